Background: an optimization exercise with open tools, aiming at small area and a short achievable clock period. Do not read the settings as production practice.
Where RTL was checked, it was by simulation tests only, not by an equivalence proof against the original.
The runs stand in the order in which they began. Some may have run side by side, so a run need not build on the results above it, and the first need not be the original design.
Not every run is shown, and edits may drop behaviour that the tests do not exercise.
The RTL of runs 1, 3, 5 to 7, 10, 11, 14 to 16, 18, 19, 22 and 24 was laid out without a check of its function.
Power and IR drop assume default switching activity.

$ cat flow/design.v
`timescale 1 ns / 1 ns 
module add4rpl (a,
   b,
   cin,
   cout,
   sum);
input   [3:0] a;  
input   [3:0] b;  
input   cin;  
output  cout;  
output  [3:0] sum;  
wire    cout; 
wire    [3:0] sum; 
wire    [3:0] cry;  
assign sum[0] = a[0] ^ b[0] ^ cry[0]; 
assign sum[1] = a[1] ^ b[1] ^ cry[1]; 
assign sum[2] = a[2] ^ b[2] ^ cry[2]; 
assign sum[3] = a[3] ^ b[3] ^ cry[3]; 
assign cry[0] = cin; 
assign cry[1] = a[0] & b[0] | cry[0] & a[0] | cry[0] & b[0]; 
assign cry[2] = a[1] & b[1] | cry[1] & a[1] | cry[1] & b[1]; 
assign cry[3] = a[2] & b[2] | cry[2] & a[2] | cry[2] & b[2]; 
assign cout = a[3] & b[3] | cry[3] & a[3] | cry[3] & b[3]; 
endmodule  
`timescale 1 ns / 1 ns  
module addsub8 (a,
   b,
   cin,
   cout4,
   cout8,
   sub,
   sum);
input   [7:0] a;  
input   [7:0] b;  
input   cin;  
output  cout4;  
output  cout8;  
input   sub;  
output  [7:0] sum;  
wire    cout4; 
wire    cout8; 
wire    [7:0] sum; 
wire    [7:0] b_sub;  
wire    [7:0] sub_v;  
wire    cout4l;  
assign sub_v = {{{{{{{sub , sub} , sub} , sub} , sub} , sub} , sub} , sub}; 
assign b_sub = b ^ sub_v; 
assign cout4 = cout4l; 
add4rpl addh (.a(a[7:4]),
          .b(b_sub[7:4]),
          .cin(cout4l),
          .cout(cout8),
.sum(sum[7:4]));
add4rpl addl (.a(a[3:0]),
          .b(b_sub[3:0]),
          .cin(cin),
          .cout(cout4l),
          .sum(sum[3:0]));
endmodule  
`timescale 1 ns / 1 ns  
module alu_log (a,
   b,
   cin,
   cout,
   ctl,
   y);
input   [7:0] a;  
input   [7:0] b;  
input   cin;  
output  cout;  
input   [2:0] ctl;  
output  [7:0] y;  
wire    cout; 
wire    [7:0] y; 
assign y = ctl == 3'b 010 ? {a[6:0] , cin} : 
	ctl == 3'b 011 ? {cin , a[7:1]} : 
	ctl == 3'b 100 ? a & b : 
	ctl == 3'b 101 ? a | b : 
	ctl == 3'b 110 ? a ^ b : 
	~a & b; 
assign cout = ctl == 3'b 010 ? a[7] : 
	a[0]; 
endmodule  
`timescale 1 ns / 1 ns  
module bcd_adj (datai,
   datao,
   bcd_en,
   cin4,
   cin8,
   cout,
   sub);
input   [7:0] datai;  
output  [7:0] datao;  
input   bcd_en;  
input   cin4;  
input   cin8;  
output  cout;  
input   sub;  
wire    [7:0] datao; 
wire    cout; 
wire    [7:0] b;  
wire    cout4;  
wire    cin4l;  
wire    cout8;  
wire    gnd;  
wire    lo_adj;  
wire    hi_adj;  
wire    lo_adj_sub;  
wire    hi_adj_sub;  
assign lo_adj = bcd_en & ~sub & (cin4 | 
		datai[3] & ~(~datai[2] & ~datai[1])); 
assign lo_adj_sub = bcd_en & sub & ~cin4; 
assign hi_adj = bcd_en & ~sub & (cin8 | 
		datai[7] & ~(~cout4 & 
		~datai[6] & ~datai[5] | cout4 & ~datai[6] & ~datai[5] & ~datai[4])); 
assign hi_adj_sub = bcd_en & sub & ~cin8; 
assign b[7:4] = hi_adj_sub == 1'b 1 ? 4'b 1010 : 
	hi_adj == 1'b 1 ? 4'b 0110 : 
	4'b 0000; 
assign b[3:0] = lo_adj_sub == 1'b 1 ? 4'b 1010 : 
	lo_adj == 1'b 1 ? 4'b 0110 : 
	4'b 0000; 
assign cout = cin8 | cout8 & ~hi_adj_sub; 
assign cin4l = cout4 & ~lo_adj_sub; 
assign gnd = 1'b 0; 
add4rpl addh (.a(datai[7:4]),
          .b(b[7:4]),
          .cin(cin4l),
          .cout(cout8),
.sum(datao[7:4]));
add4rpl addl (.a(datai[3:0]),
          .b(b[3:0]),
.cin(gnd),
          .cout(cout4),
          .sum(datao[3:0]));
endmodule  
`timescale 1 ns / 1 ns  
module m6502alu (clk,
   datai,
   datao,
   alu_ctl,
   alu_ld,
   alu2op,
   alu_out);
input   clk;  
input   [7:0] datai;  
input   [7:0] datao;  
input   [11:0] alu_ctl;  
input   [2:0] alu_ld;  
output  [5:0] alu2op;  
output  [7:0] alu_out;  
parameter zero = 8'b 00000000; 
parameter XES = 8'b xxxxxxxx; 
wire    [5:0] alu2op; 
wire    [7:0] alu_out; 
wire    [7:0] jreg;  
wire    [7:0] kreg;  
wire    [7:0] add_b;  
wire    [7:0] log_b_preinv;  
wire    [7:0] log_b;  
wire    [7:0] add_out;  
wire    [7:0] log_out;  
wire    [7:0] bcd_out;  
wire    [7:0] dcd;  
wire    [2:0] log_ctl;  
wire    [7:0] alu_outl;  
wire    add_sub;  
wire    add_cin;  
wire    add_cout4;  
wire    add_cout;  
wire    alu_cout;  
wire    log_cin;  
wire    log_cout;  
wire    bcd_en;  
wire    bcd_cout;  
wire    [7:0] sign_ext;  
wire    z_flag;  
wire    n_flag;  
wire    v_flag;  
wire    bra_carry;  
rg8l2 jrg (.dia(datai),
          .dib(datao),
          .lda(alu_ld[0]),
          .ldb(alu_ld[1]),
          .dout(jreg),
          .clk(clk));
rg8l krg (.di(datai),
          .ld(alu_ld[2]),
          .dout(kreg),
          .clk(clk));
addsub8 adder (.a(jreg),
          .b(add_b),
          .cin(add_cin),
          .cout4(add_cout4),
          .cout8(add_cout),
          .sub(add_sub),
          .sum(add_out));
alu_log logic_v (.a(jreg),
          .b(log_b),
          .cin(log_cin),
          .cout(log_cout),
          .ctl(log_ctl),
          .y(log_out));
bcd_adj bcd (.datai(add_out),
          .datao(bcd_out),
          .bcd_en(bcd_en),
          .cin4(add_cout4),
          .cin8(add_cout),
          .cout(bcd_cout),
          .sub(add_sub));
assign alu_outl = alu_ctl[5] == 1'b 1 ? zero : 
	alu_ctl[2:1] == 2'b 00 ? bcd_out : 
	log_out; 
assign alu_out = alu_outl; 
assign add_b = alu_ctl[7:6] == 2'b 00 ? zero : 
	alu_ctl[7:6] == 2'b 01 ? sign_ext : 
	alu_ctl[7:6] == 2'b 10 ? kreg : 
	alu_ctl[7:6] == 2'b 11 ? kreg : 
	XES; 
assign log_b_preinv = alu_ctl[7:6] == 2'b 00 ? zero : 
	alu_ctl[7:6] == 2'b 01 ? dcd : 
	alu_ctl[7:6] == 2'b 10 ? kreg : 
	alu_ctl[7:6] == 2'b 11 ? kreg : 
	XES; 
assign log_b = alu_ctl[11] == 1'b 1 ? ~log_b_preinv : 
	log_b_preinv; 
assign dcd[0] = alu_ctl[10:8] == 3'b 000 ? 1'b 1 : 
	1'b 0; 
assign dcd[1] = alu_ctl[10:8] == 3'b 001 ? 1'b 1 : 
	1'b 0; 
assign dcd[2] = alu_ctl[10:8] == 3'b 010 ? 1'b 1 : 
	1'b 0; 
assign dcd[3] = alu_ctl[10:8] == 3'b 011 ? 1'b 1 : 
	1'b 0; 
assign dcd[4] = alu_ctl[10:8] == 3'b 100 ? 1'b 1 : 
	1'b 0; 
assign dcd[5] = alu_ctl[10:8] == 3'b 101 ? 1'b 1 : 
	1'b 0; 
assign dcd[6] = alu_ctl[10:8] == 3'b 110 ? 1'b 1 : 
	1'b 0; 
assign dcd[7] = alu_ctl[10:8] == 3'b 111 ? 1'b 1 : 
	1'b 0; 
assign alu2op = {{{{{n_flag , v_flag} , add_cout} , bra_carry} , z_flag} , alu_cout}; 
assign bcd_en = alu_ctl[3]; 
assign sign_ext = {{{{{{{kreg[7] , kreg[7]} , kreg[7]} , kreg[7]} , kreg[7]} , kreg[7]} , kreg[7]} , 1'b 1}; 
assign z_flag = alu_outl == 8'b 00000000 ? 1'b 1 : 
	1'b 0; 
assign n_flag = alu_outl[7]; 
assign v_flag = (~alu_ctl[0] ^ jreg[7] ^ kreg[7]) & (add_out[7] ^ jreg[7]); 
assign add_sub = alu_ctl[0]; 
assign log_cin = add_cin; 
assign log_ctl = alu_ctl[2:0]; 
assign add_cin = alu_ctl[4]; 
assign alu_cout = alu_ctl[2:1] == 2'b 00 ? bcd_cout : 
	log_cout; 
assign bra_carry = add_cout ^ kreg[7] ^ jreg[7] & jreg[6] & jreg[5] & jreg[4] & jreg[3] & jreg[2] & jreg[1] & jreg[0]; 
endmodule  
`timescale 1 ns / 1 ns  
module rg8l (di,
   ld,
   dout,
   clk);
input   [7:0] di;  
input   ld;  
output  [7:0] dout;  
input   clk;  
wire    [7:0] dout; 
reg     [7:0] ido;  
assign dout = ido; 
always @(posedge clk)
   begin : ff1
   if (ld == 1'b 1)
      begin
      ido <= di;
      end
   end
endmodule  
`timescale 1 ns / 1 ns  
module rg8l2 (dia,
   dib,
   lda,
   ldb,
   dout,
   clk);
input   [7:0] dia;  
input   [7:0] dib;  
input   lda;  
input   ldb;  
output  [7:0] dout;  
input   clk;  
wire    [7:0] dout; 
reg     [7:0] ido; 
wire    [7:0] idi; 
wire    ld; 
assign dout = ido; 
assign ld = lda | ldb; 
assign idi = lda == 1'b 1 ? dia : 
	dib; 
always @(posedge clk)
   begin : ff1
   if (ld == 1'b 1)
      begin
      ido <= idi;
      end
   end
endmodule  
`timescale 1 ns / 1 ns  
module s_reg (clk,
   reset,
   datai,
   datao,
   load,
   up,
   cnt_enb);
input   clk;  
input   reset; 
input   [7:0] datai;  
output  [7:0] datao;  
input   load;  
input   up;  
input   cnt_enb; 
wire    [7:0] datao; 
reg     [7:0] dataol;  
assign datao = dataol; 
always @(posedge clk)
   begin
   if (reset == 1'b 1)
      begin
      dataol <= 8'b 00000000;
      end
   else if (load == 1'b 1 )
      begin
      dataol <= datai;
      end
   else if (cnt_enb == 1'b 1 & up == 1'b 1 )
      begin
      dataol <= dataol + 1;
      end
   else if (cnt_enb == 1'b 1 & up == 1'b 0 )
      begin
      dataol <= dataol - 1;
      end
   else
      begin
      dataol <= dataol;
      end
   end
endmodule  
`timescale 1 ns / 1 ns  
module prog_cnt (clk,
   reset,
   alu,
   cntoh,
   cntol,
   datai,
   datao,
   prog_ctl);
input   clk;  
input   reset;  
input   [7:0] alu;  
output  [7:0] cntoh;  
output  [7:0] cntol;  
input   [7:0] datai;  
input   [7:0] datao;  
input   [6:0] prog_ctl;  
parameter RST_vec_hi = 8'b 11111111;  
parameter NMI_vec_lo = 8'b 11111010; 
parameter RST_vec_lo = 8'b 11111100; 
parameter IRQ_vec_lo = 8'b 11111110; 
wire    [7:0] cntoh; 
wire    [7:0] cntol; 
wire    [7:0] cntih;  
wire    [7:0] cntil;  
reg     [7:0] hreg;  
wire    [7:0] hreg_in;  
reg     [15:0] pc;  
assign cntoh = pc[15:8]; 
assign cntol = pc[7:0]; 
assign hreg_in = prog_ctl[3] == 1'b 1 ? datai : 
	alu; 
assign cntil = prog_ctl[6:5] == 2'b 10 ? RST_vec_lo : 
	prog_ctl[6:5] == 2'b 01 ? NMI_vec_lo : 
	prog_ctl[6:5] == 2'b 11 ? IRQ_vec_lo : 
	prog_ctl[4] == 1'b 1 ? alu : 
	hreg; 
assign cntih = prog_ctl[6:5] != 2'b 00 ? RST_vec_hi : 
	prog_ctl[3] == 1'b 1 ? datai : 
	datao; 
always @(posedge clk)
   begin : counter
   if (reset == 1'b 1)
      begin
      pc <= {RST_vec_hi , RST_vec_lo};
      end
   else if (prog_ctl[2] == 1'b 1 | prog_ctl[4] == 1'b 1 )
      begin
      pc <= {cntih , cntil};
      end
   else if (prog_ctl[0] == 1'b 1 )
      begin
      pc <= pc + 1;
      end
   else
      begin
      pc <= pc;
      end
   if (reset == 1'b 1)
      begin
      hreg <= RST_vec_lo;
      end
   else if (prog_ctl[1] == 1'b 1 )
      begin
      hreg <= hreg_in;
      end
   else
      begin
      hreg <= hreg;
      end
   end
endmodule  
`timescale 1 ns / 1 ns  
module mx81_8 (a,
   b,
   c,
   d,
   e,
   f,
   g,
   h,
   s,
   y);
input   [7:0] a;  
input   [7:0] b;  
input   [7:0] c;  
input   [7:0] d;  
input   [7:0] e;  
input   [7:0] f;  
input   [7:0] g;  
input   [7:0] h;  
input   [2:0] s;  
output  [7:0] y;  
reg     [7:0] y; 
always @(a or b or c or d or e
 or f or g or h or s)
   begin
   case (s)
   3'b 000:
      begin
      y <= a;
      end
   3'b 001:
      begin
      y <= b;
      end
   3'b 010:
      begin
      y <= c;
      end
   3'b 011:
      begin
      y <= d;
      end
   3'b 100:
      begin
      y <= e;
      end
   3'b 101:
      begin
      y <= f;
      end
   3'b 110:
      begin
      y <= g;
      end
   3'b 111:
      begin
      y <= h;
      end
   default:
      begin
      y <= {{{{{{{1'b x , 1'b x} , 1'b x} , 1'b x} , 1'b x} , 1'b x} , 1'b x} , 1'b x};
      end
   endcase
   end
endmodule  
`timescale 1 ns / 1 ns  
module adl_mux (alu,
   pcl,
   dreg,
   sreg,
   clk,
   lreg_ld,
   sel,
   y);
input   [7:0] alu;  
input   [7:0] pcl;  
input   [7:0] dreg;  
input   [7:0] sreg;  
input   clk;  
input   lreg_ld;  
input   [1:0] sel;  
output  [7:0] y;  
wire    [7:0] y; 
wire    [7:0] lreg;  
assign y = sel == 2'b 00 ? pcl : 
	sel == 2'b 01 ? dreg : 
	sel == 2'b 10 ? sreg : 
	sel == 2'b 11 ? lreg : 
	{{{{{{{1'b x , 1'b x} , 1'b x} , 1'b x} , 1'b x} , 1'b x} , 1'b x} , 1'b x}; 
rg8l lrg (.di(alu),
          .ld(lreg_ld),
          .dout(lreg),
          .clk(clk));
endmodule  
`timescale 1 ns / 1 ns  
module adh_mux (alu,
   pch,
   dreg,
   sel,
   y);
input   [7:0] alu;  
input   [7:0] pch;  
input   [7:0] dreg;  
input   [3:0] sel;  
output  [7:0] y;  
parameter zero = 8'b 00000000;  
parameter one = 8'b 00000001;  
wire    [7:0] y; 
wire    [7:0] pre_y;  
assign y = sel == 4'b 0000 ? pch : 
	pre_y; 
assign pre_y[0] = (alu[0] & sel[3] | dreg[0] & sel[2] | sel[0]) & ~sel[1]; 
assign pre_y[1] = (alu[1] & sel[3] | dreg[1] & sel[2]) & ~(sel[1] | sel[0]); 
assign pre_y[2] = (alu[2] & sel[3] | dreg[2] & sel[2]) & ~(sel[1] | sel[0]); 
assign pre_y[3] = (alu[3] & sel[3] | dreg[3] & sel[2]) & ~(sel[1] | sel[0]); 
assign pre_y[4] = (alu[4] & sel[3] | dreg[4] & sel[2]) & ~(sel[1] | sel[0]); 
assign pre_y[5] = (alu[5] & sel[3] | dreg[5] & sel[2]) & ~(sel[1] | sel[0]); 
assign pre_y[6] = (alu[6] & sel[3] | dreg[6] & sel[2]) & ~(sel[1] | sel[0]); 
assign pre_y[7] = (alu[7] & sel[3] | dreg[7] & sel[2]) & ~(sel[1] | sel[0]); 
endmodule  
`timescale 1 ns / 1 ns  
module op_dcd (clk,
   datai,
   irq_n,
   nmi_n,
   res_n,
   rdy,
   sob_n,
   sync,
   vpa,
   we_n,
   dataenb,
   alu_ctl,
   alu_ld,
   sreg_up,
   sreg_cen,
   prog_ctl,
   reset,
   rg_load,
   adl_sel,
   adh_sel,
   domux_sel,
   alu2op,
   psr,
   opcde,
   cycle);
input   clk;  
input   [7:0] datai;  
input   irq_n;  
input   nmi_n;  
input   res_n;  
input   rdy;  
input   sob_n;  
output  sync;  
output  vpa;  
output  we_n;  
output  dataenb;  
output  [11:0] alu_ctl;  
output  [2:0] alu_ld;  
output  sreg_up;  
output  sreg_cen;  
output  [6:0] prog_ctl;  
output  reset;  
output  [6:0] rg_load;  
output  [1:0] adl_sel;  
output  [3:0] adh_sel;  
output  [2:0] domux_sel;  
input   [5:0] alu2op;  
output  [7:0] psr;  
output  [7:0] opcde;  
output  [8:1] cycle;  
parameter BRK = 8'b 00000000; 
parameter ORAINX = 8'b 00000001; 
parameter TSBZPG = 8'b 00000100; 
parameter ORAZPG = 8'b 00000101; 
parameter ASLZPG = 8'b 00000110; 
parameter RMB0 = 8'b 00000111; 
parameter BBR0 = 8'b 00001111; 
parameter PHP = 8'b 00001000; 
parameter ORAIMM = 8'b 00001001; 
parameter ASLACC = 8'b 00001010; 
parameter TSBABS = 8'b 00001100; 
parameter ORAABS = 8'b 00001101; 
parameter ASLABS = 8'b 00001110; 
parameter BPL = 8'b 00010000; 
parameter ORAINY = 8'b 00010001; 
parameter ORAIND = 8'b 00010010; 
parameter TRBZPG = 8'b 00010100; 
parameter ORAZPX = 8'b 00010101; 
parameter ASLZPX = 8'b 00010110; 
parameter RMB1 = 8'b 00010111; 
parameter CLC = 8'b 00011000; 
parameter ORAABY = 8'b 00011001; 
parameter INCA = 8'b 00011010; 
parameter TRBABS = 8'b 00011100; 
parameter ORAABX = 8'b 00011101; 
parameter ASLABX = 8'b 00011110; 
parameter JSR = 8'b 00100000; 
parameter BITZPG = 8'b 00100100; 
parameter ROLZPG = 8'b 00100110; 
parameter RMB2 = 8'b 00100111; 
parameter PLP = 8'b 00101000; 
parameter ANDIMM = 8'b 00101001; 
parameter ROLACC = 8'b 00101010; 
parameter BITABS = 8'b 00101100; 
parameter BMI = 8'b 00110000; 
parameter BITZPX = 8'b 00110100; 
parameter ANDIND = 8'b 00110010; 
parameter RMB3 = 8'b 00110111; 
parameter SEC = 8'b 00111000; 
parameter DECA = 8'b 00111010; 
parameter BITABX = 8'b 00111100; 
parameter RTI = 8'b 01000000; 
parameter LSRZPG = 8'b 01000110; 
parameter RMB4 = 8'b 01000111; 
parameter LSRACC = 8'b 01001010; 
parameter PHA = 8'b 01001000; 
parameter EORIMM = 8'b 01001001; 
parameter JMP = 8'b 01001100; 
parameter BVC = 8'b 01010000; 
parameter EORIND = 8'b 01010010; 
parameter RMB5 = 8'b 01010111; 
parameter CLI = 8'b 01011000; 
parameter PHY = 8'b 01011010; 
parameter RTS = 8'b 01100000; 
parameter ADCINX = 8'b 01100001; 
parameter STZZPG = 8'b 01100100; 
parameter ADCZPG = 8'b 01100101; 
parameter RORZPG = 8'b 01100110; 
parameter RMB6 = 8'b 01100111; 
parameter RORACC = 8'b 01101010; 
parameter JMPIND = 8'b 01101100; 
parameter PLA = 8'b 01101000; 
parameter ADCIMM = 8'b 01101001; 
parameter BVS = 8'b 01110000; 
parameter ADCINY = 8'b 01110001; 
parameter ADCIND = 8'b 01110010; 
parameter STZZPX = 8'b 01110100; 
parameter RMB7 = 8'b 01110111; 
parameter SEI = 8'b 01111000; 
parameter PLY = 8'b 01111010; 
parameter JMPAIX = 8'b 01111100; 
parameter BRA = 8'b 10000000; 
parameter STAINX = 8'b 10000001; 
parameter STYZPG = 8'b 10000100; 
parameter STAZPG = 8'b 10000101; 
parameter STXZPG = 8'b 10000110; 
parameter SMB0 = 8'b 10000111; 
parameter DEY = 8'b 10001000; 
parameter BITIMM = 8'b 10001001; 
parameter TXA = 8'b 10001010; 
parameter STYABS = 8'b 10001100; 
parameter STAABS = 8'b 10001101; 
parameter STXABS = 8'b 10001110; 
parameter BCC = 8'b 10010000; 
parameter STAINY = 8'b 10010001; 
parameter STAIND = 8'b 10010010; 
parameter STYZPX = 8'b 10010100; 
parameter STAZPX = 8'b 10010101; 
parameter STXZPY = 8'b 10010110; 
parameter SMB1 = 8'b 10010111; 
parameter TYA = 8'b 10011000; 
parameter STAABY = 8'b 10011001; 
parameter TXS = 8'b 10011010; 
parameter STZABS = 8'b 10011100; 
parameter STAABX = 8'b 10011101; 
parameter STZABX = 8'b 10011110; 
parameter LDYIMM = 8'b 10100000; 
parameter LDXIMM = 8'b 10100010; 
parameter LDYZPG = 8'b 10100100; 
parameter LDXZPG = 8'b 10100110; 
parameter SMB2 = 8'b 10100111; 
parameter TAY = 8'b 10101000; 
parameter LDAIMM = 8'b 10101001; 
parameter TAX = 8'b 10101010; 
parameter LDYABS = 8'b 10101100; 
parameter LDXABS = 8'b 10101110; 
parameter BCS = 8'b 10110000; 
parameter LDAIND = 8'b 10110010; 
parameter LDYZPX = 8'b 10110100; 
parameter LDXZPY = 8'b 10110110; 
parameter SMB3 = 8'b 10110111; 
parameter CLV = 8'b 10111000; 
parameter TSX = 8'b 10111010; 
parameter LDYABX = 8'b 10111100; 
parameter LDXABY = 8'b 10111110; 
parameter CPYIMM = 8'b 11000000; 
parameter CPYZPG = 8'b 11000100; 
parameter DECZPG = 8'b 11000110; 
parameter SMB4 = 8'b 11000111; 
parameter INY = 8'b 11001000; 
parameter CMPIMM = 8'b 11001001; 
parameter DEX = 8'b 11001010; 
parameter CPYABS = 8'b 11001100; 
parameter DECABS = 8'b 11001110; 
parameter BNE = 8'b 11010000; 
parameter CMPIND = 8'b 11010010; 
parameter DECZPX = 8'b 11010110; 
parameter SMB5 = 8'b 11010111; 
parameter CLD = 8'b 11011000; 
parameter PHX = 8'b 11011010; 
parameter DECABX = 8'b 11011110; 
parameter CPXIMM = 8'b 11100000; 
parameter CPXZPG = 8'b 11100100; 
parameter INCZPG = 8'b 11100110; 
parameter SMB6 = 8'b 11100111; 
parameter CPXABS = 8'b 11101100; 
parameter INX = 8'b 11101000; 
parameter SBCIMM = 8'b 11101001; 
parameter NOP = 8'b 11101010; 
parameter INCABS = 8'b 11101110; 
parameter BEQ = 8'b 11110000; 
parameter SBCIND = 8'b 11110010; 
parameter INCZPX = 8'b 11110110; 
parameter SMB7 = 8'b 11110111; 
parameter SED = 8'b 11111000; 
parameter PLX = 8'b 11111010; 
parameter INCABX = 8'b 11111110; 
wire    sync; 
wire    vpa; 
wire    we_n; 
wire    dataenb; 
reg     [11:0] alu_ctl; 
wire    [2:0] alu_ld; 
wire    sreg_up; 
wire    sreg_cen; 
wire    [6:0] prog_ctl; 
wire    reset; 
wire    [6:0] rg_load; 
wire    [1:0] adl_sel; 
wire    [3:0] adh_sel; 
wire    [2:0] domux_sel; 
wire    [7:0] psr; 
wire    [7:0] opcde; 
wire    [8:1] cycle; 
wire    [7:0] opcode;  
wire    [7:0] opcode_in;  
wire    opcode_ld;  
wire    [8:1] state;  
wire    [8:1] state_in;  
wire    syncl;  
reg     wel_n;  
wire    we_d_n;  
wire    pc_load;  
wire    pc_h_load;  
wire    pc_cen;  
wire    pc_sel_datai;  
wire    [1:0] pc_vec_sel;  
wire    pcl_alu_ld;  
reg     [7:0] psrl;  
reg     sob_n_f;  
wire    aregd_load;  
wire    dregi_load;  
wire    drego_load;  
wire    sreg_load;  
wire    xreg_load;  
wire    yreg_load;  
wire    lreg_load;  
wire    jregi_load;  
wire    jrego_load;  
wire    kregi_load;  
reg     z_flag_f;  
reg     branch_carry_f;  
wire    adh_alu;  
wire    adh_dreg;  
wire    adh_zpg;  
wire    adh_onepg;  
wire    [2:0] domux_001; 
wire    [2:0] domux_010; 
wire    [2:0] domux_011; 
wire    [2:0] domux_100; 
wire    [2:0] domux_101; 
wire    [2:0] domux_110; 
wire    [2:0] domux_111; 
reg     resetl;  
wire    interrupt;  
reg     reset_proc;  
reg     nmi_proc;  
reg     irq_proc;  
reg     irq;  
wire    irq_pend;  
reg     nmi_pend;  
reg     nmi1;  
reg     nmi2;  
reg     addr_carry;  
wire    imp2psr;  
wire    imp2tx;  
wire    imp2inc;  
wire    imm_1_addr;  
wire    rel_addr;  
wire    zpg_1_addr;  
wire    zpx_1_addr;  
wire    abs_1_addr;  
wire    abx_1_addr;  
wire    aby_1_addr;  
wire    inx_1_addr;  
wire    iny_1_addr;  
wire    ind_1_addr;  
wire    imm_3_addr;  
wire    zpg_3_addr;  
wire    zpx_3_addr;  
wire    abs_3_addr;  
wire    abx_3_addr;  
wire    acc_addr;  
wire    zpg_rmw_addr;  
wire    zpx_rmw_addr;  
wire    abs_rmw_addr;  
wire    abx_rmw_addr;  
wire    type1_read;  
reg     type1_calc;  
wire    type2_read;  
reg     type2_calc;  
reg     type2_write;  
reg     type2_done;  
wire    type3_read;  
reg     type3_calc;  
wire    branch_take;  
wire    adc_op;  
wire    lda_op;  
wire    cmp_op;  
wire    cpx_op;  
wire    cpy_op;  
wire    ora_op;  
wire    and_op;  
wire    eor_op;  
wire    sta_op;  
wire    sbc_op;  
wire    asl_op;  
wire    lsr_op;  
wire    rol_op;  
wire    ror_op;  
wire    inc_op;  
wire    dec_op;  
wire    ldx_op;  
wire    ldy_op;  
wire    stx_op;  
wire    sty_op;  
wire    bit_op;  
wire    rmb_op;  
wire    smb_op;  
wire    bbx_op;  
wire    stz_op;  
wire    trb_op;  
wire    tsb_op;  
wire    [11:0] alu_ctl_d;  
wire    [1:0] alu_ctl_bsel;  
wire    alu_ctl_carry;  
wire    alu_ctl_bcd;  
wire    [2:0] alu_ctl_mode;  
wire    log_b_inv;  
assign psr = psrl; 
assign sync = syncl; 
assign we_d_n = opcode == BRK & reset_proc == 1'b 0 & 
		(state[1] == 1'b 1 | state[2] == 1'b 1 | state[3] == 1'b 1) | 
		(opcode == PHA | opcode == PHP | 
		opcode == PHX | opcode == PHY) & 
		state[1] == 1'b 1 | opcode == JSR & 
		(state[2] == 1'b 1 | state[3] == 1'b 1) | opcode == STAZPG & 
		state[1] == 1'b 1 | opcode == STAZPX & 
		state[2] == 1'b 1 | opcode == STAABS & 
		state[2] == 1'b 1 | opcode == STAABX & 
		state[2] == 1'b 1 | opcode == STAABY & 
		state[2] == 1'b 1 | opcode == STAIND & 
		state[3] == 1'b 1 | opcode == STAINX & 
		state[4] == 1'b 1 | opcode == STAINY & 
		state[3] == 1'b 1 | opcode == STXZPG & 
		state[1] == 1'b 1 | opcode == STXZPY & 
		state[2] == 1'b 1 | opcode == STXABS & 
		state[2] == 1'b 1 | opcode == STYZPG & 
		state[1] == 1'b 1 | opcode == STYZPX & 
		state[2] == 1'b 1 | opcode == STYABS & 
		state[2] == 1'b 1 | opcode == STZZPG & 
		state[1] == 1'b 1 | opcode == STZZPX & 
		state[2] == 1'b 1 | opcode == STZABS & 
		state[2] == 1'b 1 | opcode == STZABX & 
		state[3] == 1'b 1 | type2_calc == 1'b 1 ? 1'b 0 : 
	1'b 1; 
assign we_n = wel_n; 
assign dataenb = ~wel_n; 
assign reset = resetl; 
always @(posedge clk)
   begin : elr
   if (resetl == 1'b 1)
      begin
      psrl[7] <= 1'b 0;
      end
   else
      begin
      if (rdy == 1'b 1 & (
		(opcode == PLP | opcode == RTI) & 
		state[2] == 1'b 1 | type3_read == 1'b 1 & 
		bit_op == 1'b 1))
         begin
         psrl[7] <= datai[7];
         end
      else if (rdy == 1'b 1 & (type1_calc == 1'b 1 & 
		(adc_op == 1'b 1 | sbc_op == 1'b 1 | 
		asl_op == 1'b 1 | lsr_op == 1'b 1 | 
		ror_op == 1'b 1 | rol_op == 1'b 1 | 
		cmp_op == 1'b 1 | eor_op == 1'b 1 | 
		and_op == 1'b 1 | ora_op == 1'b 1 | 
		lda_op == 1'b 1) | type3_calc == 1'b 1 & 
		(cpx_op == 1'b 1 | cpy_op == 1'b 1 | 
		ldx_op == 1'b 1 | ldy_op == 1'b 1) | 
		type2_write == 1'b 1 & (asl_op == 1'b 1 | 
		lsr_op == 1'b 1 | ror_op == 1'b 1 | 
		rol_op == 1'b 1 | dec_op == 1'b 1 | 
		inc_op == 1'b 1) | state[2] == 1'b 1 & (imp2inc == 1'b 1 | 
		imp2tx == 1'b 1 & ~(opcode == 
		TXS)) | state[3] == 1'b 1 & (opcode == PLA | 
		opcode == PLX | opcode == PLY)) )
         begin
         psrl[7] <= alu2op[5];
         end
      else
         begin
         psrl[7] <= psrl[7];
         end
      end
   if (resetl == 1'b 1)
      begin
      psrl[6] <= 1'b 0;
      end
   else
      begin
      if (sob_n == 1'b 0 & sob_n_f == 1'b 1)
         begin
         psrl[6] <= 1'b 1;
         end
      else if (rdy == 1'b 1 & (
		(opcode == PLP | opcode == RTI) & 
		state[2] == 1'b 1 | type3_read == 1'b 1 & 
		bit_op == 1'b 1) )
         begin
         psrl[6] <= datai[6];
         end
      else if (rdy == 1'b 1 & opcode == CLV & 
		state[2] == 1'b 1 )
         begin
         psrl[6] <= 1'b 0;
         end
      else if (rdy == 1'b 1 & type1_calc == 1'b 1 & 
		(adc_op == 1'b 1 | sbc_op == 1'b 1) )
         begin
         psrl[6] <= alu2op[4];
         end
      else
         begin
         psrl[6] <= psrl[6];
         end
      end
   if (resetl == 1'b 1)
      begin
      psrl[5] <= 1'b 0;
      end
   else
      begin
      if (rdy == 1'b 1 & (opcode == PLP | 
		opcode == RTI) & state[2] == 1'b 1)
         begin
         psrl[5] <= datai[5];
         end
      else
         begin
         psrl[5] <= psrl[5];
         end
      end
   if (resetl == 1'b 1)
      begin
      psrl[4] <= 1'b 0;
      end
   else
      begin
      if (rdy == 1'b 1 & opcode == RTI & 
		state[2] == 1'b 1)
         begin
         psrl[4] <= 1'b 0;
         end
      else if (rdy == 1'b 1 & opcode == PLP & 
		state[2] == 1'b 1 )
         begin
         psrl[4] <= datai[4];
         end
      else if (rdy == 1'b 1 & opcode == BRK & 
		state[1] == 1'b 1 & interrupt == 1'b 0 )
         begin
         psrl[4] <= 1'b 1;
         end
      else
         begin
         psrl[4] <= psrl[4];
         end
      end
   if (resetl == 1'b 1)
      begin
      psrl[3] <= 1'b 0;
      end
   else
      begin
      if (rdy == 1'b 1 & (opcode == PLP | 
		opcode == RTI) & state[2] == 1'b 1)
         begin
         psrl[3] <= datai[3];
         end
      else if (rdy == 1'b 1 & opcode == CLD & 
		state[2] == 1'b 1 )
         begin
         psrl[3] <= 1'b 0;
         end
      else if (rdy == 1'b 1 & opcode == SED & 
		state[2] == 1'b 1 )
         begin
         psrl[3] <= 1'b 1;
         end
      else
         begin
         psrl[3] <= psrl[3];
         end
      end
   if (resetl == 1'b 1)
      begin
      psrl[2] <= 1'b 1;
      end
   else
      begin
      if (rdy == 1'b 1 & (opcode == PLP | 
		opcode == RTI) & state[2] == 1'b 1)
         begin
         psrl[2] <= datai[2];
         end
      else if (rdy == 1'b 1 & (state[5] == 1'b 1 & opcode == BRK | 
		opcode == SEI & state[2] == 1'b 1) )
         begin
         psrl[2] <= 1'b 1;
         end
      else if (rdy == 1'b 1 & opcode == CLI & 
		state[2] == 1'b 1 )
         begin
         psrl[2] <= 1'b 0;
         end
      else
         begin
         psrl[2] <= psrl[2];
         end
      end
   if (resetl == 1'b 1)
      begin
      psrl[1] <= 1'b 0;
      end
   else
      begin
      if (rdy == 1'b 1 & (opcode == PLP | 
		opcode == RTI) & state[2] == 1'b 1)
         begin
         psrl[1] <= datai[1];
         end
      else if (rdy == 1'b 1 & (type1_calc == 1'b 1 & 
		(adc_op == 1'b 1 | sbc_op == 1'b 1 | 
		asl_op == 1'b 1 | lsr_op == 1'b 1 | 
		ror_op == 1'b 1 | rol_op == 1'b 1 | 
		cmp_op == 1'b 1 | eor_op == 1'b 1 | 
		and_op == 1'b 1 | ora_op == 1'b 1 | 
		lda_op == 1'b 1) | type3_calc == 1'b 1 & 
		(cpx_op == 1'b 1 | cpy_op == 1'b 1 | 
		ldx_op == 1'b 1 | ldy_op == 1'b 1) | 
		type2_write == 1'b 1 & (asl_op == 1'b 1 | 
		lsr_op == 1'b 1 | ror_op == 1'b 1 | 
		rol_op == 1'b 1 | dec_op == 1'b 1 | 
		inc_op == 1'b 1) | state[2] == 1'b 1 & (imp2inc == 1'b 1 | 
		imp2tx == 1'b 1 & ~(opcode == 
		TXS)) | type3_calc == 1'b 1 & bit_op == 
		1'b 1 | type2_done == 1'b 1 & (tsb_op == 
		1'b 1 | trb_op == 1'b 1) | state[3] == 1'b 1 & (opcode == PLA | 
		opcode == PLX | opcode == PLY)) )
         begin
         psrl[1] <= alu2op[1];
         end
      else
         begin
         psrl[1] <= psrl[1];
         end
      end
   if (resetl == 1'b 1)
      begin
      psrl[0] <= 1'b 0;
      end
   else
      begin
      if (rdy == 1'b 1 & opcode == CLC & 
		state[2] == 1'b 1)
         begin
         psrl[0] <= 1'b 0;
         end
      else if (rdy == 1'b 1 & opcode == SEC & 
		state[2] == 1'b 1 )
         begin
         psrl[0] <= 1'b 1;
         end
      else if (rdy == 1'b 1 & (opcode == PLP | 
		opcode == RTI) & state[2] == 1'b 1 )
         begin
         psrl[0] <= datai[0];
         end
      else if (rdy == 1'b 1 & (type1_calc == 1'b 1 & 
		(adc_op == 1'b 1 | sbc_op == 1'b 1 | 
		asl_op == 1'b 1 | lsr_op == 1'b 1 | 
		ror_op == 1'b 1 | rol_op == 1'b 1 | 
		cmp_op == 1'b 1) | type3_calc == 1'b 1 & 
		(cpx_op == 1'b 1 | cpy_op == 1'b 1) | 
		type2_write == 1'b 1 & (asl_op == 1'b 1 | 
		lsr_op == 1'b 1 | ror_op == 1'b 1 | 
		rol_op == 1'b 1)) )
         begin
         psrl[0] <= alu2op[0];
         end
      else
         begin
         psrl[0] <= psrl[0];
         end
      end
   end
assign cycle = state; 
assign opcde = opcode; 
always @(posedge clk)
   begin : misc
   if (resetl == 1'b 1)
      begin
      reset_proc <= 1'b 1;
      end
   else if (state[6] == 1'b 1 )
      begin
      reset_proc <= 1'b 0;
      end
   if (irq_pend == 1'b 1 & syncl == 1'b 1 & 
		rdy == 1'b 1)
      begin
      irq_proc <= 1'b 1;
      end
   else if (state[6] == 1'b 1 | resetl == 1'b 1 )
      begin
      irq_proc <= 1'b 0;
      end
   if (nmi_pend == 1'b 1 & syncl == 1'b 1 & 
		rdy == 1'b 1)
      begin
      nmi_proc <= 1'b 1;
      end
   else if (state[6] == 1'b 1 | resetl == 1'b 1 )
      begin
      nmi_proc <= 1'b 0;
      end
   resetl <= ~res_n;
   irq <= ~irq_n;
   if (nmi2 == 1'b 0 & nmi1 == 1'b 1)
      begin
      nmi_pend <= 1'b 1;
      end
   else if (nmi_proc == 1'b 1 | resetl == 1'b 1 )
      begin
      nmi_pend <= 1'b 0;
      end
   nmi2 <= nmi1;
   nmi1 <= ~nmi_n;
   if (resetl == 1'b 1)
      begin
      addr_carry <= 1'b 0;
      end
   else if (rdy == 1'b 1 & (opcode == JMPAIX & 
		state[1] == 1'b 1 | iny_1_addr == 1'b 1 & 
		state[2] == 1'b 1 | abx_rmw_addr == 1'b 1 & 
		state[1] == 1'b 1 | abx_1_addr == 1'b 1 & 
		state[1] == 1'b 1 | abx_3_addr == 1'b 1 & 
		state[1] == 1'b 1 | aby_1_addr == 1'b 1 & 
		state[1] == 1'b 1) )
      begin
      addr_carry <= alu2op[3];
      end
   else
      begin
      addr_carry <= addr_carry;
      end
   end
always @(posedge clk)
   begin : pipe
   if (rdy == 1'b 1)
      begin
      alu_ctl <= alu_ctl_d;
      wel_n <= we_d_n;
      z_flag_f <= alu2op[1];
      branch_carry_f <= alu2op[2];
      type1_calc <= type1_read;
      type2_done <= type2_write;
      type2_write <= type2_calc;
      type2_calc <= type2_read;
      type3_calc <= type3_read;
      sob_n_f <= sob_n;
      end
   end
rg8l opcd (.di(opcode_in),
          .ld(opcode_ld),
          .dout(opcode),
          .clk(clk));
assign opcode_ld = syncl & rdy | resetl; 
assign opcode_in = resetl == 1'b 1 | nmi_pend == 1'b 1 | 
		irq_pend == 1'b 1 ? BRK : 
	datai; 
assign irq_pend = irq & ~psrl[2] & ~nmi_pend; 
rg8l st ( 
.di(state_in),
.ld(rdy),
.dout(state),
          .clk(clk));
assign state_in = opcode_ld == 1'b 1 ? 8'b 00000001 : 
	{state[7:1] , 1'b 0}; 
assign syncl = opcode == BRK & state[7] == 1'b 1 | opcode == RTI & 
		state[5] == 1'b 1 | opcode == RTS & 
		state[5] == 1'b 1 | opcode == JSR & 
		state[6] == 1'b 1 | opcode == JMPIND & 
		state[5] == 1'b 1 | opcode == JMPAIX & 
		state[6] == 1'b 1 | opcode == STZABX & 
		state[5] == 1'b 1 | state[4] == 1'b 1 & bbx_op == 1'b 1 & 
		branch_take == 1'b 0 | state[5] == 1'b 1 & bbx_op == 1'b 1 & 
		branch_carry_f == 1'b 0 | state[6] == 1'b 1 & bbx_op == 1'b 1 | 
		state[2] == 1'b 1 & rel_addr == 1'b 1 & 
		branch_take == 1'b 0 | state[3] == 1'b 1 & rel_addr == 1'b 1 & 
		branch_carry_f == 1'b 0 | state[4] == 1'b 1 & rel_addr == 1'b 1 | 
		state[3] == 1'b 1 & (opcode == JMP | 
		opcode == PLX | opcode == PLY | 
		opcode == PHX | opcode == PHY | 
		opcode == PLA | opcode == PLP | 
		opcode == PHA | opcode == PHP) | 
		state[2] == 1'b 1 & (opcode == NOP | 
		imp2psr == 1'b 1 | imp2tx == 1'b 1 | 
		imp2inc == 1'b 1) | type3_calc == 1'b 1 | 
		type2_done == 1'b 1 | type1_calc == 1'b 1 | 
		state[8] == 1'b 1 ? 1'b 1 : 
	1'b 0; 
assign domux_001 = opcode == TAY | opcode == TAX | 
		type1_read == 1'b 1 | acc_addr == 1'b 1 & 
		state[1] == 1'b 1 | 
		(tsb_op == 1'b 1 | trb_op == 1'b 1) & 
		type2_read == 1'b 1 | bit_op == 1'b 1 & 
		type3_read == 1'b 1 | 
		(opcode == INCA | opcode == DECA) & 
		state[1] == 1'b 1 | opcode == PHA & 
		state[2] == 1'b 1 ? 3'b 001 : 
	3'b 000; 
assign domux_010 = opcode == PHP & state[2] == 1'b 1 | opcode == BRK & 
		state[4] == 1'b 1 ? 3'b 010 : 
	3'b 000; 
assign domux_011 = opcode == TSX ? 3'b 011 : 
	3'b 000; 
assign domux_101 = opcode == PHY & state[2] == 1'b 1 | opcode == TYA | 
		cpy_op == 1'b 1 & type3_read == 1'b 1 | 
		sty_op == 1'b 1 & type3_read == 1'b 1 | 
		(opcode == INY | opcode == DEY) & 
		state[1] == 1'b 1 | aby_1_addr == 1'b 1 & 
		state[1] == 1'b 1 | iny_1_addr == 1'b 1 & 
		state[2] == 1'b 1 | opcode == TYA | 
		opcode == STXZPY & state[1] == 1'b 1 | opcode == LDXZPY & 
		state[1] == 1'b 1 | opcode == LDXABY & 
		state[1] == 1'b 1 ? 3'b 101 : 
	3'b 000; 
assign domux_100 = opcode == PHX & state[2] == 1'b 1 | cpx_op == 1'b 1 & 
		type3_read == 1'b 1 | stx_op == 1'b 1 & 
		type3_read == 1'b 1 | opcode == TXA | 
		opcode == TXS | 
		(opcode == INX | opcode == DEX) & 
		state[1] == 1'b 1 | opcode == JMPAIX & 
		state[1] == 1'b 1 | opcode == STZABX & 
		state[1] == 1'b 1 | zpx_rmw_addr == 1'b 1 & 
		state[1] == 1'b 1 | abx_rmw_addr == 1'b 1 & 
		state[1] == 1'b 1 | inx_1_addr == 1'b 1 & 
		state[1] == 1'b 1 | abx_1_addr == 1'b 1 & 
		state[1] == 1'b 1 | abx_3_addr == 1'b 1 & 
		state[1] == 1'b 1 | zpx_1_addr == 1'b 1 & 
		state[1] == 1'b 1 | zpx_3_addr == 1'b 1 & 
		state[1] == 1'b 1 ? 3'b 100 : 
	3'b 000; 
assign domux_110 = opcode == BRK & state[2] == 1'b 1 | bbx_op == 1'b 1 & 
		state[4] == 1'b 1 | rel_addr == 1'b 1 & 
		state[2] == 1'b 1 | opcode == JSR & 
		state[3] == 1'b 1 ? 3'b 110 : 
	3'b 000; 
assign domux_111 = opcode == BRK & state[3] == 1'b 1 | bbx_op == 1'b 1 & 
		state[3] == 1'b 1 | rel_addr == 1'b 1 & 
		state[1] == 1'b 1 | opcode == JSR & 
		state[4] == 1'b 1 ? 3'b 111 : 
	3'b 000; 
assign domux_sel = domux_001 | domux_010 | domux_011 | domux_100 | 
		domux_101 | domux_110 | domux_111; 
assign adh_alu = abx_3_addr == 1'b 1 & state[3] == 1'b 1 | 
		(abx_1_addr == 1'b 1 | aby_1_addr == 1'b 1) & 
		state[3] == 1'b 1 | iny_1_addr == 1'b 1 & 
		state[4] == 1'b 1 ? 1'b 1 : 
	1'b 0; 
assign adh_dreg = abs_rmw_addr == 1'b 1 & (state[3] == 1'b 1 | state[4] == 1'b 1 | state[5] == 1'b 1) | abx_rmw_addr == 1'b 1 & 
		(state[4] == 1'b 1 | state[5] == 1'b 1 | state[6] == 1'b 1) | opcode == STZABX & 
		state[4] == 1'b 1 | abs_1_addr == 1'b 1 & 
		state[3] == 1'b 1 | abs_3_addr == 1'b 1 & 
		state[3] == 1'b 1 | ind_1_addr == 1'b 1 & 
		state[4] == 1'b 1 | inx_1_addr == 1'b 1 & 
		state[5] == 1'b 1 ? 1'b 1 : 
	1'b 0; 
assign adh_zpg = zpg_rmw_addr == 1'b 1 & (state[2] == 1'b 1 | state[3] == 1'b 1 | state[4] == 1'b 1) | zpx_rmw_addr == 1'b 1 & 
		(state[3] == 1'b 1 | state[4] == 1'b 1 | state[5] == 1'b 1) | zpg_1_addr == 1'b 1 & 
		state[2] == 1'b 1 | zpg_3_addr == 1'b 1 & 
		state[2] == 1'b 1 | zpx_1_addr == 1'b 1 & 
		state[3] == 1'b 1 | zpx_3_addr == 1'b 1 & 
		state[3] == 1'b 1 | bbx_op == 1'b 1 & 
		state[2] == 1'b 1 | ind_1_addr == 1'b 1 & 
		(state[2] == 1'b 1 | state[3] == 1'b 1) | inx_1_addr == 1'b 1 & 
		(state[3] == 1'b 1 | state[4] == 1'b 1) | iny_1_addr == 1'b 1 & 
		(state[2] == 1'b 1 | state[3] == 1'b 1) ? 1'b 1 : 
	1'b 0; 
assign adh_onepg = opcode == BRK & (state[2] == 1'b 1 | state[3] == 1'b 1 | state[4] == 1'b 1) | 
		(opcode == PHA | opcode == PHP | 
		opcode == PLA | opcode == PLP | 
		opcode == PLX | opcode == PHX | 
		opcode == PLY | opcode == PHY) & 
		state[2] == 1'b 1 | opcode == RTI & 
		~(state[5] == 1'b 1) | opcode == RTS & 
		~(state[5] == 1'b 1) | opcode == JSR & 
		(state[3] == 1'b 1 | state[4] == 1'b 1) ? 1'b 1 : 
	1'b 0; 
assign adh_sel = {{{adh_alu , adh_dreg} , adh_zpg} , adh_onepg}; 
assign adl_sel = bbx_op == 1'b 1 & state[2] == 1'b 1 | zpg_1_addr == 1'b 1 & 
		state[2] == 1'b 1 | zpg_3_addr == 1'b 1 & 
		state[2] == 1'b 1 | iny_1_addr == 1'b 1 & 
		state[2] == 1'b 1 | ind_1_addr == 1'b 1 & 
		state[2] == 1'b 1 | 
		(type2_read == 1'b 1 | type2_calc == 1'b 1 | 
		type2_write == 1'b 1) & zpg_rmw_addr == 1'b 1 ? 2'b 01 : 
	opcode == BITABS & state[3] == 1'b 1 | opcode == STZABX & 
		state[4] == 1'b 1 | zpx_1_addr == 1'b 1 & 
		state[3] == 1'b 1 | zpx_3_addr == 1'b 1 & 
		state[3] == 1'b 1 | abs_1_addr == 1'b 1 & 
		state[3] == 1'b 1 | abs_3_addr == 1'b 1 & 
		state[3] == 1'b 1 | abx_1_addr == 1'b 1 & 
		state[3] == 1'b 1 | abx_3_addr == 1'b 1 & 
		state[3] == 1'b 1 | aby_1_addr == 1'b 1 & 
		state[3] == 1'b 1 | ind_1_addr == 1'b 1 & 
		(state[3] == 1'b 1 | state[4] == 1'b 1) | iny_1_addr == 1'b 1 & 
		(state[3] == 1'b 1 | state[4] == 1'b 1) | inx_1_addr == 1'b 1 & 
		(state[3] == 1'b 1 | state[4] == 1'b 1 | state[5] == 1'b 1) | type2_read == 1'b 1 | 
		type2_calc == 1'b 1 | type2_write == 1'b 1 ? 2'b 11 : 
	opcode == BRK & (state[2] == 1'b 1 | state[3] == 1'b 1 | state[4] == 1'b 1) | 
		(opcode == PHA | opcode == PHP | 
		opcode == PLA | opcode == PLP | 
		opcode == PLX | opcode == PHX | 
		opcode == PLY | opcode == PHY) & 
		state[2] == 1'b 1 | opcode == RTI & 
		~(state[5] == 1'b 1) | opcode == RTS & 
		~(state[5] == 1'b 1) | opcode == JSR & 
		(state[3] == 1'b 1 | state[4] == 1'b 1) ? 2'b 10 : 
	2'b 00; 
assign pc_cen = rdy == 1'b 1 & (syncl == 1'b 1 & 
		nmi_pend == 1'b 0 & irq_pend == 1'b 0 | 
		opcode == BRK & interrupt == 1'b 0 & 
		state[1] == 1'b 1 | opcode == BRK & 
		state[5] == 1'b 1 | imm_1_addr == 1'b 1 & 
		state[1] == 1'b 1 | imm_3_addr == 1'b 1 & 
		state[1] == 1'b 1 | bbx_op == 1'b 1 & 
		state[1] == 1'b 1 | bbx_op == 1'b 1 & 
		state[3] == 1'b 1 | rel_addr == 1'b 1 & 
		state[1] == 1'b 1 | zpg_1_addr == 1'b 1 & 
		state[1] == 1'b 1 | zpg_3_addr == 1'b 1 & 
		state[1] == 1'b 1 | zpg_rmw_addr == 1'b 1 & 
		state[1] == 1'b 1 | zpx_rmw_addr == 1'b 1 & 
		state[1] == 1'b 1 | zpx_1_addr == 1'b 1 & 
		state[1] == 1'b 1 | zpx_3_addr == 1'b 1 & 
		state[1] == 1'b 1 | iny_1_addr == 1'b 1 & 
		state[1] == 1'b 1 | ind_1_addr == 1'b 1 & 
		state[1] == 1'b 1 | 
		(abs_1_addr == 1'b 1 | abx_1_addr == 1'b 1 | 
		aby_1_addr == 1'b 1 | abs_3_addr == 1'b 1 | 
		abx_3_addr == 1'b 1 | opcode == STZABX | 
		abs_rmw_addr == 1'b 1 | abx_rmw_addr == 1'b 1) & 
		(state[1] == 1'b 1 | state[2] == 1'b 1) | inx_1_addr == 1'b 1 & 
		state[1] == 1'b 1 | opcode == JMPAIX & 
		(state[1] == 1'b 1 | state[4] == 1'b 1) | opcode == JSR & 
		state[1] == 1'b 1 | opcode == RTS & 
		state[4] == 1'b 1 | opcode == JMP & 
		state[1] == 1'b 1 | opcode == JMPIND & 
		(state[1] == 1'b 1 | state[3] == 1'b 1)) ? 1'b 1 : 
	1'b 0; 
assign pc_load = resetl == 1'b 1 | rdy == 1'b 1 & 
		(opcode == BRK & state[4] == 1'b 1 | opcode == BRK & 
		state[6] == 1'b 1 | bbx_op == 1'b 1 & 
		state[5] == 1'b 1 & branch_carry_f == 1'b 1 | 
		rel_addr == 1'b 1 & state[3] == 1'b 1 & branch_carry_f == 1'b 1 | 
		opcode == RTI & state[4] == 1'b 1 | opcode == RTS & 
		state[3] == 1'b 1 | opcode == JMP & 
		state[2] == 1'b 1 | opcode == JMPAIX & 
		state[3] == 1'b 1 | opcode == JMPAIX & 
		state[5] == 1'b 1 | opcode == JMPIND & 
		state[2] == 1'b 1 | opcode == JSR & 
		state[5] == 1'b 1 | opcode == JMPIND & 
		state[4] == 1'b 1) ? 1'b 1 : 
	1'b 0; 
assign pc_h_load = resetl == 1'b 1 | bbx_op == 1'b 1 & 
		state[4] == 1'b 1 | rel_addr == 1'b 1 & 
		state[2] == 1'b 1 | opcode == BRK & 
		state[5] == 1'b 1 | opcode == RTI & 
		state[3] == 1'b 1 | opcode == RTS & 
		state[2] == 1'b 1 | opcode == JMP & 
		state[1] == 1'b 1 | opcode == JMPIND & 
		state[1] == 1'b 1 | opcode == JMPAIX & 
		state[2] == 1'b 1 | opcode == JMPAIX & 
		state[4] == 1'b 1 | opcode == JSR & 
		state[1] == 1'b 1 | opcode == JMPIND & 
		state[3] == 1'b 1 ? 1'b 1 : 
	1'b 0; 
assign pc_sel_datai = bbx_op == 1'b 1 & (state[4] == 1'b 1 | state[5] == 1'b 1) | rel_addr == 1'b 1 & 
		(state[2] == 1'b 1 | state[3] == 1'b 1) | opcode == JMPAIX & 
		(state[2] == 1'b 1 | state[3] == 1'b 1) | opcode == JSR & 
		state[5] == 1'b 1 ? 1'b 0 : 
	1'b 1; 
assign pc_vec_sel = resetl == 1'b 1 | opcode == BRK & 
		state[4] == 1'b 1 & reset_proc == 1'b 1 ? 2'b 10 : 
	opcode == BRK & state[4] == 1'b 1 & nmi_proc == 1'b 1 ? 2'b 01 : 
	opcode == BRK & state[4] == 1'b 1 ? 2'b 11 : 
	2'b 00; 
assign vpa = opcode == BRK & (state[5] == 1'b 1 | state[6] == 1'b 1) ? 1'b 1 : 
	1'b 0; 
assign pcl_alu_ld = bbx_op == 1'b 1 & branch_take == 1'b 1 & 
		alu2op[2] == 1'b 0 & state[4] == 1'b 1 | rel_addr == 1'b 1 & 
		branch_take == 1'b 1 & alu2op[2] == 1'b 0 & state[2] == 1'b 1 ? 1'b 1 : 
	1'b 0; 
assign prog_ctl = {{{{{pc_vec_sel , pcl_alu_ld} , pc_sel_datai} , pc_load} , pc_h_load} , pc_cen}; 
assign sreg_cen = rdy == 1'b 1 & (opcode == BRK & 
		state[2] == 1'b 1 | opcode == BRK & 
		state[3] == 1'b 1 | opcode == BRK & 
		state[4] == 1'b 1 | 
		(opcode == PHA | opcode == PHP | 
		opcode == PHX | opcode == PHY) & 
		state[2] == 1'b 1 | opcode == RTI & 
		(state[1] == 1'b 1 | state[2] == 1'b 1 | state[3] == 1'b 1) | opcode == RTS & 
		(state[1] == 1'b 1 | state[2] == 1'b 1) | opcode == JSR & 
		(state[3] == 1'b 1 | state[4] == 1'b 1) | 
		(opcode == PLA | opcode == PLP | 
		opcode == PLX | opcode == PLY) & 
		state[1] == 1'b 1) ? 1'b 1 : 
	1'b 0; 
assign sreg_up = opcode == RTS | opcode == RTI | 
		(opcode == PLA | opcode == PLP | 
		opcode == PLX | opcode == PLY) & 
		state[1] == 1'b 1 ? 1'b 1 : 
	1'b 0; 
assign interrupt = reset_proc | nmi_proc | irq_proc; 
assign aregd_load = resetl == 1'b 1 | type1_calc == 1'b 1 & 
		(adc_op == 1'b 1 | ora_op == 1'b 1 | 
		eor_op == 1'b 1 | and_op == 1'b 1 | 
		sbc_op == 1'b 1 | lda_op == 1'b 1 | 
		acc_addr == 1'b 1) | 
		(opcode == DECA | opcode == INCA) & 
		state[2] == 1'b 1 | 
		(opcode == TXA | opcode == TYA) & 
		state[1] == 1'b 1 | opcode == PLA & 
		state[3] == 1'b 1 ? 1'b 1 : 
	1'b 0; 
assign dregi_load = rdy == 1'b 1 & (bbx_op == 1'b 1 & 
		state[1] == 1'b 1 | zpg_1_addr == 1'b 1 & 
		state[1] == 1'b 1 | zpg_3_addr == 1'b 1 & 
		state[1] == 1'b 1 | abs_1_addr == 1'b 1 & 
		state[2] == 1'b 1 | abs_3_addr == 1'b 1 & 
		state[2] == 1'b 1 | abs_rmw_addr == 1'b 1 & 
		state[2] == 1'b 1 | zpg_rmw_addr == 1'b 1 & 
		state[1] == 1'b 1 | ind_1_addr == 1'b 1 & 
		state[1] == 1'b 1 | ind_1_addr == 1'b 1 & 
		state[3] == 1'b 1 | inx_1_addr == 1'b 1 & 
		state[4] == 1'b 1 | iny_1_addr == 1'b 1 & 
		state[1] == 1'b 1) ? 1'b 1 : 
	1'b 0; 
assign drego_load = resetl == 1'b 1 | rdy == 1'b 1 & 
		(opcode == STZABX & state[3] == 1'b 1 | abx_rmw_addr == 1'b 1 & 
		state[3] == 1'b 1) ? 1'b 1 : 
	1'b 0; 
assign sreg_load = opcode == TXS & state[1] == 1'b 1 ? 1'b 1 : 
	1'b 0; 
assign xreg_load = resetl == 1'b 1 | type3_calc == 1'b 1 & 
		ldx_op == 1'b 1 | opcode == PLX & 
		state[3] == 1'b 1 | 
		(opcode == INX | opcode == DEX) & 
		state[2] == 1'b 1 | 
		(opcode == TAX | opcode == TSX) & 
		state[1] == 1'b 1 ? 1'b 1 : 
	1'b 0; 
assign yreg_load = resetl == 1'b 1 | type3_calc == 1'b 1 & 
		ldy_op == 1'b 1 | 
		(opcode == INY | opcode == DEY) & 
		state[2] == 1'b 1 | opcode == PLY & 
		state[3] == 1'b 1 | opcode == TAY & 
		state[1] == 1'b 1 ? 1'b 1 : 
	1'b 0; 
assign lreg_load = resetl == 1'b 1 | rdy == 1'b 1 & 
		(abs_1_addr == 1'b 1 & state[2] == 1'b 1 | abs_3_addr == 1'b 1 & 
		state[2] == 1'b 1 | zpx_rmw_addr == 1'b 1 & 
		state[2] == 1'b 1 | abs_rmw_addr == 1'b 1 & 
		state[2] == 1'b 1 | abx_rmw_addr == 1'b 1 & 
		state[2] == 1'b 1 | 
		(abx_1_addr == 1'b 1 | aby_1_addr == 1'b 1 | 
		abx_3_addr == 1'b 1 | opcode == STZABX) & 
		state[2] == 1'b 1 | inx_1_addr == 1'b 1 & 
		(state[2] == 1'b 1 | state[3] == 1'b 1 | state[4] == 1'b 1) | iny_1_addr == 1'b 1 & 
		(state[2] == 1'b 1 | state[3] == 1'b 1) | ind_1_addr == 1'b 1 & 
		(state[2] == 1'b 1 | state[3] == 1'b 1) | opcode == BITABS & 
		state[2] == 1'b 1 | zpx_1_addr == 1'b 1 & 
		state[2] == 1'b 1 | zpx_3_addr == 1'b 1 & 
		state[2] == 1'b 1) ? 1'b 1 : 
	1'b 0; 
assign rg_load = {{{{{{lreg_load , yreg_load} , xreg_load} , sreg_load} , drego_load} , dregi_load} , aregd_load}; 
assign alu_ctl_d = {{{{{{log_b_inv , opcode[6:4]} , alu_ctl_bsel} , resetl} , alu_ctl_carry} , alu_ctl_bcd} , alu_ctl_mode}; 
assign alu_ctl_mode = trb_op == 1'b 1 & type2_calc == 1'b 1 ? 3'b 111 : 
	type1_read == 1'b 1 & eor_op == 1'b 1 ? 3'b 110 : 
	opcode == STZZPG & state[1] == 1'b 1 | opcode == STZZPX & 
		state[2] == 1'b 1 | opcode == STZABS & 
		state[2] == 1'b 1 | opcode == STZABX & 
		state[3] == 1'b 1 | bbx_op == 1'b 1 & 
		state[2] == 1'b 1 | type1_read == 1'b 1 & 
		and_op == 1'b 1 | bit_op == 1'b 1 & 
		type3_read == 1'b 1 | trb_op == 1'b 1 & 
		type2_write == 1'b 1 | tsb_op == 1'b 1 & 
		type2_write == 1'b 1 | rmb_op == 1'b 1 & 
		type2_calc == 1'b 1 ? 3'b 100 : 
	(type1_read == 1'b 1 | type2_read == 1'b 1 | 
		type2_calc == 1'b 1) & (asl_op == 1'b 1 | 
		rol_op == 1'b 1) ? 3'b 010 : 
	(type1_read == 1'b 1 | type2_read == 1'b 1 | 
		type2_calc == 1'b 1) & (lsr_op == 1'b 1 | 
		ror_op == 1'b 1) ? 3'b 011 : 
	(type2_read == 1'b 1 | type2_calc == 1'b 1) & 
		dec_op == 1'b 1 | 
		(opcode == DEX | opcode == DEY | 
		opcode == DECA) & state[1] == 1'b 1 | type1_read == 1'b 1 & 
		(sbc_op == 1'b 1 | cmp_op == 1'b 1) | 
		type3_read == 1'b 1 & (cpx_op == 1'b 1 | 
		cpy_op == 1'b 1) ? 3'b 001 : 
	bbx_op == 1'b 1 & (state[3] == 1'b 1 | state[4] == 1'b 1) | rel_addr == 1'b 1 & 
		(state[1] == 1'b 1 | state[2] == 1'b 1) | 
		(opcode == INX | opcode == INY | 
		opcode == INCA) & state[1] == 1'b 1 | opcode == JMPAIX & 
		(state[1] == 1'b 1 | state[2] == 1'b 1) | zpx_1_addr == 1'b 1 & 
		state[1] == 1'b 1 | zpx_3_addr == 1'b 1 & 
		state[1] == 1'b 1 | inx_1_addr == 1'b 1 & 
		(state[1] == 1'b 1 | state[2] == 1'b 1) | 
		(abx_1_addr == 1'b 1 | aby_1_addr == 1'b 1 | 
		abx_3_addr == 1'b 1 | opcode == STZABX) & 
		(state[1] == 1'b 1 | state[2] == 1'b 1) | ind_1_addr == 1'b 1 & 
		state[1] == 1'b 1 | iny_1_addr == 1'b 1 & 
		(state[1] == 1'b 1 | state[2] == 1'b 1 | state[3] == 1'b 1) | zpx_rmw_addr == 1'b 1 & 
		state[1] == 1'b 1 | abx_rmw_addr == 1'b 1 & 
		(state[1] == 1'b 1 | state[2] == 1'b 1) | 
		(type2_read == 1'b 1 | type2_calc == 1'b 1) & 
		inc_op == 1'b 1 | type1_read == 1'b 1 & 
		adc_op == 1'b 1 ? 3'b 000 : 
	3'b 101; 
assign alu_ctl_bcd = psrl[3] == 1'b 1 & type1_read == 1'b 1 & 
		(adc_op == 1'b 1 | sbc_op == 1'b 1) ? 1'b 1 : 
	1'b 0; 
assign alu_ctl_carry = (opcode == INX | opcode == INY | 
		opcode == INCA) & state[1] == 1'b 1 | bbx_op == 1'b 1 & 
		state[3] == 1'b 1 | rel_addr == 1'b 1 & 
		state[1] == 1'b 1 | inx_1_addr == 1'b 1 & 
		state[2] == 1'b 1 | iny_1_addr == 1'b 1 & 
		state[1] == 1'b 1 | ind_1_addr == 1'b 1 & 
		state[1] == 1'b 1 | 
		(type2_read == 1'b 1 | type2_calc == 1'b 1) & 
		inc_op == 1'b 1 | type1_read == 1'b 1 & 
		cmp_op == 1'b 1 | type3_read == 1'b 1 & 
		(cpx_op == 1'b 1 | cpy_op == 1'b 1) ? 1'b 1 : 
	type1_read == 1'b 1 & (adc_op == 1'b 1 | 
		sbc_op == 1'b 1) | 
		(type2_read == 1'b 1 | type2_calc == 1'b 1 | 
		type1_read == 1'b 1) & (ror_op == 1'b 1 | 
		rol_op == 1'b 1) ? psrl[0] : 
	opcode == JMPAIX & state[2] == 1'b 1 | abx_rmw_addr == 1'b 1 & 
		state[2] == 1'b 1 | iny_1_addr == 1'b 1 & 
		state[3] == 1'b 1 | 
		(abx_1_addr == 1'b 1 | aby_1_addr == 1'b 1 | 
		abx_3_addr == 1'b 1 | opcode == STZABX) & 
		state[2] == 1'b 1 ? alu2op[3] : 
	1'b 0; 
assign alu_ctl_bsel = bbx_op == 1'b 1 & state[4] == 1'b 1 | rel_addr == 1'b 1 & 
		state[2] == 1'b 1 | bbx_op == 1'b 1 & 
		state[2] == 1'b 1 | smb_op == 1'b 1 & 
		type2_calc == 1'b 1 | rmb_op == 1'b 1 & 
		type2_calc == 1'b 1 ? 2'b 01 : 
	type1_read == 1'b 1 & ~(lda_op == 
		1'b 1) | type3_read == 1'b 1 & (cpx_op == 
		1'b 1 | cpy_op == 1'b 1 | bit_op == 
		1'b 1) | opcode == JMPAIX & state[1] == 1'b 1 | opcode == STZABX & 
		state[1] == 1'b 1 | bbx_op == 1'b 1 & 
		state[3] == 1'b 1 | trb_op == 1'b 1 & 
		(type2_calc == 1'b 1 | type2_write == 1'b 1) | 
		tsb_op == 1'b 1 & (type2_calc == 1'b 1 | 
		type2_write == 1'b 1) | rel_addr == 1'b 1 & 
		state[1] == 1'b 1 | inx_1_addr == 1'b 1 & 
		(state[1] == 1'b 1 | state[2] == 1'b 1) | abx_3_addr == 1'b 1 & 
		state[1] == 1'b 1 | abx_1_addr == 1'b 1 & 
		state[1] == 1'b 1 | aby_1_addr == 1'b 1 & 
		state[1] == 1'b 1 | iny_1_addr == 1'b 1 & 
		state[2] == 1'b 1 | zpx_rmw_addr == 1'b 1 & 
		state[1] == 1'b 1 | abx_rmw_addr == 1'b 1 & 
		state[1] == 1'b 1 | zpx_3_addr == 1'b 1 & 
		state[1] == 1'b 1 | zpx_1_addr == 1'b 1 & 
		state[1] == 1'b 1 ? 2'b 10 : 
	2'b 00; 
assign log_b_inv = rmb_op == 1'b 1 & type2_calc == 1'b 1 ? 1'b 1 : 
	1'b 0; 
assign jregi_load = rdy == 1'b 1 & (type2_read == 1'b 1 & 
		~(tsb_op == 1'b 1 | trb_op == 
		1'b 1) | opcode == JMPAIX & state[2] == 1'b 1 | opcode == JSR & 
		state[2] == 1'b 1 | 
		(opcode == PLA | opcode == PLX | 
		opcode == PLY) & state[2] == 1'b 1 | opcode == STZABX & 
		state[2] == 1'b 1 | bbx_op == 1'b 1 & 
		state[2] == 1'b 1 | abs_1_addr == 1'b 1 & 
		state[1] == 1'b 1 | abs_3_addr == 1'b 1 & 
		state[1] == 1'b 1 | inx_1_addr == 1'b 1 & 
		state[3] == 1'b 1 | ind_1_addr == 1'b 1 & 
		(state[1] == 1'b 1 | state[2] == 1'b 1) | iny_1_addr == 1'b 1 & 
		(state[1] == 1'b 1 | state[3] == 1'b 1) | 
		(abx_1_addr == 1'b 1 | aby_1_addr == 1'b 1) & 
		state[2] == 1'b 1 | abx_3_addr == 1'b 1 & 
		state[2] == 1'b 1 | abs_rmw_addr == 1'b 1 & 
		state[1] == 1'b 1 | abx_rmw_addr == 1'b 1 & 
		state[2] == 1'b 1 | lda_op == 1'b 1 & 
		type1_read == 1'b 1 | ldx_op == 1'b 1 & 
		type3_read == 1'b 1 | ldy_op == 1'b 1 & 
		type3_read == 1'b 1) ? 1'b 1 : 
	1'b 0; 
assign jrego_load = resetl == 1'b 1 | rdy == 1'b 1 & 
		(state[1] == 1'b 1 & (imp2inc == 1'b 1 | 
		imp2tx == 1'b 1) | opcode == STZABX & 
		state[1] == 1'b 1 | type1_read == 1'b 1 | 
		type3_read == 1'b 1 | type2_read == 1'b 1 & 
		(tsb_op == 1'b 1 | trb_op == 1'b 1) | 
		zpx_1_addr == 1'b 1 & state[1] == 1'b 1 | zpx_3_addr == 1'b 1 & 
		state[1] == 1'b 1 | abx_1_addr == 1'b 1 & 
		state[1] == 1'b 1 | abx_3_addr == 1'b 1 & 
		state[1] == 1'b 1 | aby_1_addr == 1'b 1 & 
		state[1] == 1'b 1 | inx_1_addr == 1'b 1 & 
		state[1] == 1'b 1 | iny_1_addr == 1'b 1 & 
		state[2] == 1'b 1 | zpx_rmw_addr == 1'b 1 & 
		state[1] == 1'b 1 | abx_rmw_addr == 1'b 1 & 
		state[1] == 1'b 1 | opcode == JMPAIX & 
		state[1] == 1'b 1 | bbx_op == 1'b 1 & 
		(state[3] == 1'b 1 | state[4] == 1'b 1) | rel_addr == 1'b 1 & 
		(state[1] == 1'b 1 | state[2] == 1'b 1)) ? 1'b 1 : 
	1'b 0; 
assign kregi_load = resetl == 1'b 1 | rdy == 1'b 1 & 
		(type1_read == 1'b 1 | type3_read == 1'b 1 | 
		opcode == JMPAIX & state[1] == 1'b 1 | opcode == STZABX & 
		state[1] == 1'b 1 | bbx_op == 1'b 1 & 
		state[3] == 1'b 1 | type2_read == 1'b 1 & 
		(tsb_op == 1'b 1 | trb_op == 1'b 1) | 
		rel_addr == 1'b 1 & state[1] == 1'b 1 | zpx_rmw_addr == 1'b 1 & 
		state[1] == 1'b 1 | abx_rmw_addr == 1'b 1 & 
		state[1] == 1'b 1 | zpx_1_addr == 1'b 1 & 
		state[1] == 1'b 1 | zpx_3_addr == 1'b 1 & 
		state[1] == 1'b 1 | abx_1_addr == 1'b 1 & 
		state[1] == 1'b 1 | abx_3_addr == 1'b 1 & 
		state[1] == 1'b 1 | aby_1_addr == 1'b 1 & 
		state[1] == 1'b 1 | iny_1_addr == 1'b 1 & 
		state[2] == 1'b 1 | inx_1_addr == 1'b 1 & 
		state[1] == 1'b 1) ? 1'b 1 : 
	1'b 0; 
assign alu_ld = {{kregi_load , jrego_load} , jregi_load}; 
assign imp2psr = opcode == CLC | opcode == SEC | 
		opcode == CLI | opcode == SEI | 
		opcode == CLV | opcode == CLD | 
		opcode == SED ? 1'b 1 : 
	1'b 0; 
assign imp2tx = opcode == TXA | opcode == TXS | 
		opcode == TAX | opcode == TSX | 
		opcode == TYA | opcode == TAY ? 1'b 1 : 
	1'b 0; 
assign imp2inc = opcode == DECA | opcode == INCA | 
		opcode == DEX | opcode == DEY | 
		opcode == INX | opcode == INY ? 1'b 1 : 
	1'b 0; 
assign imm_1_addr = opcode[4:0] == 5'b 01001 ? 1'b 1 : 
	1'b 0; 
assign rel_addr = opcode[4:0] == BPL[4:0] | opcode == BRA ? 1'b 1 : 
	1'b 0; 
assign branch_take = opcode[3] == BPL[3] & (opcode[7:5] == BPL[7:5] & psrl[7] == 1'b 0 | opcode[7:5] == BMI[7:5] & psrl[7] == 1'b 1 | opcode[7:5] == BVC[7:5] & psrl[6] == 1'b 0 | opcode[7:5] == BVS[7:5] & psrl[6] == 1'b 1 | opcode[7:5] == BCC[7:5] & psrl[0] == 1'b 0 | opcode[7:5] == BCS[7:5] & psrl[0] == 1'b 1 | opcode[7:5] == BNE[7:5] & psrl[1] == 1'b 0 | opcode[7:5] == BEQ[7:5] & psrl[1] == 1'b 1 | opcode[7:4] == BRA[7:4]) | opcode[3] == BBR0[3] & ~z_flag_f == opcode[7] ? 1'b 1 : 
	1'b 0; 
assign zpg_1_addr = opcode[4:0] == ADCZPG[4:0] ? 1'b 1 : 
	1'b 0; 
assign zpx_1_addr = opcode[4:0] == ORAZPX[4:0] ? 1'b 1 : 
	1'b 0; 
assign abs_1_addr = opcode[4:0] == ORAABS[4:0] ? 1'b 1 : 
	1'b 0; 
assign abx_1_addr = opcode[4:0] == ORAABX[4:0] ? 1'b 1 : 
	1'b 0; 
assign aby_1_addr = opcode[4:0] == ORAABY[4:0] ? 1'b 1 : 
	1'b 0; 
assign inx_1_addr = opcode[4:0] == ADCINX[4:0] ? 1'b 1 : 
	1'b 0; 
assign iny_1_addr = opcode[4:0] == ADCINY[4:0] ? 1'b 1 : 
	1'b 0; 
assign ind_1_addr = opcode[4:0] == ADCIND[4:0] ? 1'b 1 : 
	1'b 0; 
assign acc_addr = opcode[7] == ASLACC[7] & opcode[4:0] == ASLACC[4:0] ? 1'b 1 : 
	1'b 0; 
assign zpg_rmw_addr = opcode[7] == ASLZPG[7] & opcode[4:0] == ASLZPG[4:0] | opcode == DECZPG | opcode == 
		INCZPG | rmb_op == 1'b 1 | smb_op == 
		1'b 1 | opcode == TRBZPG | opcode == 
		TSBZPG ? 1'b 1 : 
	1'b 0; 
assign zpx_rmw_addr = opcode[7] == ASLZPX[7] & opcode[4:0] == ASLZPX[4:0] | opcode == DECZPX | opcode == 
		INCZPX ? 1'b 1 : 
	1'b 0; 
assign abs_rmw_addr = opcode[7] == ASLABS[7] & opcode[4:0] == ASLABS[4:0] | opcode == DECABS | opcode == 
		INCABS | opcode == TRBABS | opcode == 
		TSBABS ? 1'b 1 : 
	1'b 0; 
assign abx_rmw_addr = opcode[7] == ASLABX[7] & opcode[4:0] == ASLABX[4:0] | opcode == DECABX | opcode == 
		INCABX ? 1'b 1 : 
	1'b 0; 
assign imm_3_addr = opcode == LDYIMM | opcode == LDXIMM | 
		opcode == CPXIMM | opcode == CPYIMM | 
		opcode == BITIMM ? 1'b 1 : 
	1'b 0; 
assign zpg_3_addr = opcode == BITZPG | opcode == STYZPG | 
		opcode == LDYZPG | opcode == CPYZPG | 
		opcode == CPXZPG | opcode == LDXZPG | 
		opcode == STXZPG | opcode == STZZPG ? 1'b 1 : 
	1'b 0; 
assign zpx_3_addr = opcode == LDXZPY | opcode == LDYZPX | 
		opcode == STXZPY | opcode == STYZPX | 
		opcode == BITZPX | opcode == STZZPX ? 1'b 1 : 
	1'b 0; 
assign abs_3_addr = opcode == STYABS | opcode == STXABS | 
		opcode == CPXABS | opcode == CPYABS | 
		opcode == BITABS | opcode == LDXABS | 
		opcode == LDYABS | opcode == STZABS ? 1'b 1 : 
	1'b 0; 
assign abx_3_addr = opcode == LDYABX | opcode == LDXABY | 
		opcode == BITABX ? 1'b 1 : 
	1'b 0; 
assign type1_read = imm_1_addr == 1'b 1 & state[1] == 1'b 1 | acc_addr == 1'b 1 & 
		state[1] == 1'b 1 | inx_1_addr == 1'b 1 & 
		state[5] == 1'b 1 | iny_1_addr == 1'b 1 & 
		state[4] == 1'b 1 | ind_1_addr == 1'b 1 & 
		state[4] == 1'b 1 | zpx_1_addr == 1'b 1 & 
		state[3] == 1'b 1 | abs_1_addr == 1'b 1 & 
		state[3] == 1'b 1 | abx_1_addr == 1'b 1 & 
		state[3] == 1'b 1 | aby_1_addr == 1'b 1 & 
		state[3] == 1'b 1 | zpg_1_addr == 1'b 1 & 
		state[2] == 1'b 1 ? 1'b 1 : 
	1'b 0; 
assign type2_read = zpg_rmw_addr == 1'b 1 & state[2] == 1'b 1 | zpx_rmw_addr == 1'b 1 & 
		state[3] == 1'b 1 | abs_rmw_addr == 1'b 1 & 
		state[3] == 1'b 1 | abx_rmw_addr == 1'b 1 & 
		state[4] == 1'b 1 ? 1'b 1 : 
	1'b 0; 
assign type3_read = imm_3_addr & state[1] | zpg_3_addr & state[2] | zpx_3_addr & state[3] | abs_3_addr & state[3] | abx_3_addr & state[3]; 
assign adc_op = opcode[7:5] == ADCIMM[7:5] & opcode[1:0] == ADCIMM[1:0] | opcode == ADCIND ? 1'b 1 : 
	1'b 0; 
assign sbc_op = opcode[7:5] == SBCIMM[7:5] & opcode[1:0] == SBCIMM[1:0] | opcode == SBCIND ? 1'b 1 : 
	1'b 0; 
assign ora_op = opcode[7:5] == ORAIMM[7:5] & opcode[1:0] == ORAIMM[1:0] | opcode == ORAIND ? 1'b 1 : 
	1'b 0; 
assign and_op = opcode[7:5] == ANDIMM[7:5] & opcode[1:0] == ANDIMM[1:0] | opcode == ANDIND ? 1'b 1 : 
	1'b 0; 
assign eor_op = opcode[7:5] == EORIMM[7:5] & opcode[1:0] == EORIMM[1:0] | opcode == EORIND ? 1'b 1 : 
	1'b 0; 
assign sta_op = opcode[7:5] == STAZPG[7:5] & opcode[1:0] == STAZPG[1:0] | opcode == STAIND ? 1'b 1 : 
	1'b 0; 
assign lda_op = opcode[7:5] == LDAIMM[7:5] & opcode[1:0] == LDAIMM[1:0] | opcode == LDAIND ? 1'b 1 : 
	1'b 0; 
assign cmp_op = opcode[7:5] == CMPIMM[7:5] & opcode[1:0] == CMPIMM[1:0] | opcode == CMPIND ? 1'b 1 : 
	1'b 0; 
assign asl_op = opcode[7:5] == ASLZPG[7:5] & opcode[2:0] == ASLZPG[2:0] | opcode == ASLACC ? 1'b 1 : 
	1'b 0; 
assign lsr_op = opcode[7:5] == LSRZPG[7:5] & opcode[2:0] == LSRZPG[2:0] | opcode == LSRACC ? 1'b 1 : 
	1'b 0; 
assign ror_op = opcode[7:5] == RORZPG[7:5] & opcode[2:0] == RORZPG[2:0] | opcode == RORACC ? 1'b 1 : 
	1'b 0; 
assign rol_op = opcode[7:5] == ROLZPG[7:5] & opcode[2:0] == ROLZPG[2:0] | opcode == ROLACC ? 1'b 1 : 
	1'b 0; 
assign inc_op = opcode[7:5] == INCZPG[7:5] & opcode[2:0] == INCZPG[2:0] ? 1'b 1 : 
	1'b 0; 
assign dec_op = opcode[7:5] == DECZPG[7:5] & opcode[2:0] == DECZPG[2:0] ? 1'b 1 : 
	1'b 0; 
assign cpx_op = opcode == CPXIMM | opcode == CPXZPG | 
		opcode == CPXABS ? 1'b 1 : 
	1'b 0; 
assign cpy_op = opcode == CPYIMM | opcode == CPYZPG | 
		opcode == CPYABS ? 1'b 1 : 
	1'b 0; 
assign ldx_op = opcode == LDXIMM | opcode == LDXZPG | 
		opcode == LDXZPY | opcode == LDXABS | 
		opcode == LDXABY ? 1'b 1 : 
	1'b 0; 
assign ldy_op = opcode == LDYIMM | opcode == LDYZPG | 
		opcode == LDYZPX | opcode == LDYABS | 
		opcode == LDYABX ? 1'b 1 : 
	1'b 0; 
assign stx_op = opcode == STXZPG | opcode == STXZPY | 
		opcode == STXABS ? 1'b 1 : 
	1'b 0; 
assign sty_op = opcode == STYZPG | opcode == STYZPX | 
		opcode == STYABS ? 1'b 1 : 
	1'b 0; 
assign bit_op = opcode == BITZPG | opcode == BITABS | 
		opcode == BITIMM | opcode == BITZPX | 
		opcode == BITABX ? 1'b 1 : 
	1'b 0; 
assign rmb_op = opcode == RMB0 | opcode == RMB1 | 
		opcode == RMB2 | opcode == RMB3 | 
		opcode == RMB4 | opcode == RMB5 | 
		opcode == RMB6 | opcode == RMB7 ? 1'b 1 : 
	1'b 0; 
assign smb_op = opcode == SMB0 | opcode == SMB1 | 
		opcode == SMB2 | opcode == SMB3 | 
		opcode == SMB4 | opcode == SMB5 | 
		opcode == SMB6 | opcode == SMB7 ? 1'b 1 : 
	1'b 0; 
assign bbx_op = opcode[3:0] == BBR0[3:0] ? 1'b 1 : 
	1'b 0; 
assign stz_op = opcode == STZZPG | opcode == STZZPX | 
		opcode == STZABS | opcode == STZABX ? 1'b 1 : 
	1'b 0; 
assign trb_op = opcode == TRBZPG | opcode == TRBABS ? 1'b 1 : 
	1'b 0; 
assign tsb_op = opcode == TSBZPG | opcode == TSBABS ? 1'b 1 : 
	1'b 0; 
endmodule  
`timescale 1 ns / 1 ns  
module m6502_org (clk,
   addr,
   dataenb,
   datai,
   datao,
   irq_n,
   nmi_n,
   sob_n,
   res_n,
   rdy,
   vpa,
   sync,
   we_n
   );
parameter LEFT = 0;
parameter RIGHT = 1;
input   clk;  
output  [15:0] addr;  
output  dataenb;  
input   [7:0] datai;  
output  [7:0] datao;  
input   irq_n;  
input   nmi_n;  
input   sob_n;  
input   res_n;  
input   rdy;  
output  vpa;  
output  sync;  
output  we_n;  
wire    [15:0] addr; 
wire    dataenb; 
wire    [7:0] datao; 
wire    vpa; 
wire    sync; 
wire    we_n; 
wire    [7:0] areg; 
wire    [7:0] sreg; 
wire    [7:0] xreg; 
wire    [7:0] yreg; 
wire    [7:0] pch; 
wire    [7:0] pcl; 
wire    [7:0] alu_out; 
wire    [7:0] dreg; 
wire    [7:0] psr; 
wire    [7:0] addrh;  
wire    [7:0] addrl;  
wire    [7:0] dataol;  
wire    [7:0] xregl;  
wire    [7:0] yregl;  
wire    [7:0] sregl;  
wire    [7:0] aregl;  
wire    [7:0] dregl;  
wire    [7:0] alu_outl;  
wire    [7:0] pchl;  
wire    [7:0] pcll;  
wire    [7:0] psrl;  
wire    [11:0] alu_ctl;  
wire    [5:0] alu2op;  
wire    [2:0] alu_ld;  
wire    [6:0] rg_load;  
wire    sreg_up;  
wire    sreg_cen;  
wire    [6:0] pc_ctl;  
wire    [1:0] adl_sel;  
wire    [3:0] adh_sel;  
wire    [2:0] domux_sel;  
wire    reset;  
wire    [7:0] opcde;  
wire    [8:1] cycle;  
assign areg = aregl; 
assign xreg = xregl; 
assign yreg = yregl; 
assign sreg = sregl; 
assign dreg = dregl; 
assign pch = pchl; 
assign pcl = pcll; 
assign psr = psrl; 
assign alu_out = alu_outl; 
assign datao = dataol; 
assign addr = {addrh , addrl}; 
op_dcd sm (.clk(clk),
          .datai(datai),
          .irq_n(irq_n),
          .nmi_n(nmi_n),
          .res_n(res_n),
          .rdy(rdy),
          .sob_n(sob_n),
          .sync(sync),
          .vpa(vpa),
.we_n(we_n),
          .dataenb(dataenb),
          .alu_ctl(alu_ctl),
          .alu_ld(alu_ld),
          .sreg_up(sreg_up),
          .sreg_cen(sreg_cen),
          .prog_ctl(pc_ctl),
          .reset(reset),
          .rg_load(rg_load),
          .adl_sel(adl_sel),
          .adh_sel(adh_sel),
          .domux_sel(domux_sel),
          .alu2op(alu2op),
          .psr(psrl),
          .opcde(opcde),
.cycle(cycle));
m6502alu alu (.clk(clk),
          .datai(datai),
          .datao(dataol),
          .alu_ctl(alu_ctl),
          .alu_ld(alu_ld),
          .alu2op(alu2op),
.alu_out(alu_outl));
rg8l arg (.di(dataol),
          .ld(rg_load[0]),
          .dout(aregl),
.clk(clk));
rg8l2 drg (.dia(datai),
          .dib(dataol),
          .lda(rg_load[1]),
          .ldb(rg_load[2]),
          .dout(dregl),
.clk(clk));
s_reg srg (.datai(dataol),
          .datao(sregl),
          .load(rg_load[3]),
          .up(sreg_up),
          .cnt_enb(sreg_cen),
          .reset(reset),
.clk(clk));
rg8l xrg (.di(dataol),
          .ld(rg_load[4]),
          .dout(xregl),
.clk(clk));
rg8l yrg (.di(dataol),
          .ld(rg_load[5]),
          .dout(yregl),
.clk(clk));
prog_cnt pc (.clk(clk),
          .reset(reset),
          .alu(alu_outl),
          .cntoh(pchl),
          .cntol(pcll),
          .datai(datai),
          .datao(dataol),
.prog_ctl(pc_ctl));
mx81_8 domx ( 
.a(alu_outl),
.b(aregl),
.c(psrl),
          .d(sregl),
          .e(xregl),
          .f(yregl),
          .g(pchl),
          .h(pcll),
          .s(domux_sel),
.y(dataol));
adl_mux adlmx (.alu(alu_outl),
          .pcl(pcll),
          .dreg(dregl),
          .sreg(sregl),
          .clk(clk),
          .lreg_ld(rg_load[6]),
          .sel(adl_sel),
.y(addrl));
adh_mux adhmx (.alu(alu_outl),
          .pch(pchl),
          .dreg(dregl),
          .sel(adh_sel),
          .y(addrh));
endmodule  
$ cat flow/run.sh
#!/bin/bash
# synth_recipe.tcl (not shown) runs the flow's synth.tcl, then flattens the netlist and writes it again
# the make line also repeats each setting of config.mk as NAME=value (left out here)
make -C /OpenROAD-flow-scripts/flow DESIGN_CONFIG=/design/flow/config.mk WORK_HOME=/design/flow/orfs CLKGATE_MAP_FILE= SYNTH_SCRIPT=/design/flow/synth_recipe.tcl finish
$ cat flow/config.mk
export PLATFORM = sky130hd
export DESIGN_NAME = m6502_org
export DESIGN_NICKNAME = m6502_org
export VERILOG_FILES = /design/flow/design.v
export SDC_FILE = /design/flow/constraint.sdc
export NUM_CORES = 4
export LEC_CHECK = 0
export CAP_MARGIN = 20
export CORE_MARGIN = 2
export CORE_UTILIZATION = 40
export SLEW_MARGIN = 20
$ cat flow/constraint.sdc
create_clock -name core_clock -period 14.0 [get_ports {clk}]
set_input_delay 2.8000 -clock core_clock [delete_from_list [all_inputs] [get_ports {clk}]]
set_output_delay 2.8000 -clock core_clock [all_outputs]
set_load 0.01 [all_outputs]
==> impl_results.html, run 1 <==
<table>
<tr><th>Metric</th><th>Value</th></tr>
<tr><th colspan="2">Route</th></tr>
<tr><td>Vias</td><td>roughly 12000</td></tr>
<tr><td>Detailed-router iteration count before antenna repair</td><td>8</td></tr>
<tr><td>Count of antenna-violating nets left after detailed routing</td><td>0</td></tr>
<tr><td>Routed Wire Length</td><td>slightly below 50 mm</td></tr>
<tr><td>Average vias per placed instance</td><td>around 6.7</td></tr>
<tr><td>Drt initial violations</td><td>between 2000 and 2500</td></tr>
<tr><td>Drt drc</td><td>0</td></tr>
<tr><td>Wire length per cell after detailed routing</td><td>~27 um</td></tr>
<tr><th colspan="2">Cells and area</th></tr>
<tr><td>Final core utilization</td><td>45.26%</td></tr>
<tr><td>Area added between synthesis and finish</td><td>11.09%</td></tr>
<tr><td>Register containing the most flip-flops in the final layout</td><td>pc.pc</td></tr>
<tr><td>Commonest cells after routing, fill and taps aside</td><td>nand2_1, nor2_1, a21oi_1, edfxtp_1, o21ai_0</td></tr>
<tr><td>Number of flip-flops under the largest register name</td><td>16</td></tr>
<tr><td>Fraction of final layout cells with drive strength greater than 1</td><td>8.252%</td></tr>
<tr><td>Total Nets Final</td><td>1490</td></tr>
<tr><td>Fillers</td><td>2898</td></tr>
<tr><td>Most common library cell in the layout ignoring fill and taps</td><td>nand2_1</td></tr>
<tr><td># diodes</td><td>0</td></tr>
<tr><td>Largest registers</td><td>pc.pc: 16 flops, sm.alu_ctl: 12 flops</td></tr>
<tr><th colspan="2">Yosys</th></tr>
<tr><td>Area of the mapped netlist</td><td>0.01176 sq mm</td></tr>
<tr><td>Count of flip-flops with a built-in enable after synthesis</td><td>a little over 90</td></tr>
<tr><td>Average instance area after synthesis</td><td>around 8.2 sq um</td></tr>
<tr><td>Syn nets</td><td>between 1000 and 1500</td></tr>
<tr><td>Synthesized instance count</td><td>about 1400</td></tr>
<tr><td>Share of flip-flops with an asynchronous set or reset after synthesis</td><td>0%</td></tr>
<tr><td>Unique masters post-synth</td><td>94</td></tr>
<tr><td>Total of flip-flops plus latches after synthesis</td><td>between 100 and 150</td></tr>
<tr><td>Portion of the post-synthesis area used by sequential elements</td><td>31.93%</td></tr>
<tr><td>Ys Warns</td><td>6</td></tr>
<tr><td>Dominant register cell in the synthesized netlist</td><td>edfxtp_1</td></tr>
<tr><th colspan="2">Worst setup path</th></tr>
<tr><td>Type of element launching the critical path</td><td>register</td></tr>
<tr><td>CP Data Required Time</td><td>between 10 and 15 ns</td></tr>
<tr><td>Critical Path Fanout Max</td><td>11</td></tr>
<tr><td>Cell repeated most along the worst path</td><td>fa_1</td></tr>
<tr><td>Worst Setup End Kind</td><td>primary output</td></tr>
<tr><td>Crit path max-delay cell type</td><td>fa_1</td></tr>
<tr><td>Maximum cell stage delay along the critical path</td><td>0.55 ns</td></tr>
<tr><td>Arrival time worst endpoint</td><td>around 8 ns</td></tr>
<tr><td>Worst setup path category</td><td>reg -&gt; out</td></tr>
<tr><th colspan="2">Hold path</th></tr>
<tr><td>HP Class</td><td>reg -&gt; reg</td></tr>
<tr><th colspan="2">Timing</th></tr>
<tr><td>Final Hold Fails</td><td>0</td></tr>
<tr><td>Total Neg Setup Slack</td><td>0 ns</td></tr>
<tr><td>Max-Slew Margin vs Limit</td><td>between 20 and 30%</td></tr>
<tr><td>Total of endpoints with negative setup slack in the final report</td><td>0</td></tr>
<tr><td>Worst Max-Slew Pin Slew</td><td>1.087 ns</td></tr>
<tr><td>Crit share post-route</td><td>77.77%</td></tr>
<tr><td>Final min period</td><td>10.89 ns</td></tr>
<tr><td>RSZ-0062 raised after global routing</td><td>false</td></tr>
<tr><td>Max Clock Freq</td><td>about 92 MHz</td></tr>
<tr><td>Worst setup margin</td><td>3.112 ns</td></tr>
<tr><td>Final worst clock skew</td><td>0.02870 ns</td></tr>
<tr><td>Total count of max-transition violations in the final report</td><td>0</td></tr>
<tr><th colspan="2">Clocking</th></tr>
<tr><td>Clock transition at the register clock pins on the worst setup and hold paths after CTS</td><td>roughly 0.06 ns</td></tr>
<tr><td>Hold-fix buffers at CTS</td><td>0</td></tr>
<tr><td>Number of clock buffers inserted by TritonCTS</td><td>17</td></tr>
<tr><td>Insertion delay of the later-clocked pin in the worst-skew pair</td><td>0.45 ns</td></tr>
<tr><td>TritonCTS clock tree</td><td>yes</td></tr>
<tr><td>Setup repair bufs after CTS</td><td>0</td></tr>
<tr><td>Number of resized instances in the post-cts repair step</td><td>0</td></tr>
<tr><td>TritonCTS sink count</td><td>~140</td></tr>
<tr><td>Maximum buffer depth of the clock tree</td><td>2</td></tr>
<tr><td>H-tree depth</td><td>4</td></tr>
<tr><td>Clock tree root buffer cell</td><td>clkbuf_16</td></tr>
<tr><th colspan="2">Status</th></tr>
<tr><td>Run status</td><td>no timing/DRC/antenna violations</td></tr>
<tr><th colspan="2">Floorplan</th></tr>
<tr><td>Rows</td><td>just over 60</td></tr>
<tr><td>Floorplan die width</td><td>around 180 um</td></tr>
<tr><td>Total die area</td><td>0.03078 sq mm</td></tr>
<tr><td>Starting Density</td><td>roughly 41%</td></tr>
<tr><td>Placeable core region</td><td>roughly 0.029 sq mm</td></tr>
<tr><td>Boundary Pins</td><td>between 40 and 50</td></tr>
<tr><td>Die Y</td><td>175.4 um</td></tr>
<tr><th colspan="2">Power and ir drop</th></tr>
<tr><td>Worst vdd ir</td><td>0.07879 mV</td></tr>
<tr><td>Total chip power</td><td>1.901 mW</td></tr>
<tr><td>Total power divided by cell area</td><td>approximately 150 mW/mm^2</td></tr>
<tr><td>Total leakage power</td><td>around 5 nW</td></tr>
<tr><th colspan="2">GRT</th></tr>
<tr><td>Via count of the first global-routing pass</td><td>11403</td></tr>
<tr><td>Overflow after GRT</td><td>0</td></tr>
<tr><td>Global Route Usage Sum</td><td>32.04%</td></tr>
<tr><td>Pin count of the biggest net entering global routing</td><td>slightly below 70</td></tr>
<tr><td>GR met2 Demand/Resource</td><td>47.42%</td></tr>
<tr><td>Most crowded layer after global routing</td><td>met2</td></tr>
<tr><td>Number of antenna violations at the first check in global routing</td><td>0</td></tr>
<tr><td>First-pass GRT wire length</td><td>approximately 74 mm</td></tr>
<tr><td>Global routing usage on met1</td><td>between 40% and 50%</td></tr>
<tr><td>Met3 Resource Use GR</td><td>a little under 6%</td></tr>
<tr><th colspan="2">Placement</th></tr>
<tr><td>Worst setup timing slack at the placement stage</td><td>roughly 3.6 ns</td></tr>
<tr><td>Weighted congestion at the end of routability-driven global placement</td><td>between 1 and 1.5</td></tr>
<tr><td>Number of input and output port buffers inserted</td><td>41</td></tr>
<tr><td>Dpl hpwl</td><td>between 30 and 40 mm</td></tr>
<tr><th colspan="2">Run</th></tr>
<tr><td>Number of maximum-capacitance constraint violations</td><td>0</td></tr>
</table>
==> cell usage after synthesis (all sizes together), types with 32 or more instances <==
library cell  number  share of area [%]
dfxtp             48                8.2
mux2i             36                3.1
o21ai             88                3.7
edfxtp            93                 24
nand2            176                5.6
inv               59                1.9
nor2             114                3.6
ha                33                3.5
nand3             54                2.3
a21oi             97                4.1
clkbuf            57                1.8
nand2b            32                1.7
buf               45                2.0
==> area by class of cell <==
type	instances	area, sq um	share of cell area [%]
repair buffers	80	698.2	5.346
flip-flops and latches	141	3755	28.75
multi-input cells	1128	7335	56.16
inverters	61	229.0	1.753
clock inverters	13	130.1	0.9964
clock buffers	19	432.9	3.315
well taps	384	480.5	3.679
==> path summary, 6_finish.rpt <==
| kind | from | endpoint | slack (ns) | cells after the start |
|---|---|---|---|---|
| worst max-delay path | sm.alu_ctl[7]$_SDFFCE_PP0P_ | datao[7] | 3.11 | 30 |
| worst min-delay path | sm.nmi1$_DFF_P_ | sm.nmi2$_DFF_P_ | 0.36 | 0 |
| worst min register to register | sm.nmi1$_DFF_P_ | sm.nmi2$_DFF_P_ | 0.36 | 0 |
| worst max register to register | sm.alu_ctl[7]$_SDFFCE_PP0P_ | srg.dataol[7]$_SDFFE_PP0P_ | 6.61 | 29 |
==> critical path: cells and delay by family (launching register included) <==
family | cells | cell delay (ns)
buf+inv | 8 | 1.09
compound gates | 6 | 0.94
simple gates | 4 | 1.03
xor+xnor | 1 | 0.21
flops | 1 | 0.52
fa+ha+maj | 11 | 3.81
==> stage by stage <==
step,area (sq um),hold WS [ns],instances
5_1_grt,13060,0.3628,1826
3_3_place_gp,12490,0.3346,1794
4_1_cts,13050,0.3575,1826
2_1_floorplan,11760,0.3308,1432
3_5_place_dp,12490,0.3456,1794
6_report,13060,0.3554,1826
==> kinds of logic (layout without fill, tap and decap cells) <==
group | count (synthesis) | after routing | synth area share, %
flops | 141 | 141 | 31.93
buf+inv | 163 | 173 | 5.800
xor+xnor | 39 | 39 | 2.906
simple gates | 571 | 571 | 24.74
fa+ha+maj | 47 | 47 | 5.896
compound gates | 422 | 422 | 24.41
mux | 49 | 49 | 4.310
==> where the power goes <==
group | switching, mW | leakage, nW | internal [mW]
clock network | 0.208 | 0.263 | 0.248
logic | 0.511 | 3.39 | 0.311
registers | 0.0726 | 1.33 | 0.550
total | 0.792 | 4.99 | 1.11
==> routing by layer <==
layer  vias up  wire length, um
li1       5302                -
met5         -                0
met3       168             5654
met4         0             2685
met2       862            20820
met1      5820            20290
==> inputs of run 2 (changes only) <==
--- a/flow/design.v
+++ b/flow/design.v
@@ -136,123 +136,83 @@
 endmodule  
-`timescale 1 ns / 1 ns  
-module m6502alu (clk,
-   datai,
-   datao,
-   alu_ctl,
-   alu_ld,
-   alu2op,
-   alu_out);
-input   clk;  
-input   [7:0] datai;  
-input   [7:0] datao;  
-input   [11:0] alu_ctl;  
-input   [2:0] alu_ld;  
-output  [5:0] alu2op;  
-output  [7:0] alu_out;  
-parameter zero = 8'b 00000000; 
-parameter XES = 8'b xxxxxxxx; 
-wire    [5:0] alu2op; 
-wire    [7:0] alu_out; 
-wire    [7:0] jreg;  
-wire    [7:0] kreg;  
-wire    [7:0] add_b;  
-wire    [7:0] log_b_preinv;  
-wire    [7:0] log_b;  
-wire    [7:0] add_out;  
-wire    [7:0] log_out;  
-wire    [7:0] bcd_out;  
-wire    [7:0] dcd;  
-wire    [2:0] log_ctl;  
-wire    [7:0] alu_outl;  
-wire    add_sub;  
-wire    add_cin;  
-wire    add_cout4;  
-wire    add_cout;  
-wire    alu_cout;  
-wire    log_cin;  
-wire    log_cout;  
-wire    bcd_en;  
-wire    bcd_cout;  
-wire    [7:0] sign_ext;  
-wire    z_flag;  
-wire    n_flag;  
-wire    v_flag;  
-wire    bra_carry;  
-rg8l2 jrg (.dia(datai),
-          .dib(datao),
-          .lda(alu_ld[0]),
-          .ldb(alu_ld[1]),
-          .dout(jreg),
-          .clk(clk));
-rg8l krg (.di(datai),
-          .ld(alu_ld[2]),
-          .dout(kreg),
-          .clk(clk));
-addsub8 adder (.a(jreg),
-          .b(add_b),
-          .cin(add_cin),
-          .cout4(add_cout4),
-          .cout8(add_cout),
-          .sub(add_sub),
-          .sum(add_out));
-alu_log logic_v (.a(jreg),
-          .b(log_b),
-          .cin(log_cin),
-          .cout(log_cout),
-          .ctl(log_ctl),
-          .y(log_out));
-bcd_adj bcd (.datai(add_out),
-          .datao(bcd_out),
-          .bcd_en(bcd_en),
-          .cin4(add_cout4),
-          .cin8(add_cout),
-          .cout(bcd_cout),
-          .sub(add_sub));
-assign alu_outl = alu_ctl[5] == 1'b 1 ? zero : 
-	alu_ctl[2:1] == 2'b 00 ? bcd_out : 
-	log_out; 
-assign alu_out = alu_outl; 
-assign add_b = alu_ctl[7:6] == 2'b 00 ? zero : 
-	alu_ctl[7:6] == 2'b 01 ? sign_ext : 
-	alu_ctl[7:6] == 2'b 10 ? kreg : 
-	alu_ctl[7:6] == 2'b 11 ? kreg : 
-	XES; 
-assign log_b_preinv = alu_ctl[7:6] == 2'b 00 ? zero : 
-	alu_ctl[7:6] == 2'b 01 ? dcd : 
-	alu_ctl[7:6] == 2'b 10 ? kreg : 
-	alu_ctl[7:6] == 2'b 11 ? kreg : 
-	XES; 
-assign log_b = alu_ctl[11] == 1'b 1 ? ~log_b_preinv : 
-	log_b_preinv; 
-assign dcd[0] = alu_ctl[10:8] == 3'b 000 ? 1'b 1 : 
-	1'b 0; 
-assign dcd[1] = alu_ctl[10:8] == 3'b 001 ? 1'b 1 : 
-	1'b 0; 
-assign dcd[2] = alu_ctl[10:8] == 3'b 010 ? 1'b 1 : 
-	1'b 0; 
-assign dcd[3] = alu_ctl[10:8] == 3'b 011 ? 1'b 1 : 
-	1'b 0; 
-assign dcd[4] = alu_ctl[10:8] == 3'b 100 ? 1'b 1 : 
-	1'b 0; 
-assign dcd[5] = alu_ctl[10:8] == 3'b 101 ? 1'b 1 : 
-	1'b 0; 
-assign dcd[6] = alu_ctl[10:8] == 3'b 110 ? 1'b 1 : 
-	1'b 0; 
-assign dcd[7] = alu_ctl[10:8] == 3'b 111 ? 1'b 1 : 
-	1'b 0; 
-assign alu2op = {{{{{n_flag , v_flag} , add_cout} , bra_carry} , z_flag} , alu_cout}; 
-assign bcd_en = alu_ctl[3]; 
-assign sign_ext = {{{{{{{kreg[7] , kreg[7]} , kreg[7]} , kreg[7]} , kreg[7]} , kreg[7]} , kreg[7]} , 1'b 1}; 
-assign z_flag = alu_outl == 8'b 00000000 ? 1'b 1 : 
-	1'b 0; 
-assign n_flag = alu_outl[7]; 
-assign v_flag = (~alu_ctl[0] ^ jreg[7] ^ kreg[7]) & (add_out[7] ^ jreg[7]); 
-assign add_sub = alu_ctl[0]; 
-assign log_cin = add_cin; 
-assign log_ctl = alu_ctl[2:0]; 
-assign add_cin = alu_ctl[4]; 
-assign alu_cout = alu_ctl[2:1] == 2'b 00 ? bcd_cout : 
-	log_cout; 
-assign bra_carry = add_cout ^ kreg[7] ^ jreg[7] & jreg[6] & jreg[5] & jreg[4] & jreg[3] & jreg[2] & jreg[1] & jreg[0]; 
-endmodule  
+`timescale 1 ns / 1 ns
+module m6502alu (jreg, kreg, alu_ctl, alu2op, alu_out);
+input   [7:0] jreg;
+input   [7:0] kreg;
+input   [11:0] alu_ctl;
+output  [5:0] alu2op;
+output  [7:0] alu_out;
+wire sub = alu_ctl[0];
+wire cin = alu_ctl[4];
+wire bcd_en = alu_ctl[3];
+wire [7:0] j = jreg;
+wire [7:0] sx = {{7{kreg[7]}}, 1'b1};
+wire [7:0] bs_p = alu_ctl[7] ? kreg ^ {8{sub}} : alu_ctl[6] ? sx ^ {8{sub}} : {8{sub}};
+wire [7:0] bs_g = ({8{alu_ctl[7]}} & kreg | {8{alu_ctl[6] & ~alu_ctl[7]}} & sx) ^ {8{sub}};
+wire [7:0] g = j & bs_g;
+wire [7:0] p = j ^ bs_p;
+wire g10 = g[1] | p[1] & g[0];            wire p10 = p[1] & p[0];
+wire g32 = g[3] | p[3] & g[2];            wire p32 = p[3] & p[2];
+wire g54 = g[5] | p[5] & g[4];            wire p54 = p[5] & p[4];
+wire g76 = g[7] | p[7] & g[6];            wire p76 = p[7] & p[6];
+wire g30 = g32 | p32 & g10;               wire p30 = p32 & p10;
+wire g74 = g76 | p76 & g54;               wire p74 = p76 & p54;
+wire [8:0] c;
+assign c[0] = cin;
+assign c[1] = g[0] | p[0] & cin;
+assign c[2] = g10 | p10 & cin;
+assign c[3] = g[2] | p[2] & c[2];
+assign c[4] = g30 | p30 & cin;
+assign c[5] = g[4] | p[4] & c[4];
+assign c[6] = g54 | p54 & c[4];
+assign c[7] = g[6] | p[6] & c[6];
+assign c[8] = g74 | p74 & c[4];
+wire [7:0] d = p ^ c[7:0];                 
+wire cout4 = c[4];
+wire cout8 = c[8];
+wire lo_adj     = bcd_en & ~sub & (cout4 | d[3] & (d[2] | d[1]));
+wire lo_adj_sub = bcd_en & sub & ~cout4;
+wire lo_ge10    = d[3] & (d[2] | d[1]);
+wire c4p        = lo_adj & lo_ge10;        
+wire cin4l      = c4p;
+wire hi_adj     = bcd_en & ~sub & (cout8 | d[7] & (d[6] | d[5] | c4p & d[4]));
+wire hi_adj_sub = bcd_en & sub & ~cout8;
+wire [3:0] lo = lo_adj_sub ? {~(d[3] ^ (d[2] & d[1])), d[2] ^ d[1], ~d[1], d[0]} :
+                lo_adj     ? {d[3] ^ (d[2] | d[1]), ~(d[2] ^ d[1]), ~d[1], d[0]} : d[3:0];
+wire [3:0] h = d[7:4];
+wire [3:0] h_p1 = {h[3] ^ (h[2] & h[1] & h[0]), h[2] ^ (h[1] & h[0]), h[1] ^ h[0], ~h[0]};
+wire [3:0] h_p6 = {h[3] ^ (h[2] | h[1]), ~(h[2] ^ h[1]), ~h[1], h[0]};
+wire [3:0] h_p7 = {h[3] ^ (h[2] | h[1] | h[0]), ~(h[2] ^ (h[1] | h[0])), ~(h[1] ^ h[0]), ~h[0]};
+wire [3:0] h_pa = {~(h[3] ^ (h[2] & h[1])), h[2] ^ h[1], ~h[1], h[0]};
+wire c8_p6 = h[3] & (h[2] | h[1]);
+wire c8_p7 = h[3] & (h[2] | h[1] | h[0]);
+wire c8_p1 = &h;
+wire [3:0] hi = hi_adj_sub ? h_pa :
+                hi_adj ? (cin4l ? h_p7 : h_p6) :
+                cin4l ? h_p1 : h;
+wire c8p = hi_adj ? (cin4l ? c8_p7 : c8_p6) : cin4l & c8_p1;
+wire [7:0] bcd_out = {hi, lo};
+wire bcd_cout = cout8 | c8p & ~hi_adj_sub;
+wire [7:0] dcd = 8'b1 << alu_ctl[10:8];
+wire [7:0] log_b_pre = alu_ctl[7] ? kreg : alu_ctl[6] ? dcd : 8'h00;
+wire [7:0] lb = alu_ctl[11] ? ~log_b_pre : log_b_pre;
+reg [7:0] log_out;
+always @* begin
+   case (alu_ctl[2:0])
+   3'b010: log_out = {j[6:0], cin};
+   3'b011: log_out = {cin, j[7:1]};
+   3'b100: log_out = j & lb;
+   3'b101: log_out = j | lb;
+   3'b110: log_out = j ^ lb;
+   default: log_out = ~j & lb;
+   endcase
+end
+wire log_cout = alu_ctl[2:0] == 3'b010 ? j[7] : j[0];
+wire [7:0] res = alu_ctl[5] ? 8'h00 : alu_ctl[2:1] == 2'b00 ? bcd_out : log_out;
+assign alu_out = res;
+wire z_flag = res == 8'h00;
+wire v_flag = (~sub ^ j[7] ^ kreg[7]) & (d[7] ^ j[7]);
+wire alu_cout = alu_ctl[2:1] == 2'b00 ? bcd_cout : log_cout;
+wire bra_carry = cout8 ^ kreg[7] ^ (&j);
+assign alu2op = {res[7], v_flag, cout8, bra_carry, z_flag, alu_cout};
+endmodule
 `timescale 1 ns / 1 ns  
@@ -540,53 +500,31 @@
 endmodule  
-`timescale 1 ns / 1 ns  
-module op_dcd (clk,
-   datai,
-   irq_n,
-   nmi_n,
-   res_n,
-   rdy,
-   sob_n,
-   sync,
-   vpa,
-   we_n,
-   dataenb,
-   alu_ctl,
-   alu_ld,
-   sreg_up,
-   sreg_cen,
-   prog_ctl,
-   reset,
-   rg_load,
-   adl_sel,
-   adh_sel,
-   domux_sel,
-   alu2op,
-   psr,
-   opcde,
-   cycle);
-input   clk;  
-input   [7:0] datai;  
-input   irq_n;  
-input   nmi_n;  
-input   res_n;  
-input   rdy;  
-input   sob_n;  
-output  sync;  
-output  vpa;  
-output  we_n;  
-output  dataenb;  
-output  [11:0] alu_ctl;  
-output  [2:0] alu_ld;  
-output  sreg_up;  
-output  sreg_cen;  
-output  [6:0] prog_ctl;  
-output  reset;  
-output  [6:0] rg_load;  
-output  [1:0] adl_sel;  
-output  [3:0] adh_sel;  
-output  [2:0] domux_sel;  
-input   [5:0] alu2op;  
-output  [7:0] psr;  
-output  [7:0] opcde;  
-output  [8:1] cycle;  
+`timescale 1 ns / 1 ns
+module op_dcd (
+   input  [7:0] opcode,
+   input  [8:1] state,
+   input  [7:0] psrl,
+   input  type1_calc, type2_calc, type2_write, type2_done, type3_calc,
+   input  z_flag_f, branch_carry_f,
+   input  reset_proc, nmi_proc, irq_proc, nmi_pend, irq, resetl,
+   input  rdy,
+   input  [5:0] alu2op,
+   input  [7:0] datai,
+   input  sob_n, sob_n_f,
+   input  syncl,
+   output sync_dcd, vpa, we_d_n,
+   output [11:0] alu_ctl_d,
+   output [2:0] alu_ld,
+   output sreg_up, sreg_cen,
+   output [6:0] prog_ctl,
+   output [6:0] rg_load,
+   output [1:0] adl_sel,
+   output [3:0] adh_sel,
+   output [2:0] domux_sel,
+   output reg [7:0] psr_d,
+   output type1_read, type2_read, type3_read,
+   output opcode_ld,
+   output [7:0] opcode_in,
+   output [8:1] state_in,
+   output irq_pend,
+   output adh_alu);
 parameter BRK = 8'b 00000000; 
@@ -738,136 +676,85 @@
 parameter INCABX = 8'b 11111110; 
-wire    sync; 
-wire    vpa; 
-wire    we_n; 
-wire    dataenb; 
-reg     [11:0] alu_ctl; 
-wire    [2:0] alu_ld; 
-wire    sreg_up; 
-wire    sreg_cen; 
-wire    [6:0] prog_ctl; 
-wire    reset; 
-wire    [6:0] rg_load; 
-wire    [1:0] adl_sel; 
-wire    [3:0] adh_sel; 
-wire    [2:0] domux_sel; 
-wire    [7:0] psr; 
-wire    [7:0] opcde; 
-wire    [8:1] cycle; 
-wire    [7:0] opcode;  
-wire    [7:0] opcode_in;  
-wire    opcode_ld;  
-wire    [8:1] state;  
-wire    [8:1] state_in;  
-wire    syncl;  
-reg     wel_n;  
-wire    we_d_n;  
-wire    pc_load;  
-wire    pc_h_load;  
-wire    pc_cen;  
-wire    pc_sel_datai;  
-wire    [1:0] pc_vec_sel;  
-wire    pcl_alu_ld;  
-reg     [7:0] psrl;  
-reg     sob_n_f;  
-wire    aregd_load;  
-wire    dregi_load;  
-wire    drego_load;  
-wire    sreg_load;  
-wire    xreg_load;  
-wire    yreg_load;  
-wire    lreg_load;  
-wire    jregi_load;  
-wire    jrego_load;  
-wire    kregi_load;  
-reg     z_flag_f;  
-reg     branch_carry_f;  
-wire    adh_alu;  
-wire    adh_dreg;  
-wire    adh_zpg;  
-wire    adh_onepg;  
-wire    [2:0] domux_001; 
-wire    [2:0] domux_010; 
-wire    [2:0] domux_011; 
-wire    [2:0] domux_100; 
-wire    [2:0] domux_101; 
-wire    [2:0] domux_110; 
-wire    [2:0] domux_111; 
-reg     resetl;  
-wire    interrupt;  
-reg     reset_proc;  
-reg     nmi_proc;  
-reg     irq_proc;  
-reg     irq;  
-wire    irq_pend;  
-reg     nmi_pend;  
-reg     nmi1;  
-reg     nmi2;  
-reg     addr_carry;  
-wire    imp2psr;  
-wire    imp2tx;  
-wire    imp2inc;  
-wire    imm_1_addr;  
-wire    rel_addr;  
-wire    zpg_1_addr;  
-wire    zpx_1_addr;  
-wire    abs_1_addr;  
-wire    abx_1_addr;  
-wire    aby_1_addr;  
-wire    inx_1_addr;  
-wire    iny_1_addr;  
-wire    ind_1_addr;  
-wire    imm_3_addr;  
-wire    zpg_3_addr;  
-wire    zpx_3_addr;  
-wire    abs_3_addr;  
-wire    abx_3_addr;  
-wire    acc_addr;  
-wire    zpg_rmw_addr;  
-wire    zpx_rmw_addr;  
-wire    abs_rmw_addr;  
-wire    abx_rmw_addr;  
-wire    type1_read;  
-reg     type1_calc;  
-wire    type2_read;  
-reg     type2_calc;  
-reg     type2_write;  
-reg     type2_done;  
-wire    type3_read;  
-reg     type3_calc;  
-wire    branch_take;  
-wire    adc_op;  
-wire    lda_op;  
-wire    cmp_op;  
-wire    cpx_op;  
-wire    cpy_op;  
-wire    ora_op;  
-wire    and_op;  
-wire    eor_op;  
-wire    sta_op;  
-wire    sbc_op;  
-wire    asl_op;  
-wire    lsr_op;  
-wire    rol_op;  
-wire    ror_op;  
-wire    inc_op;  
-wire    dec_op;  
-wire    ldx_op;  
-wire    ldy_op;  
-wire    stx_op;  
-wire    sty_op;  
-wire    bit_op;  
-wire    rmb_op;  
-wire    smb_op;  
-wire    bbx_op;  
-wire    stz_op;  
-wire    trb_op;  
-wire    tsb_op;  
-wire    [11:0] alu_ctl_d;  
-wire    [1:0] alu_ctl_bsel;  
-wire    alu_ctl_carry;  
-wire    alu_ctl_bcd;  
-wire    [2:0] alu_ctl_mode;  
-wire    log_b_inv;  
-assign psr = psrl; 
-assign sync = syncl; 
+wire pc_load;
+wire pc_h_load;
+wire pc_cen;
+wire pc_sel_datai;
+wire [1:0] pc_vec_sel;
+wire pcl_alu_ld;
+wire aregd_load;
+wire dregi_load;
+wire drego_load;
+wire sreg_load;
+wire xreg_load;
+wire yreg_load;
+wire lreg_load;
+wire jregi_load;
+wire jrego_load;
+wire kregi_load;
+wire adh_dreg;
+wire adh_zpg;
+wire adh_onepg;
+wire [2:0] domux_001;
+wire [2:0] domux_010;
+wire [2:0] domux_011;
+wire [2:0] domux_100;
+wire [2:0] domux_101;
+wire [2:0] domux_110;
+wire [2:0] domux_111;
+wire interrupt;
+wire imp2psr;
+wire imp2tx;
+wire imp2inc;
+wire imm_1_addr;
+wire rel_addr;
+wire zpg_1_addr;
+wire zpx_1_addr;
+wire abs_1_addr;
+wire abx_1_addr;
+wire aby_1_addr;
+wire inx_1_addr;
+wire iny_1_addr;
+wire ind_1_addr;
+wire imm_3_addr;
+wire zpg_3_addr;
+wire zpx_3_addr;
+wire abs_3_addr;
+wire abx_3_addr;
+wire acc_addr;
+wire zpg_rmw_addr;
+wire zpx_rmw_addr;
+wire abs_rmw_addr;
+wire abx_rmw_addr;
+wire branch_take;
+wire adc_op;
+wire lda_op;
+wire cmp_op;
+wire cpx_op;
+wire cpy_op;
+wire ora_op;
+wire and_op;
+wire eor_op;
+wire sta_op;
+wire sbc_op;
+wire asl_op;
+wire lsr_op;
+wire rol_op;
+wire ror_op;
+wire inc_op;
+wire dec_op;
+wire ldx_op;
+wire ldy_op;
+wire stx_op;
+wire sty_op;
+wire bit_op;
+wire rmb_op;
+wire smb_op;
+wire bbx_op;
+wire stz_op;
+wire trb_op;
+wire tsb_op;
+wire [1:0] alu_ctl_bsel;
+wire alu_ctl_carry;
+wire alu_ctl_bcd;
+wire [2:0] alu_ctl_mode;
+wire log_b_inv;
 assign we_d_n = opcode == BRK & reset_proc == 1'b 0 & 
@@ -897,6 +784,3 @@
 	1'b 1; 
-assign we_n = wel_n; 
-assign dataenb = ~wel_n; 
-assign reset = resetl; 
-always @(posedge clk)
+always @*
    begin : elr
@@ -904,3 +788,3 @@
       begin
-      psrl[7] <= 1'b 0;
+      psr_d[7] = 1'b 0;
       end
@@ -913,3 +797,3 @@
          begin
-         psrl[7] <= datai[7];
+         psr_d[7] = datai[7];
          end
@@ -932,3 +816,3 @@
          begin
-         psrl[7] <= alu2op[5];
+         psr_d[7] = alu2op[5];
          end
@@ -936,3 +820,3 @@
          begin
-         psrl[7] <= psrl[7];
+         psr_d[7] = psrl[7];
          end
@@ -941,3 +825,3 @@
       begin
-      psrl[6] <= 1'b 0;
+      psr_d[6] = 1'b 0;
       end
@@ -947,3 +831,3 @@
          begin
-         psrl[6] <= 1'b 1;
+         psr_d[6] = 1'b 1;
          end
@@ -954,3 +838,3 @@
          begin
-         psrl[6] <= datai[6];
+         psr_d[6] = datai[6];
          end
@@ -959,3 +843,3 @@
          begin
-         psrl[6] <= 1'b 0;
+         psr_d[6] = 1'b 0;
          end
@@ -964,3 +848,3 @@
          begin
-         psrl[6] <= alu2op[4];
+         psr_d[6] = alu2op[4];
          end
@@ -968,3 +852,3 @@
          begin
-         psrl[6] <= psrl[6];
+         psr_d[6] = psrl[6];
          end
@@ -973,3 +857,3 @@
       begin
-      psrl[5] <= 1'b 0;
+      psr_d[5] = 1'b 0;
       end
@@ -980,3 +864,3 @@
          begin
-         psrl[5] <= datai[5];
+         psr_d[5] = datai[5];
          end
@@ -984,3 +868,3 @@
          begin
-         psrl[5] <= psrl[5];
+         psr_d[5] = psrl[5];
          end
@@ -989,3 +873,3 @@
       begin
-      psrl[4] <= 1'b 0;
+      psr_d[4] = 1'b 0;
       end
@@ -996,3 +880,3 @@
          begin
-         psrl[4] <= 1'b 0;
+         psr_d[4] = 1'b 0;
          end
@@ -1001,3 +885,3 @@
          begin
-         psrl[4] <= datai[4];
+         psr_d[4] = datai[4];
          end
@@ -1006,3 +890,3 @@
          begin
-         psrl[4] <= 1'b 1;
+         psr_d[4] = 1'b 1;
          end
@@ -1010,3 +894,3 @@
          begin
-         psrl[4] <= psrl[4];
+         psr_d[4] = psrl[4];
          end
@@ -1015,3 +899,3 @@
       begin
-      psrl[3] <= 1'b 0;
+      psr_d[3] = 1'b 0;
       end
@@ -1022,3 +906,3 @@
          begin
-         psrl[3] <= datai[3];
+         psr_d[3] = datai[3];
          end
@@ -1027,3 +911,3 @@
          begin
-         psrl[3] <= 1'b 0;
+         psr_d[3] = 1'b 0;
          end
@@ -1032,3 +916,3 @@
          begin
-         psrl[3] <= 1'b 1;
+         psr_d[3] = 1'b 1;
          end
@@ -1036,3 +920,3 @@
          begin
-         psrl[3] <= psrl[3];
+         psr_d[3] = psrl[3];
          end
@@ -1041,3 +925,3 @@
       begin
-      psrl[2] <= 1'b 1;
+      psr_d[2] = 1'b 1;
       end
@@ -1048,3 +932,3 @@
          begin
-         psrl[2] <= datai[2];
+         psr_d[2] = datai[2];
          end
@@ -1053,3 +937,3 @@
          begin
-         psrl[2] <= 1'b 1;
+         psr_d[2] = 1'b 1;
          end
@@ -1058,3 +942,3 @@
          begin
-         psrl[2] <= 1'b 0;
+         psr_d[2] = 1'b 0;
          end
@@ -1062,3 +946,3 @@
          begin
-         psrl[2] <= psrl[2];
+         psr_d[2] = psrl[2];
          end
@@ -1067,3 +951,3 @@
       begin
-      psrl[1] <= 1'b 0;
+      psr_d[1] = 1'b 0;
       end
@@ -1074,3 +958,3 @@
          begin
-         psrl[1] <= datai[1];
+         psr_d[1] = datai[1];
          end
@@ -1095,3 +979,3 @@
          begin
-         psrl[1] <= alu2op[1];
+         psr_d[1] = alu2op[1];
          end
@@ -1099,3 +983,3 @@
          begin
-         psrl[1] <= psrl[1];
+         psr_d[1] = psrl[1];
          end
@@ -1104,3 +988,3 @@
       begin
-      psrl[0] <= 1'b 0;
+      psr_d[0] = 1'b 0;
       end
@@ -1111,3 +995,3 @@
          begin
-         psrl[0] <= 1'b 0;
+         psr_d[0] = 1'b 0;
          end
@@ -1116,3 +1000,3 @@
          begin
-         psrl[0] <= 1'b 1;
+         psr_d[0] = 1'b 1;
          end
@@ -1121,3 +1005,3 @@
          begin
-         psrl[0] <= datai[0];
+         psr_d[0] = datai[0];
          end
@@ -1133,3 +1017,3 @@
          begin
-         psrl[0] <= alu2op[0];
+         psr_d[0] = alu2op[0];
          end
@@ -1137,3 +1021,3 @@
          begin
-         psrl[0] <= psrl[0];
+         psr_d[0] = psrl[0];
          end
@@ -1141,83 +1025,2 @@
    end
-assign cycle = state; 
-assign opcde = opcode; 
-always @(posedge clk)
-   begin : misc
-   if (resetl == 1'b 1)
-      begin
-      reset_proc <= 1'b 1;
-      end
-   else if (state[6] == 1'b 1 )
-      begin
-      reset_proc <= 1'b 0;
-      end
-   if (irq_pend == 1'b 1 & syncl == 1'b 1 & 
-		rdy == 1'b 1)
-      begin
-      irq_proc <= 1'b 1;
-      end
-   else if (state[6] == 1'b 1 | resetl == 1'b 1 )
-      begin
-      irq_proc <= 1'b 0;
-      end
-   if (nmi_pend == 1'b 1 & syncl == 1'b 1 & 
-		rdy == 1'b 1)
-      begin
-      nmi_proc <= 1'b 1;
-      end
-   else if (state[6] == 1'b 1 | resetl == 1'b 1 )
-      begin
-      nmi_proc <= 1'b 0;
-      end
-   resetl <= ~res_n;
-   irq <= ~irq_n;
-   if (nmi2 == 1'b 0 & nmi1 == 1'b 1)
-      begin
-      nmi_pend <= 1'b 1;
-      end
-   else if (nmi_proc == 1'b 1 | resetl == 1'b 1 )
-      begin
-      nmi_pend <= 1'b 0;
-      end
-   nmi2 <= nmi1;
-   nmi1 <= ~nmi_n;
-   if (resetl == 1'b 1)
-      begin
-      addr_carry <= 1'b 0;
-      end
-   else if (rdy == 1'b 1 & (opcode == JMPAIX & 
-		state[1] == 1'b 1 | iny_1_addr == 1'b 1 & 
-		state[2] == 1'b 1 | abx_rmw_addr == 1'b 1 & 
-		state[1] == 1'b 1 | abx_1_addr == 1'b 1 & 
-		state[1] == 1'b 1 | abx_3_addr == 1'b 1 & 
-		state[1] == 1'b 1 | aby_1_addr == 1'b 1 & 
-		state[1] == 1'b 1) )
-      begin
-      addr_carry <= alu2op[3];
-      end
-   else
-      begin
-      addr_carry <= addr_carry;
-      end
-   end
-always @(posedge clk)
-   begin : pipe
-   if (rdy == 1'b 1)
-      begin
-      alu_ctl <= alu_ctl_d;
-      wel_n <= we_d_n;
-      z_flag_f <= alu2op[1];
-      branch_carry_f <= alu2op[2];
-      type1_calc <= type1_read;
-      type2_done <= type2_write;
-      type2_write <= type2_calc;
-      type2_calc <= type2_read;
-      type3_calc <= type3_read;
-      sob_n_f <= sob_n;
-      end
-   end
-rg8l opcd (.di(opcode_in),
-          .ld(opcode_ld),
-          .dout(opcode),
-          .clk(clk));
 assign opcode_ld = syncl & rdy | resetl; 
@@ -1227,10 +1030,5 @@
 assign irq_pend = irq & ~psrl[2] & ~nmi_pend; 
-rg8l st ( 
-.di(state_in),
-.ld(rdy),
-.dout(state),
-          .clk(clk));
 assign state_in = opcode_ld == 1'b 1 ? 8'b 00000001 : 
 	{state[7:1] , 1'b 0}; 
-assign syncl = opcode == BRK & state[7] == 1'b 1 | opcode == RTI & 
+assign sync_dcd = opcode == BRK & state[7] == 1'b 1 | opcode == RTI & 
 		state[5] == 1'b 1 | opcode == RTS & 
@@ -1851,172 +1649,195 @@
 endmodule  
-`timescale 1 ns / 1 ns  
-module m6502_org (clk,
-   addr,
-   dataenb,
-   datai,
-   datao,
-   irq_n,
-   nmi_n,
-   sob_n,
-   res_n,
-   rdy,
-   vpa,
-   sync,
-   we_n
-   );
-parameter LEFT = 0;
-parameter RIGHT = 1;
-input   clk;  
-output  [15:0] addr;  
-output  dataenb;  
-input   [7:0] datai;  
-output  [7:0] datao;  
-input   irq_n;  
-input   nmi_n;  
-input   sob_n;  
-input   res_n;  
-input   rdy;  
-output  vpa;  
-output  sync;  
-output  we_n;  
-wire    [15:0] addr; 
-wire    dataenb; 
-wire    [7:0] datao; 
-wire    vpa; 
-wire    sync; 
-wire    we_n; 
-wire    [7:0] areg; 
-wire    [7:0] sreg; 
-wire    [7:0] xreg; 
-wire    [7:0] yreg; 
-wire    [7:0] pch; 
-wire    [7:0] pcl; 
-wire    [7:0] alu_out; 
-wire    [7:0] dreg; 
-wire    [7:0] psr; 
-wire    [7:0] addrh;  
-wire    [7:0] addrl;  
-wire    [7:0] dataol;  
-wire    [7:0] xregl;  
-wire    [7:0] yregl;  
-wire    [7:0] sregl;  
-wire    [7:0] aregl;  
-wire    [7:0] dregl;  
-wire    [7:0] alu_outl;  
-wire    [7:0] pchl;  
-wire    [7:0] pcll;  
-wire    [7:0] psrl;  
-wire    [11:0] alu_ctl;  
-wire    [5:0] alu2op;  
-wire    [2:0] alu_ld;  
-wire    [6:0] rg_load;  
-wire    sreg_up;  
-wire    sreg_cen;  
-wire    [6:0] pc_ctl;  
-wire    [1:0] adl_sel;  
-wire    [3:0] adh_sel;  
-wire    [2:0] domux_sel;  
-wire    reset;  
-wire    [7:0] opcde;  
-wire    [8:1] cycle;  
-assign areg = aregl; 
-assign xreg = xregl; 
-assign yreg = yregl; 
-assign sreg = sregl; 
-assign dreg = dregl; 
-assign pch = pchl; 
-assign pcl = pcll; 
-assign psr = psrl; 
-assign alu_out = alu_outl; 
-assign datao = dataol; 
-assign addr = {addrh , addrl}; 
-op_dcd sm (.clk(clk),
-          .datai(datai),
-          .irq_n(irq_n),
-          .nmi_n(nmi_n),
-          .res_n(res_n),
-          .rdy(rdy),
-          .sob_n(sob_n),
-          .sync(sync),
-          .vpa(vpa),
-.we_n(we_n),
-          .dataenb(dataenb),
-          .alu_ctl(alu_ctl),
-          .alu_ld(alu_ld),
-          .sreg_up(sreg_up),
-          .sreg_cen(sreg_cen),
-          .prog_ctl(pc_ctl),
-          .reset(reset),
-          .rg_load(rg_load),
-          .adl_sel(adl_sel),
-          .adh_sel(adh_sel),
-          .domux_sel(domux_sel),
-          .alu2op(alu2op),
-          .psr(psrl),
-          .opcde(opcde),
-.cycle(cycle));
-m6502alu alu (.clk(clk),
-          .datai(datai),
-          .datao(dataol),
-          .alu_ctl(alu_ctl),
-          .alu_ld(alu_ld),
-          .alu2op(alu2op),
-.alu_out(alu_outl));
-rg8l arg (.di(dataol),
-          .ld(rg_load[0]),
-          .dout(aregl),
-.clk(clk));
-rg8l2 drg (.dia(datai),
-          .dib(dataol),
-          .lda(rg_load[1]),
-          .ldb(rg_load[2]),
-          .dout(dregl),
-.clk(clk));
-s_reg srg (.datai(dataol),
-          .datao(sregl),
-          .load(rg_load[3]),
-          .up(sreg_up),
-          .cnt_enb(sreg_cen),
-          .reset(reset),
-.clk(clk));
-rg8l xrg (.di(dataol),
-          .ld(rg_load[4]),
-          .dout(xregl),
-.clk(clk));
-rg8l yrg (.di(dataol),
-          .ld(rg_load[5]),
-          .dout(yregl),
-.clk(clk));
-prog_cnt pc (.clk(clk),
-          .reset(reset),
-          .alu(alu_outl),
-          .cntoh(pchl),
-          .cntol(pcll),
-          .datai(datai),
-          .datao(dataol),
-.prog_ctl(pc_ctl));
-mx81_8 domx ( 
-.a(alu_outl),
-.b(aregl),
-.c(psrl),
-          .d(sregl),
-          .e(xregl),
-          .f(yregl),
-          .g(pchl),
-          .h(pcll),
-          .s(domux_sel),
-.y(dataol));
-adl_mux adlmx (.alu(alu_outl),
-          .pcl(pcll),
-          .dreg(dregl),
-          .sreg(sregl),
-          .clk(clk),
-          .lreg_ld(rg_load[6]),
-          .sel(adl_sel),
-.y(addrl));
-adh_mux adhmx (.alu(alu_outl),
-          .pch(pchl),
-          .dreg(dregl),
-          .sel(adh_sel),
-          .y(addrh));
-endmodule  
+`timescale 1 ns / 1 ns
+module m6502_org (clk, addr, dataenb, datai, datao, irq_n, nmi_n, sob_n, res_n,
+   rdy, vpa, sync, we_n);
+input   clk;
+output  [15:0] addr;
+output  dataenb;
+input   [7:0] datai;
+output  [7:0] datao;
+input   irq_n;
+input   nmi_n;
+input   sob_n;
+input   res_n;
+input   rdy;
+output  vpa;
+output  sync;
+output  we_n;
+reg  [7:0] opcode;
+reg  [8:1] state;
+reg  [7:0] psrl;
+reg  [11:0] alu_ctl;
+reg  wel_n, z_flag_f, branch_carry_f, sob_n_f;
+reg  type1_calc, type2_calc, type2_write, type2_done, type3_calc;
+reg  resetl, reset_proc, nmi_proc, irq_proc, irq, nmi_pend, nmi1, nmi2;
+reg  [7:0] areg, xreg, yreg, sreg, dreg, jreg, kreg, lreg, hreg;
+reg  [15:0] pc;
+reg  syncl, vpa_r, dataenb_r;
+reg  [2:0] domux_sel;
+reg  [15:0] addr_r;
+reg  [7:0] datao_r;
+wire we_d_n, sreg_up, sreg_cen, opcode_ld, irq_pend;
+wire type1_read, type2_read, type3_read;
+wire [11:0] alu_ctl_d;
+wire [2:0] alu_ld;
+wire [6:0] prog_ctl;
+wire [6:0] rg_load;
+wire [7:0] psr_d, opcode_in;
+wire [8:1] state_in;
+wire [5:0] alu2op;
+wire [7:0] alu_out;
+op_dcd sm (.opcode(opcode), .state(state), .psrl(psrl),
+   .type1_calc(type1_calc), .type2_calc(type2_calc), .type2_write(type2_write),
+   .type2_done(type2_done), .type3_calc(type3_calc),
+   .z_flag_f(z_flag_f), .branch_carry_f(branch_carry_f),
+   .reset_proc(reset_proc), .nmi_proc(nmi_proc), .irq_proc(irq_proc),
+   .nmi_pend(nmi_pend), .irq(irq), .resetl(resetl), .rdy(rdy),
+   .alu2op(alu2op), .datai(datai), .sob_n(sob_n), .sob_n_f(sob_n_f),
+   .syncl(syncl),
+   .sync_dcd(), .vpa(), .we_d_n(we_d_n), .alu_ctl_d(alu_ctl_d),
+   .alu_ld(alu_ld), .sreg_up(sreg_up), .sreg_cen(sreg_cen),
+   .prog_ctl(prog_ctl), .rg_load(rg_load), .adl_sel(),
+   .adh_sel(), .domux_sel(), .psr_d(psr_d),
+   .type1_read(type1_read), .type2_read(type2_read), .type3_read(type3_read),
+   .opcode_ld(opcode_ld), .opcode_in(opcode_in), .state_in(state_in),
+   .irq_pend(irq_pend), .adh_alu());
+m6502alu alu (.jreg(jreg), .kreg(kreg), .alu_ctl(alu_ctl), .alu2op(alu2op),
+   .alu_out(alu_out));
+reg [7:0] dataol;
+always @* begin
+   case (domux_sel)
+   3'b000: dataol = alu_out;
+   3'b001: dataol = areg;
+   3'b010: dataol = psrl;
+   3'b011: dataol = sreg;
+   3'b100: dataol = xreg;
+   3'b101: dataol = yreg;
+   3'b110: dataol = pc[15:8];
+   default: dataol = pc[7:0];
+   endcase
+end
+wire reset_proc_n = resetl ? 1'b1 : state[6] ? 1'b0 : reset_proc;
+wire irq_proc_n = (irq_pend & syncl & rdy) ? 1'b1 : (state[6] | resetl) ? 1'b0 : irq_proc;
+wire nmi_proc_n = (nmi_pend & syncl & rdy) ? 1'b1 : (state[6] | resetl) ? 1'b0 : nmi_proc;
+wire nmi_pend_n = (~nmi2 & nmi1) ? 1'b1 : (nmi_proc | resetl) ? 1'b0 : nmi_pend;
+wire [11:0] alu_ctl_n = rdy ? alu_ctl_d : alu_ctl;
+wire wel_n_n = rdy ? we_d_n : wel_n;
+wire z_flag_f_n = rdy ? alu2op[1] : z_flag_f;
+wire branch_carry_f_n = rdy ? alu2op[2] : branch_carry_f;
+wire type1_calc_n = rdy ? type1_read : type1_calc;
+wire type2_done_n = rdy ? type2_write : type2_done;
+wire type2_write_n = rdy ? type2_calc : type2_write;
+wire type2_calc_n = rdy ? type2_read : type2_calc;
+wire type3_calc_n = rdy ? type3_read : type3_calc;
+wire sob_n_f_n = rdy ? sob_n : sob_n_f;
+wire [8:1] state_n = rdy ? state_in : state;
+wire [7:0] opcode_n = opcode_ld ? opcode_in : opcode;
+wire [7:0] areg_n = rg_load[0] ? dataol : areg;
+wire [7:0] dreg_n = rg_load[1] ? datai : rg_load[2] ? dataol : dreg;
+wire [7:0] xreg_n = rg_load[4] ? dataol : xreg;
+wire [7:0] yreg_n = rg_load[5] ? dataol : yreg;
+wire [7:0] lreg_n = rg_load[6] ? alu_out : lreg;
+wire [7:0] jreg_n = alu_ld[0] ? datai : alu_ld[1] ? dataol : jreg;
+wire [7:0] kreg_n = alu_ld[2] ? datai : kreg;
+wire [7:0] sreg_n = resetl ? 8'h00 : rg_load[3] ? dataol :
+                    sreg_cen ? (sreg_up ? sreg + 8'd1 : sreg - 8'd1) : sreg;
+wire [7:0] cntil = prog_ctl[6:5] == 2'b10 ? 8'hFC :
+                   prog_ctl[6:5] == 2'b01 ? 8'hFA :
+                   prog_ctl[6:5] == 2'b11 ? 8'hFE :
+                   prog_ctl[4] ? alu_out : hreg;
+wire [7:0] cntih = prog_ctl[6:5] != 2'b00 ? 8'hFF :
+                   prog_ctl[3] ? datai : dataol;
+wire [15:0] pc_n = resetl ? 16'hFFFC :
+                   (prog_ctl[2] | prog_ctl[4]) ? {cntih, cntil} :
+                   prog_ctl[0] ? pc + 16'd1 : pc;
+wire [7:0] hreg_n = resetl ? 8'hFC : prog_ctl[1] ? (prog_ctl[3] ? datai : alu_out) : hreg;
+wire sync_n, vpa_n, adh_alu_n;
+wire [1:0] adl_sel_n;
+wire [3:0] adh_sel_n;
+wire [2:0] domux_sel_n;
+op_dcd nx (.opcode(opcode_n), .state(state_n), .psrl(psr_d),
+   .type1_calc(type1_calc_n), .type2_calc(type2_calc_n), .type2_write(type2_write_n),
+   .type2_done(type2_done_n), .type3_calc(type3_calc_n),
+   .z_flag_f(z_flag_f_n), .branch_carry_f(branch_carry_f_n),
+   .reset_proc(reset_proc_n), .nmi_proc(nmi_proc_n), .irq_proc(irq_proc_n),
+   .nmi_pend(nmi_pend_n), .irq(~irq_n), .resetl(~res_n), .rdy(1'b0),
+   .alu2op(6'b0), .datai(8'h00), .sob_n(1'b1), .sob_n_f(1'b1),
+   .syncl(1'b0),
+   .sync_dcd(sync_n), .vpa(vpa_n), .we_d_n(), .alu_ctl_d(),
+   .alu_ld(), .sreg_up(), .sreg_cen(),
+   .prog_ctl(), .rg_load(), .adl_sel(adl_sel_n),
+   .adh_sel(adh_sel_n), .domux_sel(domux_sel_n), .psr_d(),
+   .type1_read(), .type2_read(), .type3_read(),
+   .opcode_ld(), .opcode_in(), .state_in(),
+   .irq_pend(), .adh_alu(adh_alu_n));
+wire [7:0] alu_adr_n = jreg_n + {7'b0, alu_ctl_n[4]};
+wire [7:0] addrl_n = adl_sel_n == 2'b00 ? pc_n[7:0] :
+                     adl_sel_n == 2'b01 ? dreg_n :
+                     adl_sel_n == 2'b10 ? sreg_n : lreg_n;
+wire [7:0] pre_y_n;
+assign pre_y_n[0] = (alu_adr_n[0] & adh_sel_n[3] | dreg_n[0] & adh_sel_n[2] | adh_sel_n[0]) & ~adh_sel_n[1];
+assign pre_y_n[7:1] = (alu_adr_n[7:1] & {7{adh_sel_n[3]}} | dreg_n[7:1] & {7{adh_sel_n[2]}}) & ~{7{adh_sel_n[1] | adh_sel_n[0]}};
+wire [7:0] addrh_n = adh_sel_n == 4'b0000 ? pc_n[15:8] : pre_y_n;
+wire [7:0] alu_nx;
+m6502alu alu2 (.jreg(jreg), .kreg(kreg), .alu_ctl(alu_ctl_d & 12'hFF7), .alu2op(),
+   .alu_out(alu_nx));
+wire [7:0] alu_wr_n = rdy ? alu_nx : alu_out;
+reg [7:0] datao_n;
+always @* begin
+   case (domux_sel_n)
+   3'b000: datao_n = alu_wr_n;
+   3'b001: datao_n = areg_n;
+   3'b010: datao_n = psr_d;
+   3'b011: datao_n = sreg_n;
+   3'b100: datao_n = xreg_n;
+   3'b101: datao_n = yreg_n;
+   3'b110: datao_n = pc_n[15:8];
+   default: datao_n = pc_n[7:0];
+   endcase
+end
+assign addr = addr_r;
+assign datao = datao_r;
+assign we_n = wel_n;
+assign dataenb = dataenb_r;
+assign sync = syncl;
+assign vpa = vpa_r;
+always @(posedge clk) begin
+   psrl <= psr_d;
+   reset_proc <= reset_proc_n;
+   irq_proc <= irq_proc_n;
+   nmi_proc <= nmi_proc_n;
+   resetl <= ~res_n;
+   irq <= ~irq_n;
+   nmi_pend <= nmi_pend_n;
+   nmi2 <= nmi1;
+   nmi1 <= ~nmi_n;
+   alu_ctl <= alu_ctl_n;
+   wel_n <= wel_n_n;
+   dataenb_r <= ~wel_n_n;
+   z_flag_f <= z_flag_f_n;
+   branch_carry_f <= branch_carry_f_n;
+   type1_calc <= type1_calc_n;
+   type2_done <= type2_done_n;
+   type2_write <= type2_write_n;
+   type2_calc <= type2_calc_n;
+   type3_calc <= type3_calc_n;
+   sob_n_f <= sob_n_f_n;
+   state <= state_n;
+   opcode <= opcode_n;
+   areg <= areg_n;
+   dreg <= dreg_n;
+   xreg <= xreg_n;
+   yreg <= yreg_n;
+   lreg <= lreg_n;
+   jreg <= jreg_n;
+   kreg <= kreg_n;
+   sreg <= sreg_n;
+   pc <= pc_n;
+   hreg <= hreg_n;
+   syncl <= sync_n;
+   vpa_r <= vpa_n;
+   domux_sel <= domux_sel_n;
+   addr_r <= {addrh_n, addrl_n};
+   datao_r <= datao_n;
+end
+endmodule
==> impl_results.html, run 2 <==
<table>
<tr><th>Metric</th><th>Value</th></tr>
<tr><th colspan="2">Clocking</th></tr>
<tr><td>H-tree depth</td><td>4 (unchanged)</td></tr>
<tr><td>Hold-fix buffers at CTS</td><td>0 (unchanged)</td></tr>
<tr><td>TritonCTS sink count</td><td>171 (+21%)</td></tr>
<tr><td>Clock tree root buffer cell</td><td>clkbuf_16</td></tr>
<tr><td>Maximum buffer depth of the clock tree</td><td>2 (unchanged)</td></tr>
<tr><td>Insertion delay of the later-clocked pin in the worst-skew pair</td><td>0.51 ns (+0.06 ns)</td></tr>
<tr><td>Number of clock buffers inserted by TritonCTS</td><td>17 (unchanged)</td></tr>
<tr><td>Setup repair bufs after CTS</td><td>0 (unchanged)</td></tr>
<tr><td>TritonCTS clock tree</td><td>yes</td></tr>
<tr><td>Number of resized instances in the post-cts repair step</td><td>0 (unchanged)</td></tr>
<tr><td>Clock transition at the register clock pins on the worst setup and hold paths after CTS</td><td>0.09 ns (+0.03 ns)</td></tr>
<tr><th colspan="2">Floorplan</th></tr>
<tr><td>Placeable core region</td><td>0.04001 sq mm (+39%)</td></tr>
<tr><td>Total die area</td><td>0.04243 sq mm (+38%)</td></tr>
<tr><td>Starting Density</td><td>40.80% (+0.057 points)</td></tr>
<tr><td>Boundary Pins</td><td>42 (unchanged)</td></tr>
<tr><td>Rows</td><td>73 (+18%)</td></tr>
<tr><td>Die Y</td><td>206.0 um (+17%)</td></tr>
<tr><td>Floorplan die width</td><td>206.0 um (+17%)</td></tr>
<tr><th colspan="2">Timing</th></tr>
<tr><td>Max Clock Freq</td><td>120.7 MHz (+31%)</td></tr>
<tr><td>Final Hold Fails</td><td>0 (unchanged)</td></tr>
<tr><td>Total of endpoints with negative setup slack in the final report</td><td>0 (unchanged)</td></tr>
<tr><td>RSZ-0062 raised after global routing</td><td>false</td></tr>
<tr><td>Total Neg Setup Slack</td><td>0 ns (unchanged)</td></tr>
<tr><td>Final worst clock skew</td><td>0.02247 ns (-0.006229 ns)</td></tr>
<tr><td>Total count of max-transition violations in the final report</td><td>0 (unchanged)</td></tr>
<tr><td>Crit share post-route</td><td>59.17% (-19 points)</td></tr>
<tr><td>Worst Max-Slew Pin Slew</td><td>1.157 ns (+0.06959 ns)</td></tr>
<tr><td>Max-Slew Margin vs Limit</td><td>22.71% (-4.7 points)</td></tr>
<tr><td>Final min period</td><td>8.283 ns (-2.604 ns)</td></tr>
<tr><th colspan="2">Cells and area</th></tr>
<tr><td>Fin cells</td><td>2722 (+49%)</td></tr>
<tr><td># diodes</td><td>0 (unchanged)</td></tr>
<tr><td>Commonest cells after routing, fill and taps aside</td><td>nand2_1, nor2_1, a21oi_1, dfxtp_1, o21ai_0</td></tr>
<tr><td>Area added between synthesis and finish</td><td>9.276%</td></tr>
<tr><td>Largest registers</td><td>addr_r: 16 flops, pc: 16 flops, alu_ctl: 12 flops</td></tr>
<tr><td>Total Nets Final</td><td>2241 (+50%)</td></tr>
<tr><td>Fraction of final layout cells with drive strength greater than 1</td><td>9.604% (+1.4 points)</td></tr>
<tr><td>Post-layout instance area</td><td>0.01783 sq mm (+37%)</td></tr>
<tr><td>Most common library cell in the layout ignoring fill and taps</td><td>nand2_1</td></tr>
<tr><th colspan="2">Power and ir drop</th></tr>
<tr><td>Worst vdd ir</td><td>0.09641 mV (+22%)</td></tr>
<tr><td>Total power divided by cell area</td><td>161.1 mW/mm^2 (+11%)</td></tr>
<tr><td>Total leakage power</td><td>6.492 nW (+30%)</td></tr>
<tr><th colspan="2">Run</th></tr>
<tr><td>Number of maximum-capacitance constraint violations</td><td>0 (unchanged)</td></tr>
<tr><th colspan="2">Yosys</th></tr>
<tr><td>Area share of the largest cell type after synthesis</td><td>18.52% (-5.2 points)</td></tr>
<tr><td>Count of flip-flops with a built-in enable after synthesis</td><td>20 (-78%)</td></tr>
<tr><td>Most repeated cell in the gate-level netlist after synthesis</td><td>nand2_1</td></tr>
<tr><td>Total of flip-flops plus latches after synthesis</td><td>171 (+21%)</td></tr>
<tr><td>Syn nets</td><td>2278 (+53%)</td></tr>
<tr><td>Unique masters post-synth</td><td>114 (+21%)</td></tr>
<tr><td>Synthesized instance count</td><td>2221 (+55%)</td></tr>
<tr><td>Leading cell types by total area after synthesis</td><td>dfxtp_1, nand2_1, a21oi_1, nor2_1, edfxtp_1</td></tr>
<tr><td>Top cell types by occurrence after synthesis</td><td>nand2_1, nor2_1, a21oi_1, dfxtp_1, o21ai_0</td></tr>
<tr><td>Average instance area after synthesis</td><td>7.348 sq um (-10%)</td></tr>
<tr><td>Top cell type by total area after synthesis</td><td>dfxtp_1</td></tr>
<tr><td>Share of flip-flops with an asynchronous set or reset after synthesis</td><td>0% (unchanged)</td></tr>
<tr><td>Dominant register cell in the synthesized netlist</td><td>dfxtp_1</td></tr>
<tr><td>Area of the mapped netlist</td><td>0.01632 sq mm (+39%)</td></tr>
<tr><td>Portion of the post-synthesis area used by sequential elements</td><td>22.20% (-9.7 points)</td></tr>
<tr><td>Ys Warns</td><td>3 (-3)</td></tr>
<tr><th colspan="2">Route</th></tr>
<tr><td>Vias</td><td>18972 (+56%)</td></tr>
<tr><td>Average vias per placed instance</td><td>6.970 (+4.7%)</td></tr>
<tr><td>Routed Wire Length</td><td>83.87 mm (+70%)</td></tr>
<tr><td>Drt drc</td><td>0 (unchanged)</td></tr>
<tr><td>Detailed-router iteration count before antenna repair</td><td>9 (+1)</td></tr>
<tr><td>Wire length per cell after detailed routing</td><td>30.81 um (+14%)</td></tr>
<tr><td>Count of antenna-violating nets left after detailed routing</td><td>0 (unchanged)</td></tr>
<tr><td>Drt initial violations</td><td>3038 (+42%)</td></tr>
<tr><th colspan="2">GRT</th></tr>
<tr><td>Pin count of the biggest net entering global routing</td><td>58 (-15%)</td></tr>
<tr><td>Number of antenna violations at the first check in global routing</td><td>1 (+1)</td></tr>
<tr><td>Global Route Usage Sum</td><td>39.44% (+7.4 points)</td></tr>
<tr><td>Global routing usage on met1</td><td>54.35% (+9.5 points)</td></tr>
<tr><td>Via count of the first global-routing pass</td><td>17580 (+54%)</td></tr>
<tr><td>First-pass GRT wire length</td><td>122.5 mm (+65%)</td></tr>
<tr><td>Met3 Resource Use GR</td><td>8.988% (+3.0 points)</td></tr>
<tr><td>Most crowded layer after global routing</td><td>met2</td></tr>
<tr><td>GR met2 Demand/Resource</td><td>57.96% (+11 points)</td></tr>
<tr><td>Overflow after GRT</td><td>0 (unchanged)</td></tr>
<tr><th colspan="2">Placement</th></tr>
<tr><td>Dpl hpwl</td><td>63.34 mm (+79%)</td></tr>
<tr><td>Number of input and output port buffers inserted</td><td>41 (unchanged)</td></tr>
<tr><td>Placed Instance Area</td><td>0.01722 sq mm (+38%)</td></tr>
<tr><td>Number of placed cells counting well taps</td><td>2690 (+50%)</td></tr>
<tr><td>Weighted congestion at the end of routability-driven global placement</td><td>1.010 (-2.1%)</td></tr>
<tr><th colspan="2">Status</th></tr>
<tr><td>Run status</td><td>no timing/DRC/antenna violations</td></tr>
<tr><th colspan="2">Worst setup path</th></tr>
<tr><td>Worst Setup End Kind</td><td>register</td></tr>
<tr><td>Worst setup path category</td><td>in -&gt; reg</td></tr>
<tr><td>CP Data Required Time</td><td>14.37 ns (+3.17 ns)</td></tr>
<tr><td>Critical Path Fanout Max</td><td>12 (+1)</td></tr>
<tr><td>Arrival time worst endpoint</td><td>8.65 ns (+0.56 ns)</td></tr>
<tr><td>Type of element launching the critical path</td><td>input pin</td></tr>
<tr><th colspan="2">Hold path</th></tr>
<tr><td>HP Class</td><td>reg -&gt; reg</td></tr>
</table>
==> run 2: kinds of logic after synthesis <==
group | Yosys count | synth area share, %
AND/OR/NAND/NOR | 846 | 26.32
AO/OA/AOI/OAI | 751 | 32.18
buffers and inverters | 244 | 6.079
flip-flops | 171 | 22.20
XOR/XNOR | 95 | 5.182
multiplexers | 66 | 4.393
adder cells (fa/ha/maj) | 48 | 3.649
==> run 2: per-layer routing <==
| layer | part of all wire, % | wire length [um] |
|---|---|---|
| met5 | 0.017 | 14 |
| met4 | 5.0 | 4233 |
| met3 | 11 | 9357 |
| met2 | 42 | 35230 |
| met1 | 42 | 35030 |
==> run 2: final cells by class <==
type	count	area (sq um)
fillers	4108	22170
multi-input cells	1806	11770
flip-flops and latches	171	3627
repair buffers	101	855.8
well taps	525	656.9
clock buffers	18	450.4
inverters	87	326.6
clock inverters	14	147.6
==> run 2: final timing paths <==
check                                     startpoint            endpoint  slack [ns]  cells after the start
worst max-delay path                        datai[5]  datao_r[6]$_DFF_P_        5.72                     15
worst min-delay path                    nmi1$_DFF_P_        nmi2$_DFF_P_        0.39                      0
worst max register to register  alu_ctl[7]$_DFFE_PP_       syncl$_DFF_P_        6.93                     21
worst min register to register          nmi1$_DFF_P_        nmi2$_DFF_P_        0.39                      0
==> run 2: critical path, cell delays in order <==
cell             delay (ns)
clkdlybuf4s50_1        0.99
inv_1                  0.38
nor4_1                 0.90
nor2_1                 0.47
inv_2                  0.30
a32oi_1                0.22
o22ai_1                0.26
a21o_1                 0.23
nor2_1                 0.07
o21ai_1                0.60
nor2_1                 0.37
a32o_1                 0.30
a2111oi_0              0.34
nor3b_1                0.27
a32oi_1                0.13
==> run 2: report_power, final <==
| part | internal [mW] | total (mW) | switching (mW) |
|---|---|---|---|
| Combinational | 0.591 | 1.62 | 1.03 |
| Clock | 0.247 | 0.506 | 0.259 |
| Sequential | 0.608 | 0.745 | 0.137 |
| Total | 1.45 | 2.87 | 1.43 |
==> run 2: metrics by stage <==
step	total power [mW]	utilization, %	hold slack, ns	worst slack (ns)
floorplan	1.738	-	0.3308	7.813
global placement	2.297	43.04	0.3865	5.143
detailed placement	2.306	43.04	0.3765	5.437
CTS	2.815	44.54	0.3894	5.952
global route	3.012	44.58	0.4004	5.389
finish	2.874	44.58	0.3856	5.717
==> inputs of run 3 (changes only) <==
--- a/flow/design.v
+++ b/flow/design.v
@@ -512,4 +512,3 @@
    input  sob_n, sob_n_f,
-   input  syncl,
-   output sync_dcd, vpa, we_d_n,
+   output syncl, vpa, we_d_n,
    output [11:0] alu_ctl_d,
@@ -1032,3 +1031,3 @@
 	{state[7:1] , 1'b 0}; 
-assign sync_dcd = opcode == BRK & state[7] == 1'b 1 | opcode == RTI & 
+assign syncl = opcode == BRK & state[7] == 1'b 1 | opcode == RTI & 
 		state[5] == 1'b 1 | opcode == RTS & 
@@ -1674,7 +1673,3 @@
 reg  [15:0] pc;
-reg  syncl, vpa_r, dataenb_r;
-reg  [2:0] domux_sel;
-reg  [15:0] addr_r;
-reg  [7:0] datao_r;
-wire we_d_n, sreg_up, sreg_cen, opcode_ld, irq_pend;
+wire syncl, vpal, we_d_n, sreg_up, sreg_cen, opcode_ld, irq_pend, adh_alu;
 wire type1_read, type2_read, type3_read;
@@ -1684,2 +1679,5 @@
 wire [6:0] rg_load;
+wire [1:0] adl_sel;
+wire [3:0] adh_sel;
+wire [2:0] domux_sel;
 wire [7:0] psr_d, opcode_in;
@@ -1695,10 +1693,9 @@
    .alu2op(alu2op), .datai(datai), .sob_n(sob_n), .sob_n_f(sob_n_f),
-   .syncl(syncl),
-   .sync_dcd(), .vpa(), .we_d_n(we_d_n), .alu_ctl_d(alu_ctl_d),
+   .syncl(syncl), .vpa(vpal), .we_d_n(we_d_n), .alu_ctl_d(alu_ctl_d),
    .alu_ld(alu_ld), .sreg_up(sreg_up), .sreg_cen(sreg_cen),
-   .prog_ctl(prog_ctl), .rg_load(rg_load), .adl_sel(),
-   .adh_sel(), .domux_sel(), .psr_d(psr_d),
+   .prog_ctl(prog_ctl), .rg_load(rg_load), .adl_sel(adl_sel),
+   .adh_sel(adh_sel), .domux_sel(domux_sel), .psr_d(psr_d),
    .type1_read(type1_read), .type2_read(type2_read), .type3_read(type3_read),
    .opcode_ld(opcode_ld), .opcode_in(opcode_in), .state_in(state_in),
-   .irq_pend(irq_pend), .adh_alu());
+   .irq_pend(irq_pend), .adh_alu(adh_alu));
 m6502alu alu (.jreg(jreg), .kreg(kreg), .alu_ctl(alu_ctl), .alu2op(alu2op),
@@ -1718,125 +1715,70 @@
 end
-wire reset_proc_n = resetl ? 1'b1 : state[6] ? 1'b0 : reset_proc;
-wire irq_proc_n = (irq_pend & syncl & rdy) ? 1'b1 : (state[6] | resetl) ? 1'b0 : irq_proc;
-wire nmi_proc_n = (nmi_pend & syncl & rdy) ? 1'b1 : (state[6] | resetl) ? 1'b0 : nmi_proc;
-wire nmi_pend_n = (~nmi2 & nmi1) ? 1'b1 : (nmi_proc | resetl) ? 1'b0 : nmi_pend;
-wire [11:0] alu_ctl_n = rdy ? alu_ctl_d : alu_ctl;
-wire wel_n_n = rdy ? we_d_n : wel_n;
-wire z_flag_f_n = rdy ? alu2op[1] : z_flag_f;
-wire branch_carry_f_n = rdy ? alu2op[2] : branch_carry_f;
-wire type1_calc_n = rdy ? type1_read : type1_calc;
-wire type2_done_n = rdy ? type2_write : type2_done;
-wire type2_write_n = rdy ? type2_calc : type2_write;
-wire type2_calc_n = rdy ? type2_read : type2_calc;
-wire type3_calc_n = rdy ? type3_read : type3_calc;
-wire sob_n_f_n = rdy ? sob_n : sob_n_f;
-wire [8:1] state_n = rdy ? state_in : state;
-wire [7:0] opcode_n = opcode_ld ? opcode_in : opcode;
-wire [7:0] areg_n = rg_load[0] ? dataol : areg;
-wire [7:0] dreg_n = rg_load[1] ? datai : rg_load[2] ? dataol : dreg;
-wire [7:0] xreg_n = rg_load[4] ? dataol : xreg;
-wire [7:0] yreg_n = rg_load[5] ? dataol : yreg;
-wire [7:0] lreg_n = rg_load[6] ? alu_out : lreg;
-wire [7:0] jreg_n = alu_ld[0] ? datai : alu_ld[1] ? dataol : jreg;
-wire [7:0] kreg_n = alu_ld[2] ? datai : kreg;
-wire [7:0] sreg_n = resetl ? 8'h00 : rg_load[3] ? dataol :
-                    sreg_cen ? (sreg_up ? sreg + 8'd1 : sreg - 8'd1) : sreg;
-wire [7:0] cntil = prog_ctl[6:5] == 2'b10 ? 8'hFC :
-                   prog_ctl[6:5] == 2'b01 ? 8'hFA :
-                   prog_ctl[6:5] == 2'b11 ? 8'hFE :
-                   prog_ctl[4] ? alu_out : hreg;
-wire [7:0] cntih = prog_ctl[6:5] != 2'b00 ? 8'hFF :
-                   prog_ctl[3] ? datai : dataol;
-wire [15:0] pc_n = resetl ? 16'hFFFC :
-                   (prog_ctl[2] | prog_ctl[4]) ? {cntih, cntil} :
-                   prog_ctl[0] ? pc + 16'd1 : pc;
-wire [7:0] hreg_n = resetl ? 8'hFC : prog_ctl[1] ? (prog_ctl[3] ? datai : alu_out) : hreg;
-wire sync_n, vpa_n, adh_alu_n;
-wire [1:0] adl_sel_n;
-wire [3:0] adh_sel_n;
-wire [2:0] domux_sel_n;
-op_dcd nx (.opcode(opcode_n), .state(state_n), .psrl(psr_d),
-   .type1_calc(type1_calc_n), .type2_calc(type2_calc_n), .type2_write(type2_write_n),
-   .type2_done(type2_done_n), .type3_calc(type3_calc_n),
-   .z_flag_f(z_flag_f_n), .branch_carry_f(branch_carry_f_n),
-   .reset_proc(reset_proc_n), .nmi_proc(nmi_proc_n), .irq_proc(irq_proc_n),
-   .nmi_pend(nmi_pend_n), .irq(~irq_n), .resetl(~res_n), .rdy(1'b0),
-   .alu2op(6'b0), .datai(8'h00), .sob_n(1'b1), .sob_n_f(1'b1),
-   .syncl(1'b0),
-   .sync_dcd(sync_n), .vpa(vpa_n), .we_d_n(), .alu_ctl_d(),
-   .alu_ld(), .sreg_up(), .sreg_cen(),
-   .prog_ctl(), .rg_load(), .adl_sel(adl_sel_n),
-   .adh_sel(adh_sel_n), .domux_sel(domux_sel_n), .psr_d(),
-   .type1_read(), .type2_read(), .type3_read(),
-   .opcode_ld(), .opcode_in(), .state_in(),
-   .irq_pend(), .adh_alu(adh_alu_n));
-wire [7:0] alu_adr_n = jreg_n + {7'b0, alu_ctl_n[4]};
-wire [7:0] addrl_n = adl_sel_n == 2'b00 ? pc_n[7:0] :
-                     adl_sel_n == 2'b01 ? dreg_n :
-                     adl_sel_n == 2'b10 ? sreg_n : lreg_n;
-wire [7:0] pre_y_n;
-assign pre_y_n[0] = (alu_adr_n[0] & adh_sel_n[3] | dreg_n[0] & adh_sel_n[2] | adh_sel_n[0]) & ~adh_sel_n[1];
-assign pre_y_n[7:1] = (alu_adr_n[7:1] & {7{adh_sel_n[3]}} | dreg_n[7:1] & {7{adh_sel_n[2]}}) & ~{7{adh_sel_n[1] | adh_sel_n[0]}};
-wire [7:0] addrh_n = adh_sel_n == 4'b0000 ? pc_n[15:8] : pre_y_n;
-wire [7:0] alu_nx;
-m6502alu alu2 (.jreg(jreg), .kreg(kreg), .alu_ctl(alu_ctl_d & 12'hFF7), .alu2op(),
-   .alu_out(alu_nx));
-wire [7:0] alu_wr_n = rdy ? alu_nx : alu_out;
-reg [7:0] datao_n;
-always @* begin
-   case (domux_sel_n)
-   3'b000: datao_n = alu_wr_n;
-   3'b001: datao_n = areg_n;
-   3'b010: datao_n = psr_d;
-   3'b011: datao_n = sreg_n;
-   3'b100: datao_n = xreg_n;
-   3'b101: datao_n = yreg_n;
-   3'b110: datao_n = pc_n[15:8];
-   default: datao_n = pc_n[7:0];
-   endcase
-end
-assign addr = addr_r;
-assign datao = datao_r;
+wire [7:0] addrl = adl_sel == 2'b00 ? pc[7:0] :
+                   adl_sel == 2'b01 ? dreg :
+                   adl_sel == 2'b10 ? sreg : lreg;
+wire [7:0] pre_y;
+assign pre_y[0] = (alu_out[0] & adh_sel[3] | dreg[0] & adh_sel[2] | adh_sel[0]) & ~adh_sel[1];
+assign pre_y[7:1] = (alu_out[7:1] & {7{adh_sel[3]}} | dreg[7:1] & {7{adh_sel[2]}}) & ~{7{adh_sel[1] | adh_sel[0]}};
+wire [7:0] addrh = adh_sel == 4'b0000 ? pc[15:8] : pre_y;
+assign addr = {addrh, addrl};
+assign datao = dataol;
 assign we_n = wel_n;
-assign dataenb = dataenb_r;
+assign dataenb = ~wel_n;
 assign sync = syncl;
-assign vpa = vpa_r;
+assign vpa = vpal;
 always @(posedge clk) begin
    psrl <= psr_d;
-   reset_proc <= reset_proc_n;
-   irq_proc <= irq_proc_n;
-   nmi_proc <= nmi_proc_n;
+   if (resetl) reset_proc <= 1'b1;
+   else if (state[6]) reset_proc <= 1'b0;
+   if (irq_pend & syncl & rdy) irq_proc <= 1'b1;
+   else if (state[6] | resetl) irq_proc <= 1'b0;
+   if (nmi_pend & syncl & rdy) nmi_proc <= 1'b1;
+   else if (state[6] | resetl) nmi_proc <= 1'b0;
    resetl <= ~res_n;
    irq <= ~irq_n;
-   nmi_pend <= nmi_pend_n;
+   if (~nmi2 & nmi1) nmi_pend <= 1'b1;
+   else if (nmi_proc | resetl) nmi_pend <= 1'b0;
    nmi2 <= nmi1;
    nmi1 <= ~nmi_n;
-   alu_ctl <= alu_ctl_n;
-   wel_n <= wel_n_n;
-   dataenb_r <= ~wel_n_n;
-   z_flag_f <= z_flag_f_n;
-   branch_carry_f <= branch_carry_f_n;
-   type1_calc <= type1_calc_n;
-   type2_done <= type2_done_n;
-   type2_write <= type2_write_n;
-   type2_calc <= type2_calc_n;
-   type3_calc <= type3_calc_n;
-   sob_n_f <= sob_n_f_n;
-   state <= state_n;
-   opcode <= opcode_n;
-   areg <= areg_n;
-   dreg <= dreg_n;
-   xreg <= xreg_n;
-   yreg <= yreg_n;
-   lreg <= lreg_n;
-   jreg <= jreg_n;
-   kreg <= kreg_n;
-   sreg <= sreg_n;
-   pc <= pc_n;
-   hreg <= hreg_n;
-   syncl <= sync_n;
-   vpa_r <= vpa_n;
-   domux_sel <= domux_sel_n;
-   addr_r <= {addrh_n, addrl_n};
-   datao_r <= datao_n;
+   if (rdy) begin
+      alu_ctl <= alu_ctl_d;
+      wel_n <= we_d_n;
+      z_flag_f <= alu2op[1];
+      branch_carry_f <= alu2op[2];
+      type1_calc <= type1_read;
+      type2_done <= type2_write;
+      type2_write <= type2_calc;
+      type2_calc <= type2_read;
+      type3_calc <= type3_read;
+      sob_n_f <= sob_n;
+      state <= state_in;
+   end
+   if (opcode_ld) opcode <= opcode_in;
+end
+always @(posedge clk) begin
+   if (rg_load[0]) areg <= dataol;
+   if (rg_load[1]) dreg <= datai;
+   else if (rg_load[2]) dreg <= dataol;
+   if (rg_load[4]) xreg <= dataol;
+   if (rg_load[5]) yreg <= dataol;
+   if (rg_load[6]) lreg <= alu_out;
+   if (alu_ld[0]) jreg <= datai;
+   else if (alu_ld[1]) jreg <= dataol;
+   if (alu_ld[2]) kreg <= datai;
+   if (resetl) sreg <= 8'h00;
+   else if (rg_load[3]) sreg <= dataol;
+   else if (sreg_cen) sreg <= sreg_up ? sreg + 8'd1 : sreg - 8'd1;
+end
+wire [7:0] cntil = prog_ctl[6:5] == 2'b10 ? 8'hFC :
+                   prog_ctl[6:5] == 2'b01 ? 8'hFA :
+                   prog_ctl[6:5] == 2'b11 ? 8'hFE :
+                   prog_ctl[4] ? alu_out : hreg;
+wire [7:0] cntih = prog_ctl[6:5] != 2'b00 ? 8'hFF :
+                   prog_ctl[3] ? datai : dataol;
+always @(posedge clk) begin
+   if (resetl) pc <= 16'hFFFC;
+   else if (prog_ctl[2] | prog_ctl[4]) pc <= {cntih, cntil};
+   else if (prog_ctl[0]) pc <= pc + 16'd1;
+   if (resetl) hreg <= 8'hFC;
+   else if (prog_ctl[1]) hreg <= prog_ctl[3] ? datai : alu_out;
 end
==> impl_results.html, run 3 <==
<table>
<tr><th>Metric</th><th>Value</th></tr>
<tr><th colspan="2">Route</th></tr>
<tr><td>Average vias per placed instance</td><td>6.795 (-2.5%)</td></tr>
<tr><td>Routed Wire Length</td><td>53.53 mm (-36%)</td></tr>
<tr><td>Detailed-router iteration count before antenna repair</td><td>8 (-1)</td></tr>
<tr><td>Drt drc</td><td>0 (unchanged)</td></tr>
<tr><td>Drt initial violations</td><td>2072 (-32%)</td></tr>
<tr><td>Count of antenna-violating nets left after detailed routing</td><td>0 (unchanged)</td></tr>
<tr><td>Vias</td><td>13210 (-30%)</td></tr>
<tr><td>Wire length per cell after detailed routing</td><td>27.54 um (-11%)</td></tr>
<tr><th colspan="2">Placement</th></tr>
<tr><td>Weighted congestion at the end of routability-driven global placement</td><td>0.9917 (-1.8%)</td></tr>
<tr><td>Dpl hpwl</td><td>38.78 mm (-39%)</td></tr>
<tr><td>Number of placed cells counting well taps</td><td>1910 (-29%)</td></tr>
<tr><td>Worst setup timing slack at the placement stage</td><td>4.769 ns (-0.6681 ns)</td></tr>
<tr><td>Placed Instance Area</td><td>0.01323 sq mm (-23%)</td></tr>
<tr><td>Number of input and output port buffers inserted</td><td>41 (unchanged)</td></tr>
<tr><th colspan="2">Cells and area</th></tr>
<tr><td>Fraction of final layout cells with drive strength greater than 1</td><td>9.832% (+0.23 points)</td></tr>
<tr><td>Post-layout instance area</td><td>0.01385 sq mm (-22%)</td></tr>
<tr><td>Largest registers</td><td>pc: 16 flops, alu_ctl: 12 flops</td></tr>
<tr><td>Final core utilization</td><td>45.15% (+0.57 points)</td></tr>
<tr><td>Most common library cell in the layout ignoring fill and taps</td><td>nand2_1</td></tr>
<tr><td>Register containing the most flip-flops in the final layout</td><td>pc</td></tr>
<tr><td>Area added between synthesis and finish</td><td>10.74%</td></tr>
<tr><td>Total Nets Final</td><td>1576 (-30%)</td></tr>
<tr><td>Number of flip-flops under the largest register name</td><td>16</td></tr>
<tr><td>Commonest cells after routing, fill and taps aside</td><td>nand2_1, nor2_1, edfxtp_1, o21ai_0, a21oi_1</td></tr>
<tr><td>Fin cells</td><td>1944 (-29%)</td></tr>
<tr><th colspan="2">Timing</th></tr>
<tr><td>Crit share post-route</td><td>70.32% (+11 points)</td></tr>
<tr><td>Final min period</td><td>9.845 ns (+1.561 ns)</td></tr>
<tr><td>Total of endpoints with negative setup slack in the final report</td><td>0 (unchanged)</td></tr>
<tr><td>Final Hold Fails</td><td>0 (unchanged)</td></tr>
<tr><td>Worst setup margin</td><td>4.155 ns (-1.561 ns)</td></tr>
<tr><td>Max Clock Freq</td><td>101.6 MHz (-16%)</td></tr>
<tr><td>RSZ-0062 raised after global routing</td><td>false</td></tr>
<tr><td>Worst Max-Slew Pin Slew</td><td>1.164 ns (+0.007465 ns)</td></tr>
<tr><td>Total count of max-transition violations in the final report</td><td>0 (unchanged)</td></tr>
<tr><td>Final worst clock skew</td><td>0.01785 ns (-0.004615 ns)</td></tr>
<tr><td>Total Neg Setup Slack</td><td>0 ns (unchanged)</td></tr>
<tr><td>Max-Slew Margin vs Limit</td><td>22.01% (-0.70 points)</td></tr>
<tr><td>Worst Hold Margin</td><td>0.3585 ns (-0.02709 ns)</td></tr>
<tr><th colspan="2">Clocking</th></tr>
<tr><td>TritonCTS clock tree</td><td>yes</td></tr>
<tr><td>Clock transition at the register clock pins on the worst setup and hold paths after CTS</td><td>0.07 ns (-0.02 ns)</td></tr>
<tr><td>Hold-fix buffers at CTS</td><td>0 (unchanged)</td></tr>
<tr><td>Maximum buffer depth of the clock tree</td><td>2 (unchanged)</td></tr>
<tr><td>Setup repair bufs after CTS</td><td>0 (unchanged)</td></tr>
<tr><td>Insertion delay of the later-clocked pin in the worst-skew pair</td><td>0.44 ns (-0.07 ns)</td></tr>
<tr><td>H-tree depth</td><td>4 (unchanged)</td></tr>
<tr><td>TritonCTS sink count</td><td>141 (-18%)</td></tr>
<tr><td>Number of resized instances in the post-cts repair step</td><td>0 (unchanged)</td></tr>
<tr><td>Clock tree root buffer cell</td><td>clkbuf_16</td></tr>
<tr><td>Number of clock buffers inserted by TritonCTS</td><td>17 (unchanged)</td></tr>
<tr><th colspan="2">Floorplan</th></tr>
<tr><td>Boundary Pins</td><td>42 (unchanged)</td></tr>
<tr><td>Floorplan die width</td><td>180.8 um (-12%)</td></tr>
<tr><td>Starting Density</td><td>40.77% (about the same)</td></tr>
<tr><td>Placeable core region</td><td>0.03067 sq mm (-23%)</td></tr>
<tr><td>Die Y</td><td>180.8 um (-12%)</td></tr>
<tr><td>Rows</td><td>64 (-12%)</td></tr>
<tr><td>Total die area</td><td>0.03269 sq mm (-23%)</td></tr>
<tr><th colspan="2">GRT</th></tr>
<tr><td>Via count of the first global-routing pass</td><td>12454 (-29%)</td></tr>
<tr><td>Global Route Usage Sum</td><td>32.26% (-7.2 points)</td></tr>
<tr><td>GR met2 Demand/Resource</td><td>50.05% (-7.9 points)</td></tr>
<tr><td>Pin count of the biggest net entering global routing</td><td>53 (-8.6%)</td></tr>
<tr><td>Overflow after GRT</td><td>0 (unchanged)</td></tr>
<tr><td>Number of antenna violations at the first check in global routing</td><td>0 (-1)</td></tr>
<tr><td>Most crowded layer after global routing</td><td>met2</td></tr>
<tr><td>Global routing usage on met1</td><td>43.27% (-11 points)</td></tr>
<tr><td>Met3 Resource Use GR</td><td>8.103% (-0.88 points)</td></tr>
<tr><td>First-pass GRT wire length</td><td>80.79 mm (-34%)</td></tr>
<tr><th colspan="2">Worst setup path</th></tr>
<tr><td>Critical R2R Launch</td><td>alu_ctl[7]$_SDFFCE_PP0P_</td></tr>
<tr><td>Worst Setup End Kind</td><td>primary output</td></tr>
<tr><td>Arrival time worst endpoint</td><td>7.04 ns (-1.61 ns)</td></tr>
<tr><td>Critical Path Fanout Max</td><td>32 (+20)</td></tr>
<tr><td>Worst setup path category</td><td>reg -&gt; out</td></tr>
<tr><td>CP Data Required Time</td><td>11.20 ns (-3.17 ns)</td></tr>
<tr><td>Type of element launching the critical path</td><td>register</td></tr>
<tr><td>Launch point of the worst path</td><td>alu_ctl[7]$_SDFFCE_PP0P_</td></tr>
<tr><th colspan="2">Power and ir drop</th></tr>
<tr><td>Worst vdd ir</td><td>0.08646 mV (-10%)</td></tr>
<tr><td>Total chip power</td><td>2.296 mW (-20%)</td></tr>
<tr><td>Total power divided by cell area</td><td>165.8 mW/mm^2 (+2.9%)</td></tr>
<tr><td>Total leakage power</td><td>5.219 nW (-20%)</td></tr>
<tr><th colspan="2">Yosys</th></tr>
<tr><td>Top cell types by occurrence after synthesis</td><td>nand2_1, nor2_1, edfxtp_1, o21ai_0, a21oi_1</td></tr>
<tr><td>Area share of the largest cell type after synthesis</td><td>22.33% (+3.8 points)</td></tr>
<tr><td>Area of the mapped netlist</td><td>0.01250 sq mm (-23%)</td></tr>
<tr><td>Most repeated cell in the gate-level netlist after synthesis</td><td>nand2_1</td></tr>
<tr><td>Average instance area after synthesis</td><td>8.094 sq um (+10%)</td></tr>
<tr><td>Ys Warns</td><td>3 (unchanged)</td></tr>
<tr><td>Total of flip-flops plus latches after synthesis</td><td>141 (-18%)</td></tr>
<tr><td>Portion of the post-synthesis area used by sequential elements</td><td>30.02% (+7.8 points)</td></tr>
<tr><td>Unique masters post-synth</td><td>112 (-1.8%)</td></tr>
<tr><td>Top cell type by total area after synthesis</td><td>edfxtp_1</td></tr>
<tr><td>Count of flip-flops with a built-in enable after synthesis</td><td>93 (+370%)</td></tr>
<tr><td>Share of flip-flops with an asynchronous set or reset after synthesis</td><td>0% (unchanged)</td></tr>
<tr><td>Synthesized instance count</td><td>1545 (-30%)</td></tr>
<tr><td>Leading cell types by total area after synthesis</td><td>edfxtp_1, dfxtp_1, nand2_1, nor2_1, o21ai_0</td></tr>
<tr><td>Dominant register cell in the synthesized netlist</td><td>edfxtp_1</td></tr>
<tr><td>Syn nets</td><td>1588 (-30%)</td></tr>
<tr><th colspan="2">Run</th></tr>
<tr><td>Number of maximum-capacitance constraint violations</td><td>0 (unchanged)</td></tr>
<tr><th colspan="2">Status</th></tr>
<tr><td>Run status</td><td>no timing/DRC/antenna violations</td></tr>
<tr><th colspan="2">Hold path</th></tr>
<tr><td>Hold_sp</td><td>nmi1$_DFF_P_</td></tr>
<tr><td>HP Class</td><td>reg -&gt; reg</td></tr>
</table>
==> run 3: changes by cell type after synthesis, sizes merged, moves of 19 or more <==
| cell | delta |
|---|---|
| inv | -19 |
| buf | -19 |
| xnor2 | -22 |
| clkbuf | -32 |
| o21ai | -31 |
| edfxtp | +73 |
| nand2 | -59 |
| nor3 | -27 |
| a21oi | -72 |
| nor4 | -20 |
| nor2 | -65 |
| dfxtp | -103 |
| o22ai | -32 |
==> run 3: kinds of logic (layout without fill, tap and decap cells) <==
family | after synthesis | count (layout) | synth area share [%]
buffers and inverters | 171 | 172 | 5.693
and+or+nand+nor | 614 | 614 | 25.22
xor gates and xnor gates | 61 | 61 | 4.663
muxes | 56 | 56 | 4.833
other | 0 | 2 | 0
adders and majority gates | 34 | 34 | 3.372
DFF | 141 | 141 | 30.02
AOI/OAI and AO/OA | 468 | 468 | 26.21
==> run 3: power breakdown <==
group	total, mW	switching [mW]	internal (mW)
clock	0.478	0.219	0.259
combinational	1.17	0.716	0.450
sequential	0.652	0.100	0.552
total	2.30	1.04	1.26
==> run 3: layout make-up <==
class / count / area, sq um
Tap cell: 396 / 495.5
Multi-Input combinational cell: 1233 / 8075
Antenna cell: 2 / 5.005
Clock inverter: 15 / 187.7
Clock buffer: 17 / 425.4
Fill cell: 3011 / 16820
Timing Repair Buffer: 75 / 660.6
Sequential cell: 141 / 3754
Inverter: 65 / 244.0
==> run 3: per-layer routing <==
layer  up-vias  wire length, um
met5         -                0
met4         0             2320
met3       157             5799
met2       890            23450
met1      6357            21960
li1       5806                -
==> run 3: worst paths after layout <==
path                             to  slack (ns)  depth (start not counted)
setup / recovery           datao[6]        4.16                         19
hold / removal         nmi2$_DFF_P_        0.36                          0
setup reg to reg  jreg[6]$_DFFE_PP_        7.54                         20
hold reg to reg        nmi2$_DFF_P_        0.36                          0
==> run 3: critical path, stage by stage (launching register included) <==
cell and delay (ns):
edfxtp_1 0.89, mux2i_1 0.39, xnor2_1 0.18, maj3_1 0.39
maj3_1 0.36, ha_1 0.19, a31oi_1 0.17, xor2_1 0.36
ha_1 0.43, and3_1 0.33, ha_1 0.18, nand2b_1 0.16
o21ai_0 0.11, a221oi_1 0.26, a21oi_1 0.11, a31oi_1 0.15
o221ai_1 0.13, o221ai_1 0.63, o2bb2ai_1 0.51, clkdlybuf4s50_1 0.69
==> inputs of run 4 (changes only) <==
==> flow/design.v: back to that of run 2 <==
--- a/flow/config.mk
+++ b/flow/config.mk
@@ -7,5 +7,6 @@
 export LEC_CHECK = 0
-export CAP_MARGIN = 20
+export ABC_AREA = 1
+export CAP_MARGIN = 60
 export CORE_MARGIN = 2
 export CORE_UTILIZATION = 40
-export SLEW_MARGIN = 20
+export SLEW_MARGIN = 60
==> impl_results.html, run 4 <==
<table>
<tr><th>Metric</th><th>Value</th></tr>
<tr><th colspan="2">Status</th></tr>
<tr><td>Run status</td><td>no timing/DRC/antenna violations</td></tr>
<tr><th colspan="2">Cells and area</th></tr>
<tr><td>Commonest cells after routing, fill and taps aside</td><td>nand2_1, inv_1, nor2_1, o21ai_0, nand3_1</td></tr>
<tr><td>Most common library cell in the layout ignoring fill and taps</td><td>nand2_1</td></tr>
<tr><td>Area added between synthesis and finish</td><td>11.32%</td></tr>
<tr><td>Fraction of final layout cells with drive strength greater than 1</td><td>8.542% (-1.3 points)</td></tr>
<tr><td>Total Nets Final</td><td>2596 (+65%)</td></tr>
<tr><td>Largest registers</td><td>addr_r: 16 flops, pc: 16 flops, alu_ctl: 12 flops</td></tr>
<tr><td>Fillers</td><td>4081 (+36%)</td></tr>
<tr><th colspan="2">Clocking</th></tr>
<tr><td>TritonCTS clock tree</td><td>yes</td></tr>
<tr><td>Number of resized instances in the post-cts repair step</td><td>0 (unchanged)</td></tr>
<tr><td>Maximum buffer depth of the clock tree</td><td>2 (unchanged)</td></tr>
<tr><td>H-tree depth</td><td>4 (unchanged)</td></tr>
<tr><td>Insertion delay of the later-clocked pin in the worst-skew pair</td><td>0.46 ns (+0.02 ns)</td></tr>
<tr><td>Setup repair bufs after CTS</td><td>0 (unchanged)</td></tr>
<tr><td>Clock tree root buffer cell</td><td>clkbuf_16</td></tr>
<tr><td>Clock transition at the register clock pins on the worst setup and hold paths after CTS</td><td>0.08 ns (about the same)</td></tr>
<tr><td>Number of clock buffers inserted by TritonCTS</td><td>17 (unchanged)</td></tr>
<tr><td>TritonCTS sink count</td><td>171 (+21%)</td></tr>
<tr><td>Hold-fix buffers at CTS</td><td>0 (unchanged)</td></tr>
<tr><th colspan="2">Yosys</th></tr>
<tr><td>Area of the mapped netlist</td><td>0.01508 sq mm (+21%)</td></tr>
<tr><td>Top cell type by total area after synthesis</td><td>dfxtp_1</td></tr>
<tr><td>Top cell types by occurrence after synthesis</td><td>nand2_1, inv_1, nor2_1, o21ai_0, nand3_1</td></tr>
<tr><td>Synth Area in XOR/XNOR</td><td>3.484% (-1.2 points)</td></tr>
<tr><td>Ys Warns</td><td>3 (unchanged)</td></tr>
<tr><td>Dominant register cell in the synthesized netlist</td><td>dfxtp_1</td></tr>
<tr><td>Proportion of synthesized area in mux cells</td><td>0% (-4.8 points)</td></tr>
<tr><td>Total of flip-flops plus latches after synthesis</td><td>171 (+21%)</td></tr>
<tr><td>Syn nets</td><td>2575 (+62%)</td></tr>
<tr><td>Synthesized-area fraction occupied by and/or/nand/nor cells</td><td>39.58% (+14 points)</td></tr>
<tr><td>Leading cell types by total area after synthesis</td><td>dfxtp_1, nand2_1, o21ai_0, inv_1, nand3_1</td></tr>
<tr><td>Area share of the largest cell type after synthesis</td><td>20.04% (-2.3 points)</td></tr>
<tr><td>Synthesized instance count</td><td>2518 (+63%)</td></tr>
<tr><td>Fraction of the mapped netlist area in adder cells</td><td>3.617% (+0.25 points)</td></tr>
<tr><td>Compound-gate portion of the synthesized area</td><td>19.46% (-6.7 points)</td></tr>
<tr><td>Combinational family with the most area after synthesis</td><td>simple AND/OR/NAND/NOR gates</td></tr>
<tr><td>Unique masters post-synth</td><td>65 (-42%)</td></tr>
<tr><td>Average instance area after synthesis</td><td>5.990 sq um (-26%)</td></tr>
<tr><td>Share of flip-flops with an asynchronous set or reset after synthesis</td><td>0% (unchanged)</td></tr>
<tr><td>Portion of the post-synthesis area used by sequential elements</td><td>24.03% (-6.0 points)</td></tr>
<tr><td>Count of flip-flops with a built-in enable after synthesis</td><td>20 (-78%)</td></tr>
<tr><td>Most repeated cell in the gate-level netlist after synthesis</td><td>nand2_1</td></tr>
<tr><th colspan="2">Route</th></tr>
<tr><td>Vias</td><td>18282 (+38%)</td></tr>
<tr><td>Average vias per placed instance</td><td>5.967 (-12%)</td></tr>
<tr><td>Count of antenna-violating nets left after detailed routing</td><td>0 (unchanged)</td></tr>
<tr><td>Routed Wire Length</td><td>73.54 mm (+37%)</td></tr>
<tr><td>Drt drc</td><td>0 (unchanged)</td></tr>
<tr><td>Drt initial violations</td><td>2622 (+27%)</td></tr>
<tr><td>Detailed-router iteration count before antenna repair</td><td>6 (-2)</td></tr>
<tr><td>Wire length per cell after detailed routing</td><td>24.00 um (-13%)</td></tr>
<tr><th colspan="2">Worst setup path</th></tr>
<tr><td>Arrival time worst endpoint</td><td>6.96 ns (-0.08 ns)</td></tr>
<tr><td>Crit path max-delay cell type</td><td>clkdlybuf4s50_1</td></tr>
<tr><td>Maximum cell stage delay along the critical path</td><td>0.78 ns (-0.11 ns)</td></tr>
<tr><td>Endpoint of the lowest-slack register-to-register path</td><td>datao_r[6]$_DFF_P_</td></tr>
<tr><td>Worst Setup End Kind</td><td>register</td></tr>
<tr><td>Type of element launching the critical path</td><td>input pin</td></tr>
<tr><td>Number of buffer and inverter stages on the critical path</td><td>5 (+4)</td></tr>
<tr><td>Critical Path Fanout Max</td><td>21 (-34%)</td></tr>
<tr><td>Top delay family on crit path</td><td>buffers and inverters</td></tr>
<tr><td>Count of cells along the worst register-to-register path</td><td>28 (+40%)</td></tr>
<tr><td>Ordered cell list for the critical path</td><td>clkdlybuf4s50_1, inv_1, o21ai_1, o21ai_1, buf_4, inv_1, nor2_1, nand2_1, nand3_1, nand2_1, nand3_1, nor2_1, a21oi_1, nor2_2, nand3_1, nor2_2, inv_2, a21oi_1, o21ai_0, o211ai_1, nand2_1</td></tr>
<tr><td>Worst setup path category</td><td>in -&gt; reg</td></tr>
<tr><td>Slack of the worst reg-to-reg path</td><td>8.27 ns (+0.73 ns)</td></tr>
<tr><td>Critical R2R Launch</td><td>opcode[7]$_DFF_P_</td></tr>
<tr><td>CP Data Required Time</td><td>14.34 ns (+3.14 ns)</td></tr>
<tr><th colspan="2">Power and ir drop</th></tr>
<tr><td>Total leakage power</td><td>7.773 nW (+49%)</td></tr>
<tr><td>Total power divided by cell area</td><td>173.7 mW/mm^2 (+4.7%)</td></tr>
<tr><td>Worst vdd ir</td><td>0.1098 mV (+27%)</td></tr>
<tr><th colspan="2">Timing</th></tr>
<tr><td>Total count of max-transition violations in the final report</td><td>0 (unchanged)</td></tr>
<tr><td>Total of endpoints with negative setup slack in the final report</td><td>0 (unchanged)</td></tr>
<tr><td>Worst setup margin</td><td>7.374 ns (+3.219 ns)</td></tr>
<tr><td>Max-Slew Margin vs Limit</td><td>55.31% (+33 points)</td></tr>
<tr><td>Worst Max-Slew Pin Slew</td><td>0.6633 ns (-0.5012 ns)</td></tr>
<tr><td>RSZ-0062 raised after global routing</td><td>false</td></tr>
<tr><td>Final min period</td><td>6.626 ns (-3.219 ns)</td></tr>
<tr><td>Final worst clock skew</td><td>0.01615 ns (-0.001700 ns)</td></tr>
<tr><td>Total Neg Setup Slack</td><td>0 ns (unchanged)</td></tr>
<tr><td>Max Clock Freq</td><td>150.9 MHz (+49%)</td></tr>
<tr><td>Crit share post-route</td><td>47.33% (-23 points)</td></tr>
<tr><td>Final Hold Fails</td><td>0 (unchanged)</td></tr>
<tr><th colspan="2">Placement</th></tr>
<tr><td>Number of input and output port buffers inserted</td><td>41 (unchanged)</td></tr>
<tr><td>Dpl hpwl</td><td>59.08 mm (+52%)</td></tr>
<tr><td>Weighted congestion at the end of routability-driven global placement</td><td>1.036 (+4.5%)</td></tr>
<tr><td>Worst setup timing slack at the placement stage</td><td>7.048 ns (+2.278 ns)</td></tr>
<tr><th colspan="2">Hold path</th></tr>
<tr><td>HP Class</td><td>reg -&gt; reg</td></tr>
<tr><td>Hold Crit Endpoint</td><td>nmi2$_DFF_P_</td></tr>
<tr><td>Hold-critical path depth</td><td>0 (unchanged)</td></tr>
<tr><td>Hold_sp</td><td>nmi1$_DFF_P_</td></tr>
<tr><th colspan="2">GRT</th></tr>
<tr><td>Overflow after GRT</td><td>0 (unchanged)</td></tr>
<tr><td>Pin count of the biggest net entering global routing</td><td>44 (-17%)</td></tr>
<tr><td>Global Route Usage Sum</td><td>37.28% (+5.0 points)</td></tr>
<tr><td>First-pass GRT wire length</td><td>108.1 mm (+34%)</td></tr>
<tr><td>Number of antenna violations at the first check in global routing</td><td>0 (unchanged)</td></tr>
<tr><td>Via count of the first global-routing pass</td><td>16721 (+34%)</td></tr>
<tr><th colspan="2">Floorplan</th></tr>
<tr><td>Rows</td><td>71 (+11%)</td></tr>
<tr><td>Floorplan die width</td><td>198.2 um (+9.6%)</td></tr>
<tr><td>Total die area</td><td>0.03927 sq mm (+20%)</td></tr>
<tr><td>Die Y</td><td>198.2 um (+9.6%)</td></tr>
<tr><td>Placeable core region</td><td>0.03740 sq mm (+22%)</td></tr>
<tr><td>Boundary Pins</td><td>42 (unchanged)</td></tr>
<tr><td>Starting Density</td><td>40.33% (-0.45 points)</td></tr>
<tr><th colspan="2">Run</th></tr>
<tr><td>Number of maximum-capacitance constraint violations</td><td>0 (unchanged)</td></tr>
</table>
run 4: cell types whose count changed in the layout (fill, tap and decap cells not counted), moves of 25 or more:
cell	delta
nand2_1	+547
inv_1	+211
nand3_1	+138
o21ai_0	+116
dfxtp_1	+98
nor2_1	+95
edfxtp_1	-73
inv_2	+40
xor2_1	+33
o21ai_1	+31
xnor2_1	-31
mux2_2	-30
nor2_2	+25
run 4: where the power goes:
group	internal (mW)	switching [mW]	leakage, nW
logic	0.500	1.14	6.01
registers	0.625	0.124	1.45
clock network	0.280	0.247	0.307
total	1.41	1.51	7.77
run 4: area by class of cell:
| type | count | area (sq um) | share of cell area [%] |
|---|---|---|---|
| tap | 511 | 639.4 | 3.808 |
| inverter | 321 | 1205 | 7.176 |
| sequential | 171 | 3630 | 21.62 |
| multi-input combinational | 1966 | 10130 | 60.35 |
| clock buffer | 19 | 446.7 | 2.660 |
| clock inverter | 13 | 170.2 | 1.013 |
| timing repair buffer | 62 | 564.3 | 3.361 |
| antenna | 1 | 2.502 | 0.01490 |
run 4: per-layer routing:
metal,routed length (um),vias up,global-route usage [%]
met5,0,-,0
met4,4349,0,18.43
met3,7109,273,5.314
met2,32060,1145,59.31
met1,30020,8429,49.32
li1,-,8435,-
run 4: worst max path at each step:
stage / start / end / slack, ns / cells past startpoint
2_1_floorplan: rdy / datao_r[3]$_DFF_P_ / 8.76 / 21
3_3_place_gp: datai[4] / addr_r[1]$_DFF_P_ / 6.87 / 21
3_5_place_dp: rdy / addr_r[1]$_DFF_P_ / 7.05 / 22
4_1_cts: rdy / addr_r[10]$_DFF_P_ / 7.52 / 17
5_1_grt: datai[4] / addr_r[0]$_DFF_P_ / 7.07 / 19
6_report: datai[4] / addr_r[5]$_DFF_P_ / 7.37 / 21
run 4: cell families after synthesis:
group,count (synthesis)
buffers and inverters,381
AO/OA/AOI/OAI,500
XOR/XNOR,60
flip-flops,171
adder cells (fa/ha/maj),43
AND/OR/NAND/NOR,1363
run 4: metrics by stage:
stage | hold WS [ns] | cells | cell area (sq um) | power (mW) | util, %
2_1_floorplan | 0.3308 | 2518 | 15080 | 1.728 | -
3_3_place_gp | 0.3788 | 3027 | 15980 | 2.314 | 42.72
3_5_place_dp | 0.3707 | 3031 | 16110 | 2.334 | 43.08
4_1_cts | 0.3829 | 3063 | 16730 | 2.859 | 44.73
5_1_grt | 0.3917 | 3063 | 16790 | 3.087 | 44.89
6_report | 0.3812 | 3064 | 16790 | 2.916 | 44.89
==> inputs of run 5 (changes only) <==
==> flow/design.v: back to that of run 3 <==
==> impl_results.html, run 5 <==
<table>
<tr><th>Metric</th><th>Value</th></tr>
<tr><th colspan="2">GRT</th></tr>
<tr><td>Via count of the first global-routing pass</td><td>12137 (-27%)</td></tr>
<tr><td>First-pass GRT wire length</td><td>76.31 mm (-29%)</td></tr>
<tr><td>Number of antenna violations at the first check in global routing</td><td>0 (unchanged)</td></tr>
<tr><td>Global Route Usage Sum</td><td>33.17% (-4.1 points)</td></tr>
<tr><td>Pin count of the biggest net entering global routing</td><td>44 (unchanged)</td></tr>
<tr><td>Overflow after GRT</td><td>0 (unchanged)</td></tr>
<tr><th colspan="2">Route</th></tr>
<tr><td>Drt initial violations</td><td>1858 (-29%)</td></tr>
<tr><td>Drt drc</td><td>0 (unchanged)</td></tr>
<tr><td>Wire length per cell after detailed routing</td><td>23.19 um (-3.4%)</td></tr>
<tr><td>Detailed-router iteration count before antenna repair</td><td>6 (unchanged)</td></tr>
<tr><td>Count of antenna-violating nets left after detailed routing</td><td>0 (unchanged)</td></tr>
<tr><td>Routed Wire Length</td><td>50.93 mm (-31%)</td></tr>
<tr><td>Average vias per placed instance</td><td>5.976 (+0.15%)</td></tr>
<tr><td>Vias</td><td>13123 (-28%)</td></tr>
<tr><th colspan="2">Yosys</th></tr>
<tr><td>Area share of the largest cell type after synthesis</td><td>23.86% (+3.8 points)</td></tr>
<tr><td>Portion of the post-synthesis area used by sequential elements</td><td>32.06% (+8.0 points)</td></tr>
<tr><td>Ys Warns</td><td>3 (unchanged)</td></tr>
<tr><td>Syn nets</td><td>1808 (-30%)</td></tr>
<tr><td>Synthesized instance count</td><td>1765 (-30%)</td></tr>
<tr><td>Count of flip-flops with a built-in enable after synthesis</td><td>93 (+370%)</td></tr>
<tr><td>Most repeated cell in the gate-level netlist after synthesis</td><td>nand2_1</td></tr>
<tr><td>Share of flip-flops with an asynchronous set or reset after synthesis</td><td>0% (unchanged)</td></tr>
<tr><td>Top cell type by total area after synthesis</td><td>edfxtp_1</td></tr>
<tr><td>Total of flip-flops plus latches after synthesis</td><td>141 (-18%)</td></tr>
<tr><td>Top cell types by occurrence after synthesis</td><td>nand2_1, nor2_1, inv_1, o21ai_0, nand3_1</td></tr>
<tr><td>Leading cell types by total area after synthesis</td><td>edfxtp_1, nand2_1, dfxtp_1, nor2_1, inv_1</td></tr>
<tr><td>Unique masters post-synth</td><td>64 (-1.5%)</td></tr>
<tr><td>Average instance area after synthesis</td><td>6.632 sq um (+11%)</td></tr>
<tr><td>Area of the mapped netlist</td><td>0.01171 sq mm (-22%)</td></tr>
<tr><td>Dominant register cell in the synthesized netlist</td><td>edfxtp_1</td></tr>
<tr><th colspan="2">Timing</th></tr>
<tr><td>Final Hold Fails</td><td>0 (unchanged)</td></tr>
<tr><td>Total Neg Setup Slack</td><td>0 ns (unchanged)</td></tr>
<tr><td>Total of endpoints with negative setup slack in the final report</td><td>0 (unchanged)</td></tr>
<tr><td>Total count of max-transition violations in the final report</td><td>0 (unchanged)</td></tr>
<tr><td>Max Clock Freq</td><td>122.2 MHz (-19%)</td></tr>
<tr><td>Worst Max-Slew Pin Slew</td><td>0.6146 ns (-0.04869 ns)</td></tr>
<tr><td>Final worst clock skew</td><td>0.02083 ns (+0.004680 ns)</td></tr>
<tr><td>Crit share post-route</td><td>58.46% (+11 points)</td></tr>
<tr><td>Max-Slew Margin vs Limit</td><td>58.60% (+3.3 points)</td></tr>
<tr><td>Worst setup margin</td><td>5.816 ns (-1.558 ns)</td></tr>
<tr><td>Final min period</td><td>8.184 ns (+1.558 ns)</td></tr>
<tr><td>RSZ-0062 raised after global routing</td><td>false</td></tr>
<tr><th colspan="2">Worst setup path</th></tr>
<tr><td>Arrival time worst endpoint</td><td>5.38 ns (-1.58 ns)</td></tr>
<tr><td>Type of element launching the critical path</td><td>register</td></tr>
<tr><td>Critical Path Fanout Max</td><td>12 (-43%)</td></tr>
<tr><td>Cell repeated most along the worst path</td><td>nand2_1</td></tr>
<tr><td>CP Data Required Time</td><td>11.20 ns (-3.14 ns)</td></tr>
<tr><td>Worst Setup End Kind</td><td>primary output</td></tr>
<tr><td>Number of buffer and inverter stages on the critical path</td><td>6 (+1)</td></tr>
<tr><td>Top delay family on crit path</td><td>simple AND/OR/NAND/NOR gates</td></tr>
<tr><td>Crit path max-delay cell type</td><td>clkdlybuf4s50_1</td></tr>
<tr><td>Maximum cell stage delay along the critical path</td><td>0.55 ns (-0.23 ns)</td></tr>
<tr><td>Worst setup path category</td><td>reg -&gt; out</td></tr>
<tr><th colspan="2">Floorplan</th></tr>
<tr><td>Placeable core region</td><td>0.02878 sq mm (-23%)</td></tr>
<tr><td>Boundary Pins</td><td>42 (unchanged)</td></tr>
<tr><td>Die Y</td><td>175.1 um (-12%)</td></tr>
<tr><td>Rows</td><td>62 (-13%)</td></tr>
<tr><td>Starting Density</td><td>40.67% (+0.35 points)</td></tr>
<tr><td>Total die area</td><td>0.03065 sq mm (-22%)</td></tr>
<tr><td>Floorplan die width</td><td>175.1 um (-12%)</td></tr>
<tr><th colspan="2">Cells and area</th></tr>
<tr><td>Commonest cells after routing, fill and taps aside</td><td>nand2_1, nor2_1, inv_1, o21ai_0, nand3_1</td></tr>
<tr><td>Most common library cell in the layout ignoring fill and taps</td><td>nand2_1</td></tr>
<tr><td>Fillers</td><td>3054 (-25%)</td></tr>
<tr><td>Total area of multi-input combinational cells</td><td>0.006945 sq mm (-31%)</td></tr>
<tr><td># diodes</td><td>0 (-1)</td></tr>
<tr><td>Largest registers</td><td>pc: 16 flops, alu_ctl: 12 flops</td></tr>
<tr><td>Area added between synthesis and finish</td><td>12.35%</td></tr>
<tr><td>Total Nets Final</td><td>1842 (-29%)</td></tr>
<tr><td>Area occupied by registers</td><td>0.003754 sq mm (+3.4%)</td></tr>
<tr><td>Fraction of final layout cells with drive strength greater than 1</td><td>8.002% (-0.54 points)</td></tr>
<tr><td>Number of flip-flops under the largest register name</td><td>16</td></tr>
<tr><td>Register containing the most flip-flops in the final layout</td><td>pc</td></tr>
<tr><th colspan="2">Power and ir drop</th></tr>
<tr><td>Worst vdd ir</td><td>0.07950 mV (-28%)</td></tr>
<tr><td>Total power divided by cell area</td><td>157.6 mW/mm^2 (-9.2%)</td></tr>
<tr><td>Total leakage power</td><td>5.850 nW (-25%)</td></tr>
<tr><th colspan="2">Clocking</th></tr>
<tr><td>Clock transition at the register clock pins on the worst setup and hold paths after CTS</td><td>0.07 ns (about the same)</td></tr>
<tr><td>Insertion delay of the later-clocked pin in the worst-skew pair</td><td>0.45 ns (about the same)</td></tr>
<tr><td>TritonCTS sink count</td><td>141 (-18%)</td></tr>
<tr><td>Setup repair bufs after CTS</td><td>0 (unchanged)</td></tr>
<tr><td>Number of resized instances in the post-cts repair step</td><td>0 (unchanged)</td></tr>
<tr><td>Maximum buffer depth of the clock tree</td><td>2 (unchanged)</td></tr>
<tr><td>H-tree depth</td><td>4 (unchanged)</td></tr>
<tr><td>Number of clock buffers inserted by TritonCTS</td><td>17 (unchanged)</td></tr>
<tr><td>TritonCTS clock tree</td><td>yes</td></tr>
<tr><td>Hold-fix buffers at CTS</td><td>0 (unchanged)</td></tr>
<tr><td>Clock tree root buffer cell</td><td>clkbuf_16</td></tr>
<tr><th colspan="2">Run</th></tr>
<tr><td>Number of maximum-capacitance constraint violations</td><td>0 (unchanged)</td></tr>
<tr><th colspan="2">Placement</th></tr>
<tr><td>Weighted congestion at the end of routability-driven global placement</td><td>1.049 (+1.2%)</td></tr>
<tr><td>Worst setup timing slack at the placement stage</td><td>6.332 ns (-0.7154 ns)</td></tr>
<tr><td>Number of input and output port buffers inserted</td><td>41 (unchanged)</td></tr>
<tr><td>Dpl hpwl</td><td>40.41 mm (-32%)</td></tr>
<tr><th colspan="2">Hold path</th></tr>
<tr><td>HP Class</td><td>reg -&gt; reg</td></tr>
<tr><th colspan="2">Status</th></tr>
<tr><td>Run status</td><td>no timing/DRC/antenna violations</td></tr>
</table>
-- run 5: through the flow --
step	hold WS, ns	util, %	cells	total power, mW	area [sq um]
2_1_floorplan	0.3308	-	1765	1.248	11710
3_5_place_dp	0.3430	43.63	2162	1.598	12560
6_report	0.3542	45.70	2196	2.073	13150
3_3_place_gp	0.3465	43.27	2158	1.591	12450
4_1_cts	0.3582	45.60	2194	2.054	13120
5_1_grt	0.3639	45.70	2196	2.203	13150
-- run 5: cell families after synthesis --
group                      after synthesis  synth area share, %
and+or+nand+nor                        926                34.25
AOI/OAI and AO/OA                      341                17.02
buffers and inverters                  276                9.363
DFF                                    141                32.06
xor gates and xnor gates                52                4.147
adders and majority gates               29                3.164
-- run 5: final cells by class --
class | count | share of cell area [%]
flip-flops and latches | 141 | 28.54
well taps | 384 | 3.653
multi-input cells | 1348 | 52.81
inverters | 234 | 6.717
clock buffers | 18 | 3.425
repair buffers | 57 | 3.967
clock inverters | 14 | 0.8848
-- run 5: layer usage --
| metal | share of wire, % | global-route usage (%) |
|---|---|---|
| met5 | 0 | 0 |
| met4 | 3.5 | 11.39 |
| met3 | 10 | 5.483 |
| met2 | 43 | 50.25 |
| met1 | 43 | 47.71 |
-- run 5: final timing paths --
kind,slack (ns),end,startpoint,cells after the start
worst min-delay path,0.35,nmi2$_DFF_P_,nmi1$_DFF_P_,0
worst max-delay path,5.82,datao[7],alu_ctl[0]$_SDFFCE_PP1P_,26
worst max register to register,9.34,jreg[7]$_DFFE_PP_,alu_ctl[0]$_SDFFCE_PP1P_,25
worst min register to register,0.35,nmi2$_DFF_P_,nmi1$_DFF_P_,0
-- run 5: report_power, final --
group / switching (mW) / total (mW) / leakage (nW) / internal [mW]
clock network: 0.214 / 0.458 / 0.287 / 0.244
registers: 0.0773 / 0.632 / 1.35 / 0.555
logic: 0.657 / 0.983 / 4.22 / 0.327
==> inputs of run 6 (changes only) <==
--- a/flow/design.v
+++ b/flow/design.v
@@ -512,3 +512,4 @@
    input  sob_n, sob_n_f,
-   output syncl, vpa, we_d_n,
+   input  syncl,
+   output sync_dcd, vpa, we_d_n,
    output [11:0] alu_ctl_d,
@@ -1031,3 +1032,3 @@
 	{state[7:1] , 1'b 0}; 
-assign syncl = opcode == BRK & state[7] == 1'b 1 | opcode == RTI & 
+assign sync_dcd = opcode == BRK & state[7] == 1'b 1 | opcode == RTI & 
 		state[5] == 1'b 1 | opcode == RTS & 
@@ -1673,3 +1674,9 @@
 reg  [15:0] pc;
-wire syncl, vpal, we_d_n, sreg_up, sreg_cen, opcode_ld, irq_pend, adh_alu;
+reg  syncl, vpa_r;
+reg  [2:0] domux_sel;
+reg  [1:0] adl_sel;
+reg  [3:0] adh_sel;
+reg  [7:0] alu_adr;        
+reg  [7:0] alu_wr;         
+wire we_d_n, sreg_up, sreg_cen, opcode_ld, irq_pend;
 wire type1_read, type2_read, type3_read;
@@ -1679,5 +1686,2 @@
 wire [6:0] rg_load;
-wire [1:0] adl_sel;
-wire [3:0] adh_sel;
-wire [2:0] domux_sel;
 wire [7:0] psr_d, opcode_in;
@@ -1693,24 +1697,86 @@
    .alu2op(alu2op), .datai(datai), .sob_n(sob_n), .sob_n_f(sob_n_f),
-   .syncl(syncl), .vpa(vpal), .we_d_n(we_d_n), .alu_ctl_d(alu_ctl_d),
+   .syncl(syncl),
+   .sync_dcd(), .vpa(), .we_d_n(we_d_n), .alu_ctl_d(alu_ctl_d),
    .alu_ld(alu_ld), .sreg_up(sreg_up), .sreg_cen(sreg_cen),
-   .prog_ctl(prog_ctl), .rg_load(rg_load), .adl_sel(adl_sel),
-   .adh_sel(adh_sel), .domux_sel(domux_sel), .psr_d(psr_d),
+   .prog_ctl(prog_ctl), .rg_load(rg_load), .adl_sel(),
+   .adh_sel(), .domux_sel(), .psr_d(psr_d),
    .type1_read(type1_read), .type2_read(type2_read), .type3_read(type3_read),
    .opcode_ld(opcode_ld), .opcode_in(opcode_in), .state_in(state_in),
-   .irq_pend(irq_pend), .adh_alu(adh_alu));
+   .irq_pend(irq_pend), .adh_alu());
 m6502alu alu (.jreg(jreg), .kreg(kreg), .alu_ctl(alu_ctl), .alu2op(alu2op),
    .alu_out(alu_out));
-reg [7:0] dataol;
+reg [7:0] dataor;
 always @* begin
    case (domux_sel)
-   3'b000: dataol = alu_out;
-   3'b001: dataol = areg;
-   3'b010: dataol = psrl;
-   3'b011: dataol = sreg;
-   3'b100: dataol = xreg;
-   3'b101: dataol = yreg;
-   3'b110: dataol = pc[15:8];
-   default: dataol = pc[7:0];
+   3'b000: dataor = 8'h00;
+   3'b001: dataor = areg;
+   3'b010: dataor = psrl;
+   3'b011: dataor = sreg;
+   3'b100: dataor = xreg;
+   3'b101: dataor = yreg;
+   3'b110: dataor = pc[15:8];
+   default: dataor = pc[7:0];
    endcase
 end
+wire dsel_alu = domux_sel == 3'b000;
+wire [7:0] dataol = dsel_alu ? alu_out : dataor;
+wire reset_proc_n = resetl ? 1'b1 : state[6] ? 1'b0 : reset_proc;
+wire irq_proc_n = (irq_pend & syncl & rdy) ? 1'b1 : (state[6] | resetl) ? 1'b0 : irq_proc;
+wire nmi_proc_n = (nmi_pend & syncl & rdy) ? 1'b1 : (state[6] | resetl) ? 1'b0 : nmi_proc;
+wire nmi_pend_n = (~nmi2 & nmi1) ? 1'b1 : (nmi_proc | resetl) ? 1'b0 : nmi_pend;
+wire [11:0] alu_ctl_n = rdy ? alu_ctl_d : alu_ctl;
+wire wel_n_n = rdy ? we_d_n : wel_n;
+wire z_flag_f_n = rdy ? alu2op[1] : z_flag_f;
+wire branch_carry_f_n = rdy ? alu2op[2] : branch_carry_f;
+wire type1_calc_n = rdy ? type1_read : type1_calc;
+wire type2_done_n = rdy ? type2_write : type2_done;
+wire type2_write_n = rdy ? type2_calc : type2_write;
+wire type2_calc_n = rdy ? type2_read : type2_calc;
+wire type3_calc_n = rdy ? type3_read : type3_calc;
+wire sob_n_f_n = rdy ? sob_n : sob_n_f;
+wire [8:1] state_n = rdy ? state_in : state;
+wire [7:0] opcode_n = opcode_ld ? opcode_in : opcode;
+wire [7:0] areg_n = rg_load[0] ? dataol : areg;
+wire [7:0] dreg_n = rg_load[1] ? datai : rg_load[2] ? dataol : dreg;
+wire [7:0] xreg_n = rg_load[4] ? dataol : xreg;
+wire [7:0] yreg_n = rg_load[5] ? dataol : yreg;
+wire [7:0] lreg_n = rg_load[6] ? alu_out : lreg;
+wire [7:0] jreg_n = alu_ld[0] ? datai : alu_ld[1] ? dataol : jreg;
+wire [7:0] kreg_n = alu_ld[2] ? datai : kreg;
+wire [7:0] sreg_n = resetl ? 8'h00 : rg_load[3] ? dataol :
+                    sreg_cen ? (sreg_up ? sreg + 8'd1 : sreg - 8'd1) : sreg;
+wire [7:0] cntil = prog_ctl[6:5] == 2'b10 ? 8'hFC :
+                   prog_ctl[6:5] == 2'b01 ? 8'hFA :
+                   prog_ctl[6:5] == 2'b11 ? 8'hFE :
+                   prog_ctl[4] ? alu_out : hreg;
+wire [7:0] cntih = prog_ctl[6:5] != 2'b00 ? 8'hFF :
+                   prog_ctl[3] ? datai : dataol;
+wire [15:0] pc_n = resetl ? 16'hFFFC :
+                   (prog_ctl[2] | prog_ctl[4]) ? {cntih, cntil} :
+                   prog_ctl[0] ? pc + 16'd1 : pc;
+wire [7:0] hreg_n = resetl ? 8'hFC : prog_ctl[1] ? (prog_ctl[3] ? datai : alu_out) : hreg;
+wire sync_n, vpa_n, adh_alu_n;
+wire [1:0] adl_sel_n;
+wire [3:0] adh_sel_n;
+wire [2:0] domux_sel_n;
+op_dcd nx (.opcode(opcode_n), .state(state_n), .psrl(psr_d),
+   .type1_calc(type1_calc_n), .type2_calc(type2_calc_n), .type2_write(type2_write_n),
+   .type2_done(type2_done_n), .type3_calc(type3_calc_n),
+   .z_flag_f(z_flag_f_n), .branch_carry_f(branch_carry_f_n),
+   .reset_proc(reset_proc_n), .nmi_proc(nmi_proc_n), .irq_proc(irq_proc_n),
+   .nmi_pend(nmi_pend_n), .irq(~irq_n), .resetl(~res_n), .rdy(1'b0),
+   .alu2op(6'b0), .datai(8'h00), .sob_n(1'b1), .sob_n_f(1'b1),
+   .syncl(1'b0),
+   .sync_dcd(sync_n), .vpa(vpa_n), .we_d_n(), .alu_ctl_d(),
+   .alu_ld(), .sreg_up(), .sreg_cen(),
+   .prog_ctl(), .rg_load(), .adl_sel(adl_sel_n),
+   .adh_sel(adh_sel_n), .domux_sel(domux_sel_n), .psr_d(),
+   .type1_read(), .type2_read(), .type3_read(),
+   .opcode_ld(), .opcode_in(), .state_in(),
+   .irq_pend(), .adh_alu(adh_alu_n));
+wire [7:0] alu_adr_n = jreg_n + {7'b0, alu_ctl_n[4]};
+wire [7:0] alu_nx;
+m6502alu alu2 (.jreg(jreg), .kreg(kreg), .alu_ctl(alu_ctl_d & 12'hFF7), .alu2op(),
+   .alu_out(alu_nx));
+wire [7:0] alu_wr_n = rdy ? alu_nx : alu_out;
 wire [7:0] addrl = adl_sel == 2'b00 ? pc[7:0] :
@@ -1719,7 +1785,7 @@
 wire [7:0] pre_y;
-assign pre_y[0] = (alu_out[0] & adh_sel[3] | dreg[0] & adh_sel[2] | adh_sel[0]) & ~adh_sel[1];
-assign pre_y[7:1] = (alu_out[7:1] & {7{adh_sel[3]}} | dreg[7:1] & {7{adh_sel[2]}}) & ~{7{adh_sel[1] | adh_sel[0]}};
+assign pre_y[0] = (alu_adr[0] & adh_sel[3] | dreg[0] & adh_sel[2] | adh_sel[0]) & ~adh_sel[1];
+assign pre_y[7:1] = (alu_adr[7:1] & {7{adh_sel[3]}} | dreg[7:1] & {7{adh_sel[2]}}) & ~{7{adh_sel[1] | adh_sel[0]}};
 wire [7:0] addrh = adh_sel == 4'b0000 ? pc[15:8] : pre_y;
 assign addr = {addrh, addrl};
-assign datao = dataol;
+assign datao = dsel_alu ? alu_wr : dataor;
 assign we_n = wel_n;
@@ -1727,58 +1793,42 @@
 assign sync = syncl;
-assign vpa = vpal;
+assign vpa = vpa_r;
 always @(posedge clk) begin
    psrl <= psr_d;
-   if (resetl) reset_proc <= 1'b1;
-   else if (state[6]) reset_proc <= 1'b0;
-   if (irq_pend & syncl & rdy) irq_proc <= 1'b1;
-   else if (state[6] | resetl) irq_proc <= 1'b0;
-   if (nmi_pend & syncl & rdy) nmi_proc <= 1'b1;
-   else if (state[6] | resetl) nmi_proc <= 1'b0;
+   reset_proc <= reset_proc_n;
+   irq_proc <= irq_proc_n;
+   nmi_proc <= nmi_proc_n;
    resetl <= ~res_n;
    irq <= ~irq_n;
-   if (~nmi2 & nmi1) nmi_pend <= 1'b1;
-   else if (nmi_proc | resetl) nmi_pend <= 1'b0;
+   nmi_pend <= nmi_pend_n;
    nmi2 <= nmi1;
    nmi1 <= ~nmi_n;
-   if (rdy) begin
-      alu_ctl <= alu_ctl_d;
-      wel_n <= we_d_n;
-      z_flag_f <= alu2op[1];
-      branch_carry_f <= alu2op[2];
-      type1_calc <= type1_read;
-      type2_done <= type2_write;
-      type2_write <= type2_calc;
-      type2_calc <= type2_read;
-      type3_calc <= type3_read;
-      sob_n_f <= sob_n;
-      state <= state_in;
-   end
-   if (opcode_ld) opcode <= opcode_in;
-end
-always @(posedge clk) begin
-   if (rg_load[0]) areg <= dataol;
-   if (rg_load[1]) dreg <= datai;
-   else if (rg_load[2]) dreg <= dataol;
-   if (rg_load[4]) xreg <= dataol;
-   if (rg_load[5]) yreg <= dataol;
-   if (rg_load[6]) lreg <= alu_out;
-   if (alu_ld[0]) jreg <= datai;
-   else if (alu_ld[1]) jreg <= dataol;
-   if (alu_ld[2]) kreg <= datai;
-   if (resetl) sreg <= 8'h00;
-   else if (rg_load[3]) sreg <= dataol;
-   else if (sreg_cen) sreg <= sreg_up ? sreg + 8'd1 : sreg - 8'd1;
-end
-wire [7:0] cntil = prog_ctl[6:5] == 2'b10 ? 8'hFC :
-                   prog_ctl[6:5] == 2'b01 ? 8'hFA :
-                   prog_ctl[6:5] == 2'b11 ? 8'hFE :
-                   prog_ctl[4] ? alu_out : hreg;
-wire [7:0] cntih = prog_ctl[6:5] != 2'b00 ? 8'hFF :
-                   prog_ctl[3] ? datai : dataol;
-always @(posedge clk) begin
-   if (resetl) pc <= 16'hFFFC;
-   else if (prog_ctl[2] | prog_ctl[4]) pc <= {cntih, cntil};
-   else if (prog_ctl[0]) pc <= pc + 16'd1;
-   if (resetl) hreg <= 8'hFC;
-   else if (prog_ctl[1]) hreg <= prog_ctl[3] ? datai : alu_out;
+   alu_ctl <= alu_ctl_n;
+   wel_n <= wel_n_n;
+   z_flag_f <= z_flag_f_n;
+   branch_carry_f <= branch_carry_f_n;
+   type1_calc <= type1_calc_n;
+   type2_done <= type2_done_n;
+   type2_write <= type2_write_n;
+   type2_calc <= type2_calc_n;
+   type3_calc <= type3_calc_n;
+   sob_n_f <= sob_n_f_n;
+   state <= state_n;
+   opcode <= opcode_n;
+   areg <= areg_n;
+   dreg <= dreg_n;
+   xreg <= xreg_n;
+   yreg <= yreg_n;
+   lreg <= lreg_n;
+   jreg <= jreg_n;
+   kreg <= kreg_n;
+   sreg <= sreg_n;
+   pc <= pc_n;
+   hreg <= hreg_n;
+   syncl <= sync_n;
+   vpa_r <= vpa_n;
+   domux_sel <= domux_sel_n;
+   adl_sel <= adl_sel_n;
+   adh_sel <= adh_sel_n;
+   alu_adr <= alu_adr_n;
+   alu_wr <= alu_wr_n;
 end
--- a/flow/config.mk
+++ b/flow/config.mk
@@ -8,5 +8,5 @@
 export ABC_AREA = 1
-export CAP_MARGIN = 60
+export CAP_MARGIN = 20
 export CORE_MARGIN = 2
 export CORE_UTILIZATION = 40
-export SLEW_MARGIN = 60
+export SLEW_MARGIN = 20
==> impl_results.html, run 6 <==
<table>
<tr><th>Metric</th><th>Value</th></tr>
<tr><th colspan="2">Yosys</th></tr>
<tr><td>Count of flip-flops with a built-in enable after synthesis</td><td>61 (-34%)</td></tr>
<tr><td>Synthesized instance count</td><td>2228 (+26%)</td></tr>
<tr><td>Dominant register cell in the synthesized netlist</td><td>dfxtp_1</td></tr>
<tr><td>Area share of the largest cell type after synthesis</td><td>14.76% (-9.1 points)</td></tr>
<tr><td>Syn nets</td><td>2285 (+26%)</td></tr>
<tr><td>Share of flip-flops with an asynchronous set or reset after synthesis</td><td>0% (unchanged)</td></tr>
<tr><td>Most repeated cell in the gate-level netlist after synthesis</td><td>nand2_1</td></tr>
<tr><td>Top cell types by occurrence after synthesis</td><td>nand2_1, inv_1, nor2_1, o21ai_0, nand3_1</td></tr>
<tr><td>Ys Warns</td><td>3 (unchanged)</td></tr>
<tr><td>Average instance area after synthesis</td><td>6.514 sq um (-1.8%)</td></tr>
<tr><td>Top cell type by total area after synthesis</td><td>dfxtp_1</td></tr>
<tr><td>Unique masters post-synth</td><td>80 (+25%)</td></tr>
<tr><td>Portion of the post-synthesis area used by sequential elements</td><td>27.38% (-4.7 points)</td></tr>
<tr><td>Area of the mapped netlist</td><td>0.01451 sq mm (+24%)</td></tr>
<tr><td>Total of flip-flops plus latches after synthesis</td><td>168 (+19%)</td></tr>
<tr><td>Leading cell types by total area after synthesis</td><td>dfxtp_1, nand2_1, edfxtp_1, inv_1, o21ai_0</td></tr>
<tr><th colspan="2">Floorplan</th></tr>
<tr><td>Total die area</td><td>0.03782 sq mm (+23%)</td></tr>
<tr><td>Die Y</td><td>194.5 um (+11%)</td></tr>
<tr><td>Starting Density</td><td>40.71% (about the same)</td></tr>
<tr><td>Placeable core region</td><td>0.03566 sq mm (+24%)</td></tr>
<tr><td>Boundary Pins</td><td>42 (unchanged)</td></tr>
<tr><td>Floorplan die width</td><td>194.5 um (+11%)</td></tr>
<tr><td>Rows</td><td>69 (+11%)</td></tr>
<tr><th colspan="2">Placement</th></tr>
<tr><td>Weighted congestion at the end of routability-driven global placement</td><td>1.027 (-2.1%)</td></tr>
<tr><td>Dpl hpwl</td><td>49.12 mm (+22%)</td></tr>
<tr><td>Number of placed cells counting well taps</td><td>2682 (+24%)</td></tr>
<tr><td>Number of input and output port buffers inserted</td><td>41 (unchanged)</td></tr>
<tr><td>Worst setup timing slack at the placement stage</td><td>7.101 ns (+0.7688 ns)</td></tr>
<tr><td>Placed Instance Area</td><td>0.01524 sq mm (+21%)</td></tr>
<tr><th colspan="2">Clocking</th></tr>
<tr><td>H-tree depth</td><td>4 (unchanged)</td></tr>
<tr><td>Setup repair bufs after CTS</td><td>0 (unchanged)</td></tr>
<tr><td>TritonCTS sink count</td><td>168 (+19%)</td></tr>
<tr><td>Maximum buffer depth of the clock tree</td><td>2 (unchanged)</td></tr>
<tr><td>Clock tree root buffer cell</td><td>clkbuf_16</td></tr>
<tr><td>Clock transition at the register clock pins on the worst setup and hold paths after CTS</td><td>0.07 ns (about the same)</td></tr>
<tr><td>Hold-fix buffers at CTS</td><td>0 (unchanged)</td></tr>
<tr><td>TritonCTS clock tree</td><td>yes</td></tr>
<tr><td>Number of clock buffers inserted by TritonCTS</td><td>17 (unchanged)</td></tr>
<tr><td>Number of resized instances in the post-cts repair step</td><td>0 (unchanged)</td></tr>
<tr><td>Insertion delay of the later-clocked pin in the worst-skew pair</td><td>0.46 ns (about the same)</td></tr>
<tr><th colspan="2">Cells and area</th></tr>
<tr><td>Final core utilization</td><td>44.40% (-1.3 points)</td></tr>
<tr><td>Total Nets Final</td><td>2298 (+25%)</td></tr>
<tr><td># diodes</td><td>0 (unchanged)</td></tr>
<tr><td>Area added between synthesis and finish</td><td>9.077%</td></tr>
<tr><td>Number of flip-flops under the largest register name</td><td>16 (unchanged)</td></tr>
<tr><td>Commonest cells after routing, fill and taps aside</td><td>nand2_1, inv_1, nor2_1, o21ai_0, nand3_1</td></tr>
<tr><td>Largest registers</td><td>pc: 16 flops, alu_ctl: 12 flops</td></tr>
<tr><td>Fin cells</td><td>2715 (+24%)</td></tr>
<tr><td>Most common library cell in the layout ignoring fill and taps</td><td>nand2_1</td></tr>
<tr><td>Fillers</td><td>3760 (+23%)</td></tr>
<tr><td>Post-layout instance area</td><td>0.01583 sq mm (+20%)</td></tr>
<tr><td>Fraction of final layout cells with drive strength greater than 1</td><td>7.587% (-0.42 points)</td></tr>
<tr><td>Register containing the most flip-flops in the final layout</td><td>pc</td></tr>
<tr><th colspan="2">Power and ir drop</th></tr>
<tr><td>Total power divided by cell area</td><td>203.6 mW/mm^2 (+29%)</td></tr>
<tr><td>Total chip power</td><td>3.224 mW (+56%)</td></tr>
<tr><td>Total leakage power</td><td>7.055 nW (+21%)</td></tr>
<tr><td>Worst vdd ir</td><td>0.09824 mV (+24%)</td></tr>
<tr><th colspan="2">Hold path</th></tr>
<tr><td>HP Class</td><td>reg -&gt; reg</td></tr>
<tr><td>Hold-critical path depth</td><td>0 (unchanged)</td></tr>
<tr><th colspan="2">Worst setup path</th></tr>
<tr><td>Worst setup path category</td><td>in -&gt; reg</td></tr>
<tr><td>Count of cells along the worst register-to-register path</td><td>27 (+8.0%)</td></tr>
<tr><td>Critical Path Fanout Max</td><td>32 (+20)</td></tr>
<tr><td>Type of element launching the critical path</td><td>input pin</td></tr>
<tr><td>Worst Setup End Kind</td><td>register</td></tr>
<tr><td>CP Data Required Time</td><td>14.34 ns (+3.14 ns)</td></tr>
<tr><td>Arrival time worst endpoint</td><td>6.88 ns (+1.50 ns)</td></tr>
<tr><th colspan="2">GRT</th></tr>
<tr><td>Via count of the first global-routing pass</td><td>15490 (+28%)</td></tr>
<tr><td>First-pass GRT wire length</td><td>94.56 mm (+24%)</td></tr>
<tr><td>Overflow after GRT</td><td>0 (unchanged)</td></tr>
<tr><td>Global Route Usage Sum</td><td>32.92% (-0.24 points)</td></tr>
<tr><td>Pin count of the biggest net entering global routing</td><td>33 (-25%)</td></tr>
<tr><td>Number of antenna violations at the first check in global routing</td><td>1 (+1)</td></tr>
<tr><th colspan="2">Timing</th></tr>
<tr><td>Max Clock Freq</td><td>153.0 MHz (+25%)</td></tr>
<tr><td>Total Neg Setup Slack</td><td>0 ns (unchanged)</td></tr>
<tr><td>Final min period</td><td>6.537 ns (-1.648 ns)</td></tr>
<tr><td>Final Hold Fails</td><td>0 (unchanged)</td></tr>
<tr><td>Crit share post-route</td><td>46.69% (-12 points)</td></tr>
<tr><td>Worst Hold Margin</td><td>0.3799 ns (+0.02569 ns)</td></tr>
<tr><td>Total of endpoints with negative setup slack in the final report</td><td>0 (unchanged)</td></tr>
<tr><td>RSZ-0062 raised after global routing</td><td>false</td></tr>
<tr><td>Final worst clock skew</td><td>0.01745 ns (-0.003386 ns)</td></tr>
<tr><td>Max-Slew Margin vs Limit</td><td>21.59% (-37 points)</td></tr>
<tr><td>Worst setup margin</td><td>7.463 ns (+1.648 ns)</td></tr>
<tr><td>Worst Max-Slew Pin Slew</td><td>1.175 ns (+0.5603 ns)</td></tr>
<tr><td>Total count of max-transition violations in the final report</td><td>0 (unchanged)</td></tr>
<tr><th colspan="2">Status</th></tr>
<tr><td>Run status</td><td>no timing/DRC/antenna violations</td></tr>
<tr><th colspan="2">Route</th></tr>
<tr><td>Drt drc</td><td>0 (unchanged)</td></tr>
<tr><td>Drt initial violations</td><td>1931 (+3.9%)</td></tr>
<tr><td>Routed Wire Length</td><td>62.65 mm (+23%)</td></tr>
<tr><td>Detailed-router iteration count before antenna repair</td><td>7 (+1)</td></tr>
<tr><td>Average vias per placed instance</td><td>6.055 (+1.3%)</td></tr>
<tr><td>Vias</td><td>16440 (+25%)</td></tr>
<tr><td>Wire length per cell after detailed routing</td><td>23.08 um (-0.50%)</td></tr>
<tr><td>Count of antenna-violating nets left after detailed routing</td><td>0 (unchanged)</td></tr>
<tr><th colspan="2">Run</th></tr>
<tr><td>Number of maximum-capacitance constraint violations</td><td>0 (unchanged)</td></tr>
</table>
[run 6: changes by cell type after synthesis, sizes merged, moves of 14 or more]
cell	previous run	this run
nor2	254	273
nand2	477	534
o21ai	153	231
inv	230	326
o211ai	10	24
nor3	29	66
edfxtp	93	61
nand3	121	136
ha	28	42
xor2	44	63
dfxtp	48	107
[run 6: power by group]
part | total [mW] | internal [mW] | leakage, nW | switching, mW
Clock | 0.488 | 0.247 | 0.288 | 0.241
Combinational | 1.91 | 0.601 | 5.27 | 1.31
Sequential | 0.827 | 0.682 | 1.50 | 0.144
[run 6: per-layer routing]
layer	GRT usage (%)	vias up	routed length, um
met4	16.27	0	3340
li1	-	7523	-
met1	42.89	7724	25290
met2	52.82	1002	28100
met5	0	-	0
met3	5.466	191	5927
[run 6: final cells by class]
class / instances / area, sq um / area share (%)
well taps: 461 / 576.8 / 3.643
clock buffers: 19 / 454.2 / 2.869
multi-input cells: 1664 / 8932 / 56.42
repair buffers: 54 / 503.0 / 3.177
flip-flops and latches: 168 / 3974 / 25.10
clock inverters: 13 / 122.6 / 0.7745
inverters: 336 / 1269 / 8.014
[run 6: final timing paths]
kind,startpoint,to,slack (ns)
max,rdy,adl_sel[1]$_SDFF_PP0_,7.46
min,nmi1$_DFF_P_,nmi2$_DFF_P_,0.38
max reg2reg,alu_ctl[0]$_DFFE_PP_,alu_adr[7]$_DFF_P_,8.55
min reg2reg,nmi1$_DFF_P_,nmi2$_DFF_P_,0.38
[run 6: cell families (layout without fill, tap and decap cells)]
| family | count (synthesis) | in the layout | share of synthesized area (%) |
|---|---|---|---|
| AOI/OAI and AO/OA | 486 | 486 | 21.03 |
| and+or+nand+nor | 1066 | 1066 | 32.43 |
| adders and majority gates | 44 | 44 | 3.836 |
| xor gates and xnor gates | 68 | 68 | 4.207 |
| DFF | 168 | 168 | 27.38 |
| buffers and inverters | 396 | 422 | 11.11 |
[run 6: worst max-delay path: stages]
cell       delay [ns]
buf_2            0.23
buf_4            0.31
inv_1            0.55
nor2_1           0.27
inv_1            0.20
nor2_1           0.09
a21oi_1          0.60
inv_1            0.34
nor2_1           0.25
nand2_1          0.13
a2111oi_0        0.41
nand4_1          0.13
nor3_1           0.26
nand2_1          0.09
o211a_1          0.21
==> inputs of run 7 (changes only) <==
==> flow/design.v: back to that of run 3 <==
==> impl_results.html, run 7 <==
<table>
<tr><th>Metric</th><th>Value</th></tr>
<tr><th colspan="2">Floorplan</th></tr>
<tr><td>Rows</td><td>62 (-10%)</td></tr>
<tr><td>Starting Density</td><td>40.67% (about the same)</td></tr>
<tr><td>Placeable core region</td><td>0.02878 sq mm (-19%)</td></tr>
<tr><td>Boundary Pins</td><td>42 (unchanged)</td></tr>
<tr><td>Total die area</td><td>0.03065 sq mm (-19%)</td></tr>
<tr><td>Die Y</td><td>175.1 um (-10%)</td></tr>
<tr><td>Floorplan die width</td><td>175.1 um (-10%)</td></tr>
<tr><th colspan="2">Clocking</th></tr>
<tr><td>Number of resized instances in the post-cts repair step</td><td>0 (unchanged)</td></tr>
<tr><td>Number of clock buffers inserted by TritonCTS</td><td>17 (unchanged)</td></tr>
<tr><td>Clock transition at the register clock pins on the worst setup and hold paths after CTS</td><td>0.07 ns (about the same)</td></tr>
<tr><td>TritonCTS sink count</td><td>141 (-16%)</td></tr>
<tr><td>H-tree depth</td><td>4 (unchanged)</td></tr>
<tr><td>Maximum buffer depth of the clock tree</td><td>2 (unchanged)</td></tr>
<tr><td>Clock tree root buffer cell</td><td>clkbuf_16</td></tr>
<tr><td>Setup repair bufs after CTS</td><td>0 (unchanged)</td></tr>
<tr><td>Insertion delay of the later-clocked pin in the worst-skew pair</td><td>0.45 ns (about the same)</td></tr>
<tr><td>TritonCTS clock tree</td><td>yes</td></tr>
<tr><td>Hold-fix buffers at CTS</td><td>0 (unchanged)</td></tr>
<tr><th colspan="2">GRT</th></tr>
<tr><td>Via count of the first global-routing pass</td><td>12093 (-22%)</td></tr>
<tr><td>Number of antenna violations at the first check in global routing</td><td>1 (unchanged)</td></tr>
<tr><td>Pin count of the biggest net entering global routing</td><td>44 (+33%)</td></tr>
<tr><td>Overflow after GRT</td><td>0 (unchanged)</td></tr>
<tr><td>Global Route Usage Sum</td><td>33.10% (+0.18 points)</td></tr>
<tr><td>First-pass GRT wire length</td><td>75.91 mm (-20%)</td></tr>
<tr><th colspan="2">Route</th></tr>
<tr><td>Detailed-router iteration count before antenna repair</td><td>7 (unchanged)</td></tr>
<tr><td>Count of antenna-violating nets left after detailed routing</td><td>0 (unchanged)</td></tr>
<tr><td>Vias</td><td>13001 (-21%)</td></tr>
<tr><td>Drt drc</td><td>0 (unchanged)</td></tr>
<tr><td>Drt initial violations</td><td>1956 (+1.3%)</td></tr>
<tr><td>Average vias per placed instance</td><td>5.937 (-2.0%)</td></tr>
<tr><td>Routed Wire Length</td><td>50.73 mm (-19%)</td></tr>
<tr><td>Wire length per cell after detailed routing</td><td>23.16 um (+0.38%)</td></tr>
<tr><th colspan="2">Hold path</th></tr>
<tr><td>HP Class</td><td>reg -&gt; reg</td></tr>
<tr><th colspan="2">Power and ir drop</th></tr>
<tr><td>Total leakage power</td><td>5.818 nW (-18%)</td></tr>
<tr><td>Worst vdd ir</td><td>0.08885 mV (-9.6%)</td></tr>
<tr><td>Total power divided by cell area</td><td>159.3 mW/mm^2 (-22%)</td></tr>
<tr><th colspan="2">Cells and area</th></tr>
<tr><td>Area occupied by registers</td><td>0.003754 sq mm (-5.5%)</td></tr>
<tr><td>Number of flip-flops under the largest register name</td><td>16 (unchanged)</td></tr>
<tr><td>Total Nets Final</td><td>1836 (-20%)</td></tr>
<tr><td>Fraction of final layout cells with drive strength greater than 1</td><td>6.977% (-0.61 points)</td></tr>
<tr><td># diodes</td><td>0 (unchanged)</td></tr>
<tr><td>Area added between synthesis and finish</td><td>11.48%</td></tr>
<tr><td>Largest registers</td><td>pc: 16 flops, alu_ctl: 12 flops</td></tr>
<tr><td>Fillers</td><td>3004 (-20%)</td></tr>
<tr><td>Most common library cell in the layout ignoring fill and taps</td><td>nand2_1</td></tr>
<tr><td>Total area of multi-input combinational cells</td><td>0.006872 sq mm (-23%)</td></tr>
<tr><td>Register containing the most flip-flops in the final layout</td><td>pc</td></tr>
<tr><td>Commonest cells after routing, fill and taps aside</td><td>nand2_1, nor2_1, inv_1, o21ai_0, nand3_1</td></tr>
<tr><th colspan="2">Yosys</th></tr>
<tr><td>Dominant register cell in the synthesized netlist</td><td>edfxtp_1</td></tr>
<tr><td>Count of flip-flops with a built-in enable after synthesis</td><td>93 (+52%)</td></tr>
<tr><td>Top cell type by total area after synthesis</td><td>edfxtp_1</td></tr>
<tr><td>Area share of the largest cell type after synthesis</td><td>23.86% (+9.1 points)</td></tr>
<tr><td>Unique masters post-synth</td><td>64 (-20%)</td></tr>
<tr><td>Ys Warns</td><td>3 (unchanged)</td></tr>
<tr><td>Total of flip-flops plus latches after synthesis</td><td>141 (-16%)</td></tr>
<tr><td>Share of flip-flops with an asynchronous set or reset after synthesis</td><td>0% (unchanged)</td></tr>
<tr><td>Average instance area after synthesis</td><td>6.632 sq um (+1.8%)</td></tr>
<tr><td>Syn nets</td><td>1808 (-21%)</td></tr>
<tr><td>Area of the mapped netlist</td><td>0.01171 sq mm (-19%)</td></tr>
<tr><td>Top cell types by occurrence after synthesis</td><td>nand2_1, nor2_1, inv_1, o21ai_0, nand3_1</td></tr>
<tr><td>Leading cell types by total area after synthesis</td><td>edfxtp_1, nand2_1, dfxtp_1, nor2_1, inv_1</td></tr>
<tr><td>Portion of the post-synthesis area used by sequential elements</td><td>32.06% (+4.7 points)</td></tr>
<tr><td>Most repeated cell in the gate-level netlist after synthesis</td><td>nand2_1</td></tr>
<tr><td>Synthesized instance count</td><td>1765 (-21%)</td></tr>
<tr><th colspan="2">Worst setup path</th></tr>
<tr><td>CP Data Required Time</td><td>11.20 ns (-3.14 ns)</td></tr>
<tr><td>Critical R2R Launch</td><td>alu_ctl[0]$_SDFFCE_PP1P_</td></tr>
<tr><td>Endpoint of the lowest-slack register-to-register path</td><td>xreg[7]$_DFFE_PP_</td></tr>
<tr><td>Type of element launching the critical path</td><td>register</td></tr>
<tr><td>Arrival time worst endpoint</td><td>5.67 ns (-1.21 ns)</td></tr>
<tr><td>Count of cells along the worst register-to-register path</td><td>24 (-11%)</td></tr>
<tr><td>Slack of the worst reg-to-reg path</td><td>9.08 ns (+0.53 ns)</td></tr>
<tr><td>Crit path capture</td><td>datao[7]</td></tr>
<tr><td>Worst Setup End Kind</td><td>primary output</td></tr>
<tr><td>Worst setup path category</td><td>reg -&gt; out</td></tr>
<tr><td>Launch point of the worst path</td><td>alu_ctl[0]$_SDFFCE_PP1P_</td></tr>
<tr><td>Critical Path Fanout Max</td><td>14 (-56%)</td></tr>
<tr><th colspan="2">Timing</th></tr>
<tr><td>RSZ-0062 raised after global routing</td><td>false</td></tr>
<tr><td>Total Neg Setup Slack</td><td>0 ns (unchanged)</td></tr>
<tr><td>Crit share post-route</td><td>60.51% (+14 points)</td></tr>
<tr><td>Final min period</td><td>8.472 ns (+1.935 ns)</td></tr>
<tr><td>Max-Slew Margin vs Limit</td><td>28.49% (+6.9 points)</td></tr>
<tr><td>Total of endpoints with negative setup slack in the final report</td><td>0 (unchanged)</td></tr>
<tr><td>Max Clock Freq</td><td>118.0 MHz (-23%)</td></tr>
<tr><td>Worst Hold Margin</td><td>0.3572 ns (-0.02266 ns)</td></tr>
<tr><td>Final Hold Fails</td><td>0 (unchanged)</td></tr>
<tr><td>Final worst clock skew</td><td>0.01546 ns (-0.001982 ns)</td></tr>
<tr><td>Worst Max-Slew Pin Slew</td><td>1.065 ns (-0.1095 ns)</td></tr>
<tr><td>Total count of max-transition violations in the final report</td><td>0 (unchanged)</td></tr>
<tr><th colspan="2">Run</th></tr>
<tr><td>Number of maximum-capacitance constraint violations</td><td>0 (unchanged)</td></tr>
<tr><th colspan="2">Placement</th></tr>
<tr><td>Weighted congestion at the end of routability-driven global placement</td><td>1.049 (+2.1%)</td></tr>
<tr><td>Dpl hpwl</td><td>40.14 mm (-18%)</td></tr>
<tr><td>Number of input and output port buffers inserted</td><td>41 (unchanged)</td></tr>
<tr><th colspan="2">Status</th></tr>
<tr><td>Run status</td><td>no timing/DRC/antenna violations</td></tr>
</table>
-- run 7: cell types whose count changed after synthesis, sizes merged, moves of 15 or more --
cell | before | now
nor3 | 66 | 29
xor2 | 63 | 44
edfxtp | 61 | 93
inv | 326 | 230
nor2 | 273 | 254
nand2 | 534 | 477
o21ai | 231 | 153
dfxtp | 107 | 48
nand3 | 136 | 121
-- run 7: layer usage --
layer	up-vias	wire (um)	global-route usage, %
met2	791	21310	49.23
met5	-	0	0
met4	0	2082	12.78
met3	137	5457	6.636
li1	5951	-	-
met1	6122	21880	47.08
-- run 7: how the worst min path moves through the flow --
| stage | start | end | slack [ns] | cells after the start |
|---|---|---|---|---|
| global placement | nmi1$_DFF_P_ | nmi2$_DFF_P_ | 0.35 | 0 |
| CTS | nmi1$_DFF_P_ | nmi2$_DFF_P_ | 0.36 | 0 |
| global route | nmi1$_DFF_P_ | nmi2$_DFF_P_ | 0.37 | 0 |
| finish | nmi1$_DFF_P_ | nmi2$_DFF_P_ | 0.36 | 0 |
| detailed placement | nmi1$_DFF_P_ | nmi2$_DFF_P_ | 0.35 | 0 |
| floorplan | nmi1$_DFF_P_ | nmi2$_DFF_P_ | 0.33 | 0 |
-- run 7: area by class of cell --
class	instances	area share, %
Sequential cell	141	28.76
Clock buffer	17	3.260
Inverter	234	6.769
Tap cell	384	3.682
Timing Repair Buffer	51	3.682
Clock inverter	15	1.189
Multi-Input combinational cell	1348	52.66
-- run 7: logic make-up (layout without fill, tap and decap cells) --
logic type | Yosys count | in the layout | share of synthesized area, %
buffers and inverters | 276 | 317 | 9.363
and+or+nand+nor | 926 | 926 | 34.25
adders and majority gates | 29 | 29 | 3.164
xor gates and xnor gates | 52 | 52 | 4.147
DFF | 141 | 141 | 32.06
AOI/OAI and AO/OA | 341 | 341 | 17.02
-- run 7: power breakdown --
| group | internal (mW) | total [mW] | switching, mW |
|---|---|---|---|
| clock | 0.264 | 0.467 | 0.202 |
| combinational | 0.323 | 0.977 | 0.654 |
| sequential | 0.555 | 0.635 | 0.0799 |
| total | 1.14 | 2.08 | 0.936 |
-- run 7: stage by stage --
stage	worst slack, ns	utilization, %	cells	power [mW]	instance area [sq um]
final	5.528	45.34	2190	2.079	13050
after global routing	5.128	45.34	2190	2.207	13050
after CTS	5.625	45.29	2190	2.061	13040
after detailed placement	6.101	43.27	2158	1.594	12450
after global placement	6.137	43.27	2158	1.591	12450
after floorplan	7.820	-	1765	1.248	11710
-- run 7: critical path, stage by stage (launching register included) --
cell and delay, ns:
edfxtp_1 0.75, inv_1 0.39, nand3_1 0.22, nand3_1 0.11, nand2_1 0.12, inv_1 0.05
ha_1 0.18, or2_2 0.29, xor2_1 0.18, ha_1 0.20, inv_1 0.05, ha_1 0.13
inv_1 0.05, nor2_1 0.38, ha_1 0.22, o21ai_1 0.06, nand3_1 0.18, nand2_1 0.14
nand2_1 0.09, nand3_1 0.07, nand2_1 0.10, nand3_1 0.20, nand2_1 0.18, nand2_1 0.18
inv_1 0.17, clkdlybuf4s50_1 0.55
==> inputs of run 8 (changes only) <==
--- a/flow/design.v
+++ b/flow/design.v
@@ -137,3 +137,3 @@
 `timescale 1 ns / 1 ns
-module m6502alu (jreg, kreg, alu_ctl, alu2op, alu_out);
+module m6502alu (jreg, kreg, alu_ctl, alu2op, alu_out, log_out);
 input   [7:0] jreg;
@@ -143,2 +143,3 @@
 output  [7:0] alu_out;
+output  [7:0] log_out;       
 wire sub = alu_ctl[0];
@@ -512,3 +513,4 @@
    input  sob_n, sob_n_f,
-   output syncl, vpa, we_d_n,
+   input  syncl,
+   output sync_dcd, vpa, we_d_n,
    output [11:0] alu_ctl_d,
@@ -1031,3 +1033,3 @@
 	{state[7:1] , 1'b 0}; 
-assign syncl = opcode == BRK & state[7] == 1'b 1 | opcode == RTI & 
+assign sync_dcd = opcode == BRK & state[7] == 1'b 1 | opcode == RTI & 
 		state[5] == 1'b 1 | opcode == RTS & 
@@ -1673,3 +1675,8 @@
 reg  [15:0] pc;
-wire syncl, vpal, we_d_n, sreg_up, sreg_cen, opcode_ld, irq_pend, adh_alu;
+reg  syncl, vpa_r;
+reg  [2:0] domux_sel;
+reg  [1:0] adl_sel;
+reg  [3:0] adh_sel;
+reg  [7:0] alu_adr;        
+wire we_d_n, sreg_up, sreg_cen, opcode_ld, irq_pend;
 wire type1_read, type2_read, type3_read;
@@ -1679,5 +1686,2 @@
 wire [6:0] rg_load;
-wire [1:0] adl_sel;
-wire [3:0] adh_sel;
-wire [2:0] domux_sel;
 wire [7:0] psr_d, opcode_in;
@@ -1686,2 +1690,4 @@
 wire [7:0] alu_out;
+wire [7:0] log_out;
+reg  [7:0] alu_r;          
 op_dcd sm (.opcode(opcode), .state(state), .psrl(psrl),
@@ -1693,24 +1699,126 @@
    .alu2op(alu2op), .datai(datai), .sob_n(sob_n), .sob_n_f(sob_n_f),
-   .syncl(syncl), .vpa(vpal), .we_d_n(we_d_n), .alu_ctl_d(alu_ctl_d),
+   .syncl(syncl),
+   .sync_dcd(), .vpa(), .we_d_n(we_d_n), .alu_ctl_d(alu_ctl_d),
    .alu_ld(alu_ld), .sreg_up(sreg_up), .sreg_cen(sreg_cen),
-   .prog_ctl(prog_ctl), .rg_load(rg_load), .adl_sel(adl_sel),
-   .adh_sel(adh_sel), .domux_sel(domux_sel), .psr_d(psr_d),
+   .prog_ctl(prog_ctl), .rg_load(rg_load), .adl_sel(),
+   .adh_sel(), .domux_sel(), .psr_d(),
    .type1_read(type1_read), .type2_read(type2_read), .type3_read(type3_read),
    .opcode_ld(opcode_ld), .opcode_in(opcode_in), .state_in(state_in),
-   .irq_pend(irq_pend), .adh_alu(adh_alu));
+   .irq_pend(irq_pend), .adh_alu());
+wire [7:0] psr_d1;
+op_dcd sm1 (.opcode(opcode), .state(state), .psrl(psrl),
+   .type1_calc(type1_calc), .type2_calc(type2_calc), .type2_write(type2_write),
+   .type2_done(type2_done), .type3_calc(type3_calc),
+   .z_flag_f(z_flag_f), .branch_carry_f(branch_carry_f),
+   .reset_proc(reset_proc), .nmi_proc(nmi_proc), .irq_proc(irq_proc),
+   .nmi_pend(nmi_pend), .irq(irq), .resetl(resetl), .rdy(1'b1),
+   .alu2op(alu2op), .datai(datai), .sob_n(sob_n), .sob_n_f(sob_n_f),
+   .syncl(syncl),
+   .sync_dcd(), .vpa(), .we_d_n(), .alu_ctl_d(),
+   .alu_ld(), .sreg_up(), .sreg_cen(),
+   .prog_ctl(), .rg_load(), .adl_sel(),
+   .adh_sel(), .domux_sel(), .psr_d(psr_d1),
+   .type1_read(), .type2_read(), .type3_read(),
+   .opcode_ld(), .opcode_in(), .state_in(),
+   .irq_pend(), .adh_alu());
+wire sob_fall = ~sob_n & sob_n_f;
+wire [7:0] psr_d0 = resetl ? 8'b0000_0100 : {psrl[7], psrl[6] | sob_fall, psrl[5:0]};
+assign psr_d = rdy ? psr_d1 : psr_d0;
 m6502alu alu (.jreg(jreg), .kreg(kreg), .alu_ctl(alu_ctl), .alu2op(alu2op),
-   .alu_out(alu_out));
-reg [7:0] dataol;
+   .alu_out(alu_out), .log_out(log_out));
+reg [7:0] dataor;
 always @* begin
    case (domux_sel)
-   3'b000: dataol = alu_out;
-   3'b001: dataol = areg;
-   3'b010: dataol = psrl;
-   3'b011: dataol = sreg;
-   3'b100: dataol = xreg;
-   3'b101: dataol = yreg;
-   3'b110: dataol = pc[15:8];
-   default: dataol = pc[7:0];
+   3'b000: dataor = 8'h00;
+   3'b001: dataor = areg;
+   3'b010: dataor = psrl;
+   3'b011: dataor = sreg;
+   3'b100: dataor = xreg;
+   3'b101: dataor = yreg;
+   3'b110: dataor = pc[15:8];
+   default: dataor = pc[7:0];
    endcase
 end
+wire dsel_alu = domux_sel == 3'b000;
+wire [7:0] dataol = dsel_alu ? alu_out : dataor;
+wire reset_proc_n = resetl ? 1'b1 : state[6] ? 1'b0 : reset_proc;
+wire irq_proc_n = (irq_pend & syncl & rdy) ? 1'b1 : (state[6] | resetl) ? 1'b0 : irq_proc;
+wire nmi_proc_n = (nmi_pend & syncl & rdy) ? 1'b1 : (state[6] | resetl) ? 1'b0 : nmi_proc;
+wire nmi_pend_n = (~nmi2 & nmi1) ? 1'b1 : (nmi_proc | resetl) ? 1'b0 : nmi_pend;
+wire [11:0] alu_ctl_n = rdy ? alu_ctl_d : alu_ctl;
+wire wel_n_n = rdy ? we_d_n : wel_n;
+wire z_flag_f_n = rdy ? alu2op[1] : z_flag_f;
+wire branch_carry_f_n = rdy ? alu2op[2] : branch_carry_f;
+wire type1_calc_n = rdy ? type1_read : type1_calc;
+wire type2_done_n = rdy ? type2_write : type2_done;
+wire type2_write_n = rdy ? type2_calc : type2_write;
+wire type2_calc_n = rdy ? type2_read : type2_calc;
+wire type3_calc_n = rdy ? type3_read : type3_calc;
+wire sob_n_f_n = rdy ? sob_n : sob_n_f;
+wire [8:1] state_n = rdy ? state_in : state;
+wire [7:0] opcode_n = opcode_ld ? opcode_in : opcode;
+wire [7:0] areg_n = rg_load[0] ? dataol : areg;
+wire [7:0] dreg_n = rg_load[1] ? datai : rg_load[2] ? dataol : dreg;
+wire [7:0] xreg_n = rg_load[4] ? dataol : xreg;
+wire [7:0] yreg_n = rg_load[5] ? dataol : yreg;
+wire [7:0] lreg_n = rg_load[6] ? alu_out : lreg;
+wire [7:0] jreg_n = alu_ld[0] ? datai : alu_ld[1] ? dataol : jreg;
+wire [7:0] kreg_n = alu_ld[2] ? datai : kreg;
+wire [7:0] sreg_n = resetl ? 8'h00 : rg_load[3] ? dataol :
+                    sreg_cen ? (sreg_up ? sreg + 8'd1 : sreg - 8'd1) : sreg;
+wire [7:0] cntil = prog_ctl[6:5] == 2'b10 ? 8'hFC :
+                   prog_ctl[6:5] == 2'b01 ? 8'hFA :
+                   prog_ctl[6:5] == 2'b11 ? 8'hFE :
+                   prog_ctl[4] ? alu_out : hreg;
+wire [7:0] cntih = prog_ctl[6:5] != 2'b00 ? 8'hFF :
+                   prog_ctl[3] ? datai : dataol;
+wire [15:0] pc_n = resetl ? 16'hFFFC :
+                   (prog_ctl[2] | prog_ctl[4]) ? {cntih, cntil} :
+                   prog_ctl[0] ? pc + 16'd1 : pc;
+wire [7:0] hreg_n = resetl ? 8'hFC : prog_ctl[1] ? (prog_ctl[3] ? datai : alu_out) : hreg;
+wire ld1 = syncl | resetl;
+wire [7:0] opcode_n1 = ld1 ? opcode_in : opcode;
+wire [8:1] state_n1 = ld1 ? 8'b0000_0001 : {state[7:1], 1'b0};
+wire sync_n1, vpa_n1, adh_alu_n1;
+wire [1:0] adl_sel_n1;
+wire [3:0] adh_sel_n1;
+wire [2:0] domux_sel_n1;
+op_dcd nx (.opcode(opcode_n1), .state(state_n1), .psrl(psr_d1),
+   .type1_calc(type1_read), .type2_calc(type2_read), .type2_write(type2_calc),
+   .type2_done(type2_write), .type3_calc(type3_read),
+   .z_flag_f(alu2op[1]), .branch_carry_f(alu2op[2]),
+   .reset_proc(1'b0), .nmi_proc(1'b0), .irq_proc(1'b0),
+   .nmi_pend(1'b0), .irq(1'b0), .resetl(1'b0), .rdy(1'b0),
+   .alu2op(6'b0), .datai(8'h00), .sob_n(1'b1), .sob_n_f(1'b1),
+   .syncl(1'b0),
+   .sync_dcd(sync_n1), .vpa(vpa_n1), .we_d_n(), .alu_ctl_d(),
+   .alu_ld(), .sreg_up(), .sreg_cen(),
+   .prog_ctl(), .rg_load(), .adl_sel(adl_sel_n1),
+   .adh_sel(adh_sel_n1), .domux_sel(domux_sel_n1), .psr_d(),
+   .type1_read(), .type2_read(), .type3_read(),
+   .opcode_ld(), .opcode_in(), .state_in(),
+   .irq_pend(), .adh_alu(adh_alu_n1));
+wire sync_b, vpa_b;
+wire [1:0] adl_sel_b;
+wire [3:0] adh_sel_b;
+wire [2:0] domux_sel_b;
+op_dcd brk (.opcode(8'h00), .state(state), .psrl(psrl),
+   .type1_calc(type1_calc), .type2_calc(type2_calc), .type2_write(type2_write),
+   .type2_done(type2_done), .type3_calc(type3_calc),
+   .z_flag_f(z_flag_f), .branch_carry_f(branch_carry_f),
+   .reset_proc(1'b0), .nmi_proc(1'b0), .irq_proc(1'b0),
+   .nmi_pend(1'b0), .irq(1'b0), .resetl(1'b0), .rdy(1'b0),
+   .alu2op(6'b0), .datai(8'h00), .sob_n(1'b1), .sob_n_f(1'b1),
+   .syncl(1'b0),
+   .sync_dcd(sync_b), .vpa(vpa_b), .we_d_n(), .alu_ctl_d(),
+   .alu_ld(), .sreg_up(), .sreg_cen(),
+   .prog_ctl(), .rg_load(), .adl_sel(adl_sel_b),
+   .adh_sel(adh_sel_b), .domux_sel(domux_sel_b), .psr_d(),
+   .type1_read(), .type2_read(), .type3_read(),
+   .opcode_ld(), .opcode_in(), .state_in(),
+   .irq_pend(), .adh_alu());
+wire bv2 = state[2] & opcode[7:6] == 2'b01 & opcode[4:0] == 5'b10000;
+wire sync_n0 = bv2 ? psr_d0[6] ^ opcode[5] : syncl;
+wire [7:0] alu_adr_n = rdy ? datai + {7'b0, alu2op[3]} : alu_adr;
+wire [7:0] alu_wr = alu_ctl[5] ? 8'h00 : alu_ctl[2] ? log_out : alu_r;
 wire [7:0] addrl = adl_sel == 2'b00 ? pc[7:0] :
@@ -1719,7 +1827,7 @@
 wire [7:0] pre_y;
-assign pre_y[0] = (alu_out[0] & adh_sel[3] | dreg[0] & adh_sel[2] | adh_sel[0]) & ~adh_sel[1];
-assign pre_y[7:1] = (alu_out[7:1] & {7{adh_sel[3]}} | dreg[7:1] & {7{adh_sel[2]}}) & ~{7{adh_sel[1] | adh_sel[0]}};
+assign pre_y[0] = (alu_adr[0] & adh_sel[3] | dreg[0] & adh_sel[2] | adh_sel[0]) & ~adh_sel[1];
+assign pre_y[7:1] = (alu_adr[7:1] & {7{adh_sel[3]}} | dreg[7:1] & {7{adh_sel[2]}}) & ~{7{adh_sel[1] | adh_sel[0]}};
 wire [7:0] addrh = adh_sel == 4'b0000 ? pc[15:8] : pre_y;
 assign addr = {addrh, addrl};
-assign datao = dataol;
+assign datao = dsel_alu ? alu_wr : dataor;
 assign we_n = wel_n;
@@ -1727,58 +1835,49 @@
 assign sync = syncl;
-assign vpa = vpal;
+assign vpa = vpa_r;
 always @(posedge clk) begin
    psrl <= psr_d;
-   if (resetl) reset_proc <= 1'b1;
-   else if (state[6]) reset_proc <= 1'b0;
-   if (irq_pend & syncl & rdy) irq_proc <= 1'b1;
-   else if (state[6] | resetl) irq_proc <= 1'b0;
-   if (nmi_pend & syncl & rdy) nmi_proc <= 1'b1;
-   else if (state[6] | resetl) nmi_proc <= 1'b0;
+   reset_proc <= reset_proc_n;
+   irq_proc <= irq_proc_n;
+   nmi_proc <= nmi_proc_n;
    resetl <= ~res_n;
    irq <= ~irq_n;
-   if (~nmi2 & nmi1) nmi_pend <= 1'b1;
-   else if (nmi_proc | resetl) nmi_pend <= 1'b0;
+   nmi_pend <= nmi_pend_n;
    nmi2 <= nmi1;
    nmi1 <= ~nmi_n;
+   alu_ctl <= alu_ctl_n;
+   wel_n <= wel_n_n;
+   z_flag_f <= z_flag_f_n;
+   branch_carry_f <= branch_carry_f_n;
+   type1_calc <= type1_calc_n;
+   type2_done <= type2_done_n;
+   type2_write <= type2_write_n;
+   type2_calc <= type2_calc_n;
+   type3_calc <= type3_calc_n;
+   sob_n_f <= sob_n_f_n;
+   state <= state_n;
+   opcode <= opcode_n;
+   areg <= areg_n;
+   dreg <= dreg_n;
+   xreg <= xreg_n;
+   yreg <= yreg_n;
+   lreg <= lreg_n;
+   jreg <= jreg_n;
+   kreg <= kreg_n;
+   sreg <= sreg_n;
+   pc <= pc_n;
+   hreg <= hreg_n;
+   syncl <= rdy ? sync_n1 : resetl ? sync_b : sync_n0;
    if (rdy) begin
-      alu_ctl <= alu_ctl_d;
-      wel_n <= we_d_n;
-      z_flag_f <= alu2op[1];
-      branch_carry_f <= alu2op[2];
-      type1_calc <= type1_read;
-      type2_done <= type2_write;
-      type2_write <= type2_calc;
-      type2_calc <= type2_read;
-      type3_calc <= type3_read;
-      sob_n_f <= sob_n;
-      state <= state_in;
+      vpa_r <= vpa_n1;
+      domux_sel <= domux_sel_n1;
+      adl_sel <= adl_sel_n1;
+      adh_sel <= adh_sel_n1;
+   end else if (resetl) begin
+      vpa_r <= vpa_b;
+      domux_sel <= domux_sel_b;
+      adl_sel <= adl_sel_b;
+      adh_sel <= adh_sel_b;
    end
-   if (opcode_ld) opcode <= opcode_in;
-end
-always @(posedge clk) begin
-   if (rg_load[0]) areg <= dataol;
-   if (rg_load[1]) dreg <= datai;
-   else if (rg_load[2]) dreg <= dataol;
-   if (rg_load[4]) xreg <= dataol;
-   if (rg_load[5]) yreg <= dataol;
-   if (rg_load[6]) lreg <= alu_out;
-   if (alu_ld[0]) jreg <= datai;
-   else if (alu_ld[1]) jreg <= dataol;
-   if (alu_ld[2]) kreg <= datai;
-   if (resetl) sreg <= 8'h00;
-   else if (rg_load[3]) sreg <= dataol;
-   else if (sreg_cen) sreg <= sreg_up ? sreg + 8'd1 : sreg - 8'd1;
-end
-wire [7:0] cntil = prog_ctl[6:5] == 2'b10 ? 8'hFC :
-                   prog_ctl[6:5] == 2'b01 ? 8'hFA :
-                   prog_ctl[6:5] == 2'b11 ? 8'hFE :
-                   prog_ctl[4] ? alu_out : hreg;
-wire [7:0] cntih = prog_ctl[6:5] != 2'b00 ? 8'hFF :
-                   prog_ctl[3] ? datai : dataol;
-always @(posedge clk) begin
-   if (resetl) pc <= 16'hFFFC;
-   else if (prog_ctl[2] | prog_ctl[4]) pc <= {cntih, cntil};
-   else if (prog_ctl[0]) pc <= pc + 16'd1;
-   if (resetl) hreg <= 8'hFC;
-   else if (prog_ctl[1]) hreg <= prog_ctl[3] ? datai : alu_out;
+   alu_adr <= alu_adr_n;
+   alu_r <= alu_out;
 end
==> impl_results.html, run 8 <==
<table>
<tr><th>Metric</th><th>Value</th></tr>
<tr><th colspan="2">Route</th></tr>
<tr><td>Routed Wire Length</td><td>57.60 mm (+14%)</td></tr>
<tr><td>Drt drc</td><td>0 (unchanged)</td></tr>
<tr><td>Detailed-router iteration count before antenna repair</td><td>5 (-2)</td></tr>
<tr><td>Drt initial violations</td><td>1649 (-16%)</td></tr>
<tr><td>Wire length per cell after detailed routing</td><td>23.74 um (+2.5%)</td></tr>
<tr><td>Count of antenna-violating nets left after detailed routing</td><td>0 (unchanged)</td></tr>
<tr><td>Average vias per placed instance</td><td>5.908 (-0.47%)</td></tr>
<tr><td>Vias</td><td>14334 (+10%)</td></tr>
<tr><th colspan="2">Yosys</th></tr>
<tr><td>Share of flip-flops with an asynchronous set or reset after synthesis</td><td>0% (unchanged)</td></tr>
<tr><td>Synthesized-area fraction occupied by and/or/nand/nor cells</td><td>27.06% (-7.2 points)</td></tr>
<tr><td>Top cell types by occurrence after synthesis</td><td>nand2_1, inv_1, nor2_1, o21ai_0, edfxtp_1</td></tr>
<tr><td>Synthesized instance count</td><td>1941 (+10%)</td></tr>
<tr><td>Leading cell types by total area after synthesis</td><td>edfxtp_1, nand2_1, inv_1, dfxtp_1, o21ai_0</td></tr>
<tr><td>Top cell type by total area after synthesis</td><td>edfxtp_1</td></tr>
<tr><td>Compound-gate portion of the synthesized area</td><td>22.48% (+5.5 points)</td></tr>
<tr><td>Ys Warns</td><td>3 (unchanged)</td></tr>
<tr><td>Count of flip-flops with a built-in enable after synthesis</td><td>119 (+28%)</td></tr>
<tr><td>Portion of the post-synthesis area used by sequential elements</td><td>33.82% (+1.8 points)</td></tr>
<tr><td>Most repeated cell in the gate-level netlist after synthesis</td><td>nand2_1</td></tr>
<tr><td>Area share of the largest cell type after synthesis</td><td>26.54% (+2.7 points)</td></tr>
<tr><td>Syn nets</td><td>1986 (+9.8%)</td></tr>
<tr><td>Synth Area in XOR/XNOR</td><td>3.168% (-0.98 points)</td></tr>
<tr><td>Fraction of the mapped netlist area in adder cells</td><td>2.936% (-0.23 points)</td></tr>
<tr><td>Area of the mapped netlist</td><td>0.01347 sq mm (+15%)</td></tr>
<tr><td>Combinational family with the most area after synthesis</td><td>simple AND/OR/NAND/NOR gates</td></tr>
<tr><td>Dominant register cell in the synthesized netlist</td><td>edfxtp_1</td></tr>
<tr><td>Average instance area after synthesis</td><td>6.938 sq um (+4.6%)</td></tr>
<tr><td>Proportion of synthesized area in mux cells</td><td>0% (unchanged)</td></tr>
<tr><td>Unique masters post-synth</td><td>71 (+11%)</td></tr>
<tr><td>Total of flip-flops plus latches after synthesis</td><td>168 (+19%)</td></tr>
<tr><th colspan="2">Clocking</th></tr>
<tr><td>TritonCTS clock tree</td><td>yes</td></tr>
<tr><td>Insertion delay of the later-clocked pin in the worst-skew pair</td><td>0.45 ns (about the same)</td></tr>
<tr><td>TritonCTS sink count</td><td>168 (+19%)</td></tr>
<tr><td>Hold-fix buffers at CTS</td><td>0 (unchanged)</td></tr>
<tr><td>Number of resized instances in the post-cts repair step</td><td>0 (unchanged)</td></tr>
<tr><td>Setup repair bufs after CTS</td><td>0 (unchanged)</td></tr>
<tr><td>H-tree depth</td><td>4 (unchanged)</td></tr>
<tr><td>Maximum buffer depth of the clock tree</td><td>2 (unchanged)</td></tr>
<tr><td>Number of clock buffers inserted by TritonCTS</td><td>17 (unchanged)</td></tr>
<tr><td>Clock tree root buffer cell</td><td>clkbuf_16</td></tr>
<tr><td>Clock transition at the register clock pins on the worst setup and hold paths after CTS</td><td>0.08 ns (about the same)</td></tr>
<tr><th colspan="2">Hold path</th></tr>
<tr><td>HP Class</td><td>reg -&gt; reg</td></tr>
<tr><td>Hold Crit Endpoint</td><td>nmi2$_DFF_P_</td></tr>
<tr><td>Hold_sp</td><td>nmi1$_DFF_P_</td></tr>
<tr><td>Hold-critical path depth</td><td>0 (unchanged)</td></tr>
<tr><th colspan="2">Floorplan</th></tr>
<tr><td>Placeable core region</td><td>0.03336 sq mm (+16%)</td></tr>
<tr><td>Die Y</td><td>187.5 um (+7.1%)</td></tr>
<tr><td>Starting Density</td><td>40.36% (-0.31 points)</td></tr>
<tr><td>Boundary Pins</td><td>42 (unchanged)</td></tr>
<tr><td>Floorplan die width</td><td>187.5 um (+7.1%)</td></tr>
<tr><td>Rows</td><td>67 (+8.1%)</td></tr>
<tr><td>Total die area</td><td>0.03515 sq mm (+15%)</td></tr>
<tr><th colspan="2">Cells and area</th></tr>
<tr><td>Final core utilization</td><td>44.66% (-0.69 points)</td></tr>
<tr><td>Most common library cell in the layout ignoring fill and taps</td><td>nand2_1</td></tr>
<tr><td>Post-layout instance area</td><td>0.01490 sq mm (+14%)</td></tr>
<tr><td>Largest registers</td><td>pc: 16 flops, alu_ctl: 12 flops</td></tr>
<tr><td># diodes</td><td>0 (unchanged)</td></tr>
<tr><td>Area added between synthesis and finish</td><td>10.64%</td></tr>
<tr><td>Number of flip-flops under the largest register name</td><td>16 (unchanged)</td></tr>
<tr><td>Fillers</td><td>3582 (+19%)</td></tr>
<tr><td>Area occupied by registers</td><td>0.004554 sq mm (+21%)</td></tr>
<tr><td>Commonest cells after routing, fill and taps aside</td><td>nand2_1, inv_1, nor2_1, o21ai_0, edfxtp_1</td></tr>
<tr><td>Total Nets Final</td><td>2010 (+9.5%)</td></tr>
<tr><td>Fraction of final layout cells with drive strength greater than 1</td><td>5.662% (-1.3 points)</td></tr>
<tr><td>Total area of multi-input combinational cells</td><td>0.007506 sq mm (+9.2%)</td></tr>
<tr><td>Register containing the most flip-flops in the final layout</td><td>pc</td></tr>
<tr><th colspan="2">Power and ir drop</th></tr>
<tr><td>Worst vdd ir</td><td>0.09605 mV (+8.1%)</td></tr>
<tr><td>Total leakage power</td><td>6.332 nW (+8.8%)</td></tr>
<tr><td>Total chip power</td><td>2.246 mW (+8.0%)</td></tr>
<tr><td>Total power divided by cell area</td><td>150.7 mW/mm^2 (-5.4%)</td></tr>
<tr><th colspan="2">Timing</th></tr>
<tr><td>Total Neg Setup Slack</td><td>0 ns (unchanged)</td></tr>
<tr><td>Final min period</td><td>6.449 ns (-2.023 ns)</td></tr>
<tr><td>RSZ-0062 raised after global routing</td><td>false</td></tr>
<tr><td>Final worst clock skew</td><td>0.01740 ns (+0.001933 ns)</td></tr>
<tr><td>Crit share post-route</td><td>46.07% (-14 points)</td></tr>
<tr><td>Total of endpoints with negative setup slack in the final report</td><td>0 (unchanged)</td></tr>
<tr><td>Max Clock Freq</td><td>155.1 MHz (+31%)</td></tr>
<tr><td>Total count of max-transition violations in the final report</td><td>0 (unchanged)</td></tr>
<tr><td>Worst Max-Slew Pin Slew</td><td>1.176 ns (+0.1109 ns)</td></tr>
<tr><td>Max-Slew Margin vs Limit</td><td>21.05% (-7.4 points)</td></tr>
<tr><td>Final Hold Fails</td><td>0 (unchanged)</td></tr>
<tr><th colspan="2">Worst setup path</th></tr>
<tr><td>Critical Path Fanout Max</td><td>10 (-4)</td></tr>
<tr><td>CP Data Required Time</td><td>11.20 ns (about the same)</td></tr>
<tr><td>Endpoint of the lowest-slack register-to-register path</td><td>pc[15]$_SDFFE_PP1P_</td></tr>
<tr><td>Cell repeated most along the worst path</td><td>nand2_1</td></tr>
<tr><td>Worst Setup End Kind</td><td>primary output</td></tr>
<tr><td>Arrival time worst endpoint</td><td>3.65 ns (-2.02 ns)</td></tr>
<tr><td>Count of cells along the worst register-to-register path</td><td>28 (+17%)</td></tr>
<tr><td>Ordered cell list for the critical path</td><td>inv_4, nand2_1, or2_1, o21ai_0, xor2_1, ha_1, nand2_1, o21ai_0, o31ai_1, nand2_1, o211ai_1, nand2_1, clkdlybuf4s50_1</td></tr>
<tr><td>Worst setup path category</td><td>reg -&gt; out</td></tr>
<tr><td>Type of element launching the critical path</td><td>register</td></tr>
<tr><td>Number of buffer and inverter stages on the critical path</td><td>2 (-4)</td></tr>
<tr><td>Critical R2R Launch</td><td>alu_ctl[0]$_SDFFCE_PP1P_</td></tr>
<tr><td>Top delay family on crit path</td><td>compound AO/OA/AOI/OAI gates</td></tr>
<tr><td>Crit path max-delay cell type</td><td>edfxtp_1</td></tr>
<tr><td>Maximum cell stage delay along the critical path</td><td>0.57 ns (-0.18 ns)</td></tr>
<tr><td>Slack of the worst reg-to-reg path</td><td>8.79 ns (-0.29 ns)</td></tr>
<tr><th colspan="2">Run</th></tr>
<tr><td>Number of maximum-capacitance constraint violations</td><td>0 (unchanged)</td></tr>
<tr><th colspan="2">GRT</th></tr>
<tr><td>Overflow after GRT</td><td>0 (unchanged)</td></tr>
<tr><td>Via count of the first global-routing pass</td><td>13756 (+14%)</td></tr>
<tr><td>Global Route Usage Sum</td><td>32.67% (-0.42 points)</td></tr>
<tr><td>First-pass GRT wire length</td><td>86.26 mm (+14%)</td></tr>
<tr><td>Number of antenna violations at the first check in global routing</td><td>0 (-1)</td></tr>
<tr><td>Pin count of the biggest net entering global routing</td><td>55 (+25%)</td></tr>
<tr><th colspan="2">Status</th></tr>
<tr><td>Run status</td><td>no timing/DRC/antenna violations</td></tr>
<tr><th colspan="2">Placement</th></tr>
<tr><td>Dpl hpwl</td><td>45.04 mm (+12%)</td></tr>
<tr><td>Number of input and output port buffers inserted</td><td>41 (unchanged)</td></tr>
<tr><td>Weighted congestion at the end of routability-driven global placement</td><td>1.036 (-1.3%)</td></tr>
<tr><td>Placed Instance Area</td><td>0.01430 sq mm (+15%)</td></tr>
</table>
run 8: per-stage QoR:
step	std cells	setup slack, ns	hold slack, ns
after floorplan	1941	9.026	0.3308
after detailed placement	2394	7.535	0.3827
after CTS	2426	7.539	0.3994
after global placement	2394	7.494	0.3837
final	2426	7.551	0.3868
after global routing	2426	7.337	0.3978
run 8: layout make-up:
class / instances / share of cell area, %
multi-input combinational: 1411 / 50.38
sequential: 168 / 30.57
inverter: 315 / 7.969
tap: 448 / 3.762
timing repair buffer: 52 / 3.275
clock buffer: 17 / 2.855
clock inverter: 15 / 1.192
run 8: how the worst max path moves through the flow:
stage                             startpoint                     end  slack (ns)  cells after the start
floorplan           alu_ctl[7]$_SDFFCE_PP0P_                datao[2]        9.03                     13
global placement                    datai[4]  domux_sel[0]$_DFFE_PP_        7.49                     18
detailed placement                  datai[4]  domux_sel[0]$_DFFE_PP_        7.53                     18
CTS                 alu_ctl[7]$_SDFFCE_PP0P_                datao[3]        7.54                     13
global route        alu_ctl[7]$_SDFFCE_PP0P_                datao[0]        7.34                     13
finish              alu_ctl[7]$_SDFFCE_PP0P_                datao[3]        7.55                     13
run 8: layer usage:
layer  wire length [um]  part of all wire (%)  global-route usage [%]
met2              26390                    46                   53.50
met5                  0                     0                       0
met4               2638                   4.6                   14.45
met1              24080                    42                   42.60
met3               4489                   7.8                   5.291
run 8: where the power goes:
part | switching, mW | total, mW | leakage (nW) | internal [mW]
clock network | 0.242 | 0.483 | 0.284 | 0.241
logic | 0.691 | 1.01 | 4.43 | 0.324
registers | 0.0880 | 0.748 | 1.62 | 0.660
total | 1.02 | 2.25 | 6.33 | 1.23
run 8: cells by family (layout without fill, tap and decap cells):
| family | Yosys count | in the layout |
|---|---|---|
| AND/OR/NAND/NOR | 845 | 845 |
| flip-flops | 168 | 168 |
| buffers and inverters | 362 | 399 |
| XOR/XNOR | 47 | 47 |
| adder cells (fa/ha/maj) | 31 | 31 |
| AO/OA/AOI/OAI | 488 | 488 |
==> inputs of run 9 (changes only) <==
--- a/flow/config.mk
+++ b/flow/config.mk
@@ -8,5 +8,5 @@
 export ABC_AREA = 1
-export CAP_MARGIN = 20
+export CAP_MARGIN = 60
 export CORE_MARGIN = 2
 export CORE_UTILIZATION = 40
-export SLEW_MARGIN = 20
+export SLEW_MARGIN = 60
==> impl_results.html, run 9 <==
<table>
<tr><th>Metric</th><th>Value</th></tr>
<tr><th colspan="2">Floorplan</th></tr>
<tr><td>Starting Density</td><td>40.36% (unchanged)</td></tr>
<tr><td>Boundary Pins</td><td>42 (unchanged)</td></tr>
<tr><td>Total die area</td><td>0.03515 sq mm (unchanged)</td></tr>
<tr><td>Floorplan die width</td><td>187.5 um (unchanged)</td></tr>
<tr><td>Placeable core region</td><td>0.03336 sq mm (unchanged)</td></tr>
<tr><td>Die Y</td><td>187.5 um (unchanged)</td></tr>
<tr><td>Rows</td><td>67 (unchanged)</td></tr>
<tr><th colspan="2">Yosys</th></tr>
<tr><td>Syn nets</td><td>1986 (unchanged)</td></tr>
<tr><td>Most repeated cell in the gate-level netlist after synthesis</td><td>nand2_1</td></tr>
<tr><td>Share of flip-flops with an asynchronous set or reset after synthesis</td><td>0% (unchanged)</td></tr>
<tr><td>Total of flip-flops plus latches after synthesis</td><td>168 (unchanged)</td></tr>
<tr><td>Count of flip-flops with a built-in enable after synthesis</td><td>119 (unchanged)</td></tr>
<tr><td>Ys Warns</td><td>3 (unchanged)</td></tr>
<tr><td>Top cell types by occurrence after synthesis</td><td>nand2_1, inv_1, nor2_1, o21ai_0, edfxtp_1</td></tr>
<tr><td>Area share of the largest cell type after synthesis</td><td>26.54% (unchanged)</td></tr>
<tr><td>Portion of the post-synthesis area used by sequential elements</td><td>33.82% (unchanged)</td></tr>
<tr><td>Average instance area after synthesis</td><td>6.938 sq um (unchanged)</td></tr>
<tr><td>Area of the mapped netlist</td><td>0.01347 sq mm (unchanged)</td></tr>
<tr><td>Dominant register cell in the synthesized netlist</td><td>edfxtp_1</td></tr>
<tr><td>Leading cell types by total area after synthesis</td><td>edfxtp_1, nand2_1, inv_1, dfxtp_1, o21ai_0</td></tr>
<tr><td>Synthesized instance count</td><td>1941 (unchanged)</td></tr>
<tr><td>Top cell type by total area after synthesis</td><td>edfxtp_1</td></tr>
<tr><td>Unique masters post-synth</td><td>71 (unchanged)</td></tr>
<tr><th colspan="2">Placement</th></tr>
<tr><td>Weighted congestion at the end of routability-driven global placement</td><td>1.036 (unchanged)</td></tr>
<tr><td>Placed Instance Area</td><td>0.01455 sq mm (+1.8%)</td></tr>
<tr><td>Worst setup timing slack at the placement stage</td><td>7.553 ns (+0.01868 ns)</td></tr>
<tr><td>Dpl hpwl</td><td>45.65 mm (+1.4%)</td></tr>
<tr><td>Number of input and output port buffers inserted</td><td>41 (unchanged)</td></tr>
<tr><th colspan="2">Clocking</th></tr>
<tr><td>Insertion delay of the later-clocked pin in the worst-skew pair</td><td>0.45 ns (about the same)</td></tr>
<tr><td>Maximum buffer depth of the clock tree</td><td>2 (unchanged)</td></tr>
<tr><td>H-tree depth</td><td>4 (unchanged)</td></tr>
<tr><td>Number of clock buffers inserted by TritonCTS</td><td>17 (unchanged)</td></tr>
<tr><td>TritonCTS sink count</td><td>168 (unchanged)</td></tr>
<tr><td>Number of resized instances in the post-cts repair step</td><td>0 (unchanged)</td></tr>
<tr><td>Setup repair bufs after CTS</td><td>0 (unchanged)</td></tr>
<tr><td>Clock tree root buffer cell</td><td>clkbuf_16</td></tr>
<tr><td>TritonCTS clock tree</td><td>yes</td></tr>
<tr><td>Clock transition at the register clock pins on the worst setup and hold paths after CTS</td><td>0.07 ns (about the same)</td></tr>
<tr><td>Hold-fix buffers at CTS</td><td>0 (unchanged)</td></tr>
<tr><th colspan="2">GRT</th></tr>
<tr><td>Global routing usage on met1</td><td>42.74% (+0.15 points)</td></tr>
<tr><td>Global Route Usage Sum</td><td>32.76% (+0.090 points)</td></tr>
<tr><td>Via count of the first global-routing pass</td><td>13748 (-0.058%)</td></tr>
<tr><td>GR met2 Demand/Resource</td><td>53.02% (-0.49 points)</td></tr>
<tr><td>Most crowded layer after global routing</td><td>met2</td></tr>
<tr><td>Overflow after GRT</td><td>0 (unchanged)</td></tr>
<tr><td>Met3 Resource Use GR</td><td>6.417% (+1.1 points)</td></tr>
<tr><td>First-pass GRT wire length</td><td>86.75 mm (+0.57%)</td></tr>
<tr><td>Number of antenna violations at the first check in global routing</td><td>0 (unchanged)</td></tr>
<tr><td>Pin count of the biggest net entering global routing</td><td>55 (unchanged)</td></tr>
<tr><th colspan="2">Cells and area</th></tr>
<tr><td>Fraction of final layout cells with drive strength greater than 1</td><td>7.893% (+2.2 points)</td></tr>
<tr><td># diodes</td><td>0 (unchanged)</td></tr>
<tr><td>Area added between synthesis and finish</td><td>13.41%</td></tr>
<tr><td>Total Nets Final</td><td>2021 (+0.55%)</td></tr>
<tr><td>Commonest cells after routing, fill and taps aside</td><td>nand2_1, inv_1, nor2_1, o21ai_0, edfxtp_1</td></tr>
<tr><td>Largest registers</td><td>pc: 16 flops, alu_ctl: 12 flops</td></tr>
<tr><td>Number of flip-flops under the largest register name</td><td>16 (unchanged)</td></tr>
<tr><td>Register containing the most flip-flops in the final layout</td><td>pc</td></tr>
<tr><td>Most common library cell in the layout ignoring fill and taps</td><td>nand2_1</td></tr>
<tr><td>Post-layout instance area</td><td>0.01527 sq mm (+2.5%)</td></tr>
<tr><th colspan="2">Worst setup path</th></tr>
<tr><td>CP Data Required Time</td><td>11.20 ns (about the same)</td></tr>
<tr><td>Endpoint of the lowest-slack register-to-register path</td><td>syncl$_DFFE_PP_</td></tr>
<tr><td>Arrival time worst endpoint</td><td>3.66 ns (about the same)</td></tr>
<tr><td>Worst setup path category</td><td>reg -&gt; out</td></tr>
<tr><td>Crit path capture</td><td>datao[3]</td></tr>
<tr><td>Critical R2R Launch</td><td>alu_ctl[0]$_SDFFCE_PP1P_</td></tr>
<tr><td>Critical Path Fanout Max</td><td>10 (unchanged)</td></tr>
<tr><td>Slack of the worst reg-to-reg path</td><td>8.98 ns (+0.19 ns)</td></tr>
<tr><td>Worst Setup End Kind</td><td>primary output</td></tr>
<tr><td>Launch point of the worst path</td><td>alu_ctl[7]$_SDFFCE_PP0P_</td></tr>
<tr><td>Type of element launching the critical path</td><td>register</td></tr>
<tr><td>Count of cells along the worst register-to-register path</td><td>33 (+18%)</td></tr>
<tr><th colspan="2">Route</th></tr>
<tr><td>Routed Wire Length</td><td>58.09 mm (+0.86%)</td></tr>
<tr><td>Vias</td><td>14516 (+1.3%)</td></tr>
<tr><td>Detailed-router iteration count before antenna repair</td><td>9 (+4)</td></tr>
<tr><td>Count of antenna-violating nets left after detailed routing</td><td>0 (unchanged)</td></tr>
<tr><td>Wire length per cell after detailed routing</td><td>23.84 um (+0.41%)</td></tr>
<tr><td>Drt initial violations</td><td>1982 (+20%)</td></tr>
<tr><td>Drt drc</td><td>0 (unchanged)</td></tr>
<tr><td>Average vias per placed instance</td><td>5.957 (+0.81%)</td></tr>
<tr><th colspan="2">Timing</th></tr>
<tr><td>Total Neg Setup Slack</td><td>0 ns (unchanged)</td></tr>
<tr><td>Final Hold Fails</td><td>0 (unchanged)</td></tr>
<tr><td>Crit share post-route</td><td>46.13% (+0.060 points)</td></tr>
<tr><td>Final min period</td><td>6.458 ns (+0.008430 ns)</td></tr>
<tr><td>Max Clock Freq</td><td>154.9 MHz (-0.13%)</td></tr>
<tr><td>Worst Max-Slew Pin Slew</td><td>0.5993 ns (-0.5771 ns)</td></tr>
<tr><td>Total of endpoints with negative setup slack in the final report</td><td>0 (unchanged)</td></tr>
<tr><td>Final worst clock skew</td><td>0.01412 ns (-0.003280 ns)</td></tr>
<tr><td>Total count of max-transition violations in the final report</td><td>0 (unchanged)</td></tr>
<tr><td>Worst setup margin</td><td>7.542 ns (-0.008430 ns)</td></tr>
<tr><td>RSZ-0062 raised after global routing</td><td>false</td></tr>
<tr><td>Max-Slew Margin vs Limit</td><td>59.90% (+39 points)</td></tr>
<tr><th colspan="2">Power and ir drop</th></tr>
<tr><td>Total chip power</td><td>2.304 mW (+2.6%)</td></tr>
<tr><td>Total leakage power</td><td>6.467 nW (+2.1%)</td></tr>
<tr><td>Worst vdd ir</td><td>0.09667 mV (+0.64%)</td></tr>
<tr><td>Total power divided by cell area</td><td>150.9 mW/mm^2 (+0.11%)</td></tr>
<tr><th colspan="2">Hold path</th></tr>
<tr><td>Hold_sp</td><td>nmi1$_DFF_P_</td></tr>
<tr><td>HP Class</td><td>reg -&gt; reg</td></tr>
<tr><th colspan="2">Run</th></tr>
<tr><td>Number of maximum-capacitance constraint violations</td><td>0 (unchanged)</td></tr>
<tr><th colspan="2">Status</th></tr>
<tr><td>Run status</td><td>no timing/DRC/antenna violations</td></tr>
</table>
==> run 9: changes by cell type in the layout (fill, tap and decap cells not counted), moves of 4 or more <==
cell / before / now
o41ai_1: 10 / 5
o21ai_0: 193 / 187
nor2_1: 251 / 244
nor2_2: 7 / 14
o21ai_4: 2 / 6
buf_4: 11 / 18
==> run 9: stage by stage <==
stage / cells / util, % / hold slack, ns
CTS: 2435 / 45.51 / 0.3961
finish: 2437 / 45.77 / 0.3852
global placement: 2394 / 42.85 / 0.3837
floorplan: 1941 / - / 0.3308
global route: 2437 / 45.77 / 0.3954
detailed placement: 2403 / 43.62 / 0.3818
==> run 9: power by group <==
part	switching, mW	total, mW	internal, mW
clock network	0.239	0.514	0.274
registers	0.0789	0.738	0.659
logic	0.712	1.05	0.340
==> run 9: cells by family after synthesis <==
logic type / share of synthesized area (%)
buf+inv: 10.53
flops: 33.82
compound gates: 22.48
xor+xnor: 3.168
fa+ha+maj: 2.936
simple gates: 27.06
==> run 9: routing by layer <==
metal  vias to the layer above  wire length (um)
met4                         0              2825
li1                       6716                 -
met2                       760             26220
met5                         -                 0
met3                       160              5178
met1                      6880             23870
==> run 9: how the worst min path moves through the flow <==
stage	endpoint	depth (start not counted)
final	nmi2$_DFF_P_	0
after CTS	nmi2$_DFF_P_	0
after detailed placement	nmi2$_DFF_P_	0
after global placement	nmi2$_DFF_P_	0
after floorplan	nmi2$_DFF_P_	0
after global routing	nmi2$_DFF_P_	0
==> run 9: area by class of cell <==
type                            count  area, sq um
Inverter                          315         1190
Sequential cell                   168         4554
Multi-Input combinational cell   1411         7756
Clock inverter                     15        203.9
Tap cell                          448        560.5
Fill cell                        3505        18090
Clock buffer                       17        425.4
Timing Repair Buffer               63        581.8
==> run 9: worst max-delay path, cell delays in order, from the launching register on <==
cell             delay [ns]
edfxtp_1               0.56
inv_4                  0.12
nand2_1                0.11
or2_1                  0.27
o21ai_0                0.25
xor2_1                 0.28
ha_1                   0.28
nand2_1                0.06
o21ai_0                0.07
o31ai_1                0.42
nand2_1                0.12
o211ai_1               0.11
nand2_1                0.07
clkdlybuf4s50_1        0.48
==> inputs of run 10 (changes only) <==
--- a/flow/design.v
+++ b/flow/design.v
@@ -1690,4 +1690,3 @@
 wire [7:0] alu_out;
-wire [7:0] log_out;
-reg  [7:0] alu_r;          
+reg  [7:0] alu_wr;         
 op_dcd sm (.opcode(opcode), .state(state), .psrl(psrl),
@@ -1727,3 +1726,3 @@
 m6502alu alu (.jreg(jreg), .kreg(kreg), .alu_ctl(alu_ctl), .alu2op(alu2op),
-   .alu_out(alu_out), .log_out(log_out));
+   .alu_out(alu_out), .log_out());
 reg [7:0] dataor;
@@ -1779,9 +1778,7 @@
 wire ld1 = syncl | resetl;
-wire [7:0] opcode_n1 = ld1 ? opcode_in : opcode;
-wire [8:1] state_n1 = ld1 ? 8'b0000_0001 : {state[7:1], 1'b0};
-wire sync_n1, vpa_n1, adh_alu_n1;
-wire [1:0] adl_sel_n1;
-wire [3:0] adh_sel_n1;
-wire [2:0] domux_sel_n1;
-op_dcd nx (.opcode(opcode_n1), .state(state_n1), .psrl(psr_d1),
+wire sync_a, vpa_a, sync_f, vpa_f;
+wire [1:0] adl_sel_a, adl_sel_f;
+wire [3:0] adh_sel_a, adh_sel_f;
+wire [2:0] domux_sel_a, domux_sel_f;
+op_dcd nxa (.opcode(opcode), .state({state[7:1], 1'b0}), .psrl(psr_d1),
    .type1_calc(type1_read), .type2_calc(type2_read), .type2_write(type2_calc),
@@ -1793,9 +1790,29 @@
    .syncl(1'b0),
-   .sync_dcd(sync_n1), .vpa(vpa_n1), .we_d_n(), .alu_ctl_d(),
+   .sync_dcd(sync_a), .vpa(vpa_a), .we_d_n(), .alu_ctl_d(),
    .alu_ld(), .sreg_up(), .sreg_cen(),
-   .prog_ctl(), .rg_load(), .adl_sel(adl_sel_n1),
-   .adh_sel(adh_sel_n1), .domux_sel(domux_sel_n1), .psr_d(),
+   .prog_ctl(), .rg_load(), .adl_sel(adl_sel_a),
+   .adh_sel(adh_sel_a), .domux_sel(domux_sel_a), .psr_d(),
    .type1_read(), .type2_read(), .type3_read(),
    .opcode_ld(), .opcode_in(), .state_in(),
-   .irq_pend(), .adh_alu(adh_alu_n1));
+   .irq_pend(), .adh_alu());
+op_dcd nxf (.opcode(opcode_in), .state(8'b0000_0001), .psrl(psr_d1),
+   .type1_calc(type1_read), .type2_calc(type2_read), .type2_write(type2_calc),
+   .type2_done(type2_write), .type3_calc(type3_read),
+   .z_flag_f(alu2op[1]), .branch_carry_f(alu2op[2]),
+   .reset_proc(1'b0), .nmi_proc(1'b0), .irq_proc(1'b0),
+   .nmi_pend(1'b0), .irq(1'b0), .resetl(1'b0), .rdy(1'b0),
+   .alu2op(6'b0), .datai(8'h00), .sob_n(1'b1), .sob_n_f(1'b1),
+   .syncl(1'b0),
+   .sync_dcd(sync_f), .vpa(vpa_f), .we_d_n(), .alu_ctl_d(),
+   .alu_ld(), .sreg_up(), .sreg_cen(),
+   .prog_ctl(), .rg_load(), .adl_sel(adl_sel_f),
+   .adh_sel(adh_sel_f), .domux_sel(domux_sel_f), .psr_d(),
+   .type1_read(), .type2_read(), .type3_read(),
+   .opcode_ld(), .opcode_in(), .state_in(),
+   .irq_pend(), .adh_alu());
+wire sync_n1 = ld1 ? sync_f : sync_a;
+wire vpa_n1 = ld1 ? vpa_f : vpa_a;
+wire [1:0] adl_sel_n1 = ld1 ? adl_sel_f : adl_sel_a;
+wire [3:0] adh_sel_n1 = ld1 ? adh_sel_f : adh_sel_a;
+wire [2:0] domux_sel_n1 = ld1 ? domux_sel_f : domux_sel_a;
 wire sync_b, vpa_b;
@@ -1822,3 +1839,15 @@
 wire [7:0] alu_adr_n = rdy ? datai + {7'b0, alu2op[3]} : alu_adr;
-wire [7:0] alu_wr = alu_ctl[5] ? 8'h00 : alu_ctl[2] ? log_out : alu_r;
+wire [7:0] wr_dcd = 8'b1 << alu_ctl_d[10:8];
+wire [7:0] wr_lbp = alu_ctl_d[7] ? kreg : alu_ctl_d[6] ? wr_dcd : 8'h00;
+wire [7:0] wr_lb = alu_ctl_d[11] ? ~wr_lbp : wr_lbp;
+reg  [7:0] wr_log;
+always @* begin
+   case (alu_ctl_d[1:0])
+   2'b00: wr_log = jreg & wr_lb;
+   2'b01: wr_log = jreg | wr_lb;
+   2'b10: wr_log = jreg ^ wr_lb;
+   default: wr_log = ~jreg & wr_lb;
+   endcase
+end
+wire [7:0] alu_wr_n = (rdy & alu_ctl_d[2]) ? (alu_ctl_d[5] ? 8'h00 : wr_log) : alu_out;
 wire [7:0] addrl = adl_sel == 2'b00 ? pc[7:0] :
@@ -1881,3 +1910,3 @@
    alu_adr <= alu_adr_n;
-   alu_r <= alu_out;
+   alu_wr <= alu_wr_n;
 end
--- a/flow/config.mk
+++ b/flow/config.mk
@@ -8,5 +8,5 @@
 export ABC_AREA = 1
-export CAP_MARGIN = 60
+export CAP_MARGIN = 20
 export CORE_MARGIN = 2
 export CORE_UTILIZATION = 40
-export SLEW_MARGIN = 60
+export SLEW_MARGIN = 20
==> impl_results.html, run 10 <==
<table>
<tr><th>Metric</th><th>Value</th></tr>
<tr><th colspan="2">Status</th></tr>
<tr><td>Run status</td><td>no timing/DRC/antenna violations</td></tr>
<tr><th colspan="2">Clocking</th></tr>
<tr><td>Insertion delay of the later-clocked pin in the worst-skew pair</td><td>0.45 ns (about the same)</td></tr>
<tr><td>Number of clock buffers inserted by TritonCTS</td><td>17 (unchanged)</td></tr>
<tr><td>Clock transition at the register clock pins on the worst setup and hold paths after CTS</td><td>0.07 ns (about the same)</td></tr>
<tr><td>H-tree depth</td><td>4 (unchanged)</td></tr>
<tr><td>Number of resized instances in the post-cts repair step</td><td>0 (unchanged)</td></tr>
<tr><td>Setup repair bufs after CTS</td><td>0 (unchanged)</td></tr>
<tr><td>Hold-fix buffers at CTS</td><td>0 (unchanged)</td></tr>
<tr><td>TritonCTS sink count</td><td>168 (unchanged)</td></tr>
<tr><td>Maximum buffer depth of the clock tree</td><td>2 (unchanged)</td></tr>
<tr><td>TritonCTS clock tree</td><td>yes</td></tr>
<tr><td>Clock tree root buffer cell</td><td>clkbuf_16</td></tr>
<tr><th colspan="2">Placement</th></tr>
<tr><td>Dpl hpwl</td><td>46.77 mm (+2.4%)</td></tr>
<tr><td>Number of input and output port buffers inserted</td><td>41 (unchanged)</td></tr>
<tr><td>Weighted congestion at the end of routability-driven global placement</td><td>1.036 (about the same)</td></tr>
<tr><th colspan="2">Cells and area</th></tr>
<tr><td>Fillers</td><td>3550 (+1.3%)</td></tr>
<tr><td>Largest registers</td><td>pc: 16 flops, alu_ctl: 12 flops</td></tr>
<tr><td>Fraction of final layout cells with drive strength greater than 1</td><td>7.339% (-0.55 points)</td></tr>
<tr><td>Area added between synthesis and finish</td><td>10.81%</td></tr>
<tr><td>Final core utilization</td><td>45.18% (-0.60 points)</td></tr>
<tr><td>Number of flip-flops under the largest register name</td><td>16 (unchanged)</td></tr>
<tr><td>Total Nets Final</td><td>2046 (+1.2%)</td></tr>
<tr><td>Register containing the most flip-flops in the final layout</td><td>pc</td></tr>
<tr><td>Total area of multi-input combinational cells</td><td>0.007850 sq mm (+1.2%)</td></tr>
<tr><td>Area occupied by registers</td><td>0.004554 sq mm (unchanged)</td></tr>
<tr><td>Most common library cell in the layout ignoring fill and taps</td><td>nand2_1</td></tr>
<tr><td>Commonest cells after routing, fill and taps aside</td><td>nand2_1, inv_1, nor2_1, o21ai_0, edfxtp_1</td></tr>
<tr><th colspan="2">Route</th></tr>
<tr><td>Detailed-router iteration count before antenna repair</td><td>6 (-3)</td></tr>
<tr><td>Vias</td><td>14638 (+0.84%)</td></tr>
<tr><td>Drt initial violations</td><td>1940 (-2.1%)</td></tr>
<tr><td>Average vias per placed instance</td><td>5.970 (+0.22%)</td></tr>
<tr><td>Count of antenna-violating nets left after detailed routing</td><td>0 (unchanged)</td></tr>
<tr><td>Wire length per cell after detailed routing</td><td>24.18 um (+1.4%)</td></tr>
<tr><td>Drt drc</td><td>0 (unchanged)</td></tr>
<tr><td>Routed Wire Length</td><td>59.29 mm (+2.1%)</td></tr>
<tr><th colspan="2">Floorplan</th></tr>
<tr><td>Placeable core region</td><td>0.03370 sq mm (+1.0%)</td></tr>
<tr><td>Boundary Pins</td><td>42 (unchanged)</td></tr>
<tr><td>Total die area</td><td>0.03585 sq mm (+2.0%)</td></tr>
<tr><td>Floorplan die width</td><td>189.3 um (+0.99%)</td></tr>
<tr><td>Rows</td><td>67 (unchanged)</td></tr>
<tr><td>Die Y</td><td>189.3 um (+0.99%)</td></tr>
<tr><td>Starting Density</td><td>40.77% (+0.41 points)</td></tr>
<tr><th colspan="2">Worst setup path</th></tr>
<tr><td>Arrival time worst endpoint</td><td>3.12 ns (-0.54 ns)</td></tr>
<tr><td>Maximum cell stage delay along the critical path</td><td>0.68 ns (+0.12 ns)</td></tr>
<tr><td>Worst Setup End Kind</td><td>primary output</td></tr>
<tr><td>Number of buffer and inverter stages on the critical path</td><td>2 (unchanged)</td></tr>
<tr><td>Worst setup path category</td><td>reg -&gt; out</td></tr>
<tr><td>Type of element launching the critical path</td><td>register</td></tr>
<tr><td>Top delay family on crit path</td><td>simple AND/OR/NAND/NOR gates</td></tr>
<tr><td>Crit path max-delay cell type</td><td>nor3_1</td></tr>
<tr><td>Critical Path Fanout Max</td><td>9 (-1)</td></tr>
<tr><td>CP Data Required Time</td><td>11.20 ns (about the same)</td></tr>
<tr><td>Ordered cell list for the critical path</td><td>inv_1, nor3_1, a221oi_1, o221ai_1, o21ai_0, nand2_1, clkdlybuf4s50_1</td></tr>
<tr><th colspan="2">Timing</th></tr>
<tr><td>Worst Max-Slew Pin Slew</td><td>1.162 ns (+0.5627 ns)</td></tr>
<tr><td>Total Neg Setup Slack</td><td>0 ns (unchanged)</td></tr>
<tr><td>Max-Slew Margin vs Limit</td><td>22.01% (-38 points)</td></tr>
<tr><td>Max Clock Freq</td><td>168.9 MHz (+9.0%)</td></tr>
<tr><td>RSZ-0062 raised after global routing</td><td>false</td></tr>
<tr><td>Final min period</td><td>5.922 ns (-0.5354 ns)</td></tr>
<tr><td>Final Hold Fails</td><td>0 (unchanged)</td></tr>
<tr><td>Total of endpoints with negative setup slack in the final report</td><td>0 (unchanged)</td></tr>
<tr><td>Total count of max-transition violations in the final report</td><td>0 (unchanged)</td></tr>
<tr><td>Final worst clock skew</td><td>0.01682 ns (+0.002699 ns)</td></tr>
<tr><td>Crit share post-route</td><td>42.30% (-3.8 points)</td></tr>
<tr><th colspan="2">Power and ir drop</th></tr>
<tr><td>Total power divided by cell area</td><td>146.2 mW/mm^2 (-3.1%)</td></tr>
<tr><td>Worst vdd ir</td><td>0.1011 mV (+4.5%)</td></tr>
<tr><td>Total leakage power</td><td>6.495 nW (+0.43%)</td></tr>
<tr><th colspan="2">Yosys</th></tr>
<tr><td>Ys Warns</td><td>3 (unchanged)</td></tr>
<tr><td>Unique masters post-synth</td><td>73 (+2.8%)</td></tr>
<tr><td>Share of flip-flops with an asynchronous set or reset after synthesis</td><td>0% (unchanged)</td></tr>
<tr><td>Syn nets</td><td>2018 (+1.6%)</td></tr>
<tr><td>Leading cell types by total area after synthesis</td><td>edfxtp_1, nand2_1, o21ai_0, inv_1, dfxtp_1</td></tr>
<tr><td>Average instance area after synthesis</td><td>7.003 sq um (+0.93%)</td></tr>
<tr><td>Portion of the post-synthesis area used by sequential elements</td><td>33.15% (-0.67 points)</td></tr>
<tr><td>Most repeated cell in the gate-level netlist after synthesis</td><td>nand2_1</td></tr>
<tr><td>Count of flip-flops with a built-in enable after synthesis</td><td>119 (unchanged)</td></tr>
<tr><td>Area of the mapped netlist</td><td>0.01374 sq mm (+2.0%)</td></tr>
<tr><td>Area share of the largest cell type after synthesis</td><td>26.01% (-0.53 points)</td></tr>
<tr><td>Top cell type by total area after synthesis</td><td>edfxtp_1</td></tr>
<tr><td>Total of flip-flops plus latches after synthesis</td><td>168 (unchanged)</td></tr>
<tr><td>Top cell types by occurrence after synthesis</td><td>nand2_1, inv_1, nor2_1, o21ai_0, edfxtp_1</td></tr>
<tr><td>Dominant register cell in the synthesized netlist</td><td>edfxtp_1</td></tr>
<tr><td>Synthesized instance count</td><td>1962 (+1.1%)</td></tr>
<tr><th colspan="2">Hold path</th></tr>
<tr><td>HP Class</td><td>reg -&gt; reg</td></tr>
<tr><th colspan="2">GRT</th></tr>
<tr><td>Via count of the first global-routing pass</td><td>13959 (+1.5%)</td></tr>
<tr><td>GR met2 Demand/Resource</td><td>51.10% (-1.9 points)</td></tr>
<tr><td>Overflow after GRT</td><td>0 (unchanged)</td></tr>
<tr><td>Met3 Resource Use GR</td><td>5.690% (-0.73 points)</td></tr>
<tr><td>Pin count of the biggest net entering global routing</td><td>51 (-7.3%)</td></tr>
<tr><td>Most crowded layer after global routing</td><td>met2</td></tr>
<tr><td>Number of antenna violations at the first check in global routing</td><td>3 (+3)</td></tr>
<tr><td>Global Route Usage Sum</td><td>33.09% (+0.33 points)</td></tr>
<tr><td>Global routing usage on met1</td><td>45.44% (+2.7 points)</td></tr>
<tr><td>First-pass GRT wire length</td><td>88.63 mm (+2.2%)</td></tr>
<tr><th colspan="2">Run</th></tr>
<tr><td>Number of maximum-capacitance constraint violations</td><td>0 (unchanged)</td></tr>
</table>
run 10: cell types whose count changed in the layout (fill, tap and decap cells not counted), sizes merged, moves of 18 or more:
cell / change
a21oi: +30
xor2: +20
inv: -19
o22ai: -19
o21ai: +18
run 10: final timing paths:
kind / slack (ns) / startpoint / end / depth (start not counted)
hold reg to reg: 0.36 / nmi1$_DFF_P_ / nmi2$_DFF_P_ / 0
hold / removal: 0.36 / nmi1$_DFF_P_ / nmi2$_DFF_P_ / 0
setup / recovery: 8.08 / domux_sel[2]$_DFFE_PP_ / datao[5] / 7
setup reg to reg: 8.64 / alu_ctl[0]$_DFFE_PP_ / jreg[5]$_DFFE_PP_ / 23
run 10: stage by stage:
step,instance area (sq um),hold slack (ns),cells,setup slack (ns),power (mW)
3_5_place_dp,14630,0.3451,2419,8.193,1.727
3_3_place_gp,14610,0.3379,2418,8.209,1.713
4_1_cts,15220,0.3581,2451,8.092,2.207
5_1_grt,15220,0.3707,2451,7.865,2.353
6_report,15220,0.3565,2452,8.078,2.225
2_1_floorplan,13740,0.3308,1962,9.406,1.363
run 10: logic make-up after synthesis:
kind of cell    after synthesis  share of synthesized area, %
compound gates              502                         21.91
xor+xnor                     65                         4.198
fa+ha+maj                    42                         3.879
buf+inv                     347                         9.853
flops                       168                         33.15
simple gates                838                         27.01
run 10: layout make-up:
class / instances / area share (%)
Multi-Input combinational cell: 1447 / 51.56
Sequential cell: 168 / 29.91
Inverter: 296 / 7.347
Tap cell: 448 / 3.682
Timing Repair Buffer: 60 / 3.600
Clock buffer: 18 / 2.885
Clock inverter: 14 / 0.9944
Antenna cell: 1 / 0.01644
run 10: metal layers:
layer / up-vias / part of all wire [%]
li1: 6768 / -
met1: 6870 / 42
met2: 838 / 44
met3: 158 / 9.0
met4: 4 / 4.6
met5: - / 0.084
run 10: power by group:
group          total [mW]  switching [mW]  internal, mW
Clock               0.482           0.238         0.244
Combinational        1.00           0.676         0.326
Sequential          0.742          0.0935         0.648
==> inputs of run 11 (changes only) <==
--- a/flow/design.v
+++ b/flow/design.v
@@ -1690,3 +1690,4 @@
 wire [7:0] alu_out;
-reg  [7:0] alu_wr;         
+wire [7:0] log_out;
+reg  [7:0] alu_r;          
 op_dcd sm (.opcode(opcode), .state(state), .psrl(psrl),
@@ -1726,3 +1727,3 @@
 m6502alu alu (.jreg(jreg), .kreg(kreg), .alu_ctl(alu_ctl), .alu2op(alu2op),
-   .alu_out(alu_out), .log_out());
+   .alu_out(alu_out), .log_out(log_out));
 reg [7:0] dataor;
@@ -1839,15 +1840,3 @@
 wire [7:0] alu_adr_n = rdy ? datai + {7'b0, alu2op[3]} : alu_adr;
-wire [7:0] wr_dcd = 8'b1 << alu_ctl_d[10:8];
-wire [7:0] wr_lbp = alu_ctl_d[7] ? kreg : alu_ctl_d[6] ? wr_dcd : 8'h00;
-wire [7:0] wr_lb = alu_ctl_d[11] ? ~wr_lbp : wr_lbp;
-reg  [7:0] wr_log;
-always @* begin
-   case (alu_ctl_d[1:0])
-   2'b00: wr_log = jreg & wr_lb;
-   2'b01: wr_log = jreg | wr_lb;
-   2'b10: wr_log = jreg ^ wr_lb;
-   default: wr_log = ~jreg & wr_lb;
-   endcase
-end
-wire [7:0] alu_wr_n = (rdy & alu_ctl_d[2]) ? (alu_ctl_d[5] ? 8'h00 : wr_log) : alu_out;
+wire [7:0] alu_wr = alu_ctl[5] ? 8'h00 : alu_ctl[2] ? log_out : alu_r;
 wire [7:0] addrl = adl_sel == 2'b00 ? pc[7:0] :
@@ -1910,3 +1899,3 @@
    alu_adr <= alu_adr_n;
-   alu_wr <= alu_wr_n;
+   alu_r <= alu_out;
 end
==> impl_results.html, run 11 <==
<table>
<tr><th>Metric</th><th>Value</th></tr>
<tr><th colspan="2">Status</th></tr>
<tr><td>Run status</td><td>no timing/DRC/antenna violations</td></tr>
<tr><th colspan="2">Yosys</th></tr>
<tr><td>Dominant register cell in the synthesized netlist</td><td>edfxtp_1</td></tr>
<tr><td>Share of flip-flops with an asynchronous set or reset after synthesis</td><td>0% (unchanged)</td></tr>
<tr><td>Top cell types by occurrence after synthesis</td><td>nand2_1, inv_1, nor2_1, o21ai_0, edfxtp_1</td></tr>
<tr><td>Top cell type by total area after synthesis</td><td>edfxtp_1</td></tr>
<tr><td>Area share of the largest cell type after synthesis</td><td>27.08% (+1.1 points)</td></tr>
<tr><td>Syn nets</td><td>1921 (-4.8%)</td></tr>
<tr><td>Area of the mapped netlist</td><td>0.01319 sq mm (-4.0%)</td></tr>
<tr><td>Most repeated cell in the gate-level netlist after synthesis</td><td>nand2_1</td></tr>
<tr><td>Total of flip-flops plus latches after synthesis</td><td>168 (unchanged)</td></tr>
<tr><td>Portion of the post-synthesis area used by sequential elements</td><td>34.52% (+1.4 points)</td></tr>
<tr><td>Ys Warns</td><td>3 (unchanged)</td></tr>
<tr><td>Leading cell types by total area after synthesis</td><td>edfxtp_1, nand2_1, inv_1, nor2_1, dfxtp_1</td></tr>
<tr><td>Synthesized instance count</td><td>1876 (-4.4%)</td></tr>
<tr><td>Unique masters post-synth</td><td>71 (-2.7%)</td></tr>
<tr><td>Count of flip-flops with a built-in enable after synthesis</td><td>119 (unchanged)</td></tr>
<tr><td>Average instance area after synthesis</td><td>7.033 sq um (+0.43%)</td></tr>
<tr><th colspan="2">Cells and area</th></tr>
<tr><td>Largest registers</td><td>pc: 16 flops, alu_ctl: 12 flops</td></tr>
<tr><td>Fillers</td><td>3416 (-3.8%)</td></tr>
<tr><td>Most common library cell in the layout ignoring fill and taps</td><td>nand2_1</td></tr>
<tr><td>Register containing the most flip-flops in the final layout</td><td>pc</td></tr>
<tr><td>Total Nets Final</td><td>1952 (-4.6%)</td></tr>
<tr><td>Commonest cells after routing, fill and taps aside</td><td>nand2_1, inv_1, nor2_1, o21ai_0, edfxtp_1</td></tr>
<tr><td>Area added between synthesis and finish</td><td>11.02%</td></tr>
<tr><td>Number of flip-flops under the largest register name</td><td>16 (unchanged)</td></tr>
<tr><td>Post-layout instance area</td><td>0.01465 sq mm (-3.8%)</td></tr>
<tr><td>Fin cells</td><td>2362 (-3.7%)</td></tr>
<tr><td>Fraction of final layout cells with drive strength greater than 1</td><td>6.302% (-1.0 points)</td></tr>
<tr><td># diodes</td><td>0 (-1)</td></tr>
<tr><th colspan="2">Clocking</th></tr>
<tr><td>Setup repair bufs after CTS</td><td>0 (unchanged)</td></tr>
<tr><td>Insertion delay of the later-clocked pin in the worst-skew pair</td><td>0.44 ns (about the same)</td></tr>
<tr><td>TritonCTS clock tree</td><td>yes</td></tr>
<tr><td>H-tree depth</td><td>4 (unchanged)</td></tr>
<tr><td>Number of resized instances in the post-cts repair step</td><td>0 (unchanged)</td></tr>
<tr><td>Hold-fix buffers at CTS</td><td>0 (unchanged)</td></tr>
<tr><td>Maximum buffer depth of the clock tree</td><td>2 (unchanged)</td></tr>
<tr><td>Clock transition at the register clock pins on the worst setup and hold paths after CTS</td><td>0.08 ns (about the same)</td></tr>
<tr><td>Number of clock buffers inserted by TritonCTS</td><td>17 (unchanged)</td></tr>
<tr><td>Clock tree root buffer cell</td><td>clkbuf_16</td></tr>
<tr><td>TritonCTS sink count</td><td>168 (unchanged)</td></tr>
<tr><th colspan="2">Worst setup path</th></tr>
<tr><td>Arrival time worst endpoint</td><td>3.60 ns (+0.48 ns)</td></tr>
<tr><td>Critical Path Fanout Max</td><td>14 (+5)</td></tr>
<tr><td>Worst Setup End Kind</td><td>primary output</td></tr>
<tr><td>Type of element launching the critical path</td><td>register</td></tr>
<tr><td>CP Data Required Time</td><td>11.20 ns (about the same)</td></tr>
<tr><td>Worst setup path category</td><td>reg -&gt; out</td></tr>
<tr><th colspan="2">GRT</th></tr>
<tr><td>Global Route Usage Sum</td><td>32.85% (-0.24 points)</td></tr>
<tr><td>First-pass GRT wire length</td><td>83.23 mm (-6.1%)</td></tr>
<tr><td>Via count of the first global-routing pass</td><td>13046 (-6.5%)</td></tr>
<tr><td>Number of antenna violations at the first check in global routing</td><td>1 (-2)</td></tr>
<tr><td>Overflow after GRT</td><td>0 (unchanged)</td></tr>
<tr><td>Pin count of the biggest net entering global routing</td><td>53 (+3.9%)</td></tr>
<tr><th colspan="2">Timing</th></tr>
<tr><td>Max Clock Freq</td><td>156.2 MHz (-7.5%)</td></tr>
<tr><td>Total of endpoints with negative setup slack in the final report</td><td>0 (unchanged)</td></tr>
<tr><td>Total Neg Setup Slack</td><td>0 ns (unchanged)</td></tr>
<tr><td>RSZ-0062 raised after global routing</td><td>false</td></tr>
<tr><td>Worst Max-Slew Pin Slew</td><td>1.048 ns (-0.1135 ns)</td></tr>
<tr><td>Total count of max-transition violations in the final report</td><td>0 (unchanged)</td></tr>
<tr><td>Crit share post-route</td><td>45.73% (+3.4 points)</td></tr>
<tr><td>Final min period</td><td>6.402 ns (+0.4796 ns)</td></tr>
<tr><td>Max-Slew Margin vs Limit</td><td>30.10% (+8.1 points)</td></tr>
<tr><td>Final Hold Fails</td><td>0 (unchanged)</td></tr>
<tr><td>Final worst clock skew</td><td>0.02101 ns (+0.004190 ns)</td></tr>
<tr><th colspan="2">Floorplan</th></tr>
<tr><td>Boundary Pins</td><td>42 (unchanged)</td></tr>
<tr><td>Starting Density</td><td>40.55% (-0.22 points)</td></tr>
<tr><td>Total die area</td><td>0.03445 sq mm (-3.9%)</td></tr>
<tr><td>Placeable core region</td><td>0.03254 sq mm (-3.5%)</td></tr>
<tr><td>Floorplan die width</td><td>185.6 um (-2.0%)</td></tr>
<tr><td>Rows</td><td>66 (-1.5%)</td></tr>
<tr><td>Die Y</td><td>185.6 um (-2.0%)</td></tr>
<tr><th colspan="2">Placement</th></tr>
<tr><td>Placed Instance Area</td><td>0.01405 sq mm (-3.9%)</td></tr>
<tr><td>Number of input and output port buffers inserted</td><td>41 (unchanged)</td></tr>
<tr><td>Weighted congestion at the end of routability-driven global placement</td><td>1.033 (-0.23%)</td></tr>
<tr><td>Number of placed cells counting well taps</td><td>2329 (-3.7%)</td></tr>
<tr><td>Dpl hpwl</td><td>44.30 mm (-5.3%)</td></tr>
<tr><th colspan="2">Route</th></tr>
<tr><td>Count of antenna-violating nets left after detailed routing</td><td>0 (unchanged)</td></tr>
<tr><td>Drt drc</td><td>0 (unchanged)</td></tr>
<tr><td>Routed Wire Length</td><td>56.17 mm (-5.3%)</td></tr>
<tr><td>Detailed-router iteration count before antenna repair</td><td>6 (unchanged)</td></tr>
<tr><td>Drt initial violations</td><td>1947 (+0.36%)</td></tr>
<tr><td>Routed length on met3</td><td>4.909 mm (-8.1%)</td></tr>
<tr><td>Wire length per cell after detailed routing</td><td>23.78 um (-1.7%)</td></tr>
<tr><td>Highest layer used for signal routing</td><td>met5</td></tr>
<tr><td>Met1 WL</td><td>22.67 mm (-9.8%)</td></tr>
<tr><td>Average vias per placed instance</td><td>5.951 (-0.31%)</td></tr>
<tr><td>Vias</td><td>14057 (-4.0%)</td></tr>
<tr><td>Total met2 wirelength after detailed routing</td><td>24.69 mm (-5.2%)</td></tr>
<tr><th colspan="2">Power and ir drop</th></tr>
<tr><td>Sequential share of power</td><td>34.0% (+0.7 points)</td></tr>
<tr><td>Net switching component of the power</td><td>949.8 uW (-5.7%)</td></tr>
<tr><td>Part of the power in the clock network</td><td>22.4% (+0.7 points)</td></tr>
<tr><td>Cell Int Power</td><td>1.210 mW (-0.63%)</td></tr>
<tr><td>Switching Fraction</td><td>43.98% (-1.3 points)</td></tr>
<tr><td>Total leakage power</td><td>6.242 nW (-3.9%)</td></tr>
<tr><td>Worst vdd ir</td><td>0.09249 mV (-8.5%)</td></tr>
<tr><td>Total power divided by cell area</td><td>147.5 mW/mm^2 (+0.89%)</td></tr>
<tr><td>Proportion of power drawn by combinational gates</td><td>43.7% (-1.3 points)</td></tr>
<tr><th colspan="2">Run</th></tr>
<tr><td>Number of maximum-capacitance constraint violations</td><td>0 (unchanged)</td></tr>
<tr><th colspan="2">Hold path</th></tr>
<tr><td>HP Class</td><td>reg -&gt; reg</td></tr>
</table>
-- run 11: cell count changes in the layout (fill, tap and decap cells not counted), sizes merged, moves of 12 or more --
cell   delta
o21ai    -54
a21oi    -28
nor2     +21
nand2    -20
xor2     -16
o22ai    +14
o31ai    +12
-- run 11: cell type report --
class	count	area [sq um]	share of cell area, %
sequential	168	4554	31.09
clock buffer	19	464.2	3.169
timing repair buffer	59	540.5	3.690
inverter	305	1150	7.850
tap	442	553.0	3.776
clock inverter	13	123.9	0.8456
multi-input combinational	1356	7262	49.58
-- run 11: layer usage --
layer | up-vias | GRT usage [%]
met5 | - | 0
met4 | 2 | 19.18
met3 | 213 | 5.576
met2 | 799 | 51.61
met1 | 6599 | 42.58
li1 | 6444 | -
-- run 11: worst max-delay path, stage by stage (launching register included) --
cell and delay (ns):
edfxtp_1 0.71, inv_1 0.41, nand3_1 0.40, nand3_1 0.27, o31ai_1 0.38, nor2_1 0.08
o31ai_1 0.32, clkdlybuf4s50_1 0.61
-- run 11: metrics by stage --
stage / worst slack [ns] / utilization (%) / total power, mW / hold WS, ns
2_1_floorplan: 9.061 / - / 1.317 / 0.3308
3_3_place_gp: 8.068 / 43.17 / 1.654 / 0.3410
3_5_place_dp: 8.089 / 43.19 / 1.662 / 0.3459
4_1_cts: 7.633 / 45.00 / 2.141 / 0.3608
5_1_grt: 7.328 / 45.02 / 2.280 / 0.3725
6_report: 7.598 / 45.02 / 2.160 / 0.3578
-- run 11: path summary, 6_finish.rpt --
path                       startpoint                  end  slack, ns  depth (start not counted)
max reg2reg  alu_ctl[0]$_SDFFCE_PP1P_  pc[14]$_SDFFE_PP1P_       8.62                         27
max          alu_ctl[0]$_SDFFCE_PP1P_             datao[7]       7.60                          7
min                      nmi1$_DFF_P_         nmi2$_DFF_P_       0.36                          0
min reg2reg              nmi1$_DFF_P_         nmi2$_DFF_P_       0.36                          0
-- run 11: kinds of logic (layout without fill, tap and decap cells) --
family          count (synthesis)  after routing  share of synthesized area, %
xor+xnor                       50             50                         3.433
simple gates                  836            836                         27.88
flops                         168            168                         34.52
fa+ha+maj                      31             31                         2.997
buf+inv                       352            396                         10.50
compound gates                439            439                         20.67
-- run 11: power by group through the flow --
stage               combinational (mW)  clock, mW  sequential, mW
floorplan                        0.620          0           0.697
global placement                 0.912          0           0.742
detailed placement               0.921          0           0.742
CTS                              0.926      0.484           0.731
global route                      1.03      0.505           0.743
finish                           0.943      0.483           0.734
==> inputs of run 12 (changes only) <==
--- a/flow/design.v
+++ b/flow/design.v
@@ -1676,6 +1676,5 @@
 reg  syncl, vpa_r;
-reg  [2:0] domux_sel;
-reg  [1:0] adl_sel;
-reg  [3:0] adh_sel;
-reg  [7:0] alu_adr;        
+reg  [7:0] dsel;           
+reg  [3:0] asel;           
+reg  h_pc, h_alu, h_alu0, h_dreg, h_dreg0, h_one;    
 wire we_d_n, sreg_up, sreg_cen, opcode_ld, irq_pend;
@@ -1690,4 +1689,3 @@
 wire [7:0] alu_out;
-wire [7:0] log_out;
-reg  [7:0] alu_r;          
+reg  [7:0] alu_wr;         
 op_dcd sm (.opcode(opcode), .state(state), .psrl(psrl),
@@ -1727,17 +1725,7 @@
 m6502alu alu (.jreg(jreg), .kreg(kreg), .alu_ctl(alu_ctl), .alu2op(alu2op),
-   .alu_out(alu_out), .log_out(log_out));
-reg [7:0] dataor;
-always @* begin
-   case (domux_sel)
-   3'b000: dataor = 8'h00;
-   3'b001: dataor = areg;
-   3'b010: dataor = psrl;
-   3'b011: dataor = sreg;
-   3'b100: dataor = xreg;
-   3'b101: dataor = yreg;
-   3'b110: dataor = pc[15:8];
-   default: dataor = pc[7:0];
-   endcase
-end
-wire dsel_alu = domux_sel == 3'b000;
+   .alu_out(alu_out), .log_out());
+wire [7:0] dataor = {8{dsel[1]}} & areg | {8{dsel[2]}} & psrl | {8{dsel[3]}} & sreg |
+                    {8{dsel[4]}} & xreg | {8{dsel[5]}} & yreg | {8{dsel[6]}} & pc[15:8] |
+                    {8{dsel[7]}} & pc[7:0];
+wire dsel_alu = dsel[0];
 wire [7:0] dataol = dsel_alu ? alu_out : dataor;
@@ -1837,13 +1825,27 @@
    .irq_pend(), .adh_alu());
+wire vpa_nx = rdy ? vpa_n1 : vpa_b;
+wire [2:0] domux_sel_nx = rdy ? domux_sel_n1 : domux_sel_b;
+wire [1:0] adl_sel_nx = rdy ? adl_sel_n1 : adl_sel_b;
+wire [3:0] adh_sel_nx = rdy ? adh_sel_n1 : adh_sel_b;
 wire bv2 = state[2] & opcode[7:6] == 2'b01 & opcode[4:0] == 5'b10000;
 wire sync_n0 = bv2 ? psr_d0[6] ^ opcode[5] : syncl;
-wire [7:0] alu_adr_n = rdy ? datai + {7'b0, alu2op[3]} : alu_adr;
-wire [7:0] alu_wr = alu_ctl[5] ? 8'h00 : alu_ctl[2] ? log_out : alu_r;
-wire [7:0] addrl = adl_sel == 2'b00 ? pc[7:0] :
-                   adl_sel == 2'b01 ? dreg :
-                   adl_sel == 2'b10 ? sreg : lreg;
-wire [7:0] pre_y;
-assign pre_y[0] = (alu_adr[0] & adh_sel[3] | dreg[0] & adh_sel[2] | adh_sel[0]) & ~adh_sel[1];
-assign pre_y[7:1] = (alu_adr[7:1] & {7{adh_sel[3]}} | dreg[7:1] & {7{adh_sel[2]}}) & ~{7{adh_sel[1] | adh_sel[0]}};
-wire [7:0] addrh = adh_sel == 4'b0000 ? pc[15:8] : pre_y;
+wire [7:0] wr_dcd = 8'b1 << alu_ctl_d[10:8];
+wire [7:0] wr_lbp = alu_ctl_d[7] ? kreg : alu_ctl_d[6] ? wr_dcd : 8'h00;
+wire [7:0] wr_lb = alu_ctl_d[11] ? ~wr_lbp : wr_lbp;
+reg  [7:0] wr_log;
+always @* begin
+   case (alu_ctl_d[1:0])
+   2'b00: wr_log = jreg & wr_lb;
+   2'b01: wr_log = jreg | wr_lb;
+   2'b10: wr_log = jreg ^ wr_lb;
+   default: wr_log = ~jreg & wr_lb;
+   endcase
+end
+wire [7:0] alu_wr_n = (rdy & alu_ctl_d[2]) ? (alu_ctl_d[5] ? 8'h00 : wr_log) : alu_out;
+wire [7:0] alu_adr = jreg + {7'b0, alu_ctl[4]};
+wire [7:0] addrl = {8{asel[0]}} & pc[7:0] | {8{asel[1]}} & dreg | {8{asel[2]}} & sreg |
+                   {8{asel[3]}} & lreg;
+wire [7:0] addrh;
+assign addrh[0] = h_pc & pc[8] | h_alu0 & alu_adr[0] | h_dreg0 & dreg[0] | h_one;
+assign addrh[7:1] = {7{h_pc}} & pc[15:9] | {7{h_alu}} & alu_adr[7:1] | {7{h_dreg}} & dreg[7:1];
 assign addr = {addrh, addrl};
@@ -1887,15 +1889,14 @@
    syncl <= rdy ? sync_n1 : resetl ? sync_b : sync_n0;
-   if (rdy) begin
-      vpa_r <= vpa_n1;
-      domux_sel <= domux_sel_n1;
-      adl_sel <= adl_sel_n1;
-      adh_sel <= adh_sel_n1;
-   end else if (resetl) begin
-      vpa_r <= vpa_b;
-      domux_sel <= domux_sel_b;
-      adl_sel <= adl_sel_b;
-      adh_sel <= adh_sel_b;
+   if (rdy | resetl) begin
+      vpa_r <= vpa_nx;
+      dsel <= 8'b1 << domux_sel_nx;
+      asel <= 4'b1 << adl_sel_nx;
+      h_pc <= adh_sel_nx == 4'b0000;
+      h_alu <= adh_sel_nx[3] & ~adh_sel_nx[1] & ~adh_sel_nx[0];
+      h_alu0 <= adh_sel_nx[3] & ~adh_sel_nx[1];
+      h_dreg <= adh_sel_nx[2] & ~adh_sel_nx[1] & ~adh_sel_nx[0];
+      h_dreg0 <= adh_sel_nx[2] & ~adh_sel_nx[1];
+      h_one <= adh_sel_nx[0] & ~adh_sel_nx[1];
    end
-   alu_adr <= alu_adr_n;
-   alu_r <= alu_out;
+   alu_wr <= alu_wr_n;
 end
==> impl_results.html, run 12 <==
<table>
<tr><th>Metric</th><th>Value</th></tr>
<tr><th colspan="2">Yosys</th></tr>
<tr><td>Average instance area after synthesis</td><td>6.993 sq um (-0.57%)</td></tr>
<tr><td>Synth Area in XOR/XNOR</td><td>3.837% (+0.40 points)</td></tr>
<tr><td>Ys Warns</td><td>3 (unchanged)</td></tr>
<tr><td>Compound-gate portion of the synthesized area</td><td>19.89% (-0.79 points)</td></tr>
<tr><td>Syn nets</td><td>2038 (+6.1%)</td></tr>
<tr><td>Proportion of synthesized area in mux cells</td><td>0% (unchanged)</td></tr>
<tr><td>Combinational family with the most area after synthesis</td><td>simple AND/OR/NAND/NOR gates</td></tr>
<tr><td>Count of flip-flops with a built-in enable after synthesis</td><td>120 (+0.84%)</td></tr>
<tr><td>Dominant register cell in the synthesized netlist</td><td>edfxtp_1</td></tr>
<tr><td>Area share of the largest cell type after synthesis</td><td>26.00% (-1.1 points)</td></tr>
<tr><td>Fraction of the mapped netlist area in adder cells</td><td>3.846% (+0.85 points)</td></tr>
<tr><td>Area of the mapped netlist</td><td>0.01386 sq mm (+5.0%)</td></tr>
<tr><td>Share of flip-flops with an asynchronous set or reset after synthesis</td><td>0% (unchanged)</td></tr>
<tr><td>Synthesized instance count</td><td>1982 (+5.7%)</td></tr>
<tr><td>Top cell types by occurrence after synthesis</td><td>nand2_1, inv_1, nor2_1, o21ai_0, edfxtp_1</td></tr>
<tr><td>Total of flip-flops plus latches after synthesis</td><td>169 (+0.60%)</td></tr>
<tr><td>Leading cell types by total area after synthesis</td><td>edfxtp_1, nand2_1, inv_1, dfxtp_1, nor2_1</td></tr>
<tr><td>Unique masters post-synth</td><td>74 (+4.2%)</td></tr>
<tr><td>Top cell type by total area after synthesis</td><td>edfxtp_1</td></tr>
<tr><td>Portion of the post-synthesis area used by sequential elements</td><td>33.08% (-1.4 points)</td></tr>
<tr><td>Most repeated cell in the gate-level netlist after synthesis</td><td>nand2_1</td></tr>
<tr><td>Synthesized-area fraction occupied by and/or/nand/nor cells</td><td>29.02% (+1.1 points)</td></tr>
<tr><th colspan="2">Power and ir drop</th></tr>
<tr><td>Part of the power in the clock network</td><td>22.5% (about the same)</td></tr>
<tr><td>Total power divided by cell area</td><td>150.2 mW/mm^2 (+1.9%)</td></tr>
<tr><td>Total chip power</td><td>2.295 mW (+6.3%)</td></tr>
<tr><td>Net switching component of the power</td><td>1.016 mW (+7.0%)</td></tr>
<tr><td>Total leakage power</td><td>6.580 nW (+5.4%)</td></tr>
<tr><td>Cell Int Power</td><td>1.279 mW (+5.7%)</td></tr>
<tr><td>Proportion of power drawn by combinational gates</td><td>45.0% (+1.3 points)</td></tr>
<tr><td>Switching Fraction</td><td>44.27% (+0.30 points)</td></tr>
<tr><td>Sequential share of power</td><td>32.6% (-1.4 points)</td></tr>
<tr><td>Worst vdd ir</td><td>0.09887 mV (+6.9%)</td></tr>
<tr><th colspan="2">Run</th></tr>
<tr><td>Number of maximum-capacitance constraint violations</td><td>0 (unchanged)</td></tr>
<tr><th colspan="2">Worst setup path</th></tr>
<tr><td>Crit path max-delay cell type</td><td>clkdlybuf4s50_1</td></tr>
<tr><td>CP Data Required Time</td><td>14.31 ns (+3.11 ns)</td></tr>
<tr><td>Worst Setup End Kind</td><td>register</td></tr>
<tr><td>Worst setup path category</td><td>in -&gt; reg</td></tr>
<tr><td>Type of element launching the critical path</td><td>input pin</td></tr>
<tr><td>Cell repeated most along the worst path</td><td>nor2_1</td></tr>
<tr><td>Ordered cell list for the critical path</td><td>clkdlybuf4s50_1, clkinv_1, nor2_2, nor2_1, inv_1, nor2_1, o21ai_0, o311ai_1, a2111oi_1, nand3_1, o311ai_1, o21ai_1, or2_1, nor2_1</td></tr>
<tr><td>Top delay family on crit path</td><td>compound AO/OA/AOI/OAI gates</td></tr>
<tr><td>Critical Path Fanout Max</td><td>9 (-5)</td></tr>
<tr><td>Maximum cell stage delay along the critical path</td><td>0.60 ns (-0.11 ns)</td></tr>
<tr><td>Number of buffer and inverter stages on the critical path</td><td>3 (+1)</td></tr>
<tr><td>Arrival time worst endpoint</td><td>5.92 ns (+2.32 ns)</td></tr>
<tr><th colspan="2">Route</th></tr>
<tr><td>Count of antenna-violating nets left after detailed routing</td><td>0 (unchanged)</td></tr>
<tr><td>Drt initial violations</td><td>2012 (+3.3%)</td></tr>
<tr><td>Detailed-router iteration count before antenna repair</td><td>7 (+1)</td></tr>
<tr><td>Wire length per cell after detailed routing</td><td>24.46 um (+2.9%)</td></tr>
<tr><td>Average vias per placed instance</td><td>6.004 (+0.89%)</td></tr>
<tr><td>Routed Wire Length</td><td>60.35 mm (+7.4%)</td></tr>
<tr><td>Drt drc</td><td>0 (unchanged)</td></tr>
<tr><td>Vias</td><td>14813 (+5.4%)</td></tr>
<tr><th colspan="2">Clocking</th></tr>
<tr><td>Clock transition at the register clock pins on the worst setup and hold paths after CTS</td><td>0.07 ns (about the same)</td></tr>
<tr><td>Insertion delay of the later-clocked pin in the worst-skew pair</td><td>0.46 ns (+0.02 ns)</td></tr>
<tr><td>Clock tree root buffer cell</td><td>clkbuf_16</td></tr>
<tr><td>Number of resized instances in the post-cts repair step</td><td>0 (unchanged)</td></tr>
<tr><td>Number of clock buffers inserted by TritonCTS</td><td>17 (unchanged)</td></tr>
<tr><td>Hold-fix buffers at CTS</td><td>0 (unchanged)</td></tr>
<tr><td>Maximum buffer depth of the clock tree</td><td>2 (unchanged)</td></tr>
<tr><td>H-tree depth</td><td>4 (unchanged)</td></tr>
<tr><td>TritonCTS sink count</td><td>169 (+0.60%)</td></tr>
<tr><td>TritonCTS clock tree</td><td>yes</td></tr>
<tr><td>Setup repair bufs after CTS</td><td>0 (unchanged)</td></tr>
<tr><th colspan="2">Placement</th></tr>
<tr><td>Weighted congestion at the end of routability-driven global placement</td><td>1.035 (+0.16%)</td></tr>
<tr><td>Placed Instance Area</td><td>0.01467 sq mm (+4.4%)</td></tr>
<tr><td>Number of input and output port buffers inserted</td><td>41 (unchanged)</td></tr>
<tr><td>Worst setup timing slack at the placement stage</td><td>7.946 ns (-0.1432 ns)</td></tr>
<tr><td>Number of placed cells counting well taps</td><td>2435 (+4.6%)</td></tr>
<tr><td>Dpl hpwl</td><td>47.69 mm (+7.7%)</td></tr>
<tr><th colspan="2">Timing</th></tr>
<tr><td>Total Neg Setup Slack</td><td>0 ns (unchanged)</td></tr>
<tr><td>Max Clock Freq</td><td>178.1 MHz (+14%)</td></tr>
<tr><td>Final Hold Fails</td><td>0 (unchanged)</td></tr>
<tr><td>Total of endpoints with negative setup slack in the final report</td><td>0 (unchanged)</td></tr>
<tr><td>Crit share post-route</td><td>40.10% (-5.6 points)</td></tr>
<tr><td>Final worst clock skew</td><td>0.01202 ns (-0.008989 ns)</td></tr>
<tr><td>Worst Hold Margin</td><td>0.3522 ns (-0.005629 ns)</td></tr>
<tr><td>RSZ-0062 raised after global routing</td><td>false</td></tr>
<tr><td>Worst setup margin</td><td>8.387 ns (+0.7885 ns)</td></tr>
<tr><td>Max-Slew Margin vs Limit</td><td>21.74% (-8.4 points)</td></tr>
<tr><td>Worst Max-Slew Pin Slew</td><td>1.144 ns (+0.09587 ns)</td></tr>
<tr><td>Final min period</td><td>5.613 ns (-0.7885 ns)</td></tr>
<tr><td>Total count of max-transition violations in the final report</td><td>0 (unchanged)</td></tr>
<tr><th colspan="2">Cells and area</th></tr>
<tr><td>Register containing the most flip-flops in the final layout</td><td>pc</td></tr>
<tr><td># diodes</td><td>0 (unchanged)</td></tr>
<tr><td>Most common library cell in the layout ignoring fill and taps</td><td>nand2_1</td></tr>
<tr><td>Fraction of final layout cells with drive strength greater than 1</td><td>7.505% (+1.2 points)</td></tr>
<tr><td>Final core utilization</td><td>44.45% (-0.57 points)</td></tr>
<tr><td>Total Nets Final</td><td>2055 (+5.3%)</td></tr>
<tr><td>Area added between synthesis and finish</td><td>10.24%</td></tr>
<tr><td>Number of flip-flops under the largest register name</td><td>16 (unchanged)</td></tr>
<tr><td>Commonest cells after routing, fill and taps aside</td><td>nand2_1, inv_1, nor2_1, o21ai_0, edfxtp_1</td></tr>
<tr><td>Largest registers</td><td>pc: 16 flops, alu_ctl: 12 flops</td></tr>
<tr><td>Fin cells</td><td>2467 (+4.4%)</td></tr>
<tr><td>Post-layout instance area</td><td>0.01528 sq mm (+4.3%)</td></tr>
<tr><th colspan="2">Floorplan</th></tr>
<tr><td>Rows</td><td>68 (+3.0%)</td></tr>
<tr><td>Placeable core region</td><td>0.03437 sq mm (+5.6%)</td></tr>
<tr><td>Total die area</td><td>0.03615 sq mm (+4.9%)</td></tr>
<tr><td>Floorplan die width</td><td>190.1 um (+2.4%)</td></tr>
<tr><td>Boundary Pins</td><td>42 (unchanged)</td></tr>
<tr><td>Starting Density</td><td>40.32% (-0.23 points)</td></tr>
<tr><td>Die Y</td><td>190.1 um (+2.4%)</td></tr>
<tr><th colspan="2">GRT</th></tr>
<tr><td>Pin count of the biggest net entering global routing</td><td>44 (-17%)</td></tr>
<tr><td>Number of antenna violations at the first check in global routing</td><td>1 (unchanged)</td></tr>
<tr><td>Via count of the first global-routing pass</td><td>14139 (+8.4%)</td></tr>
<tr><td>Global Route Usage Sum</td><td>33.69% (+0.83 points)</td></tr>
<tr><td>Overflow after GRT</td><td>0 (unchanged)</td></tr>
<tr><td>First-pass GRT wire length</td><td>90.09 mm (+8.2%)</td></tr>
<tr><th colspan="2">Hold path</th></tr>
<tr><td>HP Class</td><td>reg -&gt; reg</td></tr>
<tr><th colspan="2">Status</th></tr>
<tr><td>Run status</td><td>no timing/DRC/antenna violations</td></tr>
</table>
-- run 12: final timing paths --
kind | start | end | slack [ns] | cells after the start
max reg2reg | opcode[4]$_DFFE_PP_ | jreg[5]$_DFFE_PP_ | 8.59 | 15
min | nmi1$_DFF_P_ | nmi2$_DFF_P_ | 0.35 | 0
max | datai[4] | dsel[0]$_SDFFCE_PP0P_ | 8.39 | 14
min reg2reg | nmi1$_DFF_P_ | nmi2$_DFF_P_ | 0.35 | 0
-- run 12: logic make-up (layout without fill, tap and decap cells) --
family	count (synthesis)	in the layout
AOI/OAI and AO/OA	437	437
xor gates and xnor gates	59	59
adders and majority gates	42	42
buffers and inverters	363	393
DFF	169	169
and+or+nand+nor	912	912
-- run 12: final cells by class --
cell class	instances	area [sq um]
Fill cell	3651	19090
Multi-Input combinational cell	1450	7848
Sequential cell	169	4584
Inverter	305	1147
Tap cell	455	569.3
Timing Repair Buffer	56	518.0
Clock buffer	17	425.4
Clock inverter	15	186.4
-- run 12: metal layers --
| layer | GRT usage [%] | part of all wire [%] | up-vias |
|---|---|---|---|
| li1 | - | - | 6767 |
| met1 | 45.00 | 41 | 7000 |
| met2 | 52.70 | 44 | 872 |
| met3 | 5.165 | 8.8 | 172 |
| met4 | 17.56 | 5.6 | 2 |
| met5 | 0 | 0.020 | - |
-- run 12: power by group through the flow --
stage               Clock (mW)  Sequential (mW)  Combinational (mW)
finish                   0.515            0.748                1.03
global route             0.538            0.756                1.13
CTS                      0.515            0.744                1.01
detailed placement           0            0.754                1.01
global placement             0            0.754               0.995
floorplan                    0            0.698               0.701
==> inputs of run 13 (changes only) <==
--- a/flow/config.mk
+++ b/flow/config.mk
@@ -8,5 +8,5 @@
 export ABC_AREA = 1
-export CAP_MARGIN = 20
+export CAP_MARGIN = 60
 export CORE_MARGIN = 2
 export CORE_UTILIZATION = 40
-export SLEW_MARGIN = 20
+export SLEW_MARGIN = 60
==> impl_results.html, run 13 <==
<table>
<tr><th>Metric</th><th>Value</th></tr>
<tr><th colspan="2">Status</th></tr>
<tr><td>Run status</td><td>no timing/DRC/antenna violations</td></tr>
<tr><th colspan="2">Floorplan</th></tr>
<tr><td>Boundary Pins</td><td>42 (unchanged)</td></tr>
<tr><td>Starting Density</td><td>40.32% (unchanged)</td></tr>
<tr><td>Floorplan die width</td><td>190.1 um (unchanged)</td></tr>
<tr><td>Rows</td><td>68 (unchanged)</td></tr>
<tr><td>Total die area</td><td>0.03615 sq mm (unchanged)</td></tr>
<tr><td>Die Y</td><td>190.1 um (unchanged)</td></tr>
<tr><td>Placeable core region</td><td>0.03437 sq mm (unchanged)</td></tr>
<tr><th colspan="2">Cells and area</th></tr>
<tr><td>Fraction of final layout cells with drive strength greater than 1</td><td>9.505% (+2.0 points)</td></tr>
<tr><td>Total Nets Final</td><td>2063 (+0.39%)</td></tr>
<tr><td>Total area of multi-input combinational cells</td><td>0.008011 sq mm (+2.1%)</td></tr>
<tr><td>Area occupied by registers</td><td>0.004584 sq mm (unchanged)</td></tr>
<tr><td>Commonest cells after routing, fill and taps aside</td><td>nand2_1, inv_1, nor2_1, o21ai_0, edfxtp_1</td></tr>
<tr><td>Area added between synthesis and finish</td><td>11.76%</td></tr>
<tr><td>Most common library cell in the layout ignoring fill and taps</td><td>nand2_1</td></tr>
<tr><td>Register containing the most flip-flops in the final layout</td><td>pc</td></tr>
<tr><td>Fillers</td><td>3671 (+0.55%)</td></tr>
<tr><td>Number of flip-flops under the largest register name</td><td>16 (unchanged)</td></tr>
<tr><td>Largest registers</td><td>pc: 16 flops, alu_ctl: 12 flops</td></tr>
<tr><td># diodes</td><td>0 (unchanged)</td></tr>
<tr><th colspan="2">Yosys</th></tr>
<tr><td>Area of the mapped netlist</td><td>0.01386 sq mm (unchanged)</td></tr>
<tr><td>Ys Warns</td><td>3 (unchanged)</td></tr>
<tr><td>Average instance area after synthesis</td><td>6.993 sq um (unchanged)</td></tr>
<tr><td>Portion of the post-synthesis area used by sequential elements</td><td>33.08% (unchanged)</td></tr>
<tr><td>Compound-gate portion of the synthesized area</td><td>19.89% (unchanged)</td></tr>
<tr><td>Synthesized-area fraction occupied by and/or/nand/nor cells</td><td>29.02% (unchanged)</td></tr>
<tr><td>Area share of the largest cell type after synthesis</td><td>26.00% (unchanged)</td></tr>
<tr><td>Most repeated cell in the gate-level netlist after synthesis</td><td>nand2_1</td></tr>
<tr><td>Unique masters post-synth</td><td>74 (unchanged)</td></tr>
<tr><td>Proportion of synthesized area in mux cells</td><td>0% (unchanged)</td></tr>
<tr><td>Top cell type by total area after synthesis</td><td>edfxtp_1</td></tr>
<tr><td>Dominant register cell in the synthesized netlist</td><td>edfxtp_1</td></tr>
<tr><td>Combinational family with the most area after synthesis</td><td>simple AND/OR/NAND/NOR gates</td></tr>
<tr><td>Count of flip-flops with a built-in enable after synthesis</td><td>120 (unchanged)</td></tr>
<tr><td>Share of flip-flops with an asynchronous set or reset after synthesis</td><td>0% (unchanged)</td></tr>
<tr><td>Synth Area in XOR/XNOR</td><td>3.837% (unchanged)</td></tr>
<tr><td>Leading cell types by total area after synthesis</td><td>edfxtp_1, nand2_1, inv_1, dfxtp_1, nor2_1</td></tr>
<tr><td>Syn nets</td><td>2038 (unchanged)</td></tr>
<tr><td>Fraction of the mapped netlist area in adder cells</td><td>3.846% (unchanged)</td></tr>
<tr><td>Total of flip-flops plus latches after synthesis</td><td>169 (unchanged)</td></tr>
<tr><td>Top cell types by occurrence after synthesis</td><td>nand2_1, inv_1, nor2_1, o21ai_0, edfxtp_1</td></tr>
<tr><td>Synthesized instance count</td><td>1982 (unchanged)</td></tr>
<tr><th colspan="2">Clocking</th></tr>
<tr><td>Clock transition at the register clock pins on the worst setup and hold paths after CTS</td><td>0.07 ns (about the same)</td></tr>
<tr><td>TritonCTS sink count</td><td>169 (unchanged)</td></tr>
<tr><td>TritonCTS clock tree</td><td>yes</td></tr>
<tr><td>Number of resized instances in the post-cts repair step</td><td>0 (unchanged)</td></tr>
<tr><td>Number of clock buffers inserted by TritonCTS</td><td>17 (unchanged)</td></tr>
<tr><td>H-tree depth</td><td>4 (unchanged)</td></tr>
<tr><td>Hold-fix buffers at CTS</td><td>0 (unchanged)</td></tr>
<tr><td>Setup repair bufs after CTS</td><td>0 (unchanged)</td></tr>
<tr><td>Clock tree root buffer cell</td><td>clkbuf_16</td></tr>
<tr><td>Maximum buffer depth of the clock tree</td><td>2 (unchanged)</td></tr>
<tr><td>Insertion delay of the later-clocked pin in the worst-skew pair</td><td>0.46 ns (about the same)</td></tr>
<tr><th colspan="2">Timing</th></tr>
<tr><td>Final min period</td><td>5.595 ns (-0.01844 ns)</td></tr>
<tr><td>Worst Max-Slew Pin Slew</td><td>0.6250 ns (-0.5194 ns)</td></tr>
<tr><td>Final Hold Fails</td><td>0 (unchanged)</td></tr>
<tr><td>Total of endpoints with negative setup slack in the final report</td><td>0 (unchanged)</td></tr>
<tr><td>RSZ-0062 raised after global routing</td><td>false</td></tr>
<tr><td>Worst Hold Margin</td><td>0.3513 ns (-0.0008400 ns)</td></tr>
<tr><td>Total Neg Setup Slack</td><td>0 ns (unchanged)</td></tr>
<tr><td>Crit share post-route</td><td>39.96% (-0.13 points)</td></tr>
<tr><td>Worst setup margin</td><td>8.405 ns (+0.01844 ns)</td></tr>
<tr><td>Max-Slew Margin vs Limit</td><td>58.05% (+36 points)</td></tr>
<tr><td>Max Clock Freq</td><td>178.7 MHz (+0.33%)</td></tr>
<tr><td>Final worst clock skew</td><td>0.02047 ns (+0.008456 ns)</td></tr>
<tr><td>Total count of max-transition violations in the final report</td><td>0 (unchanged)</td></tr>
<tr><th colspan="2">Worst setup path</th></tr>
<tr><td>CP Data Required Time</td><td>11.20 ns (-3.11 ns)</td></tr>
<tr><td>Worst Setup End Kind</td><td>primary output</td></tr>
<tr><td>Count of cells along the worst register-to-register path</td><td>23 (+8)</td></tr>
<tr><td>Arrival time worst endpoint</td><td>2.79 ns (-3.13 ns)</td></tr>
<tr><td>Slack of the worst reg-to-reg path</td><td>8.58 ns (about the same)</td></tr>
<tr><td>Endpoint of the lowest-slack register-to-register path</td><td>alu_wr[7]$_DFF_P_</td></tr>
<tr><td>Critical R2R Launch</td><td>opcode[7]$_DFFE_PP_</td></tr>
<tr><td>Type of element launching the critical path</td><td>register</td></tr>
<tr><td>Critical Path Fanout Max</td><td>7 (-2)</td></tr>
<tr><td>Worst setup path category</td><td>reg -&gt; out</td></tr>
<tr><th colspan="2">Placement</th></tr>
<tr><td>Number of input and output port buffers inserted</td><td>41 (unchanged)</td></tr>
<tr><td>Worst setup timing slack at the placement stage</td><td>7.971 ns (+0.02549 ns)</td></tr>
<tr><td>Weighted congestion at the end of routability-driven global placement</td><td>1.035 (unchanged)</td></tr>
<tr><td>Dpl hpwl</td><td>47.94 mm (+0.51%)</td></tr>
<tr><th colspan="2">GRT</th></tr>
<tr><td>Number of antenna violations at the first check in global routing</td><td>1 (unchanged)</td></tr>
<tr><td>Pin count of the biggest net entering global routing</td><td>44 (unchanged)</td></tr>
<tr><td>First-pass GRT wire length</td><td>89.71 mm (-0.42%)</td></tr>
<tr><td>Via count of the first global-routing pass</td><td>13960 (-1.3%)</td></tr>
<tr><td>Global Route Usage Sum</td><td>33.59% (-0.10 points)</td></tr>
<tr><td>Overflow after GRT</td><td>0 (unchanged)</td></tr>
<tr><th colspan="2">Route</th></tr>
<tr><td>Routed Wire Length</td><td>60.55 mm (+0.33%)</td></tr>
<tr><td>Vias</td><td>14938 (+0.84%)</td></tr>
<tr><td>Count of antenna-violating nets left after detailed routing</td><td>0 (unchanged)</td></tr>
<tr><td>Drt drc</td><td>0 (unchanged)</td></tr>
<tr><td>Average vias per placed instance</td><td>6.036 (+0.52%)</td></tr>
<tr><td>Wire length per cell after detailed routing</td><td>24.47 um (about the same)</td></tr>
<tr><td>Detailed-router iteration count before antenna repair</td><td>12 (+5)</td></tr>
<tr><td>Drt initial violations</td><td>1986 (-1.3%)</td></tr>
<tr><th colspan="2">Power and ir drop</th></tr>
<tr><td>Total leakage power</td><td>6.642 nW (+0.93%)</td></tr>
<tr><td>Total power divided by cell area</td><td>148.1 mW/mm^2 (-1.4%)</td></tr>
<tr><td>Worst vdd ir</td><td>0.08578 mV (-13%)</td></tr>
<tr><th colspan="2">Run</th></tr>
<tr><td>Number of maximum-capacitance constraint violations</td><td>0 (unchanged)</td></tr>
<tr><th colspan="2">Hold path</th></tr>
<tr><td>HP Class</td><td>reg -&gt; reg</td></tr>
<tr><td>Hold_sp</td><td>nmi1$_DFF_P_</td></tr>
<tr><td>Hold Crit Endpoint</td><td>nmi2$_DFF_P_</td></tr>
<tr><td>Hold-critical path depth</td><td>0 (unchanged)</td></tr>
</table>
==> run 13: changes by cell type in the layout (fill, tap and decap cells not counted), moves of 3 or more <==
cell,delta
o21ai_0,-3
nor2_2,+9
buf_4,+6
nand2_1,-4
nor2_1,-9
o21ai_2,+6
o21ai_1,-4
nand2_2,+3
==> run 13: how the worst max path moves through the flow <==
stage                                 start                    end
after CTS                          datai[4]  dsel[6]$_SDFFCE_PN0P_
after detailed placement           datai[4]  dsel[6]$_SDFFCE_PN0P_
final                     jreg[3]$_DFFE_PP_               addr[15]
after floorplan                    datai[4]  dsel[4]$_SDFFCE_PN0P_
after global placement             datai[4]  dsel[2]$_SDFFCE_PP0P_
after global routing               datai[4]  dsel[6]$_SDFFCE_PN0P_
==> run 13: critical path, stage by stage (launching register included) <==
cell             delay (ns)
edfxtp_1               0.55
inv_1                  0.28
nor2_1                 0.16
inv_1                  0.07
nor2_1                 0.08
inv_1                  0.07
o21ai_0                0.16
o211ai_1               0.17
o221ai_1               0.18
clkdlybuf4s50_1        0.62
==> run 13: through the flow <==
stage               power [mW]  area (sq um)  utilization, %  cells
floorplan                1.399         13860               -   1982
global placement         1.749         14660           42.66   2435
detailed placement       1.773         14840           43.17   2440
CTS                      2.266         15430           44.89   2472
global route             2.423         15490           45.06   2475
finish                   2.294         15490           45.06   2475
==> run 13: power breakdown <==
group / switching, mW / leakage [nW] / internal [mW]
Combinational: 0.705 / 4.72 / 0.350
Clock: 0.229 / 0.286 / 0.267
Sequential: 0.0913 / 1.63 / 0.651
Total: 1.03 / 6.64 / 1.27
==> run 13: layer usage <==
metal	up-vias	share of wire (%)	global-route usage (%)
li1	6789	-	-
met1	7107	41	44.70
met2	867	44	52.60
met3	173	9.0	5.663
met4	2	5.7	16.99
met5	-	0.018	0
==> run 13: area by class of cell <==
| type | count | share of cell area (%) |
|---|---|---|
| multi-input combinational | 1450 | 51.72 |
| sequential | 169 | 29.60 |
| inverter | 305 | 7.407 |
| timing repair buffer | 64 | 3.788 |
| tap | 455 | 3.675 |
| clock buffer | 17 | 2.746 |
| clock inverter | 15 | 1.066 |
==> run 13: cell families after synthesis <==
logic type	after synthesis
fa+ha+maj	42
flops	169
buf+inv	363
simple gates	912
xor+xnor	59
compound gates	437
==> inputs of run 14 (changes only) <==
--- a/flow/design.v
+++ b/flow/design.v
@@ -529,3 +529,5 @@
    output irq_pend,
-   output adh_alu);
+   output adh_alu,
+   output pc_cen_p,        
+   output pcl_alu_pre);    
 parameter BRK = 8'b 00000000; 
@@ -1175,6 +1177,4 @@
 	2'b 00; 
-assign pc_cen = rdy == 1'b 1 & (syncl == 1'b 1 & 
-		nmi_pend == 1'b 0 & irq_pend == 1'b 0 | 
-		opcode == BRK & interrupt == 1'b 0 & 
-		state[1] == 1'b 1 | opcode == BRK & 
+assign pc_cen = rdy & (syncl & ~nmi_pend & ~irq_pend | opcode == BRK & ~interrupt & state[1] | pc_cen_p);
+assign pc_cen_p = (opcode == BRK & 
 		state[5] == 1'b 1 | imm_1_addr == 1'b 1 & 
@@ -1203,4 +1203,3 @@
 		state[1] == 1'b 1 | opcode == JMPIND & 
-		(state[1] == 1'b 1 | state[3] == 1'b 1)) ? 1'b 1 : 
-	1'b 0; 
+		(state[1] == 1'b 1 | state[3] == 1'b 1)); 
 assign pc_load = resetl == 1'b 1 | rdy == 1'b 1 & 
@@ -1244,6 +1243,4 @@
 	1'b 0; 
-assign pcl_alu_ld = bbx_op == 1'b 1 & branch_take == 1'b 1 & 
-		alu2op[2] == 1'b 0 & state[4] == 1'b 1 | rel_addr == 1'b 1 & 
-		branch_take == 1'b 1 & alu2op[2] == 1'b 0 & state[2] == 1'b 1 ? 1'b 1 : 
-	1'b 0; 
+assign pcl_alu_pre = bbx_op & branch_take & state[4] | rel_addr & branch_take & state[2];
+assign pcl_alu_ld = pcl_alu_pre & ~alu2op[2];
 assign prog_ctl = {{{{{pc_vec_sel , pcl_alu_ld} , pc_sel_datai} , pc_load} , pc_h_load} , pc_cen}; 
@@ -1675,3 +1672,3 @@
 reg  [15:0] pc;
-reg  syncl, vpa_r;
+reg  syncl;
 reg  [7:0] dsel;           
@@ -1682,2 +1679,3 @@
 wire [11:0] alu_ctl_d;
+wire [6:0] prog_ctl_c;
 wire [2:0] alu_ld;
@@ -1699,4 +1697,4 @@
    .sync_dcd(), .vpa(), .we_d_n(we_d_n), .alu_ctl_d(alu_ctl_d),
-   .alu_ld(alu_ld), .sreg_up(sreg_up), .sreg_cen(sreg_cen),
-   .prog_ctl(prog_ctl), .rg_load(rg_load), .adl_sel(),
+   .alu_ld(), .sreg_up(), .sreg_cen(),
+   .prog_ctl(prog_ctl_c), .rg_load(), .adl_sel(),
    .adh_sel(), .domux_sel(), .psr_d(),
@@ -1704,3 +1702,12 @@
    .opcode_ld(opcode_ld), .opcode_in(opcode_in), .state_in(state_in),
-   .irq_pend(irq_pend), .adh_alu());
+   .irq_pend(irq_pend), .adh_alu(), .pc_cen_p(), .pcl_alu_pre());
+wire interrupt = reset_proc | nmi_proc | irq_proc;
+assign alu_ld = {resetl | rdy & cr[12], resetl | rdy & cr[11], rdy & cr[10]};
+assign rg_load = {resetl | rdy & cr[19], resetl | cr[18], resetl | cr[17], cr[16],
+                  resetl | rdy & cr[15], rdy & cr[14], resetl | cr[13]};
+assign prog_ctl = {prog_ctl_c[6:5], pcl_pre & ~alu2op[2], cr[24], resetl | rdy & cr[23],
+                   resetl | cr[22],
+                   rdy & (syncl & ~nmi_pend & ~irq_pend | opcode == 8'h00 & ~interrupt & state[1] | cr[20])};
+assign sreg_cen = rdy & cr[26];
+assign sreg_up = cr[27];
 wire [7:0] psr_d1;
@@ -1720,3 +1727,3 @@
    .opcode_ld(), .opcode_in(), .state_in(),
-   .irq_pend(), .adh_alu());
+   .irq_pend(), .adh_alu(), .pc_cen_p(), .pcl_alu_pre());
 wire sob_fall = ~sob_n & sob_n_f;
@@ -1735,3 +1742,3 @@
 wire nmi_pend_n = (~nmi2 & nmi1) ? 1'b1 : (nmi_proc | resetl) ? 1'b0 : nmi_pend;
-wire [11:0] alu_ctl_n = rdy ? alu_ctl_d : alu_ctl;
+wire [11:0] alu_ctl_n = rdy ? {ctlr[11:6], resetl, alu_ctl_d[4], ctlr[3:0]} : alu_ctl;
 wire wel_n_n = rdy ? we_d_n : wel_n;
@@ -1767,6 +1774,5 @@
 wire ld1 = syncl | resetl;
-wire sync_a, vpa_a, sync_f, vpa_f;
-wire [1:0] adl_sel_a, adl_sel_f;
-wire [3:0] adh_sel_a, adh_sel_f;
-wire [2:0] domux_sel_a, domux_sel_f;
+wire [30:0] c_a, c_f, c_b;
+wire [11:0] ctl_a, ctl_f, ctl_b;
+wire [6:0] pg_a, pg_f, pg_b;
 op_dcd nxa (.opcode(opcode), .state({state[7:1], 1'b0}), .psrl(psr_d1),
@@ -1776,12 +1782,14 @@
    .reset_proc(1'b0), .nmi_proc(1'b0), .irq_proc(1'b0),
-   .nmi_pend(1'b0), .irq(1'b0), .resetl(1'b0), .rdy(1'b0),
+   .nmi_pend(1'b0), .irq(1'b0), .resetl(1'b0), .rdy(1'b1),
    .alu2op(6'b0), .datai(8'h00), .sob_n(1'b1), .sob_n_f(1'b1),
    .syncl(1'b0),
-   .sync_dcd(sync_a), .vpa(vpa_a), .we_d_n(), .alu_ctl_d(),
-   .alu_ld(), .sreg_up(), .sreg_cen(),
-   .prog_ctl(), .rg_load(), .adl_sel(adl_sel_a),
-   .adh_sel(adh_sel_a), .domux_sel(domux_sel_a), .psr_d(),
+   .sync_dcd(c_a[0]), .vpa(c_a[1]), .we_d_n(), .alu_ctl_d(ctl_a),
+   .alu_ld(c_a[12:10]), .sreg_up(c_a[27]), .sreg_cen(c_a[26]),
+   .prog_ctl(pg_a), .rg_load(c_a[19:13]), .adl_sel(c_a[3:2]),
+   .adh_sel(c_a[9:6]), .domux_sel({c_a[5:4], c_a[30]}), .psr_d(),
    .type1_read(), .type2_read(), .type3_read(),
    .opcode_ld(), .opcode_in(), .state_in(),
-   .irq_pend(), .adh_alu());
+   .irq_pend(), .adh_alu(), .pc_cen_p(c_a[20]), .pcl_alu_pre(c_a[25]));
+assign c_a[24:21] = {pg_a[3:1], 1'b0};
+assign c_a[29:28] = 2'b00;
 op_dcd nxf (.opcode(opcode_in), .state(8'b0000_0001), .psrl(psr_d1),
@@ -1791,21 +1799,14 @@
    .reset_proc(1'b0), .nmi_proc(1'b0), .irq_proc(1'b0),
-   .nmi_pend(1'b0), .irq(1'b0), .resetl(1'b0), .rdy(1'b0),
+   .nmi_pend(1'b0), .irq(1'b0), .resetl(1'b0), .rdy(1'b1),
    .alu2op(6'b0), .datai(8'h00), .sob_n(1'b1), .sob_n_f(1'b1),
    .syncl(1'b0),
-   .sync_dcd(sync_f), .vpa(vpa_f), .we_d_n(), .alu_ctl_d(),
-   .alu_ld(), .sreg_up(), .sreg_cen(),
-   .prog_ctl(), .rg_load(), .adl_sel(adl_sel_f),
-   .adh_sel(adh_sel_f), .domux_sel(domux_sel_f), .psr_d(),
+   .sync_dcd(c_f[0]), .vpa(c_f[1]), .we_d_n(), .alu_ctl_d(ctl_f),
+   .alu_ld(c_f[12:10]), .sreg_up(c_f[27]), .sreg_cen(c_f[26]),
+   .prog_ctl(pg_f), .rg_load(c_f[19:13]), .adl_sel(c_f[3:2]),
+   .adh_sel(c_f[9:6]), .domux_sel({c_f[5:4], c_f[30]}), .psr_d(),
    .type1_read(), .type2_read(), .type3_read(),
    .opcode_ld(), .opcode_in(), .state_in(),
-   .irq_pend(), .adh_alu());
-wire sync_n1 = ld1 ? sync_f : sync_a;
-wire vpa_n1 = ld1 ? vpa_f : vpa_a;
-wire [1:0] adl_sel_n1 = ld1 ? adl_sel_f : adl_sel_a;
-wire [3:0] adh_sel_n1 = ld1 ? adh_sel_f : adh_sel_a;
-wire [2:0] domux_sel_n1 = ld1 ? domux_sel_f : domux_sel_a;
-wire sync_b, vpa_b;
-wire [1:0] adl_sel_b;
-wire [3:0] adh_sel_b;
-wire [2:0] domux_sel_b;
+   .irq_pend(), .adh_alu(), .pc_cen_p(c_f[20]), .pcl_alu_pre(c_f[25]));
+assign c_f[24:21] = {pg_f[3:1], 1'b0};
+assign c_f[29:28] = 2'b00;
 op_dcd brk (.opcode(8'h00), .state(state), .psrl(psrl),
@@ -1815,24 +1816,30 @@
    .reset_proc(1'b0), .nmi_proc(1'b0), .irq_proc(1'b0),
-   .nmi_pend(1'b0), .irq(1'b0), .resetl(1'b0), .rdy(1'b0),
+   .nmi_pend(1'b0), .irq(1'b0), .resetl(1'b0), .rdy(1'b1),
    .alu2op(6'b0), .datai(8'h00), .sob_n(1'b1), .sob_n_f(1'b1),
    .syncl(1'b0),
-   .sync_dcd(sync_b), .vpa(vpa_b), .we_d_n(), .alu_ctl_d(),
-   .alu_ld(), .sreg_up(), .sreg_cen(),
-   .prog_ctl(), .rg_load(), .adl_sel(adl_sel_b),
-   .adh_sel(adh_sel_b), .domux_sel(domux_sel_b), .psr_d(),
+   .sync_dcd(c_b[0]), .vpa(c_b[1]), .we_d_n(), .alu_ctl_d(ctl_b),
+   .alu_ld(c_b[12:10]), .sreg_up(c_b[27]), .sreg_cen(c_b[26]),
+   .prog_ctl(pg_b), .rg_load(c_b[19:13]), .adl_sel(c_b[3:2]),
+   .adh_sel(c_b[9:6]), .domux_sel({c_b[5:4], c_b[30]}), .psr_d(),
    .type1_read(), .type2_read(), .type3_read(),
    .opcode_ld(), .opcode_in(), .state_in(),
-   .irq_pend(), .adh_alu());
-wire vpa_nx = rdy ? vpa_n1 : vpa_b;
-wire [2:0] domux_sel_nx = rdy ? domux_sel_n1 : domux_sel_b;
-wire [1:0] adl_sel_nx = rdy ? adl_sel_n1 : adl_sel_b;
-wire [3:0] adh_sel_nx = rdy ? adh_sel_n1 : adh_sel_b;
+   .irq_pend(), .adh_alu(), .pc_cen_p(c_b[20]), .pcl_alu_pre(c_b[25]));
+assign c_b[24:21] = {pg_b[3:1], 1'b0};
+assign c_b[29:28] = 2'b00;
+wire [30:0] c_n1 = ld1 ? c_f : c_a;
+wire [11:0] ctl_n1 = ld1 ? ctl_f : ctl_a;
 wire bv2 = state[2] & opcode[7:6] == 2'b01 & opcode[4:0] == 5'b10000;
 wire sync_n0 = bv2 ? psr_d0[6] ^ opcode[5] : syncl;
-wire [7:0] wr_dcd = 8'b1 << alu_ctl_d[10:8];
-wire [7:0] wr_lbp = alu_ctl_d[7] ? kreg : alu_ctl_d[6] ? wr_dcd : 8'h00;
-wire [7:0] wr_lb = alu_ctl_d[11] ? ~wr_lbp : wr_lbp;
+wire pclp_n0 = bv2 ? psr_d0[6] ^ ~opcode[5] : pcl_pre;
+reg  [30:1] cr;            
+reg  [11:0] ctlr;          
+wire [30:0] c_nx = rdy ? c_n1 : c_b;
+wire [11:0] ctl_nx = rdy ? ctl_n1 : ctl_b;
+wire pcl_pre = cr[25];
+wire [7:0] wr_dcd = 8'b1 << ctlr[10:8];
+wire [7:0] wr_lbp = ctlr[7] ? kreg : ctlr[6] ? wr_dcd : 8'h00;
+wire [7:0] wr_lb = ctlr[11] ? ~wr_lbp : wr_lbp;
 reg  [7:0] wr_log;
 always @* begin
-   case (alu_ctl_d[1:0])
+   case (ctlr[1:0])
    2'b00: wr_log = jreg & wr_lb;
@@ -1843,3 +1850,3 @@
 end
-wire [7:0] alu_wr_n = (rdy & alu_ctl_d[2]) ? (alu_ctl_d[5] ? 8'h00 : wr_log) : alu_out;
+wire [7:0] alu_wr_n = (rdy & ctlr[2]) ? (resetl ? 8'h00 : wr_log) : alu_out;
 wire [7:0] alu_adr = jreg + {7'b0, alu_ctl[4]};
@@ -1855,3 +1862,3 @@
 assign sync = syncl;
-assign vpa = vpa_r;
+assign vpa = cr[1];
 always @(posedge clk) begin
@@ -1888,14 +1895,16 @@
    hreg <= hreg_n;
-   syncl <= rdy ? sync_n1 : resetl ? sync_b : sync_n0;
+   syncl <= rdy ? c_n1[0] : resetl ? c_b[0] : sync_n0;
    if (rdy | resetl) begin
-      vpa_r <= vpa_nx;
-      dsel <= 8'b1 << domux_sel_nx;
-      asel <= 4'b1 << adl_sel_nx;
-      h_pc <= adh_sel_nx == 4'b0000;
-      h_alu <= adh_sel_nx[3] & ~adh_sel_nx[1] & ~adh_sel_nx[0];
-      h_alu0 <= adh_sel_nx[3] & ~adh_sel_nx[1];
-      h_dreg <= adh_sel_nx[2] & ~adh_sel_nx[1] & ~adh_sel_nx[0];
-      h_dreg0 <= adh_sel_nx[2] & ~adh_sel_nx[1];
-      h_one <= adh_sel_nx[0] & ~adh_sel_nx[1];
-   end
+      cr <= c_nx[30:1];
+      ctlr <= ctl_nx;
+      dsel <= 8'b1 << {c_nx[5:4], c_nx[30]};
+      asel <= 4'b1 << c_nx[3:2];
+      h_pc <= c_nx[9:6] == 4'b0000;
+      h_alu <= c_nx[9] & ~c_nx[7] & ~c_nx[6];
+      h_alu0 <= c_nx[9] & ~c_nx[7];
+      h_dreg <= c_nx[8] & ~c_nx[7] & ~c_nx[6];
+      h_dreg0 <= c_nx[8] & ~c_nx[7];
+      h_one <= c_nx[6] & ~c_nx[7];
+   end else
+      cr[25] <= pclp_n0;
    alu_wr <= alu_wr_n;
--- a/flow/config.mk
+++ b/flow/config.mk
@@ -8,5 +8,5 @@
 export ABC_AREA = 1
-export CAP_MARGIN = 60
+export CAP_MARGIN = 20
 export CORE_MARGIN = 2
 export CORE_UTILIZATION = 40
-export SLEW_MARGIN = 60
+export SLEW_MARGIN = 20
==> impl_results.html, run 14 <==
<table>
<tr><th>Metric</th><th>Value</th></tr>
<tr><th colspan="2">Cells and area</th></tr>
<tr><td>Largest registers</td><td>cr: 16 flops, pc: 16 flops, alu_ctl: 12 flops</td></tr>
<tr><td># diodes</td><td>0 (unchanged)</td></tr>
<tr><td>Final core utilization</td><td>44.19% (-0.87 points)</td></tr>
<tr><td>Total Nets Final</td><td>2202 (+6.7%)</td></tr>
<tr><td>Post-layout instance area</td><td>0.01653 sq mm (+6.7%)</td></tr>
<tr><td>Fraction of final layout cells with drive strength greater than 1</td><td>5.465% (-4.0 points)</td></tr>
<tr><td>Most common library cell in the layout ignoring fill and taps</td><td>nand2_1</td></tr>
<tr><td>Area added between synthesis and finish</td><td>9.646%</td></tr>
<tr><td>Commonest cells after routing, fill and taps aside</td><td>nand2_1, nor2_1, inv_1, o21ai_0, edfxtp_1</td></tr>
<tr><th colspan="2">Yosys</th></tr>
<tr><td>Syn nets</td><td>2189 (+7.4%)</td></tr>
<tr><td>Synthesized instance count</td><td>2133 (+7.6%)</td></tr>
<tr><td>Leading cell types by total area after synthesis</td><td>edfxtp_1, nand2_1, nor2_1, inv_1, dfxtp_1</td></tr>
<tr><td>Ys Warns</td><td>3 (unchanged)</td></tr>
<tr><td>Unique masters post-synth</td><td>72 (-2.7%)</td></tr>
<tr><td>Count of flip-flops with a built-in enable after synthesis</td><td>145 (+21%)</td></tr>
<tr><td>Area share of the largest cell type after synthesis</td><td>28.89% (+2.9 points)</td></tr>
<tr><td>Share of flip-flops with an asynchronous set or reset after synthesis</td><td>0% (unchanged)</td></tr>
<tr><td>Area of the mapped netlist</td><td>0.01507 sq mm (+8.8%)</td></tr>
<tr><td>Top cell type by total area after synthesis</td><td>edfxtp_1</td></tr>
<tr><td>Dominant register cell in the synthesized netlist</td><td>edfxtp_1</td></tr>
<tr><td>Most repeated cell in the gate-level netlist after synthesis</td><td>nand2_1</td></tr>
<tr><td>Portion of the post-synthesis area used by sequential elements</td><td>35.39% (+2.3 points)</td></tr>
<tr><td>Top cell types by occurrence after synthesis</td><td>nand2_1, nor2_1, inv_1, o21ai_0, edfxtp_1</td></tr>
<tr><td>Total of flip-flops plus latches after synthesis</td><td>194 (+15%)</td></tr>
<tr><td>Average instance area after synthesis</td><td>7.067 sq um (+1.1%)</td></tr>
<tr><th colspan="2">Hold path</th></tr>
<tr><td>HP Class</td><td>reg -&gt; reg</td></tr>
<tr><td>Hold-critical path depth</td><td>0 (unchanged)</td></tr>
<tr><th colspan="2">Route</th></tr>
<tr><td>Wire length per cell after detailed routing</td><td>24.13 um (-1.4%)</td></tr>
<tr><td>Vias</td><td>16103 (+7.8%)</td></tr>
<tr><td>Average vias per placed instance</td><td>6.031 (about the same)</td></tr>
<tr><td>Drt drc</td><td>0 (unchanged)</td></tr>
<tr><td>Drt initial violations</td><td>1919 (-3.4%)</td></tr>
<tr><td>Routed Wire Length</td><td>64.43 mm (+6.4%)</td></tr>
<tr><td>Detailed-router iteration count before antenna repair</td><td>6 (-6)</td></tr>
<tr><td>Count of antenna-violating nets left after detailed routing</td><td>0 (unchanged)</td></tr>
<tr><th colspan="2">Placement</th></tr>
<tr><td>Weighted congestion at the end of routability-driven global placement</td><td>1.086 (+4.9%)</td></tr>
<tr><td>Dpl hpwl</td><td>50.99 mm (+6.4%)</td></tr>
<tr><td>Number of input and output port buffers inserted</td><td>41 (unchanged)</td></tr>
<tr><td>Placed Instance Area</td><td>0.01594 sq mm (+7.4%)</td></tr>
<tr><td>Worst setup timing slack at the placement stage</td><td>7.558 ns (-0.4128 ns)</td></tr>
<tr><th colspan="2">Power and ir drop</th></tr>
<tr><td>Total leakage power</td><td>6.980 nW (+5.1%)</td></tr>
<tr><td>Total power divided by cell area</td><td>128.0 mW/mm^2 (-14%)</td></tr>
<tr><td>Worst vdd ir</td><td>0.07672 mV (-11%)</td></tr>
<tr><th colspan="2">Floorplan</th></tr>
<tr><td>Die Y</td><td>198.1 um (+4.2%)</td></tr>
<tr><td>Floorplan die width</td><td>198.1 um (+4.2%)</td></tr>
<tr><td>Boundary Pins</td><td>42 (unchanged)</td></tr>
<tr><td>Placeable core region</td><td>0.03740 sq mm (+8.8%)</td></tr>
<tr><td>Rows</td><td>71 (+4.4%)</td></tr>
<tr><td>Starting Density</td><td>40.30% (about the same)</td></tr>
<tr><td>Total die area</td><td>0.03925 sq mm (+8.6%)</td></tr>
<tr><th colspan="2">Worst setup path</th></tr>
<tr><td>Type of element launching the critical path</td><td>input pin</td></tr>
<tr><td>Worst setup path category</td><td>in -&gt; reg</td></tr>
<tr><td>Arrival time worst endpoint</td><td>6.35 ns (+3.56 ns)</td></tr>
<tr><td>CP Data Required Time</td><td>14.21 ns (+3.01 ns)</td></tr>
<tr><td>Critical Path Fanout Max</td><td>8 (+1)</td></tr>
<tr><td>Count of cells along the worst register-to-register path</td><td>36 (+57%)</td></tr>
<tr><td>Worst Setup End Kind</td><td>register</td></tr>
<tr><th colspan="2">Timing</th></tr>
<tr><td>Total Neg Setup Slack</td><td>0 ns (unchanged)</td></tr>
<tr><td>Crit share post-route</td><td>43.88% (+3.9 points)</td></tr>
<tr><td>Total count of max-transition violations in the final report</td><td>0 (unchanged)</td></tr>
<tr><td>Final min period</td><td>6.144 ns (+0.5489 ns)</td></tr>
<tr><td>Max Clock Freq</td><td>162.8 MHz (-8.9%)</td></tr>
<tr><td>Max-Slew Margin vs Limit</td><td>29.04% (-29 points)</td></tr>
<tr><td>Worst setup margin</td><td>7.856 ns (-0.5489 ns)</td></tr>
<tr><td>Total of endpoints with negative setup slack in the final report</td><td>0 (unchanged)</td></tr>
<tr><td>Final Hold Fails</td><td>0 (unchanged)</td></tr>
<tr><td>RSZ-0062 raised after global routing</td><td>false</td></tr>
<tr><td>Final worst clock skew</td><td>0.01892 ns (-0.001548 ns)</td></tr>
<tr><td>Worst Max-Slew Pin Slew</td><td>1.057 ns (+0.4323 ns)</td></tr>
<tr><th colspan="2">Clocking</th></tr>
<tr><td>Maximum buffer depth of the clock tree</td><td>2 (unchanged)</td></tr>
<tr><td>Clock transition at the register clock pins on the worst setup and hold paths after CTS</td><td>0.07 ns (about the same)</td></tr>
<tr><td>Insertion delay of the later-clocked pin in the worst-skew pair</td><td>0.46 ns (about the same)</td></tr>
<tr><td>Hold-fix buffers at CTS</td><td>0 (unchanged)</td></tr>
<tr><td>Clock tree root buffer cell</td><td>clkbuf_16</td></tr>
<tr><td>TritonCTS clock tree</td><td>yes</td></tr>
<tr><td>Number of resized instances in the post-cts repair step</td><td>0 (unchanged)</td></tr>
<tr><td>TritonCTS sink count</td><td>194 (+15%)</td></tr>
<tr><td>Number of clock buffers inserted by TritonCTS</td><td>17 (unchanged)</td></tr>
<tr><td>H-tree depth</td><td>4 (unchanged)</td></tr>
<tr><td>Setup repair bufs after CTS</td><td>0 (unchanged)</td></tr>
<tr><th colspan="2">Run</th></tr>
<tr><td>Number of maximum-capacitance constraint violations</td><td>0 (unchanged)</td></tr>
<tr><th colspan="2">Status</th></tr>
<tr><td>Run status</td><td>no timing/DRC/antenna violations</td></tr>
<tr><th colspan="2">GRT</th></tr>
<tr><td>Global Route Usage Sum</td><td>33.34% (-0.25 points)</td></tr>
<tr><td>Overflow after GRT</td><td>0 (unchanged)</td></tr>
<tr><td>Via count of the first global-routing pass</td><td>15266 (+9.4%)</td></tr>
<tr><td>First-pass GRT wire length</td><td>96.59 mm (+7.7%)</td></tr>
<tr><td>Number of antenna violations at the first check in global routing</td><td>1 (unchanged)</td></tr>
<tr><td>Pin count of the biggest net entering global routing</td><td>51 (+16%)</td></tr>
</table>
==> run 14: cell types whose count changed in the layout (fill, tap and decap cells not counted), sizes merged, moves of 6 or more <==
| cell | before | now |
|---|---|---|
| o2111ai | 17 | 23 |
| nor2 | 268 | 321 |
| nor4 | 10 | 16 |
| a21oi | 70 | 78 |
| nand2 | 446 | 459 |
| buf | 23 | 11 |
| a211oi | 8 | 14 |
| edfxtp | 120 | 145 |
| o211ai | 28 | 16 |
| xor2 | 52 | 45 |
| inv | 302 | 317 |
| nor3 | 33 | 50 |
==> run 14: routing by layer <==
| layer | track usage (%) | part of all wire (%) | up-vias |
|---|---|---|---|
| li1 | - | - | 7324 |
| met4 | 17.01 | 5.7 | 0 |
| met5 | 0 | 0 | - |
| met2 | 54.19 | 45 | 983 |
| met1 | 43.09 | 40 | 7580 |
| met3 | 4.905 | 8.8 | 216 |
==> run 14: final cells by class <==
cell class | instances | area, sq um
timing repair buffer | 51 | 480.5
multi-input combinational | 1563 | 8285
sequential | 194 | 5335
fill | 3848 | 20870
inverter | 319 | 1202
clock buffer | 19 | 442.9
tap | 511 | 639.4
clock inverter | 13 | 141.4
==> run 14: cell families after synthesis <==
family | synth area share [%]
compound gates | 19.61
xor+xnor | 3.129
fa+ha+maj | 3.536
buf+inv | 9.637
flops | 35.39
simple gates | 28.70
==> run 14: per-stage QoR <==
| stage | hold WS (ns) | instances | power [mW] |
|---|---|---|---|
| 6_report | 0.3633 | 2670 | 2.115 |
| 5_1_grt | 0.3758 | 2670 | 2.225 |
| 4_1_cts | 0.3655 | 2670 | 2.099 |
| 3_3_place_gp | 0.3494 | 2638 | 1.595 |
| 2_1_floorplan | 0.3308 | 2133 | 1.292 |
| 3_5_place_dp | 0.3540 | 2638 | 1.606 |
==> run 14: worst paths after layout <==
path	start	endpoint	slack (ns)
max reg2reg	alu_ctl[0]$_DFFE_PP_	syncl$_DFFE_PP_	8.63
max	datai[5]	dsel[3]$_SDFFCE_PP0P_	7.86
min reg2reg	nmi1$_DFF_P_	nmi2$_DFF_P_	0.36
min	nmi1$_DFF_P_	nmi2$_DFF_P_	0.36
==> run 14: report_power, final <==
| part | internal [mW] | leakage (nW) | total (mW) | switching [mW] |
|---|---|---|---|---|
| sequential | 0.723 | 1.91 | 0.819 | 0.0952 |
| clock | 0.258 | 0.289 | 0.500 | 0.242 |
| combinational | 0.259 | 4.78 | 0.796 | 0.537 |
| total | 1.24 | 6.98 | 2.12 | 0.875 |
==> run 14: worst max-delay path, stage by stage <==
cell and delay, ns:
clkdlybuf4s50_1 0.67, inv_1 0.25, nor2_1 0.54, inv_1 0.23, nor2_1 0.18, inv_1 0.08
nor2_1 0.37, nand2_1 0.20, o21ai_1 0.22, nor3_1 0.12, a41oi_1 0.38, nor2_2 0.15
inv_2 0.11, nor2_1 0.06
==> inputs of run 15 (changes only) <==
--- a/flow/design.v
+++ b/flow/design.v
@@ -529,5 +529,3 @@
    output irq_pend,
-   output adh_alu,
-   output pc_cen_p,        
-   output pcl_alu_pre);    
+   output adh_alu);
 parameter BRK = 8'b 00000000; 
@@ -1177,4 +1175,6 @@
 	2'b 00; 
-assign pc_cen = rdy & (syncl & ~nmi_pend & ~irq_pend | opcode == BRK & ~interrupt & state[1] | pc_cen_p);
-assign pc_cen_p = (opcode == BRK & 
+assign pc_cen = rdy == 1'b 1 & (syncl == 1'b 1 & 
+		nmi_pend == 1'b 0 & irq_pend == 1'b 0 | 
+		opcode == BRK & interrupt == 1'b 0 & 
+		state[1] == 1'b 1 | opcode == BRK & 
 		state[5] == 1'b 1 | imm_1_addr == 1'b 1 & 
@@ -1203,3 +1203,4 @@
 		state[1] == 1'b 1 | opcode == JMPIND & 
-		(state[1] == 1'b 1 | state[3] == 1'b 1)); 
+		(state[1] == 1'b 1 | state[3] == 1'b 1)) ? 1'b 1 : 
+	1'b 0; 
 assign pc_load = resetl == 1'b 1 | rdy == 1'b 1 & 
@@ -1243,4 +1244,6 @@
 	1'b 0; 
-assign pcl_alu_pre = bbx_op & branch_take & state[4] | rel_addr & branch_take & state[2];
-assign pcl_alu_ld = pcl_alu_pre & ~alu2op[2];
+assign pcl_alu_ld = bbx_op == 1'b 1 & branch_take == 1'b 1 & 
+		alu2op[2] == 1'b 0 & state[4] == 1'b 1 | rel_addr == 1'b 1 & 
+		branch_take == 1'b 1 & alu2op[2] == 1'b 0 & state[2] == 1'b 1 ? 1'b 1 : 
+	1'b 0; 
 assign prog_ctl = {{{{{pc_vec_sel , pcl_alu_ld} , pc_sel_datai} , pc_load} , pc_h_load} , pc_cen}; 
@@ -1672,6 +1675,6 @@
 reg  [15:0] pc;
-reg  syncl;
+reg  syncl, vpa_r;
 reg  [7:0] dsel;           
 reg  [3:0] asel;           
-reg  h_pc, h_alu, h_alu0, h_dreg, h_dreg0, h_one;    
+reg  h_pc, h_alu, h_dreg, h_one;    
 wire we_d_n, sreg_up, sreg_cen, opcode_ld, irq_pend;
@@ -1679,3 +1682,2 @@
 wire [11:0] alu_ctl_d;
-wire [6:0] prog_ctl_c;
 wire [2:0] alu_ld;
@@ -1697,4 +1699,4 @@
    .sync_dcd(), .vpa(), .we_d_n(we_d_n), .alu_ctl_d(alu_ctl_d),
-   .alu_ld(), .sreg_up(), .sreg_cen(),
-   .prog_ctl(prog_ctl_c), .rg_load(), .adl_sel(),
+   .alu_ld(alu_ld), .sreg_up(sreg_up), .sreg_cen(sreg_cen),
+   .prog_ctl(prog_ctl), .rg_load(rg_load), .adl_sel(),
    .adh_sel(), .domux_sel(), .psr_d(),
@@ -1702,13 +1704,5 @@
    .opcode_ld(opcode_ld), .opcode_in(opcode_in), .state_in(state_in),
-   .irq_pend(irq_pend), .adh_alu(), .pc_cen_p(), .pcl_alu_pre());
-wire interrupt = reset_proc | nmi_proc | irq_proc;
-assign alu_ld = {resetl | rdy & cr[12], resetl | rdy & cr[11], rdy & cr[10]};
-assign rg_load = {resetl | rdy & cr[19], resetl | cr[18], resetl | cr[17], cr[16],
-                  resetl | rdy & cr[15], rdy & cr[14], resetl | cr[13]};
-assign prog_ctl = {prog_ctl_c[6:5], pcl_pre & ~alu2op[2], cr[24], resetl | rdy & cr[23],
-                   resetl | cr[22],
-                   rdy & (syncl & ~nmi_pend & ~irq_pend | opcode == 8'h00 & ~interrupt & state[1] | cr[20])};
-assign sreg_cen = rdy & cr[26];
-assign sreg_up = cr[27];
+   .irq_pend(irq_pend), .adh_alu());
 wire [7:0] psr_d1;
+wire [6:0] prog_ctl1;     
 op_dcd sm1 (.opcode(opcode), .state(state), .psrl(psrl),
@@ -1723,3 +1717,3 @@
    .alu_ld(), .sreg_up(), .sreg_cen(),
-   .prog_ctl(), .rg_load(), .adl_sel(),
+   .prog_ctl(prog_ctl1), .rg_load(), .adl_sel(),
    .adh_sel(), .domux_sel(), .psr_d(psr_d1),
@@ -1727,3 +1721,3 @@
    .opcode_ld(), .opcode_in(), .state_in(),
-   .irq_pend(), .adh_alu(), .pc_cen_p(), .pcl_alu_pre());
+   .irq_pend(), .adh_alu());
 wire sob_fall = ~sob_n & sob_n_f;
@@ -1737,3 +1731,23 @@
 wire dsel_alu = dsel[0];
-wire [7:0] dataol = dsel_alu ? alu_out : dataor;
+wire [2:0] domux_s1;
+op_dcd s1d (.opcode(opcode), .state(8'b0000_0001), .psrl(psrl),
+   .type1_calc(1'b0), .type2_calc(1'b0), .type2_write(1'b0),
+   .type2_done(1'b0), .type3_calc(1'b0),
+   .z_flag_f(1'b0), .branch_carry_f(1'b0),
+   .reset_proc(1'b0), .nmi_proc(1'b0), .irq_proc(1'b0),
+   .nmi_pend(1'b0), .irq(1'b0), .resetl(1'b0), .rdy(1'b0),
+   .alu2op(6'b0), .datai(8'h00), .sob_n(1'b1), .sob_n_f(1'b1),
+   .syncl(1'b0),
+   .sync_dcd(), .vpa(), .we_d_n(), .alu_ctl_d(),
+   .alu_ld(), .sreg_up(), .sreg_cen(),
+   .prog_ctl(), .rg_load(), .adl_sel(),
+   .adh_sel(), .domux_sel(domux_s1), .psr_d(),
+   .type1_read(), .type2_read(), .type3_read(),
+   .opcode_ld(), .opcode_in(), .state_in(),
+   .irq_pend(), .adh_alu());
+wire [7:0] dsel_s1 = 8'b1 << domux_s1;
+wire [7:0] dataor_s1 = {8{dsel_s1[1]}} & areg | {8{dsel_s1[2]}} & psrl | {8{dsel_s1[3]}} & sreg |
+                       {8{dsel_s1[4]}} & xreg | {8{dsel_s1[5]}} & yreg | {8{dsel_s1[6]}} & pc[15:8] |
+                       {8{dsel_s1[7]}} & pc[7:0];
+wire [7:0] dataol = state[1] ? (dsel_s1[0] ? alu_out : dataor_s1) : dsel_alu ? alu_out : dataor;
 wire reset_proc_n = resetl ? 1'b1 : state[6] ? 1'b0 : reset_proc;
@@ -1742,3 +1756,3 @@
 wire nmi_pend_n = (~nmi2 & nmi1) ? 1'b1 : (nmi_proc | resetl) ? 1'b0 : nmi_pend;
-wire [11:0] alu_ctl_n = rdy ? {ctlr[11:6], resetl, alu_ctl_d[4], ctlr[3:0]} : alu_ctl;
+wire [11:0] alu_ctl_n = rdy ? alu_ctl_d : alu_ctl;
 wire wel_n_n = rdy ? we_d_n : wel_n;
@@ -1769,10 +1783,13 @@
                    prog_ctl[3] ? datai : dataol;
-wire [15:0] pc_n = resetl ? 16'hFFFC :
-                   (prog_ctl[2] | prog_ctl[4]) ? {cntih, cntil} :
-                   prog_ctl[0] ? pc + 16'd1 : pc;
+wire [15:0] pc_n1 = resetl ? 16'hFFFC :
+                    (prog_ctl1[2] | prog_ctl[4]) ? {cntih, cntil} :
+                    prog_ctl1[0] ? pc + 16'd1 : pc;
+wire [15:0] pc_n0 = resetl ? 16'hFFFC : prog_ctl[4] ? {cntih, cntil} : pc;
+wire [15:0] pc_n = rdy ? pc_n1 : pc_n0;
 wire [7:0] hreg_n = resetl ? 8'hFC : prog_ctl[1] ? (prog_ctl[3] ? datai : alu_out) : hreg;
 wire ld1 = syncl | resetl;
-wire [30:0] c_a, c_f, c_b;
-wire [11:0] ctl_a, ctl_f, ctl_b;
-wire [6:0] pg_a, pg_f, pg_b;
+wire sync_a, vpa_a, sync_f, vpa_f;
+wire [1:0] adl_sel_a, adl_sel_f;
+wire [3:0] adh_sel_a, adh_sel_f;
+wire [2:0] domux_sel_a, domux_sel_f;
 op_dcd nxa (.opcode(opcode), .state({state[7:1], 1'b0}), .psrl(psr_d1),
@@ -1782,14 +1799,12 @@
    .reset_proc(1'b0), .nmi_proc(1'b0), .irq_proc(1'b0),
-   .nmi_pend(1'b0), .irq(1'b0), .resetl(1'b0), .rdy(1'b1),
+   .nmi_pend(1'b0), .irq(1'b0), .resetl(1'b0), .rdy(1'b0),
    .alu2op(6'b0), .datai(8'h00), .sob_n(1'b1), .sob_n_f(1'b1),
    .syncl(1'b0),
-   .sync_dcd(c_a[0]), .vpa(c_a[1]), .we_d_n(), .alu_ctl_d(ctl_a),
-   .alu_ld(c_a[12:10]), .sreg_up(c_a[27]), .sreg_cen(c_a[26]),
-   .prog_ctl(pg_a), .rg_load(c_a[19:13]), .adl_sel(c_a[3:2]),
-   .adh_sel(c_a[9:6]), .domux_sel({c_a[5:4], c_a[30]}), .psr_d(),
+   .sync_dcd(sync_a), .vpa(vpa_a), .we_d_n(), .alu_ctl_d(),
+   .alu_ld(), .sreg_up(), .sreg_cen(),
+   .prog_ctl(), .rg_load(), .adl_sel(adl_sel_a),
+   .adh_sel(adh_sel_a), .domux_sel(domux_sel_a), .psr_d(),
    .type1_read(), .type2_read(), .type3_read(),
    .opcode_ld(), .opcode_in(), .state_in(),
-   .irq_pend(), .adh_alu(), .pc_cen_p(c_a[20]), .pcl_alu_pre(c_a[25]));
-assign c_a[24:21] = {pg_a[3:1], 1'b0};
-assign c_a[29:28] = 2'b00;
+   .irq_pend(), .adh_alu());
 op_dcd nxf (.opcode(opcode_in), .state(8'b0000_0001), .psrl(psr_d1),
@@ -1799,14 +1814,21 @@
    .reset_proc(1'b0), .nmi_proc(1'b0), .irq_proc(1'b0),
-   .nmi_pend(1'b0), .irq(1'b0), .resetl(1'b0), .rdy(1'b1),
+   .nmi_pend(1'b0), .irq(1'b0), .resetl(1'b0), .rdy(1'b0),
    .alu2op(6'b0), .datai(8'h00), .sob_n(1'b1), .sob_n_f(1'b1),
    .syncl(1'b0),
-   .sync_dcd(c_f[0]), .vpa(c_f[1]), .we_d_n(), .alu_ctl_d(ctl_f),
-   .alu_ld(c_f[12:10]), .sreg_up(c_f[27]), .sreg_cen(c_f[26]),
-   .prog_ctl(pg_f), .rg_load(c_f[19:13]), .adl_sel(c_f[3:2]),
-   .adh_sel(c_f[9:6]), .domux_sel({c_f[5:4], c_f[30]}), .psr_d(),
+   .sync_dcd(sync_f), .vpa(vpa_f), .we_d_n(), .alu_ctl_d(),
+   .alu_ld(), .sreg_up(), .sreg_cen(),
+   .prog_ctl(), .rg_load(), .adl_sel(adl_sel_f),
+   .adh_sel(adh_sel_f), .domux_sel(domux_sel_f), .psr_d(),
    .type1_read(), .type2_read(), .type3_read(),
    .opcode_ld(), .opcode_in(), .state_in(),
-   .irq_pend(), .adh_alu(), .pc_cen_p(c_f[20]), .pcl_alu_pre(c_f[25]));
-assign c_f[24:21] = {pg_f[3:1], 1'b0};
-assign c_f[29:28] = 2'b00;
+   .irq_pend(), .adh_alu());
+wire sync_n1 = ld1 ? sync_f : sync_a;
+wire vpa_n1 = ld1 ? vpa_f : vpa_a;
+wire [1:0] adl_sel_n1 = ld1 ? adl_sel_f : adl_sel_a;
+wire [3:0] adh_sel_n1 = ld1 ? adh_sel_f : adh_sel_a;
+wire [2:0] domux_sel_n1 = ld1 ? 3'b000 : domux_sel_a;
+wire sync_b, vpa_b;
+wire [1:0] adl_sel_b;
+wire [3:0] adh_sel_b;
+wire [2:0] domux_sel_b;
 op_dcd brk (.opcode(8'h00), .state(state), .psrl(psrl),
@@ -1816,30 +1838,24 @@
    .reset_proc(1'b0), .nmi_proc(1'b0), .irq_proc(1'b0),
-   .nmi_pend(1'b0), .irq(1'b0), .resetl(1'b0), .rdy(1'b1),
+   .nmi_pend(1'b0), .irq(1'b0), .resetl(1'b0), .rdy(1'b0),
    .alu2op(6'b0), .datai(8'h00), .sob_n(1'b1), .sob_n_f(1'b1),
    .syncl(1'b0),
-   .sync_dcd(c_b[0]), .vpa(c_b[1]), .we_d_n(), .alu_ctl_d(ctl_b),
-   .alu_ld(c_b[12:10]), .sreg_up(c_b[27]), .sreg_cen(c_b[26]),
-   .prog_ctl(pg_b), .rg_load(c_b[19:13]), .adl_sel(c_b[3:2]),
-   .adh_sel(c_b[9:6]), .domux_sel({c_b[5:4], c_b[30]}), .psr_d(),
+   .sync_dcd(sync_b), .vpa(vpa_b), .we_d_n(), .alu_ctl_d(),
+   .alu_ld(), .sreg_up(), .sreg_cen(),
+   .prog_ctl(), .rg_load(), .adl_sel(adl_sel_b),
+   .adh_sel(adh_sel_b), .domux_sel(domux_sel_b), .psr_d(),
    .type1_read(), .type2_read(), .type3_read(),
    .opcode_ld(), .opcode_in(), .state_in(),
-   .irq_pend(), .adh_alu(), .pc_cen_p(c_b[20]), .pcl_alu_pre(c_b[25]));
-assign c_b[24:21] = {pg_b[3:1], 1'b0};
-assign c_b[29:28] = 2'b00;
-wire [30:0] c_n1 = ld1 ? c_f : c_a;
-wire [11:0] ctl_n1 = ld1 ? ctl_f : ctl_a;
+   .irq_pend(), .adh_alu());
+wire vpa_nx = rdy ? vpa_n1 : vpa_b;
+wire [2:0] domux_sel_nx = rdy ? domux_sel_n1 : domux_sel_b;
+wire [1:0] adl_sel_nx = rdy ? adl_sel_n1 : adl_sel_b;
+wire [3:0] adh_sel_nx = rdy ? adh_sel_n1 : adh_sel_b;
 wire bv2 = state[2] & opcode[7:6] == 2'b01 & opcode[4:0] == 5'b10000;
 wire sync_n0 = bv2 ? psr_d0[6] ^ opcode[5] : syncl;
-wire pclp_n0 = bv2 ? psr_d0[6] ^ ~opcode[5] : pcl_pre;
-reg  [30:1] cr;            
-reg  [11:0] ctlr;          
-wire [30:0] c_nx = rdy ? c_n1 : c_b;
-wire [11:0] ctl_nx = rdy ? ctl_n1 : ctl_b;
-wire pcl_pre = cr[25];
-wire [7:0] wr_dcd = 8'b1 << ctlr[10:8];
-wire [7:0] wr_lbp = ctlr[7] ? kreg : ctlr[6] ? wr_dcd : 8'h00;
-wire [7:0] wr_lb = ctlr[11] ? ~wr_lbp : wr_lbp;
+wire [7:0] wr_dcd = 8'b1 << alu_ctl_d[10:8];
+wire [7:0] wr_lbp = alu_ctl_d[7] ? kreg : alu_ctl_d[6] ? wr_dcd : 8'h00;
+wire [7:0] wr_lb = alu_ctl_d[11] ? ~wr_lbp : wr_lbp;
 reg  [7:0] wr_log;
 always @* begin
-   case (ctlr[1:0])
+   case (alu_ctl_d[1:0])
    2'b00: wr_log = jreg & wr_lb;
@@ -1850,4 +1866,3 @@
 end
-wire [7:0] alu_wr_n = (rdy & ctlr[2]) ? (resetl ? 8'h00 : wr_log) : alu_out;
-wire [7:0] alu_adr = jreg + {7'b0, alu_ctl[4]};
+wire [7:0] alu_wr_n = (rdy & alu_ctl_d[2]) ? (alu_ctl_d[5] ? 8'h00 : wr_log) : alu_out;
 wire [7:0] addrl = {8{asel[0]}} & pc[7:0] | {8{asel[1]}} & dreg | {8{asel[2]}} & sreg |
@@ -1855,3 +1870,3 @@
 wire [7:0] addrh;
-assign addrh[0] = h_pc & pc[8] | h_alu0 & alu_adr[0] | h_dreg0 & dreg[0] | h_one;
+assign addrh[0] = h_pc & pc[8] | h_alu & alu_adr[0] | h_dreg & dreg[0] | h_one;
 assign addrh[7:1] = {7{h_pc}} & pc[15:9] | {7{h_alu}} & alu_adr[7:1] | {7{h_dreg}} & dreg[7:1];
@@ -1862,3 +1877,5 @@
 assign sync = syncl;
-assign vpa = cr[1];
+assign vpa = vpa_r;
+reg  [7:0] alu_adr;
+wire [7:0] alu_adr_n = rdy ? datai + {7'b0, alu2op[3]} : alu_adr;
 always @(posedge clk) begin
@@ -1895,17 +1912,14 @@
    hreg <= hreg_n;
-   syncl <= rdy ? c_n1[0] : resetl ? c_b[0] : sync_n0;
+   syncl <= rdy ? sync_n1 : resetl ? sync_b : sync_n0;
    if (rdy | resetl) begin
-      cr <= c_nx[30:1];
-      ctlr <= ctl_nx;
-      dsel <= 8'b1 << {c_nx[5:4], c_nx[30]};
-      asel <= 4'b1 << c_nx[3:2];
-      h_pc <= c_nx[9:6] == 4'b0000;
-      h_alu <= c_nx[9] & ~c_nx[7] & ~c_nx[6];
-      h_alu0 <= c_nx[9] & ~c_nx[7];
-      h_dreg <= c_nx[8] & ~c_nx[7] & ~c_nx[6];
-      h_dreg0 <= c_nx[8] & ~c_nx[7];
-      h_one <= c_nx[6] & ~c_nx[7];
-   end else
-      cr[25] <= pclp_n0;
+      vpa_r <= vpa_nx;
+      dsel <= 8'b1 << domux_sel_nx;
+      asel <= 4'b1 << adl_sel_nx;
+      h_pc <= adh_sel_nx == 4'b0000;
+      h_alu <= adh_sel_nx[3];
+      h_dreg <= adh_sel_nx[2];
+      h_one <= adh_sel_nx[0];
+   end
    alu_wr <= alu_wr_n;
+   alu_adr <= alu_adr_n;
 end
==> impl_results.html, run 15 <==
<table>
<tr><th>Metric</th><th>Value</th></tr>
<tr><th colspan="2">Status</th></tr>
<tr><td>Run status</td><td>no timing/DRC/antenna violations</td></tr>
<tr><th colspan="2">Cells and area</th></tr>
<tr><td>Commonest cells after routing, fill and taps aside</td><td>nand2_1, inv_1, nor2_1, edfxtp_1, o21ai_0</td></tr>
<tr><td>Register containing the most flip-flops in the final layout</td><td>pc</td></tr>
<tr><td>Largest registers</td><td>pc: 16 flops, alu_ctl: 12 flops</td></tr>
<tr><td>Fillers</td><td>3677 (-4.4%)</td></tr>
<tr><td>Final core utilization</td><td>44.64% (+0.45 points)</td></tr>
<tr><td>Fin cells</td><td>2446 (-8.4%)</td></tr>
<tr><td>Most common library cell in the layout ignoring fill and taps</td><td>nand2_1</td></tr>
<tr><td>Fraction of final layout cells with drive strength greater than 1</td><td>7.035% (+1.6 points)</td></tr>
<tr><td>Number of flip-flops under the largest register name</td><td>16</td></tr>
<tr><td>Area added between synthesis and finish</td><td>9.928%</td></tr>
<tr><td>Total Nets Final</td><td>2033 (-7.7%)</td></tr>
<tr><th colspan="2">Worst setup path</th></tr>
<tr><td>Endpoint of the lowest-slack register-to-register path</td><td>alu_wr[7]$_DFF_P_</td></tr>
<tr><td>Worst Setup End Kind</td><td>register</td></tr>
<tr><td>Type of element launching the critical path</td><td>input pin</td></tr>
<tr><td>Count of cells along the worst register-to-register path</td><td>21 (-42%)</td></tr>
<tr><td>Worst setup path category</td><td>in -&gt; reg</td></tr>
<tr><td>Slack of the worst reg-to-reg path</td><td>8.80 ns (+0.17 ns)</td></tr>
<tr><td>Critical R2R Launch</td><td>opcode[5]$_DFFE_PP_</td></tr>
<tr><td>Arrival time worst endpoint</td><td>5.69 ns (-0.66 ns)</td></tr>
<tr><td>Critical Path Fanout Max</td><td>49 (+41)</td></tr>
<tr><td>CP Data Required Time</td><td>14.19 ns (-0.02 ns)</td></tr>
<tr><th colspan="2">Route</th></tr>
<tr><td>Wire length per cell after detailed routing</td><td>25.81 um (+7.0%)</td></tr>
<tr><td>Count of antenna-violating nets left after detailed routing</td><td>0 (unchanged)</td></tr>
<tr><td>Highest layer used for signal routing</td><td>met4</td></tr>
<tr><td>Vias</td><td>14953 (-7.1%)</td></tr>
<tr><td>Drt drc</td><td>0 (unchanged)</td></tr>
<tr><td>Average vias per placed instance</td><td>6.113 (+1.4%)</td></tr>
<tr><td>Detailed-router iteration count before antenna repair</td><td>6 (unchanged)</td></tr>
<tr><td>Routed Wire Length</td><td>63.14 mm (-2.0%)</td></tr>
<tr><td>Total met2 wirelength after detailed routing</td><td>27.82 mm (-4.5%)</td></tr>
<tr><td>Routed length on met3</td><td>5.493 mm (-2.9%)</td></tr>
<tr><td>Drt initial violations</td><td>1935 (+0.83%)</td></tr>
<tr><td>Met1 WL</td><td>26.03 mm (+0.18%)</td></tr>
<tr><th colspan="2">Yosys</th></tr>
<tr><td>Most repeated cell in the gate-level netlist after synthesis</td><td>nand2_1</td></tr>
<tr><td>Syn nets</td><td>2020 (-7.7%)</td></tr>
<tr><td>Total of flip-flops plus latches after synthesis</td><td>175 (-9.8%)</td></tr>
<tr><td>Top cell types by occurrence after synthesis</td><td>nand2_1, inv_1, nor2_1, edfxtp_1, o21ai_0</td></tr>
<tr><td>Top cell type by total area after synthesis</td><td>edfxtp_1</td></tr>
<tr><td>Synthesized instance count</td><td>1964 (-7.9%)</td></tr>
<tr><td>Count of flip-flops with a built-in enable after synthesis</td><td>142 (-2.1%)</td></tr>
<tr><td>Portion of the post-synthesis area used by sequential elements</td><td>35.11% (-0.29 points)</td></tr>
<tr><td>Area of the mapped netlist</td><td>0.01403 sq mm (-6.9%)</td></tr>
<tr><td>Unique masters post-synth</td><td>71 (-1.4%)</td></tr>
<tr><td>Share of flip-flops with an asynchronous set or reset after synthesis</td><td>0% (unchanged)</td></tr>
<tr><td>Area share of the largest cell type after synthesis</td><td>30.40% (+1.5 points)</td></tr>
<tr><td>Leading cell types by total area after synthesis</td><td>edfxtp_1, nand2_1, inv_1, nor2_1, dfxtp_1</td></tr>
<tr><td>Dominant register cell in the synthesized netlist</td><td>edfxtp_1</td></tr>
<tr><td>Ys Warns</td><td>3 (unchanged)</td></tr>
<tr><td>Average instance area after synthesis</td><td>7.142 sq um (+1.1%)</td></tr>
<tr><th colspan="2">Power and ir drop</th></tr>
<tr><td>Total leakage power</td><td>6.637 nW (-4.9%)</td></tr>
<tr><td>Total power divided by cell area</td><td>136.5 mW/mm^2 (+6.7%)</td></tr>
<tr><td>Worst vdd ir</td><td>0.1083 mV (+41%)</td></tr>
<tr><th colspan="2">Hold path</th></tr>
<tr><td>HP Class</td><td>reg -&gt; reg</td></tr>
<tr><td>Hold-critical path depth</td><td>0 (unchanged)</td></tr>
<tr><td>Hold Crit Endpoint</td><td>nmi2$_DFF_P_</td></tr>
<tr><td>Hold_sp</td><td>nmi1$_DFF_P_</td></tr>
<tr><th colspan="2">Timing</th></tr>
<tr><td>Max-Slew Margin vs Limit</td><td>23.70% (-5.3 points)</td></tr>
<tr><td>Max Clock Freq</td><td>181.7 MHz (+12%)</td></tr>
<tr><td>Total of endpoints with negative setup slack in the final report</td><td>0 (unchanged)</td></tr>
<tr><td>Total Neg Setup Slack</td><td>0 ns (unchanged)</td></tr>
<tr><td>Crit share post-route</td><td>39.31% (-4.6 points)</td></tr>
<tr><td>Final worst clock skew</td><td>0.01649 ns (-0.002430 ns)</td></tr>
<tr><td>Worst Max-Slew Pin Slew</td><td>1.139 ns (+0.08184 ns)</td></tr>
<tr><td>Total count of max-transition violations in the final report</td><td>0 (unchanged)</td></tr>
<tr><td>Final Hold Fails</td><td>0 (unchanged)</td></tr>
<tr><td>Worst setup margin</td><td>8.497 ns (+0.6410 ns)</td></tr>
<tr><td>RSZ-0062 raised after global routing</td><td>false</td></tr>
<tr><td>Final min period</td><td>5.503 ns (-0.6410 ns)</td></tr>
<tr><th colspan="2">Clocking</th></tr>
<tr><td>Hold-fix buffers at CTS</td><td>0 (unchanged)</td></tr>
<tr><td>TritonCTS clock tree</td><td>yes</td></tr>
<tr><td>H-tree depth</td><td>4 (unchanged)</td></tr>
<tr><td>TritonCTS sink count</td><td>175 (-9.8%)</td></tr>
<tr><td>Clock tree root buffer cell</td><td>clkbuf_16</td></tr>
<tr><td>Insertion delay of the later-clocked pin in the worst-skew pair</td><td>0.46 ns (about the same)</td></tr>
<tr><td>Maximum buffer depth of the clock tree</td><td>2 (unchanged)</td></tr>
<tr><td>Clock transition at the register clock pins on the worst setup and hold paths after CTS</td><td>0.07 ns (about the same)</td></tr>
<tr><td>Number of resized instances in the post-cts repair step</td><td>0 (unchanged)</td></tr>
<tr><td>Number of clock buffers inserted by TritonCTS</td><td>17 (unchanged)</td></tr>
<tr><td>Setup repair bufs after CTS</td><td>0 (unchanged)</td></tr>
<tr><th colspan="2">GRT</th></tr>
<tr><td>Via count of the first global-routing pass</td><td>14178 (-7.1%)</td></tr>
<tr><td>First-pass GRT wire length</td><td>92.92 mm (-3.8%)</td></tr>
<tr><td>Pin count of the biggest net entering global routing</td><td>50 (-2.0%)</td></tr>
<tr><td>Overflow after GRT</td><td>0 (unchanged)</td></tr>
<tr><td>Global Route Usage Sum</td><td>34.75% (+1.4 points)</td></tr>
<tr><td>Number of antenna violations at the first check in global routing</td><td>1 (unchanged)</td></tr>
<tr><th colspan="2">Placement</th></tr>
<tr><td>Dpl hpwl</td><td>49.92 mm (-2.1%)</td></tr>
<tr><td>Number of input and output port buffers inserted</td><td>41 (unchanged)</td></tr>
<tr><td>Weighted congestion at the end of routability-driven global placement</td><td>1.090 (+0.38%)</td></tr>
<tr><td>Worst setup timing slack at the placement stage</td><td>8.041 ns (+0.4825 ns)</td></tr>
<tr><td>Number of placed cells counting well taps</td><td>2413 (-8.5%)</td></tr>
<tr><th colspan="2">Floorplan</th></tr>
<tr><td>Rows</td><td>68 (-4.2%)</td></tr>
<tr><td>Starting Density</td><td>40.61% (+0.30 points)</td></tr>
<tr><td>Die Y</td><td>191.3 um (-3.5%)</td></tr>
<tr><td>Placeable core region</td><td>0.03454 sq mm (-7.6%)</td></tr>
<tr><td>Boundary Pins</td><td>42 (unchanged)</td></tr>
<tr><td>Total die area</td><td>0.03658 sq mm (-6.8%)</td></tr>
<tr><td>Floorplan die width</td><td>191.3 um (-3.5%)</td></tr>
<tr><th colspan="2">Run</th></tr>
<tr><td>Number of maximum-capacitance constraint violations</td><td>0 (unchanged)</td></tr>
</table>
## run 15: cell types whose count changed after synthesis, sizes merged, moves of 10 or more
cell    change
nor2       -68
inv        -34
o21ai      -28
a221oi     +17
dfxtp      -16
xor2       +12
a21oi      +10
## run 15: worst max-delay path, cell delays in order
cell and delay [ns]:
buf_2 0.07, buf_4 0.54, inv_1 0.46, nor2_1 0.56, inv_1 0.22, nor2_2 0.58
inv_1 0.18, nor2_1 0.15, a31oi_1 0.06
## run 15: how the worst max path moves through the flow
stage	depth (start not counted)	end	startpoint
floorplan	7	pc[0]$_DFFE_PP_	rdy
global placement	11	asel[2]$_SDFFCE_PN0P_	rdy
detailed placement	11	asel[2]$_SDFFCE_PN0P_	rdy
CTS	9	pc[6]$_DFFE_PP_	rdy
global route	11	asel[0]$_SDFFCE_PP0P_	rdy
finish	9	pc[6]$_DFFE_PP_	rdy
## run 15: metal layers
layer	GRT usage, %	vias up
met2	54.11	914
met1	46.19	7120
li1	-	6745
met4	19.11	0
met3	5.251	174
met5	0	-
## run 15: cells by family after synthesis
logic type,synth area share (%)
and+or+nand+nor,28.74
AOI/OAI and AO/OA,18.78
buffers and inverters,9.393
DFF,35.11
xor gates and xnor gates,4.183
adders and majority gates,3.800
## run 15: report_power, final
part / switching (mW) / internal (mW) / leakage [nW] / total, mW
logic: 0.594 / 0.289 / 4.67 / 0.883
clock network: 0.233 / 0.239 / 0.277 / 0.472
registers: 0.0839 / 0.666 / 1.69 / 0.750
total: 0.911 / 1.19 / 6.64 / 2.10
## run 15: per-stage QoR
| stage | instance area, sq um | power, mW | hold WS (ns) |
|---|---|---|---|
| CTS | 15410 | 2.092 | 0.3602 |
| floorplan | 14030 | 1.312 | 0.3308 |
| global placement | 14830 | 1.616 | 0.3432 |
| global route | 15420 | 2.229 | 0.3668 |
| detailed placement | 14840 | 1.621 | 0.3479 |
| finish | 15420 | 2.105 | 0.3584 |
## run 15: layout make-up
| type | instances | area [sq um] | share of cell area (%) |
|---|---|---|---|
| Clock inverter | 13 | 123.9 | 0.8033 |
| Antenna cell | 1 | 2.502 | 0.01623 |
| Multi-Input combinational cell | 1453 | 7814 | 50.67 |
| Inverter | 277 | 1047 | 6.792 |
| Timing Repair Buffer | 53 | 495.5 | 3.213 |
| Tap cell | 455 | 569.3 | 3.692 |
| Sequential cell | 175 | 4925 | 31.94 |
| Clock buffer | 19 | 442.9 | 2.872 |
==> inputs of run 16 (changes only) <==
--- a/flow/design.v
+++ b/flow/design.v
@@ -1689,2 +1689,3 @@
 wire [7:0] alu_out;
+wire [7:0] log_out;
 reg  [7:0] alu_wr;         
@@ -1726,3 +1727,3 @@
 m6502alu alu (.jreg(jreg), .kreg(kreg), .alu_ctl(alu_ctl), .alu2op(alu2op),
-   .alu_out(alu_out), .log_out());
+   .alu_out(alu_out), .log_out(log_out));
 wire [7:0] dataor = {8{dsel[1]}} & areg | {8{dsel[2]}} & psrl | {8{dsel[3]}} & sreg |
@@ -1790,2 +1791,4 @@
 wire ld1 = syncl | resetl;
+wire [7:0] psr_s = {psrl[7], psrl[6] | sob_fall, psrl[5:0]};
+wire z_log = alu_ctl[5] | ~|log_out;
 wire sync_a, vpa_a, sync_f, vpa_f;
@@ -1794,6 +1797,6 @@
 wire [2:0] domux_sel_a, domux_sel_f;
-op_dcd nxa (.opcode(opcode), .state({state[7:1], 1'b0}), .psrl(psr_d1),
+op_dcd nxa (.opcode(opcode), .state({state[7:1], 1'b0}), .psrl(psr_s),
    .type1_calc(type1_read), .type2_calc(type2_read), .type2_write(type2_calc),
    .type2_done(type2_write), .type3_calc(type3_read),
-   .z_flag_f(alu2op[1]), .branch_carry_f(alu2op[2]),
+   .z_flag_f(z_log), .branch_carry_f(alu2op[2]),
    .reset_proc(1'b0), .nmi_proc(1'b0), .irq_proc(1'b0),
==> impl_results.html, run 16 <==
<table>
<tr><th>Metric</th><th>Value</th></tr>
<tr><th colspan="2">Status</th></tr>
<tr><td>Run status</td><td>no timing/DRC/antenna violations</td></tr>
<tr><th colspan="2">Cells and area</th></tr>
<tr><td>Total Nets Final</td><td>2170 (+6.7%)</td></tr>
<tr><td>Number of flip-flops under the largest register name</td><td>16 (unchanged)</td></tr>
<tr><td>Register containing the most flip-flops in the final layout</td><td>pc</td></tr>
<tr><td>Fillers</td><td>3855 (+4.8%)</td></tr>
<tr><td>Largest registers</td><td>pc: 16 flops, alu_ctl: 12 flops</td></tr>
<tr><td>Commonest cells after routing, fill and taps aside</td><td>nand2_1, inv_1, nor2_1, nand3_1, edfxtp_1</td></tr>
<tr><td>Most common library cell in the layout ignoring fill and taps</td><td>nand2_1</td></tr>
<tr><td># diodes</td><td>0 (-1)</td></tr>
<tr><td>Post-layout instance area</td><td>0.01611 sq mm (+4.5%)</td></tr>
<tr><td>Fraction of final layout cells with drive strength greater than 1</td><td>9.121% (+2.1 points)</td></tr>
<tr><td>Area added between synthesis and finish</td><td>9.502%</td></tr>
<tr><th colspan="2">Clocking</th></tr>
<tr><td>TritonCTS clock tree</td><td>yes</td></tr>
<tr><td>Clock tree root buffer cell</td><td>clkbuf_16</td></tr>
<tr><td>Setup repair bufs after CTS</td><td>0 (unchanged)</td></tr>
<tr><td>Insertion delay of the later-clocked pin in the worst-skew pair</td><td>0.46 ns (about the same)</td></tr>
<tr><td>Number of clock buffers inserted by TritonCTS</td><td>17 (unchanged)</td></tr>
<tr><td>Hold-fix buffers at CTS</td><td>0 (unchanged)</td></tr>
<tr><td>Maximum buffer depth of the clock tree</td><td>2 (unchanged)</td></tr>
<tr><td>H-tree depth</td><td>4 (unchanged)</td></tr>
<tr><td>Number of resized instances in the post-cts repair step</td><td>0 (unchanged)</td></tr>
<tr><td>Clock transition at the register clock pins on the worst setup and hold paths after CTS</td><td>0.08 ns (about the same)</td></tr>
<tr><td>TritonCTS sink count</td><td>175 (unchanged)</td></tr>
<tr><th colspan="2">Worst setup path</th></tr>
<tr><td>Arrival time worst endpoint</td><td>2.68 ns (-3.01 ns)</td></tr>
<tr><td>Worst setup path category</td><td>reg -&gt; out</td></tr>
<tr><td>Slack of the worst reg-to-reg path</td><td>8.81 ns (about the same)</td></tr>
<tr><td>Critical Path Fanout Max</td><td>15 (-69%)</td></tr>
<tr><td>CP Data Required Time</td><td>11.20 ns (-2.99 ns)</td></tr>
<tr><td>Worst Setup End Kind</td><td>primary output</td></tr>
<tr><td>Crit path capture</td><td>datao[6]</td></tr>
<tr><td>Launch point of the worst path</td><td>dsel[0]$_SDFFCE_PP0P_</td></tr>
<tr><td>Critical R2R Launch</td><td>opcode[4]$_DFFE_PP_</td></tr>
<tr><td>Type of element launching the critical path</td><td>register</td></tr>
<tr><td>Count of cells along the worst register-to-register path</td><td>16 (-24%)</td></tr>
<tr><td>Endpoint of the lowest-slack register-to-register path</td><td>alu_wr[6]$_DFF_P_</td></tr>
<tr><th colspan="2">Timing</th></tr>
<tr><td>Worst Max-Slew Pin Slew</td><td>1.059 ns (-0.08020 ns)</td></tr>
<tr><td>Final worst clock skew</td><td>0.02093 ns (+0.004435 ns)</td></tr>
<tr><td>Total Neg Setup Slack</td><td>0 ns (unchanged)</td></tr>
<tr><td>Max Clock Freq</td><td>182.3 MHz (+0.34%)</td></tr>
<tr><td>Final Hold Fails</td><td>0 (unchanged)</td></tr>
<tr><td>Crit share post-route</td><td>39.17% (-0.13 points)</td></tr>
<tr><td>RSZ-0062 raised after global routing</td><td>false</td></tr>
<tr><td>Total of endpoints with negative setup slack in the final report</td><td>0 (unchanged)</td></tr>
<tr><td>Max-Slew Margin vs Limit</td><td>28.66% (+5.0 points)</td></tr>
<tr><td>Total count of max-transition violations in the final report</td><td>0 (unchanged)</td></tr>
<tr><td>Final min period</td><td>5.484 ns (-0.01878 ns)</td></tr>
<tr><th colspan="2">Route</th></tr>
<tr><td>Count of antenna-violating nets left after detailed routing</td><td>0 (unchanged)</td></tr>
<tr><td>Average vias per placed instance</td><td>5.987 (-2.1%)</td></tr>
<tr><td>Vias</td><td>15537 (+3.9%)</td></tr>
<tr><td>Wire length per cell after detailed routing</td><td>25.38 um (-1.7%)</td></tr>
<tr><td>Drt initial violations</td><td>1930 (-0.26%)</td></tr>
<tr><td>Detailed-router iteration count before antenna repair</td><td>6 (unchanged)</td></tr>
<tr><td>Drt drc</td><td>0 (unchanged)</td></tr>
<tr><td>Routed Wire Length</td><td>65.85 mm (+4.3%)</td></tr>
<tr><th colspan="2">Yosys</th></tr>
<tr><td>Total of flip-flops plus latches after synthesis</td><td>175 (unchanged)</td></tr>
<tr><td>Top cell type by total area after synthesis</td><td>edfxtp_1</td></tr>
<tr><td>Average instance area after synthesis</td><td>6.988 sq um (-2.2%)</td></tr>
<tr><td>Area share of the largest cell type after synthesis</td><td>29.19% (-1.2 points)</td></tr>
<tr><td>Area of the mapped netlist</td><td>0.01471 sq mm (+4.9%)</td></tr>
<tr><td>Syn nets</td><td>2161 (+7.0%)</td></tr>
<tr><td>Count of flip-flops with a built-in enable after synthesis</td><td>143 (+0.70%)</td></tr>
<tr><td>Dominant register cell in the synthesized netlist</td><td>edfxtp_1</td></tr>
<tr><td>Portion of the post-synthesis area used by sequential elements</td><td>33.55% (-1.6 points)</td></tr>
<tr><td>Share of flip-flops with an asynchronous set or reset after synthesis</td><td>0% (unchanged)</td></tr>
<tr><td>Top cell types by occurrence after synthesis</td><td>nand2_1, inv_1, nor2_1, nand3_1, edfxtp_1</td></tr>
<tr><td>Synthesized instance count</td><td>2105 (+7.2%)</td></tr>
<tr><td>Ys Warns</td><td>3 (unchanged)</td></tr>
<tr><td>Leading cell types by total area after synthesis</td><td>edfxtp_1, nand2_1, inv_1, nor2_1, nand3_1</td></tr>
<tr><td>Unique masters post-synth</td><td>73 (+2.8%)</td></tr>
<tr><td>Most repeated cell in the gate-level netlist after synthesis</td><td>nand2_1</td></tr>
<tr><th colspan="2">GRT</th></tr>
<tr><td>Global routing usage on met1</td><td>47.09% (+0.90 points)</td></tr>
<tr><td>Overflow after GRT</td><td>0 (unchanged)</td></tr>
<tr><td>GR met2 Demand/Resource</td><td>54.83% (+0.72 points)</td></tr>
<tr><td>Met3 Resource Use GR</td><td>5.364% (+0.11 points)</td></tr>
<tr><td>Pin count of the biggest net entering global routing</td><td>56 (+12%)</td></tr>
<tr><td>Number of antenna violations at the first check in global routing</td><td>0 (-1)</td></tr>
<tr><td>First-pass GRT wire length</td><td>97.46 mm (+4.9%)</td></tr>
<tr><td>Via count of the first global-routing pass</td><td>14821 (+4.5%)</td></tr>
<tr><td>Most crowded layer after global routing</td><td>met2</td></tr>
<tr><td>Global Route Usage Sum</td><td>34.69% (-0.056 points)</td></tr>
<tr><th colspan="2">Hold path</th></tr>
<tr><td>Hold-critical path depth</td><td>0 (unchanged)</td></tr>
<tr><td>HP Class</td><td>reg -&gt; reg</td></tr>
<tr><th colspan="2">Power and ir drop</th></tr>
<tr><td>Total power divided by cell area</td><td>141.2 mW/mm^2 (+3.5%)</td></tr>
<tr><td>Worst vdd ir</td><td>0.08607 mV (-21%)</td></tr>
<tr><td>Total leakage power</td><td>7.309 nW (+10%)</td></tr>
<tr><td>Total chip power</td><td>2.275 mW (+8.1%)</td></tr>
<tr><th colspan="2">Floorplan</th></tr>
<tr><td>Floorplan die width</td><td>195.8 um (+2.4%)</td></tr>
<tr><td>Die Y</td><td>195.8 um (+2.4%)</td></tr>
<tr><td>Rows</td><td>70 (+2.9%)</td></tr>
<tr><td>Starting Density</td><td>40.37% (-0.24 points)</td></tr>
<tr><td>Placeable core region</td><td>0.03643 sq mm (+5.5%)</td></tr>
<tr><td>Boundary Pins</td><td>42 (unchanged)</td></tr>
<tr><td>Total die area</td><td>0.03832 sq mm (+4.8%)</td></tr>
<tr><th colspan="2">Run</th></tr>
<tr><td>Number of maximum-capacitance constraint violations</td><td>0 (unchanged)</td></tr>
<tr><th colspan="2">Placement</th></tr>
<tr><td>Dpl hpwl</td><td>52.34 mm (+4.9%)</td></tr>
<tr><td>Number of input and output port buffers inserted</td><td>41 (unchanged)</td></tr>
<tr><td>Placed Instance Area</td><td>0.01547 sq mm (+4.3%)</td></tr>
<tr><td>Weighted congestion at the end of routability-driven global placement</td><td>1.009 (-7.4%)</td></tr>
</table>
## run 16: changes by cell type after synthesis, moves of 12 or more
cell / delta
inv_1: +17
nand2_1: +120
nand2_2: +12
nand3_1: +32
nor2_1: -21
o21ai_0: -18
xor2_1: -17
## run 16: kinds of logic after synthesis
family / share of synthesized area, %
simple gates: 33.71
buf+inv: 9.935
flops: 33.55
xor+xnor: 3.632
fa+ha+maj: 3.624
compound gates: 15.55
## run 16: power by group
group / leakage [nW] / total [mW] / internal [mW] / switching (mW)
registers: 1.69 / 0.770 / 0.671 / 0.0989
logic: 5.32 / 1.00 / 0.329 / 0.672
clock network: 0.300 / 0.504 / 0.247 / 0.258
total: 7.31 / 2.27 / 1.25 / 1.03
## run 16: how the worst min path moves through the flow
stage | from | to
after floorplan | nmi1$_DFF_P_ | nmi2$_DFF_P_
after global placement | nmi1$_DFF_P_ | nmi2$_DFF_P_
after detailed placement | nmi1$_DFF_P_ | nmi2$_DFF_P_
after CTS | nmi1$_DFF_P_ | nmi2$_DFF_P_
after global routing | nmi1$_DFF_P_ | nmi2$_DFF_P_
final | nmi1$_DFF_P_ | nmi2$_DFF_P_
## run 16: area by class of cell
class / instances / area, sq um / share of cell area [%]
Tap cell: 468 / 585.6 / 3.636
Clock inverter: 15 / 196.4 / 1.220
Clock buffer: 17 / 425.4 / 2.641
Multi-Input combinational cell: 1567 / 8343 / 51.80
Timing Repair Buffer: 51 / 480.5 / 2.983
Inverter: 302 / 1141 / 7.085
Sequential cell: 175 / 4935 / 30.64
## run 16: metal layers
layer / vias to the layer above / routed length (um)
met4: 0 / 3106
met3: 147 / 6119
met5: - / 0
met1: 7356 / 27410
li1: 7090 / -
met2: 944 / 29210
## run 16: critical path, cell delays in order, from the launching register on
cell             delay [ns]
edfxtp_1               0.90
clkinv_1               0.49
nand2_1                0.27
nand2_1                0.07
clkdlybuf4s50_1        0.49
## run 16: metrics by stage
step / hold WS (ns) / worst slack [ns] / util (%) / instances
finish: 0.3524 / 8.516 / 44.21 / 2595
floorplan: 0.3308 / 8.805 / - / 2105
detailed placement: 0.3380 / 8.646 / 42.47 / 2563
global route: 0.3751 / 8.429 / 44.21 / 2595
CTS: 0.3541 / 8.578 / 44.18 / 2595
global placement: 0.3351 / 8.665 / 42.45 / 2563
==> inputs of run 17 (changes only) <==
--- a/flow/design.v
+++ b/flow/design.v
@@ -1689,3 +1689,2 @@
 wire [7:0] alu_out;
-wire [7:0] log_out;
 reg  [7:0] alu_wr;         
@@ -1707,3 +1706,2 @@
 wire [7:0] psr_d1;
-wire [6:0] prog_ctl1;     
 op_dcd sm1 (.opcode(opcode), .state(state), .psrl(psrl),
@@ -1718,3 +1716,3 @@
    .alu_ld(), .sreg_up(), .sreg_cen(),
-   .prog_ctl(prog_ctl1), .rg_load(), .adl_sel(),
+   .prog_ctl(), .rg_load(), .adl_sel(),
    .adh_sel(), .domux_sel(), .psr_d(psr_d1),
@@ -1727,3 +1725,3 @@
 m6502alu alu (.jreg(jreg), .kreg(kreg), .alu_ctl(alu_ctl), .alu2op(alu2op),
-   .alu_out(alu_out), .log_out(log_out));
+   .alu_out(alu_out), .log_out());
 wire [7:0] dataor = {8{dsel[1]}} & areg | {8{dsel[2]}} & psrl | {8{dsel[3]}} & sreg |
@@ -1784,11 +1782,7 @@
                    prog_ctl[3] ? datai : dataol;
-wire [15:0] pc_n1 = resetl ? 16'hFFFC :
-                    (prog_ctl1[2] | prog_ctl[4]) ? {cntih, cntil} :
-                    prog_ctl1[0] ? pc + 16'd1 : pc;
-wire [15:0] pc_n0 = resetl ? 16'hFFFC : prog_ctl[4] ? {cntih, cntil} : pc;
-wire [15:0] pc_n = rdy ? pc_n1 : pc_n0;
+wire [15:0] pc_n = resetl ? 16'hFFFC :
+                   (prog_ctl[2] | prog_ctl[4]) ? {cntih, cntil} :
+                   prog_ctl[0] ? pc + 16'd1 : pc;
 wire [7:0] hreg_n = resetl ? 8'hFC : prog_ctl[1] ? (prog_ctl[3] ? datai : alu_out) : hreg;
 wire ld1 = syncl | resetl;
-wire [7:0] psr_s = {psrl[7], psrl[6] | sob_fall, psrl[5:0]};
-wire z_log = alu_ctl[5] | ~|log_out;
 wire sync_a, vpa_a, sync_f, vpa_f;
@@ -1797,6 +1791,6 @@
 wire [2:0] domux_sel_a, domux_sel_f;
-op_dcd nxa (.opcode(opcode), .state({state[7:1], 1'b0}), .psrl(psr_s),
+op_dcd nxa (.opcode(opcode), .state({state[7:1], 1'b0}), .psrl(psr_d1),
    .type1_calc(type1_read), .type2_calc(type2_read), .type2_write(type2_calc),
    .type2_done(type2_write), .type3_calc(type3_read),
-   .z_flag_f(z_log), .branch_carry_f(alu2op[2]),
+   .z_flag_f(alu2op[1]), .branch_carry_f(alu2op[2]),
    .reset_proc(1'b0), .nmi_proc(1'b0), .irq_proc(1'b0),
@@ -1870,2 +1864,3 @@
 wire [7:0] alu_wr_n = (rdy & alu_ctl_d[2]) ? (alu_ctl_d[5] ? 8'h00 : wr_log) : alu_out;
+wire [7:0] alu_adr = jreg + {7'b0, alu_ctl[4]};
 wire [7:0] addrl = {8{asel[0]}} & pc[7:0] | {8{asel[1]}} & dreg | {8{asel[2]}} & sreg |
@@ -1881,4 +1876,2 @@
 assign vpa = vpa_r;
-reg  [7:0] alu_adr;
-wire [7:0] alu_adr_n = rdy ? datai + {7'b0, alu2op[3]} : alu_adr;
 always @(posedge clk) begin
@@ -1926,3 +1919,2 @@
    alu_wr <= alu_wr_n;
-   alu_adr <= alu_adr_n;
 end
==> impl_results.html, run 17 <==
<table>
<tr><th>Metric</th><th>Value</th></tr>
<tr><th colspan="2">Status</th></tr>
<tr><td>Run status</td><td>no timing/DRC/antenna violations</td></tr>
<tr><th colspan="2">GRT</th></tr>
<tr><td>Pin count of the biggest net entering global routing</td><td>46 (-18%)</td></tr>
<tr><td>Overflow after GRT</td><td>0 (unchanged)</td></tr>
<tr><td>Via count of the first global-routing pass</td><td>14226 (-4.0%)</td></tr>
<tr><td>Number of antenna violations at the first check in global routing</td><td>1 (+1)</td></tr>
<tr><td>First-pass GRT wire length</td><td>91.94 mm (-5.7%)</td></tr>
<tr><td>Global Route Usage Sum</td><td>34.81% (+0.12 points)</td></tr>
<tr><th colspan="2">Run</th></tr>
<tr><td>Number of maximum-capacitance constraint violations</td><td>0 (unchanged)</td></tr>
<tr><th colspan="2">Yosys</th></tr>
<tr><td>Area share of the largest cell type after synthesis</td><td>25.66% (-3.5 points)</td></tr>
<tr><td>Unique masters post-synth</td><td>69 (-5.5%)</td></tr>
<tr><td>Most repeated cell in the gate-level netlist after synthesis</td><td>nand2_1</td></tr>
<tr><td>Top cell types by occurrence after synthesis</td><td>nand2_1, inv_1, nor2_1, o21ai_0, edfxtp_1</td></tr>
<tr><td>Top cell type by total area after synthesis</td><td>edfxtp_1</td></tr>
<tr><td>Leading cell types by total area after synthesis</td><td>edfxtp_1, nand2_1, dfxtp_1, inv_1, nor2_1</td></tr>
<tr><td>Synthesized instance count</td><td>1993 (-5.3%)</td></tr>
<tr><td>Area of the mapped netlist</td><td>0.01381 sq mm (-6.1%)</td></tr>
<tr><td>Dominant register cell in the synthesized netlist</td><td>edfxtp_1</td></tr>
<tr><td>Average instance area after synthesis</td><td>6.930 sq um (-0.83%)</td></tr>
<tr><td>Portion of the post-synthesis area used by sequential elements</td><td>32.76% (-0.79 points)</td></tr>
<tr><td>Count of flip-flops with a built-in enable after synthesis</td><td>118 (-17%)</td></tr>
<tr><td>Ys Warns</td><td>3 (unchanged)</td></tr>
<tr><td>Syn nets</td><td>2049 (-5.2%)</td></tr>
<tr><td>Share of flip-flops with an asynchronous set or reset after synthesis</td><td>0% (unchanged)</td></tr>
<tr><td>Total of flip-flops plus latches after synthesis</td><td>167 (-4.6%)</td></tr>
<tr><th colspan="2">Floorplan</th></tr>
<tr><td>Boundary Pins</td><td>42 (unchanged)</td></tr>
<tr><td>Rows</td><td>68 (-2.9%)</td></tr>
<tr><td>Floorplan die width</td><td>189.8 um (-3.0%)</td></tr>
<tr><td>Die Y</td><td>189.8 um (-3.0%)</td></tr>
<tr><td>Placeable core region</td><td>0.03429 sq mm (-5.9%)</td></tr>
<tr><td>Total die area</td><td>0.03603 sq mm (-6.0%)</td></tr>
<tr><td>Starting Density</td><td>40.28% (-0.092 points)</td></tr>
<tr><th colspan="2">Route</th></tr>
<tr><td>Wire length per cell after detailed routing</td><td>25.38 um (about the same)</td></tr>
<tr><td>Count of antenna-violating nets left after detailed routing</td><td>0 (unchanged)</td></tr>
<tr><td>Met1 WL</td><td>24.80 mm (-9.5%)</td></tr>
<tr><td>Highest layer used for signal routing</td><td>met5</td></tr>
<tr><td>Vias</td><td>15198 (-2.2%)</td></tr>
<tr><td>Detailed-router iteration count before antenna repair</td><td>6 (unchanged)</td></tr>
<tr><td>Routed Wire Length</td><td>62.70 mm (-4.8%)</td></tr>
<tr><td>Total met2 wirelength after detailed routing</td><td>27.54 mm (-5.7%)</td></tr>
<tr><td>Average vias per placed instance</td><td>6.153 (+2.8%)</td></tr>
<tr><td>Drt initial violations</td><td>2153 (+12%)</td></tr>
<tr><td>Drt drc</td><td>0 (unchanged)</td></tr>
<tr><td>Routed length on met3</td><td>6.277 mm (+2.6%)</td></tr>
<tr><th colspan="2">Worst setup path</th></tr>
<tr><td>Worst Setup End Kind</td><td>primary output</td></tr>
<tr><td>Launch point of the worst path</td><td>jreg[0]$_DFFE_PP_</td></tr>
<tr><td>CP Data Required Time</td><td>11.20 ns (about the same)</td></tr>
<tr><td>Critical Path Fanout Max</td><td>7 (-8)</td></tr>
<tr><td>Arrival time worst endpoint</td><td>2.78 ns (+0.10 ns)</td></tr>
<tr><td>Type of element launching the critical path</td><td>register</td></tr>
<tr><td>Count of cells along the worst register-to-register path</td><td>38 (+22)</td></tr>
<tr><td>Crit path max-delay cell type</td><td>edfxtp_1</td></tr>
<tr><td>Worst setup path category</td><td>reg -&gt; out</td></tr>
<tr><td>Cell repeated most along the worst path</td><td>ha_1</td></tr>
<tr><td>Top delay family on crit path</td><td>buffers and inverters</td></tr>
<tr><td>Ordered cell list for the critical path</td><td>ha_1, ha_1, nand2_1, nor2_1, inv_1, o21ai_0, nand3_1, o211ai_1, clkdlybuf4s50_1</td></tr>
<tr><td>Endpoint of the lowest-slack register-to-register path</td><td>syncl$_DFFE_PP_</td></tr>
<tr><td>Maximum cell stage delay along the critical path</td><td>0.61 ns (-0.29 ns)</td></tr>
<tr><td>Critical R2R Launch</td><td>alu_ctl[0]$_DFFE_PP_</td></tr>
<tr><td>Number of buffer and inverter stages on the critical path</td><td>2 (unchanged)</td></tr>
<tr><td>Slack of the worst reg-to-reg path</td><td>8.52 ns (-0.29 ns)</td></tr>
<tr><th colspan="2">Cells and area</th></tr>
<tr><td># diodes</td><td>0 (unchanged)</td></tr>
<tr><td>Register containing the most flip-flops in the final layout</td><td>pc</td></tr>
<tr><td>Final core utilization</td><td>44.34% (+0.13 points)</td></tr>
<tr><td>Most common library cell in the layout ignoring fill and taps</td><td>nand2_1</td></tr>
<tr><td>Number of flip-flops under the largest register name</td><td>16 (unchanged)</td></tr>
<tr><td>Largest registers</td><td>pc: 16 flops, alu_ctl: 12 flops</td></tr>
<tr><td>Total Nets Final</td><td>2058 (-5.2%)</td></tr>
<tr><td>Commonest cells after routing, fill and taps aside</td><td>nand2_1, inv_1, nor2_1, o21ai_0, edfxtp_1</td></tr>
<tr><td>Area added between synthesis and finish</td><td>10.08%</td></tr>
<tr><td>Fraction of final layout cells with drive strength greater than 1</td><td>7.444% (-1.7 points)</td></tr>
<tr><th colspan="2">Placement</th></tr>
<tr><td>Number of input and output port buffers inserted</td><td>41 (unchanged)</td></tr>
<tr><td>Dpl hpwl</td><td>49.07 mm (-6.3%)</td></tr>
<tr><td>Weighted congestion at the end of routability-driven global placement</td><td>1.068 (+5.8%)</td></tr>
<tr><td>Worst setup timing slack at the placement stage</td><td>8.412 ns (-0.2335 ns)</td></tr>
<tr><th colspan="2">Clocking</th></tr>
<tr><td>Clock tree root buffer cell</td><td>clkbuf_16</td></tr>
<tr><td>Maximum buffer depth of the clock tree</td><td>2 (unchanged)</td></tr>
<tr><td>TritonCTS sink count</td><td>167 (-4.6%)</td></tr>
<tr><td>Hold-fix buffers at CTS</td><td>0 (unchanged)</td></tr>
<tr><td>Clock transition at the register clock pins on the worst setup and hold paths after CTS</td><td>0.07 ns (about the same)</td></tr>
<tr><td>Number of resized instances in the post-cts repair step</td><td>0 (unchanged)</td></tr>
<tr><td>Setup repair bufs after CTS</td><td>0 (unchanged)</td></tr>
<tr><td>Insertion delay of the later-clocked pin in the worst-skew pair</td><td>0.46 ns (about the same)</td></tr>
<tr><td>TritonCTS clock tree</td><td>yes</td></tr>
<tr><td>Number of clock buffers inserted by TritonCTS</td><td>17 (unchanged)</td></tr>
<tr><td>H-tree depth</td><td>4 (unchanged)</td></tr>
<tr><th colspan="2">Hold path</th></tr>
<tr><td>Hold_sp</td><td>nmi1$_DFF_P_</td></tr>
<tr><td>Hold Crit Endpoint</td><td>nmi2$_DFF_P_</td></tr>
<tr><td>Hold-critical path depth</td><td>0 (unchanged)</td></tr>
<tr><td>HP Class</td><td>reg -&gt; reg</td></tr>
<tr><th colspan="2">Power and ir drop</th></tr>
<tr><td>Net switching component of the power</td><td>1.025 mW (-0.34%)</td></tr>
<tr><td>Total leakage power</td><td>6.577 nW (-10%)</td></tr>
<tr><td>Sequential share of power</td><td>32.8% (-1.0 points)</td></tr>
<tr><td>Part of the power in the clock network</td><td>21.9% (-0.3 points)</td></tr>
<tr><td>Proportion of power drawn by combinational gates</td><td>45.4% (+1.4 points)</td></tr>
<tr><td>Cell Int Power</td><td>1.243 mW (-0.24%)</td></tr>
<tr><td>Worst vdd ir</td><td>0.08846 mV (+2.8%)</td></tr>
<tr><td>Switching Fraction</td><td>45.19% (about the same)</td></tr>
<tr><td>Total chip power</td><td>2.268 mW (-0.29%)</td></tr>
<tr><td>Total power divided by cell area</td><td>149.2 mW/mm^2 (+5.6%)</td></tr>
<tr><th colspan="2">Timing</th></tr>
<tr><td>RSZ-0062 raised after global routing</td><td>false</td></tr>
<tr><td>Total of endpoints with negative setup slack in the final report</td><td>0 (unchanged)</td></tr>
<tr><td>Final Hold Fails</td><td>0 (unchanged)</td></tr>
<tr><td>Total count of max-transition violations in the final report</td><td>0 (unchanged)</td></tr>
<tr><td>Final worst clock skew</td><td>0.01924 ns (-0.001689 ns)</td></tr>
<tr><td>Worst Max-Slew Pin Slew</td><td>1.149 ns (+0.09038 ns)</td></tr>
<tr><td>Final min period</td><td>5.583 ns (+0.09909 ns)</td></tr>
<tr><td>Total Neg Setup Slack</td><td>0 ns (unchanged)</td></tr>
<tr><td>Crit share post-route</td><td>39.88% (+0.71 points)</td></tr>
<tr><td>Max-Slew Margin vs Limit</td><td>22.96% (-5.7 points)</td></tr>
<tr><td>Worst setup margin</td><td>8.417 ns (-0.09909 ns)</td></tr>
<tr><td>Worst Hold Margin</td><td>0.3547 ns (+0.002295 ns)</td></tr>
<tr><td>Max Clock Freq</td><td>179.1 MHz (-1.8%)</td></tr>
</table>
==> run 17: cell types whose count changed after synthesis, moves of 10 or more <==
cell      change
xnor2_1      -10
nand2_1      -99
a21oi_1      -11
o211ai_1     +11
dfxtp_1      +17
edfxtp_1     -25
o21ai_0      +55
nand3_1      -55
nor2_1       +16
o221ai_1     +12
nand2_2      -11
inv_1        -12
clkbuf_1     +10
==> run 17: how the worst max path moves through the flow <==
stage               slack, ns  cells past startpoint                    end
floorplan                9.63                      5      lreg[0]$_DFFE_PP_
global placement         8.55                     11  asel[2]$_SDFFCE_PN0P_
detailed placement       8.41                     11  asel[2]$_SDFFCE_PN0P_
CTS                      8.45                      9               addr[14]
global route             7.98                     38        syncl$_DFFE_PP_
finish                   8.42                      9               addr[14]
==> run 17: cell families after synthesis <==
logic type	synth area share (%)
fa+ha+maj	3.859
simple gates	28.97
xor+xnor	3.651
buf+inv	9.911
flops	32.76
compound gates	20.85
==> run 17: area by class of cell <==
class,count,area (sq um)
Clock buffer,17,425.4
Fill cell,3577,19080
Clock inverter,15,167.7
Tap cell,455,569.3
Inverter,285,1077
Sequential cell,167,4524
Multi-Input combinational cell,1477,7936
Timing Repair Buffer,54,503.0
==> run 17: worst register-to-register path: cells and delay by family, from the launching register on <==
kind            cells  cell delay [ns]
buf+inv             9             0.92
flops               1             0.71
compound gates      1             0.21
xor+xnor            1             0.25
simple gates       23             2.40
fa+ha+maj           4             0.74
==> run 17: metrics by stage <==
stage	std cells	instance area (sq um)
after floorplan	1993	13810
after global placement	2437	14600
after detailed placement	2437	14600
after CTS	2469	15200
after global routing	2470	15200
final	2470	15200
==> run 17: metal layers <==
metal | vias to the layer above | global-route usage (%)
li1 | 6816 | -
met4 | 2 | 19.77
met2 | 1013 | 55.02
met3 | 224 | 5.811
met1 | 7143 | 45.19
met5 | - | 0
==> run 17: power groups by stage <==
stage | registers, mW | logic [mW] | clock network [mW]
floorplan | 0.686 | 0.703 | 0
global placement | 0.748 | 0.992 | 0
detailed placement | 0.747 | 1.00 | 0
CTS | 0.738 | 1.01 | 0.497
global route | 0.748 | 1.13 | 0.515
finish | 0.744 | 1.03 | 0.496
==> inputs of run 18 (changes only) <==
--- a/flow/design.v
+++ b/flow/design.v
@@ -1689,2 +1689,3 @@
 wire [7:0] alu_out;
+wire [7:0] log_out;
 reg  [7:0] alu_wr;         
@@ -1706,2 +1707,3 @@
 wire [7:0] psr_d1;
+wire [6:0] prog_ctl1;     
 op_dcd sm1 (.opcode(opcode), .state(state), .psrl(psrl),
@@ -1716,3 +1718,3 @@
    .alu_ld(), .sreg_up(), .sreg_cen(),
-   .prog_ctl(), .rg_load(), .adl_sel(),
+   .prog_ctl(prog_ctl1), .rg_load(), .adl_sel(),
    .adh_sel(), .domux_sel(), .psr_d(psr_d1),
@@ -1725,3 +1727,3 @@
 m6502alu alu (.jreg(jreg), .kreg(kreg), .alu_ctl(alu_ctl), .alu2op(alu2op),
-   .alu_out(alu_out), .log_out());
+   .alu_out(alu_out), .log_out(log_out));
 wire [7:0] dataor = {8{dsel[1]}} & areg | {8{dsel[2]}} & psrl | {8{dsel[3]}} & sreg |
@@ -1782,7 +1784,11 @@
                    prog_ctl[3] ? datai : dataol;
-wire [15:0] pc_n = resetl ? 16'hFFFC :
-                   (prog_ctl[2] | prog_ctl[4]) ? {cntih, cntil} :
-                   prog_ctl[0] ? pc + 16'd1 : pc;
+wire [15:0] pc_n1 = resetl ? 16'hFFFC :
+                    (prog_ctl1[2] | prog_ctl[4]) ? {cntih, cntil} :
+                    prog_ctl1[0] ? pc + 16'd1 : pc;
+wire [15:0] pc_n0 = resetl ? 16'hFFFC : prog_ctl[4] ? {cntih, cntil} : pc;
+wire [15:0] pc_n = rdy ? pc_n1 : pc_n0;
 wire [7:0] hreg_n = resetl ? 8'hFC : prog_ctl[1] ? (prog_ctl[3] ? datai : alu_out) : hreg;
 wire ld1 = syncl | resetl;
+wire [7:0] psr_s = {psrl[7], psrl[6] | sob_fall, psrl[5:0]};
+wire z_log = alu_ctl[5] | ~|log_out;
 wire sync_a, vpa_a, sync_f, vpa_f;
@@ -1791,6 +1797,6 @@
 wire [2:0] domux_sel_a, domux_sel_f;
-op_dcd nxa (.opcode(opcode), .state({state[7:1], 1'b0}), .psrl(psr_d1),
+op_dcd nxa (.opcode(opcode), .state({state[7:1], 1'b0}), .psrl(psr_s),
    .type1_calc(type1_read), .type2_calc(type2_read), .type2_write(type2_calc),
    .type2_done(type2_write), .type3_calc(type3_read),
-   .z_flag_f(alu2op[1]), .branch_carry_f(alu2op[2]),
+   .z_flag_f(z_log), .branch_carry_f(alu2op[2]),
    .reset_proc(1'b0), .nmi_proc(1'b0), .irq_proc(1'b0),
@@ -1864,3 +1870,2 @@
 wire [7:0] alu_wr_n = (rdy & alu_ctl_d[2]) ? (alu_ctl_d[5] ? 8'h00 : wr_log) : alu_out;
-wire [7:0] alu_adr = jreg + {7'b0, alu_ctl[4]};
 wire [7:0] addrl = {8{asel[0]}} & pc[7:0] | {8{asel[1]}} & dreg | {8{asel[2]}} & sreg |
@@ -1876,2 +1881,4 @@
 assign vpa = vpa_r;
+reg  [7:0] alu_adr;
+wire [7:0] alu_adr_n = rdy ? datai + {7'b0, alu2op[3]} : alu_adr;
 always @(posedge clk) begin
@@ -1919,2 +1926,3 @@
    alu_wr <= alu_wr_n;
+   alu_adr <= alu_adr_n;
 end
--- a/flow/config.mk
+++ b/flow/config.mk
@@ -8,5 +8,5 @@
 export ABC_AREA = 1
-export CAP_MARGIN = 20
+export CAP_MARGIN = 50
 export CORE_MARGIN = 2
 export CORE_UTILIZATION = 40
-export SLEW_MARGIN = 20
+export SLEW_MARGIN = 50
==> impl_results.html, run 18 <==
<table>
<tr><th>Metric</th><th>Value</th></tr>
<tr><th colspan="2">Status</th></tr>
<tr><td>Run status</td><td>no timing/DRC/antenna violations</td></tr>
<tr><th colspan="2">Route</th></tr>
<tr><td>Count of antenna-violating nets left after detailed routing</td><td>0 (unchanged)</td></tr>
<tr><td>Wire length per cell after detailed routing</td><td>25.43 um (+0.18%)</td></tr>
<tr><td>Vias</td><td>15694 (+3.3%)</td></tr>
<tr><td>Detailed-router iteration count before antenna repair</td><td>6 (unchanged)</td></tr>
<tr><td>Routed Wire Length</td><td>66.09 mm (+5.4%)</td></tr>
<tr><td>Average vias per placed instance</td><td>6.038 (-1.9%)</td></tr>
<tr><td>Drt drc</td><td>0 (unchanged)</td></tr>
<tr><td>Drt initial violations</td><td>1970 (-8.5%)</td></tr>
<tr><th colspan="2">GRT</th></tr>
<tr><td>Via count of the first global-routing pass</td><td>14844 (+4.3%)</td></tr>
<tr><td>Global Route Usage Sum</td><td>34.71% (-0.10 points)</td></tr>
<tr><td>First-pass GRT wire length</td><td>97.39 mm (+5.9%)</td></tr>
<tr><td>Number of antenna violations at the first check in global routing</td><td>0 (-1)</td></tr>
<tr><td>Pin count of the biggest net entering global routing</td><td>56 (+22%)</td></tr>
<tr><td>Overflow after GRT</td><td>0 (unchanged)</td></tr>
<tr><th colspan="2">Timing</th></tr>
<tr><td>Final Hold Fails</td><td>0 (unchanged)</td></tr>
<tr><td>Worst Max-Slew Pin Slew</td><td>0.7583 ns (-0.3910 ns)</td></tr>
<tr><td>Max Clock Freq</td><td>184.2 MHz (+2.8%)</td></tr>
<tr><td>RSZ-0062 raised after global routing</td><td>false</td></tr>
<tr><td>Total count of max-transition violations in the final report</td><td>0 (unchanged)</td></tr>
<tr><td>Max-Slew Margin vs Limit</td><td>48.73% (+26 points)</td></tr>
<tr><td>Worst Hold Margin</td><td>0.3526 ns (-0.002057 ns)</td></tr>
<tr><td>Crit share post-route</td><td>38.78% (-1.1 points)</td></tr>
<tr><td>Final min period</td><td>5.429 ns (-0.1542 ns)</td></tr>
<tr><td>Total Neg Setup Slack</td><td>0 ns (unchanged)</td></tr>
<tr><td>Final worst clock skew</td><td>0.01602 ns (-0.003215 ns)</td></tr>
<tr><td>Total of endpoints with negative setup slack in the final report</td><td>0 (unchanged)</td></tr>
<tr><td>Worst setup margin</td><td>8.571 ns (+0.1542 ns)</td></tr>
<tr><th colspan="2">Cells and area</th></tr>
<tr><td>Fraction of final layout cells with drive strength greater than 1</td><td>9.624% (+2.2 points)</td></tr>
<tr><td>Most common library cell in the layout ignoring fill and taps</td><td>nand2_1</td></tr>
<tr><td>Post-layout instance area</td><td>0.01619 sq mm (+6.5%)</td></tr>
<tr><td>Final core utilization</td><td>44.44% (+0.097 points)</td></tr>
<tr><td>Fin cells</td><td>2599 (+5.2%)</td></tr>
<tr><td>Number of flip-flops under the largest register name</td><td>16 (unchanged)</td></tr>
<tr><td>Largest registers</td><td>pc: 16 flops, alu_ctl: 12 flops</td></tr>
<tr><td>Area added between synthesis and finish</td><td>10.07% (about the same)</td></tr>
<tr><td>Total Nets Final</td><td>2174 (+5.6%)</td></tr>
<tr><td>Register containing the most flip-flops in the final layout</td><td>pc</td></tr>
<tr><td>Commonest cells after routing, fill and taps aside</td><td>nand2_1, inv_1, nor2_1, nand3_1, edfxtp_1</td></tr>
<tr><th colspan="2">Clocking</th></tr>
<tr><td>Maximum buffer depth of the clock tree</td><td>2 (unchanged)</td></tr>
<tr><td>Clock transition at the register clock pins on the worst setup and hold paths after CTS</td><td>0.06 ns (about the same)</td></tr>
<tr><td>Insertion delay of the later-clocked pin in the worst-skew pair</td><td>0.45 ns (about the same)</td></tr>
<tr><td>TritonCTS clock tree</td><td>yes</td></tr>
<tr><td>Hold-fix buffers at CTS</td><td>0 (unchanged)</td></tr>
<tr><td>Clock tree root buffer cell</td><td>clkbuf_16</td></tr>
<tr><td>Setup repair bufs after CTS</td><td>0 (unchanged)</td></tr>
<tr><td>H-tree depth</td><td>4 (unchanged)</td></tr>
<tr><td>Number of resized instances in the post-cts repair step</td><td>0 (unchanged)</td></tr>
<tr><td>Number of clock buffers inserted by TritonCTS</td><td>17 (unchanged)</td></tr>
<tr><td>TritonCTS sink count</td><td>175 (+4.8%)</td></tr>
<tr><th colspan="2">Placement</th></tr>
<tr><td>Worst setup timing slack at the placement stage</td><td>8.656 ns (+0.2437 ns)</td></tr>
<tr><td>Weighted congestion at the end of routability-driven global placement</td><td>1.009 (-5.5%)</td></tr>
<tr><td>Number of input and output port buffers inserted</td><td>41 (unchanged)</td></tr>
<tr><td>Placed Instance Area</td><td>0.01556 sq mm (+6.6%)</td></tr>
<tr><td>Number of placed cells counting well taps</td><td>2566 (+5.3%)</td></tr>
<tr><td>Dpl hpwl</td><td>52.58 mm (+7.2%)</td></tr>
<tr><th colspan="2">Power and ir drop</th></tr>
<tr><td>Total leakage power</td><td>7.310 nW (+11%)</td></tr>
<tr><td>Worst vdd ir</td><td>0.1080 mV (+22%)</td></tr>
<tr><td>Total chip power</td><td>2.277 mW (+0.39%)</td></tr>
<tr><td>Total power divided by cell area</td><td>140.6 mW/mm^2 (-5.7%)</td></tr>
<tr><th colspan="2">Worst setup path</th></tr>
<tr><td>Worst setup path category</td><td>reg -&gt; out</td></tr>
<tr><td>Maximum cell stage delay along the critical path</td><td>0.56 ns (-0.05 ns)</td></tr>
<tr><td>Crit path max-delay cell type</td><td>a221oi_1</td></tr>
<tr><td>Ordered cell list for the critical path</td><td>inv_1, o211ai_1, a221oi_1, a31o_2, nand2_1, clkdlybuf4s50_1</td></tr>
<tr><td>Slack of the worst reg-to-reg path</td><td>9.01 ns (+0.49 ns)</td></tr>
<tr><td>Critical Path Fanout Max</td><td>5 (-2)</td></tr>
<tr><td>CP Data Required Time</td><td>11.20 ns (about the same)</td></tr>
<tr><td>Arrival time worst endpoint</td><td>2.63 ns (-0.15 ns)</td></tr>
<tr><td>Type of element launching the critical path</td><td>register</td></tr>
<tr><td>Worst Setup End Kind</td><td>primary output</td></tr>
<tr><td>Count of cells along the worst register-to-register path</td><td>24 (-37%)</td></tr>
<tr><th colspan="2">Hold path</th></tr>
<tr><td>Hold-critical path depth</td><td>0 (unchanged)</td></tr>
<tr><td>HP Class</td><td>reg -&gt; reg</td></tr>
<tr><th colspan="2">Yosys</th></tr>
<tr><td>Area of the mapped netlist</td><td>0.01471 sq mm (+6.5%)</td></tr>
<tr><td>Ys Warns</td><td>3 (unchanged)</td></tr>
<tr><td>Syn nets</td><td>2161 (+5.5%)</td></tr>
<tr><td>Synthesized instance count</td><td>2105 (+5.6%)</td></tr>
<tr><td>Top cell type by total area after synthesis</td><td>edfxtp_1</td></tr>
<tr><td>Portion of the post-synthesis area used by sequential elements</td><td>33.55% (+0.79 points)</td></tr>
<tr><td>Dominant register cell in the synthesized netlist</td><td>edfxtp_1</td></tr>
<tr><td>Average instance area after synthesis</td><td>6.988 sq um (+0.84%)</td></tr>
<tr><td>Top cell types by occurrence after synthesis</td><td>nand2_1, inv_1, nor2_1, nand3_1, edfxtp_1</td></tr>
<tr><td>Area share of the largest cell type after synthesis</td><td>29.19% (+3.5 points)</td></tr>
<tr><td>Count of flip-flops with a built-in enable after synthesis</td><td>143 (+21%)</td></tr>
<tr><td>Leading cell types by total area after synthesis</td><td>edfxtp_1, nand2_1, inv_1, nor2_1, nand3_1</td></tr>
<tr><td>Total of flip-flops plus latches after synthesis</td><td>175 (+4.8%)</td></tr>
<tr><td>Unique masters post-synth</td><td>73 (+5.8%)</td></tr>
<tr><td>Most repeated cell in the gate-level netlist after synthesis</td><td>nand2_1</td></tr>
<tr><td>Share of flip-flops with an asynchronous set or reset after synthesis</td><td>0% (unchanged)</td></tr>
<tr><th colspan="2">Floorplan</th></tr>
<tr><td>Starting Density</td><td>40.37% (+0.092 points)</td></tr>
<tr><td>Die Y</td><td>195.8 um (+3.1%)</td></tr>
<tr><td>Floorplan die width</td><td>195.8 um (+3.1%)</td></tr>
<tr><td>Rows</td><td>70 (+2.9%)</td></tr>
<tr><td>Total die area</td><td>0.03832 sq mm (+6.4%)</td></tr>
<tr><td>Boundary Pins</td><td>42 (unchanged)</td></tr>
<tr><td>Placeable core region</td><td>0.03643 sq mm (+6.3%)</td></tr>
<tr><th colspan="2">Run</th></tr>
<tr><td>Number of maximum-capacitance constraint violations</td><td>0 (unchanged)</td></tr>
</table>
==> run 18: changes by cell type after synthesis, sizes merged, moves of 9 or more <==
cell    change
nand3      +61
nand2     +119
nor4        +9
dfxtp      -17
xnor2      +10
edfxtp     +25
o211ai     -12
inv        +20
o21ai      -63
a21oi      +21
o221ai     -12
nor2       -11
==> run 18: critical path: cells and delay by family, from the launching register on <==
kind	cells	cell delay [ns]
AOI/OAI and AO/OA	3	0.95
buffers and inverters	2	0.67
and+or+nand+nor	1	0.06
DFF	1	0.50
==> run 18: cell families after synthesis <==
| kind of cell | count (synthesis) | share of synthesized area [%] |
|---|---|---|
| and+or+nand+nor | 1103 | 33.71 |
| AOI/OAI and AO/OA | 364 | 15.55 |
| xor gates and xnor gates | 58 | 3.632 |
| buffers and inverters | 363 | 9.935 |
| DFF | 175 | 33.55 |
| adders and majority gates | 42 | 3.624 |
==> run 18: final timing paths <==
check,startpoint,to
worst max-delay path,dsel[1]$_SDFFCE_PP0P_,datao[0]
worst min register to register,nmi1$_DFF_P_,nmi2$_DFF_P_
worst min-delay path,nmi1$_DFF_P_,nmi2$_DFF_P_
worst max register to register,opcode[5]$_DFFE_PP_,sreg[7]$_SDFFE_PP0P_
==> run 18: layout make-up <==
class / count / area [sq um]
Antenna cell: 1 / 2.502
Clock buffer: 18 / 429.2
Clock inverter: 13 / 165.2
Fill cell: 3859 / 20240
Inverter: 302 / 1141
Multi-Input combinational cell: 1567 / 8414
Sequential cell: 175 / 4935
Tap cell: 468 / 585.6
Timing Repair Buffer: 55 / 518.0
==> run 18: power breakdown <==
group / internal [mW] / total (mW) / switching (mW)
Sequential: 0.671 / 0.766 / 0.0950
Clock: 0.281 / 0.498 / 0.218
Combinational: 0.332 / 1.01 / 0.680
==> run 18: per-layer routing <==
metal	up-vias	routed length (um)	GRT usage [%]
met2	963	29170	54.64
met1	7472	27460	46.73
li1	7090	-	-
met3	169	6160	6.223
met5	-	0	0
met4	0	3309	15.40
==> inputs of run 19 (changes only) <==
--- a/flow/design.v
+++ b/flow/design.v
@@ -1677,2 +1677,3 @@
 reg  [7:0] dsel;           
+reg  dsel_reg_o;           
 reg  [3:0] asel;           
@@ -1707,3 +1708,2 @@
 wire [7:0] psr_d1;
-wire [6:0] prog_ctl1;     
 op_dcd sm1 (.opcode(opcode), .state(state), .psrl(psrl),
@@ -1718,3 +1718,3 @@
    .alu_ld(), .sreg_up(), .sreg_cen(),
-   .prog_ctl(prog_ctl1), .rg_load(), .adl_sel(),
+   .prog_ctl(), .rg_load(), .adl_sel(),
    .adh_sel(), .domux_sel(), .psr_d(psr_d1),
@@ -1784,7 +1784,5 @@
                    prog_ctl[3] ? datai : dataol;
-wire [15:0] pc_n1 = resetl ? 16'hFFFC :
-                    (prog_ctl1[2] | prog_ctl[4]) ? {cntih, cntil} :
-                    prog_ctl1[0] ? pc + 16'd1 : pc;
-wire [15:0] pc_n0 = resetl ? 16'hFFFC : prog_ctl[4] ? {cntih, cntil} : pc;
-wire [15:0] pc_n = rdy ? pc_n1 : pc_n0;
+wire [15:0] pc_n = resetl ? 16'hFFFC :
+                   (prog_ctl[2] | prog_ctl[4]) ? {cntih, cntil} :
+                   prog_ctl[0] ? pc + 16'd1 : pc;
 wire [7:0] hreg_n = resetl ? 8'hFC : prog_ctl[1] ? (prog_ctl[3] ? datai : alu_out) : hreg;
@@ -1876,3 +1874,3 @@
 assign addr = {addrh, addrl};
-assign datao = dsel_alu ? alu_wr : dataor;
+assign datao = dsel_reg_o ? dataor : alu_wr;
 assign we_n = wel_n;
@@ -1919,2 +1917,3 @@
       dsel <= 8'b1 << domux_sel_nx;
+      dsel_reg_o <= domux_sel_nx != 3'b000;
       asel <= 4'b1 << adl_sel_nx;
--- a/flow/config.mk
+++ b/flow/config.mk
@@ -8,5 +8,5 @@
 export ABC_AREA = 1
-export CAP_MARGIN = 50
+export CAP_MARGIN = 20
 export CORE_MARGIN = 2
 export CORE_UTILIZATION = 40
-export SLEW_MARGIN = 50
+export SLEW_MARGIN = 20
==> impl_results.html, run 19 <==
<table>
<tr><th>Metric</th><th>Value</th></tr>
<tr><th colspan="2">Route</th></tr>
<tr><td>Drt drc</td><td>0 (unchanged)</td></tr>
<tr><td>Drt initial violations</td><td>2097 (+6.4%)</td></tr>
<tr><td>Average vias per placed instance</td><td>6.051 (+0.21%)</td></tr>
<tr><td>Routed Wire Length</td><td>65.01 mm (-1.6%)</td></tr>
<tr><td>Wire length per cell after detailed routing</td><td>25.29 um (-0.53%)</td></tr>
<tr><td>Count of antenna-violating nets left after detailed routing</td><td>0 (unchanged)</td></tr>
<tr><td>Detailed-router iteration count before antenna repair</td><td>6 (unchanged)</td></tr>
<tr><td>Vias</td><td>15552 (-0.90%)</td></tr>
<tr><th colspan="2">Hold path</th></tr>
<tr><td>HP Class</td><td>reg -&gt; reg</td></tr>
<tr><th colspan="2">GRT</th></tr>
<tr><td>Via count of the first global-routing pass</td><td>14625 (-1.5%)</td></tr>
<tr><td>Number of antenna violations at the first check in global routing</td><td>1 (+1)</td></tr>
<tr><td>First-pass GRT wire length</td><td>95.62 mm (-1.8%)</td></tr>
<tr><td>Pin count of the biggest net entering global routing</td><td>35 (-38%)</td></tr>
<tr><td>Overflow after GRT</td><td>0 (unchanged)</td></tr>
<tr><td>Global Route Usage Sum</td><td>34.18% (-0.52 points)</td></tr>
<tr><th colspan="2">Floorplan</th></tr>
<tr><td>Boundary Pins</td><td>42 (unchanged)</td></tr>
<tr><td>Die Y</td><td>193.9 um (-0.97%)</td></tr>
<tr><td>Floorplan die width</td><td>193.9 um (-0.97%)</td></tr>
<tr><td>Total die area</td><td>0.03758 sq mm (-1.9%)</td></tr>
<tr><td>Starting Density</td><td>40.54% (+0.17 points)</td></tr>
<tr><td>Placeable core region</td><td>0.03557 sq mm (-2.4%)</td></tr>
<tr><td>Rows</td><td>69 (-1.4%)</td></tr>
<tr><th colspan="2">Yosys</th></tr>
<tr><td>Synthesized instance count</td><td>2091 (-0.67%)</td></tr>
<tr><td>Top cell types by occurrence after synthesis</td><td>nand2_1, inv_1, nor2_1, nand3_1, edfxtp_1</td></tr>
<tr><td>Average instance area after synthesis</td><td>6.896 sq um (-1.3%)</td></tr>
<tr><td>Dominant register cell in the synthesized netlist</td><td>edfxtp_1</td></tr>
<tr><td>Total of flip-flops plus latches after synthesis</td><td>176 (+0.57%)</td></tr>
<tr><td>Portion of the post-synthesis area used by sequential elements</td><td>33.32% (-0.23 points)</td></tr>
<tr><td>Unique masters post-synth</td><td>72 (-1.4%)</td></tr>
<tr><td>Syn nets</td><td>2147 (-0.65%)</td></tr>
<tr><td>Ys Warns</td><td>3 (unchanged)</td></tr>
<tr><td>Leading cell types by total area after synthesis</td><td>edfxtp_1, nand2_1, dfxtp_1, inv_1, nor2_1</td></tr>
<tr><td>Count of flip-flops with a built-in enable after synthesis</td><td>128 (-10%)</td></tr>
<tr><td>Share of flip-flops with an asynchronous set or reset after synthesis</td><td>0% (unchanged)</td></tr>
<tr><td>Most repeated cell in the gate-level netlist after synthesis</td><td>nand2_1</td></tr>
<tr><td>Area share of the largest cell type after synthesis</td><td>26.66% (-2.5 points)</td></tr>
<tr><td>Top cell type by total area after synthesis</td><td>edfxtp_1</td></tr>
<tr><td>Area of the mapped netlist</td><td>0.01442 sq mm (-2.0%)</td></tr>
<tr><th colspan="2">Worst setup path</th></tr>
<tr><td>Worst Setup End Kind</td><td>primary output</td></tr>
<tr><td>CP Data Required Time</td><td>11.20 ns (about the same)</td></tr>
<tr><td>Type of element launching the critical path</td><td>register</td></tr>
<tr><td>Maximum cell stage delay along the critical path</td><td>0.47 ns (-0.09 ns)</td></tr>
<tr><td>Critical Path Fanout Max</td><td>6 (+1)</td></tr>
<tr><td>Arrival time worst endpoint</td><td>2.64 ns (about the same)</td></tr>
<tr><td>Crit path max-delay cell type</td><td>clkdlybuf4s50_1</td></tr>
<tr><td>Worst setup path category</td><td>reg -&gt; out</td></tr>
<tr><td>Ordered cell list for the critical path</td><td>inv_1, o21ai_0, a221oi_1, nand4_1, mux2_2, clkdlybuf4s50_1</td></tr>
<tr><th colspan="2">Cells and area</th></tr>
<tr><td>Total Nets Final</td><td>2152 (-1.0%)</td></tr>
<tr><td>Most common library cell in the layout ignoring fill and taps</td><td>nand2_1</td></tr>
<tr><td>Fraction of final layout cells with drive strength greater than 1</td><td>8.108% (-1.5 points)</td></tr>
<tr><td>Final core utilization</td><td>44.29% (-0.15 points)</td></tr>
<tr><td>Register containing the most flip-flops in the final layout</td><td>pc</td></tr>
<tr><td>Area added between synthesis and finish</td><td>9.259%</td></tr>
<tr><td>Commonest cells after routing, fill and taps aside</td><td>nand2_1, inv_1, nor2_1, nand3_1, edfxtp_1</td></tr>
<tr><td>Fillers</td><td>3733 (-3.3%)</td></tr>
<tr><td>Largest registers</td><td>pc: 16 flops, alu_ctl: 12 flops</td></tr>
<tr><td>Number of flip-flops under the largest register name</td><td>16 (unchanged)</td></tr>
<tr><td># diodes</td><td>0 (-1)</td></tr>
<tr><th colspan="2">Clocking</th></tr>
<tr><td>Number of resized instances in the post-cts repair step</td><td>0 (unchanged)</td></tr>
<tr><td>TritonCTS clock tree</td><td>yes</td></tr>
<tr><td>Maximum buffer depth of the clock tree</td><td>2 (unchanged)</td></tr>
<tr><td>Insertion delay of the later-clocked pin in the worst-skew pair</td><td>0.47 ns (+0.02 ns)</td></tr>
<tr><td>Setup repair bufs after CTS</td><td>0 (unchanged)</td></tr>
<tr><td>TritonCTS sink count</td><td>176 (+0.57%)</td></tr>
<tr><td>Clock transition at the register clock pins on the worst setup and hold paths after CTS</td><td>0.07 ns (about the same)</td></tr>
<tr><td>Number of clock buffers inserted by TritonCTS</td><td>17 (unchanged)</td></tr>
<tr><td>Hold-fix buffers at CTS</td><td>0 (unchanged)</td></tr>
<tr><td>H-tree depth</td><td>4 (unchanged)</td></tr>
<tr><td>Clock tree root buffer cell</td><td>clkbuf_16</td></tr>
<tr><th colspan="2">Power and ir drop</th></tr>
<tr><td>Total power divided by cell area</td><td>150.4 mW/mm^2 (+6.9%)</td></tr>
<tr><td>Worst vdd ir</td><td>0.1052 mV (-2.5%)</td></tr>
<tr><td>Total leakage power</td><td>7.084 nW (-3.1%)</td></tr>
<tr><th colspan="2">Run</th></tr>
<tr><td>Number of maximum-capacitance constraint violations</td><td>0 (unchanged)</td></tr>
<tr><th colspan="2">Timing</th></tr>
<tr><td>Final Hold Fails</td><td>0 (unchanged)</td></tr>
<tr><td>RSZ-0062 raised after global routing</td><td>false</td></tr>
<tr><td>Worst setup margin</td><td>8.560 ns (-0.01088 ns)</td></tr>
<tr><td>Total count of max-transition violations in the final report</td><td>0 (unchanged)</td></tr>
<tr><td>Final worst clock skew</td><td>0.01909 ns (+0.003065 ns)</td></tr>
<tr><td>Final min period</td><td>5.440 ns (+0.01088 ns)</td></tr>
<tr><td>Worst Hold Margin</td><td>0.3538 ns (+0.001234 ns)</td></tr>
<tr><td>Worst Max-Slew Pin Slew</td><td>1.037 ns (+0.2784 ns)</td></tr>
<tr><td>Max Clock Freq</td><td>183.8 MHz (-0.20%)</td></tr>
<tr><td>Crit share post-route</td><td>38.86% (+0.078 points)</td></tr>
<tr><td>Max-Slew Margin vs Limit</td><td>30.25% (-18 points)</td></tr>
<tr><td>Total of endpoints with negative setup slack in the final report</td><td>0 (unchanged)</td></tr>
<tr><td>Total Neg Setup Slack</td><td>0 ns (unchanged)</td></tr>
<tr><th colspan="2">Status</th></tr>
<tr><td>Run status</td><td>no timing/DRC/antenna violations</td></tr>
<tr><th colspan="2">Placement</th></tr>
<tr><td>Dpl hpwl</td><td>51.39 mm (-2.3%)</td></tr>
<tr><td>Number of input and output port buffers inserted</td><td>41 (unchanged)</td></tr>
<tr><td>Weighted congestion at the end of routability-driven global placement</td><td>1.039 (+2.9%)</td></tr>
<tr><td>Worst setup timing slack at the placement stage</td><td>8.479 ns (-0.1769 ns)</td></tr>
</table>
[run 19: cell count changes after synthesis, sizes merged, moves of 11 or more]
cell,before,now
o22ai,22,11
dfxtp,32,48
inv,298,271
o21ai,131,157
edfxtp,143,128
a21oi,98,83
[run 19: path summary, 6_finish.rpt]
path	slack, ns	start	cells after the start	to
max	8.56	dsel[3]$_SDFFCE_PP0P_	6	datao[5]
min	0.35	nmi1$_DFF_P_	0	nmi2$_DFF_P_
max reg2reg	9.05	alu_ctl[0]$_DFFE_PP_	26	dreg[7]$_DFFE_PP_
min reg2reg	0.35	nmi1$_DFF_P_	0	nmi2$_DFF_P_
[run 19: power by group]
group / internal, mW / switching, mW / leakage, nW / total (mW)
logic: 0.356 / 0.709 / 5.11 / 1.06
clock network: 0.244 / 0.243 / 0.276 / 0.487
registers: 0.680 / 0.137 / 1.70 / 0.818
[run 19: kinds of logic (layout without fill, tap and decap cells)]
| group | count (synthesis) | count (layout) | share of synthesized area, % |
|---|---|---|---|
| buffers and inverters | 342 | 360 | 9.415 |
| and+or+nand+nor | 1090 | 1090 | 33.19 |
| DFF | 176 | 176 | 33.32 |
| muxes | 7 | 7 | 0.5467 |
| AOI/OAI and AO/OA | 378 | 378 | 16.24 |
| xor gates and xnor gates | 56 | 56 | 3.584 |
| adders and majority gates | 42 | 42 | 3.697 |
[run 19: worst max-delay path, delay by kind of cell (launching register included)]
kind	cells	cell delay, ns
muxes	1	0.31
buffers and inverters	2	0.66
and+or+nand+nor	1	0.21
DFF	1	0.43
AOI/OAI and AO/OA	2	0.56
[run 19: final cells by class]
cell class | count | area, sq um | share of cell area, %
Clock inverter | 13 | 116.4 | 0.7386
Timing Repair Buffer | 51 | 480.5 | 3.050
Tap cell | 461 | 576.8 | 3.661
Inverter | 277 | 1050 | 6.663
Clock buffer | 19 | 454.2 | 2.883
Multi-Input combinational cell | 1573 | 8272 | 52.51
Sequential cell | 176 | 4805 | 30.50
[run 19: metrics by stage]
step	area [sq um]	total power [mW]	cells
finish	15750	2.369	2570
global route	15750	2.499	2570
CTS	15750	2.341	2570
detailed placement	15170	1.854	2538
global placement	15170	1.853	2538
floorplan	14420	1.465	2091
[run 19: per-layer routing]
layer	vias up	global-route usage (%)	share of wire, %
met2	1019	51.36	42
li1	7064	-	-
met5	-	0	0.018
met3	187	6.627	11
met1	7280	46.57	41
met4	2	17.93	5.6
==> inputs of run 20 (changes only) <==
--- a/flow/design.v
+++ b/flow/design.v
@@ -1677,3 +1677,2 @@
 reg  [7:0] dsel;           
-reg  dsel_reg_o;           
 reg  [3:0] asel;           
@@ -1690,3 +1689,2 @@
 wire [7:0] alu_out;
-wire [7:0] log_out;
 reg  [7:0] alu_wr;         
@@ -1727,3 +1725,3 @@
 m6502alu alu (.jreg(jreg), .kreg(kreg), .alu_ctl(alu_ctl), .alu2op(alu2op),
-   .alu_out(alu_out), .log_out(log_out));
+   .alu_out(alu_out), .log_out());
 wire [7:0] dataor = {8{dsel[1]}} & areg | {8{dsel[2]}} & psrl | {8{dsel[3]}} & sreg |
@@ -1789,4 +1787,2 @@
 wire ld1 = syncl | resetl;
-wire [7:0] psr_s = {psrl[7], psrl[6] | sob_fall, psrl[5:0]};
-wire z_log = alu_ctl[5] | ~|log_out;
 wire sync_a, vpa_a, sync_f, vpa_f;
@@ -1795,6 +1791,6 @@
 wire [2:0] domux_sel_a, domux_sel_f;
-op_dcd nxa (.opcode(opcode), .state({state[7:1], 1'b0}), .psrl(psr_s),
+op_dcd nxa (.opcode(opcode), .state({state[7:1], 1'b0}), .psrl(psr_d1),
    .type1_calc(type1_read), .type2_calc(type2_read), .type2_write(type2_calc),
    .type2_done(type2_write), .type3_calc(type3_read),
-   .z_flag_f(z_log), .branch_carry_f(alu2op[2]),
+   .z_flag_f(alu2op[1]), .branch_carry_f(alu2op[2]),
    .reset_proc(1'b0), .nmi_proc(1'b0), .irq_proc(1'b0),
@@ -1868,2 +1864,3 @@
 wire [7:0] alu_wr_n = (rdy & alu_ctl_d[2]) ? (alu_ctl_d[5] ? 8'h00 : wr_log) : alu_out;
+wire [7:0] alu_adr = jreg + {7'b0, alu_ctl[4]};
 wire [7:0] addrl = {8{asel[0]}} & pc[7:0] | {8{asel[1]}} & dreg | {8{asel[2]}} & sreg |
@@ -1874,3 +1871,3 @@
 assign addr = {addrh, addrl};
-assign datao = dsel_reg_o ? dataor : alu_wr;
+assign datao = dsel_alu ? alu_wr : dataor;
 assign we_n = wel_n;
@@ -1879,4 +1876,2 @@
 assign vpa = vpa_r;
-reg  [7:0] alu_adr;
-wire [7:0] alu_adr_n = rdy ? datai + {7'b0, alu2op[3]} : alu_adr;
 always @(posedge clk) begin
@@ -1917,3 +1912,2 @@
       dsel <= 8'b1 << domux_sel_nx;
-      dsel_reg_o <= domux_sel_nx != 3'b000;
       asel <= 4'b1 << adl_sel_nx;
@@ -1925,3 +1919,2 @@
    alu_wr <= alu_wr_n;
-   alu_adr <= alu_adr_n;
 end
--- a/flow/config.mk
+++ b/flow/config.mk
@@ -10,3 +10,3 @@
 export CORE_MARGIN = 2
-export CORE_UTILIZATION = 40
+export CORE_UTILIZATION = 60
 export SLEW_MARGIN = 20
==> impl_results.html, run 20 <==
<table>
<tr><th>Metric</th><th>Value</th></tr>
<tr><th colspan="2">Worst setup path</th></tr>
<tr><td>Type of element launching the critical path</td><td>register</td></tr>
<tr><td>Ordered cell list for the critical path</td><td>ha_1, ha_1, nand2_1, nor2_1, inv_1, o21ai_0, nand3_1, o211ai_1, clkdlybuf4s50_1</td></tr>
<tr><td>Worst Setup End Kind</td><td>primary output</td></tr>
<tr><td>Worst setup path category</td><td>reg -&gt; out</td></tr>
<tr><td>CP Data Required Time</td><td>11.20 ns (about the same)</td></tr>
<tr><td>Cell repeated most along the worst path</td><td>ha_1</td></tr>
<tr><td>Maximum cell stage delay along the critical path</td><td>0.59 ns (+0.12 ns)</td></tr>
<tr><td>Critical Path Fanout Max</td><td>7 (+1)</td></tr>
<tr><td>Crit path max-delay cell type</td><td>edfxtp_1</td></tr>
<tr><td>Arrival time worst endpoint</td><td>2.67 ns (+0.03 ns)</td></tr>
<tr><th colspan="2">Route</th></tr>
<tr><td>Detailed-router iteration count before antenna repair</td><td>19 (+13)</td></tr>
<tr><td>Vias</td><td>15840 (+1.9%)</td></tr>
<tr><td>Average vias per placed instance</td><td>6.887 (+14%)</td></tr>
<tr><td>Wire length per cell after detailed routing</td><td>26.05 um (+3.0%)</td></tr>
<tr><td>Count of antenna-violating nets left after detailed routing</td><td>0 (unchanged)</td></tr>
<tr><td>Routed Wire Length</td><td>59.91 mm (-7.8%)</td></tr>
<tr><td>Drt drc</td><td>0 (unchanged)</td></tr>
<tr><td>Drt initial violations</td><td>2797 (+33%)</td></tr>
<tr><th colspan="2">Timing</th></tr>
<tr><td>Final worst clock skew</td><td>0.01982 ns (+0.0007287 ns)</td></tr>
<tr><td>Final Hold Fails</td><td>0 (unchanged)</td></tr>
<tr><td>Max-Slew Margin vs Limit</td><td>16.85% (-13 points)</td></tr>
<tr><td>Total count of max-transition violations in the final report</td><td>0 (unchanged)</td></tr>
<tr><td>Worst Hold Margin</td><td>0.3648 ns (+0.01100 ns)</td></tr>
<tr><td>Max Clock Freq</td><td>182.7 MHz (-0.62%)</td></tr>
<tr><td>Worst Max-Slew Pin Slew</td><td>1.242 ns (+0.2051 ns)</td></tr>
<tr><td>RSZ-0062 raised after global routing</td><td>false</td></tr>
<tr><td>Total of endpoints with negative setup slack in the final report</td><td>0 (unchanged)</td></tr>
<tr><td>Crit share post-route</td><td>39.10% (+0.24 points)</td></tr>
<tr><td>Worst setup margin</td><td>8.526 ns (-0.03396 ns)</td></tr>
<tr><td>Final min period</td><td>5.474 ns (+0.03396 ns)</td></tr>
<tr><td>Total Neg Setup Slack</td><td>0 ns (unchanged)</td></tr>
<tr><th colspan="2">Cells and area</th></tr>
<tr><td>Most common library cell in the layout ignoring fill and taps</td><td>nand2_1</td></tr>
<tr><td>Area occupied by registers</td><td>0.004524 sq mm (-5.8%)</td></tr>
<tr><td>Post-layout instance area</td><td>0.01500 sq mm (-4.8%)</td></tr>
<tr><td>Final core utilization</td><td>66.24% (+22 points)</td></tr>
<tr><td>Total area of multi-input combinational cells</td><td>0.007921 sq mm (-4.2%)</td></tr>
<tr><td>Number of flip-flops under the largest register name</td><td>16 (unchanged)</td></tr>
<tr><td>Fillers</td><td>1954 (-48%)</td></tr>
<tr><td>Commonest cells after routing, fill and taps aside</td><td>nand2_1, inv_1, nor2_1, o21ai_0, edfxtp_1</td></tr>
<tr><td>Fin cells</td><td>2300 (-11%)</td></tr>
<tr><td>Total Nets Final</td><td>2058 (-4.4%)</td></tr>
<tr><td>Register containing the most flip-flops in the final layout</td><td>pc</td></tr>
<tr><td>Area added between synthesis and finish</td><td>8.597%</td></tr>
<tr><td># diodes</td><td>0 (unchanged)</td></tr>
<tr><td>Fraction of final layout cells with drive strength greater than 1</td><td>7.395% (-0.71 points)</td></tr>
<tr><td>Largest registers</td><td>pc: 16 flops, alu_ctl: 12 flops</td></tr>
<tr><th colspan="2">Placement</th></tr>
<tr><td>Worst setup timing slack at the placement stage</td><td>8.771 ns (+0.2917 ns)</td></tr>
<tr><td>Dpl hpwl</td><td>45.28 mm (-12%)</td></tr>
<tr><td>Number of placed cells counting well taps</td><td>2268 (-11%)</td></tr>
<tr><td>Weighted congestion at the end of routability-driven global placement</td><td>1.090 (+4.9%)</td></tr>
<tr><td>Placed Instance Area</td><td>0.01438 sq mm (-5.2%)</td></tr>
<tr><td>Number of input and output port buffers inserted</td><td>41 (unchanged)</td></tr>
<tr><th colspan="2">Clocking</th></tr>
<tr><td>Hold-fix buffers at CTS</td><td>0 (unchanged)</td></tr>
<tr><td>Maximum buffer depth of the clock tree</td><td>2 (unchanged)</td></tr>
<tr><td>H-tree depth</td><td>4 (unchanged)</td></tr>
<tr><td>Insertion delay of the later-clocked pin in the worst-skew pair</td><td>0.46 ns (about the same)</td></tr>
<tr><td>TritonCTS clock tree</td><td>yes</td></tr>
<tr><td>Clock transition at the register clock pins on the worst setup and hold paths after CTS</td><td>0.09 ns (+0.02 ns)</td></tr>
<tr><td>TritonCTS sink count</td><td>167 (-5.1%)</td></tr>
<tr><td>Clock tree root buffer cell</td><td>clkbuf_16</td></tr>
<tr><td>Number of resized instances in the post-cts repair step</td><td>0 (unchanged)</td></tr>
<tr><td>Setup repair bufs after CTS</td><td>0 (unchanged)</td></tr>
<tr><td>Number of clock buffers inserted by TritonCTS</td><td>17 (unchanged)</td></tr>
<tr><th colspan="2">Hold path</th></tr>
<tr><td>HP Class</td><td>reg -&gt; reg</td></tr>
<tr><th colspan="2">Yosys</th></tr>
<tr><td>Top cell types by occurrence after synthesis</td><td>nand2_1, inv_1, nor2_1, o21ai_0, edfxtp_1</td></tr>
<tr><td>Dominant register cell in the synthesized netlist</td><td>edfxtp_1</td></tr>
<tr><td>Average instance area after synthesis</td><td>6.930 sq um (+0.49%)</td></tr>
<tr><td>Count of flip-flops with a built-in enable after synthesis</td><td>118 (-7.8%)</td></tr>
<tr><td>Syn nets</td><td>2049 (-4.6%)</td></tr>
<tr><td>Ys Warns</td><td>3 (unchanged)</td></tr>
<tr><td>Area share of the largest cell type after synthesis</td><td>25.66% (-1.0 points)</td></tr>
<tr><td>Synthesized instance count</td><td>1993 (-4.7%)</td></tr>
<tr><td>Portion of the post-synthesis area used by sequential elements</td><td>32.76% (-0.56 points)</td></tr>
<tr><td>Top cell type by total area after synthesis</td><td>edfxtp_1</td></tr>
<tr><td>Most repeated cell in the gate-level netlist after synthesis</td><td>nand2_1</td></tr>
<tr><td>Total of flip-flops plus latches after synthesis</td><td>167 (-5.1%)</td></tr>
<tr><td>Area of the mapped netlist</td><td>0.01381 sq mm (-4.2%)</td></tr>
<tr><td>Unique masters post-synth</td><td>69 (-4.2%)</td></tr>
<tr><td>Leading cell types by total area after synthesis</td><td>edfxtp_1, nand2_1, dfxtp_1, inv_1, nor2_1</td></tr>
<tr><td>Share of flip-flops with an asynchronous set or reset after synthesis</td><td>0% (unchanged)</td></tr>
<tr><th colspan="2">Power and ir drop</th></tr>
<tr><td>Total chip power</td><td>2.295 mW (-3.2%)</td></tr>
<tr><td>Total leakage power</td><td>6.581 nW (-7.1%)</td></tr>
<tr><td>Worst vdd ir</td><td>0.1002 mV (-4.8%)</td></tr>
<tr><td>Total power divided by cell area</td><td>153.0 mW/mm^2 (+1.7%)</td></tr>
<tr><th colspan="2">Floorplan</th></tr>
<tr><td>Total die area</td><td>0.02425 sq mm (-35%)</td></tr>
<tr><td>Starting Density</td><td>61.00% (+20 points)</td></tr>
<tr><td>Placeable core region</td><td>0.02264 sq mm (-36%)</td></tr>
<tr><td>Floorplan die width</td><td>155.7 um (-20%)</td></tr>
<tr><td>Die Y</td><td>155.7 um (-20%)</td></tr>
<tr><td>Boundary Pins</td><td>42 (unchanged)</td></tr>
<tr><td>Rows</td><td>55 (-20%)</td></tr>
<tr><th colspan="2">GRT</th></tr>
<tr><td>Number of antenna violations at the first check in global routing</td><td>2 (+1)</td></tr>
<tr><td>Pin count of the biggest net entering global routing</td><td>45 (+29%)</td></tr>
<tr><td>Overflow after GRT</td><td>0 (unchanged)</td></tr>
<tr><td>Global Route Usage Sum</td><td>49.76% (+16 points)</td></tr>
<tr><td>Via count of the first global-routing pass</td><td>15233 (+4.2%)</td></tr>
<tr><td>First-pass GRT wire length</td><td>89.87 mm (-6.0%)</td></tr>
<tr><th colspan="2">Run</th></tr>
<tr><td>Number of maximum-capacitance constraint violations</td><td>0 (unchanged)</td></tr>
<tr><th colspan="2">Status</th></tr>
<tr><td>Run status</td><td>no timing/DRC/antenna violations</td></tr>
</table>
## run 20: cell count changes in the layout (fill, tap and decap cells not counted), sizes merged, moves of 8 or more
cell,delta
nand2,-114
nand3,-55
o21ai,+37
nor2,+18
nand4,-14
o22ai,+12
nor3,+11
xnor2,-11
edfxtp,-10
o221ai,+10
xor2,+10
nor4,-9
o31ai,+8
## run 20: worst paths after layout
check / start / endpoint / cells after the start / slack [ns]
min reg2reg: nmi1$_DFF_P_ / nmi2$_DFF_P_ / 0 / 0.36
max reg2reg: opcode[7]$_DFFE_PP_ / alu_wr[7]$_DFF_P_ / 23 / 8.61
max: jreg[0]$_DFFE_PP_ / addr[14] / 9 / 8.53
min: nmi1$_DFF_P_ / nmi2$_DFF_P_ / 0 / 0.36
## run 20: kinds of logic after synthesis
group | count (synthesis) | synth area share [%]
AND/OR/NAND/NOR | 922 | 28.97
XOR/XNOR | 55 | 3.651
AO/OA/AOI/OAI | 458 | 20.85
buffers and inverters | 349 | 9.911
flip-flops | 167 | 32.76
adder cells (fa/ha/maj) | 42 | 3.859
## run 20: report_power, final
part | switching, mW | internal, mW
registers | 0.104 | 0.639
clock network | 0.257 | 0.245
logic | 0.711 | 0.339
## run 20: critical path: cells and delay by family, from the launching register on
family / cells / cell delay (ns)
DFF: 1 / 0.59
buffers and inverters: 2 / 0.62
adders and majority gates: 2 / 0.44
AOI/OAI and AO/OA: 2 / 0.25
and+or+nand+nor: 3 / 0.31
## run 20: per-layer routing
metal	wire length (um)	share of wire (%)	GRT usage (%)	up-vias
li1	-	-	-	6825
met1	20490	34	60.87	7127
met2	24960	42	74.55	1476
met3	9342	16	16.53	410
met4	5107	8.5	33.77	2
met5	17	0.028	0	-
## run 20: cell type report
type / count / share of cell area, %
clock buffer: 17 / 2.836
clock inverter: 15 / 1.268
timing repair buffer: 54 / 3.354
tap: 285 / 2.378
sequential: 167 / 30.17
multi-input combinational: 1477 / 52.82
inverter: 285 / 7.183
==> inputs of run 21 (changes only) <==
--- a/flow/config.mk
+++ b/flow/config.mk
@@ -11,2 +11,3 @@
 export CORE_UTILIZATION = 60
+export GPL_TIMING_DRIVEN = 1
 export SLEW_MARGIN = 20
==> impl_results.html, run 21 <==
<table>
<tr><th>Metric</th><th>Value</th></tr>
<tr><th colspan="2">Clocking</th></tr>
<tr><td>Maximum buffer depth of the clock tree</td><td>2 (unchanged)</td></tr>
<tr><td>Number of clock buffers inserted by TritonCTS</td><td>17 (unchanged)</td></tr>
<tr><td>Clock transition at the register clock pins on the worst setup and hold paths after CTS</td><td>0.09 ns (about the same)</td></tr>
<tr><td>TritonCTS sink count</td><td>167 (unchanged)</td></tr>
<tr><td>Number of resized instances in the post-cts repair step</td><td>0 (unchanged)</td></tr>
<tr><td>Insertion delay of the later-clocked pin in the worst-skew pair</td><td>0.46 ns (about the same)</td></tr>
<tr><td>Setup repair bufs after CTS</td><td>0 (unchanged)</td></tr>
<tr><td>H-tree depth</td><td>4 (unchanged)</td></tr>
<tr><td>TritonCTS clock tree</td><td>yes</td></tr>
<tr><td>Clock tree root buffer cell</td><td>clkbuf_16</td></tr>
<tr><td>Hold-fix buffers at CTS</td><td>0 (unchanged)</td></tr>
<tr><th colspan="2">Floorplan</th></tr>
<tr><td>Starting Density</td><td>61.00% (unchanged)</td></tr>
<tr><td>Die Y</td><td>155.7 um (unchanged)</td></tr>
<tr><td>Floorplan die width</td><td>155.7 um (unchanged)</td></tr>
<tr><td>Total die area</td><td>0.02425 sq mm (unchanged)</td></tr>
<tr><td>Boundary Pins</td><td>42 (unchanged)</td></tr>
<tr><td>Rows</td><td>55 (unchanged)</td></tr>
<tr><td>Placeable core region</td><td>0.02264 sq mm (unchanged)</td></tr>
<tr><th colspan="2">Timing</th></tr>
<tr><td>Final Hold Fails</td><td>0 (unchanged)</td></tr>
<tr><td>Final min period</td><td>5.474 ns (unchanged)</td></tr>
<tr><td>Worst Max-Slew Pin Slew</td><td>1.242 ns (unchanged)</td></tr>
<tr><td>Total count of max-transition violations in the final report</td><td>0 (unchanged)</td></tr>
<tr><td>Max-Slew Margin vs Limit</td><td>16.85% (unchanged)</td></tr>
<tr><td>Final worst clock skew</td><td>0.01982 ns (unchanged)</td></tr>
<tr><td>Max Clock Freq</td><td>182.7 MHz (unchanged)</td></tr>
<tr><td>Worst setup margin</td><td>8.526 ns (unchanged)</td></tr>
<tr><td>Total Neg Setup Slack</td><td>0 ns (unchanged)</td></tr>
<tr><td>Total of endpoints with negative setup slack in the final report</td><td>0 (unchanged)</td></tr>
<tr><td>RSZ-0062 raised after global routing</td><td>false</td></tr>
<tr><td>Crit share post-route</td><td>39.10% (unchanged)</td></tr>
<tr><th colspan="2">Yosys</th></tr>
<tr><td>Portion of the post-synthesis area used by sequential elements</td><td>32.76% (unchanged)</td></tr>
<tr><td>Ys Warns</td><td>3 (unchanged)</td></tr>
<tr><td>Unique masters post-synth</td><td>69 (unchanged)</td></tr>
<tr><td>Share of flip-flops with an asynchronous set or reset after synthesis</td><td>0% (unchanged)</td></tr>
<tr><td>Count of flip-flops with a built-in enable after synthesis</td><td>118 (unchanged)</td></tr>
<tr><td>Top cell types by occurrence after synthesis</td><td>nand2_1, inv_1, nor2_1, o21ai_0, edfxtp_1</td></tr>
<tr><td>Top cell type by total area after synthesis</td><td>edfxtp_1</td></tr>
<tr><td>Dominant register cell in the synthesized netlist</td><td>edfxtp_1</td></tr>
<tr><td>Synthesized instance count</td><td>1993 (unchanged)</td></tr>
<tr><td>Area share of the largest cell type after synthesis</td><td>25.66% (unchanged)</td></tr>
<tr><td>Leading cell types by total area after synthesis</td><td>edfxtp_1, nand2_1, dfxtp_1, inv_1, nor2_1</td></tr>
<tr><td>Syn nets</td><td>2049 (unchanged)</td></tr>
<tr><td>Average instance area after synthesis</td><td>6.930 sq um (unchanged)</td></tr>
<tr><td>Most repeated cell in the gate-level netlist after synthesis</td><td>nand2_1</td></tr>
<tr><td>Area of the mapped netlist</td><td>0.01381 sq mm (unchanged)</td></tr>
<tr><td>Total of flip-flops plus latches after synthesis</td><td>167 (unchanged)</td></tr>
<tr><th colspan="2">GRT</th></tr>
<tr><td>Overflow after GRT</td><td>0 (unchanged)</td></tr>
<tr><td>Number of antenna violations at the first check in global routing</td><td>2 (unchanged)</td></tr>
<tr><td>Pin count of the biggest net entering global routing</td><td>45 (unchanged)</td></tr>
<tr><td>Global Route Usage Sum</td><td>49.76% (unchanged)</td></tr>
<tr><td>Via count of the first global-routing pass</td><td>15233 (unchanged)</td></tr>
<tr><td>First-pass GRT wire length</td><td>89.87 mm (unchanged)</td></tr>
<tr><th colspan="2">Worst setup path</th></tr>
<tr><td>Ordered cell list for the critical path</td><td>ha_1, ha_1, nand2_1, nor2_1, inv_1, o21ai_0, nand3_1, o211ai_1, clkdlybuf4s50_1</td></tr>
<tr><td>Critical R2R Launch</td><td>opcode[7]$_DFFE_PP_</td></tr>
<tr><td>Slack of the worst reg-to-reg path</td><td>8.61 ns (about the same)</td></tr>
<tr><td>Launch point of the worst path</td><td>jreg[0]$_DFFE_PP_</td></tr>
<tr><td>Crit path max-delay cell type</td><td>edfxtp_1</td></tr>
<tr><td>Endpoint of the lowest-slack register-to-register path</td><td>alu_wr[7]$_DFF_P_</td></tr>
<tr><td>Count of cells along the worst register-to-register path</td><td>23 (unchanged)</td></tr>
<tr><td>Type of element launching the critical path</td><td>register</td></tr>
<tr><td>Worst setup path category</td><td>reg -&gt; out</td></tr>
<tr><td>Critical Path Fanout Max</td><td>7 (unchanged)</td></tr>
<tr><td>CP Data Required Time</td><td>11.20 ns (about the same)</td></tr>
<tr><td>Worst Setup End Kind</td><td>primary output</td></tr>
<tr><td>Cell repeated most along the worst path</td><td>ha_1</td></tr>
<tr><td>Maximum cell stage delay along the critical path</td><td>0.59 ns (about the same)</td></tr>
<tr><td>Arrival time worst endpoint</td><td>2.67 ns (about the same)</td></tr>
<tr><th colspan="2">Hold path</th></tr>
<tr><td>Hold Crit Endpoint</td><td>nmi2$_DFF_P_</td></tr>
<tr><td>HP Class</td><td>reg -&gt; reg</td></tr>
<tr><td>Hold-critical path depth</td><td>0 (unchanged)</td></tr>
<tr><td>Hold_sp</td><td>nmi1$_DFF_P_</td></tr>
<tr><th colspan="2">Cells and area</th></tr>
<tr><td># diodes</td><td>0 (unchanged)</td></tr>
<tr><td>Largest registers</td><td>pc: 16 flops, alu_ctl: 12 flops</td></tr>
<tr><td>Fin cells</td><td>2300 (unchanged)</td></tr>
<tr><td>Commonest cells after routing, fill and taps aside</td><td>nand2_1, inv_1, nor2_1, o21ai_0, edfxtp_1</td></tr>
<tr><td>Fraction of final layout cells with drive strength greater than 1</td><td>7.395% (unchanged)</td></tr>
<tr><td>Total Nets Final</td><td>2058 (unchanged)</td></tr>
<tr><td>Post-layout instance area</td><td>0.01500 sq mm (unchanged)</td></tr>
<tr><td>Area added between synthesis and finish</td><td>8.597% (unchanged)</td></tr>
<tr><td>Most common library cell in the layout ignoring fill and taps</td><td>nand2_1</td></tr>
<tr><td>Register containing the most flip-flops in the final layout</td><td>pc</td></tr>
<tr><td>Number of flip-flops under the largest register name</td><td>16 (unchanged)</td></tr>
<tr><th colspan="2">Power and ir drop</th></tr>
<tr><td>Total leakage power</td><td>6.581 nW (unchanged)</td></tr>
<tr><td>Worst vdd ir</td><td>0.1002 mV (unchanged)</td></tr>
<tr><td>Total power divided by cell area</td><td>153.0 mW/mm^2 (unchanged)</td></tr>
<tr><th colspan="2">Route</th></tr>
<tr><td>Vias</td><td>15840 (unchanged)</td></tr>
<tr><td>Drt drc</td><td>0 (unchanged)</td></tr>
<tr><td>Drt initial violations</td><td>2797 (unchanged)</td></tr>
<tr><td>Count of antenna-violating nets left after detailed routing</td><td>0 (unchanged)</td></tr>
<tr><td>Detailed-router iteration count before antenna repair</td><td>19 (unchanged)</td></tr>
<tr><td>Wire length per cell after detailed routing</td><td>26.05 um (unchanged)</td></tr>
<tr><td>Average vias per placed instance</td><td>6.887 (unchanged)</td></tr>
<tr><td>Routed Wire Length</td><td>59.91 mm (unchanged)</td></tr>
<tr><th colspan="2">Placement</th></tr>
<tr><td>Number of placed cells counting well taps</td><td>2268 (unchanged)</td></tr>
<tr><td>Number of input and output port buffers inserted</td><td>41 (unchanged)</td></tr>
<tr><td>Weighted congestion at the end of routability-driven global placement</td><td>1.090 (unchanged)</td></tr>
<tr><td>Placed Instance Area</td><td>0.01438 sq mm (unchanged)</td></tr>
<tr><td>Worst setup timing slack at the placement stage</td><td>8.771 ns (unchanged)</td></tr>
<tr><td>Dpl hpwl</td><td>45.28 mm (unchanged)</td></tr>
<tr><th colspan="2">Run</th></tr>
<tr><td>Number of maximum-capacitance constraint violations</td><td>0 (unchanged)</td></tr>
<tr><th colspan="2">Status</th></tr>
<tr><td>Run status</td><td>no timing/DRC/antenna violations</td></tr>
</table>
[run 21: cell counts after synthesis]
Identical to the previous run, type by type.
[run 21: power breakdown]
part	internal, mW	leakage [nW]	switching (mW)
Clock	0.245	0.296	0.257
Combinational	0.339	4.67	0.711
Sequential	0.639	1.62	0.104
Total	1.22	6.58	1.07
[run 21: worst max-delay path by stage]
stage | to | slack, ns | cells past startpoint
finish | addr[14] | 8.53 | 9
detailed placement | lreg[5]$_DFFE_PP_ | 8.77 | 6
global placement | asel[1]$_SDFFCE_PP0P_ | 8.89 | 11
floorplan | lreg[0]$_DFFE_PP_ | 9.63 | 5
CTS | addr[14] | 8.57 | 9
global route | syncl$_DFFE_PP_ | 8.17 | 38
[run 21: logic make-up after synthesis]
logic type | Yosys count | synth area share, %
xor+xnor | 55 | 3.651
fa+ha+maj | 42 | 3.859
flops | 167 | 32.76
simple gates | 922 | 28.97
buf+inv | 349 | 9.911
compound gates | 458 | 20.85
[run 21: per-stage QoR]
step	hold WS, ns	power (mW)	utilization (%)
final	0.3648	2.295	66.24
after global routing	0.3765	2.386	66.24
after CTS	0.3657	2.224	66.23
after detailed placement	0.3472	1.734	63.51
after global placement	0.3360	1.694	63.51
after floorplan	0.3308	1.388	-
[run 21: critical path, delay by kind of cell (launching register included)]
| kind | cells | cell delay [ns] |
|---|---|---|
| DFF | 1 | 0.59 |
| and+or+nand+nor | 3 | 0.31 |
| AOI/OAI and AO/OA | 2 | 0.25 |
| buffers and inverters | 2 | 0.62 |
| adders and majority gates | 2 | 0.44 |
[run 21: final cells by class]
| cell class | instances | area [sq um] |
|---|---|---|
| clock buffer | 17 | 425.4 |
| clock inverter | 15 | 190.2 |
| fill | 1954 | 7642 |
| inverter | 285 | 1077 |
| multi-input combinational | 1477 | 7921 |
| sequential | 167 | 4524 |
| tap | 285 | 356.6 |
| timing repair buffer | 54 | 503.0 |
[run 21: per-layer routing]
metal | wire (um) | part of all wire, % | global-route usage, %
met4 | 5107 | 8.5 | 33.77
met3 | 9342 | 16 | 16.53
met2 | 24960 | 42 | 74.55
met1 | 20490 | 34 | 60.87
met5 | 17 | 0.028 | 0
==> inputs of run 22 (changes only) <==
--- a/flow/design.v
+++ b/flow/design.v
@@ -1677,2 +1677,3 @@
 reg  [7:0] dsel;           
+reg  dsel_reg_o;           
 reg  [3:0] asel;           
@@ -1689,2 +1690,3 @@
 wire [7:0] alu_out;
+wire [7:0] log_out;
 reg  [7:0] alu_wr;         
@@ -1706,2 +1708,3 @@
 wire [7:0] psr_d1;
+wire [6:0] prog_ctl1;     
 op_dcd sm1 (.opcode(opcode), .state(state), .psrl(psrl),
@@ -1716,3 +1719,3 @@
    .alu_ld(), .sreg_up(), .sreg_cen(),
-   .prog_ctl(), .rg_load(), .adl_sel(),
+   .prog_ctl(prog_ctl1), .rg_load(), .adl_sel(),
    .adh_sel(), .domux_sel(), .psr_d(psr_d1),
@@ -1725,3 +1728,3 @@
 m6502alu alu (.jreg(jreg), .kreg(kreg), .alu_ctl(alu_ctl), .alu2op(alu2op),
-   .alu_out(alu_out), .log_out());
+   .alu_out(alu_out), .log_out(log_out));
 wire [7:0] dataor = {8{dsel[1]}} & areg | {8{dsel[2]}} & psrl | {8{dsel[3]}} & sreg |
@@ -1782,7 +1785,10 @@
                    prog_ctl[3] ? datai : dataol;
-wire [15:0] pc_n = resetl ? 16'hFFFC :
-                   (prog_ctl[2] | prog_ctl[4]) ? {cntih, cntil} :
-                   prog_ctl[0] ? pc + 16'd1 : pc;
+wire pc_en = resetl | prog_ctl[0] | prog_ctl[2] | prog_ctl[4];
+wire pc_ld = prog_ctl1[2] | prog_ctl[4];
+wire [15:0] pc_d = resetl ? 16'hFFFC : pc_ld ? {cntih, cntil} : pc + 16'd1;
+wire [15:0] pc_n = pc_en ? pc_d : pc;
 wire [7:0] hreg_n = resetl ? 8'hFC : prog_ctl[1] ? (prog_ctl[3] ? datai : alu_out) : hreg;
 wire ld1 = syncl | resetl;
+wire [7:0] psr_s = {psrl[7], psrl[6] | sob_fall, psrl[5:0]};
+wire z_log = alu_ctl[5] | ~|log_out;
 wire sync_a, vpa_a, sync_f, vpa_f;
@@ -1791,6 +1797,6 @@
 wire [2:0] domux_sel_a, domux_sel_f;
-op_dcd nxa (.opcode(opcode), .state({state[7:1], 1'b0}), .psrl(psr_d1),
+op_dcd nxa (.opcode(opcode), .state({state[7:1], 1'b0}), .psrl(psr_s),
    .type1_calc(type1_read), .type2_calc(type2_read), .type2_write(type2_calc),
    .type2_done(type2_write), .type3_calc(type3_read),
-   .z_flag_f(alu2op[1]), .branch_carry_f(alu2op[2]),
+   .z_flag_f(z_log), .branch_carry_f(alu2op[2]),
    .reset_proc(1'b0), .nmi_proc(1'b0), .irq_proc(1'b0),
@@ -1864,3 +1870,2 @@
 wire [7:0] alu_wr_n = (rdy & alu_ctl_d[2]) ? (alu_ctl_d[5] ? 8'h00 : wr_log) : alu_out;
-wire [7:0] alu_adr = jreg + {7'b0, alu_ctl[4]};
 wire [7:0] addrl = {8{asel[0]}} & pc[7:0] | {8{asel[1]}} & dreg | {8{asel[2]}} & sreg |
@@ -1871,3 +1876,3 @@
 assign addr = {addrh, addrl};
-assign datao = dsel_alu ? alu_wr : dataor;
+assign datao = dsel_reg_o ? dataor : alu_wr;
 assign we_n = wel_n;
@@ -1876,2 +1881,4 @@
 assign vpa = vpa_r;
+reg  [7:0] alu_adr;
+wire [7:0] alu_adr_n = rdy ? datai + {7'b0, alu2op[3]} : alu_adr;
 always @(posedge clk) begin
@@ -1912,2 +1919,3 @@
       dsel <= 8'b1 << domux_sel_nx;
+      dsel_reg_o <= domux_sel_nx != 3'b000;
       asel <= 4'b1 << adl_sel_nx;
@@ -1919,2 +1927,3 @@
    alu_wr <= alu_wr_n;
+   alu_adr <= alu_adr_n;
 end
--- a/flow/config.mk
+++ b/flow/config.mk
@@ -10,4 +10,3 @@
 export CORE_MARGIN = 2
-export CORE_UTILIZATION = 60
-export GPL_TIMING_DRIVEN = 1
+export CORE_UTILIZATION = 50
 export SLEW_MARGIN = 20
==> impl_results.html, run 22 <==
<table>
<tr><th>Metric</th><th>Value</th></tr>
<tr><th colspan="2">Power and ir drop</th></tr>
<tr><td>Worst vdd ir</td><td>0.09123 mV (-8.9%)</td></tr>
<tr><td>Total power divided by cell area</td><td>144.6 mW/mm^2 (-5.5%)</td></tr>
<tr><td>Total leakage power</td><td>7.086 nW (+7.7%)</td></tr>
<tr><th colspan="2">Placement</th></tr>
<tr><td>Dpl hpwl</td><td>47.20 mm (+4.2%)</td></tr>
<tr><td>Placed Instance Area</td><td>0.01527 sq mm (+6.2%)</td></tr>
<tr><td>Weighted congestion at the end of routability-driven global placement</td><td>1.028 (-5.7%)</td></tr>
<tr><td>Number of placed cells counting well taps</td><td>2441 (+7.6%)</td></tr>
<tr><td>Worst setup timing slack at the placement stage</td><td>8.404 ns (-0.3670 ns)</td></tr>
<tr><td>Number of input and output port buffers inserted</td><td>41 (unchanged)</td></tr>
<tr><th colspan="2">Floorplan</th></tr>
<tr><td>Starting Density</td><td>50.79% (-10 points)</td></tr>
<tr><td>Placeable core region</td><td>0.02878 sq mm (+27%)</td></tr>
<tr><td>Boundary Pins</td><td>42 (unchanged)</td></tr>
<tr><td>Floorplan die width</td><td>175.0 um (+12%)</td></tr>
<tr><td>Total die area</td><td>0.03062 sq mm (+26%)</td></tr>
<tr><td>Rows</td><td>62 (+13%)</td></tr>
<tr><td>Die Y</td><td>175.0 um (+12%)</td></tr>
<tr><th colspan="2">Clocking</th></tr>
<tr><td>H-tree depth</td><td>4 (unchanged)</td></tr>
<tr><td>Clock tree root buffer cell</td><td>clkbuf_16</td></tr>
<tr><td>Number of clock buffers inserted by TritonCTS</td><td>17 (unchanged)</td></tr>
<tr><td>TritonCTS sink count</td><td>176 (+5.4%)</td></tr>
<tr><td>Insertion delay of the later-clocked pin in the worst-skew pair</td><td>0.46 ns (about the same)</td></tr>
<tr><td>Clock transition at the register clock pins on the worst setup and hold paths after CTS</td><td>0.07 ns (-0.02 ns)</td></tr>
<tr><td>TritonCTS clock tree</td><td>yes</td></tr>
<tr><td>Hold-fix buffers at CTS</td><td>0 (unchanged)</td></tr>
<tr><td>Maximum buffer depth of the clock tree</td><td>2 (unchanged)</td></tr>
<tr><td>Number of resized instances in the post-cts repair step</td><td>0 (unchanged)</td></tr>
<tr><td>Setup repair bufs after CTS</td><td>0 (unchanged)</td></tr>
<tr><th colspan="2">GRT</th></tr>
<tr><td>Overflow after GRT</td><td>0 (unchanged)</td></tr>
<tr><td>Number of antenna violations at the first check in global routing</td><td>0 (-2)</td></tr>
<tr><td>Via count of the first global-routing pass</td><td>14409 (-5.4%)</td></tr>
<tr><td>First-pass GRT wire length</td><td>89.54 mm (-0.37%)</td></tr>
<tr><td>Global Route Usage Sum</td><td>39.57% (-10 points)</td></tr>
<tr><td>Pin count of the biggest net entering global routing</td><td>53 (+18%)</td></tr>
<tr><th colspan="2">Run</th></tr>
<tr><td>Number of maximum-capacitance constraint violations</td><td>0 (unchanged)</td></tr>
<tr><th colspan="2">Yosys</th></tr>
<tr><td>Dominant register cell in the synthesized netlist</td><td>edfxtp_1</td></tr>
<tr><td>Most repeated cell in the gate-level netlist after synthesis</td><td>nand2_1</td></tr>
<tr><td>Top cell types by occurrence after synthesis</td><td>nand2_1, inv_1, nor2_1, edfxtp_1, o21ai_0</td></tr>
<tr><td>Synthesized instance count</td><td>2067 (+3.7%)</td></tr>
<tr><td>Count of flip-flops with a built-in enable after synthesis</td><td>144 (+22%)</td></tr>
<tr><td>Share of flip-flops with an asynchronous set or reset after synthesis</td><td>0% (unchanged)</td></tr>
<tr><td>Syn nets</td><td>2123 (+3.6%)</td></tr>
<tr><td>Portion of the post-synthesis area used by sequential elements</td><td>33.97% (+1.2 points)</td></tr>
<tr><td>Top cell type by total area after synthesis</td><td>edfxtp_1</td></tr>
<tr><td>Area share of the largest cell type after synthesis</td><td>29.58% (+3.9 points)</td></tr>
<tr><td>Total of flip-flops plus latches after synthesis</td><td>176 (+5.4%)</td></tr>
<tr><td>Leading cell types by total area after synthesis</td><td>edfxtp_1, nand2_1, inv_1, nor2_1, dfxtp_1</td></tr>
<tr><td>Ys Warns</td><td>3 (unchanged)</td></tr>
<tr><td>Average instance area after synthesis</td><td>7.071 sq um (+2.0%)</td></tr>
<tr><td>Area of the mapped netlist</td><td>0.01462 sq mm (+5.8%)</td></tr>
<tr><td>Unique masters post-synth</td><td>79 (+14%)</td></tr>
<tr><th colspan="2">Cells and area</th></tr>
<tr><td>Number of flip-flops under the largest register name</td><td>16 (unchanged)</td></tr>
<tr><td>Total area of multi-input combinational cells</td><td>0.008177 sq mm (+3.2%)</td></tr>
<tr><td>Largest registers</td><td>pc: 16 flops, alu_ctl: 12 flops</td></tr>
<tr><td>Register containing the most flip-flops in the final layout</td><td>pc</td></tr>
<tr><td>Total Nets Final</td><td>2132 (+3.6%)</td></tr>
<tr><td>Fin cells</td><td>2473 (+7.5%)</td></tr>
<tr><td>Fillers</td><td>2868 (+47%)</td></tr>
<tr><td>Commonest cells after routing, fill and taps aside</td><td>nand2_1, inv_1, nor2_1, edfxtp_1, o21ai_0</td></tr>
<tr><td>Post-layout instance area</td><td>0.01586 sq mm (+5.7%)</td></tr>
<tr><td>Area added between synthesis and finish</td><td>8.483%</td></tr>
<tr><td># diodes</td><td>0 (unchanged)</td></tr>
<tr><td>Fraction of final layout cells with drive strength greater than 1</td><td>8.234% (+0.84 points)</td></tr>
<tr><td>Area occupied by registers</td><td>0.004965 sq mm (+9.7%)</td></tr>
<tr><td>Most common library cell in the layout ignoring fill and taps</td><td>nand2_1</td></tr>
<tr><th colspan="2">Timing</th></tr>
<tr><td>Final worst clock skew</td><td>0.02039 ns (+0.0005738 ns)</td></tr>
<tr><td>Crit share post-route</td><td>37.63% (-1.5 points)</td></tr>
<tr><td>Total Neg Setup Slack</td><td>0 ns (unchanged)</td></tr>
<tr><td>Final Hold Fails</td><td>0 (unchanged)</td></tr>
<tr><td>Final min period</td><td>5.269 ns (-0.2051 ns)</td></tr>
<tr><td>Max-Slew Margin vs Limit</td><td>23.28% (+6.4 points)</td></tr>
<tr><td>Total of endpoints with negative setup slack in the final report</td><td>0 (unchanged)</td></tr>
<tr><td>Worst setup margin</td><td>8.731 ns (+0.2051 ns)</td></tr>
<tr><td>Max Clock Freq</td><td>189.8 MHz (+3.9%)</td></tr>
<tr><td>RSZ-0062 raised after global routing</td><td>false</td></tr>
<tr><td>Worst Max-Slew Pin Slew</td><td>1.136 ns (-0.1055 ns)</td></tr>
<tr><td>Total count of max-transition violations in the final report</td><td>0 (unchanged)</td></tr>
<tr><th colspan="2">Status</th></tr>
<tr><td>Run status</td><td>no timing/DRC/antenna violations</td></tr>
<tr><th colspan="2">Route</th></tr>
<tr><td>Drt initial violations</td><td>2260 (-19%)</td></tr>
<tr><td>Drt drc</td><td>0 (unchanged)</td></tr>
<tr><td>Average vias per placed instance</td><td>6.225 (-9.6%)</td></tr>
<tr><td>Wire length per cell after detailed routing</td><td>24.47 um (-6.1%)</td></tr>
<tr><td>Count of antenna-violating nets left after detailed routing</td><td>0 (unchanged)</td></tr>
<tr><td>Detailed-router iteration count before antenna repair</td><td>6 (-13)</td></tr>
<tr><td>Routed Wire Length</td><td>60.52 mm (+1.0%)</td></tr>
<tr><td>Vias</td><td>15395 (-2.8%)</td></tr>
<tr><th colspan="2">Worst setup path</th></tr>
<tr><td>CP Data Required Time</td><td>11.20 ns (about the same)</td></tr>
<tr><td>Worst setup path category</td><td>reg -&gt; out</td></tr>
<tr><td>Critical Path Fanout Max</td><td>8 (+1)</td></tr>
<tr><td>Worst Setup End Kind</td><td>primary output</td></tr>
<tr><td>Arrival time worst endpoint</td><td>2.47 ns (-0.20 ns)</td></tr>
<tr><td>Type of element launching the critical path</td><td>register</td></tr>
<tr><th colspan="2">Hold path</th></tr>
<tr><td>HP Class</td><td>reg -&gt; reg</td></tr>
</table>
run 22: cell types whose count changed after synthesis, moves of 8 or more:
cell / delta
nand2_1: +87
o21ai_0: -40
edfxtp_1: +26
dfxtp_1: -17
nand3_1: +17
nor2_1: -17
nand4_1: +14
o221ai_1: -13
inv_1: +12
o31ai_1: -10
a22oi_1: -8
run 22: cells by family (layout without fill, tap and decap cells):
| group | count (synthesis) | after routing | share of synthesized area [%] |
|---|---|---|---|
| AOI/OAI and AO/OA | 377 | 377 | 16.41 |
| buffers and inverters | 371 | 393 | 10.14 |
| muxes | 7 | 7 | 0.5393 |
| adders and majority gates | 42 | 42 | 3.647 |
| xor gates and xnor gates | 65 | 65 | 4.254 |
| DFF | 176 | 176 | 33.97 |
| and+or+nand+nor | 1029 | 1029 | 31.05 |
run 22: worst max-delay path, stage by stage, from the launching register on:
cell and delay, ns:
edfxtp_1 0.52, a22o_1 0.28, a221oi_1 0.27, nand4_1 0.16
mux2_2 0.32, clkdlybuf4s50_1 0.48
run 22: cell type report:
class | count | share of cell area, %
Clock buffer | 19 | 2.730
Sequential cell | 176 | 31.31
Inverter | 309 | 7.338
Clock inverter | 13 | 0.9469
Timing Repair Buffer | 52 | 3.077
Tap cell | 384 | 3.030
Multi-Input combinational cell | 1520 | 51.57
run 22: per-stage QoR:
stage,hold WS [ns],power [mW],utilization [%]
6_report,0.3575,2.292,55.10
5_1_grt,0.3727,2.414,55.10
4_1_cts,0.3605,2.259,55.07
3_5_place_dp,0.3491,1.772,53.05
3_3_place_gp,0.3351,1.756,53.05
2_1_floorplan,0.3308,1.433,-
run 22: per-layer routing:
layer	GRT usage, %	wire, um	vias to the layer above
met5	0	0	-
met4	20.42	3562	0
met3	10.66	7515	205
met2	58.43	25510	1085
met1	53.18	23930	7140
li1	-	-	6965
run 22: final timing paths:
path	start	end	slack (ns)	cells after the start
worst max-delay path	dsel[2]$_SDFFCE_PP0P_	datao[2]	8.73	5
worst min-delay path	nmi1$_DFF_P_	nmi2$_DFF_P_	0.36	0
worst max register to register	alu_ctl[0]$_DFFE_PP_	pc[15]$_SDFFCE_PP1P_	9.00	28
worst min register to register	nmi1$_DFF_P_	nmi2$_DFF_P_	0.36	0
run 22: power breakdown:
group          internal, mW  switching, mW  leakage (nW)
Clock                 0.267          0.222         0.278
Sequential            0.685          0.110          1.72
Combinational         0.337          0.672          5.09
==> inputs of run 23 (changes only) <==
==> flow/design.v: back to that of run 17 <==
==> impl_results.html, run 23 <==
<table>
<tr><th>Metric</th><th>Value</th></tr>
<tr><th colspan="2">Timing</th></tr>
<tr><td>Total Neg Setup Slack</td><td>0 ns (unchanged)</td></tr>
<tr><td>Max Clock Freq</td><td>182.4 MHz (-3.9%)</td></tr>
<tr><td>Worst Max-Slew Pin Slew</td><td>1.040 ns (-0.09672 ns)</td></tr>
<tr><td>Total of endpoints with negative setup slack in the final report</td><td>0 (unchanged)</td></tr>
<tr><td>Final min period</td><td>5.482 ns (+0.2128 ns)</td></tr>
<tr><td>Max-Slew Margin vs Limit</td><td>30.23% (+6.9 points)</td></tr>
<tr><td>Total count of max-transition violations in the final report</td><td>0 (unchanged)</td></tr>
<tr><td>Final worst clock skew</td><td>0.02424 ns (+0.003853 ns)</td></tr>
<tr><td>RSZ-0062 raised after global routing</td><td>false</td></tr>
<tr><td>Crit share post-route</td><td>39.15% (+1.5 points)</td></tr>
<tr><td>Worst Hold Margin</td><td>0.3602 ns (+0.002741 ns)</td></tr>
<tr><td>Final Hold Fails</td><td>0 (unchanged)</td></tr>
<tr><th colspan="2">Placement</th></tr>
<tr><td>Number of placed cells counting well taps</td><td>2322 (-4.9%)</td></tr>
<tr><td>Dpl hpwl</td><td>46.47 mm (-1.5%)</td></tr>
<tr><td>Placed Instance Area</td><td>0.01445 sq mm (-5.4%)</td></tr>
<tr><td>Number of input and output port buffers inserted</td><td>41 (unchanged)</td></tr>
<tr><td>Weighted congestion at the end of routability-driven global placement</td><td>1.063 (+3.4%)</td></tr>
<tr><th colspan="2">Route</th></tr>
<tr><td>Drt initial violations</td><td>2623 (+16%)</td></tr>
<tr><td>Highest layer used for signal routing</td><td>met4</td></tr>
<tr><td>Count of antenna-violating nets left after detailed routing</td><td>0 (unchanged)</td></tr>
<tr><td>Detailed-router iteration count before antenna repair</td><td>6 (unchanged)</td></tr>
<tr><td>Routed length on met3</td><td>7.713 mm (+2.6%)</td></tr>
<tr><td>Total met2 wirelength after detailed routing</td><td>25.23 mm (-1.1%)</td></tr>
<tr><td>Vias</td><td>15274 (-0.79%)</td></tr>
<tr><td>Drt drc</td><td>0 (unchanged)</td></tr>
<tr><td>Routed Wire Length</td><td>60.03 mm (-0.80%)</td></tr>
<tr><td>Wire length per cell after detailed routing</td><td>25.50 um (+4.2%)</td></tr>
<tr><td>Met1 WL</td><td>23.35 mm (-2.4%)</td></tr>
<tr><td>Average vias per placed instance</td><td>6.489 (+4.2%)</td></tr>
<tr><th colspan="2">Cells and area</th></tr>
<tr><td>Number of flip-flops under the largest register name</td><td>16 (unchanged)</td></tr>
<tr><td>Fraction of final layout cells with drive strength greater than 1</td><td>7.452% (-0.78 points)</td></tr>
<tr><td>Most common library cell in the layout ignoring fill and taps</td><td>nand2_1</td></tr>
<tr><td>Register containing the most flip-flops in the final layout</td><td>pc</td></tr>
<tr><td># diodes</td><td>0 (unchanged)</td></tr>
<tr><td>Post-layout instance area</td><td>0.01508 sq mm (-4.9%)</td></tr>
<tr><td>Fillers</td><td>2658 (-7.3%)</td></tr>
<tr><td>Area added between synthesis and finish</td><td>9.177%</td></tr>
<tr><td>Commonest cells after routing, fill and taps aside</td><td>nand2_1, inv_1, nor2_1, o21ai_0, edfxtp_1</td></tr>
<tr><td>Fin cells</td><td>2354 (-4.8%)</td></tr>
<tr><td>Largest registers</td><td>pc: 16 flops, alu_ctl: 12 flops</td></tr>
<tr><td>Total Nets Final</td><td>2056 (-3.6%)</td></tr>
<tr><th colspan="2">Floorplan</th></tr>
<tr><td>Boundary Pins</td><td>42 (unchanged)</td></tr>
<tr><td>Rows</td><td>60 (-3.2%)</td></tr>
<tr><td>Total die area</td><td>0.02897 sq mm (-5.4%)</td></tr>
<tr><td>Placeable core region</td><td>0.02703 sq mm (-6.1%)</td></tr>
<tr><td>Floorplan die width</td><td>170.2 um (-2.7%)</td></tr>
<tr><td>Starting Density</td><td>51.10% (+0.31 points)</td></tr>
<tr><td>Die Y</td><td>170.2 um (-2.7%)</td></tr>
<tr><th colspan="2">GRT</th></tr>
<tr><td>Number of antenna violations at the first check in global routing</td><td>0 (unchanged)</td></tr>
<tr><td>Pin count of the biggest net entering global routing</td><td>46 (-13%)</td></tr>
<tr><td>First-pass GRT wire length</td><td>88.54 mm (-1.1%)</td></tr>
<tr><td>Global Route Usage Sum</td><td>41.55% (+2.0 points)</td></tr>
<tr><td>Via count of the first global-routing pass</td><td>14107 (-2.1%)</td></tr>
<tr><td>Overflow after GRT</td><td>0 (unchanged)</td></tr>
<tr><th colspan="2">Worst setup path</th></tr>
<tr><td>Slack of the worst reg-to-reg path</td><td>8.77 ns (-0.23 ns)</td></tr>
<tr><td>Maximum cell stage delay along the critical path</td><td>0.56 ns (+0.04 ns)</td></tr>
<tr><td>Number of buffer and inverter stages on the critical path</td><td>3 (+2)</td></tr>
<tr><td>Worst Setup End Kind</td><td>primary output</td></tr>
<tr><td>Critical R2R Launch</td><td>alu_ctl[0]$_DFFE_PP_</td></tr>
<tr><td>Crit path max-delay cell type</td><td>clkdlybuf4s50_1</td></tr>
<tr><td>CP Data Required Time</td><td>11.20 ns (about the same)</td></tr>
<tr><td>Count of cells along the worst register-to-register path</td><td>28 (unchanged)</td></tr>
<tr><td>Ordered cell list for the critical path</td><td>clkinv_1, nor2_1, inv_1, o21ai_0, nand3_1, o211ai_1, clkdlybuf4s50_1</td></tr>
<tr><td>Worst setup path category</td><td>reg -&gt; out</td></tr>
<tr><td>Critical Path Fanout Max</td><td>9 (+1)</td></tr>
<tr><td>Endpoint of the lowest-slack register-to-register path</td><td>pc[15]$_SDFFE_PP1P_</td></tr>
<tr><td>Type of element launching the critical path</td><td>register</td></tr>
<tr><td>Top delay family on crit path</td><td>buffers and inverters</td></tr>
<tr><td>Arrival time worst endpoint</td><td>2.68 ns (+0.21 ns)</td></tr>
<tr><th colspan="2">Clocking</th></tr>
<tr><td>H-tree depth</td><td>4 (unchanged)</td></tr>
<tr><td>Insertion delay of the later-clocked pin in the worst-skew pair</td><td>0.46 ns (about the same)</td></tr>
<tr><td>Clock transition at the register clock pins on the worst setup and hold paths after CTS</td><td>0.08 ns (about the same)</td></tr>
<tr><td>Clock tree root buffer cell</td><td>clkbuf_16</td></tr>
<tr><td>Number of clock buffers inserted by TritonCTS</td><td>17 (unchanged)</td></tr>
<tr><td>Hold-fix buffers at CTS</td><td>0 (unchanged)</td></tr>
<tr><td>Maximum buffer depth of the clock tree</td><td>2 (unchanged)</td></tr>
<tr><td>TritonCTS clock tree</td><td>yes</td></tr>
<tr><td>Number of resized instances in the post-cts repair step</td><td>0 (unchanged)</td></tr>
<tr><td>TritonCTS sink count</td><td>167 (-5.1%)</td></tr>
<tr><td>Setup repair bufs after CTS</td><td>0 (unchanged)</td></tr>
<tr><th colspan="2">Yosys</th></tr>
<tr><td>Area share of the largest cell type after synthesis</td><td>25.66% (-3.9 points)</td></tr>
<tr><td>Top cell types by occurrence after synthesis</td><td>nand2_1, inv_1, nor2_1, o21ai_0, edfxtp_1</td></tr>
<tr><td>Synthesized instance count</td><td>1993 (-3.6%)</td></tr>
<tr><td>Average instance area after synthesis</td><td>6.930 sq um (-2.0%)</td></tr>
<tr><td>Dominant register cell in the synthesized netlist</td><td>edfxtp_1</td></tr>
<tr><td>Total of flip-flops plus latches after synthesis</td><td>167 (-5.1%)</td></tr>
<tr><td>Syn nets</td><td>2049 (-3.5%)</td></tr>
<tr><td>Share of flip-flops with an asynchronous set or reset after synthesis</td><td>0% (unchanged)</td></tr>
<tr><td>Leading cell types by total area after synthesis</td><td>edfxtp_1, nand2_1, dfxtp_1, inv_1, nor2_1</td></tr>
<tr><td>Ys Warns</td><td>3 (unchanged)</td></tr>
<tr><td>Most repeated cell in the gate-level netlist after synthesis</td><td>nand2_1</td></tr>
<tr><td>Area of the mapped netlist</td><td>0.01381 sq mm (-5.5%)</td></tr>
<tr><td>Count of flip-flops with a built-in enable after synthesis</td><td>118 (-18%)</td></tr>
<tr><td>Unique masters post-synth</td><td>69 (-13%)</td></tr>
<tr><td>Top cell type by total area after synthesis</td><td>edfxtp_1</td></tr>
<tr><td>Portion of the post-synthesis area used by sequential elements</td><td>32.76% (-1.2 points)</td></tr>
<tr><th colspan="2">Power and ir drop</th></tr>
<tr><td>Total power divided by cell area</td><td>150.7 mW/mm^2 (+4.3%)</td></tr>
<tr><td>Worst vdd ir</td><td>0.07350 mV (-19%)</td></tr>
<tr><td>Part of the power in the clock network</td><td>22.2% (+0.9 points)</td></tr>
<tr><td>Sequential share of power</td><td>32.5% (-2.2 points)</td></tr>
<tr><td>Switching Fraction</td><td>46.27% (+2.5 points)</td></tr>
<tr><td>Net switching component of the power</td><td>1.052 mW (+4.8%)</td></tr>
<tr><td>Cell Int Power</td><td>1.221 mW (-5.2%)</td></tr>
<tr><td>Proportion of power drawn by combinational gates</td><td>45.3% (+1.3 points)</td></tr>
<tr><td>Total leakage power</td><td>6.582 nW (-7.1%)</td></tr>
<tr><th colspan="2">Hold path</th></tr>
<tr><td>Hold Crit Endpoint</td><td>nmi2$_DFF_P_</td></tr>
<tr><td>HP Class</td><td>reg -&gt; reg</td></tr>
<tr><td>Hold-critical path depth</td><td>0 (unchanged)</td></tr>
<tr><td>Hold_sp</td><td>nmi1$_DFF_P_</td></tr>
<tr><th colspan="2">Status</th></tr>
<tr><td>Run status</td><td>no timing/DRC/antenna violations</td></tr>
<tr><th colspan="2">Run</th></tr>
<tr><td>Number of maximum-capacitance constraint violations</td><td>0 (unchanged)</td></tr>
</table>
run 23: how the worst max path moves through the flow:
stage / from / endpoint / slack [ns] / cells past startpoint
6_report: jreg[4]$_DFFE_PP_ / addr[14] / 8.52 / 7
5_1_grt: alu_ctl[0]$_DFFE_PP_ / syncl$_DFFE_PP_ / 8.22 / 38
4_1_cts: jreg[4]$_DFFE_PP_ / addr[14] / 8.54 / 7
3_5_place_dp: rdy / asel[2]$_SDFFCE_PN0P_ / 8.50 / 11
3_3_place_gp: rdy / asel[2]$_SDFFCE_PN0P_ / 8.67 / 11
2_1_floorplan: rdy / lreg[0]$_DFFE_PP_ / 9.63 / 5
run 23: final cells by class:
cell class / count / area (sq um) / share of cell area (%)
clock buffer: 17 / 425.4 / 2.821
timing repair buffer: 52 / 488.0 / 3.236
tap: 341 / 426.7 / 2.830
inverter: 285 / 1077 / 7.145
multi-input combinational: 1477 / 7940 / 52.66
clock inverter: 15 / 196.4 / 1.303
sequential: 167 / 4524 / 30.01
run 23: layer usage:
layer  vias to the layer above  global-route usage (%)
li1                       6814                       -
met1                      7089                   54.84
met2                      1144                   62.50
met3                       227                   10.40
met4                         0                   22.67
met5                         -                       0
run 23: stage by stage:
stage	utilization, %	power [mW]	setup slack (ns)
floorplan	-	1.388	9.629
global placement	53.45	1.713	8.670
detailed placement	53.45	1.735	8.502
CTS	55.75	2.231	8.537
global route	55.79	2.388	8.224
finish	55.79	2.273	8.518
run 23: cells by family (layout without fill, tap and decap cells):
logic type / count (synthesis) / in the layout / synth area share (%)
AO/OA/AOI/OAI: 458 / 458 / 20.85
flip-flops: 167 / 167 / 32.76
XOR/XNOR: 55 / 55 / 3.651
buffers and inverters: 349 / 369 / 9.911
adder cells (fa/ha/maj): 42 / 42 / 3.859
AND/OR/NAND/NOR: 922 / 922 / 28.97
run 23: power groups by stage:
stage | clock [mW] | combinational [mW] | sequential [mW]
after floorplan | 0 | 0.703 | 0.686
after global placement | 0 | 0.971 | 0.742
after detailed placement | 0 | 0.994 | 0.741
after CTS | 0.501 | 0.999 | 0.731
after global routing | 0.518 | 1.13 | 0.743
final | 0.504 | 1.03 | 0.739
==> inputs of run 24 (changes only) <==
--- a/flow/design.v
+++ b/flow/design.v
@@ -1864,3 +1864,2 @@
 wire [7:0] alu_wr_n = (rdy & alu_ctl_d[2]) ? (alu_ctl_d[5] ? 8'h00 : wr_log) : alu_out;
-wire [7:0] alu_adr = jreg + {7'b0, alu_ctl[4]};
 wire [7:0] addrl = {8{asel[0]}} & pc[7:0] | {8{asel[1]}} & dreg | {8{asel[2]}} & sreg |
@@ -1876,2 +1875,4 @@
 assign vpa = vpa_r;
+reg  [7:0] alu_adr;
+wire [7:0] alu_adr_n = rdy ? datai + {7'b0, alu2op[3]} : alu_adr;
 always @(posedge clk) begin
@@ -1919,2 +1920,3 @@
    alu_wr <= alu_wr_n;
+   alu_adr <= alu_adr_n;
 end
==> impl_results.html, run 24 <==
<table>
<tr><th>Metric</th><th>Value</th></tr>
<tr><th colspan="2">Cells and area</th></tr>
<tr><td>Register containing the most flip-flops in the final layout</td><td>pc</td></tr>
<tr><td>Total area of multi-input combinational cells</td><td>0.007935 sq mm (about the same)</td></tr>
<tr><td>Final core utilization</td><td>55.33% (-0.47 points)</td></tr>
<tr><td>Largest registers</td><td>pc: 16 flops, alu_ctl: 12 flops</td></tr>
<tr><td>Area added between synthesis and finish</td><td>9.462%</td></tr>
<tr><td>Number of flip-flops under the largest register name</td><td>16 (unchanged)</td></tr>
<tr><td>Total Nets Final</td><td>2057 (+0.049%)</td></tr>
<tr><td># diodes</td><td>0 (unchanged)</td></tr>
<tr><td>Fin cells</td><td>2392 (+1.6%)</td></tr>
<tr><td>Commonest cells after routing, fill and taps aside</td><td>nand2_1, nor2_1, inv_1, edfxtp_1, o21ai_0</td></tr>
<tr><td>Post-layout instance area</td><td>0.01533 sq mm (+1.7%)</td></tr>
<tr><td>Fraction of final layout cells with drive strength greater than 1</td><td>7.249% (-0.20 points)</td></tr>
<tr><td>Fillers</td><td>2754 (+3.6%)</td></tr>
<tr><td>Area occupied by registers</td><td>0.004765 sq mm (+5.3%)</td></tr>
<tr><td>Most common library cell in the layout ignoring fill and taps</td><td>nand2_1</td></tr>
<tr><th colspan="2">Clocking</th></tr>
<tr><td>Number of clock buffers inserted by TritonCTS</td><td>17 (unchanged)</td></tr>
<tr><td>Clock transition at the register clock pins on the worst setup and hold paths after CTS</td><td>0.09 ns (about the same)</td></tr>
<tr><td>H-tree depth</td><td>4 (unchanged)</td></tr>
<tr><td>Insertion delay of the later-clocked pin in the worst-skew pair</td><td>0.46 ns (about the same)</td></tr>
<tr><td>Hold-fix buffers at CTS</td><td>0 (unchanged)</td></tr>
<tr><td>Maximum buffer depth of the clock tree</td><td>2 (unchanged)</td></tr>
<tr><td>Clock tree root buffer cell</td><td>clkbuf_16</td></tr>
<tr><td>Number of resized instances in the post-cts repair step</td><td>0 (unchanged)</td></tr>
<tr><td>TritonCTS sink count</td><td>175 (+4.8%)</td></tr>
<tr><td>TritonCTS clock tree</td><td>yes</td></tr>
<tr><td>Setup repair bufs after CTS</td><td>0 (unchanged)</td></tr>
<tr><th colspan="2">Yosys</th></tr>
<tr><td>Compound-gate portion of the synthesized area</td><td>19.27% (-1.6 points)</td></tr>
<tr><td>Fraction of the mapped netlist area in adder cells</td><td>3.806% (-0.053 points)</td></tr>
<tr><td>Combinational family with the most area after synthesis</td><td>simple AND/OR/NAND/NOR gates</td></tr>
<tr><td>Average instance area after synthesis</td><td>7.048 sq um (+1.7%)</td></tr>
<tr><td>Synthesized instance count</td><td>1987 (-0.30%)</td></tr>
<tr><td>Portion of the post-synthesis area used by sequential elements</td><td>34.02% (+1.3 points)</td></tr>
<tr><td>Count of flip-flops with a built-in enable after synthesis</td><td>126 (+6.8%)</td></tr>
<tr><td>Ys Warns</td><td>3 (unchanged)</td></tr>
<tr><td>Synthesized-area fraction occupied by and/or/nand/nor cells</td><td>29.24% (+0.26 points)</td></tr>
<tr><td>Total of flip-flops plus latches after synthesis</td><td>175 (+4.8%)</td></tr>
<tr><td>Dominant register cell in the synthesized netlist</td><td>edfxtp_1</td></tr>
<tr><td>Leading cell types by total area after synthesis</td><td>edfxtp_1, nand2_1, dfxtp_1, nor2_1, inv_1</td></tr>
<tr><td>Area share of the largest cell type after synthesis</td><td>27.02% (+1.4 points)</td></tr>
<tr><td>Top cell types by occurrence after synthesis</td><td>nand2_1, nor2_1, inv_1, edfxtp_1, o21ai_0</td></tr>
<tr><td>Proportion of synthesized area in mux cells</td><td>0% (unchanged)</td></tr>
<tr><td>Area of the mapped netlist</td><td>0.01400 sq mm (+1.4%)</td></tr>
<tr><td>Syn nets</td><td>2043 (-0.29%)</td></tr>
<tr><td>Unique masters post-synth</td><td>73 (+5.8%)</td></tr>
<tr><td>Top cell type by total area after synthesis</td><td>edfxtp_1</td></tr>
<tr><td>Synth Area in XOR/XNOR</td><td>4.298% (+0.65 points)</td></tr>
<tr><td>Share of flip-flops with an asynchronous set or reset after synthesis</td><td>0% (unchanged)</td></tr>
<tr><td>Most repeated cell in the gate-level netlist after synthesis</td><td>nand2_1</td></tr>
<tr><th colspan="2">Worst setup path</th></tr>
<tr><td>Arrival time worst endpoint</td><td>5.75 ns (+3.07 ns)</td></tr>
<tr><td>Worst Setup End Kind</td><td>register</td></tr>
<tr><td>Cell repeated most along the worst path</td><td>nand2_1</td></tr>
<tr><td>Maximum cell stage delay along the critical path</td><td>0.76 ns (+0.20 ns)</td></tr>
<tr><td>Crit path max-delay cell type</td><td>edfxtp_1</td></tr>
<tr><td>Worst setup path category</td><td>reg -&gt; reg</td></tr>
<tr><td>Critical Path Fanout Max</td><td>14 (+5)</td></tr>
<tr><td>CP Data Required Time</td><td>14.36 ns (+3.16 ns)</td></tr>
<tr><td>Type of element launching the critical path</td><td>register</td></tr>
<tr><td>Slack of the worst reg-to-reg path</td><td>8.61 ns (-0.16 ns)</td></tr>
<tr><th colspan="2">GRT</th></tr>
<tr><td>Pin count of the biggest net entering global routing</td><td>51 (+11%)</td></tr>
<tr><td>Via count of the first global-routing pass</td><td>14128 (+0.15%)</td></tr>
<tr><td>Overflow after GRT</td><td>0 (unchanged)</td></tr>
<tr><td>Number of antenna violations at the first check in global routing</td><td>0 (unchanged)</td></tr>
<tr><td>Global Route Usage Sum</td><td>41.47% (-0.079 points)</td></tr>
<tr><td>First-pass GRT wire length</td><td>88.89 mm (+0.39%)</td></tr>
<tr><th colspan="2">Floorplan</th></tr>
<tr><td>Boundary Pins</td><td>42 (unchanged)</td></tr>
<tr><td>Rows</td><td>61 (+1.7%)</td></tr>
<tr><td>Floorplan die width</td><td>171.4 um (+0.68%)</td></tr>
<tr><td>Die Y</td><td>171.4 um (+0.68%)</td></tr>
<tr><td>Starting Density</td><td>50.54% (-0.56 points)</td></tr>
<tr><td>Total die area</td><td>0.02936 sq mm (+1.4%)</td></tr>
<tr><td>Placeable core region</td><td>0.02771 sq mm (+2.5%)</td></tr>
<tr><th colspan="2">Timing</th></tr>
<tr><td>RSZ-0062 raised after global routing</td><td>false</td></tr>
<tr><td>Max Clock Freq</td><td>185.4 MHz (+1.6%)</td></tr>
<tr><td>Worst Max-Slew Pin Slew</td><td>1.160 ns (+0.1201 ns)</td></tr>
<tr><td>Final min period</td><td>5.393 ns (-0.08825 ns)</td></tr>
<tr><td>Total Neg Setup Slack</td><td>0 ns (unchanged)</td></tr>
<tr><td>Max-Slew Margin vs Limit</td><td>22.35% (-7.9 points)</td></tr>
<tr><td>Worst setup margin</td><td>8.607 ns (+0.08825 ns)</td></tr>
<tr><td>Worst Hold Margin</td><td>0.4321 ns (+0.07188 ns)</td></tr>
<tr><td>Total count of max-transition violations in the final report</td><td>0 (unchanged)</td></tr>
<tr><td>Final worst clock skew</td><td>0.02259 ns (-0.001657 ns)</td></tr>
<tr><td>Crit share post-route</td><td>38.52% (-0.63 points)</td></tr>
<tr><td>Total of endpoints with negative setup slack in the final report</td><td>0 (unchanged)</td></tr>
<tr><td>Final Hold Fails</td><td>0 (unchanged)</td></tr>
<tr><th colspan="2">Placement</th></tr>
<tr><td>Weighted congestion at the end of routability-driven global placement</td><td>1.074 (+1.0%)</td></tr>
<tr><td>Placed Instance Area</td><td>0.01470 sq mm (+1.7%)</td></tr>
<tr><td>Number of placed cells counting well taps</td><td>2360 (+1.6%)</td></tr>
<tr><td>Dpl hpwl</td><td>47.61 mm (+2.5%)</td></tr>
<tr><td>Number of input and output port buffers inserted</td><td>41 (unchanged)</td></tr>
<tr><td>Worst setup timing slack at the placement stage</td><td>8.331 ns (-0.1716 ns)</td></tr>
<tr><th colspan="2">Route</th></tr>
<tr><td>Drt drc</td><td>0 (unchanged)</td></tr>
<tr><td>Routed Wire Length</td><td>60.32 mm (+0.48%)</td></tr>
<tr><td>Detailed-router iteration count before antenna repair</td><td>6 (unchanged)</td></tr>
<tr><td>Wire length per cell after detailed routing</td><td>25.22 um (-1.1%)</td></tr>
<tr><td>Average vias per placed instance</td><td>6.354 (-2.1%)</td></tr>
<tr><td>Drt initial violations</td><td>2298 (-12%)</td></tr>
<tr><td>Count of antenna-violating nets left after detailed routing</td><td>0 (unchanged)</td></tr>
<tr><td>Vias</td><td>15199 (-0.49%)</td></tr>
<tr><th colspan="2">Hold path</th></tr>
<tr><td>HP Class</td><td>reg -&gt; reg</td></tr>
<tr><th colspan="2">Run</th></tr>
<tr><td>Number of maximum-capacitance constraint violations</td><td>0 (unchanged)</td></tr>
<tr><th colspan="2">Status</th></tr>
<tr><td>Run status</td><td>no timing/DRC/antenna violations</td></tr>
<tr><th colspan="2">Power and ir drop</th></tr>
<tr><td>Total leakage power</td><td>6.772 nW (+2.9%)</td></tr>
<tr><td>Worst vdd ir</td><td>0.1035 mV (+41%)</td></tr>
<tr><td>Total chip power</td><td>2.336 mW (+2.8%)</td></tr>
<tr><td>Total power divided by cell area</td><td>152.4 mW/mm^2 (+1.1%)</td></tr>
</table>
==> run 24: power by group <==
part           switching, mW  internal, mW
logic                  0.682         0.335
clock network          0.264         0.249
registers              0.129         0.677
total                   1.07          1.26
==> run 24: critical path: cells and delay by family (launching register included) <==
kind,cells,cell delay [ns]
buf+inv,4,0.52
xor+xnor,1,0.26
compound gates,3,0.77
simple gates,19,2.30
flops,1,0.76
fa+ha+maj,3,0.65
==> run 24: cell families after synthesis <==
| family | count (synthesis) |
|---|---|
| xor+xnor | 67 |
| buf+inv | 332 |
| fa+ha+maj | 42 |
| simple gates | 956 |
| flops | 175 |
| compound gates | 415 |
==> run 24: area by class of cell <==
cell class	instances	area share (%)
clock buffers	17	2.775
clock inverters	15	1.298
inverters	274	6.759
multi-input cells	1480	51.77
flip-flops and latches	175	31.08
well taps	378	3.085
repair buffers	53	3.232
==> run 24: final timing paths <==
path	startpoint	end	cells past startpoint
max reg2reg	alu_ctl[0]$_DFFE_PP_	pc[14]$_SDFFE_PP1P_	30
min	nmi1$_DFF_P_	nmi2$_DFF_P_	0
max	alu_ctl[0]$_DFFE_PP_	pc[14]$_SDFFE_PP1P_	30
min reg2reg	nmi1$_DFF_P_	nmi2$_DFF_P_	0
==> run 24: metal layers <==
metal  part of all wire [%]  vias up  track usage (%)
li1                       -     6803                -
met1                     40     7102            55.72
met2                     42     1054            61.13
met3                     11      240            8.836
met4                    6.9        0            25.17
met5                      0        -                0
==> inputs of run 25 (changes only) <==
--- a/flow/design.v
+++ b/flow/design.v
@@ -1864,2 +1864,3 @@
 wire [7:0] alu_wr_n = (rdy & alu_ctl_d[2]) ? (alu_ctl_d[5] ? 8'h00 : wr_log) : alu_out;
+wire [7:0] alu_adr = jreg + {7'b0, alu_ctl[4]};
 wire [7:0] addrl = {8{asel[0]}} & pc[7:0] | {8{asel[1]}} & dreg | {8{asel[2]}} & sreg |
@@ -1875,4 +1876,2 @@
 assign vpa = vpa_r;
-reg  [7:0] alu_adr;
-wire [7:0] alu_adr_n = rdy ? datai + {7'b0, alu2op[3]} : alu_adr;
 always @(posedge clk) begin
@@ -1920,3 +1919,2 @@
    alu_wr <= alu_wr_n;
-   alu_adr <= alu_adr_n;
 end
--- a/flow/config.mk
+++ b/flow/config.mk
@@ -11,2 +11,3 @@
 export CORE_UTILIZATION = 50
+export CTS_BUF_LIST = sky130_fd_sc_hd__clkbuf_8 sky130_fd_sc_hd__clkbuf_16
 export SLEW_MARGIN = 20
==> impl_results.html, run 25 <==
<table>
<tr><th>Metric</th><th>Value</th></tr>
<tr><th colspan="2">Run</th></tr>
<tr><td>Number of maximum-capacitance constraint violations</td><td>0 (unchanged)</td></tr>
<tr><th colspan="2">Power and ir drop</th></tr>
<tr><td>Total power divided by cell area</td><td>150.7 mW/mm^2 (-1.1%)</td></tr>
<tr><td>Total leakage power</td><td>6.582 nW (-2.8%)</td></tr>
<tr><td>Worst vdd ir</td><td>0.07350 mV (-29%)</td></tr>
<tr><th colspan="2">GRT</th></tr>
<tr><td>Pin count of the biggest net entering global routing</td><td>46 (-9.8%)</td></tr>
<tr><td>Via count of the first global-routing pass</td><td>14107 (-0.15%)</td></tr>
<tr><td>Overflow after GRT</td><td>0 (unchanged)</td></tr>
<tr><td>Global Route Usage Sum</td><td>41.55% (+0.079 points)</td></tr>
<tr><td>First-pass GRT wire length</td><td>88.54 mm (-0.39%)</td></tr>
<tr><td>Number of antenna violations at the first check in global routing</td><td>0 (unchanged)</td></tr>
<tr><th colspan="2">Clocking</th></tr>
<tr><td>Setup repair bufs after CTS</td><td>0 (unchanged)</td></tr>
<tr><td>Hold-fix buffers at CTS</td><td>0 (unchanged)</td></tr>
<tr><td>TritonCTS sink count</td><td>167 (-4.6%)</td></tr>
<tr><td>Maximum buffer depth of the clock tree</td><td>2 (unchanged)</td></tr>
<tr><td>Clock transition at the register clock pins on the worst setup and hold paths after CTS</td><td>0.08 ns (about the same)</td></tr>
<tr><td>Clock tree root buffer cell</td><td>clkbuf_16</td></tr>
<tr><td>Number of clock buffers inserted by TritonCTS</td><td>17 (unchanged)</td></tr>
<tr><td>H-tree depth</td><td>4 (unchanged)</td></tr>
<tr><td>Number of resized instances in the post-cts repair step</td><td>0 (unchanged)</td></tr>
<tr><td>Insertion delay of the later-clocked pin in the worst-skew pair</td><td>0.46 ns (about the same)</td></tr>
<tr><td>TritonCTS clock tree</td><td>yes</td></tr>
<tr><th colspan="2">Route</th></tr>
<tr><td>Detailed-router iteration count before antenna repair</td><td>6 (unchanged)</td></tr>
<tr><td>Vias</td><td>15274 (+0.49%)</td></tr>
<tr><td>Drt drc</td><td>0 (unchanged)</td></tr>
<tr><td>Count of antenna-violating nets left after detailed routing</td><td>0 (unchanged)</td></tr>
<tr><td>Wire length per cell after detailed routing</td><td>25.50 um (+1.1%)</td></tr>
<tr><td>Average vias per placed instance</td><td>6.489 (+2.1%)</td></tr>
<tr><td>Routed Wire Length</td><td>60.03 mm (-0.48%)</td></tr>
<tr><td>Drt initial violations</td><td>2623 (+14%)</td></tr>
<tr><th colspan="2">Hold path</th></tr>
<tr><td>HP Class</td><td>reg -&gt; reg</td></tr>
<tr><td>Hold-critical path depth</td><td>0 (unchanged)</td></tr>
<tr><th colspan="2">Yosys</th></tr>
<tr><td>Average instance area after synthesis</td><td>6.930 sq um (-1.7%)</td></tr>
<tr><td>Area of the mapped netlist</td><td>0.01381 sq mm (-1.4%)</td></tr>
<tr><td>Synthesized instance count</td><td>1993 (+0.30%)</td></tr>
<tr><td>Share of flip-flops with an asynchronous set or reset after synthesis</td><td>0% (unchanged)</td></tr>
<tr><td>Count of flip-flops with a built-in enable after synthesis</td><td>118 (-6.3%)</td></tr>
<tr><td>Top cell types by occurrence after synthesis</td><td>nand2_1, inv_1, nor2_1, o21ai_0, edfxtp_1</td></tr>
<tr><td>Dominant register cell in the synthesized netlist</td><td>edfxtp_1</td></tr>
<tr><td>Portion of the post-synthesis area used by sequential elements</td><td>32.76% (-1.3 points)</td></tr>
<tr><td>Total of flip-flops plus latches after synthesis</td><td>167 (-4.6%)</td></tr>
<tr><td>Ys Warns</td><td>3 (unchanged)</td></tr>
<tr><td>Unique masters post-synth</td><td>69 (-5.5%)</td></tr>
<tr><td>Most repeated cell in the gate-level netlist after synthesis</td><td>nand2_1</td></tr>
<tr><td>Leading cell types by total area after synthesis</td><td>edfxtp_1, nand2_1, dfxtp_1, inv_1, nor2_1</td></tr>
<tr><td>Syn nets</td><td>2049 (+0.29%)</td></tr>
<tr><td>Area share of the largest cell type after synthesis</td><td>25.66% (-1.4 points)</td></tr>
<tr><td>Top cell type by total area after synthesis</td><td>edfxtp_1</td></tr>
<tr><th colspan="2">Timing</th></tr>
<tr><td>Crit share post-route</td><td>39.15% (+0.63 points)</td></tr>
<tr><td>Total count of max-transition violations in the final report</td><td>0 (unchanged)</td></tr>
<tr><td>Max Clock Freq</td><td>182.4 MHz (-1.6%)</td></tr>
<tr><td>Final Hold Fails</td><td>0 (unchanged)</td></tr>
<tr><td>Max-Slew Margin vs Limit</td><td>30.23% (+7.9 points)</td></tr>
<tr><td>Worst Max-Slew Pin Slew</td><td>1.040 ns (-0.1201 ns)</td></tr>
<tr><td>Final worst clock skew</td><td>0.02424 ns (+0.001657 ns)</td></tr>
<tr><td>Total Neg Setup Slack</td><td>0 ns (unchanged)</td></tr>
<tr><td>RSZ-0062 raised after global routing</td><td>false</td></tr>
<tr><td>Worst setup margin</td><td>8.518 ns (-0.08825 ns)</td></tr>
<tr><td>Total of endpoints with negative setup slack in the final report</td><td>0 (unchanged)</td></tr>
<tr><td>Final min period</td><td>5.482 ns (+0.08825 ns)</td></tr>
<tr><th colspan="2">Worst setup path</th></tr>
<tr><td>Critical R2R Launch</td><td>alu_ctl[0]$_DFFE_PP_</td></tr>
<tr><td>Type of element launching the critical path</td><td>register</td></tr>
<tr><td>CP Data Required Time</td><td>11.20 ns (-3.16 ns)</td></tr>
<tr><td>Critical Path Fanout Max</td><td>9 (-5)</td></tr>
<tr><td>Slack of the worst reg-to-reg path</td><td>8.77 ns (+0.16 ns)</td></tr>
<tr><td>Endpoint of the lowest-slack register-to-register path</td><td>pc[15]$_SDFFE_PP1P_</td></tr>
<tr><td>Worst Setup End Kind</td><td>primary output</td></tr>
<tr><td>Count of cells along the worst register-to-register path</td><td>28 (-6.7%)</td></tr>
<tr><td>Launch point of the worst path</td><td>jreg[4]$_DFFE_PP_</td></tr>
<tr><td>Crit path capture</td><td>addr[14]</td></tr>
<tr><td>Worst setup path category</td><td>reg -&gt; out</td></tr>
<tr><td>Arrival time worst endpoint</td><td>2.68 ns (-3.07 ns)</td></tr>
<tr><th colspan="2">Placement</th></tr>
<tr><td>Weighted congestion at the end of routability-driven global placement</td><td>1.063 (-1.0%)</td></tr>
<tr><td>Worst setup timing slack at the placement stage</td><td>8.502 ns (+0.1716 ns)</td></tr>
<tr><td>Dpl hpwl</td><td>46.47 mm (-2.4%)</td></tr>
<tr><td>Number of input and output port buffers inserted</td><td>41 (unchanged)</td></tr>
<tr><th colspan="2">Floorplan</th></tr>
<tr><td>Total die area</td><td>0.02897 sq mm (-1.3%)</td></tr>
<tr><td>Die Y</td><td>170.2 um (-0.67%)</td></tr>
<tr><td>Starting Density</td><td>51.10% (+0.56 points)</td></tr>
<tr><td>Placeable core region</td><td>0.02703 sq mm (-2.5%)</td></tr>
<tr><td>Rows</td><td>60 (-1.6%)</td></tr>
<tr><td>Floorplan die width</td><td>170.2 um (-0.67%)</td></tr>
<tr><td>Boundary Pins</td><td>42 (unchanged)</td></tr>
<tr><th colspan="2">Cells and area</th></tr>
<tr><td>Most common library cell in the layout ignoring fill and taps</td><td>nand2_1</td></tr>
<tr><td># diodes</td><td>0 (unchanged)</td></tr>
<tr><td>Largest registers</td><td>pc: 16 flops, alu_ctl: 12 flops</td></tr>
<tr><td>Number of flip-flops under the largest register name</td><td>16 (unchanged)</td></tr>
<tr><td>Commonest cells after routing, fill and taps aside</td><td>nand2_1, inv_1, nor2_1, o21ai_0, edfxtp_1</td></tr>
<tr><td>Fillers</td><td>2658 (-3.5%)</td></tr>
<tr><td>Total Nets Final</td><td>2056 (-0.049%)</td></tr>
<tr><td>Area added between synthesis and finish</td><td>9.177%</td></tr>
<tr><td>Fraction of final layout cells with drive strength greater than 1</td><td>7.452% (+0.20 points)</td></tr>
<tr><td>Final core utilization</td><td>55.79% (+0.47 points)</td></tr>
<tr><td>Register containing the most flip-flops in the final layout</td><td>pc</td></tr>
<tr><th colspan="2">Status</th></tr>
<tr><td>Run status</td><td>no timing/DRC/antenna violations</td></tr>
</table>
==> run 25: cell count changes after synthesis, sizes merged, moves of 6 or more <==
cell,change
xor2,-13
o31ai,+9
nor3,+9
o21ai,+43
edfxtp,-8
clkbuf,+7
nand2,-28
inv,+7
o221ai,+7
a22oi,-6
==> run 25: cell families (layout without fill, tap and decap cells) <==
family | after synthesis | in the layout | synth area share, %
AO/OA/AOI/OAI | 458 | 458 | 20.85
XOR/XNOR | 55 | 55 | 3.651
adder cells (fa/ha/maj) | 42 | 42 | 3.859
buffers and inverters | 349 | 369 | 9.911
flip-flops | 167 | 167 | 32.76
AND/OR/NAND/NOR | 922 | 922 | 28.97
==> run 25: final cells by class <==
cell class	instances	area [sq um]	area share (%)
multi-input cells	1477	7940	52.66
flip-flops and latches	167	4524	30.01
inverters	285	1077	7.145
repair buffers	52	488.0	3.236
well taps	341	426.7	2.830
clock buffers	17	425.4	2.821
clock inverters	15	196.4	1.303
==> run 25: power breakdown <==
group,switching (mW),internal (mW),leakage (nW)
combinational,0.694,0.336,4.66
sequential,0.100,0.639,1.62
clock,0.257,0.246,0.301
total,1.05,1.22,6.58
==> run 25: worst min path at each step <==
stage / start / endpoint / slack (ns)
after floorplan: nmi1$_DFF_P_ / nmi2$_DFF_P_ / 0.33
after global placement: nmi1$_DFF_P_ / nmi2$_DFF_P_ / 0.34
after detailed placement: nmi1$_DFF_P_ / nmi2$_DFF_P_ / 0.35
after CTS: nmi1$_DFF_P_ / nmi2$_DFF_P_ / 0.36
after global routing: nmi1$_DFF_P_ / nmi2$_DFF_P_ / 0.36
final: nmi1$_DFF_P_ / nmi2$_DFF_P_ / 0.36
==> run 25: worst max-delay path, cell delays in order, from the launching register on <==
cell and delay (ns):
edfxtp_1 0.53, clkinv_1 0.43, nor2_1 0.25, inv_1 0.08, o21ai_0 0.15, nand3_1 0.13, o211ai_1 0.11, clkdlybuf4s50_1 0.56
==> run 25: layer usage <==
metal / global-route usage [%] / vias to the layer above / routed length [um]
met2: 62.50 / 1144 / 25230
met1: 54.84 / 7089 / 23350
met3: 10.40 / 227 / 7713
met4: 22.67 / 0 / 3736
met5: 0 / - / 0
li1: - / 6814 / -
==> run 25: metrics by stage <==
stage,hold slack (ns),area (sq um),power (mW),std cells
3_3_place_gp,0.3372,14450,1.713,2322
2_1_floorplan,0.3308,13810,1.388,1993
6_report,0.3602,15080,2.273,2354
5_1_grt,0.3632,15080,2.388,2354
3_5_place_dp,0.3500,14450,1.735,2322
4_1_cts,0.3624,15070,2.231,2354

## static timing again, ports no longer ideal
No port has a modelled driver above. Below, the same layouts with a new extraction and two added sets of constraints.
Step 1, drivers: a clkbuf_16 drives clk and a buf_2 each remaining input, both assumed.
Step 2 adds t to the input delays and takes it off the output delays; t is the mean of the earliest and latest rising clock arrival at the registers after step 1. Input paths then give back, and output paths get back, about the clock's delay inside the block.
a / b / c = ideal / step 1 / step 2; a / b = the first two.
run | shift t [ns] | setup WS [ns] | hold slack, ns | clock arrival spread, ns | cell pins on the clock port's net
run 1 | 0.494 | 3.112 / 3.057 / 3.551 | 0.355 / 0.355 / 0.355 | 0.028 / 0.028 | 1
run 2 | 0.548 | 5.717 / 5.740 / 5.193 | 0.386 / 0.386 / 0.386 | 0.023 / 0.023 | 1
run 3 | 0.482 | 4.155 / 4.105 / 4.587 | 0.358 / 0.358 / 0.358 | 0.018 / 0.018 | 1
run 4 | 0.504 | 7.374 / 7.405 / 6.900 | 0.381 / 0.381 / 0.381 | 0.017 / 0.017 | 1
run 5 | 0.489 | 5.816 / 5.764 / 6.253 | 0.354 / 0.354 / 0.354 | 0.021 / 0.021 | 1
run 6 | 0.503 | 7.463 / 7.424 / 6.994 | 0.380 / 0.380 / 0.380 | 0.018 / 0.018 | 1
run 7 | 0.488 | 5.528 / 5.477 / 5.966 | 0.357 / 0.357 / 0.357 | 0.015 / 0.015 | 1
run 8 | 0.500 | 7.551 / 7.495 / 7.407 | 0.387 / 0.387 / 0.387 | 0.018 / 0.017 | 1
run 9 | 0.497 | 7.542 / 7.489 / 7.512 | 0.385 / 0.385 / 0.385 | 0.014 / 0.014 | 1
run 10 | 0.489 | 8.078 / 8.026 / 8.066 | 0.356 / 0.356 / 0.356 | 0.017 / 0.017 | 1
run 11 | 0.485 | 7.598 / 7.545 / 8.011 | 0.358 / 0.358 / 0.358 | 0.021 / 0.021 | 1
run 12 | 0.509 | 8.387 / 8.410 / 7.912 | 0.352 / 0.352 / 0.352 | 0.012 / 0.012 | 1
run 13 | 0.500 | 8.405 / 8.351 / 7.963 | 0.351 / 0.351 / 0.351 | 0.021 / 0.021 | 1
run 14 | 0.502 | 7.856 / 7.885 / 7.382 | 0.363 / 0.363 / 0.363 | 0.019 / 0.019 | 1
run 15 | 0.500 | 8.497 / 8.527 / 8.027 | 0.358 / 0.358 / 0.358 | 0.017 / 0.016 | 1
run 16 | 0.506 | 8.516 / 8.461 / 8.545 | 0.352 / 0.352 / 0.352 | 0.021 / 0.021 | 1
run 17 | 0.507 | 8.417 / 8.364 / 8.333 | 0.355 / 0.355 / 0.355 | 0.020 / 0.020 | 1
run 18 | 0.498 | 8.571 / 8.515 / 8.432 | 0.353 / 0.353 / 0.353 | 0.017 / 0.016 | 1
run 19 | 0.518 | 8.560 / 8.503 / 8.384 | 0.354 / 0.354 / 0.354 | 0.019 / 0.019 | 1
run 20 | 0.499 | 8.526 / 8.473 / 8.611 | 0.365 / 0.365 / 0.365 | 0.019 / 0.020 | 1
run 21 | 0.499 | 8.526 / 8.473 / 8.611 | 0.365 / 0.365 / 0.365 | 0.019 / 0.020 | 1
run 22 | 0.503 | 8.731 / 8.676 / 8.292 | 0.357 / 0.357 / 0.357 | 0.020 / 0.020 | 1
run 23 | 0.498 | 8.518 / 8.467 / 8.390 | 0.360 / 0.360 / 0.360 | 0.025 / 0.025 | 1
run 24 | 0.504 | 8.607 / 8.607 / 8.234 | 0.432 / 0.432 / 0.432 | 0.024 / 0.023 | 1
run 25 | 0.498 | 8.518 / 8.467 / 8.390 | 0.360 / 0.360 / 0.360 | 0.025 / 0.025 | 1
After both steps setup and hold are still met in every run listed. The setup slack of run 2, which loses most, moves by +0.023 ns with the drivers and by -0.524 ns with both steps.
